What follows belongs to an exercise in optimizing a design on an open flow for small area; a production flow would make more cautious choices.
At most, simulation tests tie the RTL to the original design; equivalence was not proved.
Runs are listed by start time; runs that overlapped did not see each other's results, and the first one shown may already differ from the original design.
Some runs may be left out. An edit can pass the tests and still lose a function that they never use.
Only the layout flow was run in runs 2, 3, 11 to 18, 21 and 22; the RTL was not checked for function there.
The clock cells of runs 18 to 27 come from the design's own scripts or RTL, not from TritonCTS.
The flow treats the clock pin as an ideal source. Dropping or thinning the clock tree relies on that and would not hold on a real chip.
Power and IR drop assume default switching activity.

**flow/config.mk**
```make
export PLATFORM = sky130hd
export DESIGN_NAME = formula
export DESIGN_NICKNAME = formula
export VERILOG_FILES = /design/flow/design.v
export SDC_FILE = /design/flow/constraint.sdc
export NUM_CORES = 4
export LEC_CHECK = 0
export CAP_MARGIN = 20
export CORE_MARGIN = 2
export CORE_UTILIZATION = 40
export SLEW_MARGIN = 20
```
**flow/design.v**
```verilog
module formula # (
	parameter LEN = 8
) (
	input                         clk,
	input                         rst,
	input  signed [    LEN - 1:0] a,
	input  signed [    LEN - 1:0] b,
	input  signed [    LEN - 1:0] c,
	input  signed [    LEN - 1:0] d,
	input                         input_vld,
	output signed [3 * LEN - 1:0] res,
	output                        res_overflow,
	output                        output_vld
);
	localparam logic [2 * LEN - 1:0] CONST1 = 1;
	localparam logic [3 * LEN - 1:0] CONST2 = 2;
	localparam logic [    LEN - 1:0] CONST3 = 3;
	localparam logic [    LEN - 1:0] CONST4 = 4;
	logic signed [    LEN    :0] sub_st1;             
	logic signed [2 * LEN - 1:0] mul1_st1, mul2_st1;  
	logic signed [2 * LEN    :0] sum_st2;             
	logic signed [3 * LEN - 1:0] mul2_st3;            
   logic signed [3 * LEN    :0] sub_st4;             
	logic signed [3 * LEN - 1:0] div_st5;             
	logic signed [    LEN - 1:0] sub_st1_reg;
	logic signed [2 * LEN - 1:0] mul1_st1_reg, mul2_st1_reg;
	logic signed [    LEN - 1:0] sub_st2_reg;
	logic signed [2 * LEN - 1:0] mul_st2_reg, sum_st2_reg;  
	logic signed [2 * LEN - 1:0] mul1_st3_reg;
	logic signed [3 * LEN - 1:0] mul2_st3_reg;               
	logic signed [3 * LEN - 1:0] sub_st4_reg;                              
	logic signed [3 * LEN - 1:0] div_st5_reg;   
	logic                    vld_st1, vld_st2, vld_st3, vld_st4, vld_st5;
	logic                    overflow_st1, overflow_st2, overflow_st3, overflow_st4, overflow_st5;	
	always_ff @ (posedge clk or posedge rst)
		if (rst) begin
			vld_st1 <= '0;
			vld_st2 <= '0;
			vld_st3 <= '0;
			vld_st4 <= '0;
			vld_st5 <= '0;
		end
		else begin
			vld_st1 <= input_vld;
			vld_st2 <= vld_st1;
			vld_st3 <= vld_st2;
			vld_st4 <= vld_st3;
			vld_st5 <= vld_st4;
		end
	assign sub_st1  = $signed(a) - $signed(b);
	assign mul1_st1 = $signed(CONST3) * $signed(c);
	assign mul2_st1 = $signed(CONST4) * $signed(d);
	always_ff @ (posedge clk or posedge rst)
		if (rst) begin
			sub_st1_reg  <= '0;
			mul1_st1_reg <= '0;
			mul2_st1_reg <= '0;
		end
		else if (input_vld) begin
			sub_st1_reg  <= sub_st1[LEN - 1:0];
			mul1_st1_reg <= mul1_st1;
			mul2_st1_reg <= mul2_st1;
		end
	always_ff @ (posedge clk or posedge rst)
		if (rst)
			overflow_st1 <= '0;
		else if (input_vld)
			overflow_st1 <= (sub_st1[LEN] ^ sub_st1[LEN - 1]    )  ||
								 (c[LEN - 1]   ^ mul1_st1[2 * LEN - 1]) ||
								 (d[LEN - 1]   ^ mul2_st1[2 * LEN - 1]);
	assign sum_st2 = $signed(CONST1) + $signed(mul1_st1_reg);
	always_ff @ (posedge clk or posedge rst)
		if (rst) begin
			sub_st2_reg <= '0;
			mul_st2_reg <= '0;
			sum_st2_reg <= '0;
		end
		else if (vld_st1 && ~overflow_st1) begin
			sub_st2_reg <= sub_st1_reg;
			mul_st2_reg <= mul2_st1_reg;
			sum_st2_reg <= sum_st2[2 * LEN - 1:0];
		end
	always_ff @ (posedge clk or posedge rst)
		if (rst)
			overflow_st2 <= '0;
		else if (vld_st1)
			overflow_st2 <= overflow_st1 || 
								 (sum_st2[2 * LEN] ^ sum_st2[2 * LEN - 1]);
	assign mul2_st3 = $signed(sub_st2_reg) * $signed(sum_st2_reg);
	always_ff @ (posedge clk or posedge rst)
		if (rst) begin
			mul1_st3_reg <= '0;
			mul2_st3_reg <= '0;
		end
		else if (vld_st2 && ~overflow_st2) begin
			mul1_st3_reg <= mul_st2_reg;
			mul2_st3_reg <= mul2_st3;
		end
	always_ff @ (posedge clk or posedge rst)
		if (rst)
			overflow_st3 <= '0;
		else if (vld_st2)
			overflow_st3 <= overflow_st2 || 
								 ((sub_st2_reg[LEN - 1] == sum_st2_reg[2 * LEN - 1]) && mul2_st3[3 * LEN - 1]);
	assign sub_st4 = $signed(mul2_st3_reg) - $signed(mul1_st3_reg);
	always_ff @ (posedge clk or posedge rst)
		if (rst) begin
			sub_st4_reg <= '0;
		end
		else if (vld_st3 && ~overflow_st3) begin
			sub_st4_reg <= sub_st4[3 * LEN - 1:0];
		end
	always_ff @ (posedge clk or posedge rst)
		if (rst)
			overflow_st4 <= '0;
		else if (vld_st3)
			overflow_st4 <= overflow_st3 ||
								 (sub_st4[3 * LEN] ^ sub_st4[3 * LEN - 1]);
	assign div_st5 = $signed(sub_st4_reg) / $signed(CONST2);
	always_ff @ (posedge clk or posedge rst)
		if (rst) begin
			div_st5_reg <= '0;
		end
		else if (vld_st4 && ~overflow_st4) begin
			div_st5_reg <= div_st5;
		end
	always_ff @ (posedge clk or posedge rst)
		if (rst)
			overflow_st5 <= '0;
		else if (vld_st4)
			overflow_st5 <= overflow_st4;
	assign output_vld   = vld_st5;
	assign res          = div_st5_reg;
	assign res_overflow = overflow_st5;
endmodule
```
**flow/constraint.sdc**
```tcl
create_clock -name core_clock -period 6.0 [get_ports {clk}]
set_input_delay 1.2000 -clock core_clock [delete_from_list [all_inputs] [get_ports {clk}]]
set_output_delay 1.2000 -clock core_clock [all_outputs]
set_load 0.01 [all_outputs]
```
**flow/run.sh**
```bash
#!/bin/bash
# synth_recipe.tcl (not shown) runs the flow's synth.tcl, then flattens the netlist and writes it again
# the make line also repeats each setting of config.mk as NAME=value (left out here)
make -C /OpenROAD-flow-scripts/flow DESIGN_CONFIG=/design/flow/config.mk WORK_HOME=/design/flow/orfs CLKGATE_MAP_FILE= SYNTH_SCRIPT=/design/flow/synth_recipe.tcl finish
```
==> flow_summary.json, run 1 <==
{
  "status": "no timing/DRC/antenna violations",
  "io_pins": 61,
  "antenna_left": 0,
  "rows": 61,
  "insertion_delay_ns": 0.42,
  "worstPathArrival_ns": 5.40,
  "ys.flop_type": "dfrtp_1",
  "clockBufferDepth": 2,
  "fmax_ghz": 0.1972,
  "rr_worst_depth": 17,
  "worstHoldPathType": "flop to flop",
  "clkTransAtPathRegs_ns": 0.07,
  "rrSetupSlack_ns": 0.93,
  "post_cts_buffers": 0,
  "rr_endpoint": "overflow_st3",
  "maxSlewHeadroom_pct": 39.78,
  "hp-start": "vld_st4",
  "cp-end-kind": "flop",
  "required_ns": 6.33,
  "grt_max_degree": 105,
  "first_pass_iters": 6,
  "finClkSkew_ns": 0.01472,
  "core_sq_um": 27860,
  "viasPerCell": 4.811,
  "yosys.area.top_type": "dfrtp_1",
  "die_w_microns": 172.6,
  "clock-sinks": 145,
  "avgSynthCellArea_sq_um": 9.791,
  "numCtsBuffers": 17,
  "port_buffers": 60,
  "num-fill-cells": 2684,
  "synth_top_area_share_pct": 31.92,
  "gr-usage-all-layers_pct": 15.19,
  "via_count": 7703,
  "final_layout_size_suffix_gt1_share_pct": 8.749,
  "grt_pass1_vias": 7937,
  "startpoint_type": "flop",
  "drt_iter0_drc": 382,
  "finalHoldViolations": 0,
  "wl_mm": 21.15,
  "gp_congestion": 0.8176,
  "critPathMaxFanout": 13,
  "wl_per_cell_microns": 13.21,
  "period_share_pct": 84.52,
  "nNetsFinal": 1422,
  "max_cap_violations": 0,
  "ctsHoldBuffers": 0,
  "netlist_area_sq_um": 11370,
  "synthTopCellsByArea": "dfrtp_1 32%, fa_1 15%, ha_1 9.8%",
  "start_util_pct": 40.80,
  "area_growth_pct": 13.98,
  "dp_hpwl_mm": 16.65,
  "setup_viol": 0,
  "yosysSeqAreaShare_pct": 31.92,
  "synth_seq_cells": 145,
  "dieHeight_microns": 172.6,
  "syn_inst": 1161,
  "diodes": 0,
  "cts_max_level": 4,
  "grt_antenna_before_repair": 0,
  "cp-startpoint": "sub_st2_reg[4]",
  "synthArstFlopShare_pct": 100.0,
  "finalCriticalPeriod_ns": 5.071,
  "cts_tree": "done",
  "synth-edff-count": 0,
  "rr_startpoint": "sub_st2_reg[4]",
  "drc": 0,
  "hold_end": "vld_st5",
  "grt_pass1_wl_mm": 37.65,
  "rsz0062_at_grt": "no",
  "tns_ns": 0,
  "grt_overflow": 0,
  "min_path_cells": 0,
  "worst_slew_pin_slew_ns": 0.9032,
  "yosys_warnings": 1,
  "yosysUniqueCellTypes": 57,
  "cts_resized": 0,
  "cts_root_buffer": "clkbuf_16",
  "slew_violations": 0,
  "die_area_sq_um": 29780,
  "critPathKind": "flop to flop"
}
## worst max path at each step
| stage | endpoint | slack [ns] | depth (start not counted) |
|---|---|---|---|
| floorplan | div_st5_reg[0] | 0.91 | 1 |
| global placement | mul2_st3_reg[23] | 1.04 | 17 |
| detailed placement | overflow_st3 | 0.90 | 17 |
| CTS | mul2_st3_reg[18] | 0.93 | 17 |
| global route | overflow_st3 | 0.62 | 17 |
| finish | overflow_st3 | 0.93 | 17 |
## synth_stat cells, types with 2 or more instances
library cell and n:
and4_1 2, nand4_1 10, nand2b_1 15, o2111ai_1 2, dfrtp_1 145, xor2_1 34
or3_1 2, fa_1 88, nor3_1 4, inv_1 148, ha_1 89, o31a_1 2
nand2_1 120, a21oi_1 45, clkbuf_1 35, a21o_1 20, o31ai_1 7, o22ai_1 2
o21ai_0 82, o21bai_1 3, a211o_1 3, and2_1 69, a211oi_1 5, mux2i_1 3
nor3b_1 3, nor2_1 45, o21ai_1 3, a21boi_0 2, a221o_1 2, nor2b_1 11
o21a_1 7, and3_1 10, mux2_2 59, nand3_1 22, xnor2_1 40
## cell families (layout without fill, tap and decap cells)
family,after synthesis,count (layout),synth area share (%)
and+or+nand+nor,318,318,13.77
buffers and inverters,184,246,6.142
muxes,62,62,6.109
DFF,145,145,31.92
xor gates and xnor gates,74,74,5.702
adders and majority gates,177,177,25.29
AOI/OAI and AO/OA,201,201,11.06
## through the flow
stage	setup slack (ns)	cell area, sq um	utilization (%)	cells	hold WS, ns
floorplan	0.9054	11370	-	1161	0.3753
global placement	1.037	12350	44.33	1569	0.3930
detailed placement	0.9005	12350	44.33	1569	0.3959
CTS	0.9274	12960	46.51	1601	0.4101
global route	0.6154	12960	46.51	1601	0.4340
finish	0.9291	12960	46.51	1601	0.4117
## placed cells by master, fill, tap and decap left out, types with 59 or more instances in the layout
cell	count
nand2_1	120
dfrtp_1	145
and2_1	69
inv_1	147
clkdlybuf4s50_1	60
ha_1	89
o21ai_0	82
mux2_2	59
fa_1	88
## critical path, cell delays in order (launching register included)
cell and delay (ns):
dfrtp_1 0.58, nand2_1 0.15, fa_1 0.53, fa_1 0.49
inv_1 0.06, fa_1 0.53, inv_1 0.05, fa_1 0.52
inv_1 0.04, ha_1 0.35, a21o_1 0.20, a21oi_1 0.19
a21oi_1 0.12, nor4_1 0.47, o31ai_1 0.21, nand4_1 0.13
a21boi_0 0.11, o31ai_1 0.25
## routing by layer
layer,up-vias,wire length [microns],GRT usage [%]
met5,-,0,0
met4,0,327,4.808
met3,27,619,2.441
met2,109,10410,26.56
met1,3641,9796,19.27
li1,3926,-,-
## layout make-up
class	count	area, sq um	area share, %
multi-input combinational	832	7043	54.36
sequential	145	3628	28.01
timing repair buffer	66	645.6	4.983
inverter	148	560.5	4.326
tap	378	473.0	3.650
clock buffer	18	439.2	3.390
clock inverter	14	166.4	1.284
Power of run 1 is left out: the tool's default activity adds up to more than one toggle a clock period on the data nets, which glitch-free logic cannot reach.
==> run 2, diff against run 1 <==
==> flow/design.v (replaced) <==
module formula # (
	parameter LEN = 8
) (
	input                         clk,
	input                         rst,
	input  signed [    LEN - 1:0] a,
	input  signed [    LEN - 1:0] b,
	input  signed [    LEN - 1:0] c,
	input  signed [    LEN - 1:0] d,
	input                         input_vld,
	output signed [3 * LEN - 1:0] res,
	output                        res_overflow,
	output                        output_vld
);
	logic [4:0] vld;
	always_ff @(posedge clk or posedge rst)
		if (rst) vld <= '0;
		else     vld <= {vld[3:0], input_vld};
	logic signed [8:0] sub;
	assign sub = a - b;
	logic signed [7:0] x1, c1, d1;
	logic              ov1;
	always_ff @(posedge clk) begin
		x1  <= sub[7:0];
		ov1 <= sub[8] ^ sub[7];
		c1  <= c;
		d1  <= d;
	end
	logic signed [16:0] p;
	logic signed [15:0] q;
	assign p = x1 * (10'sd1 + 10'sd3 * c1) - 17'sd4 * d1;
	assign q = (p + (p[16] & p[0])) >>> 1;
	logic signed [15:0] r2, r3, r4, r5;
	logic               o2, o3, o4, o5;
	always_ff @(posedge clk) begin
		r2 <= q;  o2 <= ov1;
		r3 <= r2; o3 <= o2;
		r4 <= r3; o4 <= o3;
		r5 <= r4; o5 <= o4;
	end
	assign output_vld   = vld[4];
	assign res          = {{8{r5[15]}}, r5};
	assign res_overflow = o5;
endmodule
==> run 2 against run 1 <==
The layout now fails its checks (negative setup slack). Via count fell by 42%. Synthesized area shrank 43%. Fmax is 24% lower. Sequential share of layout area fell by 5.3 points. Sequential cell count down 47. Clock skew down 0.0046 ns. Critical path type unchanged. Critical endpoint is now r2[3].
==> flow_summary.json, run 2 <==
{
  "grt_max_degree": 18,
  "final_layout_size_suffix_gt1_share_pct": 24.97,
  "first_pass_iters": 4,
  "synthArstFlopShare_pct": 5.102,
  "gp_congestion": 0.8564,
  "core_sq_um": 15890,
  "grt_overflow": 0,
  "finalCriticalPeriod_ns": 6.690,
  "synth_top_family_by_area": "adder cells",
  "rows": 46,
  "fmax_ghz": 0.1495,
  "yosys_warnings": 1,
  "period_share_pct": 111.5,
  "synthMuxAreaShare_pct": 0.4802,
  "numCtsBuffers": 9,
  "rr_worst_depth": 29,
  "layout_commonest_cell": "buf_4",
  "start_util_pct": 41.01,
  "worstHoldPathType": "flop to flop",
  "dp_slack_ns": -0.8945,
  "wl_mm": 12.89,
  "worstPathArrival_ns": 6.93,
  "port_buffers": 60,
  "ys.flop_type": "dfxtp_1",
  "antenna_left": 0,
  "io_pins": 61,
  "cp-end-kind": "flop",
  "synth_top_area_share_pct": 28.58,
  "grt_antenna_before_repair": 0,
  "netlist_area_sq_um": 6514,
  "dp_hpwl_mm": 10.82,
  "diodes": 0,
  "cts_tree": "done",
  "area_growth_pct": 34.73,
  "maxSlewHeadroom_pct": 63.51,
  "fin_cells": 985,
  "synth_seq_cells": 98,
  "clock-sinks": 98,
  "grt_pass1_vias": 4932,
  "setup_viol": 16,
  "die_area_sq_um": 17320,
  "finalHoldViolations": 0,
  "hold_slack_ns": 0.3250,
  "timing.final.ws_setup_ns": -0.6901,
  "yosys.area.top_type": "dfxtp_1",
  "critPathMaxFanout": 4,
  "drc": 0,
  "synth_xor_area_share_pct": 6.569,
  "grt_pass1_wl_mm": 22.48,
  "avgSynthCellArea_sq_um": 10.54,
  "die_w_microns": 131.6,
  "max_cap_violations": 0,
  "insertion_delay_ns": 0.35,
  "nNetsFinal": 939,
  "finClkSkew_ns": 0.01014,
  "crit_path_frequent_cell": "fa_1",
  "clkTransAtPathRegs_ns": 0.07,
  "critPathKind": "flop to flop",
  "synth-edff-count": 0,
  "wl_per_cell_microns": 13.09,
  "synthTopCellsByArea": "dfxtp_1 29%, fa_1 25%, ha_1 11%",
  "dieHeight_microns": 131.6,
  "synthAdderAreaFrac_pct": 36.23,
  "min_path_cells": 0,
  "rsz0062_at_grt": "yes",
  "drt_iter0_drc": 143,
  "syn_inst": 618,
  "fin_util_pct": 55.25,
  "startpoint_type": "flop",
  "cp_slowest_cell": "fa_1",
  "status": "complete, but fails checks",
  "yosysSeqAreaShare_pct": 30.50,
  "yosysMostFrequentCell": "inv_1",
  "synth_compound_area_share_pct": 6.070,
  "placedCellCount": 956,
  "gr-usage-all-layers_pct": 16.07,
  "clockBufferDepth": 2,
  "cts_root_buffer": "clkbuf_16",
  "ys_top_cells_by_count": "95 x inv_1, 93 x dfxtp_1, 81 x fa_1",
  "worst_slew_pin_slew_ns": 0.5466,
  "failed_checks": "negative setup slack",
  "final_cell_mix": "91 x buf_4, 90 x inv_1, 90 x dfxtp_1, 77 x fa_1, 60 x clkdlybuf4s50_1",
  "crit_path_max_incr_delay_ns": 0.57,
  "viasPerCell": 4.557,
  "slew_violations": 0,
  "yosysUniqueCellTypes": 55,
  "synthSimpleGateAreaFrac_pct": 13.18,
  "cts_max_level": 3,
  "required_ns": 6.24,
  "via_count": 4489
}
## run 2: cell types whose count changed in the layout (fill, tap and decap cells not counted), sizes merged, moves of 67 or more
| cell | previous run | this run |
|---|---|---|
| dfrtp | 145 | 5 |
| dfxtp | 0 | 93 |
| buf | 6 | 93 |
| o21ai | 85 | 15 |
| nand2 | 120 | 53 |
## run 2: final timing paths
| kind | from | to | slack, ns |
|---|---|---|---|
| min in group asynchronous | rst | vld[0] | 1.04 |
| max in group asynchronous | rst | vld[2] | 4.80 |
| worst max register to register | c1[2] | r2[3] | -0.69 |
| worst max-delay path | c1[2] | r2[3] | -0.69 |
| worst min-delay path | r2[5] | r3[5] | 0.33 |
| worst min register to register | r2[5] | r3[5] | 0.33 |
## run 2: kinds of logic after synthesis
kind of cell | count (synthesis)
muxes | 3
xor gates and xnor gates | 45
adders and majority gates | 140
buffers and inverters | 113
and+or+nand+nor | 161
DFF | 98
AOI/OAI and AO/OA | 58
## run 2: metal layers
metal	global-route usage (%)	share of wire, %	vias up	wire length, microns
li1	-	-	2237	-
met1	18.21	42	2163	5394
met2	30.22	54	73	6926
met3	3.472	3.1	16	402
met4	4.469	1.3	0	171
met5	0	0	-	0
## run 2: timing repair
item / in CTS / in global routing
resized for setup: 23 / 20
pin swaps: 30 / 16
buffers inserted: 17 / 3
hold buffers: 0 / 0
setup endpoints to repair: 16 / 16
## run 2: area by class of cell
| cell class | count | area (sq um) |
|---|---|---|
| timing repair buffer | 153 | 1306 |
| tap | 216 | 270.3 |
| multi-input combinational | 407 | 4571 |
| clock inverter | 6 | 50.05 |
| clock buffer | 10 | 229.0 |
| inverter | 95 | 356.6 |
| sequential | 98 | 1993 |
| fill | 1400 | 7109 |
## run 2: through the flow
| step | cell area [sq um] | TNS [ns] |
|---|---|---|
| 2_1_floorplan | 6809 | -3.984 |
| 3_3_place_gp | 8183 | -7.608 |
| 3_5_place_dp | 8183 | -10.35 |
| 4_1_cts | 8665 | -7.883 |
| 5_1_grt | 8776 | -11.96 |
| 6_report | 8776 | -7.234 |
## run 2: worst max-delay path, delay by kind of cell (launching register included)
kind / cells / cell delay [ns]
XOR/XNOR: 3 / 0.47
flip-flops: 1 / 0.37
AND/OR/NAND/NOR: 5 / 0.61
AO/OA/AOI/OAI: 8 / 1.44
buffers and inverters: 4 / 0.37
adder cells (fa/ha/maj): 9 / 3.32
Power of run 2 is left out for the same reason.
==> run 3, diff against run 2 <==
==> flow/design.v (replaced) <==
module formula # (
	parameter LEN = 8
) (
	input                         clk,
	input                         rst,
	input  signed [    LEN - 1:0] a,
	input  signed [    LEN - 1:0] b,
	input  signed [    LEN - 1:0] c,
	input  signed [    LEN - 1:0] d,
	input                         input_vld,
	output signed [3 * LEN - 1:0] res,
	output                        res_overflow,
	output                        output_vld
);
	logic [4:0] vld;
	always_ff @(posedge clk or posedge rst)
		if (rst) vld <= '0;
		else     vld <= {vld[3:0], input_vld};
	logic [8:0] sub;
	logic [9:0] y0;
	assign sub = {a[7], a} - {b[7], b};
	assign y0  = {{2{c[7]}}, c} + {c[7], c, 1'b0} + 10'd1;
	logic [7:0] x1, d1;
	logic [9:0] y1;
	logic       ov1;
	always_ff @(posedge clk) begin
		x1  <= sub[7:0];
		ov1 <= sub[8] ^ sub[7];
		y1  <= y0;
		d1  <= d;
	end
	wire pp1;
	wire pp2;
	wire pp3;
	wire pp4;
	wire pp5;
	wire pp6;
	wire pp7;
	wire pp8;
	wire pp9;
	wire pp10;
	wire pp11;
	wire pp12;
	wire pp13;
	wire pp14;
	wire pp15;
	wire pp16;
	wire pp17;
	wire pp18;
	wire pp19;
	wire pp20;
	wire pp21;
	wire pp22;
	wire pp23;
	wire pp24;
	wire pp25;
	wire pp26;
	wire pp27;
	wire pp28;
	wire pp29;
	wire pp30;
	wire pp31;
	wire pp32;
	wire pp33;
	wire pp34;
	wire pp35;
	wire pp36;
	wire pp37;
	wire pp38;
	wire pp39;
	wire pp40;
	wire pp41;
	wire pp42;
	wire pp43;
	wire pp44;
	wire pp45;
	wire pp46;
	wire pp47;
	wire pp48;
	wire pp49;
	wire pp50;
	wire pp51;
	wire pp52;
	wire pp53;
	wire pp54;
	wire pp55;
	wire pp56;
	wire pp57;
	wire pp58;
	wire pp59;
	wire pp60;
	wire pp61;
	wire pp62;
	wire pp63;
	wire pp64;
	wire pp65;
	wire pp66;
	wire pp67;
	wire pp68;
	wire pp69;
	wire pp70;
	wire pp71;
	wire pp72;
	wire pp73;
	wire pp74;
	wire pp75;
	wire pp76;
	wire pp77;
	wire pp78;
	wire pp79;
	wire pp80;
	wire s81;
	wire c82;
	wire s83;
	wire c84;
	wire s85;
	wire c86;
	wire s87;
	wire c88;
	wire s89;
	wire c90;
	wire s91;
	wire c92;
	wire s93;
	wire c94;
	wire s95;
	wire c96;
	wire s97;
	wire c98;
	wire s99;
	wire c100;
	wire s101;
	wire c102;
	wire s103;
	wire c104;
	wire s105;
	wire c106;
	wire s107;
	wire c108;
	wire s109;
	wire c110;
	wire s111;
	wire c112;
	wire s113;
	wire c114;
	wire s115;
	wire c116;
	wire s117;
	wire c118;
	wire s119;
	wire c120;
	wire s121;
	wire c122;
	wire s123;
	wire c124;
	wire s125;
	wire c126;
	wire s127;
	wire c128;
	wire s129;
	wire c130;
	wire s131;
	wire c132;
	wire s133;
	wire c134;
	wire s135;
	wire c136;
	wire s137;
	wire c138;
	wire s139;
	wire c140;
	wire s141;
	wire c142;
	wire s143;
	wire c144;
	wire s145;
	wire c146;
	wire s147;
	wire c148;
	wire s149;
	wire c150;
	wire s151;
	wire c152;
	wire s153;
	wire c154;
	wire s155;
	wire c156;
	wire s157;
	wire c158;
	wire s159;
	wire c160;
	wire s161;
	wire c162;
	wire s163;
	wire c164;
	wire s165;
	wire c166;
	wire s167;
	wire c168;
	wire s169;
	wire c170;
	wire s171;
	wire c172;
	wire s173;
	wire c174;
	wire s175;
	wire c176;
	wire s177;
	wire c178;
	wire s179;
	wire c180;
	wire s181;
	wire c182;
	wire s183;
	wire c184;
	wire s185;
	wire c186;
	wire s187;
	wire c188;
	wire s189;
	wire c190;
	wire s191;
	wire c192;
	wire s193;
	wire c194;
	wire s195;
	wire c196;
	wire s197;
	wire c198;
	wire s199;
	wire c200;
	wire s201;
	wire c202;
	wire s203;
	wire c204;
	wire s205;
	wire c206;
	wire s207;
	wire c208;
	wire s209;
	wire c210;
	wire s211;
	wire c212;
	wire s213;
	wire c214;
	wire s215;
	wire c216;
	wire s217;
	wire c218;
	wire s219;
	wire c220;
	wire s221;
	wire c222;
	wire s223;
	wire c224;
	wire s225;
	wire c226;
	wire s227;
	wire c228;
	wire s229;
	wire c230;
	wire s231;
	wire c232;
	wire s233;
	wire c234;
	wire s235;
	wire c236;
	wire s237;
	wire c238;
	wire s239;
	wire c240;
	wire s241;
	wire c242;
	wire s243;
	wire c244;
	wire s245;
	wire c246;
	wire s247;
	wire c248;
	wire s249;
	wire c250;
	wire s251;
	wire c252;
	wire s253;
	wire c254;
	wire s255;
	wire c256;
	wire s257;
	wire c258;
	wire k259;
	wire s260;
	wire c261;
	wire s262;
	wire c263;
	wire s264;
	wire c265;
	wire s266;
	wire c267;
	wire s268;
	wire c269;
	wire s270;
	wire c271;
	wire s272;
	wire c273;
	wire s274;
	wire c275;
	wire s276;
	wire c277;
	wire s278;
	wire c279;
	wire s280;
	wire c281;
	wire s282;
	wire c283;
	wire s284;
	wire c285;
	wire s286;
	wire c287;
	wire s288;
	wire c289;
	wire s290;
	assign pp1 = x1[0] & y1[0];
	assign pp2 = x1[0] & y1[1];
	assign pp3 = x1[0] & y1[2];
	assign pp4 = x1[0] & y1[3];
	assign pp5 = x1[0] & y1[4];
	assign pp6 = x1[0] & y1[5];
	assign pp7 = x1[0] & y1[6];
	assign pp8 = x1[0] & y1[7];
	assign pp9 = x1[0] & y1[8];
	assign pp10 = x1[1] & y1[0];
	assign pp11 = x1[1] & y1[1];
	assign pp12 = x1[1] & y1[2];
	assign pp13 = x1[1] & y1[3];
	assign pp14 = x1[1] & y1[4];
	assign pp15 = x1[1] & y1[5];
	assign pp16 = x1[1] & y1[6];
	assign pp17 = x1[1] & y1[7];
	assign pp18 = x1[1] & y1[8];
	assign pp19 = x1[2] & y1[0];
	assign pp20 = x1[2] & y1[1];
	assign pp21 = x1[2] & y1[2];
	assign pp22 = x1[2] & y1[3];
	assign pp23 = x1[2] & y1[4];
	assign pp24 = x1[2] & y1[5];
	assign pp25 = x1[2] & y1[6];
	assign pp26 = x1[2] & y1[7];
	assign pp27 = x1[2] & y1[8];
	assign pp28 = x1[3] & y1[0];
	assign pp29 = x1[3] & y1[1];
	assign pp30 = x1[3] & y1[2];
	assign pp31 = x1[3] & y1[3];
	assign pp32 = x1[3] & y1[4];
	assign pp33 = x1[3] & y1[5];
	assign pp34 = x1[3] & y1[6];
	assign pp35 = x1[3] & y1[7];
	assign pp36 = x1[3] & y1[8];
	assign pp37 = x1[4] & y1[0];
	assign pp38 = x1[4] & y1[1];
	assign pp39 = x1[4] & y1[2];
	assign pp40 = x1[4] & y1[3];
	assign pp41 = x1[4] & y1[4];
	assign pp42 = x1[4] & y1[5];
	assign pp43 = x1[4] & y1[6];
	assign pp44 = x1[4] & y1[7];
	assign pp45 = x1[4] & y1[8];
	assign pp46 = x1[5] & y1[0];
	assign pp47 = x1[5] & y1[1];
	assign pp48 = x1[5] & y1[2];
	assign pp49 = x1[5] & y1[3];
	assign pp50 = x1[5] & y1[4];
	assign pp51 = x1[5] & y1[5];
	assign pp52 = x1[5] & y1[6];
	assign pp53 = x1[5] & y1[7];
	assign pp54 = x1[5] & y1[8];
	assign pp55 = x1[6] & y1[0];
	assign pp56 = x1[6] & y1[1];
	assign pp57 = x1[6] & y1[2];
	assign pp58 = x1[6] & y1[3];
	assign pp59 = x1[6] & y1[4];
	assign pp60 = x1[6] & y1[5];
	assign pp61 = x1[6] & y1[6];
	assign pp62 = x1[6] & y1[7];
	assign pp63 = x1[6] & y1[8];
	assign pp64 = x1[7] & y1[0];
	assign pp65 = x1[7] & y1[1];
	assign pp66 = x1[7] & y1[2];
	assign pp67 = x1[7] & y1[3];
	assign pp68 = x1[7] & y1[4];
	assign pp69 = x1[7] & y1[5];
	assign pp70 = x1[7] & y1[6];
	assign pp71 = x1[7] & y1[7];
	assign pp72 = x1[7] & y1[8];
	assign pp73 = x1[0] & y1[9];
	assign pp74 = x1[1] & y1[9];
	assign pp75 = x1[2] & y1[9];
	assign pp76 = x1[3] & y1[9];
	assign pp77 = x1[4] & y1[9];
	assign pp78 = x1[5] & y1[9];
	assign pp79 = x1[6] & y1[9];
	assign pp80 = x1[7] & y1[9];
	assign s81 = pp8 ^ pp16;
	assign c82 = pp8 & pp16;
	assign s83 = pp9 ^ pp17;
	assign c84 = pp9 & pp17;
	assign s85 = pp18 ^ pp26;
	assign c86 = pp18 & pp26;
	assign s87 = pp6 ^ pp14;
	assign c88 = pp6 & pp14;
	assign s89 = pp7 ^ pp15 ^ pp23;
	assign c90 = (pp7 & pp15) | (pp7 & pp23) | (pp15 & pp23);
	assign s91 = pp31 ^ pp39;
	assign c92 = pp31 & pp39;
	assign s93 = pp24 ^ pp32 ^ pp40;
	assign c94 = (pp24 & pp32) | (pp24 & pp40) | (pp32 & pp40);
	assign s95 = pp48 ^ pp56 ^ ~pp64;
	assign c96 = (pp48 & pp56) | (pp48 & ~pp64) | (pp56 & ~pp64);
	assign s97 = ~d1[5] ^ 1'b1;
	assign c98 = ~d1[5] & 1'b1;
	assign s99 = pp25 ^ pp33 ^ pp41;
	assign c100 = (pp25 & pp33) | (pp25 & pp41) | (pp33 & pp41);
	assign s101 = pp49 ^ pp57 ^ ~pp65;
	assign c102 = (pp49 & pp57) | (pp49 & ~pp65) | (pp57 & ~pp65);
	assign s103 = ~d1[6] ^ s83 ^ c82;
	assign c104 = (~d1[6] & s83) | (~d1[6] & c82) | (s83 & c82);
	assign s105 = pp34 ^ pp42 ^ pp50;
	assign c106 = (pp34 & pp42) | (pp34 & pp50) | (pp42 & pp50);
	assign s107 = pp58 ^ ~pp66 ^ ~pp73;
	assign c108 = (pp58 & ~pp66) | (pp58 & ~pp73) | (~pp66 & ~pp73);
	assign s109 = d1[7] ^ s85 ^ c84;
	assign c110 = (d1[7] & s85) | (d1[7] & c84) | (s85 & c84);
	assign s111 = pp27 ^ pp35 ^ pp43;
	assign c112 = (pp27 & pp35) | (pp27 & pp43) | (pp35 & pp43);
	assign s113 = pp51 ^ pp59 ^ ~pp67;
	assign c114 = (pp51 & pp59) | (pp51 & ~pp67) | (pp59 & ~pp67);
	assign s115 = ~pp74 ^ c86;
	assign c116 = ~pp74 & c86;
	assign s117 = pp36 ^ pp44 ^ pp52;
	assign c118 = (pp36 & pp44) | (pp36 & pp52) | (pp44 & pp52);
	assign s119 = pp60 ^ ~pp68;
	assign c120 = pp60 & ~pp68;
	assign s121 = pp45 ^ pp53;
	assign c122 = pp45 & pp53;
	assign s123 = pp3 ^ pp11;
	assign c124 = pp3 & pp11;
	assign s125 = pp4 ^ pp12 ^ pp20;
	assign c126 = (pp4 & pp12) | (pp4 & pp20) | (pp12 & pp20);
	assign s127 = pp5 ^ pp13 ^ pp21;
	assign c128 = (pp5 & pp13) | (pp5 & pp21) | (pp13 & pp21);
	assign s129 = pp29 ^ pp37;
	assign c130 = pp29 & pp37;
	assign s131 = pp22 ^ pp30 ^ pp38;
	assign c132 = (pp22 & pp30) | (pp22 & pp38) | (pp30 & pp38);
	assign s133 = pp46 ^ ~d1[3] ^ s87;
	assign c134 = (pp46 & ~d1[3]) | (pp46 & s87) | (~d1[3] & s87);
	assign s135 = pp47 ^ pp55 ^ ~d1[4];
	assign c136 = (pp47 & pp55) | (pp47 & ~d1[4]) | (pp55 & ~d1[4]);
	assign s137 = s89 ^ s91 ^ c88;
	assign c138 = (s89 & s91) | (s89 & c88) | (s91 & c88);
	assign s139 = s81 ^ s93 ^ s95;
	assign c140 = (s81 & s93) | (s81 & s95) | (s93 & s95);
	assign s141 = s97 ^ c90 ^ c92;
	assign c142 = (s97 & c90) | (s97 & c92) | (c90 & c92);
	assign s143 = s99 ^ s101 ^ s103;
	assign c144 = (s99 & s101) | (s99 & s103) | (s101 & s103);
	assign s145 = c94 ^ c96 ^ c98;
	assign c146 = (c94 & c96) | (c94 & c98) | (c96 & c98);
	assign s147 = s105 ^ s107 ^ s109;
	assign c148 = (s105 & s107) | (s105 & s109) | (s107 & s109);
	assign s149 = c100 ^ c102 ^ c104;
	assign c150 = (c100 & c102) | (c100 & c104) | (c102 & c104);
	assign s151 = s111 ^ s113 ^ s115;
	assign c152 = (s111 & s113) | (s111 & s115) | (s113 & s115);
	assign s153 = c106 ^ c108 ^ c110;
	assign c154 = (c106 & c108) | (c106 & c110) | (c108 & c110);
	assign s155 = ~pp75 ^ s117 ^ s119;
	assign c156 = (~pp75 & s117) | (~pp75 & s119) | (s117 & s119);
	assign s157 = c112 ^ c114 ^ c116;
	assign c158 = (c112 & c114) | (c112 & c116) | (c114 & c116);
	assign s159 = pp61 ^ ~pp69 ^ ~pp76;
	assign c160 = (pp61 & ~pp69) | (pp61 & ~pp76) | (~pp69 & ~pp76);
	assign s161 = s121 ^ c118 ^ c120;
	assign c162 = (s121 & c118) | (s121 & c120) | (c118 & c120);
	assign s163 = pp54 ^ pp62 ^ ~pp70;
	assign c164 = (pp54 & pp62) | (pp54 & ~pp70) | (pp62 & ~pp70);
	assign s165 = ~pp77 ^ c122;
	assign c166 = ~pp77 & c122;
	assign s167 = pp63 ^ ~pp71;
	assign c168 = pp63 & ~pp71;
	assign s169 = pp19 ^ ~d1[0];
	assign c170 = pp19 & ~d1[0];
	assign s171 = pp28 ^ ~d1[1] ^ s125;
	assign c172 = (pp28 & ~d1[1]) | (pp28 & s125) | (~d1[1] & s125);
	assign s173 = ~d1[2] ^ s127 ^ s129;
	assign c174 = (~d1[2] & s127) | (~d1[2] & s129) | (s127 & s129);
	assign s175 = s131 ^ s133 ^ c128;
	assign c176 = (s131 & s133) | (s131 & c128) | (s133 & c128);
	assign s177 = s135 ^ s137 ^ c132;
	assign c178 = (s135 & s137) | (s135 & c132) | (s137 & c132);
	assign s179 = s139 ^ s141 ^ c136;
	assign c180 = (s139 & s141) | (s139 & c136) | (s141 & c136);
	assign s181 = s143 ^ s145 ^ c140;
	assign c182 = (s143 & s145) | (s143 & c140) | (s145 & c140);
	assign s183 = s147 ^ s149 ^ c144;
	assign c184 = (s147 & s149) | (s147 & c144) | (s149 & c144);
	assign s185 = s151 ^ s153 ^ c148;
	assign c186 = (s151 & s153) | (s151 & c148) | (s153 & c148);
	assign s187 = s155 ^ s157 ^ c152;
	assign c188 = (s155 & s157) | (s155 & c152) | (s157 & c152);
	assign s189 = s159 ^ s161 ^ c156;
	assign c190 = (s159 & s161) | (s159 & c156) | (s161 & c156);
	assign s191 = s163 ^ s165 ^ c160;
	assign c192 = (s163 & s165) | (s163 & c160) | (s165 & c160);
	assign s193 = ~pp78 ^ s167 ^ c164;
	assign c194 = (~pp78 & s167) | (~pp78 & c164) | (s167 & c164);
	assign s195 = ~pp72 ^ ~pp79;
	assign c196 = ~pp72 & ~pp79;
	assign s197 = 1'b1 ^ s123;
	assign c198 = 1'b1 & s123;
	assign s199 = c124 ^ s171 ^ c170;
	assign c200 = (c124 & s171) | (c124 & c170) | (s171 & c170);
	assign s201 = c126 ^ s173 ^ c172;
	assign c202 = (c126 & s173) | (c126 & c172) | (s173 & c172);
	assign s203 = c130 ^ s175 ^ c174;
	assign c204 = (c130 & s175) | (c130 & c174) | (s175 & c174);
	assign s205 = c134 ^ s177 ^ c176;
	assign c206 = (c134 & s177) | (c134 & c176) | (s177 & c176);
	assign s207 = c138 ^ s179 ^ c178;
	assign c208 = (c138 & s179) | (c138 & c178) | (s179 & c178);
	assign s209 = c142 ^ s181 ^ c180;
	assign c210 = (c142 & s181) | (c142 & c180) | (s181 & c180);
	assign s211 = c146 ^ s183 ^ c182;
	assign c212 = (c146 & s183) | (c146 & c182) | (s183 & c182);
	assign s213 = c150 ^ s185 ^ c184;
	assign c214 = (c150 & s185) | (c150 & c184) | (s185 & c184);
	assign s215 = c154 ^ s187 ^ c186;
	assign c216 = (c154 & s187) | (c154 & c186) | (s187 & c186);
	assign s217 = c158 ^ s189 ^ c188;
	assign c218 = (c158 & s189) | (c158 & c188) | (s189 & c188);
	assign s219 = c162 ^ s191 ^ c190;
	assign c220 = (c162 & s191) | (c162 & c190) | (s191 & c190);
	assign s221 = c166 ^ s193 ^ c192;
	assign c222 = (c166 & s193) | (c166 & c192) | (s193 & c192);
	assign s223 = c168 ^ s195 ^ c194;
	assign c224 = (c168 & s195) | (c168 & c194) | (s195 & c194);
	assign s225 = pp80 ^ c196;
	assign c226 = pp80 & c196;
	assign s227 = pp2 ^ pp10;
	assign c228 = pp2 & pp10;
	assign s229 = s169 ^ s197 ^ c228;
	assign c230 = (s169 & s197) | (s169 & c228) | (s197 & c228);
	assign s231 = s199 ^ c198 ^ c230;
	assign c232 = (s199 & c198) | (s199 & c230) | (c198 & c230);
	assign s233 = s201 ^ c200 ^ c232;
	assign c234 = (s201 & c200) | (s201 & c232) | (c200 & c232);
	assign s235 = s203 ^ c202 ^ c234;
	assign c236 = (s203 & c202) | (s203 & c234) | (c202 & c234);
	assign s237 = s205 ^ c204 ^ c236;
	assign c238 = (s205 & c204) | (s205 & c236) | (c204 & c236);
	assign s239 = s207 ^ c206 ^ c238;
	assign c240 = (s207 & c206) | (s207 & c238) | (c206 & c238);
	assign s241 = s209 ^ c208 ^ c240;
	assign c242 = (s209 & c208) | (s209 & c240) | (c208 & c240);
	assign s243 = s211 ^ c210 ^ c242;
	assign c244 = (s211 & c210) | (s211 & c242) | (c210 & c242);
	assign s245 = s213 ^ c212 ^ c244;
	assign c246 = (s213 & c212) | (s213 & c244) | (c212 & c244);
	assign s247 = s215 ^ c214 ^ c246;
	assign c248 = (s215 & c214) | (s215 & c246) | (c214 & c246);
	assign s249 = s217 ^ c216 ^ c248;
	assign c250 = (s217 & c216) | (s217 & c248) | (c216 & c248);
	assign s251 = s219 ^ c218 ^ c250;
	assign c252 = (s219 & c218) | (s219 & c250) | (c218 & c250);
	assign s253 = s221 ^ c220 ^ c252;
	assign c254 = (s221 & c220) | (s221 & c252) | (c220 & c252);
	assign s255 = s223 ^ c222 ^ c254;
	assign c256 = (s223 & c222) | (s223 & c254) | (c222 & c254);
	assign s257 = s225 ^ c224 ^ c256;
	assign c258 = (s225 & c224) | (s225 & c256) | (c224 & c256);
	logic [16:0] p2;
	logic        ov2;
	always_ff @(posedge clk) begin
		p2  <= {s257, s255, s253, s251, s249, s247, s245, s243, s241, s239, s237, s235, s233, s231, s229, s227, pp1};
		ov2 <= ov1;
	end
	assign k259 = p2[0] & p2[16];
	assign s260 = p2[1] ^ k259;
	assign c261 = p2[1] & k259;
	assign s262 = p2[2] ^ c261;
	assign c263 = p2[2] & c261;
	assign s264 = p2[3] ^ c263;
	assign c265 = p2[3] & c263;
	assign s266 = p2[4] ^ c265;
	assign c267 = p2[4] & c265;
	assign s268 = p2[5] ^ c267;
	assign c269 = p2[5] & c267;
	assign s270 = p2[6] ^ c269;
	assign c271 = p2[6] & c269;
	assign s272 = p2[7] ^ c271;
	assign c273 = p2[7] & c271;
	assign s274 = p2[8] ^ c273;
	assign c275 = p2[8] & c273;
	assign s276 = p2[9] ^ c275;
	assign c277 = p2[9] & c275;
	assign s278 = p2[10] ^ c277;
	assign c279 = p2[10] & c277;
	assign s280 = p2[11] ^ c279;
	assign c281 = p2[11] & c279;
	assign s282 = p2[12] ^ c281;
	assign c283 = p2[12] & c281;
	assign s284 = p2[13] ^ c283;
	assign c285 = p2[13] & c283;
	assign s286 = p2[14] ^ c285;
	assign c287 = p2[14] & c285;
	assign s288 = p2[15] ^ c287;
	assign c289 = p2[15] & c287;
	assign s290 = p2[16] ^ c289;
	logic [15:0] r3, r4, r5;
	always_ff @(posedge clk) begin
		r3 <= ({s290, s288, s286, s284, s282, s280, s278, s276, s274, s272, s270, s268, s266, s264, s262, s260} | {1'b0, {3{ov2}}, 12'd0}) & {~ov2, 15'h7fff};
		r4 <= r3;
		r5 <= r4;
	end
	assign output_vld   = vld[4];
	assign res_overflow = ~r5[15] & r5[14] & r5[13] & r5[12];
	assign res          = {{8{r5[15]}}, r5};
endmodule
==> run 3 against run 2 <==
Sequential cell count is the same. Non-clock buffer count is 72 lower. Clock skew barely moved. Synthesized area shrank 18%. Still fails the layout checks on negative setup slack. Highest routed layer unchanged. Design area decreased by 25%. Synthesized cell count shrank 24%. Worst hold slack lost 0.0028 ns. Cell count shrank 26%. Fmax rose by 3.4%.
==> flow_summary.json, run 3 <==
{
  "dp_hpwl_mm": 7.214,
  "worstPathBufferInverterCount": 3,
  "clock-sinks": 98,
  "synthArstFlopShare_pct": 5.102,
  "cts_max_level": 3,
  "cts_root_buffer": "clkbuf_16",
  "port_buffers": 60,
  "synthSimpleGateAreaFrac_pct": 11.17,
  "final_layout_size_suffix_gt1_share_pct": 11.93,
  "crit_path_frequent_cell": "fa_2",
  "wl_mm": 8.679,
  "synthAdderAreaFrac_pct": 37.82,
  "cts_tree": "done",
  "synth_compound_area_share_pct": 3.660,
  "yosysMostFrequentCell": "dfxtp_1",
  "gr-usage-all-layers_pct": 13.43,
  "avgSynthCellArea_sq_um": 11.37,
  "hold_slack_ns": 0.3222,
  "synthTopCellsByArea": "dfxtp_1 35%, fa_1 27%, ha_1 11%",
  "startpoint_type": "flop",
  "synth-edff-count": 0,
  "start_util_pct": 40.59,
  "synth_xor_area_share_pct": 1.971,
  "nNetsFinal": 701,
  "insertion_delay_ns": 0.34,
  "numCtsBuffers": 9,
  "maxSlewHeadroom_pct": 76.72,
  "worst_slew_pin_slew_ns": 0.3463,
  "grt_overflow": 0,
  "netlist_area_sq_um": 5333,
  "period_share_pct": 107.8,
  "drt_iter0_drc": 119,
  "status": "complete, but fails checks",
  "finalCriticalPeriod_ns": 6.470,
  "fin_area_sq_um": 6595,
  "synth_seq_cells": 98,
  "ys.flop_type": "dfxtp_1",
  "required_ns": 6.22,
  "fmax_ghz": 0.1546,
  "synthMuxAreaShare_pct": 0.3754,
  "diodes": 0,
  "grt_antenna_before_repair": 0,
  "drc": 0,
  "cp-end-kind": "flop",
  "failed_checks": "negative setup slack",
  "cp_top_family": "adder cells",
  "crit_path_max_incr_delay_ns": 0.52,
  "ctsHoldBuffers": 0,
  "synth_top_area_share_pct": 34.91,
  "cp_slowest_cell": "fa_1",
  "tns_ns": -1.026,
  "yosys_warnings": 1,
  "setup_viol": 3,
  "syn_inst": 469,
  "finalHoldViolations": 0,
  "critPathKind": "flop to flop",
  "fin_cells": 729,
  "antenna_left": 0,
  "fin_util_pct": 50.20,
  "dieHeight_microns": 119.5,
  "core_sq_um": 13140,
  "critPathMaxFanout": 5,
  "layout_commonest_cell": "dfxtp_1",
  "cp_cell_sequence": "buf_4 -> and2_1 -> fa_1 -> inv_1 -> fa_1 -> fa_1 -> inv_1 -> fa_1 -> fa_2 -> fa_2 -> fa_2 -> fa_2 -> fa_2 -> fa_2 -> fa_2 -> fa_2 -> fa_2 -> fa_2 -> xnor2_1",
  "yosys.area.top_type": "dfxtp_1",
  "worstPathArrival_ns": 6.69,
  "synth_top_family_by_area": "adder cells",
  "multi_input_comb_area_sq_um": 2980,
  "largest_register_ffs": 17,
  "grt_max_degree": 19,
  "worstHoldPathType": "flop to flop",
  "grt_pass1_wl_mm": 15.13,
  "die_area_sq_um": 14270,
  "rsz0062_at_grt": "yes",
  "timing.final.ws_setup_ns": -0.4700,
  "power.density_nw_per_um2": 574.2,
  "finClkSkew_ns": 0.01012,
  "num-fill-cells": 1235,
  "yosysUniqueCellTypes": 34,
  "ys_top_cells_by_count": "93 x dfxtp_1, 88 x inv_1, 72 x fa_1",
  "wl_per_cell_microns": 11.91,
  "placedCellCount": 712,
  "regArea_sq_um": 1998,
  "postPlaceCellArea_sq_um": 6260,
  "first_pass_iters": 4,
  "via_count": 3151,
  "gp_congestion": 0.9266,
  "yosysSeqAreaShare_pct": 37.26,
  "grt_pass1_vias": 3380,
  "die_w_microns": 119.5,
  "max_cap_violations": 0,
  "slew_violations": 0,
  "largest-register": "p2",
  "clkTransAtPathRegs_ns": 0.07,
  "area_growth_pct": 23.67,
  "p_leak_nw": 3.072,
  "ir_drop_mv": 0.2619,
  "viasPerCell": 4.322,
  "io_pins": 61,
  "final_cell_mix": "88 x dfxtp_1, 87 x inv_1, 60 x fa_1, 60 x clkdlybuf4s50_1, 47 x and2_1",
  "rows": 42,
  "clockBufferDepth": 2
}
-- run 3: worst paths after layout --
kind	startpoint	endpoint	slack, ns	cells after the start
setup / recovery	x1[2]	p2[16]	-0.47	19
hold / removal	r3[4]	r4[4]	0.32	0
setup reg to reg	x1[2]	p2[16]	-0.47	19
hold reg to reg	r3[4]	r4[4]	0.32	0
max in group asynchronous	rst	vld[0]	4.78	2
min in group asynchronous	rst	vld[4]	1.06	2
-- run 3: logic make-up after synthesis --
kind of cell / Yosys count
fa+ha+maj: 118
mux: 2
simple gates: 110
xor+xnor: 12
flops: 98
buf+inv: 102
compound gates: 27
-- run 3: cell type report --
type	count	share of cell area, %
timing repair buffer	81	11.50
clock inverter	6	0.8158
clock buffer	10	3.794
tap	176	3.339
sequential	98	30.30
multi-input combinational	269	45.19
inverter	89	5.065
-- run 3: repair_timing --
action | 4_1_cts | 5_1_grt
setup buffers | 1 | 0
endpoints found under the setup margin | 3 | 3
resized for setup | 5 | 3
pin swaps | 4 | 2
hold endpoints to repair | 0 | 0
-- run 3: stage by stage --
stage	worst slack (ns)	total power, mW
CTS	-0.4996	3.889
global placement	-0.4652	3.162
detailed placement	-0.5420	3.293
global route	-0.6198	4.282
floorplan	-0.3493	2.662
finish	-0.4700	3.787
-- run 3: metal layers --
metal	GRT usage, %	share of wire [%]
met5	0	0
met1	16.87	46
met3	2.443	3.2
met4	6.250	2.2
met2	22.46	48
-- run 3: report_power, final --
part | internal, mW | leakage (nW) | switching (mW) | total [mW]
Sequential | 0.965 | 0.843 | 0.0813 | 1.05
Combinational | 1.09 | 2.09 | 1.08 | 2.18
Clock | 0.313 | 0.140 | 0.252 | 0.565
==> run 4, diff against run 3 <==
==> flow/design.v (replaced) <==
module formula # (
	parameter LEN = 8
) (
	input                         clk,
	input                         rst,
	input  signed [    LEN - 1:0] a,
	input  signed [    LEN - 1:0] b,
	input  signed [    LEN - 1:0] c,
	input  signed [    LEN - 1:0] d,
	input                         input_vld,
	output signed [3 * LEN - 1:0] res,
	output                        res_overflow,
	output                        output_vld
);
	logic [4:0] vld;
	always_ff @(posedge clk or posedge rst)
		if (rst) vld <= '0;
		else     vld <= {vld[3:0], input_vld};
	wire na1;
	wire na2;
	wire na3;
	wire na4;
	wire na5;
	wire na6;
	wire na7;
	wire na8;
	wire nc9;
	wire nc10;
	wire nc11;
	wire nc12;
	wire nc13;
	wire nc14;
	wire nc15;
	wire nc16;
	wire s17, c17;
	wire s18, c18;
	wire s19, c19;
	wire s20, c20;
	wire s21, c21;
	wire s22, c22;
	wire s23, c23;
	wire s24, c24;
	wire ov25;
	wire s26, c26;
	wire s27, c27;
	wire s28, c28;
	wire s29, c29;
	wire s30, c30;
	wire s31, c31;
	wire s32, c32;
	wire nd33;
	wire nd34;
	wire nd35;
	wire nd36;
	wire nd37;
	wire nd38;
	wire nd39;
	assign na1 = ~a[0];
	assign na2 = ~a[1];
	assign na3 = ~a[2];
	assign na4 = ~a[3];
	assign na5 = ~a[4];
	assign na6 = ~a[5];
	assign na7 = ~a[6];
	assign na8 = ~a[7];
	assign nc9 = ~c[0];
	assign nc10 = ~c[1];
	assign nc11 = ~c[2];
	assign nc12 = ~c[3];
	assign nc13 = ~c[4];
	assign nc14 = ~c[5];
	assign nc15 = ~c[6];
	assign nc16 = ~c[7];
	ha_bit u17 (.a(na1), .b(b[0]), .s(s17), .co(c17));
	fa_bit u18 (.a(na2), .b(b[1]), .ci(c17), .s(s18), .co(c18));
	fa_bit u19 (.a(na3), .b(b[2]), .ci(c18), .s(s19), .co(c19));
	fa_bit u20 (.a(na4), .b(b[3]), .ci(c19), .s(s20), .co(c20));
	fa_bit u21 (.a(na5), .b(b[4]), .ci(c20), .s(s21), .co(c21));
	fa_bit u22 (.a(na6), .b(b[5]), .ci(c21), .s(s22), .co(c22));
	fa_bit u23 (.a(na7), .b(b[6]), .ci(c22), .s(s23), .co(c23));
	fa_bit u24 (.a(na8), .b(b[7]), .ci(c23), .s(s24), .co(c24));
	assign ov25 = c23 ^ c24;
	fa_bit u26 (.a(nc11), .b(nc10), .ci(nc9), .s(s26), .co(c26));
	fa_bit u27 (.a(nc12), .b(nc11), .ci(c26), .s(s27), .co(c27));
	fa_bit u28 (.a(nc13), .b(nc12), .ci(c27), .s(s28), .co(c28));
	fa_bit u29 (.a(nc14), .b(nc13), .ci(c28), .s(s29), .co(c29));
	fa_bit u30 (.a(nc15), .b(nc14), .ci(c29), .s(s30), .co(c30));
	fa_bit u31 (.a(nc16), .b(nc15), .ci(c30), .s(s31), .co(c31));
	fa_bit u32 (.a(nc16), .b(nc16), .ci(c31), .s(s32), .co(c32));
	assign nd33 = ~d[0];
	assign nd34 = ~d[1];
	assign nd35 = ~d[2];
	assign nd36 = ~d[3];
	assign nd37 = ~d[4];
	assign nd38 = ~d[5];
	assign nd39 = ~d[6];
	logic [7:0] nx1, nd1;
	logic [9:0] ny1;
	logic       ov1;
	always_ff @(posedge clk) begin
		nx1 <= {s24, s23, s22, s21, s20, s19, s18, s17};
		ov1 <= ov25;
		ny1 <= {c32, s32, s31, s30, s29, s28, s27, s26, nc10, c[0]};
		nd1 <= {d[7], nd39, nd38, nd37, nd36, nd35, nd34, nd33};
	end
	wire pp40;
	wire pp41;
	wire pp42;
	wire pp43;
	wire pp44;
	wire pp45;
	wire pp46;
	wire pp47;
	wire pp48;
	wire pp49;
	wire pp50;
	wire pp51;
	wire pp52;
	wire pp53;
	wire pp54;
	wire pp55;
	wire pp56;
	wire pp57;
	wire pp58;
	wire pp59;
	wire pp60;
	wire pp61;
	wire pp62;
	wire pp63;
	wire pp64;
	wire pp65;
	wire pp66;
	wire pp67;
	wire pp68;
	wire pp69;
	wire pp70;
	wire pp71;
	wire pp72;
	wire pp73;
	wire pp74;
	wire pp75;
	wire pp76;
	wire pp77;
	wire pp78;
	wire pp79;
	wire pp80;
	wire pp81;
	wire pp82;
	wire pp83;
	wire pp84;
	wire pp85;
	wire pp86;
	wire pp87;
	wire pp88;
	wire pp89;
	wire pp90;
	wire pp91;
	wire pp92;
	wire pp93;
	wire pp94;
	wire pp95;
	wire pp96;
	wire pp97;
	wire pp98;
	wire pp99;
	wire pp100;
	wire pp101;
	wire pp102;
	wire pp103;
	wire pp104;
	wire pp105;
	wire pp106;
	wire pp107;
	wire pp108;
	wire pp109;
	wire pp110;
	wire pp111;
	wire pp112;
	wire pp113;
	wire pp114;
	wire pp115;
	wire pp116;
	wire pp117;
	wire pp118;
	wire pp119;
	wire s120;
	wire s121, c121;
	wire s122, c122;
	wire s123, c123;
	wire s124, c124;
	wire s125, c125;
	wire s126, c126;
	wire s127, c127;
	wire s128, c128;
	wire s129, c129;
	wire s130, c130;
	wire s131, c131;
	wire s132, c132;
	wire s133, c133;
	wire s134, c134;
	wire s135, c135;
	wire s136, c136;
	wire s137, c137;
	wire s138, c138;
	wire s139, c139;
	wire s140, c140;
	wire s141;
	wire s142, c142;
	wire s143, c143;
	wire s144, c144;
	wire s145, c145;
	wire s146, c146;
	wire s147, c147;
	wire s148, c148;
	wire s149, c149;
	wire s150, c150;
	wire s151, c151;
	wire s152, c152;
	wire s153, c153;
	wire s154, c154;
	wire s155, c155;
	wire s156, c156;
	wire s157, c157;
	wire s158, c158;
	wire s159, c159;
	wire s160, c160;
	wire s161, c161;
	wire s162, c162;
	wire s163, c163;
	wire s164, c164;
	wire s165, c165;
	wire s166, c166;
	wire s167, c167;
	wire s168, c168;
	wire s169, c169;
	wire s170, c170;
	wire s171, c171;
	wire s172, c172;
	wire s173, c173;
	wire s174, c174;
	wire s175, c175;
	wire s176, c176;
	wire s177, c177;
	wire s178, c178;
	wire s179, c179;
	wire s180, c180;
	wire s181, c181;
	wire s182, c182;
	wire s183, c183;
	wire s184, c184;
	wire s185, c185;
	wire s186, c186;
	wire s187, c187;
	wire s188, c188;
	wire s189, c189;
	wire s190, c190;
	wire s191, c191;
	wire s192, c192;
	wire s193, c193;
	wire s194, c194;
	wire s195, c195;
	wire s196, c196;
	wire s197, c197;
	wire s198, c198;
	wire s199, c199;
	wire s200, c200;
	wire s201, c201;
	wire s202, c202;
	wire s203, c203;
	wire s204, c204;
	wire s205, c205;
	wire s206, c206;
	wire s207, c207;
	wire s208;
	assign pp40 = ~(nx1[0] | ny1[0]);
	assign pp41 = ~(nx1[0] | ny1[1]);
	assign pp42 = ~(nx1[0] | ny1[2]);
	assign pp43 = ~(nx1[0] | ny1[3]);
	assign pp44 = ~(nx1[0] | ny1[4]);
	assign pp45 = ~(nx1[0] | ny1[5]);
	assign pp46 = ~(nx1[0] | ny1[6]);
	assign pp47 = ~(nx1[0] | ny1[7]);
	assign pp48 = ~(nx1[0] | ny1[8]);
	assign pp49 = ~(nx1[1] | ny1[0]);
	assign pp50 = ~(nx1[1] | ny1[1]);
	assign pp51 = ~(nx1[1] | ny1[2]);
	assign pp52 = ~(nx1[1] | ny1[3]);
	assign pp53 = ~(nx1[1] | ny1[4]);
	assign pp54 = ~(nx1[1] | ny1[5]);
	assign pp55 = ~(nx1[1] | ny1[6]);
	assign pp56 = ~(nx1[1] | ny1[7]);
	assign pp57 = ~(nx1[1] | ny1[8]);
	assign pp58 = ~(nx1[2] | ny1[0]);
	assign pp59 = ~(nx1[2] | ny1[1]);
	assign pp60 = ~(nx1[2] | ny1[2]);
	assign pp61 = ~(nx1[2] | ny1[3]);
	assign pp62 = ~(nx1[2] | ny1[4]);
	assign pp63 = ~(nx1[2] | ny1[5]);
	assign pp64 = ~(nx1[2] | ny1[6]);
	assign pp65 = ~(nx1[2] | ny1[7]);
	assign pp66 = ~(nx1[2] | ny1[8]);
	assign pp67 = ~(nx1[3] | ny1[0]);
	assign pp68 = ~(nx1[3] | ny1[1]);
	assign pp69 = ~(nx1[3] | ny1[2]);
	assign pp70 = ~(nx1[3] | ny1[3]);
	assign pp71 = ~(nx1[3] | ny1[4]);
	assign pp72 = ~(nx1[3] | ny1[5]);
	assign pp73 = ~(nx1[3] | ny1[6]);
	assign pp74 = ~(nx1[3] | ny1[7]);
	assign pp75 = ~(nx1[3] | ny1[8]);
	assign pp76 = ~(nx1[4] | ny1[0]);
	assign pp77 = ~(nx1[4] | ny1[1]);
	assign pp78 = ~(nx1[4] | ny1[2]);
	assign pp79 = ~(nx1[4] | ny1[3]);
	assign pp80 = ~(nx1[4] | ny1[4]);
	assign pp81 = ~(nx1[4] | ny1[5]);
	assign pp82 = ~(nx1[4] | ny1[6]);
	assign pp83 = ~(nx1[4] | ny1[7]);
	assign pp84 = ~(nx1[4] | ny1[8]);
	assign pp85 = ~(nx1[5] | ny1[0]);
	assign pp86 = ~(nx1[5] | ny1[1]);
	assign pp87 = ~(nx1[5] | ny1[2]);
	assign pp88 = ~(nx1[5] | ny1[3]);
	assign pp89 = ~(nx1[5] | ny1[4]);
	assign pp90 = ~(nx1[5] | ny1[5]);
	assign pp91 = ~(nx1[5] | ny1[6]);
	assign pp92 = ~(nx1[5] | ny1[7]);
	assign pp93 = ~(nx1[5] | ny1[8]);
	assign pp94 = ~(nx1[6] | ny1[0]);
	assign pp95 = ~(nx1[6] | ny1[1]);
	assign pp96 = ~(nx1[6] | ny1[2]);
	assign pp97 = ~(nx1[6] | ny1[3]);
	assign pp98 = ~(nx1[6] | ny1[4]);
	assign pp99 = ~(nx1[6] | ny1[5]);
	assign pp100 = ~(nx1[6] | ny1[6]);
	assign pp101 = ~(nx1[6] | ny1[7]);
	assign pp102 = ~(nx1[6] | ny1[8]);
	assign pp103 = (nx1[7] | ny1[0]);
	assign pp104 = (nx1[7] | ny1[1]);
	assign pp105 = (nx1[7] | ny1[2]);
	assign pp106 = (nx1[7] | ny1[3]);
	assign pp107 = (nx1[7] | ny1[4]);
	assign pp108 = (nx1[7] | ny1[5]);
	assign pp109 = (nx1[7] | ny1[6]);
	assign pp110 = (nx1[7] | ny1[7]);
	assign pp111 = (nx1[7] | ny1[8]);
	assign pp112 = (nx1[0] | ny1[9]);
	assign pp113 = (nx1[1] | ny1[9]);
	assign pp114 = (nx1[2] | ny1[9]);
	assign pp115 = (nx1[3] | ny1[9]);
	assign pp116 = (nx1[4] | ny1[9]);
	assign pp117 = (nx1[5] | ny1[9]);
	assign pp118 = (nx1[6] | ny1[9]);
	assign pp119 = ~(nx1[7] | ny1[9]);
	assign s120 = ~pp47;
	ha_bit u121 (.a(pp48), .b(pp56), .s(s121), .co(c121));
	ha_bit u122 (.a(pp57), .b(pp65), .s(s122), .co(c122));
	ha_bit u123 (.a(pp45), .b(pp53), .s(s123), .co(c123));
	fa_bit u124 (.a(pp46), .b(pp54), .ci(pp62), .s(s124), .co(c124));
	ha_bit u125 (.a(pp70), .b(pp78), .s(s125), .co(c125));
	fa_bit u126 (.a(pp55), .b(pp63), .ci(pp71), .s(s126), .co(c126));
	fa_bit u127 (.a(pp79), .b(pp87), .ci(pp95), .s(s127), .co(c127));
	ha_bit u128 (.a(pp103), .b(nd1[5]), .s(s128), .co(c128));
	fa_bit u129 (.a(pp64), .b(pp72), .ci(pp80), .s(s129), .co(c129));
	fa_bit u130 (.a(pp88), .b(pp96), .ci(pp104), .s(s130), .co(c130));
	fa_bit u131 (.a(nd1[6]), .b(s121), .ci(pp47), .s(s131), .co(c131));
	fa_bit u132 (.a(pp73), .b(pp81), .ci(pp89), .s(s132), .co(c132));
	fa_bit u133 (.a(pp97), .b(pp105), .ci(pp112), .s(s133), .co(c133));
	fa_bit u134 (.a(nd1[7]), .b(s122), .ci(c121), .s(s134), .co(c134));
	fa_bit u135 (.a(pp66), .b(pp74), .ci(pp82), .s(s135), .co(c135));
	fa_bit u136 (.a(pp90), .b(pp98), .ci(pp106), .s(s136), .co(c136));
	ha_bit u137 (.a(pp113), .b(c122), .s(s137), .co(c137));
	fa_bit u138 (.a(pp75), .b(pp83), .ci(pp91), .s(s138), .co(c138));
	ha_bit u139 (.a(pp99), .b(pp107), .s(s139), .co(c139));
	ha_bit u140 (.a(pp84), .b(pp92), .s(s140), .co(c140));
	assign s141 = ~pp42;
	fa_bit u142 (.a(pp43), .b(pp51), .ci(pp59), .s(s142), .co(c142));
	fa_bit u143 (.a(pp44), .b(pp52), .ci(pp60), .s(s143), .co(c143));
	ha_bit u144 (.a(pp68), .b(pp76), .s(s144), .co(c144));
	fa_bit u145 (.a(pp61), .b(pp69), .ci(pp77), .s(s145), .co(c145));
	fa_bit u146 (.a(pp85), .b(nd1[3]), .ci(s123), .s(s146), .co(c146));
	fa_bit u147 (.a(pp86), .b(pp94), .ci(nd1[4]), .s(s147), .co(c147));
	fa_bit u148 (.a(s124), .b(s125), .ci(c123), .s(s148), .co(c148));
	fa_bit u149 (.a(s120), .b(s126), .ci(s127), .s(s149), .co(c149));
	fa_bit u150 (.a(s128), .b(c124), .ci(c125), .s(s150), .co(c150));
	fa_bit u151 (.a(s129), .b(s130), .ci(s131), .s(s151), .co(c151));
	fa_bit u152 (.a(c126), .b(c127), .ci(c128), .s(s152), .co(c152));
	fa_bit u153 (.a(s132), .b(s133), .ci(s134), .s(s153), .co(c153));
	fa_bit u154 (.a(c129), .b(c130), .ci(c131), .s(s154), .co(c154));
	fa_bit u155 (.a(s135), .b(s136), .ci(s137), .s(s155), .co(c155));
	fa_bit u156 (.a(c132), .b(c133), .ci(c134), .s(s156), .co(c156));
	fa_bit u157 (.a(pp114), .b(s138), .ci(s139), .s(s157), .co(c157));
	fa_bit u158 (.a(c135), .b(c136), .ci(c137), .s(s158), .co(c158));
	fa_bit u159 (.a(pp100), .b(pp108), .ci(pp115), .s(s159), .co(c159));
	fa_bit u160 (.a(s140), .b(c138), .ci(c139), .s(s160), .co(c160));
	fa_bit u161 (.a(pp93), .b(pp101), .ci(pp109), .s(s161), .co(c161));
	ha_bit u162 (.a(pp116), .b(c140), .s(s162), .co(c162));
	ha_bit u163 (.a(pp102), .b(pp110), .s(s163), .co(c163));
	ha_bit u164 (.a(pp50), .b(pp58), .s(s164), .co(c164));
	fa_bit u165 (.a(pp67), .b(nd1[1]), .ci(s142), .s(s165), .co(c165));
	fa_bit u166 (.a(nd1[2]), .b(s143), .ci(s144), .s(s166), .co(c166));
	fa_bit u167 (.a(s145), .b(s146), .ci(c143), .s(s167), .co(c167));
	fa_bit u168 (.a(s147), .b(s148), .ci(c145), .s(s168), .co(c168));
	fa_bit u169 (.a(s149), .b(s150), .ci(c147), .s(s169), .co(c169));
	fa_bit u170 (.a(s151), .b(s152), .ci(c149), .s(s170), .co(c170));
	fa_bit u171 (.a(s153), .b(s154), .ci(c151), .s(s171), .co(c171));
	fa_bit u172 (.a(s155), .b(s156), .ci(c153), .s(s172), .co(c172));
	fa_bit u173 (.a(s157), .b(s158), .ci(c155), .s(s173), .co(c173));
	fa_bit u174 (.a(s159), .b(s160), .ci(c157), .s(s174), .co(c174));
	fa_bit u175 (.a(s161), .b(s162), .ci(c159), .s(s175), .co(c175));
	fa_bit u176 (.a(pp117), .b(s163), .ci(c161), .s(s176), .co(c176));
	ha_bit u177 (.a(pp111), .b(pp118), .s(s177), .co(c177));
	ha_bit u178 (.a(nd1[0]), .b(s141), .s(s178), .co(c178));
	fa_bit u179 (.a(pp42), .b(s165), .ci(c164), .s(s179), .co(c179));
	fa_bit u180 (.a(c142), .b(s166), .ci(c165), .s(s180), .co(c180));
	fa_bit u181 (.a(c144), .b(s167), .ci(c166), .s(s181), .co(c181));
	fa_bit u182 (.a(c146), .b(s168), .ci(c167), .s(s182), .co(c182));
	fa_bit u183 (.a(c148), .b(s169), .ci(c168), .s(s183), .co(c183));
	fa_bit u184 (.a(c150), .b(s170), .ci(c169), .s(s184), .co(c184));
	fa_bit u185 (.a(c152), .b(s171), .ci(c170), .s(s185), .co(c185));
	fa_bit u186 (.a(c154), .b(s172), .ci(c171), .s(s186), .co(c186));
	fa_bit u187 (.a(c156), .b(s173), .ci(c172), .s(s187), .co(c187));
	fa_bit u188 (.a(c158), .b(s174), .ci(c173), .s(s188), .co(c188));
	fa_bit u189 (.a(c160), .b(s175), .ci(c174), .s(s189), .co(c189));
	fa_bit u190 (.a(c162), .b(s176), .ci(c175), .s(s190), .co(c190));
	fa_bit u191 (.a(c163), .b(s177), .ci(c176), .s(s191), .co(c191));
	ha_bit u192 (.a(pp119), .b(c177), .s(s192), .co(c192));
	ha_bit u193 (.a(pp41), .b(pp49), .s(s193), .co(c193));
	fa_bit u194 (.a(s164), .b(s178), .ci(c193), .s(s194), .co(c194));
	fa_bit u195 (.a(s179), .b(c178), .ci(c194), .s(s195), .co(c195));
	fa_bit u196 (.a(s180), .b(c179), .ci(c195), .s(s196), .co(c196));
	fa_bit u197 (.a(s181), .b(c180), .ci(c196), .s(s197), .co(c197));
	fa_bit u198 (.a(s182), .b(c181), .ci(c197), .s(s198), .co(c198));
	fa_bit u199 (.a(s183), .b(c182), .ci(c198), .s(s199), .co(c199));
	fa_bit u200 (.a(s184), .b(c183), .ci(c199), .s(s200), .co(c200));
	ha_bit u201 (.a(s185), .b(c184), .s(s201), .co(c201));
	fa_bit u202 (.a(s186), .b(c185), .ci(c201), .s(s202), .co(c202));
	fa_bit u203 (.a(s187), .b(c186), .ci(c202), .s(s203), .co(c203));
	fa_bit u204 (.a(s188), .b(c187), .ci(c203), .s(s204), .co(c204));
	fa_bit u205 (.a(s189), .b(c188), .ci(c204), .s(s205), .co(c205));
	fa_bit u206 (.a(s190), .b(c189), .ci(c205), .s(s206), .co(c206));
	fa_bit u207 (.a(s191), .b(c190), .ci(c206), .s(s207), .co(c207));
	assign s208 = s192 ^ c191 ^ c207;
	logic [16:0] s2;
	logic        ov2;
	always_ff @(posedge clk) begin
		s2  <= {s208, s207, s206, s205, s204, s203, s202, s201, s200, s199, s198, s197, s196, s195, s194, s193, pp40};
		ov2 <= ov1;
	end
	logic [0:0] bc2;
	always_ff @(posedge clk)
		bc2 <= {c200};
	wire s209, c209;
	wire s210, c210;
	wire s211, c211;
	wire s212, c212;
	wire s213, c213;
	wire s214, c214;
	wire s215, c215;
	wire s216;
	wire k217;
	wire s218, c218;
	wire s219, c219;
	wire s220, c220;
	wire s221, c221;
	wire s222, c222;
	wire s223, c223;
	wire s224, c224;
	wire s225, c225;
	wire s226, c226;
	wire s227, c227;
	wire s228, c228;
	wire s229, c229;
	wire s230, c230;
	wire s231, c231;
	wire s232, c232;
	wire s233;
	ha_bit u209 (.a(s2[9]), .b(bc2[0]), .s(s209), .co(c209));
	ha_bit u210 (.a(s2[10]), .b(c209), .s(s210), .co(c210));
	ha_bit u211 (.a(s2[11]), .b(c210), .s(s211), .co(c211));
	ha_bit u212 (.a(s2[12]), .b(c211), .s(s212), .co(c212));
	ha_bit u213 (.a(s2[13]), .b(c212), .s(s213), .co(c213));
	ha_bit u214 (.a(s2[14]), .b(c213), .s(s214), .co(c214));
	ha_bit u215 (.a(s2[15]), .b(c214), .s(s215), .co(c215));
	assign s216 = s2[16] ^ c215;
	assign k217 = s2[0] & s216;
	ha_bit u218 (.a(s2[1]), .b(k217), .s(s218), .co(c218));
	ha_bit u219 (.a(s2[2]), .b(c218), .s(s219), .co(c219));
	ha_bit u220 (.a(s2[3]), .b(c219), .s(s220), .co(c220));
	ha_bit u221 (.a(s2[4]), .b(c220), .s(s221), .co(c221));
	ha_bit u222 (.a(s2[5]), .b(c221), .s(s222), .co(c222));
	ha_bit u223 (.a(s2[6]), .b(c222), .s(s223), .co(c223));
	ha_bit u224 (.a(s2[7]), .b(c223), .s(s224), .co(c224));
	ha_bit u225 (.a(s2[8]), .b(c224), .s(s225), .co(c225));
	ha_bit u226 (.a(s209), .b(c225), .s(s226), .co(c226));
	ha_bit u227 (.a(s210), .b(c226), .s(s227), .co(c227));
	ha_bit u228 (.a(s211), .b(c227), .s(s228), .co(c228));
	ha_bit u229 (.a(s212), .b(c228), .s(s229), .co(c229));
	ha_bit u230 (.a(s213), .b(c229), .s(s230), .co(c230));
	ha_bit u231 (.a(s214), .b(c230), .s(s231), .co(c231));
	ha_bit u232 (.a(s215), .b(c231), .s(s232), .co(c232));
	assign s233 = s216 ^ c232;
	logic [15:0] r3, r4, r5;
	always_ff @(posedge clk) begin
		r3 <= ({s233, s232, s231, s230, s229, s228, s227, s226, s225, s224, s223, s222, s221, s220, s219, s218} | {1'b0, {3{ov2}}, 12'd0}) & {~ov2, 15'h7fff};
		r4 <= r3;
		r5 <= r4;
	end
	assign output_vld   = vld[4];
	assign res_overflow = ~r5[15] & r5[14] & r5[13] & r5[12];
	assign res          = {{8{r5[15]}}, r5};
endmodule
module fa_bit (input a, input b, input ci, output s, output co);
	assign s  = a ^ b ^ ci;
	assign co = (a & b) | (a & ci) | (b & ci);
endmodule
module ha_bit (input a, input b, output s, output co);
	assign s  = a ^ b;
	assign co = a & b;
endmodule
--- a/flow/config.mk
+++ b/flow/config.mk
@@ -10,2 +10,3 @@
 export CORE_UTILIZATION = 40
 export SLEW_MARGIN = 20
+export SYNTH_HIERARCHICAL = 1
==> run 4 against run 3 <==
Combinational power decreased by 18%. Clock power increased by 1%. Core utilization decreased by 1.1 points. Setup slack improved by 0.75 ns. Synthesized area decreased by 9.5%. Non-clock buffer count decreased by 14. Sequential power about the same. Now clean on timing, DRC and antenna. Critical endpoint is now s2[16]. Highest routed layer unchanged. Via count decreased by 20%.
==> flow_summary.json, run 4 <==
{
  "wl_mm": 7.917,
  "final_layout_size_suffix_gt1_share_pct": 9.716,
  "synthTopCellsByArea": "dfxtp_1 39%, fa_1 34%, ha_1 10%",
  "worst_slew_pin_slew_ns": 0.4115,
  "die_area_sq_um": 12960,
  "die_w_microns": 113.8,
  "final_cell_mix": "94 x dfxtp_1, 83 x fa_1, 63 x nor2_1, 60 x clkdlybuf4s50_1, 40 x ha_1",
  "cp-end-kind": "flop",
  "fmax_ghz": 0.1748,
  "maxSlewHeadroom_pct": 72.53,
  "ctsHoldBuffers": 0,
  "rr_worst_depth": 15,
  "cts_resized": 0,
  "min_path_cells": 0,
  "yosys_warnings": 7,
  "largest-register": "s2",
  "yosysSeqAreaShare_pct": 41.59,
  "rows": 40,
  "hp-start": "r3[8]",
  "avgSynthCellArea_sq_um": 13.33,
  "required_ns": 6.28,
  "dieHeight_microns": 113.8,
  "drt_iter0_drc": 126,
  "yosys.area.top_type": "dfxtp_1",
  "numCtsBuffers": 9,
  "nNetsFinal": 576,
  "total_power_mw": 3.428,
  "finalCriticalPeriod_ns": 5.722,
  "status": "no timing/DRC/antenna violations",
  "syn_inst": 362,
  "rr_startpoint": "ny1[7]",
  "layout_commonest_cell": "dfxtp_1",
  "insertion_delay_ns": 0.34,
  "critPathMaxFanout": 8,
  "start_util_pct": 40.51,
  "hold_end": "r4[8]",
  "viasPerCell": 4.434,
  "cts_tree": "done",
  "gp_congestion": 0.8562,
  "core_sq_um": 11910,
  "p_leak_nw": 2.641,
  "rr_endpoint": "s2[16]",
  "rsz0062_at_grt": "no",
  "tns_ns": 0,
  "grt_pass1_wl_mm": 13.58,
  "gr-usage-all-layers_pct": 14.05,
  "largest_register_ffs": 17,
  "fin_cells": 569,
  "critPathKind": "flop to flop",
  "power.density_nw_per_um2": 586.5,
  "synth-edff-count": 0,
  "first_pass_iters": 4,
  "synth_seq_cells": 99,
  "drc": 0,
  "dp_hpwl_mm": 6.372,
  "post_cts_buffers": 0,
  "clkTransAtPathRegs_ns": 0.06,
  "ys.flop_type": "dfxtp_1",
  "clock-sinks": 99,
  "synthArstFlopShare_pct": 5.051,
  "placedCellCount": 554,
  "clockBufferDepth": 2,
  "ys_top_cells_by_count": "94 x dfxtp_1, 83 x fa_1, 63 x nor2_1",
  "slew_violations": 0,
  "cts_max_level": 3,
  "grt_overflow": 0,
  "via_count": 2523,
  "area_growth_pct": 21.10,
  "grt_antenna_before_repair": 0,
  "grt_max_degree": 16,
  "ir_drop_mv": 0.3231,
  "period_share_pct": 95.36,
  "startpoint_type": "flop",
  "io_pins": 61,
  "worstHoldPathType": "flop to flop",
  "grt_pass1_vias": 2816,
  "finClkSkew_ns": 0.004617,
  "setup_viol": 0,
  "antenna_left": 0,
  "wl_per_cell_microns": 13.91,
  "worstPathArrival_ns": 6.00,
  "yosysUniqueCellTypes": 17,
  "diodes": 0,
  "netlist_area_sq_um": 4826,
  "finalHoldViolations": 0,
  "rrSetupSlack_ns": 0.28,
  "max_cap_violations": 0,
  "yosysMostFrequentCell": "dfxtp_1",
  "port_buffers": 60,
  "synth_top_area_share_pct": 38.99,
  "cts_root_buffer": "clkbuf_16"
}
-- run 4: worst max-delay path by stage --
stage | start | to | slack (ns) | cells after the start
final | ny1[7] | s2[16] | 0.28 | 15
after global routing | ny1[7] | s2[16] | 0.05 | 15
after CTS | ny1[7] | s2[16] | 0.21 | 15
after detailed placement | ny1[7] | s2[16] | 0.22 | 15
after global placement | ny1[7] | s2[16] | 0.28 | 15
after floorplan | ny1[8] | s2[16] | 0.34 | 16
-- run 4: final cells by class --
cell class | instances | area [sq um]
fillers | 1071 | 6067
multi-input cells | 215 | 2600
flip-flops and latches | 99 | 2007
repair buffers | 67 | 653.1
clock buffers | 11 | 254.0
well taps | 147 | 183.9
inverters | 26 | 97.59
clock inverters | 4 | 48.80
-- run 4: Yosys stat by module (local to each module, per instance) --
module | area, sq um | cells inside | flops+latches | times used
fa_bit | 20.02 | 1 | 0 | 83
formula | 2664 | 239 | 99 | 1
ha_bit | 12.51 | 1 | 0 | 40
-- run 4: critical path, cell delays in order (launching register included) --
cell and delay [ns]:
dfxtp_1 0.45, nor2_1 0.08, ha_1 0.29, fa_1 0.54
fa_1 0.45, fa_1 0.57, fa_1 0.42, ha_1 0.22
fa_1 0.37, fa_1 0.39, fa_1 0.39, fa_1 0.38
fa_1 0.39, fa_1 0.38, xnor2_1 0.18, xnor2_1 0.13
-- run 4: logic make-up (layout without fill, tap and decap cells) --
family                     after synthesis  after routing  synth area share [%]
DFF                                     99             99                 41.59
xor gates and xnor gates                 4              4                0.7261
muxes                                    1              1                0.2333
adders and majority gates              123            123                 44.80
buffers and inverters                   48            108                 4.537
and+or+nand+nor                         87             87                 8.115
-- run 4: metal layers --
layer / vias to the layer above / GRT usage (%) / wire, microns
met5: - / 0 / 0
met4: 0 / 5.854 / 159
met3: 10 / 3.932 / 264
met2: 42 / 23.79 / 4122
met1: 1273 / 16.95 / 3371
li1: 1198 / - / -
-- run 4: metrics by stage --
stage	area, sq um	hold WS [ns]	utilization (%)	worst slack [ns]
5_1_grt	5844	0.3299	49.07	0.05314
3_3_place_gp	5542	0.3102	46.52	0.2791
4_1_cts	5844	0.3261	49.07	0.2118
3_5_place_dp	5542	0.3121	46.52	0.2243
2_1_floorplan	4826	0.3096	-	0.3354
6_report	5844	0.3229	49.07	0.2783
-- run 4: power by group --
part	switching (mW)	internal, mW	total (mW)
logic	0.860	0.927	1.79
registers	0.103	0.965	1.07
clock network	0.228	0.345	0.573
==> run 5, diff against run 4 <==
==> flow/flow/run.sh (new file) <==
#!/bin/bash
set -e
bash standard.sh > standard.log 2>&1
==> flow/standard.sh (new file) <==
#!/bin/bash
# synth_recipe.tcl (not shown) runs the flow's synth.tcl, then flattens the netlist and writes it again
# the make line also repeats each setting of config.mk as NAME=value (left out here)
make -C /OpenROAD-flow-scripts/flow DESIGN_CONFIG=/design/flow/config.mk WORK_HOME=/design/flow/orfs CLKGATE_MAP_FILE= SYNTH_SCRIPT=/design/flow/synth_recipe.tcl "${@:-finish}"
removed: flow/run.sh
==> run 5 against run 4 <==
Via count unchanged. Non-clock buffer count unchanged. Sequential power barely moved. Critical path depth is the same. Setup slack is the same. Wire length stayed put. Die area is the same. Sequential share of layout area unchanged. Count of clock-buffer cells in the layout is the same. Fmax did not move. Global-route usage unchanged. Total power unchanged. Largest power group unchanged.
==> flow_summary.json, run 5 <==
{
  "status": "no timing/DRC/antenna violations",
  "layout_commonest_cell": "dfxtp_1",
  "hold_slack_ns": 0.3229,
  "synth-edff-count": 0,
  "numCtsBuffers": 9,
  "start_util_pct": 40.51,
  "clkTransAtPathRegs_ns": 0.06,
  "nNetsFinal": 576,
  "ys_top_cells_by_count": "94 x dfxtp_1, 83 x fa_1, 63 x nor2_1",
  "power.density_nw_per_um2": 586.5,
  "drt_iter0_drc": 126,
  "clock-sinks": 99,
  "worstPathArrival_ns": 6.00,
  "grt_antenna_before_repair": 0,
  "grt_pass1_vias": 2816,
  "cts_root_buffer": "clkbuf_16",
  "rsz0062_at_grt": "no",
  "netlist_area_sq_um": 4826,
  "ys.flop_type": "dfxtp_1",
  "cts_resized": 0,
  "finalHoldViolations": 0,
  "largest-register": "s2",
  "io_pins": 61,
  "syn_inst": 362,
  "ir_drop_mv": 0.3231,
  "maxSlewHeadroom_pct": 72.53,
  "insertion_delay_ns": 0.34,
  "synthArstFlopShare_pct": 5.051,
  "die_area_sq_um": 12960,
  "wl_per_cell_microns": 13.91,
  "timing.final.ws_setup_ns": 0.2783,
  "worst_slew_pin_slew_ns": 0.4115,
  "yosysSeqAreaShare_pct": 41.59,
  "drc": 0,
  "gr-usage-all-layers_pct": 14.05,
  "critPathKind": "flop to flop",
  "wl_mm": 7.917,
  "grt_max_degree": 16,
  "area_growth_pct": 21.10,
  "grt_pass1_wl_mm": 13.58,
  "tns_ns": 0,
  "synth_seq_cells": 99,
  "setup_viol": 0,
  "dp_slack_ns": 0.2243,
  "yosysMostFrequentCell": "dfxtp_1",
  "final_cell_mix": "94 x dfxtp_1, 83 x fa_1, 63 x nor2_1, 60 x clkdlybuf4s50_1, 40 x ha_1",
  "cp-end-kind": "flop",
  "dp_hpwl_mm": 6.372,
  "finClkSkew_ns": 0.004617,
  "cts_max_level": 3,
  "rows": 40,
  "period_share_pct": 95.36,
  "p_leak_nw": 2.641,
  "diodes": 0,
  "viasPerCell": 4.434,
  "cts_tree": "done",
  "worstHoldPathType": "flop to flop",
  "clockBufferDepth": 2,
  "fmax_ghz": 0.1748,
  "synthTopCellsByArea": "dfxtp_1 39%, fa_1 34%, ha_1 10%",
  "max_cap_violations": 0,
  "core_sq_um": 11910,
  "post_cts_buffers": 0,
  "num-fill-cells": 1071,
  "antenna_left": 0,
  "yosys.area.top_type": "dfxtp_1",
  "ctsHoldBuffers": 0,
  "die_w_microns": 113.8,
  "finalCriticalPeriod_ns": 5.722,
  "dieHeight_microns": 113.8,
  "final_layout_size_suffix_gt1_share_pct": 9.716,
  "critPathMaxFanout": 8,
  "grt_overflow": 0,
  "first_pass_iters": 4,
  "required_ns": 6.28,
  "largest_register_ffs": 17,
  "yosys_warnings": 7,
  "startpoint_type": "flop",
  "yosysUniqueCellTypes": 17,
  "synth_top_area_share_pct": 38.99,
  "gp_congestion": 0.8562,
  "slew_violations": 0,
  "via_count": 2523,
  "avgSynthCellArea_sq_um": 13.33,
  "port_buffers": 60
}
## run 5: final timing paths
path | cells after the start | from | endpoint | slack, ns
min in group asynchronous | 2 | rst | vld[2] | 1.05
min reg2reg | 0 | r3[8] | r4[8] | 0.32
min | 0 | r3[8] | r4[8] | 0.32
max reg2reg | 15 | ny1[7] | s2[16] | 0.28
max | 15 | ny1[7] | s2[16] | 0.28
max in group asynchronous | 2 | rst | vld[3] | 4.79
## run 5: per-stage QoR
stage	util [%]	cell area (sq um)	power (mW)	cells
final	49.07	5844	3.428	569
after detailed placement	46.52	5542	2.947	554
after floorplan	-	4826	2.420	362
after global routing	49.07	5844	3.857	569
after global placement	46.52	5542	2.897	554
after CTS	49.07	5844	3.529	569
## run 5: cells by family (layout without fill, tap and decap cells)
family                   Yosys count  in the layout  synth area share [%]
buffers and inverters             48            108                 4.537
multiplexers                       1              1                0.2333
flip-flops                        99             99                 41.59
XOR/XNOR                           4              4                0.7261
AND/OR/NAND/NOR                   87             87                 8.115
adder cells (fa/ha/maj)          123            123                 44.80
## run 5: Yosys stat by module (local to each module, per instance)
module / cells / area, sq um
formula: 239 / 2664
ha_bit: 1 / 12.51
fa_bit: 1 / 20.02
## run 5: cell type report
class	count	area [sq um]	area share (%)
inverter	26	97.59	1.670
timing repair buffer	67	653.1	11.18
multi-input combinational	215	2600	44.49
clock buffer	11	254.0	4.346
tap	147	183.9	3.147
clock inverter	4	48.80	0.8349
sequential	99	2007	34.34
## run 5: where the power goes
part / total (mW) / internal, mW / switching, mW
clock: 0.573 / 0.345 / 0.228
sequential: 1.07 / 0.965 / 0.103
combinational: 1.79 / 0.927 / 0.860
total: 3.43 / 2.24 / 1.19
## run 5: routing by layer
metal	global-route usage [%]	part of all wire (%)	wire [microns]
met1	16.95	43	3371
met2	23.79	52	4122
met5	0	0	0
met3	3.932	3.3	264
met4	5.854	2.0	159
## run 5: worst max-delay path: stages, from the launching register on
cell and delay, ns:
dfxtp_1 0.45, nor2_1 0.08, ha_1 0.29, fa_1 0.54, fa_1 0.45, fa_1 0.57, fa_1 0.42, ha_1 0.22
fa_1 0.37, fa_1 0.39, fa_1 0.39, fa_1 0.38, fa_1 0.39, fa_1 0.38, xnor2_1 0.18, xnor2_1 0.13
==> run 6, diff against run 5 <==
==> flow/flow/run.sh (replaced) <==
#!/bin/bash
# Standard layout with smaller port buffers and smaller clock buffers.
set -e
bash standard.sh BUFFER_PORTS_ARGS="-buffer_cell sky130_fd_sc_hd__buf_1" \
  CTS_ARGS="-sink_clustering_enable -repair_clock_nets -dont_use_dummy_load -buf_list {sky130_fd_sc_hd__clkbuf_4 sky130_fd_sc_hd__clkbuf_8}" finish > standard.log 2>&1
==> run 6 against run 5 <==
Die area did not move. Non-clock buffer count fell by 2. Wire length fell by 3.3%. Critical path depth fell by 1. Count of clock-buffer cells in the layout fell by 2. Synthesized cell count did not move. Clock skew rose by 0.021 ns.
==> flow_summary.json, run 6 <==
{
  "clkTransAtPathRegs_ns": 0.09,
  "gp_congestion": 0.8623,
  "wl_mm": 7.659,
  "insertion_delay_ns": 0.38,
  "antenna_left": 0,
  "cts_max_level": 3,
  "cts_root_buffer": "clkbuf_8",
  "largest-register": "s2",
  "drt_iter0_drc": 85,
  "startpoint_type": "flop",
  "crit_path_max_incr_delay_ns": 0.58,
  "cts_tree": "done",
  "synth_seq_cells": 99,
  "crit_path_frequent_cell": "fa_1",
  "fin_cells": 561,
  "period_share_pct": 94.98,
  "gr-usage-all-layers_pct": 13.10,
  "numCtsBuffers": 9,
  "worstHoldPathType": "flop to flop",
  "finClkSkew_ns": 0.02600,
  "tns_ns": 0,
  "synth_top_area_share_pct": 38.99,
  "dp_slack_ns": 0.2296,
  "synthAdderAreaFrac_pct": 44.80,
  "die_area_sq_um": 12960,
  "critPathKind": "flop to flop",
  "area_growth_pct": 9.334,
  "grt_max_degree": 18,
  "synthArstFlopShare_pct": 5.051,
  "fin_area_sq_um": 5276,
  "synthTopCellsByArea": "dfxtp_1 39%, fa_1 34%, ha_1 10%",
  "cp_cell_sequence": "nor2_1 -> fa_1 -> fa_1 -> fa_1 -> fa_1 -> ha_1 -> fa_1 -> fa_1 -> fa_1 -> fa_1 -> fa_1 -> fa_1 -> xnor2_1 -> xnor2_1",
  "synth-edff-count": 0,
  "netlist_area_sq_um": 4826,
  "finalHoldViolations": 0,
  "grt_overflow": 0,
  "postPlaceCellArea_sq_um": 5151,
  "maxSlewHeadroom_pct": 71.67,
  "timing.final.ws_setup_ns": 0.3010,
  "synthSimpleGateAreaFrac_pct": 8.115,
  "syn_inst": 362,
  "drc": 0,
  "cp_top_family": "adder cells",
  "yosys_warnings": 7,
  "port_buffers": 60,
  "cp_slowest_cell": "dfxtp_1",
  "finalCriticalPeriod_ns": 5.699,
  "ys.flop_type": "dfxtp_1",
  "layout_commonest_cell": "dfxtp_1",
  "clockBufferDepth": 2,
  "worstPathBufferInverterCount": 0,
  "yosysSeqAreaShare_pct": 41.59,
  "worstPathArrival_ns": 5.98,
  "viasPerCell": 4.499,
  "ys_top_cells_by_count": "94 x dfxtp_1, 83 x fa_1, 63 x nor2_1",
  "num-fill-cells": 1104,
  "dieHeight_microns": 113.8,
  "setup_viol": 0,
  "rows": 40,
  "grt_pass1_wl_mm": 12.48,
  "max_cap_violations": 0,
  "io_pins": 61,
  "required_ns": 6.29,
  "synthMuxAreaShare_pct": 0.2333,
  "diodes": 0,
  "grt_pass1_vias": 2668,
  "wl_per_cell_microns": 13.65,
  "placedCellCount": 552,
  "clock-sinks": 99,
  "dp_hpwl_mm": 6.142,
  "first_pass_iters": 4,
  "largest_register_ffs": 17,
  "synth_top_family_by_area": "adder cells",
  "via_count": 2524,
  "yosysUniqueCellTypes": 17,
  "worst_slew_pin_slew_ns": 0.4243,
  "avgSynthCellArea_sq_um": 13.33,
  "final_layout_size_suffix_gt1_share_pct": 8.454,
  "yosys.area.top_type": "dfxtp_1",
  "final_cell_mix": "93 x dfxtp_1, 83 x fa_1, 63 x nor2_1, 60 x buf_1, 40 x ha_1",
  "cp-end-kind": "flop",
  "regArea_sq_um": 2008,
  "fmax_ghz": 0.1755,
  "core_sq_um": 11910,
  "synth_xor_area_share_pct": 0.7260,
  "multi_input_comb_area_sq_um": 2600,
  "die_w_microns": 113.8,
  "grt_antenna_before_repair": 0,
  "nNetsFinal": 574,
  "rsz0062_at_grt": "no",
  "yosysMostFrequentCell": "dfxtp_1",
  "critPathMaxFanout": 10,
  "slew_violations": 0,
  "status": "no timing/DRC/antenna violations",
  "synth_compound_area_share_pct": 0,
  "start_util_pct": 40.51
}
==> run 6: cell count changes in the layout (fill, tap and decap cells not counted), sizes merged <==
cell / before / now
bufinv: 1 / 0
clkdlybuf4s50: 60 / 0
clkinv: 3 / 0
buf: 7 / 65
clkbuf: 11 / 9
==> run 6: worst paths after layout <==
path	start	slack, ns	end	cells past startpoint
worst max register to register	nx1[3]	0.30	s2[16]	14
max in group asynchronous	rst	5.15	vld[4]	2
worst min register to register	r3[11]	0.31	r4[11]	0
worst min-delay path	r3[11]	0.31	r4[11]	0
worst max-delay path	nx1[3]	0.30	s2[16]	14
min in group asynchronous	rst	0.69	vld[1]	2
==> run 6: per-module statistics from Yosys (local to each module, per instance) <==
module,times used,cells inside
ha_bit,40,1
formula,1,239
fa_bit,83,1
==> run 6: metal layers <==
metal  wire, microns  share of wire [%]  vias to the layer above  GRT usage (%)
met5               0                  0                        -              0
met4             143                1.9                        0          5.366
met3             412                5.4                       13          4.835
met2            3962                 52                       68          22.32
met1            3141                 41                     1256          14.94
li1                -                  -                     1187              -
==> run 6: metrics by stage <==
step | hold slack (ns) | utilization, %
global placement | 0.3101 | 43.25
finish | 0.3077 | 44.30
global route | 0.3147 | 44.30
CTS | 0.3076 | 44.29
detailed placement | 0.3121 | 43.25
floorplan | 0.3096 | -
==> run 6: what timing repair did <==
action                                  4_1_cts  5_1_grt
gates resized for setup                       0        1
setup buffers                                 0        0
endpoints found under the setup margin        0        1
hold buffers                                  0        0
==> run 6: logic make-up (layout without fill, tap and decap cells) <==
kind of cell | count (synthesis) | count (layout)
DFF | 99 | 99
muxes | 1 | 1
and+or+nand+nor | 87 | 87
xor gates and xnor gates | 4 | 4
adders and majority gates | 123 | 123
buffers and inverters | 48 | 100
==> run 6: final cells by class <==
type | instances | share of cell area, %
Clock buffer | 9 | 2.348
Inverter | 26 | 1.850
Multi-Input combinational cell | 215 | 49.28
Sequential cell | 99 | 38.06
Tap cell | 147 | 3.486
Timing Repair Buffer | 65 | 4.980
Power of run 6 is not shown: the default activity estimate is doubtful for this run.
==> run 7, diff against run 6 <==
==> flow/flow/run.sh (replaced) <==
#!/bin/bash
# Standard layout with smaller port buffers and a clock tree without dummy loads.
set -e
bash standard.sh BUFFER_PORTS_ARGS="-buffer_cell sky130_fd_sc_hd__buf_1" \
  CTS_ARGS="-sink_clustering_enable -repair_clock_nets -dont_use_dummy_load" finish > standard.log 2>&1
==> run 7 against run 6 <==
Critical path type unchanged. Critical path depth up 1. Synthesized area stayed put. Still clean on timing, DRC and antenna. Non-clock buffer count unchanged. Wire length is 0.54% lower. Register-to-register slack about the same.
==> flow_summary.json, run 7 <==
{
  "rr_worst_depth": 15,
  "port_buffers": 60,
  "syn_inst": 362,
  "fmax_ghz": 0.1759,
  "max_cap_violations": 0,
  "die_w_microns": 113.8,
  "status": "no timing/DRC/antenna violations",
  "yosys.area.top_type": "dfxtp_1",
  "period_share_pct": 94.76,
  "clock-sinks": 99,
  "wl_mm": 7.618,
  "synth_seq_cells": 99,
  "yosysMostFrequentCell": "dfxtp_1",
  "largest-register": "s2",
  "worst_slew_pin_slew_ns": 0.4204,
  "synthArstFlopShare_pct": 5.051,
  "synthTopCellsByArea": "dfxtp_1 39%, fa_1 34%, ha_1 10%",
  "yosysUniqueCellTypes": 17,
  "slew_violations": 0,
  "timing.final.ws_setup_ns": 0.3147,
  "drt_iter0_drc": 88,
  "gr-usage-all-layers_pct": 13.07,
  "insertion_delay_ns": 0.35,
  "io_pins": 61,
  "cts_root_buffer": "clkbuf_16",
  "synth-edff-count": 0,
  "synth_top_area_share_pct": 38.99,
  "ys_top_cells_by_count": "94 x dfxtp_1, 83 x fa_1, 63 x nor2_1",
  "grt_antenna_before_repair": 0,
  "cts_tree": "done",
  "crit_path_max_incr_delay_ns": 0.57,
  "rows": 40,
  "setup_viol": 0,
  "grt_overflow": 0,
  "via_count": 2518,
  "finalHoldViolations": 0,
  "startpoint_type": "flop",
  "cp_slowest_cell": "fa_1",
  "num-fill-cells": 1096,
  "grt_pass1_wl_mm": 12.45,
  "final_cell_mix": "93 x dfxtp_1, 83 x fa_1, 63 x nor2_1, 60 x buf_1, 40 x ha_1",
  "worstHoldPathType": "flop to flop",
  "ys.flop_type": "dfxtp_1",
  "cts_max_level": 3,
  "cp-end-kind": "flop",
  "clockBufferDepth": 2,
  "netlist_area_sq_um": 4826,
  "tns_ns": 0,
  "core_sq_um": 11910,
  "finClkSkew_ns": 0.02055,
  "crit_path_frequent_cell": "fa_1",
  "largest_register_ffs": 17,
  "maxSlewHeadroom_pct": 71.93,
  "cp_top_family": "adder cells",
  "grt_max_degree": 18,
  "dp_slack_ns": 0.2296,
  "post_cts_buffers": 0,
  "rsz0062_at_grt": "no",
  "clkTransAtPathRegs_ns": 0.06,
  "critPathMaxFanout": 8,
  "numCtsBuffers": 9,
  "required_ns": 6.27,
  "final_layout_size_suffix_gt1_share_pct": 8.454,
  "diodes": 0,
  "dp_hpwl_mm": 6.142,
  "first_pass_iters": 4,
  "antenna_left": 0,
  "finalCriticalPeriod_ns": 5.685,
  "min_path_cells": 0,
  "nNetsFinal": 574,
  "worstPathArrival_ns": 5.95,
  "drc": 0,
  "viasPerCell": 4.488,
  "area_growth_pct": 11.43,
  "yosys_warnings": 7,
  "layout_commonest_cell": "dfxtp_1",
  "cp_cell_sequence": "nor2_1 -> ha_1 -> fa_1 -> fa_1 -> fa_1 -> fa_1 -> ha_1 -> fa_1 -> fa_1 -> fa_1 -> fa_1 -> fa_1 -> fa_1 -> xnor2_1 -> xnor2_1",
  "cp_num_cells": 15,
  "critPathKind": "flop to flop",
  "avgSynthCellArea_sq_um": 13.33,
  "die_area_sq_um": 12960,
  "gp_congestion": 0.8623,
  "start_util_pct": 40.51,
  "wl_per_cell_microns": 13.58,
  "dieHeight_microns": 113.8,
  "grt_pass1_vias": 2664,
  "worstPathBufferInverterCount": 0,
  "yosysSeqAreaShare_pct": 41.59
}
run 7: area by class of cell:
cell class	instances	area, sq um	share of cell area (%)
multi-input cells	215	2600	48.35
inverters	26	97.59	1.815
well taps	147	183.9	3.420
repair buffers	65	262.8	4.886
flip-flops and latches	99	2008	37.34
clock buffers	9	225.2	4.188
run 7: worst paths after layout:
check / start / end / slack [ns]
max: ny1[7] / s2[16] / 0.31
min: r3[11] / r4[11] / 0.31
max reg2reg: ny1[7] / s2[16] / 0.31
min reg2reg: r3[11] / r4[11] / 0.31
max in group asynchronous: rst / vld[4] / 5.13
min in group asynchronous: rst / vld[1] / 0.71
run 7: through the flow:
| stage | instance area (sq um) | util, % | hold WS [ns] | std cells |
|---|---|---|---|---|
| 2_1_floorplan | 4826 | - | 0.3096 | 362 |
| 3_3_place_gp | 5151 | 43.25 | 0.3101 | 552 |
| 3_5_place_dp | 5151 | 43.25 | 0.3121 | 552 |
| 4_1_cts | 5376 | 45.14 | 0.3110 | 561 |
| 5_1_grt | 5378 | 45.15 | 0.3185 | 561 |
| 6_report | 5378 | 45.15 | 0.3109 | 561 |
run 7: repair_timing:
| action | in CTS | in global routing |
|---|---|---|
| gates resized for setup | 0 | 1 |
| hold buffers | 0 | 0 |
| endpoints found under the setup margin | 0 | 1 |
run 7: cell families (layout without fill, tap and decap cells):
group | count (synthesis) | in the layout | synth area share, %
and+or+nand+nor | 87 | 87 | 8.115
buffers and inverters | 48 | 100 | 4.537
muxes | 1 | 1 | 0.2333
xor gates and xnor gates | 4 | 4 | 0.7261
DFF | 99 | 99 | 41.59
adders and majority gates | 123 | 123 | 44.80
run 7: routing by layer:
| metal | up-vias | routed length, microns | track usage, % |
|---|---|---|---|
| met2 | 63 | 3887 | 21.88 |
| li1 | 1189 | - | - |
| met1 | 1250 | 3124 | 14.94 |
| met5 | - | 0 | 0 |
| met4 | 0 | 193 | 6.504 |
| met3 | 16 | 413 | 4.570 |
run 7: per-module statistics from Yosys, one instance, submodules excluded:
module	area (sq um)	copies in the design	flops+latches
formula	2664	1	99
fa_bit	20.02	83	0
ha_bit	12.51	40	0
Power of run 7 is not shown: the default activity estimate is doubtful for this run.
==> run 8, diff against run 7 <==
==> flow/design.v (replaced) <==
module formula # (
	parameter LEN = 8
) (
	input                         clk,
	input                         rst,
	input  signed [    LEN - 1:0] a,
	input  signed [    LEN - 1:0] b,
	input  signed [    LEN - 1:0] c,
	input  signed [    LEN - 1:0] d,
	input                         input_vld,
	output signed [3 * LEN - 1:0] res,
	output                        res_overflow,
	output                        output_vld
);
	logic [4:0] vld;
	always_ff @(posedge clk or posedge rst)
		if (rst) vld <= '0;
		else     vld <= {vld[3:0], input_vld};
	wire na1;
	wire na2;
	wire na3;
	wire na4;
	wire na5;
	wire na6;
	wire na7;
	wire na8;
	wire nc9;
	wire nc10;
	wire nc11;
	wire nc12;
	wire nc13;
	wire nc14;
	wire nc15;
	wire nc16;
	wire s17, c17;
	wire s18, c18;
	wire s19, c19;
	wire s20, c20;
	wire s21, c21;
	wire s22, c22;
	wire s23, c23;
	wire s24, c24;
	wire ov25;
	wire s26, c26;
	wire s27, c27;
	wire s28, c28;
	wire s29, c29;
	wire s30, c30;
	wire s31, c31;
	wire s32, c32;
	wire nd33;
	wire nd34;
	wire nd35;
	wire nd36;
	wire nd37;
	wire nd38;
	wire nd39;
	assign na1 = ~a[0];
	assign na2 = ~a[1];
	assign na3 = ~a[2];
	assign na4 = ~a[3];
	assign na5 = ~a[4];
	assign na6 = ~a[5];
	assign na7 = ~a[6];
	assign na8 = ~a[7];
	assign nc9 = ~c[0];
	assign nc10 = ~c[1];
	assign nc11 = ~c[2];
	assign nc12 = ~c[3];
	assign nc13 = ~c[4];
	assign nc14 = ~c[5];
	assign nc15 = ~c[6];
	assign nc16 = ~c[7];
	ha_bit u17 (.a(na1), .b(b[0]), .s(s17), .co(c17));
	fa_bit u18 (.a(na2), .b(b[1]), .ci(c17), .s(s18), .co(c18));
	fa_bit u19 (.a(na3), .b(b[2]), .ci(c18), .s(s19), .co(c19));
	fa_bit u20 (.a(na4), .b(b[3]), .ci(c19), .s(s20), .co(c20));
	fa_bit u21 (.a(na5), .b(b[4]), .ci(c20), .s(s21), .co(c21));
	fa_bit u22 (.a(na6), .b(b[5]), .ci(c21), .s(s22), .co(c22));
	fa_bit u23 (.a(na7), .b(b[6]), .ci(c22), .s(s23), .co(c23));
	fa_bit u24 (.a(na8), .b(b[7]), .ci(c23), .s(s24), .co(c24));
	assign ov25 = c23 ^ c24;
	fa_bit u26 (.a(nc11), .b(nc10), .ci(nc9), .s(s26), .co(c26));
	fa_bit u27 (.a(nc12), .b(nc11), .ci(c26), .s(s27), .co(c27));
	fa_bit u28 (.a(nc13), .b(nc12), .ci(c27), .s(s28), .co(c28));
	fa_bit u29 (.a(nc14), .b(nc13), .ci(c28), .s(s29), .co(c29));
	fa_bit u30 (.a(nc15), .b(nc14), .ci(c29), .s(s30), .co(c30));
	fa_bit u31 (.a(nc16), .b(nc15), .ci(c30), .s(s31), .co(c31));
	fa_bit u32 (.a(nc16), .b(nc16), .ci(c31), .s(s32), .co(c32));
	assign nd33 = ~d[0];
	assign nd34 = ~d[1];
	assign nd35 = ~d[2];
	assign nd36 = ~d[3];
	assign nd37 = ~d[4];
	assign nd38 = ~d[5];
	assign nd39 = ~d[6];
	logic [7:0] nx1, nd1;
	logic [9:0] ny1;
	logic       ov1;
	always_ff @(posedge clk) begin
		nx1 <= {s24, s23, s22, s21, s20, s19, s18, s17};
		ov1 <= ov25;
		ny1 <= {c32, s32, s31, s30, s29, s28, s27, s26, nc10, c[0]};
		nd1 <= {d[7], nd39, nd38, nd37, nd36, nd35, nd34, nd33};
	end
	wire pp40;
	wire pp41;
	wire pp42;
	wire pp43;
	wire pp44;
	wire pp45;
	wire pp46;
	wire pp47;
	wire pp48;
	wire pp49;
	wire pp50;
	wire pp51;
	wire pp52;
	wire pp53;
	wire pp54;
	wire pp55;
	wire pp56;
	wire pp57;
	wire pp58;
	wire pp59;
	wire pp60;
	wire pp61;
	wire pp62;
	wire pp63;
	wire pp64;
	wire pp65;
	wire pp66;
	wire pp67;
	wire pp68;
	wire pp69;
	wire pp70;
	wire pp71;
	wire pp72;
	wire pp73;
	wire pp74;
	wire pp75;
	wire pp76;
	wire pp77;
	wire pp78;
	wire pp79;
	wire pp80;
	wire pp81;
	wire pp82;
	wire pp83;
	wire pp84;
	wire pp85;
	wire pp86;
	wire pp87;
	wire pp88;
	wire pp89;
	wire pp90;
	wire pp91;
	wire pp92;
	wire pp93;
	wire pp94;
	wire pp95;
	wire pp96;
	wire pp97;
	wire pp98;
	wire pp99;
	wire pp100;
	wire pp101;
	wire pp102;
	wire pp103;
	wire pp104;
	wire pp105;
	wire pp106;
	wire pp107;
	wire pp108;
	wire pp109;
	wire pp110;
	wire pp111;
	wire pp112;
	wire pp113;
	wire pp114;
	wire pp115;
	wire pp116;
	wire pp117;
	wire pp118;
	wire pp119;
	wire s120;
	wire c121;
	wire s122, c122;
	wire s123, c123;
	wire s124, c124;
	wire s125, c125;
	wire s126, c126;
	wire s127, c127;
	wire s128, c128;
	wire s129, c129;
	wire s130, c130;
	wire s131, c131;
	wire s132, c132;
	wire s133, c133;
	wire s134, c134;
	wire s135, c135;
	wire s136, c136;
	wire s137, c137;
	wire s138, c138;
	wire s139, c139;
	wire s140, c140;
	wire s141;
	wire c142;
	wire s143, c143;
	wire s144, c144;
	wire s145, c145;
	wire s146, c146;
	wire s147, c147;
	wire s148, c148;
	wire s149, c149;
	wire s150, c150;
	wire s151, c151;
	wire s152, c152;
	wire s153, c153;
	wire s154, c154;
	wire s155, c155;
	wire s156, c156;
	wire s157, c157;
	wire s158, c158;
	wire s159, c159;
	wire s160, c160;
	wire s161, c161;
	wire s162, c162;
	wire s163, c163;
	wire s164, c164;
	wire s165, c165;
	wire s166, c166;
	wire s167, c167;
	wire s168, c168;
	wire s169, c169;
	wire s170, c170;
	wire s171, c171;
	wire s172, c172;
	wire s173, c173;
	wire s174, c174;
	wire s175, c175;
	wire s176, c176;
	wire s177, c177;
	wire s178, c178;
	wire s179, c179;
	wire s180, c180;
	wire s181, c181;
	wire s182, c182;
	wire s183, c183;
	wire s184, c184;
	wire s185, c185;
	wire s186, c186;
	wire s187, c187;
	wire s188, c188;
	wire s189, c189;
	wire s190, c190;
	wire s191, c191;
	wire s192, c192;
	wire s193, c193;
	wire s194, c194;
	wire s195, c195;
	wire s196, c196;
	wire s197, c197;
	wire s198, c198;
	wire s199;
	assign pp40 = ~(nx1[0] | ny1[0]);
	assign pp41 = ~(nx1[0] | ny1[1]);
	assign pp42 = ~(nx1[0] | ny1[2]);
	assign pp43 = ~(nx1[0] | ny1[3]);
	assign pp44 = ~(nx1[0] | ny1[4]);
	assign pp45 = ~(nx1[0] | ny1[5]);
	assign pp46 = ~(nx1[0] | ny1[6]);
	assign pp47 = ~(nx1[0] | ny1[7]);
	assign pp48 = ~(nx1[0] | ny1[8]);
	assign pp49 = ~(nx1[1] | ny1[0]);
	assign pp50 = ~(nx1[1] | ny1[1]);
	assign pp51 = ~(nx1[1] | ny1[2]);
	assign pp52 = ~(nx1[1] | ny1[3]);
	assign pp53 = ~(nx1[1] | ny1[4]);
	assign pp54 = ~(nx1[1] | ny1[5]);
	assign pp55 = ~(nx1[1] | ny1[6]);
	assign pp56 = ~(nx1[1] | ny1[7]);
	assign pp57 = ~(nx1[1] | ny1[8]);
	assign pp58 = ~(nx1[2] | ny1[0]);
	assign pp59 = ~(nx1[2] | ny1[1]);
	assign pp60 = ~(nx1[2] | ny1[2]);
	assign pp61 = ~(nx1[2] | ny1[3]);
	assign pp62 = ~(nx1[2] | ny1[4]);
	assign pp63 = ~(nx1[2] | ny1[5]);
	assign pp64 = ~(nx1[2] | ny1[6]);
	assign pp65 = ~(nx1[2] | ny1[7]);
	assign pp66 = ~(nx1[2] | ny1[8]);
	assign pp67 = ~(nx1[3] | ny1[0]);
	assign pp68 = ~(nx1[3] | ny1[1]);
	assign pp69 = ~(nx1[3] | ny1[2]);
	assign pp70 = ~(nx1[3] | ny1[3]);
	assign pp71 = ~(nx1[3] | ny1[4]);
	assign pp72 = ~(nx1[3] | ny1[5]);
	assign pp73 = ~(nx1[3] | ny1[6]);
	assign pp74 = ~(nx1[3] | ny1[7]);
	assign pp75 = ~(nx1[3] | ny1[8]);
	assign pp76 = ~(nx1[4] | ny1[0]);
	assign pp77 = ~(nx1[4] | ny1[1]);
	assign pp78 = ~(nx1[4] | ny1[2]);
	assign pp79 = ~(nx1[4] | ny1[3]);
	assign pp80 = ~(nx1[4] | ny1[4]);
	assign pp81 = ~(nx1[4] | ny1[5]);
	assign pp82 = ~(nx1[4] | ny1[6]);
	assign pp83 = ~(nx1[4] | ny1[7]);
	assign pp84 = ~(nx1[4] | ny1[8]);
	assign pp85 = ~(nx1[5] | ny1[0]);
	assign pp86 = ~(nx1[5] | ny1[1]);
	assign pp87 = ~(nx1[5] | ny1[2]);
	assign pp88 = ~(nx1[5] | ny1[3]);
	assign pp89 = ~(nx1[5] | ny1[4]);
	assign pp90 = ~(nx1[5] | ny1[5]);
	assign pp91 = ~(nx1[5] | ny1[6]);
	assign pp92 = ~(nx1[5] | ny1[7]);
	assign pp93 = ~(nx1[5] | ny1[8]);
	assign pp94 = ~(nx1[6] | ny1[0]);
	assign pp95 = ~(nx1[6] | ny1[1]);
	assign pp96 = ~(nx1[6] | ny1[2]);
	assign pp97 = ~(nx1[6] | ny1[3]);
	assign pp98 = ~(nx1[6] | ny1[4]);
	assign pp99 = ~(nx1[6] | ny1[5]);
	assign pp100 = ~(nx1[6] | ny1[6]);
	assign pp101 = ~(nx1[6] | ny1[7]);
	assign pp102 = ~(nx1[6] | ny1[8]);
	assign pp103 = (nx1[7] | ny1[0]);
	assign pp104 = (nx1[7] | ny1[1]);
	assign pp105 = (nx1[7] | ny1[2]);
	assign pp106 = (nx1[7] | ny1[3]);
	assign pp107 = (nx1[7] | ny1[4]);
	assign pp108 = (nx1[7] | ny1[5]);
	assign pp109 = (nx1[7] | ny1[6]);
	assign pp110 = (nx1[7] | ny1[7]);
	assign pp111 = (nx1[7] | ny1[8]);
	assign pp112 = (nx1[0] | ny1[9]);
	assign pp113 = (nx1[1] | ny1[9]);
	assign pp114 = (nx1[2] | ny1[9]);
	assign pp115 = (nx1[3] | ny1[9]);
	assign pp116 = (nx1[4] | ny1[9]);
	assign pp117 = (nx1[5] | ny1[9]);
	assign pp118 = (nx1[6] | ny1[9]);
	assign pp119 = ~(nx1[7] | ny1[9]);
	assign s120 = ~(nd1[0] ^ pp42);
	assign c121 = nd1[0] | pp42;
	fa_bit u122 (.a(pp50), .b(pp58), .ci(s120), .s(s122), .co(c122));
	fa_bit u123 (.a(nd1[1]), .b(pp43), .ci(pp51), .s(s123), .co(c123));
	fa_bit u124 (.a(pp59), .b(pp67), .ci(c121), .s(s124), .co(c124));
	fa_bit u125 (.a(s123), .b(c122), .ci(s124), .s(s125), .co(c125));
	fa_bit u126 (.a(nd1[2]), .b(pp44), .ci(pp52), .s(s126), .co(c126));
	fa_bit u127 (.a(pp60), .b(pp68), .ci(pp76), .s(s127), .co(c127));
	fa_bit u128 (.a(c123), .b(s126), .ci(s127), .s(s128), .co(c128));
	fa_bit u129 (.a(c124), .b(s128), .ci(c125), .s(s129), .co(c129));
	fa_bit u130 (.a(nd1[3]), .b(pp45), .ci(pp53), .s(s130), .co(c130));
	fa_bit u131 (.a(pp61), .b(pp69), .ci(pp77), .s(s131), .co(c131));
	fa_bit u132 (.a(pp85), .b(c126), .ci(c127), .s(s132), .co(c132));
	fa_bit u133 (.a(s130), .b(s131), .ci(c128), .s(s133), .co(c133));
	fa_bit u134 (.a(s132), .b(s133), .ci(c129), .s(s134), .co(c134));
	fa_bit u135 (.a(nd1[4]), .b(pp46), .ci(pp54), .s(s135), .co(c135));
	fa_bit u136 (.a(pp62), .b(pp70), .ci(pp78), .s(s136), .co(c136));
	fa_bit u137 (.a(pp86), .b(pp94), .ci(c130), .s(s137), .co(c137));
	fa_bit u138 (.a(c131), .b(s135), .ci(s136), .s(s138), .co(c138));
	fa_bit u139 (.a(c132), .b(s137), .ci(s138), .s(s139), .co(c139));
	fa_bit u140 (.a(c133), .b(s139), .ci(c134), .s(s140), .co(c140));
	assign s141 = ~(nd1[5] ^ pp47);
	assign c142 = nd1[5] | pp47;
	fa_bit u143 (.a(pp55), .b(pp63), .ci(pp71), .s(s143), .co(c143));
	fa_bit u144 (.a(pp79), .b(pp87), .ci(pp95), .s(s144), .co(c144));
	fa_bit u145 (.a(pp103), .b(c135), .ci(c136), .s(s145), .co(c145));
	fa_bit u146 (.a(s141), .b(s143), .ci(s144), .s(s146), .co(c146));
	fa_bit u147 (.a(c137), .b(c138), .ci(s145), .s(s147), .co(c147));
	fa_bit u148 (.a(s146), .b(c139), .ci(s147), .s(s148), .co(c148));
	fa_bit u149 (.a(nd1[6]), .b(pp48), .ci(pp56), .s(s149), .co(c149));
	fa_bit u150 (.a(pp64), .b(pp72), .ci(pp80), .s(s150), .co(c150));
	fa_bit u151 (.a(pp88), .b(pp96), .ci(pp104), .s(s151), .co(c151));
	fa_bit u152 (.a(c142), .b(c143), .ci(c144), .s(s152), .co(c152));
	fa_bit u153 (.a(s149), .b(s150), .ci(s151), .s(s153), .co(c153));
	fa_bit u154 (.a(c145), .b(c146), .ci(s152), .s(s154), .co(c154));
	fa_bit u155 (.a(s153), .b(c147), .ci(s154), .s(s155), .co(c155));
	fa_bit u156 (.a(nd1[7]), .b(pp57), .ci(pp65), .s(s156), .co(c156));
	fa_bit u157 (.a(pp73), .b(pp81), .ci(pp89), .s(s157), .co(c157));
	fa_bit u158 (.a(pp97), .b(pp105), .ci(pp112), .s(s158), .co(c158));
	fa_bit u159 (.a(c149), .b(c150), .ci(c151), .s(s159), .co(c159));
	fa_bit u160 (.a(s156), .b(s157), .ci(s158), .s(s160), .co(c160));
	fa_bit u161 (.a(c152), .b(c153), .ci(s159), .s(s161), .co(c161));
	fa_bit u162 (.a(s160), .b(c154), .ci(s161), .s(s162), .co(c162));
	fa_bit u163 (.a(pp66), .b(pp74), .ci(pp82), .s(s163), .co(c163));
	fa_bit u164 (.a(pp90), .b(pp98), .ci(pp106), .s(s164), .co(c164));
	fa_bit u165 (.a(pp113), .b(c156), .ci(c157), .s(s165), .co(c165));
	fa_bit u166 (.a(c158), .b(s163), .ci(s164), .s(s166), .co(c166));
	fa_bit u167 (.a(c159), .b(c160), .ci(s165), .s(s167), .co(c167));
	fa_bit u168 (.a(s166), .b(c161), .ci(s167), .s(s168), .co(c168));
	fa_bit u169 (.a(pp75), .b(pp83), .ci(pp91), .s(s169), .co(c169));
	fa_bit u170 (.a(pp99), .b(pp107), .ci(pp114), .s(s170), .co(c170));
	fa_bit u171 (.a(c163), .b(c164), .ci(s169), .s(s171), .co(c171));
	fa_bit u172 (.a(s170), .b(c165), .ci(c166), .s(s172), .co(c172));
	fa_bit u173 (.a(s171), .b(c167), .ci(s172), .s(s173), .co(c173));
	fa_bit u174 (.a(pp84), .b(pp92), .ci(pp100), .s(s174), .co(c174));
	fa_bit u175 (.a(pp108), .b(pp115), .ci(c169), .s(s175), .co(c175));
	fa_bit u176 (.a(c170), .b(s174), .ci(c171), .s(s176), .co(c176));
	fa_bit u177 (.a(s175), .b(c172), .ci(s176), .s(s177), .co(c177));
	fa_bit u178 (.a(pp93), .b(pp101), .ci(pp109), .s(s178), .co(c178));
	fa_bit u179 (.a(pp116), .b(c174), .ci(s178), .s(s179), .co(c179));
	fa_bit u180 (.a(c175), .b(s179), .ci(c176), .s(s180), .co(c180));
	fa_bit u181 (.a(pp102), .b(pp110), .ci(pp117), .s(s181), .co(c181));
	fa_bit u182 (.a(c178), .b(s181), .ci(c179), .s(s182), .co(c182));
	fa_bit u183 (.a(pp111), .b(pp118), .ci(c181), .s(s183), .co(c183));
	ha_bit u184 (.a(pp41), .b(pp49), .s(s184), .co(c184));
	ha_bit u185 (.a(s122), .b(c184), .s(s185), .co(c185));
	ha_bit u186 (.a(s125), .b(c185), .s(s186), .co(c186));
	ha_bit u187 (.a(s129), .b(c186), .s(s187), .co(c187));
	ha_bit u188 (.a(s134), .b(c187), .s(s188), .co(c188));
	ha_bit u189 (.a(s140), .b(c188), .s(s189), .co(c189));
	fa_bit u190 (.a(s148), .b(c140), .ci(c189), .s(s190), .co(c190));
	fa_bit u191 (.a(c148), .b(s155), .ci(c190), .s(s191), .co(c191));
	ha_bit u192 (.a(c155), .b(s162), .s(s192), .co(c192));
	fa_bit u193 (.a(c162), .b(s168), .ci(c192), .s(s193), .co(c193));
	fa_bit u194 (.a(c168), .b(s173), .ci(c193), .s(s194), .co(c194));
	fa_bit u195 (.a(c173), .b(s177), .ci(c194), .s(s195), .co(c195));
	fa_bit u196 (.a(c177), .b(s180), .ci(c195), .s(s196), .co(c196));
	fa_bit u197 (.a(s182), .b(c180), .ci(c196), .s(s197), .co(c197));
	fa_bit u198 (.a(s183), .b(c182), .ci(c197), .s(s198), .co(c198));
	assign s199 = pp119 ^ c183 ^ c198;
	logic [16:0] s2;
	logic        ov2;
	always_ff @(posedge clk) begin
		s2  <= {s199, s198, s197, s196, s195, s194, s193, s192, s191, s190, s189, s188, s187, s186, s185, s184, pp40};
		ov2 <= ov1;
	end
	logic [0:0] bc2;
	always_ff @(posedge clk)
		bc2 <= {c191};
	wire sg200;
	wire k201;
	wire s202, c202;
	wire s203, c203;
	wire s204, c204;
	wire s205, c205;
	wire s206, c206;
	wire s207, c207;
	wire s208, c208;
	wire s209, c209;
	wire s210, c210;
	wire s211, c211;
	wire s212, c212;
	wire s213, c213;
	wire s214, c214;
	wire s215, c215;
	wire s216, c216;
	wire s217;
	assign sg200 = s2[16] ^ (bc2[0] & s2[9] & s2[10] & s2[11] & s2[12] & s2[13] & s2[14] & s2[15]);
	assign k201 = s2[0] & sg200;
	ha_bit u202 (.a(s2[1]), .b(k201), .s(s202), .co(c202));
	ha_bit u203 (.a(s2[2]), .b(c202), .s(s203), .co(c203));
	ha_bit u204 (.a(s2[3]), .b(c203), .s(s204), .co(c204));
	ha_bit u205 (.a(s2[4]), .b(c204), .s(s205), .co(c205));
	ha_bit u206 (.a(s2[5]), .b(c205), .s(s206), .co(c206));
	ha_bit u207 (.a(s2[6]), .b(c206), .s(s207), .co(c207));
	ha_bit u208 (.a(s2[7]), .b(c207), .s(s208), .co(c208));
	ha_bit u209 (.a(s2[8]), .b(c208), .s(s209), .co(c209));
	fa_bit u210 (.a(s2[9]), .b(c209), .ci(bc2[0]), .s(s210), .co(c210));
	ha_bit u211 (.a(s2[10]), .b(c210), .s(s211), .co(c211));
	ha_bit u212 (.a(s2[11]), .b(c211), .s(s212), .co(c212));
	ha_bit u213 (.a(s2[12]), .b(c212), .s(s213), .co(c213));
	ha_bit u214 (.a(s2[13]), .b(c213), .s(s214), .co(c214));
	ha_bit u215 (.a(s2[14]), .b(c214), .s(s215), .co(c215));
	ha_bit u216 (.a(s2[15]), .b(c215), .s(s216), .co(c216));
	assign s217 = s2[16] ^ c216;
	logic [15:0] r3, r4, r5;
	always_ff @(posedge clk) begin
		r3 <= ({s217, s216, s215, s214, s213, s212, s211, s210, s209, s208, s207, s206, s205, s204, s203, s202} | {1'b0, {3{ov2}}, 12'd0}) & {~ov2, 15'h7fff};
		r4 <= r3;
		r5 <= r4;
	end
	assign output_vld   = vld[4];
	assign res_overflow = ~r5[15] & r5[14] & r5[13] & r5[12];
	assign res          = {{8{r5[15]}}, r5};
endmodule
module fa_bit (input a, input b, input ci, output s, output co);
	assign s  = a ^ b ^ ci;
	assign co = (a & b) | (a & ci) | (b & ci);
endmodule
module ha_bit (input a, input b, output s, output co);
	assign s  = a ^ b;
	assign co = a & b;
endmodule
==> flow/flow/run.sh (replaced) <==
#!/bin/bash
# Standard layout with the smallest port buffers and a plain clock tree of clkbuf_8.
set -e
bash standard.sh BUFFER_PORTS_ARGS="-buffer_cell sky130_fd_sc_hd__buf_1" \
  CTS_ARGS="-sink_clustering_enable -repair_clock_nets -dont_use_dummy_load -buf_list {sky130_fd_sc_hd__clkbuf_8}" finish > standard.log 2>&1
--- a/flow/config.mk
+++ b/flow/config.mk
@@ -6,7 +6,8 @@
 export NUM_CORES = 4
 export LEC_CHECK = 0
-export CAP_MARGIN = 20
+export CAP_MARGIN = 0
 export CORE_MARGIN = 2
 export CORE_UTILIZATION = 40
-export SLEW_MARGIN = 20
+export GPL_TIMING_DRIVEN = 0
+export SLEW_MARGIN = 0
 export SYNTH_HIERARCHICAL = 1
==> run 8 against run 7 <==
Critical path type unchanged. Global-route usage up 1.0 points. Via count down 0.12%. First-iteration DRC count up 10%. Synthesized area down 3.9%.
==> flow_summary.json, run 8 <==
{
  "cts_max_level": 3,
  "drt_iter0_drc": 97,
  "rsz0062_at_grt": "no",
  "ys_top_cells_by_count": "94 x dfxtp_1, 83 x fa_1, 63 x nor2_1",
  "power.share.combinational_pct": 51.8,
  "yosysMostFrequentCell": "dfxtp_1",
  "dp_hpwl_mm": 5.942,
  "cp_cell_sequence": "clkbuf_1 -> nor2_1 -> fa_1 -> fa_1 -> fa_1 -> fa_1 -> ha_1 -> fa_1 -> fa_1 -> fa_1 -> fa_1 -> fa_1 -> fa_1 -> xnor2_1 -> xnor2_1",
  "worstHoldPathType": "flop to flop",
  "viasPerCell": 4.475,
  "diodes": 0,
  "yosys_warnings": 7,
  "gr-usage-all-layers_pct": 14.12,
  "synth_seq_cells": 99,
  "largest_register_ffs": 17,
  "synth_top_area_share_pct": 40.57,
  "finalHoldViolations": 0,
  "via_count": 2515,
  "tns_ns": 0,
  "core_sq_um": 11370,
  "syn_inst": 352,
  "area_growth_pct": 11.22,
  "grt_overflow": 0,
  "crit_path_max_incr_delay_ns": 0.53,
  "status": "no timing/DRC/antenna violations",
  "power.density_nw_per_um2": 550.6,
  "p_leak_nw": 2.272,
  "crit_path_frequent_cell": "fa_1",
  "drc": 0,
  "critPathMaxFanout": 10,
  "synth-edff-count": 0,
  "avgSynthCellArea_sq_um": 13.18,
  "synthTopCellsByArea": "dfxtp_1 41%, fa_1 36%, ha_1 6.5%",
  "largest-register": "s2",
  "clockBufferDepth": 2,
  "clkTransAtPathRegs_ns": 0.10,
  "dieHeight_microns": 111.7,
  "pwr-share-seq_pct": 36.9,
  "cp-end-kind": "flop",
  "worst_slew_pin_slew_ns": 0.5968,
  "die_area_sq_um": 12470,
  "die_w_microns": 111.7,
  "post_cts_buffers": 0,
  "period_share_pct": 94.88,
  "clkPwrFrac_pct": 11.3,
  "cp_slowest_cell": "fa_1",
  "first_pass_iters": 4,
  "swShare_pct": 36.65,
  "ys.flop_type": "dfxtp_1",
  "clock-sinks": 99,
  "cts_root_buffer": "clkbuf_8",
  "port_buffers": 60,
  "maxSlewHeadroom_pct": 60.22,
  "slew_violations": 0,
  "worstPathArrival_ns": 5.94,
  "netlist_area_sq_um": 4638,
  "critPathKind": "flop to flop",
  "wl_per_cell_microns": 13.62,
  "layout_commonest_cell": "dfxtp_1",
  "synthArstFlopShare_pct": 5.051,
  "final_cell_mix": "94 x dfxtp_1, 83 x fa_1, 63 x nor2_1, 60 x buf_1, 30 x inv_1",
  "p_int_mw": 1.799,
  "hold_slack_ns": 0.3039,
  "yosysUniqueCellTypes": 16,
  "max_cap_violations": 0,
  "yosys.area.top_type": "dfxtp_1",
  "insertion_delay_ns": 0.39,
  "ir_drop_mv": 0.3111,
  "p_sw_mw": 1.041,
  "fin_area_sq_um": 5159,
  "start_util_pct": 40.79,
  "postPlaceCellArea_sq_um": 5042,
  "cts_tree": "done",
  "io_pins": 61,
  "wl_mm": 7.653,
  "fin_cells": 562,
  "grt_pass1_wl_mm": 13.20,
  "grt_antenna_before_repair": 0,
  "grt_pass1_vias": 2915,
  "yosysSeqAreaShare_pct": 43.27,
  "fmax_ghz": 0.1757,
  "final_layout_size_suffix_gt1_share_pct": 9.069,
  "grt_max_degree": 20,
  "numCtsBuffers": 9,
  "startpoint_type": "flop",
  "nNetsFinal": 563,
  "required_ns": 6.25,
  "gp_congestion": 0.8273,
  "placedCellCount": 555,
  "rows": 39,
  "finClkSkew_ns": 0.03387,
  "finalCriticalPeriod_ns": 5.693,
  "antenna_left": 0,
  "setup_viol": 0
}
## run 8: cell types whose count changed after synthesis, sizes merged, moves of 2 or more
| cell | delta |
|---|---|
| ha | -16 |
| nand4 | +2 |
| inv | +4 |
| buf | -7 |
| clkbuf | +7 |
## run 8: worst max-delay path: cells and delay by family (launching register included)
| kind | cells | cell delay (ns) |
|---|---|---|
| simple gates | 1 | 0.14 |
| fa+ha+maj | 11 | 4.40 |
| buf+inv | 1 | 0.42 |
| flops | 1 | 0.31 |
| xor+xnor | 2 | 0.28 |
## run 8: final cells by class
cell class	count	area, sq um
fill	1060	6211
multi-input combinational	201	2406
sequential	99	2007
timing repair buffer	60	225.2
tap	143	178.9
clock buffer	9	123.9
inverter	30	112.6
buffer	20	105.1
## run 8: cell families (layout without fill, tap and decap cells)
family / after synthesis / count (layout) / synth area share [%]
fa+ha+maj: 107 / 107 / 42.30
flops: 99 / 99 / 43.27
simple gates: 88 / 88 / 8.552
buf+inv: 52 / 119 / 4.856
xor+xnor: 4 / 4 / 0.7555
compound gates: 2 / 2 / 0.2697
## run 8: layer usage
metal  up-vias  routed length [microns]  part of all wire, %  GRT usage [%]
met3        22                      414                  5.4          5.008
met4         0                      210                  2.7          6.008
met5         -                        0                    0              0
met1      1262                     3034                   40          15.09
li1       1171                        -                    -              -
met2        60                     3993                   52          25.21
## run 8: timing repair
action,in CTS,in global routing
hold buffers,0,0
gates resized for setup,0,0
setup endpoints to repair,0,1
## run 8: path summary, 6_finish.rpt
| check | cells after the start | to | slack (ns) | start |
|---|---|---|---|---|
| setup / recovery | 15 | s2[16] | 0.31 | nx1[0] |
| hold / removal | 0 | r5[3] | 0.30 | r4[3] |
| setup reg to reg | 15 | s2[16] | 0.31 | nx1[0] |
| hold reg to reg | 0 | r5[3] | 0.30 | r4[3] |
| max in group asynchronous | 2 | vld[1] | 5.19 | rst |
| min in group asynchronous | 2 | vld[0] | 0.65 | rst |
## run 8: power by group through the flow
stage / clock network [mW] / registers (mW) / logic [mW]
6_report: 0.322 / 1.05 / 1.47
3_5_place_dp: 0 / 1.06 / 1.55
4_1_cts: 0.343 / 1.04 / 1.55
3_3_place_gp: 0 / 1.05 / 1.54
5_1_grt: 0.367 / 1.08 / 1.80
2_1_floorplan: 0 / 1.06 / 1.15
## run 8: per-module statistics from Yosys (local to each module, per instance)
module	area, sq um	flip-flops and latches	cells	copies in the design
fa_bit	20.02	0	1	83
formula	2701	99	247	1
ha_bit	12.51	0	1	22
## run 8: through the flow
stage          total power, mW  utilization [%]  setup WS (ns)
2_1_floorplan            2.215                -         0.6593
3_3_place_gp             2.595            44.35         0.3204
3_5_place_dp             2.613            44.35         0.2532
4_1_cts                  2.938            45.44         0.2368
5_1_grt                  3.248            45.37        0.02896
6_report                 2.840            45.37         0.3074
==> run 9, diff against run 8 <==
==> flow/flow/run.sh (replaced) <==
#!/bin/bash
# Standard layout, except: synthesis buffers removed at floorplan, smallest port
# buffers, and a clock tree of clkbuf_8 without dummy loads.
set -e
bash standard.sh REMOVE_ABC_BUFFERS=1 BUFFER_PORTS_ARGS="-buffer_cell sky130_fd_sc_hd__buf_1" \
  CTS_ARGS="-sink_clustering_enable -repair_clock_nets -dont_use_dummy_load -buf_list {sky130_fd_sc_hd__clkbuf_8} -sink_clustering_size 25" finish > standard.log 2>&1
==> run 9 against run 8 <==
Still clean. Non-clock buffer count decreased by 20. Die area unchanged. Synthesized area is the same. Clock power hardly changed. Critical path depth down 1. Sequential power rose by 4%. Clock skew is 0.012 ns lower. Total power barely moved. Design area is 2.0% lower. Wire length fell by 5.7%. Critical path type unchanged.
==> flow_summary.json, run 9 <==
{
  "clock-sinks": 99,
  "port_buffers": 60,
  "hold_slack_ns": 0.3192,
  "synth_top_area_share_pct": 40.57,
  "rsz0062_at_grt": "no",
  "max_cap_violations": 0,
  "drt_iter0_drc": 82,
  "required_ns": 6.26,
  "rows": 39,
  "slew_violations": 0,
  "synthTopCellsByArea": "dfxtp_1 41%, fa_1 36%, ha_1 6.5%",
  "final_cell_mix": "94 x dfxtp_1, 83 x fa_1, 63 x nor2_1, 60 x buf_1, 30 x inv_1",
  "dieHeight_microns": 111.7,
  "power.share.combinational_pct": 50.4,
  "largest-register": "s2",
  "period_share_pct": 91.82,
  "clkPwrFrac_pct": 11.3,
  "die_w_microns": 111.7,
  "diodes": 0,
  "worstHoldPathType": "flop to flop",
  "critPathMaxFanout": 10,
  "p_leak_nw": 2.216,
  "grt_pass1_vias": 2708,
  "yosysUniqueCellTypes": 16,
  "synth_seq_cells": 99,
  "finClkSkew_ns": 0.02149,
  "status": "no timing/DRC/antenna violations",
  "first_pass_iters": 4,
  "grt_pass1_wl_mm": 12.58,
  "cts_tree": "done",
  "syn_inst": 352,
  "power.density_nw_per_um2": 562.0,
  "maxSlewHeadroom_pct": 70.40,
  "wl_mm": 7.216,
  "clockBufferDepth": 2,
  "synth-edff-count": 0,
  "cts_max_level": 3,
  "worst_slew_pin_slew_ns": 0.4434,
  "fmax_ghz": 0.1815,
  "largest_register_ffs": 17,
  "viasPerCell": 4.535,
  "numCtsBuffers": 9,
  "startpoint_type": "flop",
  "ir_drop_mv": 0.2673,
  "yosysMostFrequentCell": "dfxtp_1",
  "worstPathArrival_ns": 5.77,
  "p_int_mw": 1.788,
  "cts_resized": 0,
  "setup_viol": 0,
  "insertion_delay_ns": 0.37,
  "final_layout_size_suffix_gt1_share_pct": 7.519,
  "critPathKind": "flop to flop",
  "area_growth_pct": 8.956,
  "swShare_pct": 37.03,
  "cp-end-kind": "flop",
  "grt_overflow": 0,
  "cts_root_buffer": "clkbuf_8",
  "layout_commonest_cell": "dfxtp_1",
  "finalHoldViolations": 0,
  "ys.flop_type": "dfxtp_1",
  "drc": 0,
  "gp_congestion": 0.8436,
  "finalCriticalPeriod_ns": 5.509,
  "gr-usage-all-layers_pct": 13.19,
  "io_pins": 61,
  "synthArstFlopShare_pct": 5.051,
  "yosys.area.top_type": "dfxtp_1",
  "nNetsFinal": 543,
  "dp_hpwl_mm": 5.622,
  "avgSynthCellArea_sq_um": 13.18,
  "grt_max_degree": 17,
  "netlist_area_sq_um": 4638,
  "ctsHoldBuffers": 0,
  "core_sq_um": 11370,
  "yosys_warnings": 7,
  "die_area_sq_um": 12470,
  "clkTransAtPathRegs_ns": 0.09,
  "start_util_pct": 40.79,
  "antenna_left": 0,
  "ys_top_cells_by_count": "94 x dfxtp_1, 83 x fa_1, 63 x nor2_1",
  "pwr-share-seq_pct": 38.3,
  "grt_antenna_before_repair": 0,
  "post_cts_buffers": 0,
  "p_sw_mw": 1.051,
  "rrSetupSlack_ns": 0.49,
  "wl_per_cell_microns": 13.31,
  "via_count": 2458,
  "tns_ns": 0,
  "yosysSeqAreaShare_pct": 43.27
}
-- run 9: cell counts after synthesis --
Identical to the previous run, type by type.
-- run 9: per-module statistics from Yosys, one instance, submodules excluded --
module | cells inside | area [sq um]
fa_bit | 1 | 20.02
ha_bit | 1 | 12.51
formula | 247 | 2701
-- run 9: cell type report --
type / count / area, sq um
flip-flops and latches: 99 / 2007
multi-input cells: 201 / 2406
well taps: 143 / 178.9
fillers: 1065 / 6316
repair buffers: 60 / 225.2
inverters: 30 / 112.6
clock buffers: 9 / 123.9
-- run 9: kinds of logic (layout without fill, tap and decap cells) --
group / Yosys count / in the layout / share of synthesized area [%]
DFF: 99 / 99 / 43.27
buffers and inverters: 52 / 99 / 4.856
AOI/OAI and AO/OA: 2 / 2 / 0.2697
adders and majority gates: 107 / 107 / 42.30
xor gates and xnor gates: 4 / 4 / 0.7555
and+or+nand+nor: 88 / 88 / 8.552
-- run 9: worst paths after layout --
path,startpoint,endpoint,cells past startpoint
setup / recovery,nx1[2],s2[16],14
hold / removal,r3[4],r4[4],0
setup reg to reg,nx1[2],s2[16],14
hold reg to reg,r3[4],r4[4],0
max in group asynchronous,rst,vld[3],2
min in group asynchronous,rst,vld[0],2
-- run 9: through the flow --
stage / power [mW] / std cells / utilization [%] / instance area [sq um] / setup WS (ns)
floorplan: 2.180 / 330 / - / 4526 / 0.7487
global placement: 2.543 / 533 / 43.36 / 4930 / 0.4734
detailed placement: 2.601 / 533 / 43.36 / 4930 / 0.4592
CTS: 2.935 / 542 / 44.45 / 5054 / 0.4575
global route: 3.277 / 542 / 44.45 / 5054 / 0.2104
finish: 2.840 / 542 / 44.45 / 5054 / 0.4905
-- run 9: worst max-delay path, cell delays in order (launching register included) --
cell	delay, ns
dfxtp_1	0.60
nor2_1	0.12
fa_1	0.51
fa_1	0.45
fa_1	0.53
fa_1	0.41
ha_1	0.20
fa_1	0.38
fa_1	0.39
fa_1	0.39
fa_1	0.38
fa_1	0.38
fa_1	0.39
xnor2_1	0.14
xnor2_1	0.13
-- run 9: power by group through the flow --
stage	Combinational (mW)	Clock [mW]	Sequential, mW
6_report	1.43	0.322	1.09
5_1_grt	1.79	0.370	1.12
4_1_cts	1.50	0.344	1.09
3_5_place_dp	1.49	0	1.11
3_3_place_gp	1.44	0	1.10
2_1_floorplan	1.08	0	1.10
-- run 9: per-layer routing --
layer	track usage, %	vias to the layer above	wire (microns)
li1	-	1133	-
met1	15.08	1252	2844
met2	22.55	64	3817
met3	5.171	9	435
met4	4.691	0	118
met5	0	-	0
==> run 10, diff against run 9 <==
==> flow/flow/run.sh (replaced) <==
#!/bin/bash
# Standard layout, except: synthesis buffers removed at floorplan, smallest port
# buffers, and a clock tree of clkbuf_8 without dummy loads.
set -e
bash standard.sh REMOVE_ABC_BUFFERS=1 BUFFER_PORTS_ARGS="-buffer_cell sky130_fd_sc_hd__buf_1" \
  CTS_ARGS="-sink_clustering_enable -repair_clock_nets -dont_use_dummy_load -buf_list {sky130_fd_sc_hd__clkbuf_8}" finish > standard.log 2>&1
==> run 10 against run 9 <==
Register-to-register slack about the same. Sequential cell count unchanged. Critical path depth unchanged.
==> flow_summary.json, run 10 <==
{
  "status": "no timing/DRC/antenna violations",
  "antenna_left": 0,
  "rsz0062_at_grt": "no",
  "placedCellCount": 533,
  "cts_tree": "done",
  "final_layout_size_suffix_gt1_share_pct": 7.519,
  "grt.busiest_layer": "met2",
  "port_buffers": 60,
  "yosysUniqueCellTypes": 16,
  "ir_drop_mv": 0.2673,
  "yosys.area.top_type": "dfxtp_1",
  "finClkSkew_ns": 0.02149,
  "wl_mm": 7.216,
  "synthArstFlopShare_pct": 5.051,
  "grt_pass1_wl_mm": 12.58,
  "yosysMostFrequentCell": "dfxtp_1",
  "total_power_mw": 2.840,
  "viasPerCell": 4.535,
  "netlist_area_sq_um": 4638,
  "worstHoldPathType": "flop to flop",
  "finalCriticalPeriod_ns": 5.509,
  "die_w_microns": 111.7,
  "finalHoldViolations": 0,
  "core_sq_um": 11370,
  "diodes": 0,
  "worst_slew_pin_slew_ns": 0.4434,
  "first_pass_iters": 4,
  "grt_overflow": 0,
  "synth_top_area_share_pct": 40.57,
  "yosysSeqAreaShare_pct": 43.27,
  "insertion_delay_ns": 0.37,
  "worstPathBufferInverterCount": 0,
  "multi_input_comb_area_sq_um": 2406,
  "synthTopCellsByArea": "dfxtp_1 41%, fa_1 36%, ha_1 6.5%",
  "cts_max_level": 3,
  "die_area_sq_um": 12470,
  "rr_startpoint": "nx1[2]",
  "met1_usage_pct": 15.08,
  "period_share_pct": 91.82,
  "startpoint_type": "flop",
  "fin_area_sq_um": 5054,
  "numCtsBuffers": 9,
  "io_pins": 61,
  "min_path_cells": 0,
  "cp-end-kind": "flop",
  "rr_endpoint": "s2[16]",
  "grt.met3_usage_pct": 5.171,
  "pwr-share-seq_pct": 38.3,
  "yosys_warnings": 7,
  "hold_slack_ns": 0.3192,
  "synth-edff-count": 0,
  "dp_slack_ns": 0.4592,
  "clock-sinks": 99,
  "num-fill-cells": 1065,
  "worstPathArrival_ns": 5.77,
  "required_ns": 6.26,
  "largest-register": "s2",
  "area_growth_pct": 8.956,
  "synth_seq_cells": 99,
  "setup_viol": 0,
  "crit_path_frequent_cell": "fa_1",
  "layout_commonest_cell": "dfxtp_1",
  "tns_ns": 0,
  "maxSlewHeadroom_pct": 70.40,
  "ys.flop_type": "dfxtp_1",
  "avgSynthCellArea_sq_um": 13.18,
  "met2_usage_pct": 22.55,
  "power.density_nw_per_um2": 562.0,
  "clkTransAtPathRegs_ns": 0.09,
  "gp_congestion": 0.8436,
  "regArea_sq_um": 2007,
  "postPlaceCellArea_sq_um": 4930,
  "post_cts_buffers": 0,
  "clkPwrFrac_pct": 11.3,
  "rr_worst_depth": 14,
  "critPathMaxFanout": 10,
  "dieHeight_microns": 111.7,
  "hp-start": "r3[4]",
  "cts_root_buffer": "clkbuf_8",
  "rrSetupSlack_ns": 0.49,
  "syn_inst": 352,
  "start_util_pct": 40.79,
  "ctsHoldBuffers": 0,
  "drc": 0,
  "grt_max_degree": 17,
  "hold_end": "r4[4]",
  "via_count": 2458,
  "p_sw_mw": 1.051,
  "timing.final.ws_setup_ns": 0.4905,
  "cp_cell_sequence": "nor2_1 -> fa_1 -> fa_1 -> fa_1 -> fa_1 -> ha_1 -> fa_1 -> fa_1 -> fa_1 -> fa_1 -> fa_1 -> fa_1 -> xnor2_1 -> xnor2_1",
  "crit_path_max_incr_delay_ns": 0.60,
  "dp_hpwl_mm": 5.622,
  "swShare_pct": 37.03,
  "ys_top_cells_by_count": "94 x dfxtp_1, 83 x fa_1, 63 x nor2_1",
  "grt_pass1_vias": 2708,
  "cp_top_family": "adder cells",
  "cts_resized": 0,
  "slew_violations": 0,
  "clockBufferDepth": 2,
  "p_leak_nw": 2.216,
  "final_cell_mix": "94 x dfxtp_1, 83 x fa_1, 63 x nor2_1, 60 x buf_1, 30 x inv_1",
  "power.share.combinational_pct": 50.4,
  "rows": 39,
  "p_int_mw": 1.788,
  "gr-usage-all-layers_pct": 13.19,
  "largest_register_ffs": 17,
  "fmax_ghz": 0.1815,
  "wl_per_cell_microns": 13.31,
  "max_cap_violations": 0,
  "cp_slowest_cell": "dfxtp_1",
  "grt_antenna_before_repair": 0,
  "critPathKind": "flop to flop",
  "drt_iter0_drc": 82,
  "nNetsFinal": 543,
  "fin_cells": 542,
  "fin_util_pct": 44.45
}
-- run 10: final cells by class --
| type | count | area share (%) |
|---|---|---|
| Timing Repair Buffer | 60 | 4.457 |
| Inverter | 30 | 2.228 |
| Multi-Input combinational cell | 201 | 47.61 |
| Sequential cell | 99 | 39.71 |
| Clock buffer | 9 | 2.451 |
| Tap cell | 143 | 3.540 |
-- run 10: power groups by stage --
stage          Combinational [mW]  Clock, mW  Sequential, mW
4_1_cts                      1.50      0.344            1.09
2_1_floorplan                1.08          0            1.10
3_3_place_gp                 1.44          0            1.10
5_1_grt                      1.79      0.370            1.12
6_report                     1.43      0.322            1.09
3_5_place_dp                 1.49          0            1.11
-- run 10: per-module statistics from Yosys, one instance, submodules excluded --
module / flip-flops and latches / times used / cells inside
ha_bit: 0 / 22 / 1
formula: 99 / 1 / 247
fa_bit: 0 / 83 / 1
-- run 10: cell families (layout without fill, tap and decap cells) --
group                      Yosys count  in the layout  share of synthesized area (%)
AOI/OAI and AO/OA                    2              2                         0.2697
xor gates and xnor gates             4              4                         0.7555
adders and majority gates          107            107                          42.30
buffers and inverters               52             99                          4.856
DFF                                 99             99                          43.27
and+or+nand+nor                     88             88                          8.552
-- run 10: how the worst max path moves through the flow --
stage,start,endpoint,depth (start not counted)
floorplan,ny1[1],s2[16],14
global placement,nx1[0],s2[16],14
detailed placement,nx1[0],s2[16],14
CTS,nx1[0],s2[16],14
global route,nx1[2],s2[16],14
finish,nx1[2],s2[16],14
-- run 10: worst register-to-register path, delay by kind of cell, from the launching register on --
| family | cells | cell delay (ns) |
|---|---|---|
| adders and majority gates | 11 | 4.41 |
| xor gates and xnor gates | 2 | 0.27 |
| DFF | 1 | 0.60 |
| and+or+nand+nor | 1 | 0.12 |
-- run 10: per-layer routing --
metal | vias to the layer above | share of wire [%]
met4 | 0 | 1.6
met1 | 1252 | 39
met5 | - | 0
li1 | 1133 | -
met2 | 64 | 53
met3 | 9 | 6.0
==> run 11, diff against run 10 <==
--- a/flow/design.v
+++ b/flow/design.v
@@ -184,6 +184,6 @@
 	wire pp118;
 	wire pp119;
-	wire s120;
-	wire c121;
+	wire s120, c120;
+	wire s121, c121;
 	wire s122, c122;
 	wire s123, c123;
@@ -205,6 +205,6 @@
 	wire s139, c139;
 	wire s140, c140;
-	wire s141;
-	wire c142;
+	wire s141, c141;
+	wire s142, c142;
 	wire s143, c143;
 	wire s144, c144;
@@ -261,7 +261,5 @@
 	wire s195, c195;
 	wire s196, c196;
-	wire s197, c197;
-	wire s198, c198;
-	wire s199;
+	wire s197;
 	assign pp40 = ~(nx1[0] | ny1[0]);
 	assign pp41 = ~(nx1[0] | ny1[1]);
@@ -344,95 +342,95 @@
 	assign pp118 = (nx1[6] | ny1[9]);
 	assign pp119 = ~(nx1[7] | ny1[9]);
-	assign s120 = ~(nd1[0] ^ pp42);
-	assign c121 = nd1[0] | pp42;
-	fa_bit u122 (.a(pp50), .b(pp58), .ci(s120), .s(s122), .co(c122));
-	fa_bit u123 (.a(nd1[1]), .b(pp43), .ci(pp51), .s(s123), .co(c123));
-	fa_bit u124 (.a(pp59), .b(pp67), .ci(c121), .s(s124), .co(c124));
-	fa_bit u125 (.a(s123), .b(c122), .ci(s124), .s(s125), .co(c125));
-	fa_bit u126 (.a(nd1[2]), .b(pp44), .ci(pp52), .s(s126), .co(c126));
-	fa_bit u127 (.a(pp60), .b(pp68), .ci(pp76), .s(s127), .co(c127));
-	fa_bit u128 (.a(c123), .b(s126), .ci(s127), .s(s128), .co(c128));
-	fa_bit u129 (.a(c124), .b(s128), .ci(c125), .s(s129), .co(c129));
-	fa_bit u130 (.a(nd1[3]), .b(pp45), .ci(pp53), .s(s130), .co(c130));
-	fa_bit u131 (.a(pp61), .b(pp69), .ci(pp77), .s(s131), .co(c131));
-	fa_bit u132 (.a(pp85), .b(c126), .ci(c127), .s(s132), .co(c132));
-	fa_bit u133 (.a(s130), .b(s131), .ci(c128), .s(s133), .co(c133));
-	fa_bit u134 (.a(s132), .b(s133), .ci(c129), .s(s134), .co(c134));
-	fa_bit u135 (.a(nd1[4]), .b(pp46), .ci(pp54), .s(s135), .co(c135));
-	fa_bit u136 (.a(pp62), .b(pp70), .ci(pp78), .s(s136), .co(c136));
-	fa_bit u137 (.a(pp86), .b(pp94), .ci(c130), .s(s137), .co(c137));
-	fa_bit u138 (.a(c131), .b(s135), .ci(s136), .s(s138), .co(c138));
-	fa_bit u139 (.a(c132), .b(s137), .ci(s138), .s(s139), .co(c139));
-	fa_bit u140 (.a(c133), .b(s139), .ci(c134), .s(s140), .co(c140));
-	assign s141 = ~(nd1[5] ^ pp47);
-	assign c142 = nd1[5] | pp47;
-	fa_bit u143 (.a(pp55), .b(pp63), .ci(pp71), .s(s143), .co(c143));
-	fa_bit u144 (.a(pp79), .b(pp87), .ci(pp95), .s(s144), .co(c144));
-	fa_bit u145 (.a(pp103), .b(c135), .ci(c136), .s(s145), .co(c145));
-	fa_bit u146 (.a(s141), .b(s143), .ci(s144), .s(s146), .co(c146));
-	fa_bit u147 (.a(c137), .b(c138), .ci(s145), .s(s147), .co(c147));
-	fa_bit u148 (.a(s146), .b(c139), .ci(s147), .s(s148), .co(c148));
-	fa_bit u149 (.a(nd1[6]), .b(pp48), .ci(pp56), .s(s149), .co(c149));
-	fa_bit u150 (.a(pp64), .b(pp72), .ci(pp80), .s(s150), .co(c150));
-	fa_bit u151 (.a(pp88), .b(pp96), .ci(pp104), .s(s151), .co(c151));
-	fa_bit u152 (.a(c142), .b(c143), .ci(c144), .s(s152), .co(c152));
-	fa_bit u153 (.a(s149), .b(s150), .ci(s151), .s(s153), .co(c153));
-	fa_bit u154 (.a(c145), .b(c146), .ci(s152), .s(s154), .co(c154));
-	fa_bit u155 (.a(s153), .b(c147), .ci(s154), .s(s155), .co(c155));
-	fa_bit u156 (.a(nd1[7]), .b(pp57), .ci(pp65), .s(s156), .co(c156));
-	fa_bit u157 (.a(pp73), .b(pp81), .ci(pp89), .s(s157), .co(c157));
-	fa_bit u158 (.a(pp97), .b(pp105), .ci(pp112), .s(s158), .co(c158));
-	fa_bit u159 (.a(c149), .b(c150), .ci(c151), .s(s159), .co(c159));
-	fa_bit u160 (.a(s156), .b(s157), .ci(s158), .s(s160), .co(c160));
-	fa_bit u161 (.a(c152), .b(c153), .ci(s159), .s(s161), .co(c161));
-	fa_bit u162 (.a(s160), .b(c154), .ci(s161), .s(s162), .co(c162));
-	fa_bit u163 (.a(pp66), .b(pp74), .ci(pp82), .s(s163), .co(c163));
-	fa_bit u164 (.a(pp90), .b(pp98), .ci(pp106), .s(s164), .co(c164));
-	fa_bit u165 (.a(pp113), .b(c156), .ci(c157), .s(s165), .co(c165));
-	fa_bit u166 (.a(c158), .b(s163), .ci(s164), .s(s166), .co(c166));
-	fa_bit u167 (.a(c159), .b(c160), .ci(s165), .s(s167), .co(c167));
-	fa_bit u168 (.a(s166), .b(c161), .ci(s167), .s(s168), .co(c168));
-	fa_bit u169 (.a(pp75), .b(pp83), .ci(pp91), .s(s169), .co(c169));
-	fa_bit u170 (.a(pp99), .b(pp107), .ci(pp114), .s(s170), .co(c170));
-	fa_bit u171 (.a(c163), .b(c164), .ci(s169), .s(s171), .co(c171));
-	fa_bit u172 (.a(s170), .b(c165), .ci(c166), .s(s172), .co(c172));
-	fa_bit u173 (.a(s171), .b(c167), .ci(s172), .s(s173), .co(c173));
-	fa_bit u174 (.a(pp84), .b(pp92), .ci(pp100), .s(s174), .co(c174));
-	fa_bit u175 (.a(pp108), .b(pp115), .ci(c169), .s(s175), .co(c175));
-	fa_bit u176 (.a(c170), .b(s174), .ci(c171), .s(s176), .co(c176));
-	fa_bit u177 (.a(s175), .b(c172), .ci(s176), .s(s177), .co(c177));
-	fa_bit u178 (.a(pp93), .b(pp101), .ci(pp109), .s(s178), .co(c178));
-	fa_bit u179 (.a(pp116), .b(c174), .ci(s178), .s(s179), .co(c179));
-	fa_bit u180 (.a(c175), .b(s179), .ci(c176), .s(s180), .co(c180));
-	fa_bit u181 (.a(pp102), .b(pp110), .ci(pp117), .s(s181), .co(c181));
-	fa_bit u182 (.a(c178), .b(s181), .ci(c179), .s(s182), .co(c182));
-	fa_bit u183 (.a(pp111), .b(pp118), .ci(c181), .s(s183), .co(c183));
-	ha_bit u184 (.a(pp41), .b(pp49), .s(s184), .co(c184));
-	ha_bit u185 (.a(s122), .b(c184), .s(s185), .co(c185));
-	ha_bit u186 (.a(s125), .b(c185), .s(s186), .co(c186));
-	ha_bit u187 (.a(s129), .b(c186), .s(s187), .co(c187));
-	ha_bit u188 (.a(s134), .b(c187), .s(s188), .co(c188));
-	ha_bit u189 (.a(s140), .b(c188), .s(s189), .co(c189));
-	fa_bit u190 (.a(s148), .b(c140), .ci(c189), .s(s190), .co(c190));
-	fa_bit u191 (.a(c148), .b(s155), .ci(c190), .s(s191), .co(c191));
-	ha_bit u192 (.a(c155), .b(s162), .s(s192), .co(c192));
-	fa_bit u193 (.a(c162), .b(s168), .ci(c192), .s(s193), .co(c193));
-	fa_bit u194 (.a(c168), .b(s173), .ci(c193), .s(s194), .co(c194));
-	fa_bit u195 (.a(c173), .b(s177), .ci(c194), .s(s195), .co(c195));
-	fa_bit u196 (.a(c177), .b(s180), .ci(c195), .s(s196), .co(c196));
-	fa_bit u197 (.a(s182), .b(c180), .ci(c196), .s(s197), .co(c197));
-	fa_bit u198 (.a(s183), .b(c182), .ci(c197), .s(s198), .co(c198));
-	assign s199 = pp119 ^ c183 ^ c198;
+	fa_bit u120 (.a(nd1[0]), .b(pp42), .ci(1'b1), .s(s120), .co(c120));
+	fa_bit u121 (.a(pp50), .b(pp58), .ci(s120), .s(s121), .co(c121));
+	fa_bit u122 (.a(nd1[1]), .b(pp43), .ci(pp51), .s(s122), .co(c122));
+	fa_bit u123 (.a(pp59), .b(pp67), .ci(c120), .s(s123), .co(c123));
+	fa_bit u124 (.a(s122), .b(c121), .ci(s123), .s(s124), .co(c124));
+	fa_bit u125 (.a(nd1[2]), .b(pp44), .ci(pp52), .s(s125), .co(c125));
+	fa_bit u126 (.a(pp60), .b(pp68), .ci(pp76), .s(s126), .co(c126));
+	fa_bit u127 (.a(c122), .b(s125), .ci(s126), .s(s127), .co(c127));
+	fa_bit u128 (.a(c123), .b(s127), .ci(c124), .s(s128), .co(c128));
+	fa_bit u129 (.a(nd1[3]), .b(pp45), .ci(pp53), .s(s129), .co(c129));
+	fa_bit u130 (.a(pp61), .b(pp69), .ci(pp77), .s(s130), .co(c130));
+	fa_bit u131 (.a(pp85), .b(c125), .ci(c126), .s(s131), .co(c131));
+	fa_bit u132 (.a(s129), .b(s130), .ci(c127), .s(s132), .co(c132));
+	fa_bit u133 (.a(s131), .b(s132), .ci(c128), .s(s133), .co(c133));
+	fa_bit u134 (.a(nd1[4]), .b(pp46), .ci(pp54), .s(s134), .co(c134));
+	fa_bit u135 (.a(pp62), .b(pp70), .ci(pp78), .s(s135), .co(c135));
+	fa_bit u136 (.a(pp86), .b(pp94), .ci(c129), .s(s136), .co(c136));
+	fa_bit u137 (.a(c130), .b(s134), .ci(s135), .s(s137), .co(c137));
+	fa_bit u138 (.a(c131), .b(s136), .ci(s137), .s(s138), .co(c138));
+	fa_bit u139 (.a(c132), .b(s138), .ci(c133), .s(s139), .co(c139));
+	fa_bit u140 (.a(nd1[5]), .b(pp47), .ci(1'b1), .s(s140), .co(c140));
+	fa_bit u141 (.a(pp55), .b(pp63), .ci(pp71), .s(s141), .co(c141));
+	fa_bit u142 (.a(pp79), .b(pp87), .ci(pp95), .s(s142), .co(c142));
+	fa_bit u143 (.a(pp103), .b(c134), .ci(c135), .s(s143), .co(c143));
+	fa_bit u144 (.a(s140), .b(s141), .ci(s142), .s(s144), .co(c144));
+	fa_bit u145 (.a(c136), .b(c137), .ci(s143), .s(s145), .co(c145));
+	fa_bit u146 (.a(s144), .b(c138), .ci(s145), .s(s146), .co(c146));
+	fa_bit u147 (.a(nd1[6]), .b(pp48), .ci(pp56), .s(s147), .co(c147));
+	fa_bit u148 (.a(pp64), .b(pp72), .ci(pp80), .s(s148), .co(c148));
+	fa_bit u149 (.a(pp88), .b(pp96), .ci(pp104), .s(s149), .co(c149));
+	fa_bit u150 (.a(c140), .b(c141), .ci(c142), .s(s150), .co(c150));
+	fa_bit u151 (.a(s147), .b(s148), .ci(s149), .s(s151), .co(c151));
+	fa_bit u152 (.a(c143), .b(c144), .ci(s150), .s(s152), .co(c152));
+	fa_bit u153 (.a(s151), .b(c145), .ci(s152), .s(s153), .co(c153));
+	fa_bit u154 (.a(nd1[7]), .b(pp57), .ci(pp65), .s(s154), .co(c154));
+	fa_bit u155 (.a(pp73), .b(pp81), .ci(pp89), .s(s155), .co(c155));
+	fa_bit u156 (.a(pp97), .b(pp105), .ci(pp112), .s(s156), .co(c156));
+	fa_bit u157 (.a(c147), .b(c148), .ci(c149), .s(s157), .co(c157));
+	fa_bit u158 (.a(s154), .b(s155), .ci(s156), .s(s158), .co(c158));
+	fa_bit u159 (.a(c150), .b(c151), .ci(s157), .s(s159), .co(c159));
+	fa_bit u160 (.a(s158), .b(c152), .ci(s159), .s(s160), .co(c160));
+	fa_bit u161 (.a(pp66), .b(pp74), .ci(pp82), .s(s161), .co(c161));
+	fa_bit u162 (.a(pp90), .b(pp98), .ci(pp106), .s(s162), .co(c162));
+	fa_bit u163 (.a(pp113), .b(c154), .ci(c155), .s(s163), .co(c163));
+	fa_bit u164 (.a(c156), .b(s161), .ci(s162), .s(s164), .co(c164));
+	fa_bit u165 (.a(c157), .b(c158), .ci(s163), .s(s165), .co(c165));
+	fa_bit u166 (.a(s164), .b(c159), .ci(s165), .s(s166), .co(c166));
+	fa_bit u167 (.a(pp75), .b(pp83), .ci(pp91), .s(s167), .co(c167));
+	fa_bit u168 (.a(pp99), .b(pp107), .ci(pp114), .s(s168), .co(c168));
+	fa_bit u169 (.a(c161), .b(c162), .ci(s167), .s(s169), .co(c169));
+	fa_bit u170 (.a(s168), .b(c163), .ci(c164), .s(s170), .co(c170));
+	fa_bit u171 (.a(s169), .b(c165), .ci(s170), .s(s171), .co(c171));
+	fa_bit u172 (.a(pp84), .b(pp92), .ci(pp100), .s(s172), .co(c172));
+	fa_bit u173 (.a(pp108), .b(pp115), .ci(c167), .s(s173), .co(c173));
+	fa_bit u174 (.a(c168), .b(s172), .ci(c169), .s(s174), .co(c174));
+	fa_bit u175 (.a(s173), .b(c170), .ci(s174), .s(s175), .co(c175));
+	fa_bit u176 (.a(pp93), .b(pp101), .ci(pp109), .s(s176), .co(c176));
+	fa_bit u177 (.a(pp116), .b(c172), .ci(s176), .s(s177), .co(c177));
+	fa_bit u178 (.a(c173), .b(s177), .ci(c174), .s(s178), .co(c178));
+	fa_bit u179 (.a(pp102), .b(pp110), .ci(pp117), .s(s179), .co(c179));
+	fa_bit u180 (.a(c176), .b(s179), .ci(c177), .s(s180), .co(c180));
+	fa_bit u181 (.a(pp111), .b(pp118), .ci(c179), .s(s181), .co(c181));
+	ha_bit u182 (.a(pp41), .b(pp49), .s(s182), .co(c182));
+	ha_bit u183 (.a(s121), .b(c182), .s(s183), .co(c183));
+	ha_bit u184 (.a(s124), .b(c183), .s(s184), .co(c184));
+	ha_bit u185 (.a(s128), .b(c184), .s(s185), .co(c185));
+	ha_bit u186 (.a(s133), .b(c185), .s(s186), .co(c186));
+	ha_bit u187 (.a(s139), .b(c186), .s(s187), .co(c187));
+	fa_bit u188 (.a(s146), .b(c139), .ci(c187), .s(s188), .co(c188));
+	fa_bit u189 (.a(c146), .b(s153), .ci(c188), .s(s189), .co(c189));
+	ha_bit u190 (.a(c153), .b(s160), .s(s190), .co(c190));
+	fa_bit u191 (.a(c160), .b(s166), .ci(c190), .s(s191), .co(c191));
+	fa_bit u192 (.a(c166), .b(s171), .ci(c191), .s(s192), .co(c192));
+	fa_bit u193 (.a(c171), .b(s175), .ci(c192), .s(s193), .co(c193));
+	fa_bit u194 (.a(c175), .b(s178), .ci(c193), .s(s194), .co(c194));
+	fa_bit u195 (.a(s180), .b(c178), .ci(c194), .s(s195), .co(c195));
+	fa_bit u196 (.a(s181), .b(c180), .ci(c195), .s(s196), .co(c196));
+	assign s197 = pp119 ^ c181 ^ c196;
 	logic [16:0] s2;
 	logic        ov2;
 	always_ff @(posedge clk) begin
-		s2  <= {s199, s198, s197, s196, s195, s194, s193, s192, s191, s190, s189, s188, s187, s186, s185, s184, pp40};
+		s2  <= {s197, s196, s195, s194, s193, s192, s191, s190, s189, s188, s187, s186, s185, s184, s183, s182, pp40};
 		ov2 <= ov1;
 	end
 	logic [0:0] bc2;
 	always_ff @(posedge clk)
-		bc2 <= {c191};
-	wire sg200;
-	wire k201;
+		bc2 <= {c189};
+	wire sg198;
+	wire k199;
+	wire s200, c200;
+	wire s201, c201;
 	wire s202, c202;
 	wire s203, c203;
@@ -448,28 +446,26 @@
 	wire s213, c213;
 	wire s214, c214;
-	wire s215, c215;
-	wire s216, c216;
-	wire s217;
-	assign sg200 = s2[16] ^ (bc2[0] & s2[9] & s2[10] & s2[11] & s2[12] & s2[13] & s2[14] & s2[15]);
-	assign k201 = s2[0] & sg200;
-	ha_bit u202 (.a(s2[1]), .b(k201), .s(s202), .co(c202));
-	ha_bit u203 (.a(s2[2]), .b(c202), .s(s203), .co(c203));
-	ha_bit u204 (.a(s2[3]), .b(c203), .s(s204), .co(c204));
-	ha_bit u205 (.a(s2[4]), .b(c204), .s(s205), .co(c205));
-	ha_bit u206 (.a(s2[5]), .b(c205), .s(s206), .co(c206));
-	ha_bit u207 (.a(s2[6]), .b(c206), .s(s207), .co(c207));
-	ha_bit u208 (.a(s2[7]), .b(c207), .s(s208), .co(c208));
-	ha_bit u209 (.a(s2[8]), .b(c208), .s(s209), .co(c209));
-	fa_bit u210 (.a(s2[9]), .b(c209), .ci(bc2[0]), .s(s210), .co(c210));
-	ha_bit u211 (.a(s2[10]), .b(c210), .s(s211), .co(c211));
-	ha_bit u212 (.a(s2[11]), .b(c211), .s(s212), .co(c212));
-	ha_bit u213 (.a(s2[12]), .b(c212), .s(s213), .co(c213));
-	ha_bit u214 (.a(s2[13]), .b(c213), .s(s214), .co(c214));
-	ha_bit u215 (.a(s2[14]), .b(c214), .s(s215), .co(c215));
-	ha_bit u216 (.a(s2[15]), .b(c215), .s(s216), .co(c216));
-	assign s217 = s2[16] ^ c216;
+	wire s215;
+	assign sg198 = s2[16] ^ (bc2[0] & s2[9] & s2[10] & s2[11] & s2[12] & s2[13] & s2[14] & s2[15]);
+	assign k199 = s2[0] & sg198;
+	ha_bit u200 (.a(s2[1]), .b(k199), .s(s200), .co(c200));
+	ha_bit u201 (.a(s2[2]), .b(c200), .s(s201), .co(c201));
+	ha_bit u202 (.a(s2[3]), .b(c201), .s(s202), .co(c202));
+	ha_bit u203 (.a(s2[4]), .b(c202), .s(s203), .co(c203));
+	ha_bit u204 (.a(s2[5]), .b(c203), .s(s204), .co(c204));
+	ha_bit u205 (.a(s2[6]), .b(c204), .s(s205), .co(c205));
+	ha_bit u206 (.a(s2[7]), .b(c205), .s(s206), .co(c206));
+	ha_bit u207 (.a(s2[8]), .b(c206), .s(s207), .co(c207));
+	fa_bit u208 (.a(s2[9]), .b(c207), .ci(bc2[0]), .s(s208), .co(c208));
+	ha_bit u209 (.a(s2[10]), .b(c208), .s(s209), .co(c209));
+	ha_bit u210 (.a(s2[11]), .b(c209), .s(s210), .co(c210));
+	ha_bit u211 (.a(s2[12]), .b(c210), .s(s211), .co(c211));
+	ha_bit u212 (.a(s2[13]), .b(c211), .s(s212), .co(c212));
+	ha_bit u213 (.a(s2[14]), .b(c212), .s(s213), .co(c213));
+	ha_bit u214 (.a(s2[15]), .b(c213), .s(s214), .co(c214));
+	assign s215 = s2[16] ^ c214;
 	logic [15:0] r3, r4, r5;
 	always_ff @(posedge clk) begin
-		r3 <= ({s217, s216, s215, s214, s213, s212, s211, s210, s209, s208, s207, s206, s205, s204, s203, s202} | {1'b0, {3{ov2}}, 12'd0}) & {~ov2, 15'h7fff};
+		r3 <= ({s215, s214, s213, s212, s211, s210, s209, s208, s207, s206, s205, s204, s203, s202, s201, s200} | {1'b0, {3{ov2}}, 12'd0}) & {~ov2, 15'h7fff};
 		r4 <= r3;
 		r5 <= r4;
==> flow/flow/run.sh (replaced) <==
#!/bin/bash
# The standard layout (standard.sh) with these ORFS settings:
# synthesis buffers removed at floorplan, the smallest buffer on each port,
# and a clock tree of small clock buffers without dummy loads.
set -e
bash standard.sh REMOVE_ABC_BUFFERS=1 BUFFER_PORTS_ARGS="-buffer_cell sky130_fd_sc_hd__buf_1" CTS_ARGS="-sink_clustering_enable -repair_clock_nets -dont_use_dummy_load -buf_list {sky130_fd_sc_hd__clkbuf_8}" finish > standard.log 2>&1
--- a/flow/config.mk
+++ b/flow/config.mk
@@ -8,5 +8,5 @@
 export CAP_MARGIN = 0
 export CORE_MARGIN = 2
-export CORE_UTILIZATION = 40
+export CORE_UTILIZATION = 65
 export GPL_TIMING_DRIVEN = 0
 export SLEW_MARGIN = 0
==> run 11 against run 10 <==
Combinational power about the same. Cell count decreased by 9.4%. First-iteration DRC count decreased by 38%. Sequential share of layout area increased by 0.51 points. Sequential cell count unchanged. Sequential power about the same. Global-route usage increased by 7.5 points. Non-clock buffer count unchanged. Synthesized cell count decreased by 0.85%. Worst hold slack improved by 0.011 ns. Total power increased by 1.2%. Die area decreased by 37%. Largest power group unchanged.
==> flow_summary.json, run 11 <==
{
  "yosysSeqAreaShare_pct": 43.28,
  "grt_antenna_before_repair": 0,
  "cp_cell_sequence": "nor2_1 -> fa_1 -> fa_1 -> fa_1 -> fa_1 -> ha_1 -> fa_1 -> fa_1 -> fa_1 -> fa_1 -> fa_1 -> fa_1 -> xnor2_1 -> xnor2_1",
  "yosysMostFrequentCell": "dfxtp_1",
  "io_pins": 61,
  "wl_mm": 6.989,
  "grt_overflow": 0,
  "ctsHoldBuffers": 0,
  "power.density_nw_per_um2": 575.9,
  "grt_max_degree": 19,
  "die_area_sq_um": 7825,
  "finClkSkew_ns": 0.02422,
  "startpoint_type": "flop",
  "crit_path_max_incr_delay_ns": 0.61,
  "cp-end-kind": "flop",
  "synth-edff-count": 0,
  "worstHoldPathType": "flop to flop",
  "yosys_warnings": 7,
  "clkTransAtPathRegs_ns": 0.09,
  "fin_area_sq_um": 4990,
  "critPathMaxFanout": 10,
  "via_count": 2451,
  "nNetsFinal": 539,
  "period_share_pct": 95.12,
  "final_layout_size_suffix_gt1_share_pct": 7.089,
  "wl_per_cell_microns": 14.23,
  "dieHeight_microns": 88.46,
  "clockBufferDepth": 2,
  "port_buffers": 60,
  "finalHoldViolations": 0,
  "synthTopCellsByArea": "dfxtp_1 41%, fa_1 37%, ha_1 5.9%",
  "syn_inst": 349,
  "clock-sinks": 99,
  "dp_hpwl_mm": 5.437,
  "yosysUniqueCellTypes": 17,
  "ir_drop_mv": 0.2654,
  "largest-register": "s2",
  "rows": 30,
  "status": "no timing/DRC/antenna violations",
  "synth_seq_cells": 99,
  "yosys.area.top_type": "dfxtp_1",
  "antenna_left": 0,
  "avgSynthCellArea_sq_um": 13.29,
  "drt_iter0_drc": 51,
  "ys.flop_type": "dfxtp_1",
  "tns_ns": 0,
  "cts_tree": "done",
  "slew_violations": 0,
  "fmax_ghz": 0.1752,
  "synth_xor_area_share_pct": 0.7555,
  "synth_top_area_share_pct": 40.58,
  "die_w_microns": 88.46,
  "drc": 0,
  "cts_max_level": 3,
  "finalCriticalPeriod_ns": 5.707,
  "cts_root_buffer": "clkbuf_8",
  "rsz0062_at_grt": "no",
  "synth_compound_area_share_pct": 0.2698,
  "numCtsBuffers": 9,
  "cp_slowest_cell": "dfxtp_1",
  "grt_pass1_wl_mm": 11.64,
  "synthArstFlopShare_pct": 5.051,
  "post_cts_buffers": 0,
  "final_cell_mix": "94 x dfxtp_1, 85 x fa_1, 65 x nor2_1, 60 x buf_1, 24 x inv_1",
  "layout_commonest_cell": "dfxtp_1",
  "synth_top_family_by_area": "adder cells",
  "synthSimpleGateAreaFrac_pct": 8.446,
  "ys_top_cells_by_count": "94 x dfxtp_1, 85 x fa_1, 65 x nor2_1",
  "first_pass_iters": 4,
  "start_util_pct": 67.88,
  "synthMuxAreaShare_pct": 0,
  "setup_viol": 0,
  "critPathKind": "flop to flop",
  "grt_pass1_vias": 2456,
  "num-fill-cells": 512,
  "insertion_delay_ns": 0.36,
  "worstPathArrival_ns": 5.94,
  "postPlaceCellArea_sq_um": 4866,
  "viasPerCell": 4.992,
  "cts_resized": 0,
  "core_sq_um": 6832,
  "largest_register_ffs": 17,
  "synthAdderAreaFrac_pct": 42.63,
  "netlist_area_sq_um": 4637,
  "gr-usage-all-layers_pct": 20.72,
  "gp_congestion": 0.8970,
  "diodes": 0,
  "area_growth_pct": 7.609,
  "p_leak_nw": 2.198,
  "crit_path_frequent_cell": "fa_1",
  "required_ns": 6.23,
  "max_cap_violations": 0
}
## run 11: cell count changes in the layout (fill, tap and decap cells not counted)
cell	previous run	this run
inv_1	30	24
conb_1	0	2
fa_1	83	85
ha_1	24	22
nor2_1	63	65
or2_2	21	19
## run 11: worst paths after layout
check | cells after the start | endpoint | slack [ns] | start
worst max-delay path | 14 | s2[16] | 0.29 | nx1[0]
worst min-delay path | 0 | r4[6] | 0.33 | r3[6]
worst max register to register | 14 | s2[16] | 0.29 | nx1[0]
worst min register to register | 0 | r4[6] | 0.33 | r3[6]
max in group asynchronous | 2 | vld[4] | 5.12 | rst
min in group asynchronous | 2 | vld[0] | 0.70 | rst
## run 11: logic make-up (layout without fill, tap and decap cells)
kind of cell | count (synthesis) | after routing
compound gates | 2 | 2
other cells | 1 | 2
flops | 99 | 99
simple gates | 88 | 88
fa+ha+maj | 107 | 107
xor+xnor | 4 | 4
buf+inv | 48 | 93
## run 11: power breakdown
part	total, mW	internal, mW	switching, mW	leakage (nW)
combinational	1.45	0.700	0.752	1.28
clock	0.327	0.135	0.192	0.0647
sequential	1.09	0.958	0.137	0.850
total	2.87	1.79	1.08	2.20
## run 11: routing by layer
layer  part of all wire, %  up-vias  wire length [microns]  track usage (%)
met4                   1.8        0                    127            8.815
met3                   5.1       12                    359            4.664
met1                    42     1229                   2953            25.58
met5                     0        -                      0                0
met2                    51       89                   3548            35.41
li1                      -     1121                      -                -
## run 11: per-stage QoR
step | utilization, % | hold slack [ns] | total power, mW | instances | setup WS (ns)
after CTS | 73.04 | 0.3310 | 2.937 | 491 | 0.2866
after global routing | 73.04 | 0.3364 | 3.224 | 491 | 0.07816
after floorplan | - | 0.3096 | 2.177 | 326 | 0.7487
after detailed placement | 71.23 | 0.3135 | 2.588 | 482 | 0.2997
final | 73.04 | 0.3300 | 2.874 | 491 | 0.2929
after global placement | 71.23 | 0.3099 | 2.506 | 482 | 0.3790
## run 11: per-module statistics from Yosys, one instance, submodules excluded
module   cell area, sq um  flops+latches
formula              2660             99
fa_bit              20.02              0
ha_bit              12.51              0
## run 11: critical path, delay by kind of cell, from the launching register on
kind | cells | cell delay, ns
flip-flops | 1 | 0.61
adder cells (fa/ha/maj) | 11 | 4.49
AND/OR/NAND/NOR | 1 | 0.13
XOR/XNOR | 2 | 0.35
## run 11: area by class of cell
type	instances	area, sq um	area share (%)
clock buffer	9	123.9	2.482
inverter	24	90.09	1.805
multi-input combinational	203	2424	48.57
sequential	99	2007	40.22
tap	96	120.1	2.407
timing repair buffer	60	225.2	4.514
==> run 12, diff against run 11 <==
--- a/flow/config.mk
+++ b/flow/config.mk
@@ -8,5 +8,5 @@
 export CAP_MARGIN = 0
 export CORE_MARGIN = 2
-export CORE_UTILIZATION = 65
+export CORE_UTILIZATION = 40
 export GPL_TIMING_DRIVEN = 0
 export SLEW_MARGIN = 0
==> run 12 against run 11 <==
Still clean on timing, DRC and antenna. First-iteration DRC count grew to 3.1 times the previous value. Core utilization is 29 points lower. Register-to-register slack better by 0.19 ns. Count of clock-buffer cells in the layout stayed put. Clock skew is 0.0086 ns higher. Clock power hardly changed. Worst hold slack worse by 0.018 ns. Via count is 0.86% lower. Combinational power is 3% lower. Total power is 2.4% lower. Largest power group unchanged.
==> flow_summary.json, run 12 <==
{
  "critPathMaxFanout": 10,
  "slew_violations": 0,
  "grt_overflow": 0,
  "drt_iter0_drc": 160,
  "first_pass_iters": 4,
  "required_ns": 6.24,
  "gr-usage-all-layers_pct": 12.96,
  "synthTopCellsByArea": "dfxtp_1 41%, fa_1 37%, ha_1 5.9%",
  "yosysUniqueCellTypes": 17,
  "rows": 39,
  "ir_drop_mv": 0.3370,
  "numCtsBuffers": 9,
  "synth_top_area_share_pct": 40.58,
  "placedCellCount": 529,
  "ctsHoldBuffers": 0,
  "power.density_nw_per_um2": 555.7,
  "final_layout_size_suffix_gt1_share_pct": 7.089,
  "layout_commonest_cell": "dfxtp_1",
  "yosysSeqAreaShare_pct": 43.28,
  "synth_seq_cells": 99,
  "critPathKind": "flop to flop",
  "netlist_area_sq_um": 4637,
  "min_path_cells": 0,
  "setup_viol": 0,
  "core_sq_um": 11370,
  "post_cts_buffers": 0,
  "cts_tree": "done",
  "tns_ns": 0,
  "yosys_warnings": 7,
  "num-fill-cells": 1045,
  "grt_max_degree": 19,
  "max_cap_violations": 0,
  "largest-register": "s2",
  "finalCriticalPeriod_ns": 5.514,
  "rsz0062_at_grt": "no",
  "clkTransAtPathRegs_ns": 0.08,
  "port_buffers": 60,
  "clockBufferDepth": 2,
  "diodes": 0,
  "regArea_sq_um": 2007,
  "startpoint_type": "flop",
  "cp-end-kind": "flop",
  "wl_per_cell_microns": 12.88,
  "die_w_microns": 111.7,
  "io_pins": 61,
  "yosys.area.top_type": "dfxtp_1",
  "fin_area_sq_um": 5049,
  "period_share_pct": 91.90,
  "p_leak_nw": 2.198,
  "largest_register_ffs": 17,
  "final_cell_mix": "94 x dfxtp_1, 85 x fa_1, 65 x nor2_1, 60 x buf_1, 24 x inv_1",
  "yosysMostFrequentCell": "dfxtp_1",
  "grt_antenna_before_repair": 0,
  "rr_worst_depth": 14,
  "dp_hpwl_mm": 5.394,
  "status": "no timing/DRC/antenna violations",
  "dieHeight_microns": 111.7,
  "multi_input_comb_area_sq_um": 2424,
  "synthArstFlopShare_pct": 5.051,
  "gp_congestion": 0.8184,
  "nNetsFinal": 539,
  "die_area_sq_um": 12470,
  "grt_pass1_wl_mm": 12.24,
  "fmax_ghz": 0.1814,
  "drc": 0,
  "finalHoldViolations": 0,
  "finClkSkew_ns": 0.03283,
  "cts_root_buffer": "clkbuf_8",
  "ys.flop_type": "dfxtp_1",
  "fin_cells": 538,
  "grt_pass1_vias": 2669,
  "avgSynthCellArea_sq_um": 13.29,
  "start_util_pct": 40.78,
  "fin_util_pct": 44.40,
  "insertion_delay_ns": 0.38,
  "viasPerCell": 4.517,
  "postPlaceCellArea_sq_um": 4925,
  "clock-sinks": 99,
  "cts_resized": 0,
  "via_count": 2430,
  "area_growth_pct": 8.877,
  "worstHoldPathType": "flop to flop",
  "wl_mm": 6.932,
  "worstPathArrival_ns": 5.75,
  "syn_inst": 349,
  "antenna_left": 0,
  "cts_max_level": 3,
  "synth-edff-count": 0,
  "ys_top_cells_by_count": "94 x dfxtp_1, 85 x fa_1, 65 x nor2_1"
}
## run 12: cell counts in the layout (fill, tap and decap cells not counted)
No cell type changed its count.
## run 12: worst max-delay path, stage by stage (launching register included)
cell and delay [ns]:
dfxtp_1 0.59, nor2_1 0.13, fa_1 0.51, fa_1 0.46
fa_1 0.53, fa_1 0.41, ha_1 0.20, fa_1 0.37
fa_1 0.38, fa_1 0.38, fa_1 0.38, fa_1 0.38
fa_1 0.39, xnor2_1 0.14, xnor2_1 0.13
## run 12: final timing paths
kind | startpoint | endpoint | slack [ns]
min | r3[14] | r4[14] | 0.31
min in group asynchronous | rst | vld[1] | 0.67
max in group asynchronous | rst | vld[4] | 5.17
min reg2reg | r3[14] | r4[14] | 0.31
max | nx1[0] | s2[16] | 0.49
max reg2reg | nx1[0] | s2[16] | 0.49
## run 12: power breakdown
part,switching (mW),internal (mW),leakage (nW)
logic,0.714,0.682,1.28
clock network,0.189,0.134,0.0647
registers,0.129,0.957,0.850
## run 12: modules after synthesis (local to each module, per instance)
module   cell area (sq um)  cells  times used  flip-flops and latches
fa_bit               20.02      1          85                       0
formula               2660    242           1                      99
ha_bit               12.51      1          22                       0
## run 12: stage by stage
step                hold slack (ns)  power [mW]  worst slack [ns]
floorplan                    0.3096       2.177            0.7487
detailed placement           0.3121       2.576            0.4552
CTS                          0.3117       2.907            0.4170
finish                       0.3121       2.806            0.4858
global route                 0.3112       3.181            0.2168
global placement             0.3100       2.541            0.4901
## run 12: cell type report
type	instances	share of cell area (%)
Clock buffer	9	2.454
Inverter	24	1.784
Multi-Input combinational cell	203	48.00
Sequential cell	99	39.75
Tap cell	143	3.544
Timing Repair Buffer	60	4.461
## run 12: routing by layer
layer	wire length (microns)	up-vias	global-route usage, %
met5	0	-	0
met4	161	0	5.514
met3	415	11	5.226
met2	3695	75	21.82
met1	2658	1222	14.62
li1	-	1122	-
## run 12: cell families after synthesis
group / count (synthesis) / synth area share (%)
other cells: 1 / 0.08087
simple gates: 88 / 8.446
fa+ha+maj: 107 / 42.63
compound gates: 2 / 0.2698
xor+xnor: 4 / 0.7557
buf+inv: 48 / 4.533
flops: 99 / 43.28
==> run 13, diff against run 12 <==
==> flow/flow/run.sh (replaced) <==
#!/bin/bash
# The standard layout (standard.sh) with these ORFS settings:
# synthesis buffers removed at floorplan, the smallest buffer on each port,
# and a clock tree of small clock buffers without dummy loads.
set -e
bash standard.sh REMOVE_ABC_BUFFERS=1 BUFFER_PORTS_ARGS="-buffer_cell sky130_fd_sc_hd__buf_1" CTS_ARGS="-sink_clustering_enable -repair_clock_nets -dont_use_dummy_load -buf_list {sky130_fd_sc_hd__clkbuf_8} -sink_clustering_size 30 -sink_clustering_max_diameter 150 -sink_buffer_max_cap_derate 1.0" finish > standard.log 2>&1
==> run 13 against run 12 <==
Die area unchanged. Sequential share of layout area did not move. Sequential power barely moved. Wire length unchanged. Largest cell class unchanged. Register-to-register slack about the same. Non-clock buffer count is the same. Fmax unchanged. Setup slack is the same. Design area stayed put. Highest routed layer unchanged. Total power did not move. Via count stayed put. Clock power barely moved.
==> flow_summary.json, run 13 <==
{
  "status": "no timing/DRC/antenna violations",
  "worstPathArrival_ns": 5.75,
  "layout_commonest_cell": "dfxtp_1",
  "dp_hpwl_mm": 5.394,
  "final_cell_mix": "94 x dfxtp_1, 85 x fa_1, 65 x nor2_1, 60 x buf_1, 24 x inv_1",
  "via_count": 2430,
  "cts_resized": 0,
  "synth-edff-count": 0,
  "start_util_pct": 40.78,
  "die_w_microns": 111.7,
  "nNetsFinal": 539,
  "rows": 39,
  "p_leak_nw": 2.198,
  "synthArstFlopShare_pct": 5.051,
  "first_pass_iters": 4,
  "finalHoldViolations": 0,
  "ys.flop_type": "dfxtp_1",
  "rr_endpoint": "s2[16]",
  "cts_max_level": 3,
  "diodes": 0,
  "cts_tree": "done",
  "cp-end-kind": "flop",
  "finalCriticalPeriod_ns": 5.514,
  "cts_root_buffer": "clkbuf_8",
  "netlist_area_sq_um": 4637,
  "postPlaceCellArea_sq_um": 4925,
  "hp-start": "r3[14]",
  "grt_pass1_wl_mm": 12.24,
  "critPathMaxFanout": 10,
  "final_layout_size_suffix_gt1_share_pct": 7.089,
  "slew_violations": 0,
  "worstHoldPathType": "flop to flop",
  "fin_area_sq_um": 5049,
  "clockBufferDepth": 2,
  "rr_worst_depth": 14,
  "gp_congestion": 0.8184,
  "gr-usage-all-layers_pct": 12.96,
  "synth_seq_cells": 99,
  "yosys_warnings": 7,
  "grt_antenna_before_repair": 0,
  "hold_end": "r4[14]",
  "clkTransAtPathRegs_ns": 0.08,
  "ir_drop_mv": 0.3370,
  "grt_max_degree": 19,
  "rrSetupSlack_ns": 0.49,
  "setup_viol": 0,
  "viasPerCell": 4.517,
  "placedCellCount": 529,
  "yosysSeqAreaShare_pct": 43.28,
  "yosysUniqueCellTypes": 17,
  "dieHeight_microns": 111.7,
  "min_path_cells": 0,
  "timing.final.ws_setup_ns": 0.4858,
  "rsz0062_at_grt": "no",
  "avgSynthCellArea_sq_um": 13.29,
  "power.density_nw_per_um2": 555.7,
  "critPathKind": "flop to flop",
  "post_cts_buffers": 0,
  "core_sq_um": 11370,
  "synthTopCellsByArea": "dfxtp_1 41%, fa_1 37%, ha_1 5.9%",
  "drt_iter0_drc": 160,
  "synth_top_area_share_pct": 40.58,
  "antenna_left": 0,
  "largest_register_ffs": 17,
  "fin_cells": 538,
  "rr_startpoint": "nx1[0]",
  "max_cap_violations": 0,
  "startpoint_type": "flop",
  "period_share_pct": 91.90,
  "area_growth_pct": 8.877,
  "required_ns": 6.24,
  "dp_slack_ns": 0.4552,
  "fmax_ghz": 0.1814,
  "wl_mm": 6.932,
  "numCtsBuffers": 9,
  "grt_pass1_vias": 2669,
  "yosys.area.top_type": "dfxtp_1",
  "die_area_sq_um": 12470,
  "insertion_delay_ns": 0.38,
  "ctsHoldBuffers": 0,
  "io_pins": 61,
  "yosysMostFrequentCell": "dfxtp_1",
  "finClkSkew_ns": 0.03283,
  "syn_inst": 349,
  "wl_per_cell_microns": 12.88,
  "drc": 0,
  "grt_overflow": 0,
  "clock-sinks": 99,
  "largest-register": "s2",
  "tns_ns": 0,
  "port_buffers": 60,
  "ys_top_cells_by_count": "94 x dfxtp_1, 85 x fa_1, 65 x nor2_1"
}
run 13: cell counts after synthesis:
Identical to the previous run, type by type.
run 13: cell type report:
| class | instances | area [sq um] |
|---|---|---|
| clock buffer | 9 | 123.9 |
| fill | 1045 | 6321 |
| inverter | 24 | 90.09 |
| multi-input combinational | 203 | 2424 |
| sequential | 99 | 2007 |
| tap | 143 | 178.9 |
| timing repair buffer | 60 | 225.2 |
run 13: cell families (layout without fill, tap and decap cells):
| kind of cell | count (synthesis) | after routing | synth area share (%) |
|---|---|---|---|
| xor gates and xnor gates | 4 | 4 | 0.7557 |
| and+or+nand+nor | 88 | 88 | 8.446 |
| other | 1 | 2 | 0.08087 |
| AOI/OAI and AO/OA | 2 | 2 | 0.2698 |
| buffers and inverters | 48 | 93 | 4.533 |
| adders and majority gates | 107 | 107 | 42.63 |
| DFF | 99 | 99 | 43.28 |
run 13: worst max path at each step:
stage          depth (start not counted)  slack, ns     end    from
4_1_cts                               14       0.42  s2[16]  nx1[0]
2_1_floorplan                         14       0.75  s2[16]  ny1[1]
3_3_place_gp                          14       0.49  s2[16]  nx1[0]
6_report                              14       0.49  s2[16]  nx1[0]
5_1_grt                               14       0.22  s2[16]  nx1[0]
3_5_place_dp                          14       0.46  s2[16]  nx1[0]
run 13: through the flow:
| step | hold slack [ns] | total power, mW | util (%) |
|---|---|---|---|
| floorplan | 0.3096 | 2.177 | - |
| global placement | 0.3100 | 2.541 | 43.31 |
| detailed placement | 0.3121 | 2.576 | 43.31 |
| CTS | 0.3117 | 2.907 | 44.40 |
| global route | 0.3112 | 3.181 | 44.40 |
| finish | 0.3121 | 2.806 | 44.40 |
run 13: per-module statistics from Yosys (local to each module, per instance):
| module | area (sq um) | cells inside | flip-flops and latches | times used |
|---|---|---|---|---|
| fa_bit | 20.02 | 1 | 0 | 85 |
| formula | 2660 | 242 | 99 | 1 |
| ha_bit | 12.51 | 1 | 0 | 22 |
run 13: layer usage:
layer,wire length [microns],GRT usage (%),vias up
met3,415,5.226,11
met4,161,5.514,0
met1,2658,14.62,1222
met5,0,0,-
met2,3695,21.82,75
li1,-,-,1122
run 13: report_power, final:
part | internal, mW | switching (mW) | total [mW]
Combinational | 0.682 | 0.714 | 1.40
Clock | 0.134 | 0.189 | 0.324
Sequential | 0.957 | 0.129 | 1.09
Total | 1.77 | 1.03 | 2.81
run 13: worst max-delay path, stage by stage (launching register included):
cell	delay [ns]
dfxtp_1	0.59
nor2_1	0.13
fa_1	0.51
fa_1	0.46
fa_1	0.53
fa_1	0.41
ha_1	0.20
fa_1	0.37
fa_1	0.38
fa_1	0.38
fa_1	0.38
fa_1	0.38
fa_1	0.39
xnor2_1	0.14
xnor2_1	0.13
==> run 14, diff against run 13 <==
==> flow/flow/run.sh (replaced) <==
#!/bin/bash
# The standard layout (standard.sh) with these ORFS settings:
# synthesis buffers removed at floorplan, the smallest buffer on each port,
# and a clock tree of small clock buffers without dummy loads.
set -e
bash standard.sh REMOVE_ABC_BUFFERS=1 BUFFER_PORTS_ARGS="-buffer_cell sky130_fd_sc_hd__buf_1" CTS_ARGS="-sink_clustering_enable -repair_clock_nets -dont_use_dummy_load -buf_list {sky130_fd_sc_hd__clkbuf_4 sky130_fd_sc_hd__clkbuf_8} -root_buf sky130_fd_sc_hd__clkbuf_8 -sink_clustering_size 12 -sink_buffer_max_cap_derate 1.0" finish > standard.log 2>&1
==> run 14 against run 13 <==
Still clean. Design area stayed put. Count of clock-buffer cells in the layout stayed put. Synthesized cell count stayed put. Critical endpoint unchanged. Largest cell class unchanged. Highest routed layer unchanged.
==> flow_summary.json, run 14 <==
{
  "wl_mm": 6.932,
  "yosys.area.top_type": "dfxtp_1",
  "netlist_area_sq_um": 4637,
  "cts_max_level": 3,
  "port_buffers": 60,
  "grt_overflow": 0,
  "critPathMaxFanout": 10,
  "crit_path_frequent_cell": "fa_1",
  "synth_seq_cells": 99,
  "post_cts_buffers": 0,
  "finClkSkew_ns": 0.03283,
  "rrSetupSlack_ns": 0.49,
  "viasPerCell": 4.517,
  "area_growth_pct": 8.877,
  "gr-usage-all-layers_pct": 12.96,
  "num-fill-cells": 1045,
  "hold_end": "r4[14]",
  "fmax_ghz": 0.1814,
  "antenna_left": 0,
  "startpoint_type": "flop",
  "final_layout_size_suffix_gt1_share_pct": 7.089,
  "yosysMostFrequentCell": "dfxtp_1",
  "largest_register_ffs": 17,
  "rr_endpoint": "s2[16]",
  "cp-end-kind": "flop",
  "grt_pass1_vias": 2669,
  "worstPathArrival_ns": 5.75,
  "dieHeight_microns": 111.7,
  "numCtsBuffers": 9,
  "cts_resized": 0,
  "max_cap_violations": 0,
  "layout_commonest_cell": "dfxtp_1",
  "grt_pass1_wl_mm": 12.24,
  "first_pass_iters": 4,
  "min_path_cells": 0,
  "syn_inst": 349,
  "ctsHoldBuffers": 0,
  "status": "no timing/DRC/antenna violations",
  "worstHoldPathType": "flop to flop",
  "required_ns": 6.24,
  "cts_tree": "done",
  "gp_congestion": 0.8184,
  "synthTopCellsByArea": "dfxtp_1 41%, fa_1 37%, ha_1 5.9%",
  "insertion_delay_ns": 0.38,
  "tns_ns": 0,
  "synthArstFlopShare_pct": 5.051,
  "yosys_warnings": 7,
  "cp_slowest_cell": "dfxtp_1",
  "setup_viol": 0,
  "die_area_sq_um": 12470,
  "period_share_pct": 91.90,
  "worstPathBufferInverterCount": 0,
  "swShare_pct": 36.80,
  "p_int_mw": 1.773,
  "die_w_microns": 111.7,
  "rsz0062_at_grt": "no",
  "via_count": 2430,
  "final_cell_mix": "94 x dfxtp_1, 85 x fa_1, 65 x nor2_1, 60 x buf_1, 24 x inv_1",
  "rr_worst_depth": 14,
  "ys.flop_type": "dfxtp_1",
  "synth-edff-count": 0,
  "clkTransAtPathRegs_ns": 0.08,
  "power.share.combinational_pct": 49.8,
  "clock-sinks": 99,
  "cp_cell_sequence": "nor2_1 -> fa_1 -> fa_1 -> fa_1 -> fa_1 -> ha_1 -> fa_1 -> fa_1 -> fa_1 -> fa_1 -> fa_1 -> fa_1 -> xnor2_1 -> xnor2_1",
  "slew_violations": 0,
  "drc": 0,
  "hold_slack_ns": 0.3121,
  "ir_drop_mv": 0.3370,
  "grt_max_degree": 19,
  "rows": 39,
  "cp_top_family": "adder cells",
  "wl_per_cell_microns": 12.88,
  "p_leak_nw": 2.198,
  "ys_top_cells_by_count": "94 x dfxtp_1, 85 x fa_1, 65 x nor2_1",
  "cts_root_buffer": "clkbuf_8",
  "drt_iter0_drc": 160,
  "hp-start": "r3[14]",
  "power.density_nw_per_um2": 555.7,
  "p_sw_mw": 1.032,
  "synth_top_area_share_pct": 40.58,
  "diodes": 0,
  "clockBufferDepth": 2,
  "finalCriticalPeriod_ns": 5.514,
  "pwr-share-seq_pct": 38.7,
  "largest-register": "s2",
  "nNetsFinal": 539,
  "grt_antenna_before_repair": 0,
  "io_pins": 61,
  "yosysSeqAreaShare_pct": 43.28,
  "avgSynthCellArea_sq_um": 13.29,
  "core_sq_um": 11370,
  "crit_path_max_incr_delay_ns": 0.59,
  "critPathKind": "flop to flop",
  "clkPwrFrac_pct": 11.5,
  "dp_hpwl_mm": 5.394,
  "rr_startpoint": "nx1[0]",
  "finalHoldViolations": 0,
  "start_util_pct": 40.78,
  "total_power_mw": 2.806,
  "yosysUniqueCellTypes": 17
}
==> run 14: cell counts after synthesis <==
Identical to the previous run, type by type.
==> run 14: stage by stage <==
stage / worst slack (ns) / cells / util (%) / area (sq um)
6_report: 0.4858 / 538 / 44.40 / 5049
5_1_grt: 0.2168 / 538 / 44.40 / 5049
4_1_cts: 0.4170 / 538 / 44.40 / 5049
3_5_place_dp: 0.4552 / 529 / 43.31 / 4925
3_3_place_gp: 0.4901 / 529 / 43.31 / 4925
2_1_floorplan: 0.7487 / 326 / - / 4521
==> run 14: worst max-delay path by stage <==
| stage | end | cells after the start | startpoint |
|---|---|---|---|
| detailed placement | s2[16] | 14 | nx1[0] |
| global route | s2[16] | 14 | nx1[0] |
| finish | s2[16] | 14 | nx1[0] |
| floorplan | s2[16] | 14 | ny1[1] |
| CTS | s2[16] | 14 | nx1[0] |
| global placement | s2[16] | 14 | nx1[0] |
==> run 14: power by group through the flow <==
stage               Sequential (mW)  Combinational [mW]  Clock [mW]
global placement               1.10                1.44           0
global route                   1.12                1.69       0.373
floorplan                      1.10                1.08           0
finish                         1.09                1.40       0.324
CTS                            1.09                1.47       0.343
detailed placement             1.11                1.47           0
==> run 14: cells by family after synthesis <==
logic type,Yosys count,synth area share (%)
compound gates,2,0.2698
fa+ha+maj,107,42.63
other cells,1,0.08087
buf+inv,48,4.533
simple gates,88,8.446
flops,99,43.28
xor+xnor,4,0.7557
==> run 14: worst register-to-register path: stages, from the launching register on <==
cell     delay (ns)
dfxtp_1        0.59
nor2_1         0.13
fa_1           0.51
fa_1           0.46
fa_1           0.53
fa_1           0.41
ha_1           0.20
fa_1           0.37
fa_1           0.38
fa_1           0.38
fa_1           0.38
fa_1           0.38
fa_1           0.39
xnor2_1        0.14
xnor2_1        0.13
==> run 14: per-module statistics from Yosys, one instance, submodules excluded <==
module	area (sq um)	times used
formula	2660	1
fa_bit	20.02	85
ha_bit	12.51	22
==> run 14: layout make-up <==
cell class	count	area [sq um]	area share, %
sequential	99	2007	39.75
clock buffer	9	123.9	2.454
multi-input combinational	203	2424	48.00
tap	143	178.9	3.544
timing repair buffer	60	225.2	4.461
inverter	24	90.09	1.784
==> run 14: metal layers <==
layer	up-vias	GRT usage (%)	part of all wire, %
met3	11	5.226	6.0
met4	0	5.514	2.3
li1	1122	-	-
met2	75	21.82	53
met1	1222	14.62	38
met5	-	0	0
==> run 15, diff against run 14 <==
==> flow/design.v (replaced) <==
module formula # (
	parameter LEN = 8
) (
	input                         clk,
	input                         rst,
	input  signed [    LEN - 1:0] a,
	input  signed [    LEN - 1:0] b,
	input  signed [    LEN - 1:0] c,
	input  signed [    LEN - 1:0] d,
	input                         input_vld,
	output signed [3 * LEN - 1:0] res,
	output                        res_overflow,
	output                        output_vld
);
	logic [4:0] vld;
	always_ff @(posedge clk or posedge rst)
		if (rst) vld <= '0;
		else     vld <= {vld[3:0], input_vld};
	wire na1;
	wire na2;
	wire na3;
	wire na4;
	wire na5;
	wire na6;
	wire na7;
	wire na8;
	wire nc9;
	wire nc10;
	wire nc11;
	wire nc12;
	wire nc13;
	wire nc14;
	wire nc15;
	wire nc16;
	wire s17, c17;
	wire s18, c18;
	wire s19, c19;
	wire s20, c20;
	wire s21, c21;
	wire s22, c22;
	wire s23, c23;
	wire s24, c24;
	wire ov25;
	wire s26, c26;
	wire s27, c27;
	wire s28, c28;
	wire s29, c29;
	wire s30, c30;
	wire s31, c31;
	wire s32, c32;
	wire nd33;
	wire nd34;
	wire nd35;
	wire nd36;
	wire nd37;
	wire nd38;
	wire nd39;
	assign na1 = ~a[0];
	assign na2 = ~a[1];
	assign na3 = ~a[2];
	assign na4 = ~a[3];
	assign na5 = ~a[4];
	assign na6 = ~a[5];
	assign na7 = ~a[6];
	assign na8 = ~a[7];
	assign nc9 = ~c[0];
	assign nc10 = ~c[1];
	assign nc11 = ~c[2];
	assign nc12 = ~c[3];
	assign nc13 = ~c[4];
	assign nc14 = ~c[5];
	assign nc15 = ~c[6];
	assign nc16 = ~c[7];
	ha_bit u17 (.a(na1), .b(b[0]), .s(s17), .co(c17));
	fa_bit u18 (.a(na2), .b(b[1]), .ci(c17), .s(s18), .co(c18));
	fa_bit u19 (.a(na3), .b(b[2]), .ci(c18), .s(s19), .co(c19));
	fa_bit u20 (.a(na4), .b(b[3]), .ci(c19), .s(s20), .co(c20));
	fa_bit u21 (.a(na5), .b(b[4]), .ci(c20), .s(s21), .co(c21));
	fa_bit u22 (.a(na6), .b(b[5]), .ci(c21), .s(s22), .co(c22));
	fa_bit u23 (.a(na7), .b(b[6]), .ci(c22), .s(s23), .co(c23));
	fa_bit u24 (.a(na8), .b(b[7]), .ci(c23), .s(s24), .co(c24));
	assign ov25 = c23 ^ c24;
	fa_bit u26 (.a(nc11), .b(nc10), .ci(nc9), .s(s26), .co(c26));
	fa_bit u27 (.a(nc12), .b(nc11), .ci(c26), .s(s27), .co(c27));
	fa_bit u28 (.a(nc13), .b(nc12), .ci(c27), .s(s28), .co(c28));
	fa_bit u29 (.a(nc14), .b(nc13), .ci(c28), .s(s29), .co(c29));
	fa_bit u30 (.a(nc15), .b(nc14), .ci(c29), .s(s30), .co(c30));
	fa_bit u31 (.a(nc16), .b(nc15), .ci(c30), .s(s31), .co(c31));
	fa_bit u32 (.a(nc16), .b(nc16), .ci(c31), .s(s32), .co(c32));
	assign nd33 = ~d[0];
	assign nd34 = ~d[1];
	assign nd35 = ~d[2];
	assign nd36 = ~d[3];
	assign nd37 = ~d[4];
	assign nd38 = ~d[5];
	assign nd39 = ~d[6];
	logic [7:0] nx1, nd1;
	logic [9:0] ny1;
	logic       ov1;
	always_ff @(posedge clk) begin
		nx1 <= {s24, s23, s22, s21, s20, s19, s18, s17};
		ov1 <= ov25;
		ny1 <= {c32, s32, s31, s30, s29, s28, s27, s26, nc10, c[0]};
		nd1 <= {d[7], nd39, nd38, nd37, nd36, nd35, nd34, nd33};
	end
	wire bn40;
	wire bt41;
	wire bs42;
	wire pp43;
	wire pp44;
	wire pp45;
	wire pp46;
	wire pp47;
	wire pp48;
	wire pp49;
	wire pp50;
	wire pp51;
	wire pp52;
	wire pp53;
	wire bn54;
	wire bt55;
	wire bs56;
	wire pp57;
	wire pp58;
	wire pp59;
	wire pp60;
	wire pp61;
	wire pp62;
	wire pp63;
	wire pp64;
	wire pp65;
	wire pp66;
	wire pp67;
	wire bn68;
	wire bt69;
	wire bs70;
	wire pp71;
	wire pp72;
	wire pp73;
	wire pp74;
	wire pp75;
	wire pp76;
	wire pp77;
	wire pp78;
	wire pp79;
	wire pp80;
	wire pp81;
	wire bn82;
	wire bt83;
	wire bs84;
	wire pp85;
	wire pp86;
	wire pp87;
	wire pp88;
	wire pp89;
	wire pp90;
	wire pp91;
	wire pp92;
	wire pp93;
	wire pp94;
	wire pp95;
	wire s96, c96;
	wire s97, c97;
	wire s98, c98;
	wire s99, c99;
	wire s100, c100;
	wire s101, c101;
	wire s102, c102;
	wire s103, c103;
	wire s104, c104;
	wire s105, c105;
	wire s106, c106;
	wire s107, c107;
	wire s108, c108;
	wire s109, c109;
	wire s110, c110;
	wire s111, c111;
	wire s112, c112;
	wire s113, c113;
	wire s114, c114;
	wire s115, c115;
	wire s116, c116;
	wire s117, c117;
	wire s118, c118;
	wire s119, c119;
	wire s120, c120;
	wire s121, c121;
	wire s122, c122;
	wire s123, c123;
	wire s124, c124;
	wire s125, c125;
	wire s126, c126;
	wire s127, c127;
	wire s128, c128;
	wire s129, c129;
	wire s130, c130;
	wire s131, c131;
	wire s132, c132;
	wire s133, c133;
	wire s134, c134;
	wire s135, c135;
	wire s136, c136;
	wire s137, c137;
	wire s138, c138;
	wire s139, c139;
	wire s140, c140;
	wire s141, c141;
	wire s142, c142;
	wire s143, c143;
	wire s144, c144;
	wire s145, c145;
	wire s146;
	assign bn40 = ~(nx1[0] ^ 1'b1);
	assign bt41 = ~((nx1[0] & 1'b1 & ~nx1[1]) | (~nx1[0] & ~1'b1 & nx1[1]));
	assign bs42 = ~nx1[1];
	assign pp43 = (~(bn40 | ny1[0])) ^ bs42;
	assign pp44 = (~((bn40 | ny1[1]) & (bt41 | ny1[0]))) ^ bs42;
	assign pp45 = (~((bn40 | ny1[2]) & (bt41 | ny1[1]))) ^ bs42;
	assign pp46 = (~((bn40 | ny1[3]) & (bt41 | ny1[2]))) ^ bs42;
	assign pp47 = (~((bn40 | ny1[4]) & (bt41 | ny1[3]))) ^ bs42;
	assign pp48 = (~((bn40 | ny1[5]) & (bt41 | ny1[4]))) ^ bs42;
	assign pp49 = (~((bn40 | ny1[6]) & (bt41 | ny1[5]))) ^ bs42;
	assign pp50 = (~((bn40 | ny1[7]) & (bt41 | ny1[6]))) ^ bs42;
	assign pp51 = (~((bn40 | ny1[8]) & (bt41 | ny1[7]))) ^ bs42;
	assign pp52 = (~((bn40 | ny1[9]) & (bt41 | ny1[8]))) ^ bs42;
	assign pp53 = ~((~((bn40 | ny1[9]) & (bt41 | ny1[9]))) ^ bs42);
	assign bn54 = ~(nx1[2] ^ nx1[1]);
	assign bt55 = ~((nx1[2] & nx1[1] & ~nx1[3]) | (~nx1[2] & ~nx1[1] & nx1[3]));
	assign bs56 = ~nx1[3];
	assign pp57 = (~(bn54 | ny1[0])) ^ bs56;
	assign pp58 = (~((bn54 | ny1[1]) & (bt55 | ny1[0]))) ^ bs56;
	assign pp59 = (~((bn54 | ny1[2]) & (bt55 | ny1[1]))) ^ bs56;
	assign pp60 = (~((bn54 | ny1[3]) & (bt55 | ny1[2]))) ^ bs56;
	assign pp61 = (~((bn54 | ny1[4]) & (bt55 | ny1[3]))) ^ bs56;
	assign pp62 = (~((bn54 | ny1[5]) & (bt55 | ny1[4]))) ^ bs56;
	assign pp63 = (~((bn54 | ny1[6]) & (bt55 | ny1[5]))) ^ bs56;
	assign pp64 = (~((bn54 | ny1[7]) & (bt55 | ny1[6]))) ^ bs56;
	assign pp65 = (~((bn54 | ny1[8]) & (bt55 | ny1[7]))) ^ bs56;
	assign pp66 = (~((bn54 | ny1[9]) & (bt55 | ny1[8]))) ^ bs56;
	assign pp67 = ~((~((bn54 | ny1[9]) & (bt55 | ny1[9]))) ^ bs56);
	assign bn68 = ~(nx1[4] ^ nx1[3]);
	assign bt69 = ~((nx1[4] & nx1[3] & ~nx1[5]) | (~nx1[4] & ~nx1[3] & nx1[5]));
	assign bs70 = ~nx1[5];
	assign pp71 = (~(bn68 | ny1[0])) ^ bs70;
	assign pp72 = (~((bn68 | ny1[1]) & (bt69 | ny1[0]))) ^ bs70;
	assign pp73 = (~((bn68 | ny1[2]) & (bt69 | ny1[1]))) ^ bs70;
	assign pp74 = (~((bn68 | ny1[3]) & (bt69 | ny1[2]))) ^ bs70;
	assign pp75 = (~((bn68 | ny1[4]) & (bt69 | ny1[3]))) ^ bs70;
	assign pp76 = (~((bn68 | ny1[5]) & (bt69 | ny1[4]))) ^ bs70;
	assign pp77 = (~((bn68 | ny1[6]) & (bt69 | ny1[5]))) ^ bs70;
	assign pp78 = (~((bn68 | ny1[7]) & (bt69 | ny1[6]))) ^ bs70;
	assign pp79 = (~((bn68 | ny1[8]) & (bt69 | ny1[7]))) ^ bs70;
	assign pp80 = (~((bn68 | ny1[9]) & (bt69 | ny1[8]))) ^ bs70;
	assign pp81 = ~((~((bn68 | ny1[9]) & (bt69 | ny1[9]))) ^ bs70);
	assign bn82 = ~(nx1[6] ^ nx1[5]);
	assign bt83 = ~((nx1[6] & nx1[5] & ~nx1[7]) | (~nx1[6] & ~nx1[5] & nx1[7]));
	assign bs84 = ~nx1[7];
	assign pp85 = (~(bn82 | ny1[0])) ^ bs84;
	assign pp86 = (~((bn82 | ny1[1]) & (bt83 | ny1[0]))) ^ bs84;
	assign pp87 = (~((bn82 | ny1[2]) & (bt83 | ny1[1]))) ^ bs84;
	assign pp88 = (~((bn82 | ny1[3]) & (bt83 | ny1[2]))) ^ bs84;
	assign pp89 = (~((bn82 | ny1[4]) & (bt83 | ny1[3]))) ^ bs84;
	assign pp90 = (~((bn82 | ny1[5]) & (bt83 | ny1[4]))) ^ bs84;
	assign pp91 = (~((bn82 | ny1[6]) & (bt83 | ny1[5]))) ^ bs84;
	assign pp92 = (~((bn82 | ny1[7]) & (bt83 | ny1[6]))) ^ bs84;
	assign pp93 = (~((bn82 | ny1[8]) & (bt83 | ny1[7]))) ^ bs84;
	assign pp94 = (~((bn82 | ny1[9]) & (bt83 | ny1[8]))) ^ bs84;
	assign pp95 = ~((~((bn82 | ny1[9]) & (bt83 | ny1[9]))) ^ bs84);
	fa_bit u96 (.a(nd1[0]), .b(bs56), .ci(1'b1), .s(s96), .co(c96));
	fa_bit u97 (.a(s96), .b(pp45), .ci(pp57), .s(s97), .co(c97));
	fa_bit u98 (.a(nd1[1]), .b(c96), .ci(pp46), .s(s98), .co(c98));
	fa_bit u99 (.a(pp58), .b(c97), .ci(s98), .s(s99), .co(c99));
	fa_bit u100 (.a(nd1[2]), .b(bs70), .ci(pp47), .s(s100), .co(c100));
	fa_bit u101 (.a(pp59), .b(pp71), .ci(c98), .s(s101), .co(c101));
	fa_bit u102 (.a(s100), .b(c99), .ci(s101), .s(s102), .co(c102));
	fa_bit u103 (.a(nd1[3]), .b(pp48), .ci(pp60), .s(s103), .co(c103));
	fa_bit u104 (.a(pp72), .b(c100), .ci(s103), .s(s104), .co(c104));
	fa_bit u105 (.a(c101), .b(s104), .ci(c102), .s(s105), .co(c105));
	fa_bit u106 (.a(nd1[4]), .b(bs84), .ci(pp49), .s(s106), .co(c106));
	fa_bit u107 (.a(pp61), .b(pp73), .ci(pp85), .s(s107), .co(c107));
	fa_bit u108 (.a(c103), .b(s106), .ci(s107), .s(s108), .co(c108));
	fa_bit u109 (.a(c104), .b(s108), .ci(c105), .s(s109), .co(c109));
	fa_bit u110 (.a(nd1[5]), .b(pp50), .ci(pp62), .s(s110), .co(c110));
	fa_bit u111 (.a(pp74), .b(pp86), .ci(c106), .s(s111), .co(c111));
	fa_bit u112 (.a(c107), .b(s110), .ci(c108), .s(s112), .co(c112));
	fa_bit u113 (.a(s111), .b(s112), .ci(c109), .s(s113), .co(c113));
	fa_bit u114 (.a(nd1[6]), .b(pp51), .ci(pp63), .s(s114), .co(c114));
	fa_bit u115 (.a(pp75), .b(pp87), .ci(c110), .s(s115), .co(c115));
	fa_bit u116 (.a(s114), .b(c111), .ci(s115), .s(s116), .co(c116));
	fa_bit u117 (.a(c112), .b(s116), .ci(c113), .s(s117), .co(c117));
	fa_bit u118 (.a(nd1[7]), .b(pp52), .ci(1'b1), .s(s118), .co(c118));
	fa_bit u119 (.a(pp64), .b(pp76), .ci(pp88), .s(s119), .co(c119));
	fa_bit u120 (.a(c114), .b(s118), .ci(s119), .s(s120), .co(c120));
	fa_bit u121 (.a(c115), .b(s120), .ci(c116), .s(s121), .co(c121));
	fa_bit u122 (.a(pp53), .b(pp65), .ci(pp77), .s(s122), .co(c122));
	fa_bit u123 (.a(pp89), .b(c118), .ci(c119), .s(s123), .co(c123));
	fa_bit u124 (.a(s122), .b(c120), .ci(s123), .s(s124), .co(c124));
	fa_bit u125 (.a(pp66), .b(pp78), .ci(1'b1), .s(s125), .co(c125));
	fa_bit u126 (.a(pp90), .b(c122), .ci(s125), .s(s126), .co(c126));
	fa_bit u127 (.a(c123), .b(s126), .ci(c124), .s(s127), .co(c127));
	fa_bit u128 (.a(pp67), .b(pp79), .ci(pp91), .s(s128), .co(c128));
	fa_bit u129 (.a(c125), .b(s128), .ci(c126), .s(s129), .co(c129));
	fa_bit u130 (.a(pp80), .b(pp92), .ci(1'b1), .s(s130), .co(c130));
	fa_bit u131 (.a(c128), .b(s130), .ci(c129), .s(s131), .co(c131));
	fa_bit u132 (.a(pp81), .b(pp93), .ci(c130), .s(s132), .co(c132));
	fa_bit u133 (.a(pp94), .b(c132), .ci(1'b1), .s(s133), .co(c133));
	ha_bit u134 (.a(bs42), .b(pp43), .s(s134), .co(c134));
	ha_bit u135 (.a(pp44), .b(c134), .s(s135), .co(c135));
	ha_bit u136 (.a(s97), .b(c135), .s(s136), .co(c136));
	ha_bit u137 (.a(s99), .b(c136), .s(s137), .co(c137));
	ha_bit u138 (.a(s102), .b(c137), .s(s138), .co(c138));
	ha_bit u139 (.a(s105), .b(c138), .s(s139), .co(c139));
	ha_bit u140 (.a(s121), .b(c117), .s(s140), .co(c140));
	fa_bit u141 (.a(s124), .b(c121), .ci(c140), .s(s141), .co(c141));
	ha_bit u142 (.a(s129), .b(c127), .s(s142), .co(c142));
	ha_bit u143 (.a(s131), .b(c142), .s(s143), .co(c143));
	fa_bit u144 (.a(s132), .b(c131), .ci(c143), .s(s144), .co(c144));
	ha_bit u145 (.a(s133), .b(c144), .s(s145), .co(c145));
	assign s146 = pp95 ^ c133 ^ c145;
	logic [16:0] s2;
	logic        ov2;
	always_ff @(posedge clk) begin
		s2  <= {s146, s145, s144, s143, s142, s127, s141, s140, s117, s113, s109, s139, s138, s137, s136, s135, s134};
		ov2 <= ov1;
	end
	logic [1:0] bc2;
	always_ff @(posedge clk)
		bc2 <= {c141, c139};
	wire sg147;
	wire k148;
	wire s149, c149;
	wire s150, c150;
	wire s151, c151;
	wire s152, c152;
	wire s153, c153;
	wire s154, c154;
	wire s155, c155;
	wire s156, c156;
	wire s157, c157;
	wire s158, c158;
	wire s159, c159;
	wire s160, c160;
	wire s161, c161;
	wire s162, c162;
	wire s163, c163;
	wire s164;
	assign sg147 = s2[16] ^ (s2[15] & (s2[14] & (s2[13] & (s2[12] & ((s2[11] & (s2[10] & (s2[9] & (s2[8] & (s2[7] & (s2[6] & bc2[0])))))) | (s2[11] & bc2[1]) | ((s2[10] & (s2[9] & (s2[8] & (s2[7] & (s2[6] & bc2[0]))))) & bc2[1]))))));
	assign k148 = s2[0] & sg147;
	ha_bit u149 (.a(s2[1]), .b(k148), .s(s149), .co(c149));
	ha_bit u150 (.a(s2[2]), .b(c149), .s(s150), .co(c150));
	ha_bit u151 (.a(s2[3]), .b(c150), .s(s151), .co(c151));
	ha_bit u152 (.a(s2[4]), .b(c151), .s(s152), .co(c152));
	ha_bit u153 (.a(s2[5]), .b(c152), .s(s153), .co(c153));
	fa_bit u154 (.a(s2[6]), .b(c153), .ci(bc2[0]), .s(s154), .co(c154));
	ha_bit u155 (.a(s2[7]), .b(c154), .s(s155), .co(c155));
	ha_bit u156 (.a(s2[8]), .b(c155), .s(s156), .co(c156));
	ha_bit u157 (.a(s2[9]), .b(c156), .s(s157), .co(c157));
	ha_bit u158 (.a(s2[10]), .b(c157), .s(s158), .co(c158));
	fa_bit u159 (.a(s2[11]), .b(c158), .ci(bc2[1]), .s(s159), .co(c159));
	ha_bit u160 (.a(s2[12]), .b(c159), .s(s160), .co(c160));
	ha_bit u161 (.a(s2[13]), .b(c160), .s(s161), .co(c161));
	ha_bit u162 (.a(s2[14]), .b(c161), .s(s162), .co(c162));
	ha_bit u163 (.a(s2[15]), .b(c162), .s(s163), .co(c163));
	assign s164 = s2[16] ^ c163;
	logic [15:0] r3, r4, r5;
	always_ff @(posedge clk) begin
		r3 <= ({s164, s163, s162, s161, s160, s159, s158, s157, s156, s155, s154, s153, s152, s151, s150, s149} | {1'b0, {3{ov2}}, 12'd0}) & {~ov2, 15'h7fff};
		r4 <= r3;
		r5 <= r4;
	end
	assign output_vld   = vld[4];
	assign res_overflow = ~r5[15] & r5[14] & r5[13] & r5[12];
	assign res          = {{8{r5[15]}}, r5};
endmodule
module fa_bit (input a, input b, input ci, output s, output co);
	assign s  = a ^ b ^ ci;
	assign co = (a & b) | (a & ci) | (b & ci);
endmodule
module ha_bit (input a, input b, output s, output co);
	assign s  = a ^ b;
	assign co = a & b;
endmodule
==> flow/flow/run.sh (replaced) <==
#!/bin/bash
# The standard layout (standard.sh) with these ORFS settings:
# synthesis buffers removed at floorplan, the smallest buffer on each port,
# and a clock tree of small clock buffers without dummy loads.
set -e
bash standard.sh REMOVE_ABC_BUFFERS=1 BUFFER_PORTS_ARGS="-buffer_cell sky130_fd_sc_hd__buf_1" RECOVER_POWER=100 CTS_ARGS="-sink_clustering_enable -repair_clock_nets -dont_use_dummy_load -buf_list {sky130_fd_sc_hd__clkbuf_8}" finish > standard.log 2>&1
==> run 15 against run 14 <==
Synthesized area is 1.3% higher. First-iteration DRC count is 26% lower. Sequential share of layout area hardly changed. Critical path type unchanged. Sequential cell count is 1 higher. Die area is 1.2% higher.
==> flow_summary.json, run 15 <==
{
  "dieHeight_microns": 112.4,
  "fmax_ghz": 0.1899,
  "tns_ns": 0,
  "core_sq_um": 11420,
  "critPathMaxFanout": 13,
  "area_growth_pct": 8.551,
  "rsz0062_at_grt": "no",
  "gp_congestion": 0.8416,
  "avgSynthCellArea_sq_um": 12.98,
  "finClkSkew_ns": 0.01866,
  "numCtsBuffers": 9,
  "cp_cell_sequence": "inv_1 -> fa_1 -> fa_1 -> fa_1 -> fa_1 -> fa_1 -> fa_1 -> fa_1 -> fa_1 -> ha_1 -> fa_1",
  "maxSlewHeadroom_pct": 46.60,
  "wl_per_cell_microns": 12.88,
  "startpoint_type": "flop",
  "worstHoldPathType": "flop to flop",
  "ys.flop_type": "dfxtp_1",
  "wl_mm": 7.097,
  "yosysMostFrequentCell": "dfxtp_1",
  "period_share_pct": 87.75,
  "synth_seq_cells": 100,
  "gr-usage-all-layers_pct": 12.72,
  "status": "no timing/DRC/antenna violations",
  "yosys_warnings": 7,
  "final_cell_mix": "95 x dfxtp_1, 60 x buf_1, 56 x fa_1, 37 x xnor2_1, 35 x o22ai_1",
  "cts_resized": 0,
  "clockBufferDepth": 2,
  "worst_slew_pin_slew_ns": 0.7999,
  "clkTransAtPathRegs_ns": 0.09,
  "synth-edff-count": 0,
  "first_pass_iters": 4,
  "clock-sinks": 100,
  "critPathKind": "flop to flop",
  "largest_register_ffs": 17,
  "worstPathArrival_ns": 5.49,
  "start_util_pct": 41.14,
  "synth_top_area_share_pct": 40.49,
  "die_area_sq_um": 12620,
  "diodes": 0,
  "yosysUniqueCellTypes": 34,
  "final_layout_size_suffix_gt1_share_pct": 4.167,
  "yosys.area.top_type": "dfxtp_1",
  "insertion_delay_ns": 0.36,
  "rows": 39,
  "antenna_left": 0,
  "grt_max_degree": 18,
  "ys_top_cells_by_count": "95 x dfxtp_1, 56 x fa_1, 37 x xnor2_1",
  "layout_commonest_cell": "dfxtp_1",
  "largest-register": "s2",
  "crit_path_max_incr_delay_ns": 0.83,
  "ctsHoldBuffers": 0,
  "synthArstFlopShare_pct": 5.000,
  "syn_inst": 362,
  "io_pins": 61,
  "netlist_area_sq_um": 4697,
  "max_cap_violations": 0,
  "cts_max_level": 3,
  "dp_hpwl_mm": 5.546,
  "fin_util_pct": 44.65,
  "cp_slowest_cell": "dfxtp_1",
  "setup_viol": 0,
  "post_cts_buffers": 0,
  "nNetsFinal": 531,
  "viasPerCell": 4.684,
  "crit_path_frequent_cell": "fa_1",
  "drc": 0,
  "via_count": 2581,
  "finalCriticalPeriod_ns": 5.265,
  "cp-end-kind": "flop",
  "finalHoldViolations": 0,
  "yosysSeqAreaShare_pct": 43.15,
  "cts_tree": "done",
  "grt_pass1_wl_mm": 12.67,
  "die_w_microns": 112.4,
  "grt_overflow": 0,
  "port_buffers": 60,
  "grt_pass1_vias": 2713,
  "cts_root_buffer": "clkbuf_8",
  "slew_violations": 0,
  "drt_iter0_drc": 119,
  "required_ns": 6.23,
  "synthTopCellsByArea": "dfxtp_1 40%, fa_1 24%, ha_1 8.0%",
  "grt_antenna_before_repair": 0
}
run 15: cell types whose count changed after synthesis, sizes merged, moves of 10 or more:
| cell | before | now |
|---|---|---|
| o22ai | 0 | 35 |
| or2 | 19 | 3 |
| fa | 85 | 56 |
| inv | 24 | 34 |
| nor2 | 65 | 6 |
| mux2i | 0 | 12 |
| xnor2 | 3 | 37 |
| buf | 8 | 19 |
run 15: cell families (layout without fill, tap and decap cells):
group / Yosys count / in the layout / synth area share (%)
buffers and inverters: 61 / 103 / 5.621
multiplexers: 12 / 12 / 3.356
AO/OA/AOI/OAI: 43 / 43 / 5.860
XOR/XNOR: 38 / 38 / 7.086
flip-flops: 100 / 100 / 43.15
AND/OR/NAND/NOR: 21 / 21 / 2.984
other: 1 / 5 / 0.07984
adder cells (fa/ha/maj): 86 / 86 / 31.86
run 15: per-module statistics from Yosys, one instance, submodules excluded:
module | cell area (sq um) | copies in the design | cells inside | flip-flops and latches
fa_bit | 20.02 | 56 | 1 | 0
formula | 3276 | 1 | 282 | 100
ha_bit | 12.51 | 24 | 1 | 0
run 15: area by class of cell:
class | count | area, sq um
repair buffers | 60 | 225.2
multi-input cells | 205 | 2416
inverters | 34 | 127.6
fillers | 1109 | 6320
flip-flops and latches | 100 | 2027
clock buffers | 9 | 123.9
well taps | 143 | 178.9
run 15: stage by stage:
stage	setup slack (ns)	cell area, sq um	cells	hold WS [ns]
after floorplan	1.097	4576	339	0.3096
after global placement	0.6391	4980	542	0.3101
after detailed placement	0.6544	4980	542	0.3121
after CTS	0.6343	5104	551	0.3148
after global routing	0.4027	5099	551	0.3161
final	0.7353	5099	551	0.3143
run 15: worst max-delay path, delay by kind of cell, from the launching register on:
kind,cells,cell delay [ns]
fa+ha+maj,10,4.04
flops,1,0.83
buf+inv,1,0.29
run 15: path summary, 6_finish.rpt:
kind / endpoint / start / cells past startpoint / slack (ns)
max: s2[10] / nx1[3] / 11 / 0.74
min: r4[10] / r3[10] / 0 / 0.31
max reg2reg: s2[10] / nx1[3] / 11 / 0.74
min reg2reg: r4[10] / r3[10] / 0 / 0.31
max in group asynchronous: vld[1] / rst / 2 / 5.13
min in group asynchronous: vld[4] / rst / 2 / 0.69
run 15: per-layer routing:
metal	GRT usage, %	routed length (microns)	vias up	part of all wire, %
li1	-	-	1255	-
met5	0	0	-	0
met1	15.65	3071	1257	43
met4	5.285	169	0	2.4
met3	3.186	307	13	4.3
met2	21.45	3549	56	50
Power of run 15 is not shown: the default activity estimate is doubtful for this run.
==> run 16, diff against run 15 <==
==> flow/design.v (replaced) <==
module formula # (
	parameter LEN = 8
) (
	input                         clk,
	input                         rst,
	input  signed [    LEN - 1:0] a,
	input  signed [    LEN - 1:0] b,
	input  signed [    LEN - 1:0] c,
	input  signed [    LEN - 1:0] d,
	input                         input_vld,
	output signed [3 * LEN - 1:0] res,
	output                        res_overflow,
	output                        output_vld
);
	logic [4:0] vld;
	always_ff @(posedge clk or posedge rst)
		if (rst) vld <= '0;
		else     vld <= {vld[3:0], input_vld};
	wire na1;
	wire na2;
	wire na3;
	wire na4;
	wire na5;
	wire na6;
	wire na7;
	wire na8;
	wire nc9;
	wire nc10;
	wire nc11;
	wire nc12;
	wire nc13;
	wire nc14;
	wire nc15;
	wire nc16;
	wire s17, c17;
	wire s18, c18;
	wire s19, c19;
	wire s20, c20;
	wire s21, c21;
	wire s22, c22;
	wire s23, c23;
	wire s24, c24;
	wire ov25;
	wire s26, c26;
	wire s27, c27;
	wire s28, c28;
	wire s29, c29;
	wire s30, c30;
	wire s31, c31;
	wire s32, c32;
	wire nd33;
	wire nd34;
	wire nd35;
	wire nd36;
	wire nd37;
	wire nd38;
	wire nd39;
	assign na1 = ~a[0];
	assign na2 = ~a[1];
	assign na3 = ~a[2];
	assign na4 = ~a[3];
	assign na5 = ~a[4];
	assign na6 = ~a[5];
	assign na7 = ~a[6];
	assign na8 = ~a[7];
	assign nc9 = ~c[0];
	assign nc10 = ~c[1];
	assign nc11 = ~c[2];
	assign nc12 = ~c[3];
	assign nc13 = ~c[4];
	assign nc14 = ~c[5];
	assign nc15 = ~c[6];
	assign nc16 = ~c[7];
	ha_bit u17 (.a(na1), .b(b[0]), .s(s17), .co(c17));
	fa_bit u18 (.a(na2), .b(b[1]), .ci(c17), .s(s18), .co(c18));
	fa_bit u19 (.a(na3), .b(b[2]), .ci(c18), .s(s19), .co(c19));
	fa_bit u20 (.a(na4), .b(b[3]), .ci(c19), .s(s20), .co(c20));
	fa_bit u21 (.a(na5), .b(b[4]), .ci(c20), .s(s21), .co(c21));
	fa_bit u22 (.a(na6), .b(b[5]), .ci(c21), .s(s22), .co(c22));
	fa_bit u23 (.a(na7), .b(b[6]), .ci(c22), .s(s23), .co(c23));
	fa_bit u24 (.a(na8), .b(b[7]), .ci(c23), .s(s24), .co(c24));
	assign ov25 = c23 ^ c24;
	fa_bit u26 (.a(nc11), .b(nc10), .ci(nc9), .s(s26), .co(c26));
	fa_bit u27 (.a(nc12), .b(nc11), .ci(c26), .s(s27), .co(c27));
	fa_bit u28 (.a(nc13), .b(nc12), .ci(c27), .s(s28), .co(c28));
	fa_bit u29 (.a(nc14), .b(nc13), .ci(c28), .s(s29), .co(c29));
	fa_bit u30 (.a(nc15), .b(nc14), .ci(c29), .s(s30), .co(c30));
	fa_bit u31 (.a(nc16), .b(nc15), .ci(c30), .s(s31), .co(c31));
	fa_bit u32 (.a(nc16), .b(nc16), .ci(c31), .s(s32), .co(c32));
	assign nd33 = ~d[0];
	assign nd34 = ~d[1];
	assign nd35 = ~d[2];
	assign nd36 = ~d[3];
	assign nd37 = ~d[4];
	assign nd38 = ~d[5];
	assign nd39 = ~d[6];
	logic [7:0] nx1, nd1;
	logic [9:0] ny1;
	logic       ov1;
	always_ff @(posedge clk) begin
		nx1 <= {s24, s23, s22, s21, s20, s19, s18, s17};
		ov1 <= ov25;
		ny1 <= {c32, s32, s31, s30, s29, s28, s27, s26, nc10, c[0]};
		nd1 <= {d[7], nd39, nd38, nd37, nd36, nd35, nd34, nd33};
	end
	wire pp40;
	wire pp41;
	wire pp42;
	wire pp43;
	wire pp44;
	wire pp45;
	wire pp46;
	wire pp47;
	wire pp48;
	wire pp49;
	wire pp50;
	wire pp51;
	wire pp52;
	wire pp53;
	wire pp54;
	wire pp55;
	wire pp56;
	wire pp57;
	wire pp58;
	wire pp59;
	wire pp60;
	wire pp61;
	wire pp62;
	wire pp63;
	wire pp64;
	wire pp65;
	wire pp66;
	wire pp67;
	wire pp68;
	wire pp69;
	wire pp70;
	wire pp71;
	wire pp72;
	wire pp73;
	wire pp74;
	wire pp75;
	wire pp76;
	wire pp77;
	wire pp78;
	wire pp79;
	wire pp80;
	wire pp81;
	wire pp82;
	wire pp83;
	wire pp84;
	wire pp85;
	wire pp86;
	wire pp87;
	wire pp88;
	wire pp89;
	wire pp90;
	wire pp91;
	wire pp92;
	wire pp93;
	wire pp94;
	wire pp95;
	wire pp96;
	wire pp97;
	wire pp98;
	wire pp99;
	wire pp100;
	wire pp101;
	wire pp102;
	wire pp103;
	wire pp104;
	wire pp105;
	wire pp106;
	wire pp107;
	wire pp108;
	wire pp109;
	wire pp110;
	wire pp111;
	wire pp112;
	wire pp113;
	wire pp114;
	wire pp115;
	wire pp116;
	wire pp117;
	wire pp118;
	wire pp119;
	wire s120, c120;
	wire s121, c121;
	wire s122, c122;
	wire s123, c123;
	wire s124, c124;
	wire s125, c125;
	wire s126, c126;
	wire s127, c127;
	wire s128, c128;
	wire s129, c129;
	wire s130, c130;
	wire s131, c131;
	wire s132, c132;
	wire s133, c133;
	wire s134, c134;
	wire s135, c135;
	wire s136, c136;
	wire s137, c137;
	wire s138, c138;
	wire s139, c139;
	wire s140, c140;
	wire s141, c141;
	wire s142, c142;
	wire s143, c143;
	wire s144, c144;
	wire s145, c145;
	wire s146, c146;
	wire s147, c147;
	wire s148, c148;
	wire s149, c149;
	wire s150, c150;
	wire s151, c151;
	wire s152, c152;
	wire s153, c153;
	wire s154, c154;
	wire s155, c155;
	wire s156, c156;
	wire s157, c157;
	wire s158, c158;
	wire s159, c159;
	wire s160, c160;
	wire s161, c161;
	wire s162, c162;
	wire s163, c163;
	wire s164, c164;
	wire s165, c165;
	wire s166, c166;
	wire s167, c167;
	wire s168, c168;
	wire s169, c169;
	wire s170, c170;
	wire s171, c171;
	wire s172, c172;
	wire s173, c173;
	wire s174, c174;
	wire s175, c175;
	wire s176, c176;
	wire s177, c177;
	wire s178, c178;
	wire s179, c179;
	wire s180, c180;
	wire s181, c181;
	wire s182, c182;
	wire s183, c183;
	wire s184, c184;
	wire s185, c185;
	wire s186, c186;
	wire s187, c187;
	wire s188, c188;
	wire s189, c189;
	wire s190, c190;
	wire s191, c191;
	wire s192;
	assign pp40 = ~(nx1[0] | ny1[0]);
	assign pp41 = ~(nx1[0] | ny1[1]);
	assign pp42 = ~(nx1[0] | ny1[2]);
	assign pp43 = ~(nx1[0] | ny1[3]);
	assign pp44 = ~(nx1[0] | ny1[4]);
	assign pp45 = ~(nx1[0] | ny1[5]);
	assign pp46 = ~(nx1[0] | ny1[6]);
	assign pp47 = ~(nx1[0] | ny1[7]);
	assign pp48 = ~(nx1[0] | ny1[8]);
	assign pp49 = ~(nx1[1] | ny1[0]);
	assign pp50 = ~(nx1[1] | ny1[1]);
	assign pp51 = ~(nx1[1] | ny1[2]);
	assign pp52 = ~(nx1[1] | ny1[3]);
	assign pp53 = ~(nx1[1] | ny1[4]);
	assign pp54 = ~(nx1[1] | ny1[5]);
	assign pp55 = ~(nx1[1] | ny1[6]);
	assign pp56 = ~(nx1[1] | ny1[7]);
	assign pp57 = ~(nx1[1] | ny1[8]);
	assign pp58 = ~(nx1[2] | ny1[0]);
	assign pp59 = ~(nx1[2] | ny1[1]);
	assign pp60 = ~(nx1[2] | ny1[2]);
	assign pp61 = ~(nx1[2] | ny1[3]);
	assign pp62 = ~(nx1[2] | ny1[4]);
	assign pp63 = ~(nx1[2] | ny1[5]);
	assign pp64 = ~(nx1[2] | ny1[6]);
	assign pp65 = ~(nx1[2] | ny1[7]);
	assign pp66 = ~(nx1[2] | ny1[8]);
	assign pp67 = ~(nx1[3] | ny1[0]);
	assign pp68 = ~(nx1[3] | ny1[1]);
	assign pp69 = ~(nx1[3] | ny1[2]);
	assign pp70 = ~(nx1[3] | ny1[3]);
	assign pp71 = ~(nx1[3] | ny1[4]);
	assign pp72 = ~(nx1[3] | ny1[5]);
	assign pp73 = ~(nx1[3] | ny1[6]);
	assign pp74 = ~(nx1[3] | ny1[7]);
	assign pp75 = ~(nx1[3] | ny1[8]);
	assign pp76 = ~(nx1[4] | ny1[0]);
	assign pp77 = ~(nx1[4] | ny1[1]);
	assign pp78 = ~(nx1[4] | ny1[2]);
	assign pp79 = ~(nx1[4] | ny1[3]);
	assign pp80 = ~(nx1[4] | ny1[4]);
	assign pp81 = ~(nx1[4] | ny1[5]);
	assign pp82 = ~(nx1[4] | ny1[6]);
	assign pp83 = ~(nx1[4] | ny1[7]);
	assign pp84 = ~(nx1[4] | ny1[8]);
	assign pp85 = ~(nx1[5] | ny1[0]);
	assign pp86 = ~(nx1[5] | ny1[1]);
	assign pp87 = ~(nx1[5] | ny1[2]);
	assign pp88 = ~(nx1[5] | ny1[3]);
	assign pp89 = ~(nx1[5] | ny1[4]);
	assign pp90 = ~(nx1[5] | ny1[5]);
	assign pp91 = ~(nx1[5] | ny1[6]);
	assign pp92 = ~(nx1[5] | ny1[7]);
	assign pp93 = ~(nx1[5] | ny1[8]);
	assign pp94 = ~(nx1[6] | ny1[0]);
	assign pp95 = ~(nx1[6] | ny1[1]);
	assign pp96 = ~(nx1[6] | ny1[2]);
	assign pp97 = ~(nx1[6] | ny1[3]);
	assign pp98 = ~(nx1[6] | ny1[4]);
	assign pp99 = ~(nx1[6] | ny1[5]);
	assign pp100 = ~(nx1[6] | ny1[6]);
	assign pp101 = ~(nx1[6] | ny1[7]);
	assign pp102 = ~(nx1[6] | ny1[8]);
	assign pp103 = (nx1[7] | ny1[0]);
	assign pp104 = (nx1[7] | ny1[1]);
	assign pp105 = (nx1[7] | ny1[2]);
	assign pp106 = (nx1[7] | ny1[3]);
	assign pp107 = (nx1[7] | ny1[4]);
	assign pp108 = (nx1[7] | ny1[5]);
	assign pp109 = (nx1[7] | ny1[6]);
	assign pp110 = (nx1[7] | ny1[7]);
	assign pp111 = (nx1[7] | ny1[8]);
	assign pp112 = (nx1[0] | ny1[9]);
	assign pp113 = (nx1[1] | ny1[9]);
	assign pp114 = (nx1[2] | ny1[9]);
	assign pp115 = (nx1[3] | ny1[9]);
	assign pp116 = (nx1[4] | ny1[9]);
	assign pp117 = (nx1[5] | ny1[9]);
	assign pp118 = (nx1[6] | ny1[9]);
	assign pp119 = ~(nx1[7] | ny1[9]);
	fa_bit u120 (.a(nd1[0]), .b(pp42), .ci(1'b1), .s(s120), .co(c120));
	fa_bit u121 (.a(pp50), .b(pp58), .ci(s120), .s(s121), .co(c121));
	fa_bit u122 (.a(nd1[1]), .b(pp43), .ci(pp51), .s(s122), .co(c122));
	fa_bit u123 (.a(pp59), .b(pp67), .ci(c120), .s(s123), .co(c123));
	fa_bit u124 (.a(s122), .b(c121), .ci(s123), .s(s124), .co(c124));
	fa_bit u125 (.a(nd1[2]), .b(pp44), .ci(pp52), .s(s125), .co(c125));
	fa_bit u126 (.a(pp60), .b(pp68), .ci(pp76), .s(s126), .co(c126));
	fa_bit u127 (.a(c122), .b(s125), .ci(s126), .s(s127), .co(c127));
	fa_bit u128 (.a(c123), .b(s127), .ci(c124), .s(s128), .co(c128));
	fa_bit u129 (.a(nd1[3]), .b(pp45), .ci(pp53), .s(s129), .co(c129));
	fa_bit u130 (.a(pp61), .b(pp69), .ci(pp77), .s(s130), .co(c130));
	fa_bit u131 (.a(pp85), .b(c125), .ci(c126), .s(s131), .co(c131));
	fa_bit u132 (.a(s129), .b(s130), .ci(c127), .s(s132), .co(c132));
	fa_bit u133 (.a(s131), .b(s132), .ci(c128), .s(s133), .co(c133));
	fa_bit u134 (.a(nd1[4]), .b(pp46), .ci(pp54), .s(s134), .co(c134));
	fa_bit u135 (.a(pp62), .b(pp70), .ci(pp78), .s(s135), .co(c135));
	fa_bit u136 (.a(pp86), .b(pp94), .ci(c129), .s(s136), .co(c136));
	fa_bit u137 (.a(c130), .b(s134), .ci(s135), .s(s137), .co(c137));
	fa_bit u138 (.a(c131), .b(s136), .ci(s137), .s(s138), .co(c138));
	fa_bit u139 (.a(c132), .b(s138), .ci(c133), .s(s139), .co(c139));
	fa_bit u140 (.a(nd1[5]), .b(pp47), .ci(1'b1), .s(s140), .co(c140));
	fa_bit u141 (.a(pp55), .b(pp63), .ci(pp71), .s(s141), .co(c141));
	fa_bit u142 (.a(pp79), .b(pp87), .ci(pp95), .s(s142), .co(c142));
	fa_bit u143 (.a(pp103), .b(c134), .ci(c135), .s(s143), .co(c143));
	fa_bit u144 (.a(s140), .b(s141), .ci(s142), .s(s144), .co(c144));
	fa_bit u145 (.a(c136), .b(c137), .ci(s143), .s(s145), .co(c145));
	fa_bit u146 (.a(s144), .b(c138), .ci(s145), .s(s146), .co(c146));
	fa_bit u147 (.a(nd1[6]), .b(pp48), .ci(pp56), .s(s147), .co(c147));
	fa_bit u148 (.a(pp64), .b(pp72), .ci(pp80), .s(s148), .co(c148));
	fa_bit u149 (.a(pp88), .b(pp96), .ci(pp104), .s(s149), .co(c149));
	fa_bit u150 (.a(c140), .b(c141), .ci(c142), .s(s150), .co(c150));
	fa_bit u151 (.a(s147), .b(s148), .ci(s149), .s(s151), .co(c151));
	fa_bit u152 (.a(c143), .b(c144), .ci(s150), .s(s152), .co(c152));
	fa_bit u153 (.a(s151), .b(c145), .ci(s152), .s(s153), .co(c153));
	fa_bit u154 (.a(nd1[7]), .b(pp57), .ci(pp65), .s(s154), .co(c154));
	fa_bit u155 (.a(pp73), .b(pp81), .ci(pp89), .s(s155), .co(c155));
	fa_bit u156 (.a(pp97), .b(pp105), .ci(pp112), .s(s156), .co(c156));
	fa_bit u157 (.a(c147), .b(c148), .ci(c149), .s(s157), .co(c157));
	fa_bit u158 (.a(s154), .b(s155), .ci(s156), .s(s158), .co(c158));
	fa_bit u159 (.a(c150), .b(c151), .ci(s157), .s(s159), .co(c159));
	fa_bit u160 (.a(s158), .b(c152), .ci(s159), .s(s160), .co(c160));
	fa_bit u161 (.a(pp66), .b(pp74), .ci(pp82), .s(s161), .co(c161));
	fa_bit u162 (.a(pp90), .b(pp98), .ci(pp106), .s(s162), .co(c162));
	fa_bit u163 (.a(pp113), .b(c154), .ci(c155), .s(s163), .co(c163));
	fa_bit u164 (.a(c156), .b(s161), .ci(s162), .s(s164), .co(c164));
	fa_bit u165 (.a(c157), .b(c158), .ci(s163), .s(s165), .co(c165));
	fa_bit u166 (.a(s164), .b(c159), .ci(s165), .s(s166), .co(c166));
	fa_bit u167 (.a(pp75), .b(pp83), .ci(pp91), .s(s167), .co(c167));
	fa_bit u168 (.a(pp99), .b(pp107), .ci(pp114), .s(s168), .co(c168));
	fa_bit u169 (.a(c161), .b(c162), .ci(s167), .s(s169), .co(c169));
	fa_bit u170 (.a(s168), .b(c163), .ci(c164), .s(s170), .co(c170));
	fa_bit u171 (.a(s169), .b(c165), .ci(s170), .s(s171), .co(c171));
	fa_bit u172 (.a(pp84), .b(pp92), .ci(pp100), .s(s172), .co(c172));
	fa_bit u173 (.a(pp108), .b(pp115), .ci(c167), .s(s173), .co(c173));
	fa_bit u174 (.a(c168), .b(s172), .ci(c169), .s(s174), .co(c174));
	fa_bit u175 (.a(s173), .b(c170), .ci(s174), .s(s175), .co(c175));
	fa_bit u176 (.a(pp93), .b(pp101), .ci(pp109), .s(s176), .co(c176));
	fa_bit u177 (.a(pp116), .b(c172), .ci(s176), .s(s177), .co(c177));
	fa_bit u178 (.a(c173), .b(s177), .ci(c174), .s(s178), .co(c178));
	fa_bit u179 (.a(pp102), .b(pp110), .ci(pp117), .s(s179), .co(c179));
	fa_bit u180 (.a(c176), .b(s179), .ci(c177), .s(s180), .co(c180));
	fa_bit u181 (.a(pp111), .b(pp118), .ci(c179), .s(s181), .co(c181));
	ha_bit u182 (.a(pp41), .b(pp49), .s(s182), .co(c182));
	ha_bit u183 (.a(s146), .b(c139), .s(s183), .co(c183));
	fa_bit u184 (.a(c146), .b(s153), .ci(c183), .s(s184), .co(c184));
	ha_bit u185 (.a(c153), .b(s160), .s(s185), .co(c185));
	fa_bit u186 (.a(c160), .b(s166), .ci(c185), .s(s186), .co(c186));
	fa_bit u187 (.a(c166), .b(s171), .ci(c186), .s(s187), .co(c187));
	fa_bit u188 (.a(c171), .b(s175), .ci(c187), .s(s188), .co(c188));
	fa_bit u189 (.a(c175), .b(s178), .ci(c188), .s(s189), .co(c189));
	fa_bit u190 (.a(s180), .b(c178), .ci(c189), .s(s190), .co(c190));
	fa_bit u191 (.a(s181), .b(c180), .ci(c190), .s(s191), .co(c191));
	assign s192 = pp119 ^ c181 ^ c191;
	logic [16:0] s2;
	logic        ov2;
	always_ff @(posedge clk) begin
		s2  <= {s192, s191, s190, s189, s188, s187, s186, s185, s184, s183, s139, s133, s128, s124, s121, s182, pp40};
		ov2 <= ov1;
	end
	logic [1:0] bc2;
	always_ff @(posedge clk)
		bc2 <= {c184, c182};
	wire sg193;
	wire k194;
	wire s195, c195;
	wire s196, c196;
	wire s197, c197;
	wire s198, c198;
	wire s199, c199;
	wire s200, c200;
	wire s201, c201;
	wire s202, c202;
	wire s203, c203;
	wire s204, c204;
	wire s205, c205;
	wire s206, c206;
	wire s207, c207;
	wire s208, c208;
	wire s209, c209;
	wire s210;
	assign sg193 = s2[16] ^ (s2[15] & (s2[14] & (s2[13] & (s2[12] & (s2[11] & (s2[10] & ((s2[9] & (s2[8] & (s2[7] & (s2[6] & (s2[5] & (s2[4] & (s2[3] & (s2[2] & bc2[0])))))))) | (s2[9] & bc2[1]) | ((s2[8] & (s2[7] & (s2[6] & (s2[5] & (s2[4] & (s2[3] & (s2[2] & bc2[0]))))))) & bc2[1]))))))));
	assign k194 = s2[0] & sg193;
	ha_bit u195 (.a(s2[1]), .b(k194), .s(s195), .co(c195));
	fa_bit u196 (.a(s2[2]), .b(c195), .ci(bc2[0]), .s(s196), .co(c196));
	ha_bit u197 (.a(s2[3]), .b(c196), .s(s197), .co(c197));
	ha_bit u198 (.a(s2[4]), .b(c197), .s(s198), .co(c198));
	ha_bit u199 (.a(s2[5]), .b(c198), .s(s199), .co(c199));
	ha_bit u200 (.a(s2[6]), .b(c199), .s(s200), .co(c200));
	ha_bit u201 (.a(s2[7]), .b(c200), .s(s201), .co(c201));
	ha_bit u202 (.a(s2[8]), .b(c201), .s(s202), .co(c202));
	fa_bit u203 (.a(s2[9]), .b(c202), .ci(bc2[1]), .s(s203), .co(c203));
	ha_bit u204 (.a(s2[10]), .b(c203), .s(s204), .co(c204));
	ha_bit u205 (.a(s2[11]), .b(c204), .s(s205), .co(c205));
	ha_bit u206 (.a(s2[12]), .b(c205), .s(s206), .co(c206));
	ha_bit u207 (.a(s2[13]), .b(c206), .s(s207), .co(c207));
	ha_bit u208 (.a(s2[14]), .b(c207), .s(s208), .co(c208));
	ha_bit u209 (.a(s2[15]), .b(c208), .s(s209), .co(c209));
	assign s210 = s2[16] ^ c209;
	logic [15:0] r3, r4, r5;
	always_ff @(posedge clk) begin
		r3 <= ({s210, s209, s208, s207, s206, s205, s204, s203, s202, s201, s200, s199, s198, s197, s196, s195} | {1'b0, {3{ov2}}, 12'd0}) & {~ov2, 15'h7fff};
		r4 <= r3;
		r5 <= r4;
	end
	assign output_vld   = vld[4];
	assign res_overflow = ~r5[15] & r5[14] & r5[13] & r5[12];
	assign res          = {{8{r5[15]}}, r5};
endmodule
module fa_bit (input a, input b, input ci, output s, output co);
	assign s  = a ^ b ^ ci;
	assign co = (a & b) | (a & ci) | (b & ci);
endmodule
module ha_bit (input a, input b, output s, output co);
	assign s  = a ^ b;
	assign co = a & b;
endmodule
==> flow/flow/run.sh (replaced) <==
#!/bin/bash
# The standard layout (standard.sh) with these ORFS settings:
# synthesis buffers removed at floorplan, the smallest buffer on each port,
# and a clock tree of small clock buffers without dummy loads.
set -e
bash standard.sh REMOVE_ABC_BUFFERS=1 BUFFER_PORTS_ARGS="-buffer_cell sky130_fd_sc_hd__buf_1" CTS_ARGS="-sink_clustering_enable -repair_clock_nets -dont_use_dummy_load -buf_list {sky130_fd_sc_hd__clkbuf_16} -root_buf sky130_fd_sc_hd__clkbuf_8 -sink_clustering_size 30 -sink_clustering_max_diameter 200" finish > standard.log 2>&1
==> run 16 against run 15 <==
Die area shrank 1.3%. Synthesized cell count shrank 3.9%. Largest cell class unchanged. Core utilization shrank 0.29 points. Wire length increased by 2.2%. Synthesized area is 1.4% lower. First-iteration DRC count grew 29%. Still clean on timing, DRC and antenna. Worst hold slack got worse by 0.013 ns. Critical path depth is 3 higher. Via count is 5.9% lower. Design area shrank 1.1%. Global-route usage grew 0.11 points.
==> flow_summary.json, run 16 <==
{
  "status": "no timing/DRC/antenna violations",
  "setup_viol": 0,
  "max_cap_violations": 0,
  "insertion_delay_ns": 0.36,
  "postPlaceCellArea_sq_um": 4920,
  "met1_usage_pct": 15.58,
  "ctsHoldBuffers": 0,
  "finClkSkew_ns": 0.03199,
  "period_share_pct": 96.67,
  "io_pins": 61,
  "slew_violations": 0,
  "grt_pass1_vias": 2678,
  "gr-usage-all-layers_pct": 12.84,
  "dieHeight_microns": 111.6,
  "timing.final.ws_setup_ns": 0.2000,
  "final_cell_mix": "95 x dfxtp_1, 85 x fa_1, 65 x nor2_1, 60 x buf_1, 24 x inv_1",
  "gp_congestion": 0.8584,
  "die_area_sq_um": 12460,
  "cp_cell_sequence": "nor2_1 -> fa_1 -> fa_1 -> fa_1 -> fa_1 -> ha_1 -> fa_1 -> fa_1 -> fa_1 -> fa_1 -> fa_1 -> fa_1 -> xnor2_1 -> xnor2_1",
  "die_w_microns": 111.6,
  "clock-sinks": 100,
  "diodes": 0,
  "cts_max_level": 3,
  "wl_mm": 7.255,
  "viasPerCell": 4.521,
  "drc": 0,
  "fmax_ghz": 0.1724,
  "min_path_cells": 0,
  "grt_overflow": 0,
  "synth_top_area_share_pct": 41.06,
  "yosys_warnings": 7,
  "largest-register": "s2",
  "ys.flop_type": "dfxtp_1",
  "grt.met3_usage_pct": 3.538,
  "syn_inst": 348,
  "ir_drop_mv": 0.2149,
  "rr_startpoint": "nx1[0]",
  "yosysSeqAreaShare_pct": 43.76,
  "tns_ns": 0,
  "first_pass_iters": 4,
  "clockBufferDepth": 2,
  "grt.busiest_layer": "met2",
  "crit_path_frequent_cell": "fa_1",
  "rr_endpoint": "s2[16]",
  "nNetsFinal": 533,
  "area_growth_pct": 8.887,
  "startpoint_type": "flop",
  "synth-edff-count": 0,
  "wl_per_cell_microns": 13.51,
  "rsz0062_at_grt": "no",
  "critPathMaxFanout": 10,
  "worstPathArrival_ns": 6.04,
  "start_util_pct": 40.74,
  "rrSetupSlack_ns": 0.20,
  "yosysUniqueCellTypes": 19,
  "core_sq_um": 11370,
  "grt_pass1_wl_mm": 12.46,
  "fin_area_sq_um": 5044,
  "post_cts_buffers": 0,
  "grt_max_degree": 20,
  "synthArstFlopShare_pct": 5.000,
  "port_buffers": 60,
  "cp_slowest_cell": "dfxtp_1",
  "critPathKind": "flop to flop",
  "synth_seq_cells": 100,
  "clkTransAtPathRegs_ns": 0.11,
  "drt_iter0_drc": 153,
  "netlist_area_sq_um": 4632,
  "rows": 39,
  "numCtsBuffers": 9,
  "hp-start": "r3[12]",
  "antenna_left": 0,
  "finalCriticalPeriod_ns": 5.800,
  "ys_top_cells_by_count": "95 x dfxtp_1, 85 x fa_1, 65 x nor2_1",
  "power.density_nw_per_um2": 569.2,
  "layout_commonest_cell": "dfxtp_1",
  "fin_util_pct": 44.36,
  "cts_root_buffer": "clkbuf_8",
  "p_leak_nw": 2.166,
  "cts_tree": "done",
  "grt_antenna_before_repair": 0,
  "met2_usage_pct": 21.75,
  "worstHoldPathType": "flop to flop",
  "hold_slack_ns": 0.3017,
  "finalHoldViolations": 0,
  "avgSynthCellArea_sq_um": 13.31,
  "final_layout_size_suffix_gt1_share_pct": 7.360,
  "dp_hpwl_mm": 5.623,
  "synthTopCellsByArea": "dfxtp_1 41%, fa_1 37%, nor2_1 5.3%",
  "yosysMostFrequentCell": "dfxtp_1",
  "required_ns": 6.24,
  "crit_path_max_incr_delay_ns": 0.61,
  "largest_register_ffs": 17,
  "cts_resized": 0,
  "rr_worst_depth": 14,
  "via_count": 2428,
  "dp_slack_ns": 0.2303,
  "yosys.area.top_type": "dfxtp_1",
  "cp-end-kind": "flop",
  "hold_end": "r4[12]"
}
[run 16: kinds of logic (layout without fill, tap and decap cells)]
logic type	after synthesis	count (layout)	share of synthesized area [%]
fa+ha+maj	102	102	41.33
xor+xnor	4	4	0.7565
other cells	1	2	0.08096
compound gates	4	4	0.9186
flops	100	100	43.76
simple gates	89	89	8.617
buf+inv	48	93	4.538
[run 16: how the worst max path moves through the flow]
stage                     startpoint      to  slack [ns]  depth (start not counted)
after detailed placement      nx1[0]  s2[16]        0.23                         14
after global routing          nx1[0]  s2[16]        0.02                         14
after global placement        nx1[0]  s2[16]        0.27                         14
after floorplan               ny1[1]  s2[16]        0.75                         14
final                         nx1[0]  s2[16]        0.20                         14
after CTS                     nx1[0]  s2[16]        0.20                         14
[run 16: area by class of cell]
class / instances / area [sq um]
fillers: 1045 / 6326
multi-input cells: 201 / 2399
flip-flops and latches: 100 / 2027
repair buffers: 60 / 225.2
well taps: 143 / 178.9
clock buffers: 9 / 123.9
inverters: 24 / 90.09
[run 16: per-module statistics from Yosys, one instance, submodules excluded]
module / area (sq um) / times used / cells / flip-flops and latches
formula: 2718 / 1 / 246 / 100
ha_bit: 12.51 / 17 / 1 / 0
fa_bit: 20.02 / 85 / 1 / 0
[run 16: per-layer routing]
layer	vias to the layer above	wire length, microns
li1	1120	-
met1	1205	3163
met2	94	3535
met3	9	441
met4	0	114
met5	-	0
[run 16: critical path: cells and delay by family (launching register included)]
family,cells,cell delay (ns)
adders and majority gates,11,4.54
xor gates and xnor gates,2,0.40
DFF,1,0.61
and+or+nand+nor,1,0.14
[run 16: power by group]
group / total [mW] / leakage [nW] / switching (mW) / internal [mW]
Sequential: 1.10 / 0.858 / 0.141 / 0.964
Clock: 0.331 / 0.0647 / 0.196 / 0.135
Combinational: 1.43 / 1.24 / 0.743 / 0.691
[run 16: stage by stage]
| step | cells | total power, mW |
|---|---|---|
| floorplan | 325 | 2.152 |
| global placement | 528 | 2.554 |
| detailed placement | 528 | 2.604 |
| CTS | 537 | 2.947 |
| global route | 537 | 3.209 |
| finish | 537 | 2.871 |
==> run 17, diff against run 16 <==
--- a/flow/design.v
+++ b/flow/design.v
@@ -411,12 +411,9 @@
 	assign s192 = pp119 ^ c181 ^ c191;
 	logic [16:0] s2;
-	logic        ov2;
-	always_ff @(posedge clk) begin
-		s2  <= {s192, s191, s190, s189, s188, s187, s186, s185, s184, s183, s139, s133, s128, s124, s121, s182, pp40};
-		ov2 <= ov1;
-	end
+	always_ff @(posedge clk)
+		s2  <= ({s192, s191, s190, s189, s188, s187, s186, s185, s184, s183, s139, s133, s128, s124, s121, s182, pp40} | {1'b0, {3{ov1}}, 13'd0}) & {~ov1, 16'hffff};
 	logic [1:0] bc2;
 	always_ff @(posedge clk)
-		bc2 <= {c184, c182};
+		bc2 <= {c184, c182} & {2{~ov1}};
 	wire sg193;
 	wire k194;
@@ -457,5 +454,5 @@
 	logic [15:0] r3, r4, r5;
 	always_ff @(posedge clk) begin
-		r3 <= ({s210, s209, s208, s207, s206, s205, s204, s203, s202, s201, s200, s199, s198, s197, s196, s195} | {1'b0, {3{ov2}}, 12'd0}) & {~ov2, 15'h7fff};
+		r3 <= {s210, s209, s208, s207, s206, s205, s204, s203, s202, s201, s200, s199, s198, s197, s196, s195};
 		r4 <= r3;
 		r5 <= r4;
==> flow/flow/run.sh (replaced) <==
#!/bin/bash
# The standard layout (standard.sh) with these ORFS settings:
# synthesis buffers removed at floorplan, the smallest buffer on each port,
# and a clock tree of small clock buffers without dummy loads.
set -e
bash standard.sh REMOVE_ABC_BUFFERS=1 BUFFER_PORTS_ARGS="-buffer_cell sky130_fd_sc_hd__buf_1" CTS_ARGS="-sink_clustering_enable -repair_clock_nets -dont_use_dummy_load -buf_list {sky130_fd_sc_hd__clkbuf_8}" finish > standard.log 2>&1
==> run 17 against run 16 <==
Clock power fell by 2%. Clock skew is 0.0055 ns higher. Fmax grew 0.56%. Register-to-register slack better by 0.03 ns. Die area fell by 0.16%. Wire length down 4.4%. Via count shrank 0.16%. Synthesized cell count grew 0.29%. Total power is 0.40% higher. First-iteration DRC count is 27% lower. Global-route usage down 0.28 points.
==> flow_summary.json, run 17 <==
{
  "synth_top_area_share_pct": 40.69,
  "power.share.combinational_pct": 51.2,
  "ir_drop_mv": 0.2031,
  "insertion_delay_ns": 0.37,
  "wl_per_cell_microns": 12.89,
  "layout_commonest_cell": "dfxtp_1",
  "cp-end-kind": "flop",
  "synth-edff-count": 0,
  "p_sw_mw": 1.077,
  "dp_hpwl_mm": 5.386,
  "nNetsFinal": 534,
  "rr_worst_depth": 15,
  "clkTransAtPathRegs_ns": 0.11,
  "fin_util_pct": 44.33,
  "rows": 39,
  "grt_pass1_vias": 2634,
  "yosys.area.top_type": "dfxtp_1",
  "required_ns": 6.24,
  "area_growth_pct": 8.983,
  "finalHoldViolations": 0,
  "setup_viol": 0,
  "max_cap_violations": 0,
  "period_share_pct": 96.13,
  "final_layout_size_suffix_gt1_share_pct": 8.101,
  "avgSynthCellArea_sq_um": 13.25,
  "startpoint_type": "flop",
  "synth_seq_cells": 99,
  "die_w_microns": 111.5,
  "p_leak_nw": 2.165,
  "cts_root_buffer": "clkbuf_8",
  "viasPerCell": 4.506,
  "hp-start": "r4[15]",
  "largest-register": "s2",
  "tns_ns": 0,
  "yosys_warnings": 7,
  "grt_antenna_before_repair": 0,
  "worstPathArrival_ns": 6.00,
  "synthTopCellsByArea": "dfxtp_1 41%, fa_1 37%, nor2_1 5.3%",
  "dp_slack_ns": 0.1431,
  "netlist_area_sq_um": 4624,
  "rr_startpoint": "nx1[1]",
  "drc": 0,
  "power.density_nw_per_um2": 571.9,
  "post_cts_buffers": 0,
  "synthArstFlopShare_pct": 5.051,
  "core_sq_um": 11370,
  "rsz0062_at_grt": "no",
  "die_area_sq_um": 12440,
  "p_int_mw": 1.805,
  "port_buffers": 60,
  "cts_max_level": 3,
  "diodes": 0,
  "gp_congestion": 0.8530,
  "clkPwrFrac_pct": 11.3,
  "largest_register_ffs": 17,
  "rrSetupSlack_ns": 0.23,
  "grt_overflow": 0,
  "clock-sinks": 99,
  "grt_max_degree": 21,
  "grt_pass1_wl_mm": 12.18,
  "slew_violations": 0,
  "critPathMaxFanout": 10,
  "wl_mm": 6.934,
  "yosysSeqAreaShare_pct": 43.40,
  "min_path_cells": 0,
  "worstHoldPathType": "flop to flop",
  "hold_end": "r5[15]",
  "antenna_left": 0,
  "swShare_pct": 37.37,
  "dieHeight_microns": 111.5,
  "pwr-share-seq_pct": 37.5,
  "ys_top_cells_by_count": "94 x dfxtp_1, 85 x fa_1, 65 x nor2_1",
  "rr_endpoint": "s2[16]",
  "numCtsBuffers": 9,
  "yosysMostFrequentCell": "dfxtp_1",
  "gr-usage-all-layers_pct": 12.56,
  "start_util_pct": 40.67,
  "yosysUniqueCellTypes": 20,
  "total_power_mw": 2.882,
  "finClkSkew_ns": 0.03746,
  "via_count": 2424,
  "ctsHoldBuffers": 0,
  "critPathKind": "flop to flop",
  "first_pass_iters": 5,
  "status": "no timing/DRC/antenna violations",
  "final_cell_mix": "91 x dfxtp_1, 85 x fa_1, 65 x nor2_1, 60 x buf_1, 24 x inv_1",
  "io_pins": 61,
  "ys.flop_type": "dfxtp_1",
  "syn_inst": 349,
  "timing.final.ws_setup_ns": 0.2324,
  "clockBufferDepth": 2,
  "fmax_ghz": 0.1734,
  "cts_tree": "done",
  "drt_iter0_drc": 111,
  "finalCriticalPeriod_ns": 5.768
}
run 17: worst max path at each step:
stage,start,endpoint,slack [ns]
floorplan,nx1[7],s2[16],0.68
global placement,nx1[0],s2[16],0.18
detailed placement,nx1[0],s2[16],0.14
CTS,nx1[0],s2[16],0.14
global route,nx1[1],s2[16],0.002
finish,nx1[1],s2[16],0.23
run 17: layout make-up:
cell class                      count  area (sq um)
Timing Repair Buffer               60         225.2
Multi-Input combinational cell    203          2411
Fill cell                        1066          6330
Clock buffer                        9         123.9
Inverter                           24         90.09
Sequential cell                    99          2011
Tap cell                          143         178.9
run 17: kinds of logic (layout without fill, tap and decap cells):
logic type	count (synthesis)	in the layout	synth area share (%)
buffers and inverters	48	93	4.546
flip-flops	99	99	43.40
XOR/XNOR	4	4	0.7577
AO/OA/AOI/OAI	4	4	0.9201
adder cells (fa/ha/maj)	102	102	41.40
AND/OR/NAND/NOR	91	91	8.901
other	1	2	0.08109
run 17: worst max-delay path, cell delays in order (launching register included):
cell and delay [ns]:
dfxtp_1 0.60, nor2_1 0.12, fa_1 0.46, fa_1 0.45
fa_1 0.60, fa_1 0.42, ha_1 0.20, fa_1 0.38
fa_1 0.39, fa_1 0.39, fa_1 0.38, fa_1 0.40
fa_1 0.39, xor2_1 0.16, xnor2_1 0.26, nor2_1 0.07
run 17: metrics by stage:
stage	hold slack (ns)	cells	area, sq um
floorplan	0.3096	326	4508
global placement	0.3120	529	4912
detailed placement	0.3121	529	4912
CTS	0.3034	538	5036
global route	0.3108	538	5040
finish	0.3065	538	5040
run 17: timing repair:
action                                  4_1_cts  5_1_grt
endpoints found under the setup margin        0        1
resized for setup                             0        3
hold endpoints to repair                      0        0
run 17: per-module statistics from Yosys, one instance, submodules excluded:
| module | cells inside | copies in the design | area (sq um) |
|---|---|---|---|
| fa_bit | 1 | 85 | 20.02 |
| formula | 247 | 1 | 2710 |
| ha_bit | 1 | 17 | 12.51 |
run 17: power by group through the flow:
| stage | registers, mW | clock network, mW | logic [mW] |
|---|---|---|---|
| floorplan | 1.10 | 0 | 1.08 |
| CTS | 1.08 | 0.345 | 1.52 |
| detailed placement | 1.10 | 0 | 1.51 |
| global route | 1.12 | 0.374 | 1.77 |
| finish | 1.08 | 0.325 | 1.48 |
| global placement | 1.09 | 0 | 1.48 |
run 17: per-layer routing:
layer | routed length [microns] | global-route usage (%) | vias up
met2 | 3294 | 20.65 | 87
met3 | 449 | 3.647 | 8
li1 | - | - | 1124
met1 | 3126 | 16.24 | 1205
met5 | 0 | 0 | -
met4 | 63 | 3.868 | 0
==> run 18, diff against run 17 <==
==> flow/flow/run.sh (replaced) <==
#!/bin/bash
# The standard layout (standard.sh) with these ORFS settings:
# synthesis buffers removed at floorplan, the smallest buffer on each port,
# and a hand-built one-level clock tree (flow/manual_cts.tcl) in place of CTS.
set -e
here=$(pwd)
bash standard.sh REMOVE_ABC_BUFFERS=1 BUFFER_PORTS_ARGS="-buffer_cell sky130_fd_sc_hd__buf_1" \
  PRE_CTS_TCL=$here/flow/manual_cts.tcl finish > standard.log 2>&1
==> flow/flow/manual_cts.tcl (new file) <==
# Clock tree built by hand before CTS: the clock port drives NGROUP clock buffers,
# each of which drives the registers of one placement region. All registers sit
# at the same depth (one buffer) so the tree is balanced.
set ngx 2
set ngy 2
set bufcell sky130_fd_sc_hd__clkbuf_16
set db [ord::get_db]
set block [ord::get_db_block]
set master [$db findMaster $bufcell]
set clk_net [$block findNet clk]
set sinks {}
foreach it [$clk_net getITerms] {
  set inst [$it getInst]
  set bb [$inst getBBox]
  set x [expr {([$bb xMin] + [$bb xMax]) / 2}]
  set y [expr {([$bb yMin] + [$bb yMax]) / 2}]
  lappend sinks [list $it $x $y]
}
puts "manual CTS: [llength $sinks] sinks"
set n [llength $sinks]
set byx [lsort -integer -index 1 $sinks]
set per_col [expr {($n + $ngx - 1) / $ngx}]
set g 0
for {set cx 0} {$cx < $ngx} {incr cx} {
  set col [lrange $byx [expr {$cx * $per_col}] [expr {($cx + 1) * $per_col - 1}]]
  set byy [lsort -integer -index 2 $col]
  set m [llength $byy]
  set per_row [expr {($m + $ngy - 1) / $ngy}]
  for {set cy 0} {$cy < $ngy} {incr cy} {
    set grp [lrange $byy [expr {$cy * $per_row}] [expr {($cy + 1) * $per_row - 1}]]
    if {[llength $grp] == 0} { continue }
    set sx 0; set sy 0
    foreach s $grp { incr sx [lindex $s 1]; incr sy [lindex $s 2] }
    set mx [expr {$sx / [llength $grp]}]
    set my [expr {$sy / [llength $grp]}]
    set inst [odb::dbInst_create $block $master "clkbuf_man_$g"]
    set net [odb::dbNet_create $block "clknet_man_$g"]
    $net setSigType CLOCK
    [$inst findITerm A] connect $clk_net
    [$inst findITerm X] connect $net
    foreach s $grp {
      set it [lindex $s 0]
      $it disconnect
      $it connect $net
    }
    $inst setLocation $mx $my
    $inst setPlacementStatus PLACED
    puts "manual CTS: buffer $g drives [llength $grp] sinks at ($mx, $my)"
    incr g
  }
}
# the tree is in place; the flow's clock_tree_synthesis call is skipped
proc clock_tree_synthesis {args} { puts "clock_tree_synthesis skipped: manual clock tree" }
==> run 18 against run 17 <==
Design area decreased by 0.45%. Worst hold slack better by 0.026 ns. Die area unchanged. Fmax increased by 0.33%. Critical endpoint unchanged.
==> flow_summary.json, run 18 <==
{
  "placedCellCount": 529,
  "avgSynthCellArea_sq_um": 13.25,
  "fin_area_sq_um": 5017,
  "grt_pass1_vias": 2564,
  "finClkSkew_ns": 0.007399,
  "netlist_area_sq_um": 4624,
  "period_share_pct": 95.81,
  "num-fill-cells": 1074,
  "critPathMaxFanout": 10,
  "setup_viol": 0,
  "postPlaceCellArea_sq_um": 4912,
  "synth_seq_cells": 99,
  "ctsHoldBuffers": 0,
  "regArea_sq_um": 2012,
  "diodes": 0,
  "antenna_left": 0,
  "final_layout_size_suffix_gt1_share_pct": 7.179,
  "yosys.area.top_type": "dfxtp_1",
  "tns_ns": 0,
  "yosysUniqueCellTypes": 20,
  "final_cell_mix": "90 x dfxtp_1, 85 x fa_1, 65 x nor2_1, 60 x buf_1, 24 x inv_1",
  "dp_slack_ns": 0.1431,
  "io_pins": 61,
  "syn_inst": 349,
  "startpoint_type": "flop",
  "drc": 0,
  "ys.flop_type": "dfxtp_1",
  "power.density_nw_per_um2": 563.0,
  "via_count": 2393,
  "wl_mm": 6.729,
  "p_leak_nw": 2.150,
  "critPathKind": "flop to flop",
  "grt_max_degree": 26,
  "dp_hpwl_mm": 5.386,
  "grt_pass1_wl_mm": 11.91,
  "yosysSeqAreaShare_pct": 43.40,
  "finalCriticalPeriod_ns": 5.749,
  "layout_commonest_cell": "dfxtp_1",
  "timing.final.ws_setup_ns": 0.2514,
  "synthTopCellsByArea": "dfxtp_1 41%, fa_1 37%, nor2_1 5.3%",
  "synth-edff-count": 0,
  "total_power_mw": 2.825,
  "core_sq_um": 11370,
  "dieHeight_microns": 111.5,
  "synthArstFlopShare_pct": 5.051,
  "gr-usage-all-layers_pct": 11.45,
  "nNetsFinal": 529,
  "yosys_warnings": 7,
  "multi_input_comb_area_sq_um": 2411,
  "gp_congestion": 0.8530,
  "drt_iter0_drc": 83,
  "ir_drop_mv": 0.3073,
  "largest-register": "s2",
  "fin_util_pct": 44.13,
  "insertion_delay_ns": 0.15,
  "viasPerCell": 4.490,
  "required_ns": 6.05,
  "die_w_microns": 111.5,
  "slew_violations": 0,
  "area_growth_pct": 8.496,
  "clkTransAtPathRegs_ns": 0.09,
  "largest_register_ffs": 17,
  "die_area_sq_um": 12440,
  "rsz0062_at_grt": "no",
  "wl_per_cell_microns": 12.62,
  "first_pass_iters": 4,
  "finalHoldViolations": 0,
  "hold_slack_ns": 0.3320,
  "yosysMostFrequentCell": "dfxtp_1",
  "worstHoldPathType": "flop to flop",
  "grt_antenna_before_repair": 0,
  "ys_top_cells_by_count": "94 x dfxtp_1, 85 x fa_1, 65 x nor2_1",
  "status": "no timing/DRC/antenna violations",
  "synth_top_area_share_pct": 40.69,
  "cp-end-kind": "flop",
  "start_util_pct": 40.67,
  "port_buffers": 60,
  "worstPathArrival_ns": 5.79,
  "grt_overflow": 0,
  "fin_cells": 533,
  "max_cap_violations": 0,
  "rows": 39,
  "fmax_ghz": 0.1740
}
[run 18: final cells by class]
type	instances	area share, %
Multi-Input combinational cell	203	48.05
Sequential cell	99	40.10
Timing Repair Buffer	60	4.489
Tap cell	143	3.566
Buffer	4	1.995
Inverter	24	1.796
[run 18: power breakdown]
| part | internal [mW] | switching, mW | leakage (nW) |
|---|---|---|---|
| combinational | 0.723 | 0.749 | 1.25 |
| clock | 0.122 | 0.149 | 0.0493 |
| sequential | 0.945 | 0.137 | 0.849 |
[run 18: critical path: stages (launching register included)]
cell     delay [ns]
dfxtp_1        0.59
nor2_1         0.12
fa_1           0.46
fa_1           0.42
fa_1           0.60
fa_1           0.42
ha_1           0.20
fa_1           0.38
fa_1           0.39
fa_1           0.39
fa_1           0.38
fa_1           0.40
fa_1           0.39
xor2_1         0.16
xnor2_1        0.26
nor2_1         0.07
[run 18: what timing repair did]
item                       4_1_cts  5_1_grt
setup buffers                    0        0
setup endpoints to repair        0        1
resized for setup                0        4
[run 18: cell families (layout without fill, tap and decap cells)]
family	after synthesis	after routing	synth area share [%]
adders and majority gates	102	102	41.40
AOI/OAI and AO/OA	4	4	0.9201
other	1	2	0.08109
xor gates and xnor gates	4	4	0.7577
and+or+nand+nor	91	91	8.901
DFF	99	99	43.40
buffers and inverters	48	88	4.546
[run 18: Yosys stat by module, one instance, submodules excluded]
module   copies in the design  flip-flops and latches
fa_bit                     85                       0
formula                     1                      99
ha_bit                     17                       0
[run 18: metal layers]
layer | GRT usage [%] | up-vias | routed length, microns
li1 | - | 1116 | -
met1 | 15.71 | 1198 | 3044
met2 | 20.53 | 70 | 3217
met3 | 0.7621 | 9 | 333
met4 | 1.893 | 0 | 133
met5 | 0 | - | 0
[run 18: path summary, 6_finish.rpt]
kind                              from     end  slack, ns  cells after the start
worst max-delay path            nx1[4]  s2[16]       0.25                     15
worst min-delay path            r4[15]  r5[15]       0.33                      0
worst max register to register  nx1[4]  s2[16]       0.25                     15
worst min register to register  r4[15]  r5[15]       0.33                      0
max in group asynchronous          rst  vld[0]       4.94                      2
min in group asynchronous          rst  vld[2]       0.90                      2
==> run 19, diff against run 18 <==
--- a/flow/design.v
+++ b/flow/design.v
@@ -402,8 +402,8 @@
 	ha_bit u183 (.a(s146), .b(c139), .s(s183), .co(c183));
 	fa_bit u184 (.a(c146), .b(s153), .ci(c183), .s(s184), .co(c184));
-	ha_bit u185 (.a(c153), .b(s160), .s(s185), .co(c185));
+	fa_bit u185 (.a(c153), .b(s160), .ci(c184), .s(s185), .co(c185));
 	fa_bit u186 (.a(c160), .b(s166), .ci(c185), .s(s186), .co(c186));
 	fa_bit u187 (.a(c166), .b(s171), .ci(c186), .s(s187), .co(c187));
-	fa_bit u188 (.a(c171), .b(s175), .ci(c187), .s(s188), .co(c188));
+	ha_bit u188 (.a(c171), .b(s175), .s(s188), .co(c188));
 	fa_bit u189 (.a(c175), .b(s178), .ci(c188), .s(s189), .co(c189));
 	fa_bit u190 (.a(s180), .b(c178), .ci(c189), .s(s190), .co(c190));
@@ -415,5 +415,5 @@
 	logic [1:0] bc2;
 	always_ff @(posedge clk)
-		bc2 <= {c184, c182} & {2{~ov1}};
+		bc2 <= {c187, c182} & {2{~ov1}};
 	wire sg193;
 	wire k194;
@@ -434,5 +434,5 @@
 	wire s209, c209;
 	wire s210;
-	assign sg193 = s2[16] ^ (s2[15] & (s2[14] & (s2[13] & (s2[12] & (s2[11] & (s2[10] & ((s2[9] & (s2[8] & (s2[7] & (s2[6] & (s2[5] & (s2[4] & (s2[3] & (s2[2] & bc2[0])))))))) | (s2[9] & bc2[1]) | ((s2[8] & (s2[7] & (s2[6] & (s2[5] & (s2[4] & (s2[3] & (s2[2] & bc2[0]))))))) & bc2[1]))))))));
+	assign sg193 = s2[16] ^ (s2[15] & (s2[14] & (s2[13] & ((s2[12] & (s2[11] & (s2[10] & (s2[9] & (s2[8] & (s2[7] & (s2[6] & (s2[5] & (s2[4] & (s2[3] & (s2[2] & bc2[0]))))))))))) | (s2[12] & bc2[1]) | ((s2[11] & (s2[10] & (s2[9] & (s2[8] & (s2[7] & (s2[6] & (s2[5] & (s2[4] & (s2[3] & (s2[2] & bc2[0])))))))))) & bc2[1])))));
 	assign k194 = s2[0] & sg193;
 	ha_bit u195 (.a(s2[1]), .b(k194), .s(s195), .co(c195));
@@ -444,8 +444,8 @@
 	ha_bit u201 (.a(s2[7]), .b(c200), .s(s201), .co(c201));
 	ha_bit u202 (.a(s2[8]), .b(c201), .s(s202), .co(c202));
-	fa_bit u203 (.a(s2[9]), .b(c202), .ci(bc2[1]), .s(s203), .co(c203));
+	ha_bit u203 (.a(s2[9]), .b(c202), .s(s203), .co(c203));
 	ha_bit u204 (.a(s2[10]), .b(c203), .s(s204), .co(c204));
 	ha_bit u205 (.a(s2[11]), .b(c204), .s(s205), .co(c205));
-	ha_bit u206 (.a(s2[12]), .b(c205), .s(s206), .co(c206));
+	fa_bit u206 (.a(s2[12]), .b(c205), .ci(bc2[1]), .s(s206), .co(c206));
 	ha_bit u207 (.a(s2[13]), .b(c206), .s(s207), .co(c207));
 	ha_bit u208 (.a(s2[14]), .b(c207), .s(s208), .co(c208));
==> run 19 against run 18 <==
Still clean. Core utilization rose by 0.058 points. Wire length rose by 2.8%. Synthesized area fell by 0.22%. Clock power rose by 2%. First-iteration DRC count fell by 2.4%. Cell count rose by 0.19%. Largest power group unchanged.
==> flow_summary.json, run 19 <==
{
  "status": "no timing/DRC/antenna violations",
  "yosysUniqueCellTypes": 21,
  "period_share_pct": 85.91,
  "grt_max_degree": 26,
  "yosys.area.top_type": "dfxtp_1",
  "layout_commonest_cell": "dfxtp_1",
  "core_sq_um": 11320,
  "required_ns": 6.05,
  "gr-usage-all-layers_pct": 11.64,
  "max_cap_violations": 0,
  "fmax_ghz": 0.1940,
  "synth-edff-count": 0,
  "grt_pass1_vias": 2575,
  "dp_hpwl_mm": 5.563,
  "antenna_left": 0,
  "final_cell_mix": "94 x dfxtp_1, 85 x fa_1, 65 x nor2_1, 60 x buf_1, 24 x inv_1",
  "grt.busiest_layer": "met2",
  "fin_area_sq_um": 5002,
  "start_util_pct": 40.76,
  "synthTopCellsByArea": "dfxtp_1 41%, fa_1 37%, nor2_1 5.3%",
  "area_growth_pct": 8.406,
  "tns_ns": 0,
  "rsz0062_at_grt": "no",
  "finalHoldViolations": 0,
  "insertion_delay_ns": 0.16,
  "nNetsFinal": 530,
  "avgSynthCellArea_sq_um": 13.18,
  "dieHeight_microns": 111.4,
  "drt_iter0_drc": 81,
  "die_area_sq_um": 12410,
  "num-fill-cells": 1089,
  "grt_overflow": 0,
  "diodes": 0,
  "worstHoldPathType": "flop to flop",
  "met1_usage_pct": 16.12,
  "clkTransAtPathRegs_ns": 0.10,
  "synthArstFlopShare_pct": 5.051,
  "die_w_microns": 111.4,
  "setup_viol": 0,
  "synth_top_family_by_area": "adder cells",
  "port_buffers": 60,
  "synth_xor_area_share_pct": 0.7592,
  "grt_antenna_before_repair": 0,
  "finalCriticalPeriod_ns": 5.155,
  "synthMuxAreaShare_pct": 0.2169,
  "min_path_cells": 0,
  "viasPerCell": 4.459,
  "post_cts_buffers": 0,
  "synthSimpleGateAreaFrac_pct": 9.192,
  "ctsHoldBuffers": 0,
  "gp_congestion": 0.8377,
  "worstPathArrival_ns": 5.21,
  "regArea_sq_um": 2007,
  "critPathMaxFanout": 10,
  "power.density_nw_per_um2": 562.9,
  "startpoint_type": "flop",
  "timing.final.ws_setup_ns": 0.8453,
  "finClkSkew_ns": 0.01500,
  "wl_mm": 6.915,
  "netlist_area_sq_um": 4614,
  "cts_resized": 0,
  "grt.met3_usage_pct": 1.361,
  "yosys_warnings": 7,
  "met2_usage_pct": 20.73,
  "multi_input_comb_area_sq_um": 2401,
  "synth_seq_cells": 99,
  "first_pass_iters": 4,
  "rr_worst_depth": 13,
  "p_leak_nw": 2.158,
  "rows": 39,
  "postPlaceCellArea_sq_um": 4902,
  "yosysSeqAreaShare_pct": 43.49,
  "critPathKind": "flop to flop",
  "synthAdderAreaFrac_pct": 41.70,
  "final_layout_size_suffix_gt1_share_pct": 5.882,
  "syn_inst": 350,
  "largest-register": "s2",
  "grt_pass1_wl_mm": 12.08,
  "yosysMostFrequentCell": "dfxtp_1",
  "slew_violations": 0,
  "ys_top_cells_by_count": "94 x dfxtp_1, 85 x fa_1, 65 x nor2_1",
  "ys.flop_type": "dfxtp_1",
  "largest_register_ffs": 17,
  "drc": 0,
  "cp-end-kind": "flop",
  "ir_drop_mv": 0.3158,
  "via_count": 2381,
  "dp_slack_ns": 0.7942,
  "io_pins": 61,
  "synth_top_area_share_pct": 40.78,
  "wl_per_cell_microns": 12.95,
  "synth_compound_area_share_pct": 0
}
run 19: logic make-up after synthesis:
family | count (synthesis)
adders and majority gates | 103
DFF | 99
and+or+nand+nor | 94
buffers and inverters | 48
xor gates and xnor gates | 4
muxes | 1
other | 1
run 19: metrics by stage:
step	cells	util [%]	hold slack [ns]	total power [mW]
finish	534	44.19	0.3309	2.816
global route	534	44.19	0.3391	3.242
CTS	534	44.19	0.3121	2.826
detailed placement	530	43.30	0.3121	2.593
global placement	530	43.30	0.3117	2.542
floorplan	327	-	0.3096	2.150
run 19: per-module statistics from Yosys (local to each module, per instance):
| module | copies in the design | cells | flip-flops and latches |
|---|---|---|---|
| formula | 1 | 248 | 99 |
| fa_bit | 85 | 1 | 0 |
| ha_bit | 17 | 1 | 0 |
run 19: final timing paths:
kind | start | to | slack [ns]
max reg2reg | nx1[0] | bc2[1] | 0.85
min | r4[11] | r5[11] | 0.33
min reg2reg | r4[11] | r5[11] | 0.33
max | nx1[0] | bc2[1] | 0.85
max in group asynchronous | rst | vld[3] | 4.93
min in group asynchronous | rst | vld[4] | 0.90
run 19: worst max-delay path, stage by stage, from the launching register on:
cell,delay (ns)
dfxtp_1,0.58
nor2_1,0.13
fa_1,0.48
fa_1,0.40
fa_1,0.41
fa_1,0.39
fa_1,0.39
fa_1,0.38
ha_1,0.20
fa_1,0.39
fa_1,0.40
fa_1,0.40
fa_1,0.36
nor2b_1,0.13
run 19: cell type report:
type                            instances  share of cell area [%]
Multi-Input combinational cell        204                   48.00
Sequential cell                        99                   40.12
Timing Repair Buffer                   60                   4.502
Tap cell                              143                   3.577
Buffer                                  4                   2.001
Inverter                               24                   1.801
run 19: layer usage:
layer	share of wire (%)	up-vias
met5	0	-
met4	1.0	0
met1	44	1176
met2	49	85
met3	6.8	7
li1	-	1113
run 19: where the power goes:
group | switching [mW] | internal (mW)
Sequential | 0.134 | 0.945
Clock | 0.153 | 0.122
Combinational | 0.747 | 0.714
==> run 20, diff against run 19 <==
--- a/flow/flow/run.sh
+++ b/flow/flow/run.sh
@@ -2,5 +2,5 @@
 # The standard layout (standard.sh) with these ORFS settings:
 # synthesis buffers removed at floorplan, the smallest buffer on each port,
-# and a hand-built one-level clock tree (flow/manual_cts.tcl) in place of CTS.
+# and a hand-built one-level clock tree of four buffers (flow/manual_cts.tcl) in place of CTS.
 set -e
 here=$(pwd)
==> flow/flow/manual_cts.tcl (replaced) <==
# Clock tree built by hand before CTS (the flow's clock_tree_synthesis call is
# skipped). The registers are split by placement into a left and a right half,
# and each half into a lower and an upper part. The clock port drives one clock
# buffer per part: a larger part gets a clkbuf_16, a smaller one a clkbuf_8.
# Every register is one buffer away from the clock port.
set parts {{0.6 sky130_fd_sc_hd__clkbuf_16} {0.4 sky130_fd_sc_hd__clkbuf_8}}
set db [ord::get_db]
set block [ord::get_db_block]
set clk_net [$block findNet clk]
set sinks {}
foreach it [$clk_net getITerms] {
  set bb [[$it getInst] getBBox]
  lappend sinks [list $it [expr {([$bb xMin] + [$bb xMax]) / 2}] [expr {([$bb yMin] + [$bb yMax]) / 2}]]
}
set n [llength $sinks]
puts "manual CTS: $n sinks"
set byx [lsort -integer -index 1 $sinks]
set half [expr {$n / 2}]
set cols [list [lrange $byx 0 [expr {$half - 1}]] [lrange $byx $half end]]
set g 0
foreach col $cols {
  set byy [lsort -integer -index 2 $col]
  set m [llength $byy]
  set k0 [expr {int(round($m * [lindex $parts 0 0]))}]
  # the larger part is the lower one in the left half and the upper one in the right half
  if {$g == 0} {
    set grps [list [list [lrange $byy 0 [expr {$k0 - 1}]] [lindex $parts 0 1]] [list [lrange $byy $k0 end] [lindex $parts 1 1]]]
  } else {
    set k1 [expr {$m - $k0}]
    set grps [list [list [lrange $byy 0 [expr {$k1 - 1}]] [lindex $parts 1 1]] [list [lrange $byy $k1 end] [lindex $parts 0 1]]]
  }
  foreach gb $grps {
    lassign $gb grp cell
    set sx 0; set sy 0
    foreach s $grp { incr sx [lindex $s 1]; incr sy [lindex $s 2] }
    set mx [expr {$sx / [llength $grp]}]
    set my [expr {$sy / [llength $grp]}]
    set inst [odb::dbInst_create $block [$db findMaster $cell] "clkbuf_man_$g"]
    set net [odb::dbNet_create $block "clknet_man_$g"]
    $net setSigType CLOCK
    [$inst findITerm A] connect $clk_net
    [$inst findITerm X] connect $net
    foreach s $grp {
      set it [lindex $s 0]
      $it disconnect
      $it connect $net
    }
    $inst setLocation $mx $my
    $inst setPlacementStatus PLACED
    puts "manual CTS: $cell $g drives [llength $grp] sinks at ($mx, $my)"
    incr g
  }
}
proc clock_tree_synthesis {args} { puts "clock_tree_synthesis skipped: manual clock tree" }
==> run 20 against run 19 <==
Still clean. First-iteration DRC count decreased by 3.7%. Fmax about the same. Register-to-register slack is essentially flat. Clock power fell by 11%. Synthesized area did not move. Sequential share of layout area up 0.18 points. Critical path depth unchanged. Global-route usage is 0.082 points higher. Via count hardly changed. Wire length grew 0.32%.
==> flow_summary.json, run 20 <==
{
  "status": "no timing/DRC/antenna violations",
  "dp_slack_ns": 0.7942,
  "grt_pass1_wl_mm": 12.15,
  "finalHoldViolations": 0,
  "power.density_nw_per_um2": 559.8,
  "syn_inst": 350,
  "worstHoldPathType": "flop to flop",
  "ir_drop_mv": 0.2793,
  "dp_hpwl_mm": 5.563,
  "io_pins": 61,
  "power.share.combinational_pct": 52.5,
  "yosys_warnings": 7,
  "p_int_mw": 1.752,
  "largest_register_ffs": 17,
  "viasPerCell": 4.463,
  "diodes": 0,
  "ys.flop_type": "dfxtp_1",
  "synthArstFlopShare_pct": 5.051,
  "start_util_pct": 40.76,
  "startpoint_type": "flop",
  "critPathMaxFanout": 10,
  "antenna_left": 0,
  "num-fill-cells": 1090,
  "first_pass_iters": 4,
  "finalCriticalPeriod_ns": 5.151,
  "yosys.area.top_type": "dfxtp_1",
  "p_sw_mw": 1.035,
  "synth_seq_cells": 99,
  "grt.met3_usage_pct": 1.361,
  "fmax_ghz": 0.1942,
  "rsz0062_at_grt": "no",
  "dieHeight_microns": 111.4,
  "placedCellCount": 530,
  "finClkSkew_ns": 0.01562,
  "via_count": 2383,
  "cts_resized": 0,
  "fin_area_sq_um": 4980,
  "final_layout_size_suffix_gt1_share_pct": 5.882,
  "yosysSeqAreaShare_pct": 43.49,
  "nNetsFinal": 530,
  "clkPwrFrac_pct": 8.8,
  "synthTopCellsByArea": "dfxtp_1 41%, fa_1 37%, nor2_1 5.3%",
  "die_area_sq_um": 12410,
  "p_leak_nw": 2.148,
  "core_sq_um": 11320,
  "gr-usage-all-layers_pct": 11.72,
  "die_w_microns": 111.4,
  "postPlaceCellArea_sq_um": 4902,
  "ctsHoldBuffers": 0,
  "wl_per_cell_microns": 12.99,
  "synth_top_area_share_pct": 40.78,
  "required_ns": 6.07,
  "layout_commonest_cell": "dfxtp_1",
  "yosysMostFrequentCell": "dfxtp_1",
  "grt_pass1_vias": 2577,
  "drc": 0,
  "met2_usage_pct": 20.98,
  "worstPathArrival_ns": 5.22,
  "tns_ns": 0,
  "largest-register": "s2",
  "synth-edff-count": 0,
  "grt_antenna_before_repair": 0,
  "cp-end-kind": "flop",
  "fin_cells": 534,
  "drt_iter0_drc": 78,
  "fin_util_pct": 43.99,
  "gp_congestion": 0.8377,
  "yosysUniqueCellTypes": 21,
  "avgSynthCellArea_sq_um": 13.18,
  "port_buffers": 60,
  "max_cap_violations": 0,
  "pwr-share-seq_pct": 38.7,
  "critPathKind": "flop to flop",
  "grt_overflow": 0,
  "post_cts_buffers": 0,
  "netlist_area_sq_um": 4614,
  "timing.final.ws_setup_ns": 0.8494,
  "met1_usage_pct": 16.09,
  "ys_top_cells_by_count": "94 x dfxtp_1, 85 x fa_1, 65 x nor2_1",
  "grt.busiest_layer": "met2",
  "area_growth_pct": 7.918,
  "swShare_pct": 37.14,
  "slew_violations": 0,
  "period_share_pct": 85.84,
  "grt_max_degree": 31,
  "final_cell_mix": "94 x dfxtp_1, 85 x fa_1, 65 x nor2_1, 60 x buf_1, 24 x inv_1",
  "setup_viol": 0,
  "insertion_delay_ns": 0.17,
  "clkTransAtPathRegs_ns": 0.12,
  "wl_mm": 6.937,
  "rows": 39
}
==> run 20: changes by cell type in the layout (fill, tap and decap cells not counted) <==
cell	delta
clkbuf_16	-2
clkbuf_8	+2
==> run 20: kinds of logic after synthesis <==
| group | count (synthesis) | share of synthesized area [%] |
|---|---|---|
| other cells | 1 | 0.08127 |
| flops | 99 | 43.49 |
| mux | 1 | 0.2169 |
| fa+ha+maj | 103 | 41.70 |
| simple gates | 94 | 9.192 |
| buf+inv | 48 | 4.555 |
| xor+xnor | 4 | 0.7594 |
==> run 20: worst max-delay path, cell delays in order, from the launching register on <==
cell	delay [ns]
dfxtp_1	0.59
nor2_1	0.13
fa_1	0.48
fa_1	0.40
fa_1	0.41
fa_1	0.39
fa_1	0.39
fa_1	0.38
ha_1	0.20
fa_1	0.39
fa_1	0.40
fa_1	0.40
fa_1	0.36
nor2b_1	0.13
==> run 20: per-layer routing <==
layer  up-vias  routed length [microns]
met4         0                       91
met5         -                        0
li1       1115                        -
met3         9                      425
met1      1176                     3010
met2        83                     3410
==> run 20: worst paths after layout <==
kind	from	endpoint	slack [ns]	depth (start not counted)
worst min-delay path	r3[9]	r4[9]	0.33	0
worst max register to register	nx1[0]	bc2[1]	0.85	13
max in group asynchronous	rst	vld[3]	4.95	2
min in group asynchronous	rst	vld[4]	0.88	2
worst min register to register	r3[9]	r4[9]	0.33	0
worst max-delay path	nx1[0]	bc2[1]	0.85	13
==> run 20: power groups by stage <==
stage               Combinational (mW)  Sequential, mW  Clock [mW]
global placement                  1.45            1.09           0
CTS                               1.51            1.10       0.191
floorplan                         1.05            1.10           0
finish                            1.46            1.08       0.245
global route                      1.81            1.12       0.288
detailed placement                1.49            1.10           0
==> run 20: layout make-up <==
class | instances | area, sq um | share of cell area [%]
Buffer | 4 | 77.57 | 1.558
Multi-Input combinational cell | 204 | 2401 | 48.22
Tap cell | 143 | 178.9 | 3.593
Inverter | 24 | 90.09 | 1.809
Timing Repair Buffer | 60 | 225.2 | 4.523
Sequential cell | 99 | 2007 | 40.30
==> run 20: modules after synthesis (local to each module, per instance) <==
module / area, sq um / flops+latches / cells
ha_bit: 12.51 / 0 / 1
formula: 2700 / 99 / 248
fa_bit: 20.02 / 0 / 1
==> run 20: metrics by stage <==
| stage | power, mW | hold slack [ns] |
|---|---|---|
| floorplan | 2.150 | 0.3096 |
| global placement | 2.542 | 0.3117 |
| detailed placement | 2.593 | 0.3121 |
| CTS | 2.797 | 0.3121 |
| global route | 3.214 | 0.3439 |
| finish | 2.788 | 0.3349 |
==> run 21, diff against run 20 <==
==> flow/design.v (replaced) <==
module formula # (
	parameter LEN = 8
) (
	input                         clk,
	input                         rst,
	input  signed [    LEN - 1:0] a,
	input  signed [    LEN - 1:0] b,
	input  signed [    LEN - 1:0] c,
	input  signed [    LEN - 1:0] d,
	input                         input_vld,
	output signed [3 * LEN - 1:0] res,
	output                        res_overflow,
	output                        output_vld
);
	logic [4:0] vld;
	always_ff @(posedge clk or posedge rst)
		if (rst) vld <= '0;
		else     vld <= {vld[3:0], input_vld};
	wire na1;
	wire na2;
	wire na3;
	wire na4;
	wire na5;
	wire na6;
	wire na7;
	wire na8;
	wire nc9;
	wire nc10;
	wire nc11;
	wire nc12;
	wire nc13;
	wire nc14;
	wire nc15;
	wire nc16;
	wire s17, c17;
	wire s18, c18;
	wire s19, c19;
	wire s20, c20;
	wire s21, c21;
	wire s22, c22;
	wire s23, c23;
	wire s24, c24;
	wire ov25;
	wire s26, c26;
	wire s27, c27;
	wire s28, c28;
	wire s29, c29;
	wire s30, c30;
	wire s31, c31;
	wire s32, c32;
	wire nd33;
	wire nd34;
	wire nd35;
	wire nd36;
	wire nd37;
	wire nd38;
	wire nd39;
	assign na1 = ~a[0];
	assign na2 = ~a[1];
	assign na3 = ~a[2];
	assign na4 = ~a[3];
	assign na5 = ~a[4];
	assign na6 = ~a[5];
	assign na7 = ~a[6];
	assign na8 = ~a[7];
	assign nc9 = ~c[0];
	assign nc10 = ~c[1];
	assign nc11 = ~c[2];
	assign nc12 = ~c[3];
	assign nc13 = ~c[4];
	assign nc14 = ~c[5];
	assign nc15 = ~c[6];
	assign nc16 = ~c[7];
	ha_bit u17 (.a(na1), .b(b[0]), .s(s17), .co(c17));
	fa_bit u18 (.a(na2), .b(b[1]), .ci(c17), .s(s18), .co(c18));
	fa_bit u19 (.a(na3), .b(b[2]), .ci(c18), .s(s19), .co(c19));
	fa_bit u20 (.a(na4), .b(b[3]), .ci(c19), .s(s20), .co(c20));
	fa_bit u21 (.a(na5), .b(b[4]), .ci(c20), .s(s21), .co(c21));
	fa_bit u22 (.a(na6), .b(b[5]), .ci(c21), .s(s22), .co(c22));
	fa_bit u23 (.a(na7), .b(b[6]), .ci(c22), .s(s23), .co(c23));
	fa_bit u24 (.a(na8), .b(b[7]), .ci(c23), .s(s24), .co(c24));
	assign ov25 = c23 ^ c24;
	fa_bit u26 (.a(nc11), .b(nc10), .ci(nc9), .s(s26), .co(c26));
	fa_bit u27 (.a(nc12), .b(nc11), .ci(c26), .s(s27), .co(c27));
	fa_bit u28 (.a(nc13), .b(nc12), .ci(c27), .s(s28), .co(c28));
	fa_bit u29 (.a(nc14), .b(nc13), .ci(c28), .s(s29), .co(c29));
	fa_bit u30 (.a(nc15), .b(nc14), .ci(c29), .s(s30), .co(c30));
	fa_bit u31 (.a(nc16), .b(nc15), .ci(c30), .s(s31), .co(c31));
	fa_bit u32 (.a(nc16), .b(nc16), .ci(c31), .s(s32), .co(c32));
	assign nd33 = ~d[0];
	assign nd34 = ~d[1];
	assign nd35 = ~d[2];
	assign nd36 = ~d[3];
	assign nd37 = ~d[4];
	assign nd38 = ~d[5];
	assign nd39 = ~d[6];
	logic [7:0] nx1, nd1;
	logic [9:0] ny1;
	logic       ov1;
	always_ff @(posedge clk) begin
		nx1 <= {s24, s23, s22, s21, s20, s19, s18, s17};
		ov1 <= ov25;
		ny1 <= {c32, s32, s31, s30, s29, s28, s27, s26, nc10, c[0]};
		nd1 <= {d[7], nd39, nd38, nd37, nd36, nd35, nd34, nd33};
	end
	wire bn40, bt40, bs40;
	wire pp41;
	wire pp42;
	wire pp43;
	wire pp44;
	wire pp45;
	wire pp46;
	wire pp47;
	wire pp48;
	wire pp49;
	wire pp50;
	wire pp51;
	wire bn52, bt52, bs52;
	wire pp53;
	wire pp54;
	wire pp55;
	wire pp56;
	wire pp57;
	wire pp58;
	wire pp59;
	wire pp60;
	wire pp61;
	wire pp62;
	wire pp63;
	wire bn64, bt64, bs64;
	wire pp65;
	wire pp66;
	wire pp67;
	wire pp68;
	wire pp69;
	wire pp70;
	wire pp71;
	wire pp72;
	wire pp73;
	wire pp74;
	wire pp75;
	wire bn76, bt76, bs76;
	wire pp77;
	wire pp78;
	wire pp79;
	wire pp80;
	wire pp81;
	wire pp82;
	wire pp83;
	wire pp84;
	wire pp85;
	wire pp86;
	wire pp87;
	wire s88, c88;
	wire s89, c89;
	wire s90, c90;
	wire s91, c91;
	wire s92, c92;
	wire s93, c93;
	wire s94, c94;
	wire s95, c95;
	wire s96, c96;
	wire s97, c97;
	wire s98, c98;
	wire s99, c99;
	wire s100, c100;
	wire s101, c101;
	wire s102, c102;
	wire s103, c103;
	wire s104, c104;
	wire s105, c105;
	wire s106, c106;
	wire s107, c107;
	wire s108, c108;
	wire s109, c109;
	wire s110, c110;
	wire s111, c111;
	wire s112, c112;
	wire s113, c113;
	wire s114, c114;
	wire s115, c115;
	wire s116, c116;
	wire s117, c117;
	wire s118, c118;
	wire s119, c119;
	wire s120, c120;
	wire s121, c121;
	wire s122, c122;
	wire s123, c123;
	wire s124, c124;
	wire s125, c125;
	wire s126, c126;
	wire s127, c127;
	wire s128, c128;
	wire s129, c129;
	wire s130, c130;
	wire s131, c131;
	wire s132, c132;
	wire s133, c133;
	wire s134;
	booth_enc u40 (.nh(nx1[1]), .nm(nx1[0]), .nl(1'b1), .n1(bn40), .n2(bt40), .s(bs40));
	booth_pp u41 (.n1(bn40), .n2(bt40), .ny0(ny1[0]), .ny1(1'b1), .s(bs40), .p(pp41));
	booth_pp u42 (.n1(bn40), .n2(bt40), .ny0(ny1[1]), .ny1(ny1[0]), .s(bs40), .p(pp42));
	booth_pp u43 (.n1(bn40), .n2(bt40), .ny0(ny1[2]), .ny1(ny1[1]), .s(bs40), .p(pp43));
	booth_pp u44 (.n1(bn40), .n2(bt40), .ny0(ny1[3]), .ny1(ny1[2]), .s(bs40), .p(pp44));
	booth_pp u45 (.n1(bn40), .n2(bt40), .ny0(ny1[4]), .ny1(ny1[3]), .s(bs40), .p(pp45));
	booth_pp u46 (.n1(bn40), .n2(bt40), .ny0(ny1[5]), .ny1(ny1[4]), .s(bs40), .p(pp46));
	booth_pp u47 (.n1(bn40), .n2(bt40), .ny0(ny1[6]), .ny1(ny1[5]), .s(bs40), .p(pp47));
	booth_pp u48 (.n1(bn40), .n2(bt40), .ny0(ny1[7]), .ny1(ny1[6]), .s(bs40), .p(pp48));
	booth_pp u49 (.n1(bn40), .n2(bt40), .ny0(ny1[8]), .ny1(ny1[7]), .s(bs40), .p(pp49));
	booth_pp u50 (.n1(bn40), .n2(bt40), .ny0(ny1[9]), .ny1(ny1[8]), .s(bs40), .p(pp50));
	booth_ppn u51 (.n1(bn40), .n2(bt40), .ny0(ny1[9]), .ny1(ny1[9]), .s(bs40), .p(pp51));
	booth_enc u52 (.nh(nx1[3]), .nm(nx1[2]), .nl(nx1[1]), .n1(bn52), .n2(bt52), .s(bs52));
	booth_pp u53 (.n1(bn52), .n2(bt52), .ny0(ny1[0]), .ny1(1'b1), .s(bs52), .p(pp53));
	booth_pp u54 (.n1(bn52), .n2(bt52), .ny0(ny1[1]), .ny1(ny1[0]), .s(bs52), .p(pp54));
	booth_pp u55 (.n1(bn52), .n2(bt52), .ny0(ny1[2]), .ny1(ny1[1]), .s(bs52), .p(pp55));
	booth_pp u56 (.n1(bn52), .n2(bt52), .ny0(ny1[3]), .ny1(ny1[2]), .s(bs52), .p(pp56));
	booth_pp u57 (.n1(bn52), .n2(bt52), .ny0(ny1[4]), .ny1(ny1[3]), .s(bs52), .p(pp57));
	booth_pp u58 (.n1(bn52), .n2(bt52), .ny0(ny1[5]), .ny1(ny1[4]), .s(bs52), .p(pp58));
	booth_pp u59 (.n1(bn52), .n2(bt52), .ny0(ny1[6]), .ny1(ny1[5]), .s(bs52), .p(pp59));
	booth_pp u60 (.n1(bn52), .n2(bt52), .ny0(ny1[7]), .ny1(ny1[6]), .s(bs52), .p(pp60));
	booth_pp u61 (.n1(bn52), .n2(bt52), .ny0(ny1[8]), .ny1(ny1[7]), .s(bs52), .p(pp61));
	booth_pp u62 (.n1(bn52), .n2(bt52), .ny0(ny1[9]), .ny1(ny1[8]), .s(bs52), .p(pp62));
	booth_ppn u63 (.n1(bn52), .n2(bt52), .ny0(ny1[9]), .ny1(ny1[9]), .s(bs52), .p(pp63));
	booth_enc u64 (.nh(nx1[5]), .nm(nx1[4]), .nl(nx1[3]), .n1(bn64), .n2(bt64), .s(bs64));
	booth_pp u65 (.n1(bn64), .n2(bt64), .ny0(ny1[0]), .ny1(1'b1), .s(bs64), .p(pp65));
	booth_pp u66 (.n1(bn64), .n2(bt64), .ny0(ny1[1]), .ny1(ny1[0]), .s(bs64), .p(pp66));
	booth_pp u67 (.n1(bn64), .n2(bt64), .ny0(ny1[2]), .ny1(ny1[1]), .s(bs64), .p(pp67));
	booth_pp u68 (.n1(bn64), .n2(bt64), .ny0(ny1[3]), .ny1(ny1[2]), .s(bs64), .p(pp68));
	booth_pp u69 (.n1(bn64), .n2(bt64), .ny0(ny1[4]), .ny1(ny1[3]), .s(bs64), .p(pp69));
	booth_pp u70 (.n1(bn64), .n2(bt64), .ny0(ny1[5]), .ny1(ny1[4]), .s(bs64), .p(pp70));
	booth_pp u71 (.n1(bn64), .n2(bt64), .ny0(ny1[6]), .ny1(ny1[5]), .s(bs64), .p(pp71));
	booth_pp u72 (.n1(bn64), .n2(bt64), .ny0(ny1[7]), .ny1(ny1[6]), .s(bs64), .p(pp72));
	booth_pp u73 (.n1(bn64), .n2(bt64), .ny0(ny1[8]), .ny1(ny1[7]), .s(bs64), .p(pp73));
	booth_pp u74 (.n1(bn64), .n2(bt64), .ny0(ny1[9]), .ny1(ny1[8]), .s(bs64), .p(pp74));
	booth_ppn u75 (.n1(bn64), .n2(bt64), .ny0(ny1[9]), .ny1(ny1[9]), .s(bs64), .p(pp75));
	booth_enc u76 (.nh(nx1[7]), .nm(nx1[6]), .nl(nx1[5]), .n1(bn76), .n2(bt76), .s(bs76));
	booth_pp u77 (.n1(bn76), .n2(bt76), .ny0(ny1[0]), .ny1(1'b1), .s(bs76), .p(pp77));
	booth_pp u78 (.n1(bn76), .n2(bt76), .ny0(ny1[1]), .ny1(ny1[0]), .s(bs76), .p(pp78));
	booth_pp u79 (.n1(bn76), .n2(bt76), .ny0(ny1[2]), .ny1(ny1[1]), .s(bs76), .p(pp79));
	booth_pp u80 (.n1(bn76), .n2(bt76), .ny0(ny1[3]), .ny1(ny1[2]), .s(bs76), .p(pp80));
	booth_pp u81 (.n1(bn76), .n2(bt76), .ny0(ny1[4]), .ny1(ny1[3]), .s(bs76), .p(pp81));
	booth_pp u82 (.n1(bn76), .n2(bt76), .ny0(ny1[5]), .ny1(ny1[4]), .s(bs76), .p(pp82));
	booth_pp u83 (.n1(bn76), .n2(bt76), .ny0(ny1[6]), .ny1(ny1[5]), .s(bs76), .p(pp83));
	booth_pp u84 (.n1(bn76), .n2(bt76), .ny0(ny1[7]), .ny1(ny1[6]), .s(bs76), .p(pp84));
	booth_pp u85 (.n1(bn76), .n2(bt76), .ny0(ny1[8]), .ny1(ny1[7]), .s(bs76), .p(pp85));
	booth_pp u86 (.n1(bn76), .n2(bt76), .ny0(ny1[9]), .ny1(ny1[8]), .s(bs76), .p(pp86));
	booth_ppn u87 (.n1(bn76), .n2(bt76), .ny0(ny1[9]), .ny1(ny1[9]), .s(bs76), .p(pp87));
	fa_bit u88 (.a(nd1[0]), .b(bs52), .ci(1'b1), .s(s88), .co(c88));
	fa_bit u89 (.a(s88), .b(pp43), .ci(pp53), .s(s89), .co(c89));
	fa_bit u90 (.a(nd1[1]), .b(c88), .ci(pp44), .s(s90), .co(c90));
	fa_bit u91 (.a(pp54), .b(c89), .ci(s90), .s(s91), .co(c91));
	fa_bit u92 (.a(nd1[2]), .b(bs64), .ci(pp45), .s(s92), .co(c92));
	fa_bit u93 (.a(pp55), .b(pp65), .ci(c90), .s(s93), .co(c93));
	fa_bit u94 (.a(s92), .b(c91), .ci(s93), .s(s94), .co(c94));
	fa_bit u95 (.a(nd1[3]), .b(pp46), .ci(pp56), .s(s95), .co(c95));
	fa_bit u96 (.a(pp66), .b(c92), .ci(s95), .s(s96), .co(c96));
	fa_bit u97 (.a(c93), .b(s96), .ci(c94), .s(s97), .co(c97));
	fa_bit u98 (.a(nd1[4]), .b(bs76), .ci(pp47), .s(s98), .co(c98));
	fa_bit u99 (.a(pp57), .b(pp67), .ci(pp77), .s(s99), .co(c99));
	fa_bit u100 (.a(c95), .b(s98), .ci(s99), .s(s100), .co(c100));
	fa_bit u101 (.a(c96), .b(s100), .ci(c97), .s(s101), .co(c101));
	fa_bit u102 (.a(nd1[5]), .b(pp48), .ci(pp58), .s(s102), .co(c102));
	fa_bit u103 (.a(pp68), .b(pp78), .ci(c98), .s(s103), .co(c103));
	fa_bit u104 (.a(c99), .b(s102), .ci(c100), .s(s104), .co(c104));
	fa_bit u105 (.a(s103), .b(s104), .ci(c101), .s(s105), .co(c105));
	fa_bit u106 (.a(nd1[6]), .b(pp49), .ci(pp59), .s(s106), .co(c106));
	fa_bit u107 (.a(pp69), .b(pp79), .ci(c102), .s(s107), .co(c107));
	fa_bit u108 (.a(s106), .b(c103), .ci(s107), .s(s108), .co(c108));
	fa_bit u109 (.a(c104), .b(s108), .ci(c105), .s(s109), .co(c109));
	fa_bit u110 (.a(nd1[7]), .b(pp50), .ci(1'b1), .s(s110), .co(c110));
	fa_bit u111 (.a(pp60), .b(pp70), .ci(pp80), .s(s111), .co(c111));
	fa_bit u112 (.a(c106), .b(s110), .ci(s111), .s(s112), .co(c112));
	fa_bit u113 (.a(c107), .b(s112), .ci(c108), .s(s113), .co(c113));
	fa_bit u114 (.a(pp51), .b(pp61), .ci(pp71), .s(s114), .co(c114));
	fa_bit u115 (.a(pp81), .b(c110), .ci(c111), .s(s115), .co(c115));
	fa_bit u116 (.a(s114), .b(c112), .ci(s115), .s(s116), .co(c116));
	fa_bit u117 (.a(pp62), .b(pp72), .ci(1'b1), .s(s117), .co(c117));
	fa_bit u118 (.a(pp82), .b(c114), .ci(s117), .s(s118), .co(c118));
	fa_bit u119 (.a(c115), .b(s118), .ci(c116), .s(s119), .co(c119));
	fa_bit u120 (.a(pp63), .b(pp73), .ci(pp83), .s(s120), .co(c120));
	fa_bit u121 (.a(c117), .b(s120), .ci(c118), .s(s121), .co(c121));
	fa_bit u122 (.a(pp74), .b(pp84), .ci(1'b1), .s(s122), .co(c122));
	fa_bit u123 (.a(c120), .b(s122), .ci(c121), .s(s123), .co(c123));
	fa_bit u124 (.a(pp75), .b(pp85), .ci(c122), .s(s124), .co(c124));
	fa_bit u125 (.a(pp86), .b(c124), .ci(1'b1), .s(s125), .co(c125));
	ha_bit u126 (.a(bs40), .b(pp41), .s(s126), .co(c126));
	ha_bit u127 (.a(s113), .b(c109), .s(s127), .co(c127));
	ha_bit u128 (.a(s116), .b(c113), .s(s128), .co(c128));
	ha_bit u129 (.a(s119), .b(c128), .s(s129), .co(c129));
	fa_bit u130 (.a(s121), .b(c119), .ci(c129), .s(s130), .co(c130));
	ha_bit u131 (.a(s123), .b(c130), .s(s131), .co(c131));
	fa_bit u132 (.a(s124), .b(c123), .ci(c131), .s(s132), .co(c132));
	ha_bit u133 (.a(s125), .b(c132), .s(s133), .co(c133));
	assign s134 = pp87 ^ c125 ^ c133;
	logic [16:0] s2;
	always_ff @(posedge clk)
		s2  <= ({s134, s133, s132, s131, s130, s129, s128, s127, s109, s105, s101, s97, s94, s91, s89, pp42, s126} | {1'b0, {3{ov1}}, 13'd0}) & {~ov1, 16'hffff};
	logic [1:0] bc2;
	always_ff @(posedge clk)
		bc2 <= {c127, c126} & {2{~ov1}};
	wire sg135;
	wire k136;
	wire s137, c137;
	wire s138, c138;
	wire s139, c139;
	wire s140, c140;
	wire s141, c141;
	wire s142, c142;
	wire s143, c143;
	wire s144, c144;
	wire s145, c145;
	wire s146, c146;
	wire s147, c147;
	wire s148, c148;
	wire s149, c149;
	wire s150, c150;
	wire s151, c151;
	wire s152;
	assign sg135 = s2[16] ^ (s2[15] & (s2[14] & (s2[13] & (s2[12] & (s2[11] & ((s2[10] & (s2[9] & (s2[8] & (s2[7] & (s2[6] & (s2[5] & (s2[4] & (s2[3] & (s2[2] & (s2[1] & bc2[0])))))))))) | (s2[10] & bc2[1]) | ((s2[9] & (s2[8] & (s2[7] & (s2[6] & (s2[5] & (s2[4] & (s2[3] & (s2[2] & (s2[1] & bc2[0]))))))))) & bc2[1])))))));
	assign k136 = s2[0] & sg135;
	fa_bit u137 (.a(s2[1]), .b(k136), .ci(bc2[0]), .s(s137), .co(c137));
	ha_bit u138 (.a(s2[2]), .b(c137), .s(s138), .co(c138));
	ha_bit u139 (.a(s2[3]), .b(c138), .s(s139), .co(c139));
	ha_bit u140 (.a(s2[4]), .b(c139), .s(s140), .co(c140));
	ha_bit u141 (.a(s2[5]), .b(c140), .s(s141), .co(c141));
	ha_bit u142 (.a(s2[6]), .b(c141), .s(s142), .co(c142));
	ha_bit u143 (.a(s2[7]), .b(c142), .s(s143), .co(c143));
	ha_bit u144 (.a(s2[8]), .b(c143), .s(s144), .co(c144));
	ha_bit u145 (.a(s2[9]), .b(c144), .s(s145), .co(c145));
	fa_bit u146 (.a(s2[10]), .b(c145), .ci(bc2[1]), .s(s146), .co(c146));
	ha_bit u147 (.a(s2[11]), .b(c146), .s(s147), .co(c147));
	ha_bit u148 (.a(s2[12]), .b(c147), .s(s148), .co(c148));
	ha_bit u149 (.a(s2[13]), .b(c148), .s(s149), .co(c149));
	ha_bit u150 (.a(s2[14]), .b(c149), .s(s150), .co(c150));
	ha_bit u151 (.a(s2[15]), .b(c150), .s(s151), .co(c151));
	assign s152 = s2[16] ^ c151;
	logic [15:0] r3, r4, r5;
	always_ff @(posedge clk) begin
		r3 <= {s152, s151, s150, s149, s148, s147, s146, s145, s144, s143, s142, s141, s140, s139, s138, s137};
		r4 <= r3;
		r5 <= r4;
	end
	assign output_vld   = vld[4];
	assign res_overflow = ~r5[15] & r5[14] & r5[13] & r5[12];
	assign res          = {{8{r5[15]}}, r5};
endmodule
module fa_bit (input a, input b, input ci, output s, output co);
	assign s  = a ^ b ^ ci;
	assign co = (a & b) | (a & ci) | (b & ci);
endmodule
module ha_bit (input a, input b, output s, output co);
	assign s  = a ^ b;
	assign co = a & b;
endmodule
module booth_enc (input nh, input nm, input nl, output n1, output n2, output s);
	assign n1 = ~(nm ^ nl);
	assign n2 = ~((nh ^ nm) & ~(nm ^ nl));
	assign s  = ~nh;
endmodule
module booth_pp (input n1, input n2, input ny0, input ny1, input s, output p);
	wire q;
	booth_sel u0 (.n1(n1), .n2(n2), .ny0(ny0), .ny1(ny1), .q(q));
	xor_bit u1 (.a(q), .b(s), .y(p));
endmodule
module booth_ppn (input n1, input n2, input ny0, input ny1, input s, output p);
	wire q;
	booth_sel u0 (.n1(n1), .n2(n2), .ny0(ny0), .ny1(ny1), .q(q));
	xnor_bit u1 (.a(q), .b(s), .y(p));
endmodule
module booth_sel (input n1, input n2, input ny0, input ny1, output q);
	assign q = ~((n1 | ny0) & (n2 | ny1));
endmodule
module xor_bit (input a, input b, output y);
	assign y = a ^ b;
endmodule
module xnor_bit (input a, input b, output y);
	assign y = ~(a ^ b);
endmodule
==> run 21 against run 20 <==
Still clean. Sequential share of layout area up 0.52 points. Die area down 3.3%. Global-route usage down 0.21 points. First-iteration DRC count up 36%. Synthesized cell count down 3.7%. Design area down 1.3%. Critical path type unchanged. Largest cell class unchanged.
==> flow_summary.json, run 21 <==
{
  "status": "no timing/DRC/antenna violations",
  "area_growth_pct": 10.30,
  "cts_resized": 0,
  "met2_usage_pct": 20.37,
  "dp_hpwl_mm": 5.271,
  "port_buffers": 60,
  "drc": 0,
  "maxSlewHeadroom_pct": 30.42,
  "critPathMaxFanout": 11,
  "grt_pass1_wl_mm": 11.30,
  "synthAdderAreaFrac_pct": 30.77,
  "yosysMostFrequentCell": "dfxtp_1",
  "yosys.area.top_type": "dfxtp_1",
  "postPlaceCellArea_sq_um": 4838,
  "io_pins": 61,
  "grt.met3_usage_pct": 0.7706,
  "wl_per_cell_microns": 12.36,
  "synth_xor_area_share_pct": 10.22,
  "wl_mm": 6.726,
  "avgSynthCellArea_sq_um": 13.22,
  "finalHoldViolations": 0,
  "insertion_delay_ns": 0.16,
  "first_pass_iters": 4,
  "via_count": 2475,
  "synthTopCellsByArea": "dfxtp_1 42%, fa_1 25%, xor2_1 8.5%",
  "syn_inst": 337,
  "hold_slack_ns": 0.3342,
  "largest-register": "s2",
  "synth_compound_area_share_pct": 7.355,
  "final_layout_size_suffix_gt1_share_pct": 1.733,
  "drt_iter0_drc": 106,
  "tns_ns": 0,
  "worst_slew_pin_slew_ns": 1.036,
  "cp_cell_sequence": "and3b_1 -> a21oi_1 -> o22ai_1 -> xor2_1 -> fa_1 -> fa_1 -> fa_1 -> fa_1 -> ha_1 -> ha_1 -> fa_1 -> ha_1 -> fa_1 -> ha_1 -> or2_2",
  "startpoint_type": "flop",
  "fmax_ghz": 0.1854,
  "start_util_pct": 41.11,
  "rows": 38,
  "core_sq_um": 10840,
  "antenna_left": 0,
  "diodes": 0,
  "grt.busiest_layer": "met2",
  "slew_violations": 0,
  "synth-edff-count": 0,
  "crit_path_max_incr_delay_ns": 0.68,
  "gp_congestion": 0.8029,
  "finalCriticalPeriod_ns": 5.393,
  "synth_top_family_by_area": "adder cells",
  "ys_top_cells_by_count": "94 x dfxtp_1, 56 x fa_1, 44 x o22ai_1",
  "fin_util_pct": 45.35,
  "cp_slowest_cell": "a21oi_1",
  "dieHeight_microns": 109.6,
  "yosysSeqAreaShare_pct": 45.03,
  "netlist_area_sq_um": 4457,
  "period_share_pct": 89.89,
  "fin_area_sq_um": 4916,
  "worstHoldPathType": "flop to flop",
  "rsz0062_at_grt": "no",
  "max_cap_violations": 0,
  "layout_commonest_cell": "dfxtp_1",
  "grt_overflow": 0,
  "crit_path_frequent_cell": "fa_1",
  "ys.flop_type": "dfxtp_1",
  "grt_pass1_vias": 2482,
  "clkTransAtPathRegs_ns": 0.11,
  "worstPathArrival_ns": 5.45,
  "synthArstFlopShare_pct": 5.051,
  "critPathKind": "flop to flop",
  "ctsHoldBuffers": 0,
  "yosys_warnings": 7,
  "synthMuxAreaShare_pct": 0,
  "required_ns": 6.06,
  "die_area_sq_um": 12000,
  "grt_antenna_before_repair": 0,
  "yosysUniqueCellTypes": 23,
  "cp-end-kind": "flop",
  "setup_viol": 0,
  "largest_register_ffs": 17,
  "synthSimpleGateAreaFrac_pct": 2.835,
  "nNetsFinal": 517,
  "synth_seq_cells": 99,
  "post_cts_buffers": 0,
  "viasPerCell": 4.550,
  "final_cell_mix": "94 x dfxtp_1, 60 x buf_1, 56 x fa_1, 44 x o22ai_1, 43 x xor2_1",
  "gr-usage-all-layers_pct": 11.51,
  "synth_top_area_share_pct": 42.22,
  "grt_max_degree": 31,
  "die_w_microns": 109.6,
  "met1_usage_pct": 15.81,
  "finClkSkew_ns": 0.005471
}
## run 21: changes by cell type in the layout (fill, tap and decap cells not counted), moves of 10 or more
cell | previous run | this run
o22ai_1 | 0 | 44
nor2_1 | 65 | 5
or2_2 | 19 | 3
conb_1 | 2 | 12
fa_1 | 85 | 56
xor2_1 | 3 | 43
## run 21: path summary, 6_finish.rpt
kind / slack, ns / to / startpoint / cells past startpoint
worst min-delay path: 0.33 / r4[5] / r3[5] / 0
worst max-delay path: 0.61 / s2[15] / nx1[1] / 15
min in group asynchronous: 0.88 / vld[0] / rst / 2
max in group asynchronous: 4.97 / vld[4] / rst / 2
worst min register to register: 0.33 / r4[5] / r3[5] / 0
worst max register to register: 0.61 / s2[15] / nx1[1] / 15
## run 21: area by class of cell
cell class | count | area, sq um
flip-flops and latches | 99 | 2007
fillers | 1027 | 5924
well taps | 140 | 175.2
inverters | 28 | 105.1
multi-input cells | 213 | 2326
repair buffers | 60 | 225.2
plain buffers | 4 | 77.57
## run 21: per-module statistics from Yosys, one instance, submodules excluded, a selection
module     times used  flops+latches
ha_bit             20              0
xor_bit            40              0
formula             1             99
booth_sel          44              0
fa_bit             56              0
booth_enc           4              0
xnor_bit            4              0
## run 21: routing by layer
metal / up-vias / share of wire [%]
met3: 6 / 5.1
li1: 1234 / -
met2: 81 / 46
met1: 1154 / 47
met5: - / 0
met4: 0 / 1.6
## run 21: cell families after synthesis
family | after synthesis
AOI/OAI and AO/OA | 52
xor gates and xnor gates | 52
and+or+nand+nor | 21
other | 1
adders and majority gates | 76
buffers and inverters | 36
DFF | 99
## run 21: worst max-delay path, delay by kind of cell (launching register included)
kind                       cells  cell delay [ns]
and+or+nand+nor                2             0.47
DFF                            1             0.43
AOI/OAI and AO/OA              2             0.85
xor gates and xnor gates       1             0.21
adders and majority gates     10             3.32
## run 21: metrics by stage
| step | setup slack, ns | cells |
|---|---|---|
| final | 0.6065 | 544 |
| after global routing | 0.3124 | 544 |
| after detailed placement | 0.6319 | 540 |
| after CTS | 0.6066 | 544 |
| after global placement | 0.7194 | 540 |
| after floorplan | 1.140 | 340 |
Power of run 21 is not shown: the default activity estimate is doubtful for this run.
==> run 22, diff against run 21 <==
--- a/flow/design.v
+++ b/flow/design.v
@@ -197,6 +197,5 @@
 	wire s131, c131;
 	wire s132, c132;
-	wire s133, c133;
-	wire s134;
+	wire s133;
 	booth_enc u40 (.nh(nx1[1]), .nm(nx1[0]), .nl(1'b1), .n1(bn40), .n2(bt40), .s(bs40));
 	booth_pp u41 (.n1(bn40), .n2(bt40), .ny0(ny1[0]), .ny1(1'b1), .s(bs40), .p(pp41));
@@ -287,19 +286,19 @@
 	ha_bit u126 (.a(bs40), .b(pp41), .s(s126), .co(c126));
 	ha_bit u127 (.a(s113), .b(c109), .s(s127), .co(c127));
-	ha_bit u128 (.a(s116), .b(c113), .s(s128), .co(c128));
-	ha_bit u129 (.a(s119), .b(c128), .s(s129), .co(c129));
-	fa_bit u130 (.a(s121), .b(c119), .ci(c129), .s(s130), .co(c130));
-	ha_bit u131 (.a(s123), .b(c130), .s(s131), .co(c131));
-	fa_bit u132 (.a(s124), .b(c123), .ci(c131), .s(s132), .co(c132));
-	ha_bit u133 (.a(s125), .b(c132), .s(s133), .co(c133));
-	assign s134 = pp87 ^ c125 ^ c133;
+	fa_bit u128 (.a(s116), .b(c113), .ci(c127), .s(s128), .co(c128));
+	ha_bit u129 (.a(s121), .b(c119), .s(s129), .co(c129));
+	ha_bit u130 (.a(s123), .b(c129), .s(s130), .co(c130));
+	fa_bit u131 (.a(s124), .b(c123), .ci(c130), .s(s131), .co(c131));
+	ha_bit u132 (.a(s125), .b(c131), .s(s132), .co(c132));
+	assign s133 = pp87 ^ c125 ^ c132;
 	logic [16:0] s2;
 	always_ff @(posedge clk)
-		s2  <= ({s134, s133, s132, s131, s130, s129, s128, s127, s109, s105, s101, s97, s94, s91, s89, pp42, s126} | {1'b0, {3{ov1}}, 13'd0}) & {~ov1, 16'hffff};
+		s2  <= ({s133, s132, s131, s130, s129, s119, s128, s127, s109, s105, s101, s97, s94, s91, s89, pp42, s126} | {1'b0, {3{ov1}}, 13'd0}) & {~ov1, 16'hffff};
 	logic [1:0] bc2;
 	always_ff @(posedge clk)
-		bc2 <= {c127, c126} & {2{~ov1}};
-	wire sg135;
-	wire k136;
+		bc2 <= {c128, c126} & {2{~ov1}};
+	wire sg134;
+	wire k135;
+	wire s136, c136;
 	wire s137, c137;
 	wire s138, c138;
@@ -316,27 +315,26 @@
 	wire s149, c149;
 	wire s150, c150;
-	wire s151, c151;
-	wire s152;
-	assign sg135 = s2[16] ^ (s2[15] & (s2[14] & (s2[13] & (s2[12] & (s2[11] & ((s2[10] & (s2[9] & (s2[8] & (s2[7] & (s2[6] & (s2[5] & (s2[4] & (s2[3] & (s2[2] & (s2[1] & bc2[0])))))))))) | (s2[10] & bc2[1]) | ((s2[9] & (s2[8] & (s2[7] & (s2[6] & (s2[5] & (s2[4] & (s2[3] & (s2[2] & (s2[1] & bc2[0]))))))))) & bc2[1])))))));
-	assign k136 = s2[0] & sg135;
-	fa_bit u137 (.a(s2[1]), .b(k136), .ci(bc2[0]), .s(s137), .co(c137));
-	ha_bit u138 (.a(s2[2]), .b(c137), .s(s138), .co(c138));
-	ha_bit u139 (.a(s2[3]), .b(c138), .s(s139), .co(c139));
-	ha_bit u140 (.a(s2[4]), .b(c139), .s(s140), .co(c140));
-	ha_bit u141 (.a(s2[5]), .b(c140), .s(s141), .co(c141));
-	ha_bit u142 (.a(s2[6]), .b(c141), .s(s142), .co(c142));
-	ha_bit u143 (.a(s2[7]), .b(c142), .s(s143), .co(c143));
-	ha_bit u144 (.a(s2[8]), .b(c143), .s(s144), .co(c144));
-	ha_bit u145 (.a(s2[9]), .b(c144), .s(s145), .co(c145));
-	fa_bit u146 (.a(s2[10]), .b(c145), .ci(bc2[1]), .s(s146), .co(c146));
-	ha_bit u147 (.a(s2[11]), .b(c146), .s(s147), .co(c147));
-	ha_bit u148 (.a(s2[12]), .b(c147), .s(s148), .co(c148));
-	ha_bit u149 (.a(s2[13]), .b(c148), .s(s149), .co(c149));
-	ha_bit u150 (.a(s2[14]), .b(c149), .s(s150), .co(c150));
-	ha_bit u151 (.a(s2[15]), .b(c150), .s(s151), .co(c151));
-	assign s152 = s2[16] ^ c151;
+	wire s151;
+	assign sg134 = s2[16] ^ (s2[15] & (s2[14] & (s2[13] & (s2[12] & ((s2[11] & (s2[10] & (s2[9] & (s2[8] & (s2[7] & (s2[6] & (s2[5] & (s2[4] & (s2[3] & (s2[2] & (s2[1] & bc2[0]))))))))))) | (s2[11] & bc2[1]) | ((s2[10] & (s2[9] & (s2[8] & (s2[7] & (s2[6] & (s2[5] & (s2[4] & (s2[3] & (s2[2] & (s2[1] & bc2[0])))))))))) & bc2[1]))))));
+	assign k135 = s2[0] & sg134;
+	fa_bit u136 (.a(s2[1]), .b(k135), .ci(bc2[0]), .s(s136), .co(c136));
+	ha_bit u137 (.a(s2[2]), .b(c136), .s(s137), .co(c137));
+	ha_bit u138 (.a(s2[3]), .b(c137), .s(s138), .co(c138));
+	ha_bit u139 (.a(s2[4]), .b(c138), .s(s139), .co(c139));
+	ha_bit u140 (.a(s2[5]), .b(c139), .s(s140), .co(c140));
+	ha_bit u141 (.a(s2[6]), .b(c140), .s(s141), .co(c141));
+	ha_bit u142 (.a(s2[7]), .b(c141), .s(s142), .co(c142));
+	ha_bit u143 (.a(s2[8]), .b(c142), .s(s143), .co(c143));
+	ha_bit u144 (.a(s2[9]), .b(c143), .s(s144), .co(c144));
+	ha_bit u145 (.a(s2[10]), .b(c144), .s(s145), .co(c145));
+	fa_bit u146 (.a(s2[11]), .b(c145), .ci(bc2[1]), .s(s146), .co(c146));
+	ha_bit u147 (.a(s2[12]), .b(c146), .s(s147), .co(c147));
+	ha_bit u148 (.a(s2[13]), .b(c147), .s(s148), .co(c148));
+	ha_bit u149 (.a(s2[14]), .b(c148), .s(s149), .co(c149));
+	ha_bit u150 (.a(s2[15]), .b(c149), .s(s150), .co(c150));
+	assign s151 = s2[16] ^ c150;
 	logic [15:0] r3, r4, r5;
 	always_ff @(posedge clk) begin
-		r3 <= {s152, s151, s150, s149, s148, s147, s146, s145, s144, s143, s142, s141, s140, s139, s138, s137};
+		r3 <= {s151, s150, s149, s148, s147, s146, s145, s144, s143, s142, s141, s140, s139, s138, s137, s136};
 		r4 <= r3;
 		r5 <= r4;
==> run 22 against run 21 <==
Still clean on timing, DRC and antenna. Design area down 0.20%. Clock skew up 0.011 ns. Register-to-register slack got worse by 0.12 ns. Fmax decreased by 2.2%. First-iteration DRC count down 21%. Sequential cell count stayed put. Via count rose by 1.1%. Critical path depth is 1 lower. Synthesized cell count is 0.30% lower. Critical path type unchanged. Highest routed layer unchanged.
==> flow_summary.json, run 22 <==
{
  "hp-start": "r3[3]",
  "largest-register": "s2",
  "viasPerCell": 4.606,
  "gp_congestion": 0.7837,
  "synth_seq_cells": 99,
  "synthTopCellsByArea": "dfxtp_1 42%, fa_1 25%, xor2_1 8.5%",
  "start_util_pct": 41.02,
  "largest_register_ffs": 17,
  "period_share_pct": 91.87,
  "yosys.area.top_type": "dfxtp_1",
  "maxSlewHeadroom_pct": 27.94,
  "tns_ns": 0,
  "final_layout_size_suffix_gt1_share_pct": 1.985,
  "hold_end": "r4[3]",
  "wl_mm": 6.933,
  "yosysUniqueCellTypes": 24,
  "slew_violations": 0,
  "yosys_warnings": 7,
  "grt_max_degree": 31,
  "area_growth_pct": 10.33,
  "ys.flop_type": "dfxtp_1",
  "met2_usage_pct": 22.57,
  "first_pass_iters": 4,
  "port_buffers": 60,
  "num-fill-cells": 1021,
  "diodes": 0,
  "clkTransAtPathRegs_ns": 0.12,
  "finalHoldViolations": 0,
  "antenna_left": 0,
  "rr_worst_depth": 14,
  "min_path_cells": 0,
  "setup_viol": 0,
  "wl_per_cell_microns": 12.77,
  "netlist_area_sq_um": 4447,
  "grt.met3_usage_pct": 1.126,
  "dieHeight_microns": 109.4,
  "rows": 38,
  "grt.busiest_layer": "met2",
  "syn_inst": 336,
  "io_pins": 61,
  "finClkSkew_ns": 0.01658,
  "critPathMaxFanout": 11,
  "post_cts_buffers": 0,
  "dp_hpwl_mm": 5.412,
  "yosysSeqAreaShare_pct": 45.13,
  "yosysMostFrequentCell": "dfxtp_1",
  "required_ns": 6.08,
  "worstPathArrival_ns": 5.59,
  "via_count": 2501,
  "fmax_ghz": 0.1814,
  "finalCriticalPeriod_ns": 5.512,
  "rsz0062_at_grt": "no",
  "core_sq_um": 10840,
  "grt_pass1_wl_mm": 12.00,
  "grt_overflow": 0,
  "insertion_delay_ns": 0.17,
  "nNetsFinal": 515,
  "die_w_microns": 109.4,
  "avgSynthCellArea_sq_um": 13.23,
  "cp-end-kind": "flop",
  "drc": 0,
  "gr-usage-all-layers_pct": 12.27,
  "ctsHoldBuffers": 0,
  "worstHoldPathType": "flop to flop",
  "status": "no timing/DRC/antenna violations",
  "grt_pass1_vias": 2669,
  "die_area_sq_um": 11980,
  "worst_slew_pin_slew_ns": 1.073,
  "drt_iter0_drc": 84,
  "layout_commonest_cell": "dfxtp_1",
  "startpoint_type": "flop",
  "met1_usage_pct": 16.03,
  "rr_startpoint": "nx1[1]",
  "grt_antenna_before_repair": 0,
  "synth-edff-count": 0,
  "final_cell_mix": "94 x dfxtp_1, 60 x buf_1, 56 x fa_1, 44 x o22ai_1, 43 x xor2_1",
  "critPathKind": "flop to flop",
  "synth_top_area_share_pct": 42.32,
  "ys_top_cells_by_count": "94 x dfxtp_1, 56 x fa_1, 44 x o22ai_1",
  "cts_resized": 0,
  "rrSetupSlack_ns": 0.49,
  "max_cap_violations": 0,
  "rr_endpoint": "bc2[1]",
  "synthArstFlopShare_pct": 5.051
}
-- run 22: cell type report --
cell class	instances	area [sq um]	share of cell area, %
plain buffers	4	77.57	1.581
inverters	28	105.1	2.142
multi-input cells	212	2316	47.21
flip-flops and latches	99	2007	40.91
well taps	140	175.2	3.571
repair buffers	60	225.2	4.591
-- run 22: critical path, cell delays in order, from the launching register on --
cell     delay [ns]
dfxtp_1        0.43
and3b_1        0.20
a21oi_1        0.76
o22ai_1        0.18
xor2_1         0.23
fa_1           0.46
fa_1           0.42
fa_1           0.42
fa_1           0.39
fa_1           0.42
fa_1           0.40
fa_1           0.40
ha_1           0.21
fa_1           0.35
nor2b_1        0.13
-- run 22: how the worst max path moves through the flow --
stage	from	to	cells past startpoint
global placement	nx1[1]	bc2[1]	14
finish	nx1[1]	bc2[1]	14
global route	nx1[1]	bc2[1]	14
floorplan	nx1[1]	bc2[1]	14
detailed placement	nx1[1]	bc2[1]	14
CTS	nx1[1]	bc2[1]	14
-- run 22: modules after synthesis (local to each module, per instance), a selection --
| module | times used | area [sq um] | flops+latches | cells |
|---|---|---|---|---|
| xor_bit | 40 | 8.758 | 0 | 1 |
| booth_sel | 44 | 6.256 | 0 | 1 |
| ha_bit | 19 | 12.51 | 0 | 1 |
| xnor_bit | 4 | 8.758 | 0 | 1 |
| fa_bit | 56 | 20.02 | 0 | 1 |
| formula | 1 | 2307 | 99 | 153 |
| booth_enc | 4 | 30.03 | 0 | 5 |
-- run 22: cells by family (layout without fill, tap and decap cells) --
kind of cell,after synthesis,in the layout,share of synthesized area [%]
fa+ha+maj,76,76,30.78
flops,99,99,45.13
other cells,1,12,0.08433
mux,1,1,0.2251
buf+inv,36,92,3.714
xor+xnor,52,52,10.24
compound gates,48,48,6.640
simple gates,23,23,3.179
-- run 22: through the flow --
stage / instance area [sq um] / setup WS [ns] / hold slack [ns] / utilization [%] / instances
4_1_cts: 4906 / 0.5951 / 0.3121 / 45.26 / 543
3_5_place_dp: 4828 / 0.6086 / 0.3121 / 44.54 / 539
5_1_grt: 4906 / 0.2748 / 0.3420 / 45.26 / 543
3_3_place_gp: 4828 / 0.6493 / 0.3107 / 44.54 / 539
6_report: 4906 / 0.4876 / 0.3348 / 45.26 / 543
2_1_floorplan: 4428 / 1.130 / 0.3096 / - / 339
-- run 22: metal layers --
| metal | vias up | part of all wire (%) |
|---|---|---|
| met5 | - | 0 |
| met4 | 0 | 1.2 |
| met3 | 9 | 5.4 |
| met2 | 73 | 48 |
| met1 | 1191 | 45 |
| li1 | 1228 | - |
Power of run 22 is not shown: the default activity estimate is doubtful for this run.
==> run 23, diff against run 22 <==
==> flow/design.v (replaced) <==
module formula # (
	parameter LEN = 8
) (
	input                         clk,
	input                         rst,
	input  signed [    LEN - 1:0] a,
	input  signed [    LEN - 1:0] b,
	input  signed [    LEN - 1:0] c,
	input  signed [    LEN - 1:0] d,
	input                         input_vld,
	output signed [3 * LEN - 1:0] res,
	output                        res_overflow,
	output                        output_vld
);
	logic [4:0] vld;
	always_ff @(posedge clk or posedge rst)
		if (rst) vld <= '0;
		else     vld <= {vld[3:0], input_vld};
	wire na1;
	wire na2;
	wire na3;
	wire na4;
	wire na5;
	wire na6;
	wire na7;
	wire na8;
	wire nc9;
	wire nc10;
	wire nc11;
	wire nc12;
	wire nc13;
	wire nc14;
	wire nc15;
	wire nc16;
	wire s17, c17;
	wire s18, c18;
	wire s19, c19;
	wire s20, c20;
	wire s21, c21;
	wire s22, c22;
	wire s23, c23;
	wire s24, c24;
	wire ov25;
	wire s26, c26;
	wire s27, c27;
	wire s28, c28;
	wire s29, c29;
	wire s30, c30;
	wire s31, c31;
	wire s32, c32;
	wire nd33;
	wire nd34;
	wire nd35;
	wire nd36;
	wire nd37;
	wire nd38;
	wire nd39;
	assign na1 = ~a[0];
	assign na2 = ~a[1];
	assign na3 = ~a[2];
	assign na4 = ~a[3];
	assign na5 = ~a[4];
	assign na6 = ~a[5];
	assign na7 = ~a[6];
	assign na8 = ~a[7];
	assign nc9 = ~c[0];
	assign nc10 = ~c[1];
	assign nc11 = ~c[2];
	assign nc12 = ~c[3];
	assign nc13 = ~c[4];
	assign nc14 = ~c[5];
	assign nc15 = ~c[6];
	assign nc16 = ~c[7];
	ha_bit u17 (.a(na1), .b(b[0]), .s(s17), .co(c17));
	fa_bit u18 (.a(na2), .b(b[1]), .ci(c17), .s(s18), .co(c18));
	fa_bit u19 (.a(na3), .b(b[2]), .ci(c18), .s(s19), .co(c19));
	fa_bit u20 (.a(na4), .b(b[3]), .ci(c19), .s(s20), .co(c20));
	fa_bit u21 (.a(na5), .b(b[4]), .ci(c20), .s(s21), .co(c21));
	fa_bit u22 (.a(na6), .b(b[5]), .ci(c21), .s(s22), .co(c22));
	fa_bit u23 (.a(na7), .b(b[6]), .ci(c22), .s(s23), .co(c23));
	fa_bit u24 (.a(na8), .b(b[7]), .ci(c23), .s(s24), .co(c24));
	assign ov25 = c23 ^ c24;
	fa_bit u26 (.a(nc11), .b(nc10), .ci(nc9), .s(s26), .co(c26));
	fa_bit u27 (.a(nc12), .b(nc11), .ci(c26), .s(s27), .co(c27));
	fa_bit u28 (.a(nc13), .b(nc12), .ci(c27), .s(s28), .co(c28));
	fa_bit u29 (.a(nc14), .b(nc13), .ci(c28), .s(s29), .co(c29));
	fa_bit u30 (.a(nc15), .b(nc14), .ci(c29), .s(s30), .co(c30));
	fa_bit u31 (.a(nc16), .b(nc15), .ci(c30), .s(s31), .co(c31));
	fa_bit u32 (.a(nc16), .b(nc16), .ci(c31), .s(s32), .co(c32));
	assign nd33 = ~d[0];
	assign nd34 = ~d[1];
	assign nd35 = ~d[2];
	assign nd36 = ~d[3];
	assign nd37 = ~d[4];
	assign nd38 = ~d[5];
	assign nd39 = ~d[6];
	logic [7:0] nx1, nd1;
	logic [9:0] ny1;
	logic       ov1;
	always_ff @(posedge clk) begin
		nx1 <= {s24, s23, s22, s21, s20, s19, s18, s17};
		ov1 <= ov25;
		ny1 <= {c32, s32, s31, s30, s29, s28, s27, s26, nc10, c[0]};
		nd1 <= {d[7], nd39, nd38, nd37, nd36, nd35, nd34, nd33};
	end
	wire bt40;
	wire bs41;
	wire pp42;
	wire pp43;
	wire pp44;
	wire pp45;
	wire pp46;
	wire pp47;
	wire pp48;
	wire pp49;
	wire pp50;
	wire pp51;
	wire pp52;
	wire bn53, bt53, bs53;
	wire pp54;
	wire pp55;
	wire pp56;
	wire pp57;
	wire pp58;
	wire pp59;
	wire pp60;
	wire pp61;
	wire pp62;
	wire pp63;
	wire pp64;
	wire bn65, bt65, bs65;
	wire pp66;
	wire pp67;
	wire pp68;
	wire pp69;
	wire pp70;
	wire pp71;
	wire pp72;
	wire pp73;
	wire pp74;
	wire pp75;
	wire pp76;
	wire bn77, bt77, bs77;
	wire pp78;
	wire pp79;
	wire pp80;
	wire pp81;
	wire pp82;
	wire pp83;
	wire pp84;
	wire pp85;
	wire pp86;
	wire pp87;
	wire pp88;
	wire s89, c89;
	wire s90, c90;
	wire s91, c91;
	wire s92, c92;
	wire s93, c93;
	wire s94, c94;
	wire s95, c95;
	wire s96, c96;
	wire s97, c97;
	wire s98, c98;
	wire s99, c99;
	wire s100, c100;
	wire s101, c101;
	wire s102, c102;
	wire s103, c103;
	wire s104, c104;
	wire s105, c105;
	wire s106, c106;
	wire s107, c107;
	wire s108, c108;
	wire s109, c109;
	wire s110, c110;
	wire s111, c111;
	wire s112, c112;
	wire s113, c113;
	wire s114, c114;
	wire s115, c115;
	wire s116, c116;
	wire s117, c117;
	wire s118, c118;
	wire s119, c119;
	wire s120, c120;
	wire s121, c121;
	wire s122, c122;
	wire s123, c123;
	wire s124, c124;
	wire s125, c125;
	wire s126, c126;
	wire s127, c127;
	wire s128, c128;
	wire s129, c129;
	wire s130, c130;
	wire s131, c131;
	wire s132, c132;
	wire s133, c133;
	wire s134;
	assign bt40 = nx1[1] | ~nx1[0];
	assign bs41 = ~nx1[1];
	booth_pp0 u42 (.n1(nx1[0]), .ny0(ny1[0]), .s(bs41), .p(pp42));
	booth_pp u43 (.n1(nx1[0]), .n2(bt40), .ny0(ny1[1]), .ny1(ny1[0]), .s(bs41), .p(pp43));
	booth_pp u44 (.n1(nx1[0]), .n2(bt40), .ny0(ny1[2]), .ny1(ny1[1]), .s(bs41), .p(pp44));
	booth_pp u45 (.n1(nx1[0]), .n2(bt40), .ny0(ny1[3]), .ny1(ny1[2]), .s(bs41), .p(pp45));
	booth_pp u46 (.n1(nx1[0]), .n2(bt40), .ny0(ny1[4]), .ny1(ny1[3]), .s(bs41), .p(pp46));
	booth_pp u47 (.n1(nx1[0]), .n2(bt40), .ny0(ny1[5]), .ny1(ny1[4]), .s(bs41), .p(pp47));
	booth_pp u48 (.n1(nx1[0]), .n2(bt40), .ny0(ny1[6]), .ny1(ny1[5]), .s(bs41), .p(pp48));
	booth_pp u49 (.n1(nx1[0]), .n2(bt40), .ny0(ny1[7]), .ny1(ny1[6]), .s(bs41), .p(pp49));
	booth_pp u50 (.n1(nx1[0]), .n2(bt40), .ny0(ny1[8]), .ny1(ny1[7]), .s(bs41), .p(pp50));
	booth_pp u51 (.n1(nx1[0]), .n2(bt40), .ny0(ny1[9]), .ny1(ny1[8]), .s(bs41), .p(pp51));
	booth_ppn9 u52 (.n1(nx1[0]), .n2(bt40), .ny0(ny1[9]), .s(bs41), .p(pp52));
	booth_enc u53 (.nh(nx1[3]), .nm(nx1[2]), .nl(nx1[1]), .n1(bn53), .n2(bt53), .s(bs53));
	booth_pp0 u54 (.n1(bn53), .ny0(ny1[0]), .s(bs53), .p(pp54));
	booth_pp u55 (.n1(bn53), .n2(bt53), .ny0(ny1[1]), .ny1(ny1[0]), .s(bs53), .p(pp55));
	booth_pp u56 (.n1(bn53), .n2(bt53), .ny0(ny1[2]), .ny1(ny1[1]), .s(bs53), .p(pp56));
	booth_pp u57 (.n1(bn53), .n2(bt53), .ny0(ny1[3]), .ny1(ny1[2]), .s(bs53), .p(pp57));
	booth_pp u58 (.n1(bn53), .n2(bt53), .ny0(ny1[4]), .ny1(ny1[3]), .s(bs53), .p(pp58));
	booth_pp u59 (.n1(bn53), .n2(bt53), .ny0(ny1[5]), .ny1(ny1[4]), .s(bs53), .p(pp59));
	booth_pp u60 (.n1(bn53), .n2(bt53), .ny0(ny1[6]), .ny1(ny1[5]), .s(bs53), .p(pp60));
	booth_pp u61 (.n1(bn53), .n2(bt53), .ny0(ny1[7]), .ny1(ny1[6]), .s(bs53), .p(pp61));
	booth_pp u62 (.n1(bn53), .n2(bt53), .ny0(ny1[8]), .ny1(ny1[7]), .s(bs53), .p(pp62));
	booth_pp u63 (.n1(bn53), .n2(bt53), .ny0(ny1[9]), .ny1(ny1[8]), .s(bs53), .p(pp63));
	booth_ppn9 u64 (.n1(bn53), .n2(bt53), .ny0(ny1[9]), .s(bs53), .p(pp64));
	booth_enc u65 (.nh(nx1[5]), .nm(nx1[4]), .nl(nx1[3]), .n1(bn65), .n2(bt65), .s(bs65));
	booth_pp0 u66 (.n1(bn65), .ny0(ny1[0]), .s(bs65), .p(pp66));
	booth_pp u67 (.n1(bn65), .n2(bt65), .ny0(ny1[1]), .ny1(ny1[0]), .s(bs65), .p(pp67));
	booth_pp u68 (.n1(bn65), .n2(bt65), .ny0(ny1[2]), .ny1(ny1[1]), .s(bs65), .p(pp68));
	booth_pp u69 (.n1(bn65), .n2(bt65), .ny0(ny1[3]), .ny1(ny1[2]), .s(bs65), .p(pp69));
	booth_pp u70 (.n1(bn65), .n2(bt65), .ny0(ny1[4]), .ny1(ny1[3]), .s(bs65), .p(pp70));
	booth_pp u71 (.n1(bn65), .n2(bt65), .ny0(ny1[5]), .ny1(ny1[4]), .s(bs65), .p(pp71));
	booth_pp u72 (.n1(bn65), .n2(bt65), .ny0(ny1[6]), .ny1(ny1[5]), .s(bs65), .p(pp72));
	booth_pp u73 (.n1(bn65), .n2(bt65), .ny0(ny1[7]), .ny1(ny1[6]), .s(bs65), .p(pp73));
	booth_pp u74 (.n1(bn65), .n2(bt65), .ny0(ny1[8]), .ny1(ny1[7]), .s(bs65), .p(pp74));
	booth_pp u75 (.n1(bn65), .n2(bt65), .ny0(ny1[9]), .ny1(ny1[8]), .s(bs65), .p(pp75));
	booth_ppn9 u76 (.n1(bn65), .n2(bt65), .ny0(ny1[9]), .s(bs65), .p(pp76));
	booth_enc u77 (.nh(nx1[7]), .nm(nx1[6]), .nl(nx1[5]), .n1(bn77), .n2(bt77), .s(bs77));
	booth_pp0 u78 (.n1(bn77), .ny0(ny1[0]), .s(bs77), .p(pp78));
	booth_pp u79 (.n1(bn77), .n2(bt77), .ny0(ny1[1]), .ny1(ny1[0]), .s(bs77), .p(pp79));
	booth_pp u80 (.n1(bn77), .n2(bt77), .ny0(ny1[2]), .ny1(ny1[1]), .s(bs77), .p(pp80));
	booth_pp u81 (.n1(bn77), .n2(bt77), .ny0(ny1[3]), .ny1(ny1[2]), .s(bs77), .p(pp81));
	booth_pp u82 (.n1(bn77), .n2(bt77), .ny0(ny1[4]), .ny1(ny1[3]), .s(bs77), .p(pp82));
	booth_pp u83 (.n1(bn77), .n2(bt77), .ny0(ny1[5]), .ny1(ny1[4]), .s(bs77), .p(pp83));
	booth_pp u84 (.n1(bn77), .n2(bt77), .ny0(ny1[6]), .ny1(ny1[5]), .s(bs77), .p(pp84));
	booth_pp u85 (.n1(bn77), .n2(bt77), .ny0(ny1[7]), .ny1(ny1[6]), .s(bs77), .p(pp85));
	booth_pp u86 (.n1(bn77), .n2(bt77), .ny0(ny1[8]), .ny1(ny1[7]), .s(bs77), .p(pp86));
	booth_pp u87 (.n1(bn77), .n2(bt77), .ny0(ny1[9]), .ny1(ny1[8]), .s(bs77), .p(pp87));
	booth_ppn9 u88 (.n1(bn77), .n2(bt77), .ny0(ny1[9]), .s(bs77), .p(pp88));
	xnor_bit u89a (.a(nd1[0]), .b(bs53), .y(s89));
	or_bit u89b (.a(nd1[0]), .b(bs53), .y(c89));
	fa_bit u90 (.a(s89), .b(pp44), .ci(pp54), .s(s90), .co(c90));
	fa_bit u91 (.a(nd1[1]), .b(c89), .ci(pp45), .s(s91), .co(c91));
	fa_bit u92 (.a(pp55), .b(c90), .ci(s91), .s(s92), .co(c92));
	fa_bit u93 (.a(nd1[2]), .b(bs65), .ci(pp46), .s(s93), .co(c93));
	fa_bit u94 (.a(pp56), .b(pp66), .ci(c91), .s(s94), .co(c94));
	fa_bit u95 (.a(s93), .b(c92), .ci(s94), .s(s95), .co(c95));
	fa_bit u96 (.a(nd1[3]), .b(pp47), .ci(pp57), .s(s96), .co(c96));
	fa_bit u97 (.a(pp67), .b(c93), .ci(s96), .s(s97), .co(c97));
	fa_bit u98 (.a(c94), .b(s97), .ci(c95), .s(s98), .co(c98));
	fa_bit u99 (.a(nd1[4]), .b(bs77), .ci(pp48), .s(s99), .co(c99));
	fa_bit u100 (.a(pp58), .b(pp68), .ci(pp78), .s(s100), .co(c100));
	fa_bit u101 (.a(c96), .b(s99), .ci(s100), .s(s101), .co(c101));
	fa_bit u102 (.a(c97), .b(s101), .ci(c98), .s(s102), .co(c102));
	fa_bit u103 (.a(nd1[5]), .b(pp49), .ci(pp59), .s(s103), .co(c103));
	fa_bit u104 (.a(pp69), .b(pp79), .ci(c99), .s(s104), .co(c104));
	fa_bit u105 (.a(c100), .b(s103), .ci(c101), .s(s105), .co(c105));
	fa_bit u106 (.a(s104), .b(s105), .ci(c102), .s(s106), .co(c106));
	fa_bit u107 (.a(nd1[6]), .b(pp50), .ci(pp60), .s(s107), .co(c107));
	fa_bit u108 (.a(pp70), .b(pp80), .ci(c103), .s(s108), .co(c108));
	fa_bit u109 (.a(s107), .b(c104), .ci(s108), .s(s109), .co(c109));
	fa_bit u110 (.a(c105), .b(s109), .ci(c106), .s(s110), .co(c110));
	xnor_bit u111a (.a(nd1[7]), .b(pp51), .y(s111));
	or_bit u111b (.a(nd1[7]), .b(pp51), .y(c111));
	fa_bit u112 (.a(pp61), .b(pp71), .ci(pp81), .s(s112), .co(c112));
	fa_bit u113 (.a(c107), .b(s111), .ci(s112), .s(s113), .co(c113));
	fa_bit u114 (.a(c108), .b(s113), .ci(c109), .s(s114), .co(c114));
	fa_bit u115 (.a(pp52), .b(pp62), .ci(pp72), .s(s115), .co(c115));
	fa_bit u116 (.a(pp82), .b(c111), .ci(c112), .s(s116), .co(c116));
	fa_bit u117 (.a(s115), .b(c113), .ci(s116), .s(s117), .co(c117));
	xnor_bit u118a (.a(pp63), .b(pp73), .y(s118));
	or_bit u118b (.a(pp63), .b(pp73), .y(c118));
	fa_bit u119 (.a(pp83), .b(c115), .ci(s118), .s(s119), .co(c119));
	fa_bit u120 (.a(c116), .b(s119), .ci(c117), .s(s120), .co(c120));
	fa_bit u121 (.a(pp64), .b(pp74), .ci(pp84), .s(s121), .co(c121));
	fa_bit u122 (.a(c118), .b(s121), .ci(c119), .s(s122), .co(c122));
	xnor_bit u123a (.a(pp75), .b(pp85), .y(s123));
	or_bit u123b (.a(pp75), .b(pp85), .y(c123));
	fa_bit u124 (.a(c121), .b(s123), .ci(c122), .s(s124), .co(c124));
	fa_bit u125 (.a(pp76), .b(pp86), .ci(c123), .s(s125), .co(c125));
	xnor_bit u126a (.a(pp87), .b(c125), .y(s126));
	or_bit u126b (.a(pp87), .b(c125), .y(c126));
	ha_bit u127 (.a(bs41), .b(pp42), .s(s127), .co(c127));
	ha_bit u128 (.a(s114), .b(c110), .s(s128), .co(c128));
	fa_bit u129 (.a(s117), .b(c114), .ci(c128), .s(s129), .co(c129));
	ha_bit u130 (.a(s122), .b(c120), .s(s130), .co(c130));
	ha_bit u131 (.a(s124), .b(c130), .s(s131), .co(c131));
	fa_bit u132 (.a(s125), .b(c124), .ci(c131), .s(s132), .co(c132));
	ha_bit u133 (.a(s126), .b(c132), .s(s133), .co(c133));
	assign s134 = pp88 ^ c126 ^ c133;
	logic [16:0] s2;
	always_ff @(posedge clk)
		s2  <= ({s134, s133, s132, s131, s130, s120, s129, s128, s110, s106, s102, s98, s95, s92, s90, pp43, s127} | {1'b0, {3{ov1}}, 13'd0}) & {~ov1, 16'hffff};
	logic [1:0] bc2;
	always_ff @(posedge clk)
		bc2 <= {c129, c127} & {2{~ov1}};
	wire sg135;
	wire k136;
	wire s137, c137;
	wire s138, c138;
	wire s139, c139;
	wire s140, c140;
	wire s141, c141;
	wire s142, c142;
	wire s143, c143;
	wire s144, c144;
	wire s145, c145;
	wire s146, c146;
	wire s147, c147;
	wire s148, c148;
	wire s149, c149;
	wire s150, c150;
	wire s151, c151;
	wire s152;
	assign sg135 = s2[16] ^ (s2[15] & (s2[14] & (s2[13] & (s2[12] & ((s2[11] & (s2[10] & (s2[9] & (s2[8] & (s2[7] & (s2[6] & (s2[5] & (s2[4] & (s2[3] & (s2[2] & (s2[1] & bc2[0]))))))))))) | (s2[11] & bc2[1]) | ((s2[10] & (s2[9] & (s2[8] & (s2[7] & (s2[6] & (s2[5] & (s2[4] & (s2[3] & (s2[2] & (s2[1] & bc2[0])))))))))) & bc2[1]))))));
	assign k136 = s2[0] & sg135;
	fa_bit u137 (.a(s2[1]), .b(k136), .ci(bc2[0]), .s(s137), .co(c137));
	ha_bit u138 (.a(s2[2]), .b(c137), .s(s138), .co(c138));
	ha_bit u139 (.a(s2[3]), .b(c138), .s(s139), .co(c139));
	ha_bit u140 (.a(s2[4]), .b(c139), .s(s140), .co(c140));
	ha_bit u141 (.a(s2[5]), .b(c140), .s(s141), .co(c141));
	ha_bit u142 (.a(s2[6]), .b(c141), .s(s142), .co(c142));
	ha_bit u143 (.a(s2[7]), .b(c142), .s(s143), .co(c143));
	ha_bit u144 (.a(s2[8]), .b(c143), .s(s144), .co(c144));
	ha_bit u145 (.a(s2[9]), .b(c144), .s(s145), .co(c145));
	ha_bit u146 (.a(s2[10]), .b(c145), .s(s146), .co(c146));
	fa_bit u147 (.a(s2[11]), .b(c146), .ci(bc2[1]), .s(s147), .co(c147));
	ha_bit u148 (.a(s2[12]), .b(c147), .s(s148), .co(c148));
	ha_bit u149 (.a(s2[13]), .b(c148), .s(s149), .co(c149));
	ha_bit u150 (.a(s2[14]), .b(c149), .s(s150), .co(c150));
	ha_bit u151 (.a(s2[15]), .b(c150), .s(s151), .co(c151));
	assign s152 = s2[16] ^ c151;
	logic [15:0] r3, r4, r5;
	always_ff @(posedge clk) begin
		r3 <= {s152, s151, s150, s149, s148, s147, s146, s145, s144, s143, s142, s141, s140, s139, s138, s137};
		r4 <= r3;
		r5 <= r4;
	end
	assign output_vld   = vld[4];
	assign res_overflow = ~r5[15] & r5[14] & r5[13] & r5[12];
	assign res          = {{8{r5[15]}}, r5};
endmodule
module fa_bit (input a, input b, input ci, output s, output co);
	assign s  = a ^ b ^ ci;
	assign co = (a & b) | (a & ci) | (b & ci);
endmodule
module ha_bit (input a, input b, output s, output co);
	assign s  = a ^ b;
	assign co = a & b;
endmodule
module booth_enc (input nh, input nm, input nl, output n1, output n2, output s);
	assign n1 = ~(nm ^ nl);
	assign n2 = ~((nh ^ nm) & ~(nm ^ nl));
	assign s  = ~nh;
endmodule
module booth_pp (input n1, input n2, input ny0, input ny1, input s, output p);
	wire q;
	booth_sel u0 (.n1(n1), .n2(n2), .ny0(ny0), .ny1(ny1), .q(q));
	xor_bit u1 (.a(q), .b(s), .y(p));
endmodule
module booth_ppn (input n1, input n2, input ny0, input ny1, input s, output p);
	wire q;
	booth_sel u0 (.n1(n1), .n2(n2), .ny0(ny0), .ny1(ny1), .q(q));
	xnor_bit u1 (.a(q), .b(s), .y(p));
endmodule
module booth_pp0 (input n1, input ny0, input s, output p);
	wire q;
	nor_bit u0 (.a(n1), .b(ny0), .y(q));
	xor_bit u1 (.a(q), .b(s), .y(p));
endmodule
module booth_ppn9 (input n1, input n2, input ny0, input s, output p);
	wire q;
	booth_sel u0 (.n1(n1), .n2(n2), .ny0(ny0), .ny1(ny0), .q(q));
	xnor_bit u1 (.a(q), .b(s), .y(p));
endmodule
module or_bit (input a, input b, output y);
	assign y = a | b;
endmodule
module nor_bit (input a, input b, output y);
	assign y = ~(a | b);
endmodule
module booth_sel (input n1, input n2, input ny0, input ny1, output q);
	assign q = ~((n1 | ny0) & (n2 | ny1));
endmodule
module xor_bit (input a, input b, output y);
	assign y = a ^ b;
endmodule
module xnor_bit (input a, input b, output y);
	assign y = ~(a ^ b);
endmodule
==> run 23 against run 22 <==
Still clean. Global-route usage is 0.99 points lower. Cell count is 1.8% lower. Critical path depth unchanged. Setup slack better by 0.11 ns. Critical endpoint unchanged.
==> flow_summary.json, run 23 <==
{
  "maxSlewHeadroom_pct": 30.17,
  "viasPerCell": 4.552,
  "grt_overflow": 0,
  "worstHoldPathType": "flop to flop",
  "die_area_sq_um": 11820,
  "via_count": 2426,
  "synth_top_area_share_pct": 42.91,
  "io_pins": 61,
  "antenna_left": 0,
  "first_pass_iters": 4,
  "core_sq_um": 10750,
  "grt_max_degree": 31,
  "synthArstFlopShare_pct": 5.051,
  "nNetsFinal": 500,
  "rr_worst_depth": 14,
  "finClkSkew_ns": 0.01053,
  "cp-end-kind": "flop",
  "avgSynthCellArea_sq_um": 13.01,
  "required_ns": 6.06,
  "hp-start": "r4[13]",
  "synth_seq_cells": 99,
  "cts_resized": 0,
  "drt_iter0_drc": 83,
  "ctsHoldBuffers": 0,
  "start_util_pct": 40.81,
  "slew_violations": 0,
  "setup_viol": 0,
  "synth-edff-count": 0,
  "yosysUniqueCellTypes": 24,
  "startpoint_type": "flop",
  "tns_ns": 0,
  "grt_pass1_wl_mm": 10.97,
  "largest-register": "s2",
  "post_cts_buffers": 0,
  "port_buffers": 60,
  "fmax_ghz": 0.1851,
  "drc": 0,
  "critPathKind": "flop to flop",
  "finalHoldViolations": 0,
  "grt_pass1_vias": 2419,
  "finalCriticalPeriod_ns": 5.403,
  "num-fill-cells": 1047,
  "grt_antenna_before_repair": 0,
  "insertion_delay_ns": 0.17,
  "met2WireLength_mm": 3.014,
  "wl_met1_mm": 2.983,
  "dieHeight_microns": 108.7,
  "period_share_pct": 90.05,
  "clkTransAtPathRegs_ns": 0.11,
  "wl_mm": 6.541,
  "worstPathArrival_ns": 5.46,
  "critPathMaxFanout": 13,
  "dp_hpwl_mm": 5.027,
  "yosysMostFrequentCell": "dfxtp_1",
  "yosys.area.top_type": "dfxtp_1",
  "rrSetupSlack_ns": 0.60,
  "netlist_area_sq_um": 4385,
  "worst_slew_pin_slew_ns": 1.040,
  "max_cap_violations": 0,
  "layout_commonest_cell": "dfxtp_1",
  "hold_end": "r5[13]",
  "rr_endpoint": "bc2[1]",
  "syn_inst": 337,
  "ys_top_cells_by_count": "94 x dfxtp_1, 51 x fa_1, 43 x xor2_1",
  "yosysSeqAreaShare_pct": 45.76,
  "diodes": 0,
  "largest_register_ffs": 17,
  "gp_congestion": 0.8308,
  "final_layout_size_suffix_gt1_share_pct": 2.036,
  "min_path_cells": 0,
  "synthTopCellsByArea": "dfxtp_1 43%, fa_1 23%, xor2_1 8.6%",
  "gr-usage-all-layers_pct": 11.28,
  "status": "no timing/DRC/antenna violations",
  "rows": 38,
  "die_w_microns": 108.7,
  "wl_per_cell_microns": 12.27,
  "highest_layer": "met4",
  "rsz0062_at_grt": "no",
  "wl_met3_microns": 446,
  "final_cell_mix": "94 x dfxtp_1, 60 x buf_1, 51 x fa_1, 43 x xor2_1, 40 x o22ai_1",
  "ys.flop_type": "dfxtp_1",
  "area_growth_pct": 9.529,
  "yosys_warnings": 7,
  "rr_startpoint": "nx1[1]"
}
run 23: cell types whose count changed after synthesis, sizes merged, moves of 3 or more:
cell	delta
xnor2	+4
or2	+5
fa	-5
o22ai	-4
nor2	+3
run 23: per-stage QoR:
stage / area, sq um / instances / worst slack [ns] / hold slack, ns / util [%]
after floorplan: 4325 / 329 / 1.171 / 0.3096 / -
after global placement: 4726 / 529 / 0.6685 / 0.3110 / 43.98
after detailed placement: 4726 / 529 / 0.6113 / 0.3121 / 43.98
after CTS: 4803 / 533 / 0.6037 / 0.3121 / 44.70
after global routing: 4803 / 533 / 0.3380 / 0.3386 / 44.70
final: 4803 / 533 / 0.5970 / 0.3350 / 44.70
run 23: cells by family (layout without fill, tap and decap cells):
group / count (synthesis) / after routing / synth area share (%)
adder cells (fa/ha/maj): 71 / 71 / 28.93
AO/OA/AOI/OAI: 43 / 43 / 6.048
multiplexers: 1 / 1 / 0.2283
buffers and inverters: 36 / 92 / 3.766
XOR/XNOR: 56 / 56 / 11.18
flip-flops: 99 / 99 / 45.76
AND/OR/NAND/NOR: 31 / 31 / 4.080
run 23: worst max-delay path, cell delays in order, from the launching register on:
cell,delay [ns]
dfxtp_1,0.35
inv_1,0.48
nand2_1,0.42
o22ai_1,0.25
xor2_1,0.21
fa_1,0.48
fa_1,0.42
fa_1,0.42
fa_1,0.39
fa_1,0.42
fa_1,0.40
fa_1,0.39
ha_1,0.20
fa_1,0.35
nor2b_1,0.13
run 23: final cells by class:
class                   instances  area [sq um]  area share [%]
plain buffers                   4         77.57           1.615
inverters                      28         105.1           2.188
well taps                     140         175.2           3.647
flip-flops and latches         99          2007           41.78
multi-input cells             202          2213           46.08
repair buffers                 60         225.2           4.689
run 23: worst max-delay path by stage:
stage | start | to | cells after the start | slack, ns
finish | nx1[1] | bc2[1] | 14 | 0.60
global route | nx1[1] | bc2[1] | 14 | 0.34
global placement | nx1[1] | bc2[1] | 14 | 0.67
CTS | nx1[1] | bc2[1] | 14 | 0.60
floorplan | nx1[1] | bc2[1] | 14 | 1.17
detailed placement | nx1[1] | bc2[1] | 14 | 0.61
run 23: routing by layer:
| metal | track usage [%] | up-vias |
|---|---|---|
| li1 | - | 1207 |
| met2 | 20.36 | 93 |
| met5 | 0 | - |
| met3 | 1.255 | 7 |
| met1 | 14.98 | 1119 |
| met4 | 1.557 | 0 |
run 23: per-module statistics from Yosys, one instance, submodules excluded, a selection:
module / times used / flops+latches
booth_sel: 40 / 0
xnor_bit: 9 / 0
or_bit: 5 / 0
xor_bit: 40 / 0
formula: 1 / 99
fa_bit: 51 / 0
nor_bit: 4 / 0
booth_enc: 3 / 0
ha_bit: 19 / 0
Power of run 23 is not shown: the default activity estimate is doubtful for this run.
==> run 24, diff against run 23 <==
==> flow/design.v (replaced) <==
module formula # (
	parameter LEN = 8
) (
	input                         clk,
	input                         rst,
	input  signed [    LEN - 1:0] a,
	input  signed [    LEN - 1:0] b,
	input  signed [    LEN - 1:0] c,
	input  signed [    LEN - 1:0] d,
	input                         input_vld,
	output signed [3 * LEN - 1:0] res,
	output                        res_overflow,
	output                        output_vld
);
	logic [4:0] vld;
	always_ff @(posedge clk or posedge rst)
		if (rst) vld <= '0;
		else     vld <= {vld[3:0], input_vld};
	wire na1;
	wire na2;
	wire na3;
	wire na4;
	wire na5;
	wire na6;
	wire na7;
	wire na8;
	wire nc9;
	wire nc10;
	wire nc11;
	wire nc12;
	wire nc13;
	wire nc14;
	wire nc15;
	wire nc16;
	wire s17, c17;
	wire s18, c18;
	wire s19, c19;
	wire s20, c20;
	wire s21, c21;
	wire s22, c22;
	wire s23, c23;
	wire s24, c24;
	wire ov25;
	wire s26, c26;
	wire s27, c27;
	wire s28, c28;
	wire s29, c29;
	wire s30, c30;
	wire s31, c31;
	wire s32, c32;
	wire nd33;
	wire nd34;
	wire nd35;
	wire nd36;
	wire nd37;
	wire nd38;
	wire nd39;
	assign na1 = ~a[0];
	assign na2 = ~a[1];
	assign na3 = ~a[2];
	assign na4 = ~a[3];
	assign na5 = ~a[4];
	assign na6 = ~a[5];
	assign na7 = ~a[6];
	assign na8 = ~a[7];
	assign nc9 = ~c[0];
	assign nc10 = ~c[1];
	assign nc11 = ~c[2];
	assign nc12 = ~c[3];
	assign nc13 = ~c[4];
	assign nc14 = ~c[5];
	assign nc15 = ~c[6];
	assign nc16 = ~c[7];
	ha_bit u17 (.a(na1), .b(b[0]), .s(s17), .co(c17));
	fa_bit u18 (.a(na2), .b(b[1]), .ci(c17), .s(s18), .co(c18));
	fa_bit u19 (.a(na3), .b(b[2]), .ci(c18), .s(s19), .co(c19));
	fa_bit u20 (.a(na4), .b(b[3]), .ci(c19), .s(s20), .co(c20));
	fa_bit u21 (.a(na5), .b(b[4]), .ci(c20), .s(s21), .co(c21));
	fa_bit u22 (.a(na6), .b(b[5]), .ci(c21), .s(s22), .co(c22));
	fa_bit u23 (.a(na7), .b(b[6]), .ci(c22), .s(s23), .co(c23));
	fa_bit u24 (.a(na8), .b(b[7]), .ci(c23), .s(s24), .co(c24));
	assign ov25 = c23 ^ c24;
	fa_bit u26 (.a(nc11), .b(nc10), .ci(nc9), .s(s26), .co(c26));
	fa_bit u27 (.a(nc12), .b(nc11), .ci(c26), .s(s27), .co(c27));
	fa_bit u28 (.a(nc13), .b(nc12), .ci(c27), .s(s28), .co(c28));
	fa_bit u29 (.a(nc14), .b(nc13), .ci(c28), .s(s29), .co(c29));
	fa_bit u30 (.a(nc15), .b(nc14), .ci(c29), .s(s30), .co(c30));
	fa_bit u31 (.a(nc16), .b(nc15), .ci(c30), .s(s31), .co(c31));
	fa_bit u32 (.a(nc16), .b(nc16), .ci(c31), .s(s32), .co(c32));
	assign nd33 = ~d[0];
	assign nd34 = ~d[1];
	assign nd35 = ~d[2];
	assign nd36 = ~d[3];
	assign nd37 = ~d[4];
	assign nd38 = ~d[5];
	assign nd39 = ~d[6];
	logic [7:0] nx1, nd1;
	logic [9:0] ny1;
	logic       ov1;
	always_ff @(posedge clk) begin
		nx1 <= {s24, s23, s22, s21, s20, s19, s18, s17};
		ov1 <= ov25;
		ny1 <= {c32, s32, s31, s30, s29, s28, s27, s26, nc10, c[0]};
		nd1 <= {d[7], nd39, nd38, nd37, nd36, nd35, nd34, nd33};
	end
	wire bt40;
	wire pp41;
	wire pp42;
	wire pp43;
	wire pp44;
	wire pp45;
	wire pp46;
	wire pp47;
	wire pp48;
	wire pp49;
	wire pp50;
	wire pp51;
	wire pp52;
	wire bn53, bt53;
	wire pp54;
	wire pp55;
	wire pp56;
	wire pp57;
	wire pp58;
	wire pp59;
	wire pp60;
	wire pp61;
	wire pp62;
	wire pp63;
	wire pp64;
	wire pp65;
	wire bn66, bt66;
	wire pp67;
	wire pp68;
	wire pp69;
	wire pp70;
	wire pp71;
	wire pp72;
	wire pp73;
	wire pp74;
	wire pp75;
	wire pp76;
	wire pp77;
	wire pp78;
	wire bn79, bt79;
	wire pp80;
	wire pp81;
	wire pp82;
	wire pp83;
	wire pp84;
	wire pp85;
	wire pp86;
	wire pp87;
	wire pp88;
	wire pp89;
	wire pp90;
	wire pp91;
	wire s92, c92;
	wire s93, c93;
	wire s94, c94;
	wire s95, c95;
	wire s96, c96;
	wire s97, c97;
	wire s98, c98;
	wire s99, c99;
	wire s100, c100;
	wire s101, c101;
	wire s102, c102;
	wire s103, c103;
	wire s104, c104;
	wire s105, c105;
	wire s106, c106;
	wire s107, c107;
	wire s108, c108;
	wire s109, c109;
	wire s110, c110;
	wire s111, c111;
	wire s112, c112;
	wire s113, c113;
	wire s114, c114;
	wire s115, c115;
	wire s116, c116;
	wire s117, c117;
	wire s118, c118;
	wire s119, c119;
	wire s120, c120;
	wire s121, c121;
	wire s122, c122;
	wire s123, c123;
	wire s124, c124;
	wire s125, c125;
	wire s126, c126;
	wire s127, c127;
	wire s128, c128;
	wire s129, c129;
	wire s130, c130;
	wire s131, c131;
	wire s132, c132;
	wire s133, c133;
	wire s134, c134;
	wire s135, c135;
	wire s136, c136;
	wire s137, c137;
	wire s138, c138;
	wire s139, c139;
	wire s140, c140;
	wire s141;
	assign bt40 = nx1[1] | ~nx1[0];
	nor_bit u41 (.a(nx1[0]), .b(ny1[0]), .y(pp41));
	nor_bit u42 (.a(nx1[1]), .b(pp41), .y(pp42));
	booth_ppxn u43 (.n1(nx1[0]), .n2(bt40), .ny0(ny1[1]), .ny1(ny1[0]), .h(nx1[1]), .p(pp43));
	booth_ppxn u44 (.n1(nx1[0]), .n2(bt40), .ny0(ny1[2]), .ny1(ny1[1]), .h(nx1[1]), .p(pp44));
	booth_ppxn u45 (.n1(nx1[0]), .n2(bt40), .ny0(ny1[3]), .ny1(ny1[2]), .h(nx1[1]), .p(pp45));
	booth_ppxn u46 (.n1(nx1[0]), .n2(bt40), .ny0(ny1[4]), .ny1(ny1[3]), .h(nx1[1]), .p(pp46));
	booth_ppxn u47 (.n1(nx1[0]), .n2(bt40), .ny0(ny1[5]), .ny1(ny1[4]), .h(nx1[1]), .p(pp47));
	booth_ppxn u48 (.n1(nx1[0]), .n2(bt40), .ny0(ny1[6]), .ny1(ny1[5]), .h(nx1[1]), .p(pp48));
	booth_ppxn u49 (.n1(nx1[0]), .n2(bt40), .ny0(ny1[7]), .ny1(ny1[6]), .h(nx1[1]), .p(pp49));
	booth_ppxn u50 (.n1(nx1[0]), .n2(bt40), .ny0(ny1[8]), .ny1(ny1[7]), .h(nx1[1]), .p(pp50));
	booth_ppxn u51 (.n1(nx1[0]), .n2(bt40), .ny0(ny1[9]), .ny1(ny1[8]), .h(nx1[1]), .p(pp51));
	booth_ppx u52 (.n1(nx1[0]), .n2(bt40), .ny0(ny1[9]), .ny1(ny1[9]), .h(nx1[1]), .p(pp52));
	booth_enc2 u53 (.nh(nx1[3]), .nm(nx1[2]), .nl(nx1[1]), .n1(bn53), .n2(bt53));
	nor_bit u54 (.a(bn53), .b(ny1[0]), .y(pp54));
	nor_bit u55 (.a(nx1[3]), .b(pp54), .y(pp55));
	booth_ppxn u56 (.n1(bn53), .n2(bt53), .ny0(ny1[1]), .ny1(ny1[0]), .h(nx1[3]), .p(pp56));
	booth_ppxn u57 (.n1(bn53), .n2(bt53), .ny0(ny1[2]), .ny1(ny1[1]), .h(nx1[3]), .p(pp57));
	booth_ppxn u58 (.n1(bn53), .n2(bt53), .ny0(ny1[3]), .ny1(ny1[2]), .h(nx1[3]), .p(pp58));
	booth_ppxn u59 (.n1(bn53), .n2(bt53), .ny0(ny1[4]), .ny1(ny1[3]), .h(nx1[3]), .p(pp59));
	booth_ppxn u60 (.n1(bn53), .n2(bt53), .ny0(ny1[5]), .ny1(ny1[4]), .h(nx1[3]), .p(pp60));
	booth_ppxn u61 (.n1(bn53), .n2(bt53), .ny0(ny1[6]), .ny1(ny1[5]), .h(nx1[3]), .p(pp61));
	booth_ppxn u62 (.n1(bn53), .n2(bt53), .ny0(ny1[7]), .ny1(ny1[6]), .h(nx1[3]), .p(pp62));
	booth_ppxn u63 (.n1(bn53), .n2(bt53), .ny0(ny1[8]), .ny1(ny1[7]), .h(nx1[3]), .p(pp63));
	booth_ppxn u64 (.n1(bn53), .n2(bt53), .ny0(ny1[9]), .ny1(ny1[8]), .h(nx1[3]), .p(pp64));
	booth_ppx u65 (.n1(bn53), .n2(bt53), .ny0(ny1[9]), .ny1(ny1[9]), .h(nx1[3]), .p(pp65));
	booth_enc2 u66 (.nh(nx1[5]), .nm(nx1[4]), .nl(nx1[3]), .n1(bn66), .n2(bt66));
	nor_bit u67 (.a(bn66), .b(ny1[0]), .y(pp67));
	nor_bit u68 (.a(nx1[5]), .b(pp67), .y(pp68));
	booth_ppxn u69 (.n1(bn66), .n2(bt66), .ny0(ny1[1]), .ny1(ny1[0]), .h(nx1[5]), .p(pp69));
	booth_ppxn u70 (.n1(bn66), .n2(bt66), .ny0(ny1[2]), .ny1(ny1[1]), .h(nx1[5]), .p(pp70));
	booth_ppxn u71 (.n1(bn66), .n2(bt66), .ny0(ny1[3]), .ny1(ny1[2]), .h(nx1[5]), .p(pp71));
	booth_ppxn u72 (.n1(bn66), .n2(bt66), .ny0(ny1[4]), .ny1(ny1[3]), .h(nx1[5]), .p(pp72));
	booth_ppxn u73 (.n1(bn66), .n2(bt66), .ny0(ny1[5]), .ny1(ny1[4]), .h(nx1[5]), .p(pp73));
	booth_ppxn u74 (.n1(bn66), .n2(bt66), .ny0(ny1[6]), .ny1(ny1[5]), .h(nx1[5]), .p(pp74));
	booth_ppxn u75 (.n1(bn66), .n2(bt66), .ny0(ny1[7]), .ny1(ny1[6]), .h(nx1[5]), .p(pp75));
	booth_ppxn u76 (.n1(bn66), .n2(bt66), .ny0(ny1[8]), .ny1(ny1[7]), .h(nx1[5]), .p(pp76));
	booth_ppxn u77 (.n1(bn66), .n2(bt66), .ny0(ny1[9]), .ny1(ny1[8]), .h(nx1[5]), .p(pp77));
	booth_ppx u78 (.n1(bn66), .n2(bt66), .ny0(ny1[9]), .ny1(ny1[9]), .h(nx1[5]), .p(pp78));
	booth_enc2 u79 (.nh(nx1[7]), .nm(nx1[6]), .nl(nx1[5]), .n1(bn79), .n2(bt79));
	nor_bit u80 (.a(bn79), .b(ny1[0]), .y(pp80));
	nor_bit u81 (.a(nx1[7]), .b(pp80), .y(pp81));
	booth_ppxn u82 (.n1(bn79), .n2(bt79), .ny0(ny1[1]), .ny1(ny1[0]), .h(nx1[7]), .p(pp82));
	booth_ppxn u83 (.n1(bn79), .n2(bt79), .ny0(ny1[2]), .ny1(ny1[1]), .h(nx1[7]), .p(pp83));
	booth_ppxn u84 (.n1(bn79), .n2(bt79), .ny0(ny1[3]), .ny1(ny1[2]), .h(nx1[7]), .p(pp84));
	booth_ppxn u85 (.n1(bn79), .n2(bt79), .ny0(ny1[4]), .ny1(ny1[3]), .h(nx1[7]), .p(pp85));
	booth_ppxn u86 (.n1(bn79), .n2(bt79), .ny0(ny1[5]), .ny1(ny1[4]), .h(nx1[7]), .p(pp86));
	booth_ppxn u87 (.n1(bn79), .n2(bt79), .ny0(ny1[6]), .ny1(ny1[5]), .h(nx1[7]), .p(pp87));
	booth_ppxn u88 (.n1(bn79), .n2(bt79), .ny0(ny1[7]), .ny1(ny1[6]), .h(nx1[7]), .p(pp88));
	booth_ppxn u89 (.n1(bn79), .n2(bt79), .ny0(ny1[8]), .ny1(ny1[7]), .h(nx1[7]), .p(pp89));
	booth_ppxn u90 (.n1(bn79), .n2(bt79), .ny0(ny1[9]), .ny1(ny1[8]), .h(nx1[7]), .p(pp90));
	booth_ppx u91 (.n1(bn79), .n2(bt79), .ny0(ny1[9]), .ny1(ny1[9]), .h(nx1[7]), .p(pp91));
	xnor_bit u92a (.a(nd1[0]), .b(pp44), .y(s92));
	or_bit u92b (.a(nd1[0]), .b(pp44), .y(c92));
	fa_bit u93 (.a(nd1[1]), .b(pp45), .ci(pp55), .s(s93), .co(c93));
	fa_bit u94 (.a(pp56), .b(c92), .ci(s93), .s(s94), .co(c94));
	fa_bit u95 (.a(nd1[2]), .b(pp46), .ci(pp57), .s(s95), .co(c95));
	fa_bit u96 (.a(pp67), .b(c93), .ci(s95), .s(s96), .co(c96));
	fa_bit u97 (.a(nd1[3]), .b(pp47), .ci(pp58), .s(s97), .co(c97));
	fa_bit u98 (.a(pp68), .b(pp69), .ci(c95), .s(s98), .co(c98));
	fa_bit u99 (.a(s97), .b(c96), .ci(s98), .s(s99), .co(c99));
	fa_bit u100 (.a(nd1[4]), .b(pp48), .ci(pp59), .s(s100), .co(c100));
	fa_bit u101 (.a(pp70), .b(pp80), .ci(c97), .s(s101), .co(c101));
	fa_bit u102 (.a(s100), .b(c98), .ci(s101), .s(s102), .co(c102));
	fa_bit u103 (.a(nd1[5]), .b(pp49), .ci(pp60), .s(s103), .co(c103));
	fa_bit u104 (.a(pp71), .b(pp81), .ci(pp82), .s(s104), .co(c104));
	fa_bit u105 (.a(c100), .b(s103), .ci(s104), .s(s105), .co(c105));
	fa_bit u106 (.a(c101), .b(s105), .ci(c102), .s(s106), .co(c106));
	fa_bit u107 (.a(nd1[6]), .b(pp50), .ci(pp61), .s(s107), .co(c107));
	fa_bit u108 (.a(pp72), .b(pp83), .ci(c103), .s(s108), .co(c108));
	fa_bit u109 (.a(c104), .b(s107), .ci(c105), .s(s109), .co(c109));
	fa_bit u110 (.a(s108), .b(s109), .ci(c106), .s(s110), .co(c110));
	xnor_bit u111a (.a(nd1[7]), .b(pp51), .y(s111));
	or_bit u111b (.a(nd1[7]), .b(pp51), .y(c111));
	fa_bit u112 (.a(pp62), .b(pp73), .ci(pp84), .s(s112), .co(c112));
	fa_bit u113 (.a(c107), .b(s111), .ci(s112), .s(s113), .co(c113));
	fa_bit u114 (.a(c108), .b(s113), .ci(c109), .s(s114), .co(c114));
	fa_bit u115 (.a(pp52), .b(pp63), .ci(pp74), .s(s115), .co(c115));
	fa_bit u116 (.a(pp85), .b(c111), .ci(c112), .s(s116), .co(c116));
	fa_bit u117 (.a(s115), .b(c113), .ci(s116), .s(s117), .co(c117));
	xnor_bit u118a (.a(pp64), .b(pp75), .y(s118));
	or_bit u118b (.a(pp64), .b(pp75), .y(c118));
	fa_bit u119 (.a(pp86), .b(c115), .ci(s118), .s(s119), .co(c119));
	fa_bit u120 (.a(c116), .b(s119), .ci(c117), .s(s120), .co(c120));
	fa_bit u121 (.a(pp65), .b(pp76), .ci(pp87), .s(s121), .co(c121));
	fa_bit u122 (.a(c118), .b(s121), .ci(c119), .s(s122), .co(c122));
	xnor_bit u123a (.a(pp77), .b(pp88), .y(s123));
	or_bit u123b (.a(pp77), .b(pp88), .y(c123));
	fa_bit u124 (.a(c121), .b(s123), .ci(c122), .s(s124), .co(c124));
	fa_bit u125 (.a(pp78), .b(pp89), .ci(c123), .s(s125), .co(c125));
	xnor_bit u126a (.a(pp90), .b(c125), .y(s126));
	or_bit u126b (.a(pp90), .b(c125), .y(c126));
	ha_bit u127 (.a(pp42), .b(pp43), .s(s127), .co(c127));
	fa_bit u128 (.a(pp54), .b(s92), .ci(c127), .s(s128), .co(c128));
	ha_bit u129 (.a(s94), .b(c128), .s(s129), .co(c129));
	fa_bit u130 (.a(c94), .b(s96), .ci(c129), .s(s130), .co(c130));
	ha_bit u131 (.a(s99), .b(c130), .s(s131), .co(c131));
	fa_bit u132 (.a(c99), .b(s102), .ci(c131), .s(s132), .co(c132));
	ha_bit u133 (.a(s106), .b(c132), .s(s133), .co(c133));
	ha_bit u134 (.a(s110), .b(c133), .s(s134), .co(c134));
	fa_bit u135 (.a(s114), .b(c110), .ci(c134), .s(s135), .co(c135));
	fa_bit u136 (.a(s117), .b(c114), .ci(c135), .s(s136), .co(c136));
	ha_bit u137 (.a(s122), .b(c120), .s(s137), .co(c137));
	ha_bit u138 (.a(s124), .b(c137), .s(s138), .co(c138));
	fa_bit u139 (.a(s125), .b(c124), .ci(c138), .s(s139), .co(c139));
	ha_bit u140 (.a(s126), .b(c139), .s(s140), .co(c140));
	assign s141 = pp91 ^ c126 ^ c140;
	logic [16:0] s2;
	always_ff @(posedge clk)
		s2  <= ({s141, s140, s139, s138, s137, s120, s136, s135, s134, s133, s132, s131, s130, s129, s128, s127, pp41} | {1'b0, {3{ov1}}, 13'd0}) & {~ov1, 16'hffff};
	logic [0:0] bc2;
	always_ff @(posedge clk)
		bc2 <= {c136} & {1{~ov1}};
	wire sg142;
	wire k143;
	wire s144, c144;
	wire s145, c145;
	wire s146, c146;
	wire s147, c147;
	wire s148, c148;
	wire s149, c149;
	wire s150, c150;
	wire s151, c151;
	wire s152, c152;
	wire s153, c153;
	wire s154, c154;
	wire s155, c155;
	wire s156, c156;
	wire s157, c157;
	wire s158, c158;
	wire s159;
	assign sg142 = s2[16] ^ (s2[15] & (s2[14] & (s2[13] & (s2[12] & (s2[11] & bc2[0])))));
	assign k143 = s2[0] & sg142;
	ha_bit u144 (.a(s2[1]), .b(k143), .s(s144), .co(c144));
	ha_bit u145 (.a(s2[2]), .b(c144), .s(s145), .co(c145));
	ha_bit u146 (.a(s2[3]), .b(c145), .s(s146), .co(c146));
	ha_bit u147 (.a(s2[4]), .b(c146), .s(s147), .co(c147));
	ha_bit u148 (.a(s2[5]), .b(c147), .s(s148), .co(c148));
	ha_bit u149 (.a(s2[6]), .b(c148), .s(s149), .co(c149));
	ha_bit u150 (.a(s2[7]), .b(c149), .s(s150), .co(c150));
	ha_bit u151 (.a(s2[8]), .b(c150), .s(s151), .co(c151));
	ha_bit u152 (.a(s2[9]), .b(c151), .s(s152), .co(c152));
	ha_bit u153 (.a(s2[10]), .b(c152), .s(s153), .co(c153));
	fa_bit u154 (.a(s2[11]), .b(c153), .ci(bc2[0]), .s(s154), .co(c154));
	ha_bit u155 (.a(s2[12]), .b(c154), .s(s155), .co(c155));
	ha_bit u156 (.a(s2[13]), .b(c155), .s(s156), .co(c156));
	ha_bit u157 (.a(s2[14]), .b(c156), .s(s157), .co(c157));
	ha_bit u158 (.a(s2[15]), .b(c157), .s(s158), .co(c158));
	assign s159 = s2[16] ^ c158;
	logic [15:0] r3, r4, r5;
	always_ff @(posedge clk) begin
		r3 <= {s159, s158, s157, s156, s155, s154, s153, s152, s151, s150, s149, s148, s147, s146, s145, s144};
		r4 <= r3;
		r5 <= r4;
	end
	assign output_vld   = vld[4];
	assign res_overflow = ~r5[15] & r5[14] & r5[13] & r5[12];
	assign res          = {{8{r5[15]}}, r5};
endmodule
module fa_bit (input a, input b, input ci, output s, output co);
	assign s  = a ^ b ^ ci;
	assign co = (a & b) | (a & ci) | (b & ci);
endmodule
module ha_bit (input a, input b, output s, output co);
	assign s  = a ^ b;
	assign co = a & b;
endmodule
module booth_enc (input nh, input nm, input nl, output n1, output n2, output s);
	assign n1 = ~(nm ^ nl);
	assign n2 = ~((nh ^ nm) & ~(nm ^ nl));
	assign s  = ~nh;
endmodule
module booth_pp (input n1, input n2, input ny0, input ny1, input s, output p);
	wire q;
	booth_sel u0 (.n1(n1), .n2(n2), .ny0(ny0), .ny1(ny1), .q(q));
	xor_bit u1 (.a(q), .b(s), .y(p));
endmodule
module booth_ppn (input n1, input n2, input ny0, input ny1, input s, output p);
	wire q;
	booth_sel u0 (.n1(n1), .n2(n2), .ny0(ny0), .ny1(ny1), .q(q));
	xnor_bit u1 (.a(q), .b(s), .y(p));
endmodule
module booth_pp0 (input n1, input ny0, input s, output p);
	wire q;
	nor_bit u0 (.a(n1), .b(ny0), .y(q));
	xor_bit u1 (.a(q), .b(s), .y(p));
endmodule
module booth_ppn9 (input n1, input n2, input ny0, input s, output p);
	wire q;
	booth_sel u0 (.n1(n1), .n2(n2), .ny0(ny0), .ny1(ny0), .q(q));
	xnor_bit u1 (.a(q), .b(s), .y(p));
endmodule
module or_bit (input a, input b, output y);
	assign y = a | b;
endmodule
module nor_bit (input a, input b, output y);
	assign y = ~(a | b);
endmodule
module booth_enc2 (input nh, input nm, input nl, output n1, output n2);
	wire t;
	xnor_bit u0 (.a(nm), .b(nl), .y(n1));
	xor_bit u1 (.a(nh), .b(nm), .y(t));
	nand_bit u2 (.a(t), .b(n1), .y(n2));
endmodule
module nand_bit (input a, input b, output y);
	assign y = ~(a & b);
endmodule
module booth_ppxn (input n1, input n2, input ny0, input ny1, input h, output p);
	wire q;
	booth_sel u0 (.n1(n1), .n2(n2), .ny0(ny0), .ny1(ny1), .q(q));
	xnor_bit u1 (.a(q), .b(h), .y(p));
endmodule
module booth_ppx (input n1, input n2, input ny0, input ny1, input h, output p);
	wire q;
	booth_sel u0 (.n1(n1), .n2(n2), .ny0(ny0), .ny1(ny1), .q(q));
	xor_bit u1 (.a(q), .b(h), .y(p));
endmodule
module booth_sel (input n1, input n2, input ny0, input ny1, output q);
	assign q = ~((n1 | ny0) & (n2 | ny1));
endmodule
module xor_bit (input a, input b, output y);
	assign y = a ^ b;
endmodule
module xnor_bit (input a, input b, output y);
	assign y = ~(a ^ b);
endmodule
==> run 24 against run 23 <==
Global-route usage grew 0.68 points. Sequential share of layout area grew 0.096 points. Setup slack lost 0.15 ns. First-iteration DRC count grew 6.0%. Highest routed layer unchanged. Critical path depth shrank 2. Register-to-register slack lost 0.15 ns. Sequential cell count shrank 1. Cell count shrank 2.6%. Via count shrank 0.66%.
==> flow_summary.json, run 24 <==
{
  "max_cap_violations": 0,
  "cp-end-kind": "flop",
  "synthTopCellsByArea": "dfxtp_1 43%, fa_1 24%, xnor2_1 9.1%",
  "drt_iter0_drc": 88,
  "wl_mm": 6.416,
  "syn_inst": 327,
  "yosysUniqueCellTypes": 20,
  "core_sq_um": 10420,
  "worst_slew_pin_slew_ns": 1.038,
  "via_count": 2410,
  "synthArstFlopShare_pct": 5.102,
  "fmax_ghz": 0.1802,
  "startpoint_type": "flop",
  "area_growth_pct": 9.722,
  "fin_cells": 519,
  "io_pins": 61,
  "dieHeight_microns": 108.0,
  "die_area_sq_um": 11660,
  "ctsHoldBuffers": 0,
  "yosysSeqAreaShare_pct": 45.95,
  "insertion_delay_ns": 0.17,
  "placedCellCount": 515,
  "nNetsFinal": 494,
  "grt_antenna_before_repair": 0,
  "maxSlewHeadroom_pct": 30.30,
  "cp-startpoint": "nx1[3]",
  "ys_top_cells_by_count": "93 x dfxtp_1, 51 x fa_1, 45 x xnor2_1",
  "critPathMaxFanout": 13,
  "diodes": 0,
  "min_path_cells": 0,
  "clkTransAtPathRegs_ns": 0.11,
  "synth_seq_cells": 98,
  "yosys.area.top_type": "dfxtp_1",
  "period_share_pct": 92.47,
  "rr_endpoint": "bc2",
  "port_buffers": 60,
  "rr_startpoint": "nx1[3]",
  "antenna_left": 0,
  "yosysMostFrequentCell": "dfxtp_1",
  "slew_violations": 0,
  "setup_viol": 0,
  "largest_register_ffs": 17,
  "netlist_area_sq_um": 4324,
  "worstPathArrival_ns": 5.61,
  "grt_max_degree": 30,
  "status": "no timing/DRC/antenna violations",
  "rr_worst_depth": 12,
  "yosys_warnings": 7,
  "dp_slack_ns": 0.3926,
  "postPlaceCellArea_sq_um": 4659,
  "endpoint": "bc2",
  "gp_congestion": 0.8107,
  "first_pass_iters": 4,
  "die_w_microns": 108.0,
  "wl_per_cell_microns": 12.36,
  "required_ns": 6.06,
  "fin_area_sq_um": 4745,
  "layout_commonest_cell": "dfxtp_1",
  "rows": 37,
  "avgSynthCellArea_sq_um": 13.22,
  "synth-edff-count": 0,
  "rrSetupSlack_ns": 0.45,
  "grt_pass1_wl_mm": 11.57,
  "ys.flop_type": "dfxtp_1",
  "worstHoldPathType": "flop to flop",
  "finClkSkew_ns": 0.008925,
  "timing.final.ws_setup_ns": 0.4516,
  "dp_hpwl_mm": 5.029,
  "tns_ns": 0,
  "final_cell_mix": "93 x dfxtp_1, 60 x buf_1, 51 x fa_1, 44 x xnor2_1, 40 x o22ai_1",
  "final_layout_size_suffix_gt1_share_pct": 2.089,
  "grt_pass1_vias": 2575,
  "gr-usage-all-layers_pct": 11.97,
  "synth_top_area_share_pct": 43.06,
  "drc": 0,
  "viasPerCell": 4.644,
  "finalHoldViolations": 0,
  "grt_overflow": 0,
  "num-fill-cells": 976,
  "critPathKind": "flop to flop",
  "finalCriticalPeriod_ns": 5.548,
  "start_util_pct": 41.51,
  "rsz0062_at_grt": "no",
  "largest-register": "s2",
  "post_cts_buffers": 0
}
[run 24: logic make-up after synthesis]
family	share of synthesized area [%]
buffers and inverters	3.472
DFF	45.95
AOI/OAI and AO/OA	6.076
and+or+nand+nor	3.096
xor gates and xnor gates	11.14
adders and majority gates	30.27
[run 24: what timing repair did]
item                                    CTS  global route
endpoints found under the hold margin     0             0
endpoints found under the setup margin    0             1
resized for setup                         0             1
[run 24: per-layer routing]
layer	global-route usage, %	routed length (microns)	up-vias
met5	0	0	-
met2	22.46	3243	46
met4	2.106	138	0
met3	0.6631	225	9
met1	15.41	2809	1182
li1	-	-	1173
[run 24: cell type report]
class | count | area [sq um] | area share [%]
plain buffers | 4 | 77.57 | 1.635
inverters | 24 | 90.09 | 1.899
multi-input cells | 197 | 2195 | 46.26
flip-flops and latches | 98 | 1987 | 41.88
well taps | 136 | 170.2 | 3.586
repair buffers | 60 | 225.2 | 4.747
[run 24: worst max-delay path, cell delays in order (launching register included)]
cell	delay [ns]
dfxtp_1	0.55
xnor2_1	0.94
nand2_1	0.51
o22ai_1	0.30
xnor2_1	0.14
fa_1	0.61
fa_1	0.44
fa_1	0.42
fa_1	0.44
ha_1	0.23
fa_1	0.38
fa_1	0.36
nor2b_1	0.13
[run 24: how the worst min path moves through the flow]
stage          slack [ns]  endpoint    from
3_3_place_gp         0.31     r5[2]   r4[2]
3_5_place_dp         0.31     r5[3]   r4[3]
6_report             0.34     r5[7]   r4[7]
5_1_grt              0.34     r5[7]   r4[7]
2_1_floorplan        0.31     r4[0]   r3[0]
4_1_cts              0.31    r4[14]  r3[14]
[run 24: per-module statistics from Yosys, one instance, submodules excluded, a selection]
module / area, sq um / flip-flops and latches / copies in the design
booth_sel: 6.256 / 0 / 40
fa_bit: 20.02 / 0 / 51
formula: 2246 / 98 / 1
ha_bit: 12.51 / 0 / 23
nand_bit: 3.754 / 0 / 3
nor_bit: 3.754 / 0 / 8
or_bit: 6.256 / 0 / 5
xnor_bit: 8.758 / 0 / 44
xor_bit: 8.758 / 0 / 7
[run 24: per-stage QoR]
stage | hold slack (ns) | utilization, %
after detailed placement | 0.3121 | 44.73
after CTS | 0.3121 | 45.48
after global routing | 0.3411 | 45.55
after global placement | 0.3096 | 44.73
after floorplan | 0.3096 | -
final | 0.3350 | 45.55
Power of run 24 is not shown: the default activity estimate is doubtful for this run.
==> run 25, diff against run 24 <==
--- a/flow/design.v
+++ b/flow/design.v
@@ -203,7 +203,5 @@
 	wire s137, c137;
 	wire s138, c138;
-	wire s139, c139;
-	wire s140, c140;
-	wire s141;
+	wire s139;
 	assign bt40 = nx1[1] | ~nx1[0];
 	nor_bit u41 (.a(nx1[0]), .b(ny1[0]), .y(pp41));
@@ -292,33 +290,31 @@
 	fa_bit u121 (.a(pp65), .b(pp76), .ci(pp87), .s(s121), .co(c121));
 	fa_bit u122 (.a(c118), .b(s121), .ci(c119), .s(s122), .co(c122));
-	xnor_bit u123a (.a(pp77), .b(pp88), .y(s123));
-	or_bit u123b (.a(pp77), .b(pp88), .y(c123));
-	fa_bit u124 (.a(c121), .b(s123), .ci(c122), .s(s124), .co(c124));
-	fa_bit u125 (.a(pp78), .b(pp89), .ci(c123), .s(s125), .co(c125));
-	xnor_bit u126a (.a(pp90), .b(c125), .y(s126));
-	or_bit u126b (.a(pp90), .b(c125), .y(c126));
-	ha_bit u127 (.a(pp42), .b(pp43), .s(s127), .co(c127));
-	fa_bit u128 (.a(pp54), .b(s92), .ci(c127), .s(s128), .co(c128));
-	ha_bit u129 (.a(s94), .b(c128), .s(s129), .co(c129));
-	fa_bit u130 (.a(c94), .b(s96), .ci(c129), .s(s130), .co(c130));
-	ha_bit u131 (.a(s99), .b(c130), .s(s131), .co(c131));
-	fa_bit u132 (.a(c99), .b(s102), .ci(c131), .s(s132), .co(c132));
-	ha_bit u133 (.a(s106), .b(c132), .s(s133), .co(c133));
-	ha_bit u134 (.a(s110), .b(c133), .s(s134), .co(c134));
-	fa_bit u135 (.a(s114), .b(c110), .ci(c134), .s(s135), .co(c135));
-	fa_bit u136 (.a(s117), .b(c114), .ci(c135), .s(s136), .co(c136));
-	ha_bit u137 (.a(s122), .b(c120), .s(s137), .co(c137));
-	ha_bit u138 (.a(s124), .b(c137), .s(s138), .co(c138));
-	fa_bit u139 (.a(s125), .b(c124), .ci(c138), .s(s139), .co(c139));
-	ha_bit u140 (.a(s126), .b(c139), .s(s140), .co(c140));
-	assign s141 = pp91 ^ c126 ^ c140;
+	fa_bit u123 (.a(pp77), .b(pp88), .ci(c121), .s(s123), .co(c123));
+	fa_bit u124 (.a(pp78), .b(pp89), .ci(c123), .s(s124), .co(c124));
+	ha_bit u125 (.a(pp42), .b(pp43), .s(s125), .co(c125));
+	fa_bit u126 (.a(pp54), .b(s92), .ci(c125), .s(s126), .co(c126));
+	ha_bit u127 (.a(s94), .b(c126), .s(s127), .co(c127));
+	fa_bit u128 (.a(c94), .b(s96), .ci(c127), .s(s128), .co(c128));
+	ha_bit u129 (.a(s99), .b(c128), .s(s129), .co(c129));
+	fa_bit u130 (.a(c99), .b(s102), .ci(c129), .s(s130), .co(c130));
+	ha_bit u131 (.a(s106), .b(c130), .s(s131), .co(c131));
+	ha_bit u132 (.a(s110), .b(c131), .s(s132), .co(c132));
+	fa_bit u133 (.a(s114), .b(c110), .ci(c132), .s(s133), .co(c133));
+	fa_bit u134 (.a(s117), .b(c114), .ci(c133), .s(s134), .co(c134));
+	ha_bit u135 (.a(s122), .b(c120), .s(s135), .co(c135));
+	fa_bit u136 (.a(s123), .b(c122), .ci(c135), .s(s136), .co(c136));
+	ha_bit u137 (.a(s124), .b(c136), .s(s137), .co(c137));
+	fa_bit u138 (.a(pp90), .b(c124), .ci(c137), .s(s138), .co(c138));
+	assign s139 = pp91 ^ c138;
 	logic [16:0] s2;
 	always_ff @(posedge clk)
-		s2  <= ({s141, s140, s139, s138, s137, s120, s136, s135, s134, s133, s132, s131, s130, s129, s128, s127, pp41} | {1'b0, {3{ov1}}, 13'd0}) & {~ov1, 16'hffff};
+		s2  <= ({s139, s138, s137, s136, s135, s120, s134, s133, s132, s131, s130, s129, s128, s127, s126, s125, pp41} | ({17{ov1}} & 17'h04000)) & ~({17{ov1}} & 17'h1a000);
 	logic [0:0] bc2;
 	always_ff @(posedge clk)
-		bc2 <= {c136} & {1{~ov1}};
-	wire sg142;
-	wire k143;
+		bc2 <= {c134} & {1{~ov1}};
+	wire sg140;
+	wire k141;
+	wire s142, c142;
+	wire s143, c143;
 	wire s144, c144;
 	wire s145, c145;
@@ -334,28 +330,28 @@
 	wire s155, c155;
 	wire s156, c156;
-	wire s157, c157;
-	wire s158, c158;
-	wire s159;
-	assign sg142 = s2[16] ^ (s2[15] & (s2[14] & (s2[13] & (s2[12] & (s2[11] & bc2[0])))));
-	assign k143 = s2[0] & sg142;
-	ha_bit u144 (.a(s2[1]), .b(k143), .s(s144), .co(c144));
-	ha_bit u145 (.a(s2[2]), .b(c144), .s(s145), .co(c145));
-	ha_bit u146 (.a(s2[3]), .b(c145), .s(s146), .co(c146));
-	ha_bit u147 (.a(s2[4]), .b(c146), .s(s147), .co(c147));
-	ha_bit u148 (.a(s2[5]), .b(c147), .s(s148), .co(c148));
-	ha_bit u149 (.a(s2[6]), .b(c148), .s(s149), .co(c149));
-	ha_bit u150 (.a(s2[7]), .b(c149), .s(s150), .co(c150));
-	ha_bit u151 (.a(s2[8]), .b(c150), .s(s151), .co(c151));
-	ha_bit u152 (.a(s2[9]), .b(c151), .s(s152), .co(c152));
-	ha_bit u153 (.a(s2[10]), .b(c152), .s(s153), .co(c153));
-	fa_bit u154 (.a(s2[11]), .b(c153), .ci(bc2[0]), .s(s154), .co(c154));
-	ha_bit u155 (.a(s2[12]), .b(c154), .s(s155), .co(c155));
-	ha_bit u156 (.a(s2[13]), .b(c155), .s(s156), .co(c156));
-	ha_bit u157 (.a(s2[14]), .b(c156), .s(s157), .co(c157));
-	ha_bit u158 (.a(s2[15]), .b(c157), .s(s158), .co(c158));
-	assign s159 = s2[16] ^ c158;
+	wire s157;
+	assign sg140 = (s2[16] ^ (s2[15] | (s2[14] & (s2[13] | (s2[12] & (s2[11] & bc2[0]))))));
+	assign k141 = s2[0] & sg140;
+	ha_bit u142 (.a(s2[1]), .b(k141), .s(s142), .co(c142));
+	ha_bit u143 (.a(s2[2]), .b(c142), .s(s143), .co(c143));
+	ha_bit u144 (.a(s2[3]), .b(c143), .s(s144), .co(c144));
+	ha_bit u145 (.a(s2[4]), .b(c144), .s(s145), .co(c145));
+	ha_bit u146 (.a(s2[5]), .b(c145), .s(s146), .co(c146));
+	ha_bit u147 (.a(s2[6]), .b(c146), .s(s147), .co(c147));
+	ha_bit u148 (.a(s2[7]), .b(c147), .s(s148), .co(c148));
+	ha_bit u149 (.a(s2[8]), .b(c148), .s(s149), .co(c149));
+	ha_bit u150 (.a(s2[9]), .b(c149), .s(s150), .co(c150));
+	ha_bit u151 (.a(s2[10]), .b(c150), .s(s151), .co(c151));
+	fa_bit u152 (.a(s2[11]), .b(c151), .ci(bc2[0]), .s(s152), .co(c152));
+	ha_bit u153 (.a(s2[12]), .b(c152), .s(s153), .co(c153));
+	xnor_bit u154a (.a(s2[13]), .b(c153), .y(s154));
+	or_bit u154b (.a(s2[13]), .b(c153), .y(c154));
+	ha_bit u155 (.a(s2[14]), .b(c154), .s(s155), .co(c155));
+	xnor_bit u156a (.a(s2[15]), .b(c155), .y(s156));
+	or_bit u156b (.a(s2[15]), .b(c155), .y(c156));
+	assign s157 = s2[16] ^ c156;
 	logic [15:0] r3, r4, r5;
 	always_ff @(posedge clk) begin
-		r3 <= {s159, s158, s157, s156, s155, s154, s153, s152, s151, s150, s149, s148, s147, s146, s145, s144};
+		r3 <= {s157, s156, s155, s154, s153, s152, s151, s150, s149, s148, s147, s146, s145, s144, s143, s142};
 		r4 <= r3;
 		r5 <= r4;
==> run 25 against run 24 <==
Cell count is 0.58% lower. Critical path depth is 2 higher. Critical endpoint is now s2[16]. Still clean. Highest routed layer unchanged. Synthesized cell count is 0.92% lower. Fmax is 0.39% lower. Register-to-register slack worse by 0.02 ns. Largest cell class unchanged. Synthesized area is 0.58% lower. Global-route usage is 0.49 points lower. Clock skew is 0.0015 ns higher. Design area is 0.53% lower. Core utilization hardly changed. Sequential cell count stayed put.
==> flow_summary.json, run 25 <==
{
  "wl_mm": 6.434,
  "wl_per_cell_microns": 12.47,
  "drc": 0,
  "drt_iter0_drc": 106,
  "gr-usage-all-layers_pct": 11.48,
  "rows": 37,
  "setup_viol": 0,
  "cp-end-kind": "flop",
  "met2_usage_pct": 19.41,
  "period_share_pct": 92.84,
  "rsz0062_at_grt": "no",
  "grt.busiest_layer": "met2",
  "multi_input_comb_area_sq_um": 2170,
  "yosys_warnings": 7,
  "netlist_area_sq_um": 4299,
  "met1_usage_pct": 16.92,
  "maxSlewHeadroom_pct": 34.89,
  "fmax_ghz": 0.1795,
  "dieHeight_microns": 107.7,
  "rr_worst_depth": 14,
  "start_util_pct": 41.46,
  "first_pass_iters": 4,
  "slew_violations": 0,
  "yosysMostFrequentCell": "dfxtp_1",
  "critPathMaxFanout": 13,
  "post_cts_buffers": 0,
  "io_pins": 61,
  "port_buffers": 60,
  "syn_inst": 324,
  "finalHoldViolations": 0,
  "crit_path_frequent_cell": "fa_1",
  "worstPathBufferInverterCount": 0,
  "ys_top_cells_by_count": "93 x dfxtp_1, 52 x fa_1, 45 x xnor2_1",
  "via_count": 2324,
  "grt_overflow": 0,
  "worstHoldPathType": "flop to flop",
  "min_path_cells": 0,
  "gp_congestion": 0.8461,
  "diodes": 0,
  "die_area_sq_um": 11590,
  "max_cap_violations": 0,
  "status": "no timing/DRC/antenna violations",
  "largest_register_ffs": 17,
  "grt_max_degree": 30,
  "critPathKind": "flop to flop",
  "tns_ns": 0,
  "antenna_left": 0,
  "yosysUniqueCellTypes": 20,
  "yosys.area.top_type": "dfxtp_1",
  "ys.flop_type": "dfxtp_1",
  "synth-edff-count": 0,
  "cp_num_cells": 14,
  "cp_slowest_cell": "xnor2_1",
  "synth_top_area_share_pct": 43.31,
  "dp_hpwl_mm": 5.164,
  "required_ns": 6.07,
  "viasPerCell": 4.504,
  "synthTopCellsByArea": "dfxtp_1 43%, fa_1 24%, xnor2_1 9.2%",
  "grt_pass1_vias": 2360,
  "final_layout_size_suffix_gt1_share_pct": 1.579,
  "yosysSeqAreaShare_pct": 46.22,
  "finClkSkew_ns": 0.01043,
  "grt_antenna_before_repair": 0,
  "synth_seq_cells": 98,
  "layout_commonest_cell": "dfxtp_1",
  "grt_pass1_wl_mm": 11.03,
  "cp_cell_sequence": "xnor2_1 -> nand2_1 -> o22ai_1 -> xnor2_1 -> fa_1 -> fa_1 -> fa_1 -> fa_1 -> ha_1 -> fa_1 -> ha_1 -> fa_1 -> xnor2_1 -> nor2_1",
  "synthArstFlopShare_pct": 5.102,
  "startpoint_type": "flop",
  "area_growth_pct": 9.779,
  "crit_path_max_incr_delay_ns": 0.89,
  "num-fill-cells": 997,
  "avgSynthCellArea_sq_um": 13.27,
  "final_cell_mix": "93 x dfxtp_1, 60 x buf_1, 52 x fa_1, 44 x xnor2_1, 40 x o22ai_1",
  "finalCriticalPeriod_ns": 5.570,
  "core_sq_um": 10370,
  "cp_top_family": "adder cells",
  "worst_slew_pin_slew_ns": 0.9697,
  "largest-register": "s2",
  "worstPathArrival_ns": 5.64,
  "regArea_sq_um": 1987,
  "nNetsFinal": 489,
  "grt.met3_usage_pct": 0.8475,
  "die_w_microns": 107.7,
  "clkTransAtPathRegs_ns": 0.11,
  "insertion_delay_ns": 0.17
}
[run 25: cell count changes in the layout (fill, tap and decap cells not counted), sizes merged, moves of 2 or more]
cell	before	now
a21oi	0	2
or2	8	6
nor2b	1	3
ha	23	20
[run 25: area by class of cell]
| class | instances | area share, % |
|---|---|---|
| Buffer | 4 | 1.644 |
| Sequential cell | 98 | 42.10 |
| Inverter | 24 | 1.909 |
| Tap cell | 136 | 3.606 |
| Timing Repair Buffer | 60 | 4.772 |
| Multi-Input combinational cell | 194 | 45.97 |
[run 25: path summary, 6_finish.rpt]
| check | startpoint | endpoint | slack [ns] |
|---|---|---|---|
| max | nx1[3] | s2[16] | 0.43 |
| min | r3[5] | r4[5] | 0.34 |
| max reg2reg | nx1[3] | s2[16] | 0.43 |
| min reg2reg | r3[5] | r4[5] | 0.34 |
| max in group asynchronous | rst | vld[0] | 4.95 |
| min in group asynchronous | rst | vld[4] | 0.89 |
[run 25: timing repair]
item | CTS | global route
hold buffers | 0 | 0
resized for setup | 0 | 1
endpoints found under the setup margin | 0 | 2
[run 25: Yosys stat by module (local to each module, per instance), a selection]
module / area [sq um] / flops+latches / times used / cells inside
booth_sel: 6.256 / 0 / 40 / 1
xnor_bit: 8.758 / 0 / 44 / 1
fa_bit: 20.02 / 0 / 52 / 1
nor_bit: 3.754 / 0 / 8 / 1
ha_bit: 12.51 / 0 / 20 / 1
xor_bit: 8.758 / 0 / 7 / 1
nand_bit: 3.754 / 0 / 3 / 1
formula: 2238 / 98 / 1 / 145
[run 25: logic make-up after synthesis]
| group | share of synthesized area (%) |
|---|---|
| buffers and inverters | 3.493 |
| DFF | 46.22 |
| xor gates and xnor gates | 11.00 |
| adders and majority gates | 30.03 |
| AOI/OAI and AO/OA | 6.228 |
| and+or+nand+nor | 3.027 |
[run 25: metal layers]
| metal | share of wire [%] | vias to the layer above |
|---|---|---|
| li1 | - | 1165 |
| met1 | 48 | 1100 |
| met2 | 47 | 55 |
| met3 | 4.2 | 4 |
| met4 | 1.0 | 0 |
| met5 | 0 | - |
[run 25: through the flow]
step | hold slack [ns] | std cells | setup slack (ns) | utilization (%) | instance area [sq um]
finish | 0.3351 | 516 | 0.4299 | 45.51 | 4720
global route | 0.3388 | 516 | 0.09604 | 45.51 | 4720
CTS | 0.3121 | 516 | 0.2835 | 45.44 | 4712
detailed placement | 0.3121 | 512 | 0.2829 | 44.69 | 4634
global placement | 0.3095 | 512 | 0.4153 | 44.69 | 4634
floorplan | 0.3096 | 316 | 1.054 | - | 4239
Power of run 25 is not shown: the default activity estimate is doubtful for this run.
==> run 26, diff against run 25 <==
--- a/flow/config.mk
+++ b/flow/config.mk
@@ -9,5 +9,5 @@
 export CORE_MARGIN = 2
 export CORE_UTILIZATION = 40
-export GPL_TIMING_DRIVEN = 0
+export GPL_TIMING_DRIVEN = 1
 export SLEW_MARGIN = 0
 export SYNTH_HIERARCHICAL = 1
==> run 26 against run 25 <==
Still clean on timing, DRC and antenna. Die area stayed put. Wire length is 1.1% higher. Cell count stayed put. Design area is 0.16% lower. Sequential cell count stayed put. Worst hold slack worse by 0.0026 ns. Critical path type unchanged. Critical endpoint is now bc2.
==> flow_summary.json, run 26 <==
{
  "cp_cell_sequence": "xnor2_1 -> nand2_1 -> o22ai_1 -> xnor2_1 -> fa_1 -> fa_1 -> fa_1 -> ha_1 -> fa_1 -> ha_1 -> ha_1 -> fa_1 -> fa_1 -> nor2b_1",
  "insertion_delay_ns": 0.17,
  "finalHoldViolations": 0,
  "synthTopCellsByArea": "dfxtp_1 43%, fa_1 24%, xnor2_1 9.2%",
  "grt_max_degree": 30,
  "yosys_warnings": 7,
  "gp_congestion": 0.8827,
  "required_ns": 6.07,
  "yosysUniqueCellTypes": 20,
  "viasPerCell": 4.566,
  "cp_slowest_cell": "xnor2_1",
  "fmax_ghz": 0.1843,
  "start_util_pct": 41.46,
  "drc": 0,
  "die_w_microns": 107.7,
  "nNetsFinal": 489,
  "antenna_left": 0,
  "grt_overflow": 0,
  "max_cap_violations": 0,
  "ys.flop_type": "dfxtp_1",
  "area_growth_pct": 9.604,
  "maxSlewHeadroom_pct": 40.35,
  "clkTransAtPathRegs_ns": 0.11,
  "rsz0062_at_grt": "no",
  "yosysMostFrequentCell": "dfxtp_1",
  "critPathMaxFanout": 13,
  "netlist_area_sq_um": 4299,
  "cts_resized": 0,
  "yosysSeqAreaShare_pct": 46.22,
  "critPathKind": "flop to flop",
  "startpoint_type": "flop",
  "wl_per_cell_microns": 12.61,
  "yosys.area.top_type": "dfxtp_1",
  "tns_ns": 0,
  "grt_antenna_before_repair": 0,
  "ctsHoldBuffers": 0,
  "die_area_sq_um": 11590,
  "dp_slack_ns": 0.6348,
  "diodes": 0,
  "finalCriticalPeriod_ns": 5.426,
  "status": "no timing/DRC/antenna violations",
  "setup_viol": 0,
  "grt_pass1_vias": 2249,
  "rows": 37,
  "synth_seq_cells": 98,
  "crit_path_frequent_cell": "fa_1",
  "gr-usage-all-layers_pct": 11.05,
  "via_count": 2356,
  "timing.final.ws_setup_ns": 0.5742,
  "dieHeight_microns": 107.7,
  "slew_violations": 0,
  "post_cts_buffers": 0,
  "first_pass_iters": 4,
  "layout_commonest_cell": "dfxtp_1",
  "core_sq_um": 10370,
  "cp-end-kind": "flop",
  "worst_slew_pin_slew_ns": 0.8883,
  "wl_mm": 6.507,
  "fin_util_pct": 45.44,
  "ys_top_cells_by_count": "93 x dfxtp_1, 52 x fa_1, 45 x xnor2_1",
  "final_cell_mix": "93 x dfxtp_1, 60 x buf_1, 52 x fa_1, 45 x xnor2_1, 40 x o22ai_1",
  "worstPathArrival_ns": 5.49,
  "worstHoldPathType": "flop to flop",
  "largest_register_ffs": 17,
  "final_layout_size_suffix_gt1_share_pct": 1.316,
  "syn_inst": 324,
  "synth_top_area_share_pct": 43.31,
  "grt_pass1_wl_mm": 10.46,
  "finClkSkew_ns": 0.01179,
  "io_pins": 61,
  "crit_path_max_incr_delay_ns": 0.80,
  "synth-edff-count": 0,
  "avgSynthCellArea_sq_um": 13.27,
  "dp_hpwl_mm": 5.197,
  "drt_iter0_drc": 120,
  "period_share_pct": 90.43,
  "port_buffers": 60,
  "synthArstFlopShare_pct": 5.102,
  "largest-register": "s2"
}
-- run 26: cell types whose count changed in the layout (fill, tap and decap cells not counted) --
cell and delta:
xnor2_1 +1, xnor2_2 -1
-- run 26: per-stage QoR --
| step | hold slack [ns] | cell area (sq um) | cells |
|---|---|---|---|
| after floorplan | 0.3096 | 4239 | 316 |
| after global placement | 0.3097 | 4634 | 512 |
| after detailed placement | 0.3121 | 4634 | 512 |
| after CTS | 0.3121 | 4712 | 516 |
| after global routing | 0.3417 | 4712 | 516 |
| final | 0.3325 | 4712 | 516 |
-- run 26: layout make-up --
type                    instances  area, sq um
well taps                     136        170.2
multi-input cells             194         2162
flip-flops and latches         98         1987
inverters                      24        90.09
fillers                       975         5658
plain buffers                   4        77.57
repair buffers                 60        225.2
-- run 26: final timing paths --
check / start / end / slack [ns] / depth (start not counted)
worst max-delay path: nx1[1] / bc2 / 0.57 / 14
min in group asynchronous: rst / vld[4] / 0.88 / 2
worst min-delay path: r3[9] / r4[9] / 0.33 / 0
max in group asynchronous: rst / vld[1] / 4.95 / 2
worst min register to register: r3[9] / r4[9] / 0.33 / 0
worst max register to register: nx1[1] / bc2 / 0.57 / 14
-- run 26: modules after synthesis, one instance, submodules excluded, a selection --
module,cells,flip-flops and latches,copies in the design,area (sq um)
formula,145,98,1,2238
nor_bit,1,0,8,3.754
xnor_bit,1,0,44,8.758
or_bit,1,0,5,6.256
xor_bit,1,0,7,8.758
nand_bit,1,0,3,3.754
booth_sel,1,0,40,6.256
ha_bit,1,0,20,12.51
fa_bit,1,0,52,20.02
-- run 26: worst max-delay path, delay by kind of cell, from the launching register on --
family	cells	cell delay (ns)
AOI/OAI and AO/OA	1	0.27
DFF	1	0.51
adders and majority gates	9	3.03
xor gates and xnor gates	2	0.98
and+or+nand+nor	2	0.55
-- run 26: cell families (layout without fill, tap and decap cells) --
logic type | after synthesis | count (layout) | synth area share, %
flip-flops | 98 | 98 | 46.22
adder cells (fa/ha/maj) | 72 | 72 | 30.03
XOR/XNOR | 54 | 54 | 11.00
AO/OA/AOI/OAI | 43 | 43 | 6.228
buffers and inverters | 32 | 88 | 3.493
AND/OR/NAND/NOR | 25 | 25 | 3.027
-- run 26: routing by layer --
| metal | wire length [microns] | GRT usage (%) | vias up | part of all wire, % |
|---|---|---|---|---|
| met1 | 2905 | 15.21 | 1101 | 45 |
| met3 | 341 | 0.6053 | 9 | 5.2 |
| met4 | 147 | 2.198 | 0 | 2.3 |
| li1 | - | - | 1162 | - |
| met2 | 3112 | 19.41 | 84 | 48 |
| met5 | 0 | 0 | - | 0 |
Power of run 26 is not shown: the default activity estimate is doubtful for this run.
==> run 27, diff against run 26 <==
--- a/flow/config.mk
+++ b/flow/config.mk
@@ -8,6 +8,6 @@
 export CAP_MARGIN = 0
 export CORE_MARGIN = 2
-export CORE_UTILIZATION = 40
-export GPL_TIMING_DRIVEN = 1
+export CORE_UTILIZATION = 55
+export GPL_TIMING_DRIVEN = 0
 export SLEW_MARGIN = 0
 export SYNTH_HIERARCHICAL = 1
==> run 27 against run 26 <==
Largest cell class unchanged. First-iteration DRC count is 49% lower. Wire length is 6.3% lower. Still clean on timing, DRC and antenna. Die area down 26%. Sequential cell count stayed put. Design area decreased by 0.74%.
==> flow_summary.json, run 27 <==
{
  "fmax_ghz": 0.1828,
  "largest-register": "s2",
  "wl_per_cell_microns": 12.65,
  "grt_antenna_before_repair": 0,
  "crit_path_max_incr_delay_ns": 0.88,
  "area_growth_pct": 8.789,
  "dieHeight_microns": 92.41,
  "wl_mm": 6.099,
  "period_share_pct": 91.18,
  "num-fill-cells": 650,
  "synth_xor_area_share_pct": 11.00,
  "crit_path_frequent_cell": "fa_1",
  "avgSynthCellArea_sq_um": 13.27,
  "slew_violations": 0,
  "rows": 32,
  "die_area_sq_um": 8540,
  "drt_iter0_drc": 61,
  "synthTopCellsByArea": "dfxtp_1 43%, fa_1 24%, xnor2_1 9.2%",
  "maxSlewHeadroom_pct": 34.71,
  "core_sq_um": 7647,
  "rsz0062_at_grt": "no",
  "synth_top_area_share_pct": 43.31,
  "tns_ns": 0,
  "synthSimpleGateAreaFrac_pct": 3.027,
  "port_buffers": 60,
  "first_pass_iters": 4,
  "cts_resized": 0,
  "yosys_warnings": 7,
  "synthAdderAreaFrac_pct": 30.03,
  "hold_slack_ns": 0.3338,
  "required_ns": 6.07,
  "ys_top_cells_by_count": "93 x dfxtp_1, 52 x fa_1, 45 x xnor2_1",
  "regArea_sq_um": 1987,
  "layout_commonest_cell": "dfxtp_1",
  "fin_util_pct": 61.16,
  "critPathKind": "flop to flop",
  "synth_compound_area_share_pct": 6.228,
  "finalHoldViolations": 0,
  "start_util_pct": 56.22,
  "grt_overflow": 0,
  "largest_register_ffs": 17,
  "final_layout_size_suffix_gt1_share_pct": 1.579,
  "worst_slew_pin_slew_ns": 0.9724,
  "postPlaceCellArea_sq_um": 4592,
  "grt_pass1_wl_mm": 10.38,
  "cp_top_family": "adder cells",
  "worstPathBufferInverterCount": 0,
  "status": "no timing/DRC/antenna violations",
  "synthArstFlopShare_pct": 5.102,
  "gr-usage-all-layers_pct": 14.95,
  "grt_max_degree": 30,
  "grt_pass1_vias": 2249,
  "post_cts_buffers": 0,
  "dp_hpwl_mm": 4.847,
  "cp_cell_sequence": "xnor2_1 -> nand2_1 -> o22ai_1 -> xnor2_1 -> fa_1 -> fa_1 -> fa_1 -> fa_1 -> ha_1 -> fa_1 -> ha_1 -> fa_1 -> xnor2_1 -> nor2_1",
  "yosysUniqueCellTypes": 20,
  "critPathMaxFanout": 13,
  "fin_area_sq_um": 4677,
  "yosysMostFrequentCell": "dfxtp_1",
  "ctsHoldBuffers": 0,
  "drc": 0,
  "finalCriticalPeriod_ns": 5.471,
  "cp_slowest_cell": "xnor2_1",
  "finClkSkew_ns": 0.005529,
  "yosysSeqAreaShare_pct": 46.22,
  "insertion_delay_ns": 0.16,
  "io_pins": 61,
  "synthMuxAreaShare_pct": 0,
  "final_cell_mix": "93 x dfxtp_1, 60 x buf_1, 52 x fa_1, 44 x xnor2_1, 40 x o22ai_1",
  "setup_viol": 0,
  "syn_inst": 324,
  "gp_congestion": 0.8662,
  "synth_top_family_by_area": "adder cells",
  "nNetsFinal": 489,
  "startpoint_type": "flop",
  "yosys.area.top_type": "dfxtp_1",
  "antenna_left": 0,
  "synth_seq_cells": 98,
  "cp-end-kind": "flop",
  "worstPathArrival_ns": 5.54,
  "netlist_area_sq_um": 4299,
  "max_cap_violations": 0,
  "ys.flop_type": "dfxtp_1",
  "diodes": 0,
  "viasPerCell": 4.809,
  "die_w_microns": 92.41,
  "multi_input_comb_area_sq_um": 2170,
  "via_count": 2318,
  "worstHoldPathType": "flop to flop",
  "clkTransAtPathRegs_ns": 0.11,
  "synth-edff-count": 0
}
-- run 27: cell types whose count changed in the layout (fill, tap and decap cells not counted) --
cell / change
xnor2_1: -1
xnor2_2: +1
-- run 27: final cells by class --
type                       count  share of cell area [%]
multi-input combinational    194                   46.39
sequential                    98                   42.48
timing repair buffer          60                   4.815
tap                          102                   2.729
inverter                      24                   1.926
buffer                         4                   1.659
-- run 27: Yosys stat by module (local to each module, per instance), a selection --
module	cells inside	area, sq um	flip-flops and latches	times used
xor_bit	1	8.758	0	7
formula	145	2238	98	1
booth_sel	1	6.256	0	40
fa_bit	1	20.02	0	52
or_bit	1	6.256	0	5
nor_bit	1	3.754	0	8
xnor_bit	1	8.758	0	44
ha_bit	1	12.51	0	20
nand_bit	1	3.754	0	3
-- run 27: layer usage --
layer  track usage [%]  part of all wire, %  vias to the layer above
li1                  -                    -                     1169
met3            0.9764                  4.8                       10
met4             3.234                  2.5                        0
met5                 0                    0                        -
met2             26.82                   47                       82
met1             20.09                   46                     1057
-- run 27: logic make-up after synthesis --
kind of cell	count (synthesis)
compound gates	43
xor+xnor	54
fa+ha+maj	72
buf+inv	32
flops	98
simple gates	25
-- run 27: worst paths after layout --
check,startpoint,end,slack [ns],cells past startpoint
worst min register to register,r3[9],r4[9],0.33,0
worst min-delay path,r3[9],r4[9],0.33,0
max in group asynchronous,rst,vld[1],4.95,2
min in group asynchronous,rst,vld[3],0.89,2
worst max register to register,nx1[5],s2[16],0.53,14
worst max-delay path,nx1[5],s2[16],0.53,14
-- run 27: stage by stage --
stage | cells | setup WS, ns
final | 482 | 0.5295
after global placement | 478 | 0.2021
after global routing | 482 | 0.1018
after floorplan | 316 | 1.054
after CTS | 482 | 0.1576
after detailed placement | 478 | 0.1558
Power of run 27 is not shown: the default activity estimate is doubtful for this run.

[port drivers added, routing unchanged]
The results above use ideal ports. As a check the final layouts listed here were re-extracted and re-timed, cells and wires unchanged. Step 1: set_driving_cell puts a clkbuf_16 on clk and a buf_2 on each other input, an assumption about the parent block. Step 2 times the ports against the registers' clock, not the clock port: input delays grow and output delays shrink by t, the midpoint of the rising clock arrivals with the driver on. Three values: ideal ports, drivers, drivers and shift; two values: the first two.
run | t (ns) | setup WS [ns] | worst data-port slew with drivers (ns)
run 1 | 0.466 | 0.929 / 0.929 / 0.929 | 0.03
run 2 | 0.385 | -0.690 / -0.690 / -0.690 | 0.04
run 3 | 0.376 | -0.470 / -0.470 / -0.470 | 0.03
run 4 | 0.378 | 0.278 / 0.278 / 0.278 | 0.04
run 5 | 0.378 | 0.278 / 0.278 / 0.278 | 0.04
run 6 | 0.397 | 0.301 / 0.301 / 0.301 | 0.03
run 7 | 0.381 | 0.315 / 0.315 / 0.315 | 0.03
run 8 | 0.401 | 0.307 / 0.307 / 0.307 | 0.03
run 9 | 0.387 | 0.491 / 0.491 / 0.491 | 0.03
run 10 | 0.387 | 0.491 / 0.491 / 0.491 | 0.03
run 11 | 0.380 | 0.293 / 0.293 / 0.293 | 0.04
run 12 | 0.393 | 0.486 / 0.486 / 0.486 | 0.04
run 13 | 0.393 | 0.486 / 0.486 / 0.486 | 0.04
run 14 | 0.393 | 0.486 / 0.486 / 0.486 | 0.04
run 15 | 0.377 | 0.735 / 0.735 / 0.735 | 0.03
run 16 | 0.382 | 0.200 / 0.200 / 0.200 | 0.03
run 17 | 0.382 | 0.232 / 0.232 / 0.232 | 0.03
run 18 | 0.235 | 0.251 / 0.251 / 0.251 | 0.03
run 19 | 0.225 | 0.845 / 0.845 / 0.845 | 0.04
run 20 | 0.231 | 0.849 / 0.850 / 0.850 | 0.04
run 21 | 0.235 | 0.607 / 0.606 / 0.606 | 0.03
run 22 | 0.233 | 0.488 / 0.488 / 0.488 | 0.03
run 23 | 0.231 | 0.597 / 0.597 / 0.597 | 0.03
run 24 | 0.239 | 0.452 / 0.452 / 0.452 | 0.03
run 25 | 0.225 | 0.430 / 0.430 / 0.430 | 0.04
run 26 | 0.235 | 0.574 / 0.574 / 0.574 | 0.03
run 27 | 0.232 | 0.529 / 0.529 / 0.529 | 0.03
For run 21, which loses most, drivers alone change the setup slack by -0.001 ns; drivers and shift together by -0.001 ns.
